Background: an optimization exercise with open tools, aiming at small area, a short achievable clock period and few clock cycles. Do not read the settings as production practice.
RTL that was checked went through simulation tests only; none was proved equivalent to the original.
Runs are listed by start time; runs that overlapped did not see each other's results, and the first one shown may already differ from the original design.
Some runs may be left out. An edit can pass the tests and still lose a function that they never use.
The RTL of runs 5, 7 to 10, 14, 28 to 30, 32 to 35, 37, 40, 41, 43, 54, 57, 58, 64 and 65 was laid out without a check of its function.
Power figures rest on the tool's default switching activity, not on a simulated workload.

**flow/config.mk**
```make
export PLATFORM = sky130hd
export DESIGN_NAME = cpu
export DESIGN_NICKNAME = cpu
export VERILOG_FILES = /design/flow/design.v
export SDC_FILE = /design/flow/constraint.sdc
export NUM_CORES = 4
export LEC_CHECK = 0
export CAP_MARGIN = 20
export CORE_MARGIN = 2
export CORE_UTILIZATION = 40
export SLEW_MARGIN = 20
```
**flow/constraint.sdc**
```tcl
create_clock -name core_clock -period 5.5 [get_ports {clk}]
set_input_delay 1.1000 -clock core_clock [delete_from_list [all_inputs] [get_ports {clk}]]
set_output_delay 1.1000 -clock core_clock [all_outputs]
set_load 0.01 [all_outputs]
```
**flow/design.v**
```verilog
module FSM_controller(clk, s, reset, opcode, op, w, nsel, control);
    input clk;
    input s, reset;
    input [1:0] op;
    input [2:0] opcode;
    output w;
    reg w;
    output [2:0] nsel;
    reg [2:0] nsel;
    output [10:0] control;
    reg write, loada, loadb, asel, bsel, loads, loadc;
    reg [3:0] vsel;
    reg [8:0] next_state, present_state;
    assign control = {write, loada, loadb, asel, bsel, loads, loadc, vsel};
    always @(posedge clk) begin
        present_state <= reset ? 9'b000_000_001 : next_state;
    end
    always @(*) begin
        {write, loada, loadb, asel, bsel, loads, loadc, vsel} = {11{1'b0}};
        nsel = 3'b000;
        w = 1'b0;
        next_state = 9'b000_000_001;
        case(present_state)
            9'b000_000_001: if(s == 1'b1) begin
                    next_state = 9'b000_000_010;
                    w = 1'b1;
                end else begin
                    next_state = 9'b000_000_001;
                    w = 1'b1;
                end
            9'b000_000_010: if({opcode, op} == 5'b110_10) begin
                    next_state = 9'b000_000_100;
                end else if ({opcode, op} == 5'b110_00 || {opcode, op} == 5'b101_11) begin
                    next_state = 9'b000_010_000;
                end else if ({opcode, op} == 5'b101_00 || {opcode, op} == 5'b101_01 || {opcode, op} == 5'b101_10) begin
                    next_state = 9'b000_001_000;
                end else begin
                    next_state = 9'b000_000_001;
                end
            9'b000_000_100: begin
                    next_state = 9'b000_000_001;
                    nsel = 3'b100;
                    write = 1'b1;
                    vsel = 4'b0100;
                end
            9'b000_001_000: begin
                    next_state = 9'b000_010_000;
                    nsel = 3'b100;
                    loada = 1'b1;
                end
            9'b000_010_000: begin
                    if ({opcode, op} == 5'b110_00 || {opcode, op} == 5'b101_11) begin
                        next_state = 9'b000_100_000;
                    end else begin
                        next_state = 9'b001_000_000;
                    end
                    nsel = 3'b001;
                    loadb = 1'b1;
                end
            9'b001_000_000: begin
                    if ({opcode, op} == 5'b101_01) begin
                        next_state = 9'b100_000_000;
                        loadc= 1'b0;
                    end else begin
                        next_state = 9'b010_000_000;
                        loadc= 1'b1;
                    end
                    asel = 1'b0;
                    bsel = 1'b0;
                end
            9'b000_100_000: begin
                    next_state = 9'b010_000_000;
                    asel = 1'b1;
                    bsel = 1'b0;
                    loadc = 1'b1;
                end
            9'b010_000_000: begin
                    next_state = 9'b000_000_001;
                    nsel = 3'b010;
                    vsel = 4'b0001;
                    write = 1'b1;
                end
            9'b100_000_000: begin
                    next_state = 9'b000_000_001;
                    loads = 1'b1;
                end
        endcase
    end
endmodule
module ALU(Ain, Bin, ALUop, out, Z, N, O);
    input [15:0] Ain, Bin;
    input [1:0] ALUop;
    output [15:0] out;
    reg [15:0] out;
    output Z, N, O;
    reg Z, N, O;
    always @(*) begin
        {Z, N, O} = 3'b000;
        if (ALUop == 2'b00) begin
            out = Ain + Bin;
        end else if (ALUop == 2'b01) begin
            out = Ain - Bin;
            Z = (out == 16'd0) ? 1'b1 : 1'b0;
            N = (out[15] == 1'b1) ? 1'b1 : 1'b0;
            O = (out [15] != out[7]) ? 1'b1 : 1'b0;
        end else if (ALUop == 2'b10) begin
            out = Ain & Bin;
        end else if (ALUop == 2'b11) begin
            out = ~Bin;
        end else begin
            out = {16{1'bx}};
        end
    end
endmodule
module shifter (in, shift, sout);
    input [15:0] in;
    input [1:0] shift;
    output [15:0] sout;
    reg [15:0] sout;
    always @(*) begin
        if (shift == 2'b00) begin
            sout = in;  
        end else if (shift == 2'b01) begin
            sout = {in[14:0], 1'b0};  
        end else if (shift == 2'b10) begin
            sout = {1'b0, in[15:1]};  
        end else if (shift == 2'b11) begin
            sout = {in[15], in[15:1]};  
        end else begin
            sout = {16{1'bx}};
        end
    end
endmodule
module regfile(data_in, writenum, write, readnum, clk, data_out);
    input [15:0] data_in;
    input [2:0] writenum, readnum;
    input write, clk;
    output [15:0] data_out;
    reg [15:0] data_out;
    wire [7:0] onehot_writenum, onehot_readnum, load_enable;
    wire [15:0] R0, R1, R2, R3, R4, R5, R6, R7;
    three_to_eight_decoder top(writenum, onehot_writenum);
    three_to_eight_decoder bot(readnum, onehot_readnum);
    assign load_enable = onehot_writenum & {8{write}};
    vDFFE #(16) R0_out(clk, load_enable[0], data_in, R0);
    vDFFE #(16) R1_out(clk, load_enable[1], data_in, R1);
    vDFFE #(16) R2_out(clk, load_enable[2], data_in, R2);
    vDFFE #(16) R3_out(clk, load_enable[3], data_in, R3);
    vDFFE #(16) R4_out(clk, load_enable[4], data_in, R4);
    vDFFE #(16) R5_out(clk, load_enable[5], data_in, R5);
    vDFFE #(16) R6_out(clk, load_enable[6], data_in, R6);
    vDFFE #(16) R7_out(clk, load_enable[7], data_in, R7);
    always @(*) begin
        if (onehot_readnum[0] == 1'b1) begin
            data_out = R0;
        end else if (onehot_readnum[1] == 1'b1) begin
            data_out = R1;          
        end else if (onehot_readnum[2] == 1'b1) begin
            data_out = R2;
        end else if (onehot_readnum[3] == 1'b1) begin
            data_out = R3;
        end else if (onehot_readnum[4] == 1'b1) begin
            data_out = R4;
        end else if (onehot_readnum[5] == 1'b1) begin
            data_out = R5;
        end else if (onehot_readnum[6] == 1'b1) begin
            data_out = R6;
        end else if (onehot_readnum[7] == 1'b1) begin
            data_out = R7;
        end else begin
            data_out = {16{1'bx}};
        end
    end
endmodule
module three_to_eight_decoder(in, out);
    input [2:0] in;
    output [7:0] out;
    reg [7:0] out;
    always @(*) begin
        if (in == 3'b000) begin
            out = 8'b0000001;
        end else if (in == 3'b001) begin
            out = 8'b00000010;
        end else if (in == 3'b010) begin
            out = 8'b00000100;
        end else if (in == 3'b011) begin
            out = 8'b00001000;
        end else if (in == 3'b100) begin
            out = 8'b00010000;
        end else if (in == 3'b101) begin
            out = 8'b00100000;
        end else if (in == 3'b110) begin
            out = 8'b01000000;
        end else if (in == 3'b111) begin
            out = 8'b10000000;
        end else begin
            out = 8'bxxxxxxxx;
        end
    end
endmodule
module vDFFE(clk, en, in, out);
    parameter n = 1;  
    input clk, en;
    input [n-1:0] in;
    output [n-1:0] out;
    reg [n-1:0] out;
    wire [n-1:0] next_out;
    assign next_out = en ? in: out;
    always @(posedge clk) begin
        out <= next_out;
    end
endmodule
module instruction_decoder(instruction, nsel, opcode, op, ALUop, sximm5, sximm8, shift, readnum, writenum);
    input [15:0] instruction;
    input [2:0] nsel;  
    output [15:0] sximm5, sximm8;
    output [2:0] opcode, readnum, writenum;
    output [1:0] op, ALUop, shift;
    reg[2:0] readnum, writenum;
    wire [2:0] Rn = instruction[10:8];
    wire [2:0] Rd = instruction[7:5];
    wire [2:0] Rm = instruction[2:0];
    assign opcode = instruction[15:13];
    assign op = instruction [12:11];
    assign ALUop = instruction[12:11];
    assign shift = instruction[4:3];
    always @(*) begin
        if (nsel[2] == 1'b1) begin
            readnum = Rn;
            writenum = Rn;
        end else if (nsel[1] == 1'b1) begin
            readnum = Rd;
            writenum = Rd;
        end else if (nsel[0] == 1'b1) begin
            readnum = Rm;
            writenum = Rm;
        end else begin
            readnum = 3'bxxx;
            writenum = 3'bxxx;
        end
    end
    assign sximm5 = instruction[4] ? {{11{1'b1}}, instruction[4:0]} : {{11{1'b0}}, instruction[4:0]};
    assign sximm8 = instruction[7] ? {{8{1'b1}}, instruction[7:0]} : {{8{1'b0}}, instruction[7:0]};
endmodule
module datapath (clk,
                readnum,
                vsel,  
                loada,
                loadb,
                shift,
                asel,
                bsel,
                ALUop,
                loadc,
                loads,
                sximm5,  
                writenum,
                write,  
                datapath_in,
                mdata,  
                PC,  
                status,
                datapath_out);
    input [15:0] datapath_in, sximm5, mdata;  
    input [7:0] PC;  
    input [3:0] vsel;  
    input [2:0] writenum, readnum;
    input [1:0] ALUop, shift;
    input write, clk, loada, loadb, asel, bsel, loads, loadc;
    output [2:0] status;
    output [15:0] datapath_out;
    wire [15:0] data_out, loada_out, loadb_out, sout, Ain, Bin, out;
    reg [15:0] data_in;
    wire zout, nout, oout;
    always @(*) begin
        if (vsel[3] == 1'b1) begin
            data_in = mdata;
        end else if (vsel[2] == 1'b1) begin
            data_in = datapath_in;
        end else if (vsel[1] == 1'b1) begin
            data_in = {8'b0, PC};
        end else if (vsel[0] == 1'b1) begin
            data_in = datapath_out;
        end else begin
            data_in = {16{1'bx}};
        end
    end
    regfile REGFILE(data_in, writenum, write, readnum, clk, data_out);
    vDFFE #(16) load_a(clk, loada, data_out, loada_out);
    vDFFE #(16) load_b(clk, loadb, data_out, loadb_out);
    shifter shift_op(loadb_out, shift, sout);
    assign Ain = asel ? {16{1'b0}} : loada_out;
    assign Bin = bsel ? sximm5 : sout;  
    ALU alu_op(Ain, Bin, ALUop, out, zout, nout, oout);
    vDFFE #(16) vDFFE_c(clk, loadc, out, datapath_out);
    vDFFE #(3) vDFFE_s(clk, loads, {zout, nout, oout}, status);
endmodule
module cpu(clk, reset, s, load, in, out, N, V, Z, w);
    input clk, reset, s, load;
    input [15:0] in;
    output [15:0] out;
    output N, V, Z, w;
    wire [15:0] currentInstruction, sximm5, sximm8;
    wire [10:0] control_signal;
    wire [2:0] nsel, opcode, readnum, writenum;
    wire [1:0] op, ALUop, shift;
    vDFFE #(16) vDFFE_instruction(.clk(clk), .en(load), .in(in), .out(currentInstruction));
    instruction_decoder decoder(.instruction(currentInstruction), .nsel(nsel), .opcode(opcode),
    .op(op), .ALUop(ALUop), .sximm5(sximm5), .sximm8(sximm8), .shift(shift),
    .readnum(readnum), .writenum(writenum));
    FSM_controller controller(.clk(clk), .s(s), .reset(reset), .opcode(opcode), .op(op), .w(w), .nsel(nsel), .control(control_signal));
    datapath DP(.clk(clk), .readnum(readnum), .vsel(control_signal[3:0]), .loada(control_signal[9]),
                .loadb(control_signal[8]), .shift(shift), .asel(control_signal[7]), .bsel(control_signal[6]),
                .ALUop(ALUop), .loadc(control_signal[4]), .loads(control_signal[5]), .sximm5(sximm5), .writenum(writenum),
                .write(control_signal[10]), .datapath_in(sximm8), .mdata({16{1'b0}}),
                .PC({8{1'b0}}), .status({Z, N, V}), .datapath_out(out));
endmodule
```
**flow/run.sh**
```bash
#!/bin/bash
# synth_recipe.tcl (not shown) runs the flow's synth.tcl, then flattens the netlist and writes it again
# the make line also repeats each setting of config.mk as NAME=value (left out here)
make -C /OpenROAD-flow-scripts/flow DESIGN_CONFIG=/design/flow/config.mk WORK_HOME=/design/flow/orfs CLKGATE_MAP_FILE= SYNTH_SCRIPT=/design/flow/synth_recipe.tcl finish
```
==> results of run 1 <==
[Yosys cell counts, types with 4 or more instances]
cell,instances,share of area [%]
and3_1,4,0.25
edfxtp_1,195,58
o21a_1,4,0.30
ha_1,31,3.9
buf_1,8,0.30
mux2_2,20,2.2
a21oi_1,33,1.6
nor2b_1,7,0.43
xnor2_1,23,2.0
and2_1,16,0.99
mux4_2,22,4.9
mux2i_1,21,2.1
dfxtp_1,9,1.8
inv_1,33,1.2
o21bai_1,4,0.30
a21o_1,10,0.75
nor3b_1,4,0.30
clkbuf_1,19,0.71
nor3_1,14,0.70
buf_2,7,0.35
nand2b_1,10,0.62
nand2_1,99,3.7
a41oi_1,16,1.4
o21ai_0,31,1.5
o211ai_1,5,0.37
nor2_1,52,1.9
a211oi_1,5,0.37
[cell usage in the layout (no fill, tap or decap), types with 20 or more instances in the layout]
cell type	n
edfxtp_1	195
nand2_1	99
nor2_1	52
clkdlybuf4s50_1	39
inv_1	33
a21oi_1	33
ha_1	31
o21ai_0	30
xnor2_1	23
clkbuf_16	23
mux4_2	22
mux2_2	20
[tightest hold or removal path, cell delays in order (launching register included)]
cell	delay, ns
dfxtp_1	0.34
nand3_1	0.12
nor3b_1	0.06
[sequential cells by signal (all words and copies together) (netlist names)]
| signal | cells |
|---|---|
| DP.REGFILE.R0_out.out | 16 |
| DP.REGFILE.R1_out.out | 16 |
| DP.REGFILE.R2_out.out | 16 |
| DP.REGFILE.R3_out.out | 16 |
| DP.REGFILE.R4_out.out | 16 |
| DP.REGFILE.R5_out.out | 16 |
| DP.REGFILE.R6_out.out | 16 |
| DP.REGFILE.R7_out.out | 16 |
| DP.load_a.out | 16 |
| DP.load_b.out | 16 |
| DP.vDFFE_c.out | 16 |
| DP.vDFFE_s.out | 3 |
| controller.present_state | 9 |
| vDFFE_instruction.out | 16 |
[cell families after synthesis]
logic type | count (synthesis) | synth area share (%)
simple gates | 235 | 11.5
flops | 204 | 59.9
compound gates | 138 | 9.40
buf+inv | 72 | 2.99
mux | 65 | 9.62
fa+ha+maj | 33 | 4.25
xor+xnor | 26 | 2.26
[stage by stage]
| stage | hold slack, ns | total power [mW] | utilization, % | cells | setup slack, ns |
|---|---|---|---|---|---|
| 2_1_floorplan | 0.507 | 2.00 | - | 773 | 0.981 |
| 3_3_place_gp | 0.560 | 2.10 | 43.7 | 1118 | 1.00 |
| 3_5_place_dp | 0.557 | 2.10 | 43.7 | 1118 | 0.876 |
| 4_1_cts | 0.568 | 3.52 | 46.5 | 1160 | 0.848 |
| 5_1_grt | 0.602 | 3.61 | 46.5 | 1160 | 0.615 |
| 6_report | 0.564 | 3.49 | 46.5 | 1160 | 0.903 |
[layout make-up]
| cell class | count | share of cell area, % |
|---|---|---|
| clock buffers | 28 | 5.12 |
| clock inverters | 14 | 0.873 |
| inverters | 34 | 1.10 |
| multi-input cells | 497 | 33.0 |
| flip-flops and latches | 204 | 52.0 |
| well taps | 330 | 3.56 |
| repair buffers | 53 | 4.38 |
[how the worst max path moves through the flow]
| stage | startpoint | end | depth (start not counted) |
|---|---|---|---|
| 2_1_floorplan | controller.present_state[4] | DP.REGFILE.R6_out.out[0] | 7 |
| 3_5_place_dp | controller.present_state[4] | DP.vDFFE_s.out[2] | 13 |
| 4_1_cts | controller.present_state[4] | DP.vDFFE_s.out[2] | 13 |
| 5_1_grt | controller.present_state[4] | DP.vDFFE_s.out[2] | 15 |
| 3_3_place_gp | controller.present_state[4] | DP.vDFFE_s.out[2] | 13 |
| 6_report | controller.present_state[4] | DP.vDFFE_s.out[2] | 13 |
[metal layers]
layer / GRT usage, % / part of all wire (%) / vias up
met5: 0 / 0 / -
met1: 24.1 / 46 / 3062
met2: 29.1 / 49 / 121
met3: 2.11 / 3.9 / 24
met4: 3.66 / 1.4 / 0
li1: - / - / 2969
[power groups by stage]
stage / logic, mW / registers [mW] / clock network, mW
after detailed placement: 0.343 / 1.75 / 0
after floorplan: 0.260 / 1.74 / 0
after global placement: 0.343 / 1.75 / 0
after global routing: 0.378 / 1.72 / 1.51
after CTS: 0.346 / 1.72 / 1.45
final: 0.345 / 1.72 / 1.42
==> impl_metrics.py, run 1 <==
metrics = {
    "run_status": {
        "outcome": "finished clean",
    },
    "timing": {
        "rsz0062_at_grt": "false",
        "period_share_pct": 83.6,
        "worst_pin_slew_ns": 0.834,
        "setup_tns_ns": 0,
        "fin_skew_ns": 0.0109,
        "clock.fmax_ghz": 0.218,
        "maxSlewViolCount": 0,
        "timing.slew.headroom_pct": 43.2,
        "hold_viol": 0,
        "layout_min_cycle_time_ns": 4.60,
        "setup_viol": 0,
    },
    "hold_path": {
        "holdPathStages": 2,
        "min_from": "controller.present_state[4]",
        "hold_end": "controller.present_state[6]",
        "min_path_type": "flip-flop to flip-flop",
    },
    "setup_path": {
        "crit_chain": "or4_4 -> nor4_1 -> nand2_1 -> and2_1 -> ha_1 -> nor3_2 -> or3_1 -> a311oi_2 -> xnor2_1 -> a2111oi_4 -> o211ai_1 -> or4_1 -> nor4_2",
        "path_class": "flip-flop to flip-flop",
        "cp-start-kind": "flip-flop",
        "r2r_end": "DP.vDFFE_s.out[2]",
        "worstPathArrival_ns": 4.94,
        "required_ns": 5.84,
        "slowest_stage": "or4_4",
        "r2r_slack_ns": 0.90,
        "cp_top_family": "simple AND/OR/NAND/NOR gates",
        "reg2reg_depth": 13,
        "worstSetupEndpointType": "flip-flop",
        "path_max_fanout": 18,
        "cp_num_buf_inv": 0,
        "slowest_delay_ns": 0.58,
        "r2r-start": "controller.present_state[4]",
    },
    "routing": {
        "final_antenna_net_count": 0,
        "via_count": 6176,
        "wl_mm": 22.4,
        "drc": 0,
        "drt_iter0_markers": 442,
        "post_drt_wl_per_cell_um": 19.3,
        "firstDrtPassIters": 5,
        "routed_via_density": 5.32,
    },
    "yosys": {
        "ys_warn_count": 9,
        "synthArstFlopShare_pct": 0,
        "synthCells": 773,
        "synth-edff-count": 195,
        "yosys_most_used_dff": "edfxtp_1",
        "ys_seq_elements": 204,
        "synth.avg_cell_area_um2": 13.0,
        "netlist-cell-type-count": 72,
        "syn-cell-area_um2": 10100,
        "ys_seq_area_share_pct": 59.9,
        "syn_nets": 826,
    },
    "clocking": {
        "clock_latency_ns": 0.51,
        "cts_sinks": 204,
        "htreeDepth": 1,
        "cts_resized": 0,
        "hold_buffers": 0,
        "numCtsBuffers": 23,
        "cts-root-buf": "clkbuf_16",
        "clk_pin_slew_worst_paths_ns": 0.07,
        "cts_setup_buffers": 0,
        "cts_tree": "yes",
        "cts.path.max_buffers": 3,
    },
    "floorplanning": {
        "core_area_um2": 25000,
        "die-area_um2": 26500,
        "placementRows": 58,
        "initial_core_util_pct": 40.3,
        "io_pins": 40,
        "die_x_um": 163,
        "die_h_um": 163,
    },
    "power": {
        "swShare_pct": 23.3,
        "power_density_nw_per_um2": 300,
        "p_comb_share_pct": 9.9,
        "p_int_mw": 2.67,
        "switching_power_mw": 0.813,
        "p_leak_nw": 3.98,
        "seqPwrFrac_pct": 49.4,
        "clkPwrFrac_pct": 40.8,
        "irDropWorstVdd_v": 0.000210,
    },
    "finish": {
        "post-route-cell-area_um2": 11600,
        "antennaDiodeCount": 0,
        "flow.area_growth_from_synthesis_pct": 15.3,
        "seqCellArea_um2": 6040,
        "nFillCells": 2254,
        "final_net_count": 866,
        "drive_gt1_share_pct": 14.2,
        "multiInputGateArea_um2": 3830,
    },
    "place": {
        "io_buffers": 39,
        "gp_congestion": 0.853,
        "placed_area_um2": 10900,
        "hpwl_mm": 16.2,
    },
    "grt": {
        "grt_pass1_vias": 6237,
        "grt_pass1_wl_mm": 35.3,
        "grt_overflow": 0,
        "grt_max_degree": 43,
        "grt.total_usage_pct": 17.2,
        "grt_antenna_before_repair": 0,
    },
    "flow_run": {
        "max_cap_viol_count": 0,
    },
}
Testbench counts, summed over its fixed seeds: cycles 29,179.
==> inputs of run 2 (changes only) <==
==> flow/design.v (replaced) <==
module FSM_controller(clk, reset, s, w, start);
    input clk, reset, s;
    output w, start;
    reg w;
    always @(posedge clk) w <= ~reset;
    assign start = s & ~reset;
endmodule
module ALU(clk, p, g, ci, wc, cmp, sum, out, Z, N, V);
    input clk;
    input [15:0] p, g;
    input ci, wc, cmp;
    output [15:0] sum, out;
    output Z, N, V;
    wire [16:0] g0 = {g, ci};
    wire [16:0] p0 = {p, 1'b0};
    wire [16:0] g1, p1, g2, p2, g3, p3, g4, p4;
    genvar i;
    generate
        for (i = 0; i < 17; i = i + 1) begin : l1
            if (i >= 1) begin : c
                assign g1[i] = g0[i] | (p0[i] & g0[i-1]);
                assign p1[i] = p0[i] & p0[i-1];
            end else begin : n
                assign g1[i] = g0[i];
                assign p1[i] = p0[i];
            end
        end
        for (i = 0; i < 17; i = i + 1) begin : l2
            if (i >= 2) begin : c
                assign g2[i] = g1[i] | (p1[i] & g1[i-2]);
                assign p2[i] = p1[i] & p1[i-2];
            end else begin : n
                assign g2[i] = g1[i];
                assign p2[i] = p1[i];
            end
        end
        for (i = 0; i < 17; i = i + 1) begin : l3
            if (i >= 4) begin : c
                assign g3[i] = g2[i] | (p2[i] & g2[i-4]);
                assign p3[i] = p2[i] & p2[i-4];
            end else begin : n
                assign g3[i] = g2[i];
                assign p3[i] = p2[i];
            end
        end
        for (i = 0; i < 17; i = i + 1) begin : l4
            if (i >= 8) begin : c
                assign g4[i] = g3[i] | (p3[i] & g3[i-8]);
                assign p4[i] = p3[i] & p3[i-8];
            end else begin : n
                assign g4[i] = g3[i];
                assign p4[i] = p3[i];
            end
        end
    endgenerate
    wire [15:0] c = g4[15:0];
    assign sum = p ^ c;
    reg [15:0] creg;
    reg [2:0] freg;
    assign out = wc ? sum : creg;
    assign {Z, N, V} = cmp ? {&p, sum[15], sum[15] ^ sum[7]} : freg;
    always @(posedge clk) begin
        creg <= out;
        freg <= {Z, N, V};
    end
endmodule
module shifter (in, shift, sout);
    input [15:0] in;
    input [1:0] shift;
    output [15:0] sout;
    reg [15:0] sout;
    always @(*) begin
        case (shift)
            2'b00: sout = in;                   
            2'b01: sout = {in[14:0], 1'b0};     
            2'b10: sout = {1'b0, in[15:1]};     
            default: sout = {in[15], in[15:1]};  
        endcase
    end
endmodule
module regfile(clk, we, wa, wd, ra, rb, a, b);
    input clk, we;
    input [2:0] wa, ra, rb;
    input [15:0] wd;
    output [15:0] a, b;
    reg [15:0] r [0:7];
    integer k;
    always @(posedge clk)
        for (k = 0; k < 8; k = k + 1)
            if (we && wa == k) r[k] <= wd;
    wire hit_a = we && (wa == ra);
    wire hit_b = we && (wa == rb);
    assign a = hit_a ? wd : r[ra];
    assign b = hit_b ? wd : r[rb];
endmodule
module instruction_decoder(ins, start, wr, wc, cmp, ci, fn, rd, rn, rm, sh);
    input [15:0] ins;
    input start;
    output wr, wc, cmp, ci;
    output [3:0] fn;
    output [2:0] rd, rn, rm;
    output [1:0] sh;
    wire [2:0] opcode = ins[15:13];
    wire [1:0] op = ins[12:11];
    wire movi = (opcode == 3'b110) && (op == 2'b10);
    wire movr = (opcode == 3'b110) && (op == 2'b00);
    wire alu  = (opcode == 3'b101);
    wire iscmp = alu && (op == 2'b01);
    assign wr  = start & (movi | movr | (alu & ~iscmp));
    assign wc  = start & (movr | (alu & ~iscmp));
    assign cmp = start & iscmp;
    assign ci  = iscmp;
    assign fn[0] = (opcode == 3'b110) && (op == 2'b10);
    assign fn[1] = (opcode != 3'b110) && (op[1] == 1'b0);   
    assign fn[2] = (opcode != 3'b110) && (op == 2'b10);     
    assign fn[3] = (opcode != 3'b110) && (op[0] == 1'b1);   
    assign rn = ins[10:8];
    assign rd = movi ? ins[10:8] : ins[7:5];
    assign rm = ins[2:0];
    assign sh = ins[4:3];
endmodule
module datapath(a, b, imm, fn, p, g);
    input [15:0] a, b;
    input [7:0] imm;
    input [3:0] fn;
    output [15:0] p, g;
    wire [15:0] bx = b ^ {16{fn[3]}};
    wire [15:0] ax = a & {16{fn[1]}};
    wire [15:0] sx = {{8{imm[7]}}, imm};
    assign g = ax & bx;
    assign p = fn[0] ? sx : fn[2] ? (a & b) : (ax ^ bx);
endmodule
module cpu(clk, reset, s, load, in, out, N, V, Z, w);
    input clk, reset, s, load;
    input [15:0] in;
    output [15:0] out;
    output N, V, Z, w;
    reg [15:0] ir;
    always @(posedge clk) if (load) ir <= in;
    wire [15:0] ins = load ? in : ir;
    FSM_controller ctl(.clk(clk), .reset(reset), .s(s), .w(w), .start(start));
    wire start;
    wire wr1, wc1, cmp1, ci1;
    wire [2:0] rd1, rn, rm;
    wire [1:0] sh;
    wire [3:0] fn1;
    instruction_decoder dec(.ins(ins), .start(start), .wr(wr1), .wc(wc1), .cmp(cmp1),
                            .ci(ci1), .fn(fn1), .rd(rd1), .rn(rn), .rm(rm), .sh(sh));
    reg [15:0] p2, g2;
    reg ci2, wr2, wc2, cmp2;
    reg [2:0] rd2;
    wire [15:0] res2;
    wire [15:0] a, braw, b;
    regfile rf(.clk(clk), .we(wr2), .wa(rd2), .wd(res2), .ra(rn), .rb(rm), .a(a), .b(braw));
    shifter shf(.in(braw), .shift(sh), .sout(b));
    wire [15:0] p1, g1;
    datapath dp(.a(a), .b(b), .imm(ins[7:0]), .fn(fn1), .p(p1), .g(g1));
    always @(posedge clk) begin
        p2 <= p1;
        g2 <= g1;
        ci2 <= ci1;
        wr2 <= wr1;
        wc2 <= wc1;
        cmp2 <= cmp1;
        rd2 <= rd1;
    end
    ALU alu(.clk(clk), .p(p2), .g(g2), .ci(ci2), .wc(wc2), .cmp(cmp2),
            .sum(res2), .out(out), .Z(Z), .N(N), .V(V));
endmodule
==> impl_metrics.py, run 2 <==
metrics = {
    "timing": {
        "worst_pin_slew_ns": 0.996,
        "layout_min_cycle_time_ns": 4.69,
        "setup_ws_ns": 0.812,
        "hold_viol": 0,
        "timing.slew.headroom_pct": 33.5,
        "rsz0062_at_grt": "false",
        "setup_viol": 0,
        "period_share_pct": 85.2,
        "setup_tns_ns": 0,
    },
    "finish": {
        "antennaDiodeCount": 0,
        "final_cell_mix": "nand2_1, edfxtp_1, a21oi_1",
        "nFillCells": 2429,
        "regMostFlops": "rf.r",
    },
    "routing": {
        "met3_length_mm": 2.86,
        "firstDrtPassIters": 6,
        "final_antenna_net_count": 0,
        "via_count": 8678,
        "drt_iter0_markers": 1182,
        "dr.max_layer_used": "met4",
        "wl_mm": 32.9,
        "wl_met1_mm": 14.2,
        "routed_via_density": 6.04,
    },
    "place": {
        "hpwl_mm": 23.1,
        "gp_congestion": 0.911,
    },
    "yosys": {
        "synth_top_family_by_area": "compound AO/OA/AOI/OAI gates",
        "synth_mux_area_share_pct": 8.80,
        "synth_area_leader_cell": "edfxtp_1",
        "synth.most_common_cell": "nand2_1",
        "netlist-cell-type-count": 78,
        "synth_top_cell_area_share_pct": 36.4,
        "synth_compound_area_share_pct": 17.0,
        "synth.avg_cell_area_um2": 10.1,
        "ys_seq_elements": 202,
        "yosys.area_share.xor_xnor_pct": 2.57,
        "yosys_most_used_dff": "edfxtp_1",
    },
    "clocking": {
        "hold_buffers": 0,
        "clk_pin_slew_worst_paths_ns": 0.06,
        "cts_resized": 0,
        "clock_latency_ns": 0.52,
        "cts_tree": "yes",
        "cts.path.max_buffers": 3,
        "numCtsBuffers": 22,
        "cts_setup_buffers": 0,
        "htreeDepth": 1,
    },
    "grt": {
        "grt_antenna_before_repair": 0,
        "use_met3_pct": 3.50,
        "grt_max_degree": 48,
        "grt_pass1_vias": 8367,
        "grt_use_met2_pct": 36.9,
        "grt_overflow": 0,
        "grt.total_usage_pct": 23.6,
        "grt_pass1_wl_mm": 50.8,
        "busiest_layer": "met2",
    },
    "floorplanning": {
        "die_h_um": 166,
        "die-area_um2": 27700,
        "placementRows": 59,
        "die_x_um": 166,
        "core_area_um2": 26000,
    },
    "setup_path": {
        "path_class": "flip-flop to output pin",
        "cp_num_buf_inv": 1,
        "path_max_fanout": 7,
        "worstPathArrival_ns": 3.59,
        "slowest_delay_ns": 0.62,
        "worstSetupEndpointType": "output pin",
        "cp_top_family": "compound AO/OA/AOI/OAI gates",
        "slowest_stage": "a2111oi_2",
        "required_ns": 4.40,
    },
    "run_status": {
        "outcome": "finished clean",
    },
    "power": {
        "p_leak_nw": 4.46,
        "irDropWorstVdd_v": 0.000307,
    },
    "flow_run": {
        "max_cap_viol_count": 0,
    },
}
## run 2: cell types whose count changed after synthesis, moves of 16 or more
cell	delta
edfxtp_1	-67
dfxtp_1	+65
nand2_1	+59
a21oi_1	+46
nand3_1	+41
nor2_1	+23
a31oi_1	+18
a41oi_1	-16
## run 2: worst reg2reg max path: stages (launching register included)
cell       delay [ns]
dfxtp_1          0.37
a21oi_1          0.31
a21oi_1          0.26
a2111oi_2        0.62
nor3_1           0.20
nor3_1           0.49
buf_4            0.30
nand2b_1         0.13
nand3b_1         0.13
xnor2_1          0.16
ha_1             0.30
a21oi_1          0.12
o21ai_1          0.09
## run 2: report_power, final
part / internal (mW) / switching (mW) / leakage (nW)
combinational: 0.654 / 1.08 / 2.32
clock: 0.916 / 0.614 / 0.367
sequential: 1.98 / 0.153 / 1.77
total: 3.55 / 1.85 / 4.46
## run 2: final cells by class
type,instances,area [um^2],share of cell area [%]
sequential,202,5330,43.7
clock inverter,4,45.0,0.369
tap,335,419,3.44
clock buffer,36,699,5.74
multi-input combinational,750,4890,40.1
inverter,26,97.6,0.800
timing repair buffer,84,723,5.93
## run 2: worst paths after layout
check                            startpoint          end  slack (ns)  cells after the start
worst max-delay path                  p2[5]      out[14]        0.81                      7
worst min-delay path            alu.creg[8]  alu.creg[8]        0.47                      1
worst max register to register        p2[5]       p2[13]        1.89                     12
worst min register to register  alu.creg[8]  alu.creg[8]        0.47                      1
## run 2: through the flow
step,utilization (%),area (um^2),power [mW],hold WS (ns),std cells
after floorplan,-,10500,3.16,0.439,1043
after global placement,44.1,11500,3.86,0.456,1397
after detailed placement,44.1,11500,3.88,0.460,1397
after CTS,46.9,12200,5.41,0.476,1437
after global routing,46.9,12200,5.66,0.484,1437
final,46.9,12200,5.40,0.469,1437
Testbench counts for the RTL of run 2, summed over its fixed seeds: cycles 6,000.
==> inputs of run 3 (changes only) <==
--- a/flow/config.mk
+++ b/flow/config.mk
@@ -8,4 +8,5 @@
 export CAP_MARGIN = 20
 export CORE_MARGIN = 2
 export CORE_UTILIZATION = 40
+export SETUP_SLACK_MARGIN = 2.5
 export SLEW_MARGIN = 20
==> impl_metrics.py, run 3 <==
metrics = {
    "run_status": {
        "outcome": "finished clean",
    },
    "timing": {
        "setup_ws_ns": 1.64,
        "period_share_pct": 70.1,
        "rsz0062_at_grt": "true",
        "worst_pin_slew_ns": 1.08,
        "hold_viol": 0,
        "timing.slew.headroom_pct": 27.5,
        "setup_viol": 0,
        "setup_tns_ns": 0,
        "fin_skew_ns": 0.0185,
        "finalHoldWorstSlack_ns": 0.468,
    },
    "power": {
        "power_density_nw_per_um2": 418,
        "p_leak_nw": 5.80,
        "seqPwrFrac_pct": 34.0,
        "comb_cell_power_mw": 2.72,
        "power_mw": 6.40,
        "swShare_pct": 35.2,
        "clkPwrFrac_pct": 23.5,
        "sequentialPower_mw": 2.18,
        "irDropWorstVdd_v": 0.000416,
        "power_leader": "combinational cells",
        "p_int_mw": 4.15,
        "switching_power_mw": 2.26,
        "power_clock_mw": 1.51,
    },
    "floorplanning": {
        "placementRows": 59,
        "core_area_um2": 26000,
        "die_x_um": 166,
        "initial_core_util_pct": 40.6,
        "io_pins": 40,
    },
    "clocking": {
        "clk_pin_slew_worst_paths_ns": 0.06,
        "numCtsBuffers": 22,
        "clock_latency_ns": 0.52,
        "cts.path.max_buffers": 3,
        "hold_buffers": 0,
        "htreeDepth": 1,
        "cts-root-buf": "clkbuf_16",
    },
    "yosys": {
        "ys_seq_area_share_pct": 50.5,
        "synth_top_cell_area_share_pct": 36.4,
        "ys_seq_elements": 202,
        "netlist-cell-type-count": 78,
        "ys_warn_count": 6,
        "synthCells": 1043,
        "synthArstFlopShare_pct": 0,
        "yosys_most_used_dff": "edfxtp_1",
        "synth.area.top_cells": "edfxtp_1, dfxtp_1, nand2_1",
        "synth.most_common_cell": "nand2_1",
        "synth_common_cells": "nand2_1, edfxtp_1, a21oi_1, nor2_1, dfxtp_1",
    },
    "place": {
        "dp_worst_setup_slack_ns": 0.858,
        "io_buffers": 39,
        "placed_area_um2": 11500,
        "gp_congestion": 0.895,
    },
    "routing": {
        "drc": 0,
        "wl_mm": 38.5,
        "via_count": 9838,
        "firstDrtPassIters": 7,
    },
    "grt": {
        "grt_pass1_vias": 9197,
        "grt_max_degree": 34,
        "grt_overflow": 0,
        "grt_antenna_before_repair": 1,
        "grt_pass1_wl_mm": 55.3,
        "grt.total_usage_pct": 25.7,
    },
    "finish": {
        "regMostFlops": "rf.r",
        "drive_gt1_share_pct": 40.3,
        "antennaDiodeCount": 0,
        "instances_no_fill": 1607,
        "final_cell_mix": "buf_4, nand2_1, edfxtp_1",
        "fin_util_pct": 58.9,
    },
    "setup_path": {
        "worstSetupEndpointType": "output pin",
        "required_ns": 4.40,
        "cp-start-kind": "flip-flop",
        "path_max_fanout": 4,
    },
}
[run 3: cell counts after synthesis]
Identical to the previous run, type by type.
[run 3: routing by layer]
metal | global-route usage, % | wire, um | vias to the layer above
met5 | 0 | 12 | -
met4 | 7.57 | 1160 | 2
met3 | 5.34 | 3940 | 96
met2 | 40.9 | 17700 | 608
met1 | 35.4 | 15600 | 4823
li1 | - | - | 4309
[run 3: final timing paths]
check	cells after the start	to	slack (ns)
worst min register to register	1	alu.creg[5]	0.47
worst max-delay path	13	V	1.64
worst max register to register	17	p2[12]	2.15
worst min-delay path	1	alu.creg[5]	0.47
[run 3: what timing repair did]
item,CTS,global route
buffers inserted,116,51
setup endpoints to repair,54,50
pin swaps,80,85
resized for setup,310,137
hold endpoints to repair,0,0
cloned,8,2
[run 3: final cells by class]
class	instances	area [um^2]
fill	2071	10700
multi-input combinational	751	6120
sequential	202	5380
timing repair buffer	252	2490
clock buffer	31	628
tap	335	419
inverter	26	160
clock inverter	9	104
timing repair inverter	1	11.3
[run 3: cell families (layout without fill, tap and decap cells)]
| group | after synthesis | after routing | synth area share [%] |
|---|---|---|---|
| compound gates | 269 | 269 | 17.0 |
| xor+xnor | 31 | 31 | 2.57 |
| fa+ha+maj | 16 | 16 | 1.90 |
| buf+inv | 91 | 319 | 3.62 |
| flops | 202 | 202 | 50.5 |
| mux | 74 | 74 | 8.80 |
| simple gates | 360 | 361 | 15.7 |
[run 3: worst max-delay path, stage by stage, from the launching register on]
cell and delay, ns:
dfxtp_4 0.37, ha_4 0.16, o211ai_1 0.22, buf_4 0.17, a21oi_4 0.05, buf_6 0.15, nor3_4 0.18, buf_6 0.13
nor3_4 0.05, nor3_4 0.17, buf_6 0.15, xnor2_2 0.06, mux2_4 0.27, buf_6 0.12
==> inputs of run 4 (changes only) <==
--- a/flow/config.mk
+++ b/flow/config.mk
@@ -8,5 +8,5 @@
 export CAP_MARGIN = 20
 export CORE_MARGIN = 2
 export CORE_UTILIZATION = 40
-export SETUP_SLACK_MARGIN = 2.5
+export SETUP_SLACK_MARGIN = 1.5
 export SLEW_MARGIN = 20
==> impl_metrics.py, run 4 <==
metrics = {
    "clocking": {
        "clock_latency_ns": 0.51,
        "hold_buffers": 0,
        "cts_setup_buffers": 11,
        "htreeDepth": 1,
        "cts.path.max_buffers": 3,
        "cts_resized": 30,
        "cts_tree": "yes",
        "numCtsBuffers": 22,
        "clk_pin_slew_worst_paths_ns": 0.06,
    },
    "yosys": {
        "synth_common_cells": "nand2_1, edfxtp_1, a21oi_1, nor2_1, dfxtp_1",
        "syn_nets": 1079,
        "ys_seq_area_share_pct": 50.5,
        "yosys_most_used_dff": "edfxtp_1",
        "synth_top_cell_area_share_pct": 36.4,
        "synthCells": 1043,
        "netlist-cell-type-count": 78,
        "synth_area_leader_cell": "edfxtp_1",
        "synth.most_common_cell": "nand2_1",
    },
    "power": {
        "p_leak_nw": 4.68,
    },
    "timing": {
        "hold_viol": 0,
        "setup_tns_ns": 0,
        "finalHoldWorstSlack_ns": 0.469,
        "setup_viol": 0,
        "timing.slew.headroom_pct": 30.4,
        "period_share_pct": 72.6,
        "maxSlewViolCount": 0,
        "worst_pin_slew_ns": 1.04,
        "layout_min_cycle_time_ns": 3.99,
    },
    "finish": {
        "final_cell_mix": "nand2_1, edfxtp_1, nor2_1, buf_4, a21oi_1",
        "fin_util_pct": 48.9,
        "antennaDiodeCount": 0,
        "largest_register_ffs": 128,
        "final_common_cell": "nand2_1",
        "drive_gt1_share_pct": 18.6,
        "flow.area_growth_from_synthesis_pct": 20.4,
        "regMostFlops": "rf.r",
    },
    "routing": {
        "dr.max_layer_used": "met4",
        "wl_mm": 33.5,
        "firstDrtPassIters": 5,
        "met3_length_mm": 2.77,
        "drt_iter0_markers": 1256,
        "drc": 0,
    },
    "setup_path": {
        "worstPathArrival_ns": 2.89,
        "critPathLaunch": "p2[0]",
        "cp_num_buf_inv": 2,
        "r2r-start": "p2[0]",
        "crit_chain": "ha_2 -> o211ai_1 -> buf_4 -> a21oi_4 -> o2111ai_1 -> a21oi_2 -> xnor2_2 -> a21oi_1 -> clkdlybuf4s50_1",
        "cp_top_family": "compound AO/OA/AOI/OAI gates",
        "worstSetupEndpointType": "output pin",
        "path_class": "flip-flop to output pin",
        "cp-start-kind": "flip-flop",
        "path_max_fanout": 4,
    },
    "floorplanning": {
        "die_x_um": 166,
        "io_pins": 40,
        "placementRows": 59,
        "core_area_um2": 26000,
        "die-area_um2": 27700,
    },
    "grt": {
        "use_met1_pct": 34.5,
        "grt_pass1_wl_mm": 51.2,
        "use_met3_pct": 3.27,
        "grt_antenna_before_repair": 0,
        "grt_max_degree": 48,
        "grt_overflow": 0,
        "grt.total_usage_pct": 23.7,
        "grt_pass1_vias": 8432,
    },
    "flow_run": {
        "max_cap_viol_count": 0,
    },
    "place": {
        "io_buffers": 39,
        "gp_congestion": 0.911,
    },
    "hold_path": {
        "min_path_type": "flip-flop to flip-flop",
        "min_from": "alu.creg[8]",
    },
    "run_status": {
        "outcome": "finished clean",
    },
}
==> run 4: cell types whose count changed in the layout (fill, tap and decap cells not counted), sizes merged, moves of 2 or more <==
| cell | before | now |
|---|---|---|
| clkbuf | 33 | 36 |
| clkinvlp | 5 | 1 |
| buf | 226 | 78 |
| bufbuf | 3 | 0 |
| clkdlybuf4s50 | 13 | 32 |
| clkdlybuf4s15 | 4 | 2 |
==> run 4: cells by family after synthesis <==
logic type | count (synthesis) | share of synthesized area [%]
adder cells (fa/ha/maj) | 16 | 1.90
XOR/XNOR | 31 | 2.57
AO/OA/AOI/OAI | 269 | 17.0
flip-flops | 202 | 50.5
multiplexers | 74 | 8.80
AND/OR/NAND/NOR | 360 | 15.7
buffers and inverters | 91 | 3.62
==> run 4: metrics by stage <==
step / std cells / total power, mW / setup WS [ns] / instance area, um^2
final: 1469 / 5.64 / 1.51 / 12700
after detailed placement: 1397 / 3.88 / 0.912 / 11500
after global routing: 1469 / 5.90 / 1.38 / 12700
after CTS: 1448 / 5.53 / 1.36 / 12400
after floorplan: 1043 / 3.16 / 1.73 / 10500
after global placement: 1397 / 3.86 / 0.931 / 11500
==> run 4: layout make-up <==
cell class	instances	area, um^2
multi-input combinational	750	5090
tap	335	419
timing repair buffer	116	997
clock buffer	36	699
fill	2406	13300
clock inverter	4	45.0
sequential	202	5330
inverter	26	111
==> run 4: path summary, 6_finish.rpt <==
check,end,slack (ns),depth (start not counted)
worst max-delay path,out[13],1.51,9
worst min-delay path,alu.creg[8],0.47,1
worst max register to register,p2[6],2.17,14
worst min register to register,alu.creg[8],0.47,1
==> run 4: power by group <==
part           switching [mW]  internal [mW]
clock                   0.609          0.916
combinational            1.16          0.799
sequential              0.168           1.98
total                    1.94           3.70
==> inputs of run 5 (changes only) <==
--- a/flow/design.v
+++ b/flow/design.v
@@ -1,9 +1,12 @@
-module FSM_controller(clk, reset, s, w, start);
-    input clk, reset, s;
-    output w, start;
-    reg w;
-    always @(posedge clk) w <= ~reset;
-    assign start = s & ~reset;
+module FSM_controller(clk, reset, s, load, w, rep, start);
+    input clk, reset, s, load;
+    output w, rep, start;
+    reg w, rep;
+    always @(posedge clk) begin
+        w <= ~reset & ~(s & ~load);
+        rep <= ~reset & s & ~load;
+    end
+    assign start = ~reset & ((s & load) | rep);
 endmodule
 module ALU(clk, p, g, ci, wc, cmp, sum, out, Z, N, V);
     input clk;
@@ -57,7 +60,9 @@
     assign sum = p ^ c;
     reg [15:0] creg;
     reg [2:0] freg;
-    assign out = wc ? sum : creg;
+    wire [15:0] o0 = wc ? p : creg;
+    wire [15:0] o1 = wc ? ~p : creg;
+    assign out = (o1 & c) | (o0 & ~c);
     assign {Z, N, V} = cmp ? {&p, sum[15], sum[15] ^ sum[7]} : freg;
     always @(posedge clk) begin
         creg <= out;
@@ -137,8 +142,9 @@
     output N, V, Z, w;
     reg [15:0] ir;
     always @(posedge clk) if (load) ir <= in;
-    wire [15:0] ins = load ? in : ir;
-    FSM_controller ctl(.clk(clk), .reset(reset), .s(s), .w(w), .start(start));
+    wire rep;
+    wire [15:0] ins = rep ? ir : in;
+    FSM_controller ctl(.clk(clk), .reset(reset), .s(s), .load(load), .w(w), .rep(rep), .start(start));
     wire start;
     wire wr1, wc1, cmp1, ci1;
     wire [2:0] rd1, rn, rm;
==> impl_metrics.py, run 5 <==
metrics = {
    "finish": {
        "n_all_buffers": 113,
        "seqCellArea_um2": 5520,
        "top_area_cell_class": "flip-flops and latches",
        "sh_seq_area_pct": 43.4,
        "instances_no_fill": 1389,
        "buffer_area_share_pct": 7.74,
        "final_net_count": 1075,
        "final_common_cell": "edfxtp_1",
        "post-route-cell-area_um2": 12700,
        "multiInputGateArea_um2": 4990,
        "inverters": 12,
        "nFillCells": 2361,
        "regMostFlops": "rf.r",
        "largest_register_ffs": 128,
    },
    "timing": {
        "finalHoldWorstSlack_ns": 0.468,
        "worst_pin_slew_ns": 0.923,
        "clock.fmax_ghz": 0.253,
        "setup_viol": 0,
        "period_share_pct": 71.8,
        "fin_skew_ns": 0.0397,
    },
    "setup_path": {
        "worstPathArrival_ns": 2.85,
        "slowest_delay_ns": 0.40,
        "reg2reg_depth": 17,
        "slowest_stage": "dfxtp_4",
        "r2r_end": "p2[11]",
        "path_class": "flip-flop to output pin",
        "cp_top_family": "buffers and inverters",
        "r2r_slack_ns": 1.84,
        "path_max_fanout": 5,
        "cp_num_buf_inv": 4,
        "cp-start-kind": "flip-flop",
        "required_ns": 4.40,
    },
    "clocking": {
        "cts.path.max_buffers": 3,
        "cts_tree": "yes",
        "cts_sinks": 203,
        "numCtsBuffers": 22,
    },
    "yosys": {
        "syn-cell-area_um2": 10500,
        "synth-edff-count": 144,
        "syn_nets": 991,
        "synth_area_leader_cell": "edfxtp_1",
        "synth_common_cells": "edfxtp_1, nand2_1, nor2_1, a21oi_1, dfxtp_1",
        "synth.avg_cell_area_um2": 11.0,
        "synth.area.top_cells": "edfxtp_1, dfxtp_1, mux4_2",
        "yosys_most_used_dff": "edfxtp_1",
    },
    "floorplanning": {
        "placementRows": 59,
        "nWellTaps": 335,
        "die_x_um": 166,
        "die-area_um2": 27600,
    },
    "grt": {
        "grt_use_met2_pct": 34.2,
        "grt_max_degree": 31,
    },
    "routing": {
        "firstDrtPassIters": 7,
        "final_antenna_net_count": 0,
        "routed_via_density": 6.00,
        "met3_length_mm": 2.93,
        "met2_length_mm": 13.9,
        "wl_mm": 31.4,
        "wl_met1_mm": 13.3,
        "dr.max_layer_used": "met5",
    },
    "power": {
        "power_density_nw_per_um2": 395,
        "power_mw": 5.02,
        "p_int_mw": 3.44,
        "switching_power_mw": 1.58,
        "p_leak_nw": 4.56,
        "seqPwrFrac_pct": 40.6,
    },
    "hold_path": {
        "min_from": "alu.creg[11]",
        "holdPathStages": 1,
    },
    "flow_run": {
        "max_cap_viol_count": 0,
    },
    "place": {
        "hpwl_mm": 21.0,
        "io_buffers": 39,
        "gp_congestion": 0.906,
    },
    "run_status": {
        "outcome": "finished clean",
    },
}
==> run 5: cell count changes after synthesis, moves of 6 or more <==
| cell | previous run | this run |
|---|---|---|
| buf_1 | 8 | 1 |
| edfxtp_1 | 128 | 144 |
| and2_1 | 13 | 5 |
| nor3_1 | 25 | 19 |
| o22ai_1 | 15 | 6 |
| a221oi_1 | 5 | 14 |
| nor2_1 | 75 | 84 |
| inv_1 | 20 | 12 |
| mux4_2 | 7 | 20 |
| dfxtp_1 | 74 | 59 |
| nand2_1 | 158 | 117 |
| nand3_1 | 44 | 30 |
| clkbuf_1 | 34 | 24 |
==> run 5: worst max path at each step <==
| stage | from | to | cells past startpoint |
|---|---|---|---|
| 2_1_floorplan | in[0] | p2[11] | 9 |
| 3_3_place_gp | in[1] | p2[11] | 10 |
| 3_5_place_dp | in[1] | p2[11] | 10 |
| 4_1_cts | ci2 | V | 10 |
| 5_1_grt | in[1] | p2[12] | 12 |
| 6_report | ci2 | out[13] | 11 |
==> run 5: timing repair <==
action | in CTS | in global routing
buffers inserted | 19 | 17
pin swaps | 10 | 12
setup endpoints to repair | 21 | 20
gates cloned | 0 | 2
resized for setup | 34 | 34
==> run 5: power by group through the flow <==
stage / combinational [mW] / clock, mW / sequential, mW
after global placement: 1.24 / 0 / 2.05
after CTS: 1.33 / 1.55 / 2.02
after detailed placement: 1.25 / 0 / 2.05
after floorplan: 0.747 / 0 / 2.01
final: 1.45 / 1.53 / 2.04
after global routing: 1.56 / 1.62 / 2.05
==> run 5: cells by family (layout without fill, tap and decap cells) <==
kind of cell	count (synthesis)	after routing	synth area share, %
AOI/OAI and AO/OA	259	259	16.4
xor gates and xnor gates	34	34	2.83
adders and majority gates	16	16	1.90
muxes	82	83	11.0
and+or+nand+nor	295	295	12.4
buffers and inverters	66	164	3.20
DFF	203	203	52.3
==> inputs of run 6 (changes only) <==
--- a/flow/design.v
+++ b/flow/design.v
@@ -1,12 +1,9 @@
-module FSM_controller(clk, reset, s, load, w, rep, start);
-    input clk, reset, s, load;
-    output w, rep, start;
-    reg w, rep;
-    always @(posedge clk) begin
-        w <= ~reset & ~(s & ~load);
-        rep <= ~reset & s & ~load;
-    end
-    assign start = ~reset & ((s & load) | rep);
+module FSM_controller(clk, reset, s, w, start);
+    input clk, reset, s;
+    output w, start;
+    reg w;
+    always @(posedge clk) w <= ~reset;
+    assign start = s & ~reset;
 endmodule
 module ALU(clk, p, g, ci, wc, cmp, sum, out, Z, N, V);
     input clk;
@@ -60,9 +57,7 @@
     assign sum = p ^ c;
     reg [15:0] creg;
     reg [2:0] freg;
-    wire [15:0] o0 = wc ? p : creg;
-    wire [15:0] o1 = wc ? ~p : creg;
-    assign out = (o1 & c) | (o0 & ~c);
+    assign out = wc ? sum : creg;
     assign {Z, N, V} = cmp ? {&p, sum[15], sum[15] ^ sum[7]} : freg;
     always @(posedge clk) begin
         creg <= out;
@@ -142,9 +137,8 @@
     output N, V, Z, w;
     reg [15:0] ir;
     always @(posedge clk) if (load) ir <= in;
-    wire rep;
-    wire [15:0] ins = rep ? ir : in;
-    FSM_controller ctl(.clk(clk), .reset(reset), .s(s), .load(load), .w(w), .rep(rep), .start(start));
+    wire [15:0] ins = load ? in : ir;
+    FSM_controller ctl(.clk(clk), .reset(reset), .s(s), .w(w), .start(start));
     wire start;
     wire wr1, wc1, cmp1, ci1;
     wire [2:0] rd1, rn, rm;
==> flow/flow/run.sh (new file) <==
#!/bin/bash
# Standard synthesis, then the standard layout with port buffers of a
# stronger cell and sizing not held to each cell's footprint.
set -euo pipefail
bash standard.sh synth > synth.log 2>&1
bash standard.sh MATCH_CELL_FOOTPRINT=0 'BUFFER_PORTS_ARGS=-buffer_cell sky130_fd_sc_hd__buf_4' finish > layout.log 2>&1
==> flow/standard.sh (new file) <==
#!/bin/bash
# synth_recipe.tcl (not shown) runs the flow's synth.tcl, then flattens the netlist and writes it again
# the make line also repeats each setting of config.mk as NAME=value (left out here)
make -C /OpenROAD-flow-scripts/flow DESIGN_CONFIG=/design/flow/config.mk WORK_HOME=/design/flow/orfs CLKGATE_MAP_FILE= SYNTH_SCRIPT=/design/flow/synth_recipe.tcl "${@:-finish}"
removed: flow/run.sh
==> impl_metrics.py, run 6 <==
metrics = {
    "run_status": {
        "outcome": "finished clean",
    },
    "yosys": {
        "synth.avg_cell_area_um2": 10.1,
        "syn_nets": 1079,
        "ys_seq_area_share_pct": 50.5,
        "synthCells": 1043,
        "synth_common_cells": "nand2_1, edfxtp_1, a21oi_1, nor2_1, dfxtp_1",
        "synth-edff-count": 128,
        "synth.most_common_cell": "nand2_1",
        "synth_area_leader_cell": "edfxtp_1",
        "syn-cell-area_um2": 10500,
        "synth.area.top_cells": "edfxtp_1, dfxtp_1, nand2_1",
        "netlist-cell-type-count": 78,
        "ys_warn_count": 6,
        "yosys_most_used_dff": "edfxtp_1",
        "synthArstFlopShare_pct": 0,
        "synth_top_cell_area_share_pct": 36.4,
        "ys_seq_elements": 202,
    },
    "floorplanning": {
        "io_pins": 40,
        "die_h_um": 166,
        "placementRows": 59,
        "initial_core_util_pct": 40.6,
        "core_area_um2": 26000,
        "die_x_um": 166,
        "die-area_um2": 27700,
    },
    "setup_path": {
        "worstPathArrival_ns": 2.85,
        "cp-start-kind": "flip-flop",
        "reg2reg_depth": 11,
        "required_ns": 4.40,
        "r2r_slack_ns": 2.13,
        "path_max_fanout": 10,
        "path_class": "flip-flop to output pin",
        "worstSetupEndpointType": "output pin",
    },
    "timing": {
        "rsz0062_at_grt": "true",
        "setup_viol": 0,
        "timing.slew.headroom_pct": 29.1,
        "fin_skew_ns": 0.0166,
        "clock.fmax_ghz": 0.253,
        "layout_min_cycle_time_ns": 3.95,
        "hold_viol": 0,
        "maxSlewViolCount": 0,
        "worst_pin_slew_ns": 1.06,
        "finalHoldWorstSlack_ns": 0.472,
        "period_share_pct": 71.8,
        "setup_tns_ns": 0,
    },
    "power": {
        "irDropWorstVdd_v": 0.000335,
        "p_leak_nw": 4.57,
        "power_density_nw_per_um2": 457,
    },
    "grt": {
        "grt_pass1_wl_mm": 50.0,
        "grt_pass1_vias": 8317,
        "grt_overflow": 0,
        "grt_antenna_before_repair": 0,
        "grt_max_degree": 41,
        "grt.total_usage_pct": 23.3,
    },
    "place": {
        "hpwl_mm": 22.4,
        "io_buffers": 39,
        "gp_congestion": 0.893,
    },
    "finish": {
        "final_common_cell": "nand2_1",
        "fin_util_pct": 47.6,
        "flow.area_growth_from_synthesis_pct": 17.2,
        "drive_gt1_share_pct": 18.7,
        "largest_register_ffs": 128,
        "regMostFlops": "rf.r",
        "final_net_count": 1122,
        "final_cell_mix": "nand2_1, edfxtp_1, a21oi_1",
    },
    "routing": {
        "drt_iter0_markers": 1033,
        "firstDrtPassIters": 5,
        "final_antenna_net_count": 0,
        "drc": 0,
        "routed_via_density": 6.05,
        "post_drt_wl_per_cell_um": 22.9,
        "via_count": 8717,
        "wl_mm": 33.0,
    },
    "clocking": {
        "cts_tree": "yes",
        "cts.path.max_buffers": 3,
        "htreeDepth": 1,
        "clock_latency_ns": 0.52,
        "cts-root-buf": "clkbuf_16",
        "numCtsBuffers": 24,
        "hold_buffers": 0,
        "clk_pin_slew_worst_paths_ns": 0.06,
        "cts_sinks": 202,
    },
    "flow_run": {
        "max_cap_viol_count": 0,
    },
    "hold_path": {
        "holdPathStages": 1,
        "min_path_type": "flip-flop to flip-flop",
    },
}
## run 6: worst max-delay path, cell delays in order (launching register included)
cell and delay [ns]:
dfxtp_1 0.38, a21oi_2 0.24, o211ai_1 0.12, buf_4 0.18, a2111oi_4 0.49, nor3_2 0.14, nor3_2 0.22, buf_4 0.25
mux2_2 0.19, buf_4 0.12
## run 6: logic make-up after synthesis
group	Yosys count	synth area share, %
simple gates	360	15.7
buf+inv	91	3.62
xor+xnor	31	2.57
fa+ha+maj	16	1.90
mux	74	8.80
flops	202	50.5
compound gates	269	17.0
## run 6: cell type report
class                      count  area [um^2]
timing repair buffer          82          647
clock buffer                  26          629
clock inverter                18          240
tap                          335          419
multi-input combinational    750         5000
sequential                   202         5330
inverter                      26          101
fill                        2427        13600
antenna                        1         2.50
## run 6: metrics by stage
step | cell area (um^2) | setup slack, ns | power [mW] | std cells
after global placement | 11300 | 0.995 | 3.80 | 1385
final | 12400 | 1.55 | 5.65 | 1440
after detailed placement | 11300 | 0.963 | 3.82 | 1385
after CTS | 12200 | 1.50 | 5.60 | 1435
after global routing | 12400 | 1.45 | 5.90 | 1439
after floorplan | 10500 | 1.73 | 3.16 | 1043
## run 6: path summary, 6_finish.rpt
kind                               endpoint   startpoint
worst max register to register       p2[10]        g2[3]
worst min-delay path            alu.creg[8]  alu.creg[8]
worst min register to register  alu.creg[8]  alu.creg[8]
worst max-delay path                out[14]        p2[5]
## run 6: timing repair
action	4_1_cts	5_1_grt
gates resized for setup	8	23
pin swaps	3	6
setup endpoints to repair	10	26
setup buffers	6	3
## run 6: power by group
group	internal, mW	switching (mW)
Sequential	1.98	0.157
Clock	1.10	0.640
Combinational	0.654	1.11
## run 6: routing by layer
metal  GRT usage, %  part of all wire, %
met4           8.62                  3.7
met3           4.39                  8.1
met2           37.3                   45
met5              0                    0
met1           31.7                   43
Testbench counts for the RTL of run 6, summed over its fixed seeds: cycles 6,000.
==> inputs of run 7 (changes only) <==
==> flow/design.v (replaced) <==
module FSM_controller(reset, s, load, rep, w_nx, rep_nx, start);
    input reset, s, load, rep;
    output w_nx, rep_nx, start;
    assign w_nx = ~reset & ~(s & ~load);
    assign rep_nx = ~reset & s & ~load;
    assign start = ~reset & ((s & load) | rep);
endmodule
module ALU(a, b, ci, andop, wc, cmp, creg, freg, res, out, f);
    input [15:0] a, b, creg;
    input ci, andop, wc, cmp;
    input [2:0] freg;
    output [15:0] res, out;
    output [2:0] f;
    wire [15:0] c;
    carries cy(.g(a & b), .t(a | b), .ci(ci), .c(c));
    wire [15:0] x = a ^ b;
    wire [15:0] r0 = andop ? (a & b) : x;
    wire [15:0] r1 = andop ? (a & b) : ~x;
    assign res = (c & r1) | (~c & r0);
    wire [15:0] o0 = wc ? r0 : creg;
    wire [15:0] o1 = wc ? r1 : creg;
    assign out = (c & o1) | (~c & o0);
    wire z = cmp ? &x : freg[2];
    wire n0 = cmp ? x[15] : freg[1];
    wire n1 = cmp ? ~x[15] : freg[1];
    wire v0 = cmp ? (x[15] ^ res[7]) : freg[0];
    wire v1 = cmp ? ~(x[15] ^ res[7]) : freg[0];
    assign f = {z, c[15] ? n1 : n0, c[15] ? v1 : v0};
endmodule
module carries(g, t, ci, c);
    input [15:0] g, t;
    input ci;
    output [15:0] c;
    wire [16:0] g0 = {g, ci};
    wire [16:0] t0 = {t, 1'b0};
    wire [16:0] g1, t1, g2, t2, g3, t3, g4;
    genvar i;
    generate
        for (i = 0; i < 17; i = i + 1) begin : l1
            if (i >= 1) begin : c
                assign g1[i] = g0[i] | (t0[i] & g0[i-1]);
                assign t1[i] = t0[i] & t0[i-1];
            end else begin : n
                assign g1[i] = g0[i];
                assign t1[i] = t0[i];
            end
        end
        for (i = 0; i < 17; i = i + 1) begin : l2
            if (i >= 2) begin : c
                assign g2[i] = g1[i] | (t1[i] & g1[i-2]);
                assign t2[i] = t1[i] & t1[i-2];
            end else begin : n
                assign g2[i] = g1[i];
                assign t2[i] = t1[i];
            end
        end
        for (i = 0; i < 17; i = i + 1) begin : l3
            if (i >= 4) begin : c
                assign g3[i] = g2[i] | (t2[i] & g2[i-4]);
                assign t3[i] = t2[i] & t2[i-4];
            end else begin : n
                assign g3[i] = g2[i];
                assign t3[i] = t2[i];
            end
        end
        for (i = 0; i < 17; i = i + 1) begin : l4
            if (i >= 8) begin : c
                assign g4[i] = g3[i] | (t3[i] & g3[i-8]);
            end else begin : n
                assign g4[i] = g3[i];
            end
        end
    endgenerate
    assign c = g4[15:0];
endmodule
module shifter (in, shift, sout);
    input [15:0] in;
    input [1:0] shift;
    output [15:0] sout;
    reg [15:0] sout;
    always @(*) begin
        case (shift)
            2'b00: sout = in;                   
            2'b01: sout = {in[14:0], 1'b0};     
            2'b10: sout = {1'b0, in[15:1]};     
            default: sout = {in[15], in[15:1]};  
        endcase
    end
endmodule
module regfile(we, wa, wd, r0, r1, r2, r3, r4, r5, r6, r7, n0, n1, n2, n3, n4, n5, n6, n7);
    input we;
    input [2:0] wa;
    input [15:0] wd;
    input [15:0] r0, r1, r2, r3, r4, r5, r6, r7;
    output [15:0] n0, n1, n2, n3, n4, n5, n6, n7;
    assign n0 = (we && wa == 3'd0) ? wd : r0;
    assign n1 = (we && wa == 3'd1) ? wd : r1;
    assign n2 = (we && wa == 3'd2) ? wd : r2;
    assign n3 = (we && wa == 3'd3) ? wd : r3;
    assign n4 = (we && wa == 3'd4) ? wd : r4;
    assign n5 = (we && wa == 3'd5) ? wd : r5;
    assign n6 = (we && wa == 3'd6) ? wd : r6;
    assign n7 = (we && wa == 3'd7) ? wd : r7;
endmodule
module readport(sel, d0, d1, d2, d3, d4, d5, d6, d7, q);
    input [2:0] sel;
    input [15:0] d0, d1, d2, d3, d4, d5, d6, d7;
    output [15:0] q;
    reg [15:0] q;
    always @(*) begin
        case (sel)
            3'd0: q = d0;
            3'd1: q = d1;
            3'd2: q = d2;
            3'd3: q = d3;
            3'd4: q = d4;
            3'd5: q = d5;
            3'd6: q = d6;
            default: q = d7;
        endcase
    end
endmodule
module instruction_decoder(ins, start, wr, wc, cmp, andop, ci, aen, movi, inv, ben, rd, rn, rm, sh);
    input [15:0] ins;
    input start;
    output wr, wc, cmp, andop, ci, aen, movi, inv, ben;
    output [2:0] rd, rn, rm;
    output [1:0] sh;
    wire [2:0] opcode = ins[15:13];
    wire [1:0] op = ins[12:11];
    wire alu  = (opcode == 3'b101);
    wire mov  = (opcode == 3'b110);
    wire movr = mov && (op == 2'b00);
    wire iscmp = alu && (op == 2'b01);
    assign movi = mov && (op == 2'b10);
    assign wr  = start & (movi | movr | (alu & ~iscmp));
    assign wc  = start & (movr | (alu & ~iscmp));
    assign cmp = start & iscmp;
    assign andop = alu && (op == 2'b10);
    assign ci  = iscmp;
    assign aen = alu && (op != 2'b11);    
    assign inv = alu && op[0];            
    assign ben = ~movi;
    assign rn = ins[10:8];
    assign rd = movi ? ins[10:8] : ins[7:5];
    assign rm = ins[2:0];
    assign sh = ins[4:3];
endmodule
module datapath(a, b, imm, aen, movi, inv, ben, a1, b1);
    input [15:0] a, b;
    input [7:0] imm;
    input aen, movi, inv, ben;
    output [15:0] a1, b1;
    assign a1 = movi ? {{8{imm[7]}}, imm} : (a & {16{aen}});
    assign b1 = (b ^ {16{inv}}) & {16{ben}};
endmodule
module cpu(clk, reset, s, load, in, out, N, V, Z, w);
    input clk, reset, s, load;
    input [15:0] in;
    output [15:0] out;
    output N, V, Z, w;
    reg w, rep;
    reg [15:0] ir;
    wire w_nx, rep_nx, start;
    FSM_controller ctl(.reset(reset), .s(s), .load(load), .rep(rep),
                       .w_nx(w_nx), .rep_nx(rep_nx), .start(start));
    always @(posedge clk) begin
        w <= w_nx;
        rep <= rep_nx;
        if (load) ir <= in;
    end
    wire [15:0] ins = rep ? ir : in;
    wire wr1, wc1, cmp1, and1, ci1, aen, movi, inv, ben;
    wire [2:0] rd1, rn, rm;
    wire [1:0] sh;
    instruction_decoder dec(.ins(ins), .start(start), .wr(wr1), .wc(wc1), .cmp(cmp1),
                            .andop(and1), .ci(ci1), .aen(aen), .movi(movi), .inv(inv), .ben(ben),
                            .rd(rd1), .rn(rn), .rm(rm), .sh(sh));
    reg [15:0] r0, r1, r2, r3, r4, r5, r6, r7;
    wire [15:0] n0, n1, n2, n3, n4, n5, n6, n7;
    reg wr2;
    reg [2:0] rd2;
    wire [15:0] res;
    regfile rf(.we(wr2), .wa(rd2), .wd(res),
               .r0(r0), .r1(r1), .r2(r2), .r3(r3), .r4(r4), .r5(r5), .r6(r6), .r7(r7),
               .n0(n0), .n1(n1), .n2(n2), .n3(n3), .n4(n4), .n5(n5), .n6(n6), .n7(n7));
    always @(posedge clk) begin
        r0 <= n0; r1 <= n1; r2 <= n2; r3 <= n3;
        r4 <= n4; r5 <= n5; r6 <= n6; r7 <= n7;
    end
    wire [15:0] a, braw, b;
    readport pa(.sel(rn), .d0(n0), .d1(n1), .d2(n2), .d3(n3), .d4(n4), .d5(n5), .d6(n6), .d7(n7), .q(a));
    readport pb(.sel(rm), .d0(n0), .d1(n1), .d2(n2), .d3(n3), .d4(n4), .d5(n5), .d6(n6), .d7(n7), .q(braw));
    shifter shf(.in(braw), .shift(sh), .sout(b));
    wire [15:0] a1, b1;
    datapath dp(.a(a), .b(b), .imm(ins[7:0]), .aen(aen), .movi(movi), .inv(inv), .ben(ben),
                .a1(a1), .b1(b1));
    reg [15:0] a2, b2, creg;
    reg ci2, wc2, cmp2, and2;
    reg [2:0] freg;
    wire [15:0] out_nx;
    wire [2:0] f_nx;
    always @(posedge clk) begin
        a2 <= a1;
        b2 <= b1;
        ci2 <= ci1;
        wr2 <= wr1;
        wc2 <= wc1;
        cmp2 <= cmp1;
        and2 <= and1;
        rd2 <= rd1;
        creg <= out_nx;
        freg <= f_nx;
    end
    ALU alu(.a(a2), .b(b2), .ci(ci2), .andop(and2), .wc(wc2), .cmp(cmp2), .creg(creg), .freg(freg),
            .res(res), .out(out_nx), .f(f_nx));
    assign out = out_nx;
    assign {Z, N, V} = f_nx;
endmodule
--- a/flow/config.mk
+++ b/flow/config.mk
@@ -10,3 +10,5 @@
 export CORE_UTILIZATION = 40
 export SETUP_SLACK_MARGIN = 1.5
 export SLEW_MARGIN = 20
+export SYNTH_HIERARCHICAL = 0
+export SYNTH_MINIMUM_KEEP_SIZE = 0
==> impl_metrics.py, run 7 <==
metrics = {
    "clocking": {
        "cts-root-buf": "clkbuf_16",
        "cts_tree": "yes",
        "cts.path.max_buffers": 3,
        "cts_sinks": 205,
        "hold_buffers": 0,
        "clk_pin_slew_worst_paths_ns": 0.06,
    },
    "floorplanning": {
        "die-area_um2": 30300,
        "die_x_um": 174,
        "die_h_um": 174,
        "io_pins": 40,
        "initial_core_util_pct": 40.4,
        "placementRows": 62,
    },
    "place": {
        "hpwl_mm": 32.5,
        "placed_area_um2": 12400,
        "io_buffers": 39,
    },
    "setup_path": {
        "worstPathArrival_ns": 2.94,
        "slowest_stage": "a211o_4",
        "cp_num_buf_inv": 2,
        "path_class": "flip-flop to output pin",
        "path_max_fanout": 4,
        "crit_chain": "inv_1 -> ha_2 -> nand2b_4 -> a211o_4 -> o211ai_4 -> a211oi_4 -> o2111a_1 -> nor3_4 -> a21oi_2 -> buf_4",
    },
    "timing": {
        "setup_tns_ns": 0,
        "maxSlewViolCount": 0,
        "layout_min_cycle_time_ns": 4.04,
        "hold_viol": 0,
        "setup_ws_ns": 1.46,
        "timing.slew.headroom_pct": 31.2,
        "setup_viol": 0,
        "fin_skew_ns": 0.0287,
    },
    "routing": {
        "routed_via_density": 6.32,
        "via_count": 11900,
        "drt_iter0_markers": 1660,
        "wl_mm": 45.5,
        "drc": 0,
        "post_drt_wl_per_cell_um": 24.2,
        "firstDrtPassIters": 6,
    },
    "yosys": {
        "synth-edff-count": 16,
        "synthArstFlopShare_pct": 0,
        "ys_seq_area_share_pct": 36.8,
        "synthCells": 1437,
        "synth_common_cells": "dfxtp_1, nor2_1, nand2_1, a21oi_1, o21ai_0",
        "ys_warn_count": 3,
        "yosys_most_used_dff": "dfxtp_1",
        "synth_top_cell_area_share_pct": 32.7,
        "netlist-cell-type-count": 100,
        "synth_area_leader_cell": "dfxtp_1",
        "synth.area.top_cells": "dfxtp_1, nor2_1, a21oi_1",
        "synth.avg_cell_area_um2": 8.05,
    },
    "power": {
        "seqPwrFrac_pct": 39.0,
        "switching_power_mw": 1.57,
        "sequentialPower_mw": 1.85,
        "power_density_nw_per_um2": 345,
        "p_leak_nw": 5.09,
        "power_leader": "registers",
        "power_clock_mw": 1.61,
        "p_int_mw": 3.16,
        "p_comb_share_pct": 27.0,
    },
    "run_status": {
        "outcome": "finished clean",
    },
    "finish": {
        "post-route-cell-area_um2": 13700,
        "final_net_count": 1531,
        "fin_util_pct": 47.9,
        "final_common_cell": "nor2_1",
        "instances_no_fill": 1882,
        "flow.area_growth_from_synthesis_pct": 18.5,
    },
    "grt": {
        "grt.total_usage_pct": 29.2,
        "grt_antenna_before_repair": 1,
        "grt_overflow": 0,
        "grt_max_degree": 34,
        "grt_pass1_wl_mm": 67.6,
    },
    "hold_path": {
        "holdPathStages": 2,
    },
    "flow_run": {
        "max_cap_viol_count": 0,
    },
}
-- run 7: cell types whose count changed after synthesis, sizes merged, moves of 17 or more --
cell / before / now
a211oi: 7 / 29
a21oi: 79 / 122
clkbuf: 35 / 58
dfxtp: 74 / 189
edfxtp: 128 / 16
inv: 24 / 60
nand3: 44 / 25
nor2: 75 / 186
o21ai: 46 / 130
xnor2: 23 / 6
-- run 7: cell type report --
type | count | area (um^2) | share of cell area (%)
diodes | 1 | 2.50 | 0.0182
repair buffers | 113 | 882 | 6.43
flip-flops and latches | 205 | 4280 | 31.2
clock inverters | 9 | 90.1 | 0.657
multi-input cells | 1076 | 7050 | 51.4
well taps | 384 | 480 | 3.50
clock buffers | 34 | 699 | 5.10
inverters | 60 | 230 | 1.68
-- run 7: metal layers --
layer	vias up	part of all wire [%]	global-route usage, %
met5	-	0	0
met4	0	7.3	17.3
met3	181	11	5.75
met2	758	41	43.4
met1	5577	40	39.2
li1	5375	-	-
-- run 7: what timing repair did --
item | in CTS | in global routing
gates resized for setup | 33 | 58
buffers inserted | 13 | 11
pin swaps | 12 | 21
endpoints found under the setup margin | 18 | 13
-- run 7: final timing paths --
| path | from | endpoint | slack, ns |
|---|---|---|---|
| worst max-delay path | a2[0] | out[14] | 1.46 |
| worst min-delay path | freg[1] | freg[1] | 0.47 |
| worst max register to register | rd2[2] | a2[5] | 1.60 |
| worst min register to register | freg[1] | freg[1] | 0.47 |
-- run 7: cell families (layout without fill, tap and decap cells) --
group	count (synthesis)	after routing	share of synthesized area, %
and+or+nand+nor	484	484	19.5
muxes	55	55	4.98
buffers and inverters	156	216	5.69
adders and majority gates	31	31	3.35
AOI/OAI and AO/OA	498	498	29.1
other	0	1	0
DFF	205	205	36.8
xor gates and xnor gates	8	8	0.605
==> inputs of run 8 (changes only) <==
--- a/flow/config.mk
+++ b/flow/config.mk
@@ -10,5 +10,5 @@
 export CORE_UTILIZATION = 40
 export SETUP_SLACK_MARGIN = 1.5
 export SLEW_MARGIN = 20
-export SYNTH_HIERARCHICAL = 0
+export SYNTH_HIERARCHICAL = 1
 export SYNTH_MINIMUM_KEEP_SIZE = 0
==> impl_metrics.py, run 8 <==
metrics = {
    "place": {
        "gp_congestion": 0.834,
        "hpwl_mm": 19.7,
        "io_buffers": 39,
        "dp_worst_setup_slack_ns": 1.14,
    },
    "routing": {
        "firstDrtPassIters": 6,
        "routed_via_density": 5.70,
        "wl_mm": 29.7,
        "drc": 0,
        "drt_iter0_markers": 713,
        "final_antenna_net_count": 0,
        "post_drt_wl_per_cell_um": 21.1,
        "via_count": 8044,
    },
    "floorplanning": {
        "die_x_um": 169,
        "die_h_um": 169,
        "die-area_um2": 28500,
        "core_area_um2": 26800,
        "io_pins": 40,
        "placementRows": 60,
        "initial_core_util_pct": 40.5,
    },
    "setup_path": {
        "path_max_fanout": 4,
        "worstPathArrival_ns": 2.99,
        "required_ns": 4.40,
        "worstSetupEndpointType": "output pin",
        "cp-start-kind": "flip-flop",
        "path_class": "flip-flop to output pin",
    },
    "timing": {
        "fin_skew_ns": 0.0189,
        "worst_pin_slew_ns": 1.15,
        "clock.fmax_ghz": 0.245,
        "period_share_pct": 74.3,
        "hold_viol": 0,
        "maxSlewViolCount": 0,
        "setup_ws_ns": 1.41,
        "setup_viol": 0,
        "timing.slew.headroom_pct": 23.3,
        "layout_min_cycle_time_ns": 4.09,
        "setup_tns_ns": 0,
        "rsz0062_at_grt": "true",
    },
    "finish": {
        "final_common_cell": "dfxtp_1",
        "final_cell_mix": "dfxtp_1, mux2_2, nand2_1",
        "fin_util_pct": 45.7,
        "flow.area_growth_from_synthesis_pct": 12.7,
        "multiInputGateArea_um2": 6050,
        "final_net_count": 1105,
        "antennaDiodeCount": 0,
        "nFillCells": 2497,
        "drive_gt1_share_pct": 32.8,
        "seqCellArea_um2": 4270,
    },
    "power": {
        "clkPwrFrac_pct": 36.1,
        "switching_power_mw": 1.31,
        "power_mw": 4.46,
        "power_clock_mw": 1.61,
        "p_comb_share_pct": 24.3,
        "irDropWorstVdd_v": 0.000217,
        "seqPwrFrac_pct": 39.6,
        "power_density_nw_per_um2": 364,
        "swShare_pct": 29.4,
        "comb_cell_power_mw": 1.08,
        "power_leader": "registers",
        "sequentialPower_mw": 1.76,
        "p_int_mw": 3.15,
        "p_leak_nw": 5.18,
    },
    "grt": {
        "grt_pass1_wl_mm": 45.2,
        "grt_overflow": 0,
        "grt_max_degree": 35,
        "grt_antenna_before_repair": 0,
        "grt.total_usage_pct": 20.4,
        "grt_pass1_vias": 7791,
    },
    "clocking": {
        "cts-root-buf": "clkbuf_16",
        "htreeDepth": 1,
        "clock_latency_ns": 0.52,
        "hold_buffers": 0,
        "cts_tree": "yes",
        "clk_pin_slew_worst_paths_ns": 0.06,
        "cts.path.max_buffers": 3,
        "numCtsBuffers": 23,
        "cts_sinks": 205,
    },
    "yosys": {
        "synth.avg_cell_area_um2": 10.4,
        "ys_warn_count": 9,
        "syn_nets": 1097,
        "synthCells": 1045,
        "syn-cell-area_um2": 10900,
    },
    "hold_path": {
        "min_path_type": "flip-flop to flip-flop",
    },
    "run_status": {
        "outcome": "finished clean",
    },
    "flow_run": {
        "max_cap_viol_count": 0,
    },
}
[run 8: layer usage]
metal	GRT usage (%)	wire, um	part of all wire [%]
met5	0	0	0
met4	9.07	1250	4.2
met3	2.97	1530	5.1
met2	33.0	13600	46
met1	27.3	13400	45
[run 8: timing repair]
item / in CTS / in global routing
pin swaps: 3 / 18
buffers inserted: 3 / 10
resized for setup: 24 / 34
setup endpoints to repair: 17 / 14
[run 8: area by class of cell]
cell class / count / share of cell area, %
Clock inverter: 12 / 1.20
Multi-Input combinational cell: 702 / 49.4
Clock buffer: 30 / 5.24
Tap cell: 341 / 3.48
Timing Repair Buffer: 65 / 4.02
Inverter: 56 / 1.74
Sequential cell: 205 / 34.9
[run 8: path summary, 6_finish.rpt]
path                              start  endpoint  slack (ns)  cells past startpoint
worst max-delay path              b2[3]   out[14]        1.41                     12
worst min register to register  creg[5]   creg[5]        0.47                      1
worst min-delay path            creg[5]   creg[5]        0.47                      1
worst max register to register    b2[3]    b2[15]        1.61                     20
[run 8: per-stage QoR]
stage / hold slack (ns) / cells / instance area (um^2)
after floorplan: 0.450 / 1045 / 10900
after global placement: 0.456 / 1356 / 11100
after detailed placement: 0.463 / 1356 / 11100
after CTS: 0.479 / 1401 / 12000
after global routing: 0.487 / 1411 / 12200
final: 0.475 / 1411 / 12200
[run 8: critical path, stage by stage (launching register included)]
cell and delay (ns):
dfxtp_2 0.32, inv_2 0.06, ha_4 0.14, inv_4 0.04
o21a_1 0.18, o211a_1 0.26, a21oi_4 0.22, a21oi_4 0.10
a221o_1 0.38, xnor2_2 0.22, o21ai_4 0.11, mux2_4 0.30
buf_6 0.13
==> inputs of run 9 (changes only) <==
--- a/flow/design.v
+++ b/flow/design.v
@@ -5,21 +5,21 @@
     assign rep_nx = ~reset & s & ~load;
     assign start = ~reset & ((s & load) | rep);
 endmodule
-module ALU(a, b, ci, andop, wc, cmp, creg, freg, res, out, f);
-    input [15:0] a, b, creg;
-    input ci, andop, wc, cmp;
+module ALU(g, t, ci, gsel, wc, cmp, creg, freg, res, out, f);
+    input [15:0] g, t, creg;
+    input ci, gsel, wc, cmp;
     input [2:0] freg;
     output [15:0] res, out;
     output [2:0] f;
     wire [15:0] c;
-    carries cy(.g(a & b), .t(a | b), .ci(ci), .c(c));
-    wire [15:0] x = a ^ b;
-    wire [15:0] r0 = andop ? (a & b) : x;
-    wire [15:0] r1 = andop ? (a & b) : ~x;
-    assign res = (c & r1) | (~c & r0);
+    carries cy(.g(g), .t(t), .ci(ci), .c(c));
+    wire [15:0] x = t & ~g;
+    wire [15:0] r0 = gsel ? g : x;
+    wire [15:0] r1 = gsel ? g : ~x;
+    csel16 sres(.c(c), .d0(r0), .d1(r1), .y(res));
     wire [15:0] o0 = wc ? r0 : creg;
     wire [15:0] o1 = wc ? r1 : creg;
-    assign out = (c & o1) | (~c & o0);
+    csel16 sout(.c(c), .d0(o0), .d1(o1), .y(out));
     wire z = cmp ? &x : freg[2];
     wire n0 = cmp ? x[15] : freg[1];
     wire n1 = cmp ? ~x[15] : freg[1];
@@ -27,47 +27,62 @@
     wire v1 = cmp ? ~(x[15] ^ res[7]) : freg[0];
     assign f = {z, c[15] ? n1 : n0, c[15] ? v1 : v0};
 endmodule
+module csel16(c, d0, d1, y);
+    input [15:0] c, d0, d1;
+    output [15:0] y;
+    assign y = (c & d1) | (~c & d0);
+endmodule
+module pfx_n(gh, th, gl, tl, ng, nt);
+    input gh, th, gl, tl;
+    output ng, nt;
+    assign ng = ~(gh | (th & gl));
+    assign nt = ~(th & tl);
+endmodule
+module pfx_p(ngh, nth, ngl, ntl, g, t);
+    input ngh, nth, ngl, ntl;
+    output g, t;
+    assign g = ~(ngh & (nth | ngl));
+    assign t = ~(nth | ntl);
+endmodule
 module carries(g, t, ci, c);
     input [15:0] g, t;
     input ci;
     output [15:0] c;
     wire [16:0] g0 = {g, ci};
     wire [16:0] t0 = {t, 1'b0};
-    wire [16:0] g1, t1, g2, t2, g3, t3, g4;
+    wire [16:0] g1, t1, g2, t2, g3, t3, g4, t4;    
     genvar i;
     generate
         for (i = 0; i < 17; i = i + 1) begin : l1
-            if (i >= 1) begin : c
-                assign g1[i] = g0[i] | (t0[i] & g0[i-1]);
-                assign t1[i] = t0[i] & t0[i-1];
-            end else begin : n
-                assign g1[i] = g0[i];
-                assign t1[i] = t0[i];
+            if (i >= 1) begin : nd
+                pfx_n u(.gh(g0[i]), .th(t0[i]), .gl(g0[i-1]), .tl(t0[i-1]), .ng(g1[i]), .nt(t1[i]));
+            end else begin : pass
+                assign g1[i] = ~g0[i];
+                assign t1[i] = ~t0[i];
             end
         end
         for (i = 0; i < 17; i = i + 1) begin : l2
-            if (i >= 2) begin : c
-                assign g2[i] = g1[i] | (t1[i] & g1[i-2]);
-                assign t2[i] = t1[i] & t1[i-2];
-            end else begin : n
-                assign g2[i] = g1[i];
-                assign t2[i] = t1[i];
+            if (i >= 2) begin : nd
+                pfx_p u(.ngh(g1[i]), .nth(t1[i]), .ngl(g1[i-2]), .ntl(t1[i-2]), .g(g2[i]), .t(t2[i]));
+            end else begin : pass
+                assign g2[i] = ~g1[i];
+                assign t2[i] = ~t1[i];
             end
         end
         for (i = 0; i < 17; i = i + 1) begin : l3
-            if (i >= 4) begin : c
-                assign g3[i] = g2[i] | (t2[i] & g2[i-4]);
-                assign t3[i] = t2[i] & t2[i-4];
-            end else begin : n
-                assign g3[i] = g2[i];
-                assign t3[i] = t2[i];
+            if (i >= 4) begin : nd
+                pfx_n u(.gh(g2[i]), .th(t2[i]), .gl(g2[i-4]), .tl(t2[i-4]), .ng(g3[i]), .nt(t3[i]));
+            end else begin : pass
+                assign g3[i] = ~g2[i];
+                assign t3[i] = ~t2[i];
             end
         end
         for (i = 0; i < 17; i = i + 1) begin : l4
-            if (i >= 8) begin : c
-                assign g4[i] = g3[i] | (t3[i] & g3[i-8]);
-            end else begin : n
-                assign g4[i] = g3[i];
+            if (i >= 8) begin : nd
+                pfx_p u(.ngh(g3[i]), .nth(t3[i]), .ngl(g3[i-8]), .ntl(t3[i-8]), .g(g4[i]), .t(t4[i]));
+            end else begin : pass
+                assign g4[i] = ~g3[i];
+                assign t4[i] = ~t3[i];
             end
         end
     endgenerate
@@ -120,10 +135,10 @@
         endcase
     end
 endmodule
-module instruction_decoder(ins, start, wr, wc, cmp, andop, ci, aen, movi, inv, ben, rd, rn, rm, sh);
+module instruction_decoder(ins, start, wr, wc, cmp, gsel, ci, aen, movi, inv, rd, rn, rm, sh);
     input [15:0] ins;
     input start;
-    output wr, wc, cmp, andop, ci, aen, movi, inv, ben;
+    output wr, wc, cmp, gsel, ci, aen, movi, inv;
     output [2:0] rd, rn, rm;
     output [1:0] sh;
     wire [2:0] opcode = ins[15:13];
@@ -136,23 +151,25 @@
     assign wr  = start & (movi | movr | (alu & ~iscmp));
     assign wc  = start & (movr | (alu & ~iscmp));
     assign cmp = start & iscmp;
-    assign andop = alu && (op == 2'b10);
+    assign gsel = movi | (alu && (op == 2'b10));    
     assign ci  = iscmp;
     assign aen = alu && (op != 2'b11);    
     assign inv = alu && op[0];            
-    assign ben = ~movi;
     assign rn = ins[10:8];
     assign rd = movi ? ins[10:8] : ins[7:5];
     assign rm = ins[2:0];
     assign sh = ins[4:3];
 endmodule
-module datapath(a, b, imm, aen, movi, inv, ben, a1, b1);
+module datapath(a, b, imm, aen, movi, inv, g, t);
     input [15:0] a, b;
     input [7:0] imm;
-    input aen, movi, inv, ben;
-    output [15:0] a1, b1;
-    assign a1 = movi ? {{8{imm[7]}}, imm} : (a & {16{aen}});
-    assign b1 = (b ^ {16{inv}}) & {16{ben}};
+    input aen, movi, inv;
+    output [15:0] g, t;
+    wire [15:0] am = a & {16{aen}};
+    wire [15:0] bx = b ^ {16{inv}};
+    wire [15:0] sx = {{8{imm[7]}}, imm} & {16{movi}};
+    assign g = (am & bx) | sx;
+    assign t = (am | bx) & {16{~movi}};
 endmodule
 module cpu(clk, reset, s, load, in, out, N, V, Z, w);
     input clk, reset, s, load;
@@ -170,11 +187,11 @@
         if (load) ir <= in;
     end
     wire [15:0] ins = rep ? ir : in;
-    wire wr1, wc1, cmp1, and1, ci1, aen, movi, inv, ben;
+    wire wr1, wc1, cmp1, gsel1, ci1, aen, movi, inv;
     wire [2:0] rd1, rn, rm;
     wire [1:0] sh;
     instruction_decoder dec(.ins(ins), .start(start), .wr(wr1), .wc(wc1), .cmp(cmp1),
-                            .andop(and1), .ci(ci1), .aen(aen), .movi(movi), .inv(inv), .ben(ben),
+                            .gsel(gsel1), .ci(ci1), .aen(aen), .movi(movi), .inv(inv),
                             .rd(rd1), .rn(rn), .rm(rm), .sh(sh));
     reg [15:0] r0, r1, r2, r3, r4, r5, r6, r7;
     wire [15:0] n0, n1, n2, n3, n4, n5, n6, n7;
@@ -192,27 +209,27 @@
     readport pa(.sel(rn), .d0(n0), .d1(n1), .d2(n2), .d3(n3), .d4(n4), .d5(n5), .d6(n6), .d7(n7), .q(a));
     readport pb(.sel(rm), .d0(n0), .d1(n1), .d2(n2), .d3(n3), .d4(n4), .d5(n5), .d6(n6), .d7(n7), .q(braw));
     shifter shf(.in(braw), .shift(sh), .sout(b));
-    wire [15:0] a1, b1;
-    datapath dp(.a(a), .b(b), .imm(ins[7:0]), .aen(aen), .movi(movi), .inv(inv), .ben(ben),
-                .a1(a1), .b1(b1));
-    reg [15:0] a2, b2, creg;
-    reg ci2, wc2, cmp2, and2;
+    wire [15:0] g1, t1;
+    datapath dp(.a(a), .b(b), .imm(ins[7:0]), .aen(aen), .movi(movi), .inv(inv),
+                .g(g1), .t(t1));
+    reg [15:0] g2, t2, creg;
+    reg ci2, wc2, cmp2, gsel2;
     reg [2:0] freg;
     wire [15:0] out_nx;
     wire [2:0] f_nx;
     always @(posedge clk) begin
-        a2 <= a1;
-        b2 <= b1;
+        g2 <= g1;
+        t2 <= t1;
         ci2 <= ci1;
         wr2 <= wr1;
         wc2 <= wc1;
         cmp2 <= cmp1;
-        and2 <= and1;
+        gsel2 <= gsel1;
         rd2 <= rd1;
         creg <= out_nx;
         freg <= f_nx;
     end
-    ALU alu(.a(a2), .b(b2), .ci(ci2), .andop(and2), .wc(wc2), .cmp(cmp2), .creg(creg), .freg(freg),
+    ALU alu(.g(g2), .t(t2), .ci(ci2), .gsel(gsel2), .wc(wc2), .cmp(cmp2), .creg(creg), .freg(freg),
             .res(res), .out(out_nx), .f(f_nx));
     assign out = out_nx;
     assign {Z, N, V} = f_nx;
==> impl_metrics.py, run 9 <==
metrics = {
    "run_status": {
        "outcome": "finished clean",
    },
    "finish": {
        "final_net_count": 1134,
        "drive_gt1_share_pct": 32.1,
        "final_cell_mix": "dfxtp_1, mux2_2, nand2_1",
        "post-route-cell-area_um2": 12400,
        "flow.area_growth_from_synthesis_pct": 9.22,
        "antennaDiodeCount": 0,
        "final_common_cell": "dfxtp_1",
    },
    "routing": {
        "final_antenna_net_count": 0,
        "firstDrtPassIters": 5,
        "post_drt_wl_per_cell_um": 19.9,
        "routed_via_density": 5.69,
        "drc": 0,
        "via_count": 8582,
        "wl_mm": 30.1,
        "drt_iter0_markers": 688,
    },
    "hold_path": {
        "min_from": "freg[2]",
        "min_path_type": "flip-flop to flip-flop",
    },
    "timing": {
        "rsz0062_at_grt": "false",
        "worst_pin_slew_ns": 1.04,
        "timing.slew.headroom_pct": 30.4,
        "fin_skew_ns": 0.0226,
        "maxSlewViolCount": 0,
        "layout_min_cycle_time_ns": 3.82,
        "period_share_pct": 69.4,
        "finalHoldWorstSlack_ns": 0.445,
        "setup_tns_ns": 0,
        "clock.fmax_ghz": 0.262,
        "setup_viol": 0,
        "hold_viol": 0,
    },
    "setup_path": {
        "crit_path_frequent_cell": "a21oi_2",
        "crit_chain": "a21oi_2 -> o21ai_4 -> a21oi_2 -> inv_1 -> mux2_4 -> xnor3_1 -> o21ai_0 -> buf_4",
        "path_max_fanout": 9,
        "slowest_stage": "mux2_4",
        "path_class": "flip-flop to output pin",
        "worstSetupEndpointType": "output pin",
        "slowest_delay_ns": 0.38,
        "required_ns": 4.40,
        "r2r-start": "rep",
        "cp-start-kind": "flip-flop",
        "critPathLaunch": "t2[0]",
        "worstPathArrival_ns": 2.72,
    },
    "grt": {
        "grt_pass1_vias": 8184,
        "grt_pass1_wl_mm": 47.0,
        "grt_max_degree": 48,
        "grt_overflow": 0,
        "grt.total_usage_pct": 20.4,
        "grt_antenna_before_repair": 0,
    },
    "place": {
        "gp_congestion": 0.864,
        "placed_area_um2": 11600,
        "hpwl_mm": 21.0,
        "io_buffers": 39,
    },
    "clocking": {
        "numCtsBuffers": 25,
        "clk_pin_slew_worst_paths_ns": 0.06,
        "cts.path.max_buffers": 3,
        "cts_tree": "yes",
        "hold_buffers": 0,
        "cts_sinks": 205,
        "clock_latency_ns": 0.53,
        "cts_setup_buffers": 0,
        "htreeDepth": 1,
        "cts-root-buf": "clkbuf_16",
        "cts_resized": 0,
    },
    "power": {
        "p_leak_nw": 4.71,
        "swShare_pct": 29.6,
        "seqPwrFrac_pct": 39.0,
        "p_int_mw": 3.26,
        "p_comb_share_pct": 26.0,
        "switching_power_mw": 1.37,
        "irDropWorstVdd_v": 0.000280,
        "clkPwrFrac_pct": 35.0,
        "power_density_nw_per_um2": 374,
    },
    "floorplanning": {
        "core_area_um2": 27900,
        "placementRows": 61,
        "initial_core_util_pct": 40.7,
        "die_x_um": 172,
        "die-area_um2": 29700,
        "io_pins": 40,
        "die_h_um": 172,
    },
    "yosys": {
        "syn-cell-area_um2": 11300,
        "synthCells": 1128,
        "ys_warn_count": 9,
        "synth.avg_cell_area_um2": 10.0,
        "syn_nets": 1148,
    },
    "flow_run": {
        "max_cap_viol_count": 0,
    },
}
run 9: area by class of cell:
cell class / count / area, um^2
Sequential cell: 205 / 4270
Clock buffer: 37 / 711
Timing Repair Buffer: 48 / 360
Multi-Input combinational cell: 820 / 6430
Clock inverter: 7 / 91.3
Tap cell: 378 / 473
Fill cell: 2674 / 15500
Inverter: 14 / 52.6
run 9: power groups by stage:
stage	clock, mW	combinational, mW	sequential [mW]
final	1.62	1.20	1.81
after global routing	1.72	1.31	1.83
after CTS	1.65	1.20	1.81
after detailed placement	0	1.20	1.84
after global placement	0	1.18	1.83
after floorplan	0	0.892	1.80
run 9: worst max-delay path, delay by kind of cell (launching register included):
family	cells	cell delay (ns)
mux	1	0.38
flops	1	0.36
xor+xnor	1	0.37
compound gates	4	0.81
buf+inv	2	0.27
run 9: path summary, 6_finish.rpt:
path | end | slack [ns] | depth (start not counted)
worst min-delay path | freg[2] | 0.44 | 2
worst max-delay path | V | 1.68 | 8
worst max register to register | g2[4] | 1.95 | 10
worst min register to register | freg[2] | 0.44 | 2
run 9: routing by layer:
| layer | vias to the layer above | GRT usage, % | routed length, um |
|---|---|---|---|
| met1 | 4172 | 28.0 | 13600 |
| li1 | 4078 | - | - |
| met3 | 69 | 1.90 | 1370 |
| met4 | 0 | 9.06 | 1290 |
| met2 | 263 | 32.7 | 13800 |
| met5 | - | 0 | 0 |
run 9: per-stage QoR:
stage	setup slack, ns	total power [mW]	utilization [%]	instances
6_report	1.68	4.63	44.4	1509
5_1_grt	1.51	4.86	44.4	1509
4_1_cts	1.52	4.66	44.4	1509
3_5_place_dp	1.50	3.04	41.5	1465
3_3_place_gp	1.46	3.02	41.5	1465
2_1_floorplan	2.43	2.69	-	1128
==> inputs of run 10 (changes only) <==
--- a/flow/config.mk
+++ b/flow/config.mk
@@ -7,7 +7,9 @@
 export LEC_CHECK = 0
 export CAP_MARGIN = 20
 export CORE_MARGIN = 2
-export CORE_UTILIZATION = 40
+export CORE_UTILIZATION = 60
+export CTS_CLUSTER_DIAMETER = 100
+export CTS_CLUSTER_SIZE = 40
 export SETUP_SLACK_MARGIN = 1.5
 export SLEW_MARGIN = 20
 export SYNTH_HIERARCHICAL = 1
==> impl_metrics.py, run 10 <==
metrics = {
    "finish": {
        "antennaDiodeCount": 0,
        "drive_gt1_share_pct": 31.6,
        "final_common_cell": "dfxtp_1",
        "instances_no_fill": 1340,
        "final_net_count": 1122,
        "final_cell_mix": "dfxtp_1, mux2_2, nand2_1",
        "nFillCells": 1640,
        "flow.area_growth_from_synthesis_pct": 3.85,
    },
    "timing": {
        "period_share_pct": 69.9,
        "worst_pin_slew_ns": 1.08,
        "fin_skew_ns": 0.0403,
        "maxSlewViolCount": 0,
        "setup_ws_ns": 1.65,
        "hold_viol": 0,
        "clock.fmax_ghz": 0.260,
        "rsz0062_at_grt": "false",
        "layout_min_cycle_time_ns": 3.85,
        "setup_viol": 0,
        "timing.slew.headroom_pct": 28.0,
        "setup_tns_ns": 0,
    },
    "grt": {
        "grt_max_degree": 47,
        "grt_overflow": 0,
        "grt_antenna_before_repair": 0,
        "grt.total_usage_pct": 28.3,
        "grt_pass1_wl_mm": 44.6,
        "grt_pass1_vias": 7849,
    },
    "routing": {
        "wl_met1_mm": 13.2,
        "final_antenna_net_count": 0,
        "met3_length_mm": 1.44,
        "firstDrtPassIters": 5,
        "post_drt_wl_per_cell_um": 21.2,
        "routed_via_density": 6.24,
        "via_count": 8360,
        "drt_iter0_markers": 650,
        "drc": 0,
        "met2_length_mm": 13.0,
        "dr.max_layer_used": "met4",
        "wl_mm": 28.4,
    },
    "hold_path": {
        "min_path_type": "flip-flop to flip-flop",
    },
    "yosys": {
        "syn_nets": 1148,
        "synth.avg_cell_area_um2": 10.0,
        "syn-cell-area_um2": 11300,
        "synthCells": 1128,
        "ys_warn_count": 9,
    },
    "power": {
        "power_mw": 3.91,
        "power_leader": "registers",
        "p_leak_nw": 4.50,
        "comb_cell_power_mw": 1.19,
        "swShare_pct": 31.8,
        "p_comb_share_pct": 30.4,
        "power_clock_mw": 0.920,
        "clkPwrFrac_pct": 23.5,
        "switching_power_mw": 1.24,
        "seqPwrFrac_pct": 46.1,
        "p_int_mw": 2.67,
        "power_density_nw_per_um2": 332,
        "sequentialPower_mw": 1.80,
        "irDropWorstVdd_v": 0.000293,
    },
    "run_status": {
        "outcome": "finished clean",
    },
    "clocking": {
        "cts_tree": "yes",
        "cts-root-buf": "clkbuf_16",
        "hold_buffers": 0,
        "cts_setup_buffers": 0,
        "cts.path.max_buffers": 3,
        "htreeDepth": 1,
        "cts_sinks": 205,
        "numCtsBuffers": 11,
        "clk_pin_slew_worst_paths_ns": 0.11,
        "clock_latency_ns": 0.48,
    },
    "setup_path": {
        "r2r_end": "t2[9]",
        "r2r-start": "t2[7]",
        "path_class": "flip-flop to output pin",
        "cp_num_buf_inv": 2,
        "cp_top_family": "compound AO/OA/AOI/OAI gates",
        "critPathLaunch": "t2[1]",
        "cp-endpoint": "V",
        "slowest_delay_ns": 0.46,
        "crit_chain": "nand2_1 -> o21ai_2 -> a21oi_2 -> inv_1 -> mux2_4 -> xnor3_1 -> o21ai_0 -> buf_4",
        "slowest_stage": "dfxtp_1",
        "cp.depth": 8,
        "path_max_fanout": 9,
        "cp-start-kind": "flip-flop",
        "reg2reg_depth": 14,
        "r2r_slack_ns": 2.06,
        "worstSetupEndpointType": "output pin",
        "worstPathArrival_ns": 2.75,
        "required_ns": 4.40,
    },
    "floorplanning": {
        "die-area_um2": 20000,
        "initial_core_util_pct": 60.8,
        "core_area_um2": 18600,
        "placementRows": 50,
        "io_pins": 40,
        "die_x_um": 141,
        "die_h_um": 141,
    },
    "place": {
        "dp_cells": 1321,
        "gp_congestion": 0.937,
        "hpwl_mm": 20.4,
        "io_buffers": 39,
        "dp_worst_setup_slack_ns": 1.78,
    },
    "flow_run": {
        "max_cap_viol_count": 0,
    },
}
-- run 10: per-stage QoR --
| stage | cell area, um^2 | hold WS (ns) | utilization [%] |
|---|---|---|---|
| after floorplan | 11300 | 0.450 | - |
| after CTS | 11700 | 0.458 | 63.0 |
| after global placement | 11400 | 0.432 | 61.1 |
| final | 11800 | 0.458 | 63.1 |
| after global routing | 11800 | 0.491 | 63.1 |
| after detailed placement | 11400 | 0.428 | 61.1 |
-- run 10: timing repair --
action                     in CTS  in global routing
pin swaps                       0                  0
setup endpoints to repair       1                  1
resized for setup               1                  3
-- run 10: worst min-delay path: cells and delay by family, from the launching register on --
family / cells / cell delay [ns]
AND/OR/NAND/NOR: 1 / 0.05
flip-flops: 1 / 0.33
AO/OA/AOI/OAI: 1 / 0.06
-- run 10: worst min path at each step --
stage,start,to,slack [ns],cells after the start
6_report,freg[2],freg[2],0.46,2
5_1_grt,freg[2],freg[2],0.49,2
4_1_cts,freg[2],freg[2],0.46,2
3_5_place_dp,freg[2],freg[2],0.43,2
3_3_place_gp,freg[2],freg[2],0.43,2
2_1_floorplan,r0[6],r0[6],0.45,1
-- run 10: area by class of cell --
| class | instances | area, um^2 | share of cell area (%) |
|---|---|---|---|
| flip-flops and latches | 205 | 4270 | 36.3 |
| multi-input cells | 820 | 6420 | 54.5 |
| inverters | 14 | 52.6 | 0.446 |
| clock inverters | 6 | 73.8 | 0.627 |
| well taps | 234 | 293 | 2.49 |
| clock buffers | 11 | 275 | 2.34 |
| repair buffers | 50 | 387 | 3.28 |
-- run 10: metal layers --
layer  GRT usage, %  vias to the layer above
li1               -                     4034
met1           40.6                     4014
met2           45.8                      266
met3           2.53                       46
met4           7.89                        0
met5              0                        -
==> inputs of run 11 (changes only) <==
--- a/flow/design.v
+++ b/flow/design.v
@@ -23,8 +23,10 @@
     wire z = cmp ? &x : freg[2];
     wire n0 = cmp ? x[15] : freg[1];
     wire n1 = cmp ? ~x[15] : freg[1];
-    wire v0 = cmp ? (x[15] ^ res[7]) : freg[0];
-    wire v1 = cmp ? ~(x[15] ^ res[7]) : freg[0];
+    wire v00 = cmp ? (x[15] ^ x[7]) : freg[0];
+    wire v11 = cmp ? ~(x[15] ^ x[7]) : freg[0];
+    wire v0 = c[7] ? v11 : v00;    
+    wire v1 = c[7] ? v00 : v11;    
     assign f = {z, c[15] ? n1 : n0, c[15] ? v1 : v0};
 endmodule
 module csel16(c, d0, d1, y);
==> flow/config.mk (replaced) <==
export PLATFORM = sky130hd
export DESIGN_NAME = cpu
export DESIGN_NICKNAME = cpu
export VERILOG_FILES = /design/flow/design.v
export SDC_FILE = /design/flow/constraint.sdc
export NUM_CORES = 4
export LEC_CHECK = 0
export CAP_MARGIN = 20
export CORE_MARGIN = 2
export CORE_UTILIZATION = 40
export SETUP_SLACK_MARGIN = 2.5
export SLEW_MARGIN = 20
export SYNTH_HIERARCHICAL = 1
export SYNTH_MINIMUM_KEEP_SIZE = 0
==> impl_metrics.py, run 11 <==
metrics = {
    "run_status": {
        "outcome": "finished clean",
    },
    "clocking": {
        "cts.path.max_buffers": 3,
        "clk_pin_slew_worst_paths_ns": 0.06,
        "cts-root-buf": "clkbuf_16",
        "numCtsBuffers": 24,
        "htreeDepth": 1,
        "cts_tree": "yes",
        "clock_latency_ns": 0.53,
        "cts_sinks": 205,
    },
    "timing": {
        "setup_viol": 0,
        "finalHoldWorstSlack_ns": 0.481,
        "rsz0062_at_grt": "true",
        "period_share_pct": 58.6,
        "fin_skew_ns": 0.0252,
        "maxSlewViolCount": 0,
        "setup_tns_ns": 0,
        "timing.slew.headroom_pct": 38.7,
        "setup_ws_ns": 2.28,
        "hold_viol": 0,
        "layout_min_cycle_time_ns": 3.22,
        "worst_pin_slew_ns": 0.916,
        "clock.fmax_ghz": 0.310,
    },
    "routing": {
        "post_drt_wl_per_cell_um": 21.1,
        "drc": 0,
        "wl_mm": 33.1,
        "routed_via_density": 5.69,
        "via_count": 8920,
        "drt_iter0_markers": 590,
        "final_antenna_net_count": 0,
        "firstDrtPassIters": 5,
    },
    "finish": {
        "antennaDiodeCount": 0,
        "nFillCells": 2535,
        "final_net_count": 1193,
        "final_cell_mix": "dfxtp_1, nand2_1, mux2_2",
        "multiInputGateArea_um2": 7120,
        "seqCellArea_um2": 4360,
        "post-route-cell-area_um2": 13900,
        "instances_no_fill": 1569,
        "final_common_cell": "dfxtp_1",
        "flow.area_growth_from_synthesis_pct": 23.1,
        "drive_gt1_share_pct": 45.8,
    },
    "place": {
        "dp_worst_setup_slack_ns": 1.55,
        "dp_cells": 1463,
        "gp_congestion": 0.860,
        "hpwl_mm": 21.3,
        "placed_area_um2": 11500,
        "io_buffers": 39,
    },
    "setup_path": {
        "required_ns": 4.40,
        "cp_num_buf_inv": 3,
        "r2r_end": "t2[6]",
        "reg2reg_depth": 14,
        "cp_top_family": "compound AO/OA/AOI/OAI gates",
        "slowest_delay_ns": 0.38,
        "path_max_fanout": 5,
        "r2r-start": "t2[1]",
        "worstPathArrival_ns": 2.12,
        "path_class": "flip-flop to output pin",
        "crit_chain": "a21oi_4 -> buf_6 -> o21ai_4 -> a21oi_4 -> o21ai_4 -> buf_4 -> mux2_4 -> buf_6",
        "worstSetupEndpointType": "output pin",
        "cp-start-kind": "flip-flop",
        "slowest_stage": "dfxtp_4",
        "r2r_slack_ns": 2.37,
    },
    "yosys": {
        "syn-cell-area_um2": 11300,
        "ys_warn_count": 9,
        "synth.avg_cell_area_um2": 10.0,
        "synthCells": 1126,
        "syn_nets": 1146,
    },
    "floorplanning": {
        "initial_core_util_pct": 40.5,
        "core_area_um2": 27800,
        "io_pins": 40,
        "die_h_um": 172,
        "die-area_um2": 29500,
        "placementRows": 61,
        "die_x_um": 172,
    },
    "power": {
        "power_density_nw_per_um2": 352,
        "seqPwrFrac_pct": 37.6,
        "p_int_mw": 3.39,
        "clkPwrFrac_pct": 33.7,
        "switching_power_mw": 1.49,
        "swShare_pct": 30.6,
        "p_comb_share_pct": 28.8,
        "p_leak_nw": 5.35,
        "irDropWorstVdd_v": 0.000259,
    },
    "grt": {
        "grt_pass1_vias": 8715,
        "grt_max_degree": 47,
        "grt_antenna_before_repair": 0,
        "grt_overflow": 0,
        "grt_pass1_wl_mm": 49.8,
        "grt.total_usage_pct": 21.8,
    },
    "hold_path": {
        "min_from": "r0[1]",
        "hold_end": "r0[1]",
        "min_path_type": "flip-flop to flip-flop",
        "holdPathStages": 1,
    },
    "flow_run": {
        "max_cap_viol_count": 0,
    },
}
==> run 11: worst max-delay path by stage <==
stage           from       to  slack (ns)  cells after the start
2_1_floorplan  in[1]   t2[10]        2.49                     12
3_3_place_gp   in[0]    t2[1]        1.59                     10
3_5_place_dp   in[0]    t2[1]        1.55                     10
4_1_cts        g2[0]        Z        2.31                      5
5_1_grt        t2[7]  out[12]        2.19                      6
6_report       g2[1]  out[13]        2.28                      8
==> run 11: power groups by stage <==
| stage | Clock (mW) | Combinational (mW) | Sequential (mW) |
|---|---|---|---|
| after floorplan | 0 | 0.893 | 1.80 |
| after global placement | 0 | 1.18 | 1.83 |
| after detailed placement | 0 | 1.20 | 1.83 |
| after CTS | 1.66 | 1.27 | 1.82 |
| after global routing | 1.72 | 1.51 | 1.85 |
| final | 1.64 | 1.41 | 1.83 |
==> run 11: final cells by class <==
type / instances / share of cell area (%)
multi-input combinational: 819 / 51.4
sequential: 205 / 31.4
timing repair buffer: 109 / 7.37
clock buffer: 34 / 5.07
tap: 378 / 3.41
clock inverter: 10 / 0.849
inverter: 13 / 0.424
timing repair inverter: 1 / 0.0542
==> run 11: layer usage <==
metal  part of all wire [%]  global-route usage, %
met1                     44                   28.9
met2                     47                   36.7
met3                    5.4                   2.83
met4                    3.0                   7.31
met5                      0                      0
==> run 11: repair_timing <==
| action | in CTS | in global routing |
|---|---|---|
| setup buffers | 35 | 21 |
| setup endpoints to repair | 51 | 51 |
| hold buffers | 0 | 0 |
| gates cloned | 4 | 2 |
| pin swaps | 38 | 34 |
| gates resized for setup | 118 | 127 |
==> run 11: stage by stage <==
step / utilization, % / power, mW
finish: 49.9 / 4.88
floorplan: - / 2.69
global route: 49.9 / 5.08
CTS: 47.3 / 4.75
detailed placement: 41.6 / 3.03
global placement: 41.6 / 3.01
Testbench counts for the RTL of run 11, summed over its fixed seeds: cycles 6,000.
==> inputs of run 12 (changes only) <==
--- a/flow/config.mk
+++ b/flow/config.mk
@@ -8,7 +8,7 @@
 export CAP_MARGIN = 20
 export CORE_MARGIN = 2
 export CORE_UTILIZATION = 40
-export SETUP_SLACK_MARGIN = 2.5
+export SETUP_SLACK_MARGIN = 2.0
 export SLEW_MARGIN = 20
 export SYNTH_HIERARCHICAL = 1
 export SYNTH_MINIMUM_KEEP_SIZE = 0
==> impl_metrics.py, run 12 <==
metrics = {
    "finish": {
        "buffer_area_share_pct": 3.16,
        "post-route-cell-area_um2": 12500,
        "multiInputGateArea_um2": 6460,
        "nMultiInputCombCells": 819,
        "inverters": 14,
        "final_common_cell": "dfxtp_1",
        "sh_seq_area_pct": 34.2,
        "flow.area_growth_from_synthesis_pct": 11.1,
        "clockNetworkAreaShare_pct": 6.76,
        "seqCellArea_um2": 4280,
        "top_area_cell_class": "multi-input gates",
        "multi_input_area_share_pct": 51.6,
    },
    "clocking": {
        "clk_pin_slew_worst_paths_ns": 0.06,
        "cts_tree": "yes",
        "hold_buffers": 0,
        "cts.path.max_buffers": 3,
        "htreeDepth": 1,
        "clock_latency_ns": 0.54,
        "numCtsBuffers": 24,
        "cts-root-buf": "clkbuf_16",
        "cts_sinks": 205,
    },
    "power": {
        "p_leak_nw": 4.75,
        "seqPwrFrac_pct": 38.5,
        "switching_power_mw": 1.41,
        "clkPwrFrac_pct": 35.8,
        "p_comb_share_pct": 25.8,
        "irDropWorstVdd_v": 0.000287,
    },
    "routing": {
        "drt_iter0_markers": 569,
        "routed_via_density": 5.65,
        "wl_mm": 30.2,
        "via_count": 8534,
        "drc": 0,
        "post_drt_wl_per_cell_um": 20.0,
    },
    "hold_path": {
        "hold_end": "r0[14]",
        "holdPathStages": 1,
        "min_path_type": "flip-flop to flip-flop",
        "min_from": "r0[14]",
    },
    "timing": {
        "hold_viol": 0,
        "fin_skew_ns": 0.0334,
        "setup_tns_ns": 0,
        "worst_pin_slew_ns": 1.00,
        "setup_viol": 0,
        "rsz0062_at_grt": "true",
    },
    "run_status": {
        "outcome": "finished clean",
    },
    "floorplanning": {
        "core_area_um2": 27800,
        "initial_core_util_pct": 40.5,
    },
    "flow_run": {
        "max_cap_viol_count": 0,
    },
    "setup_path": {
        "r2r-start": "t2[1]",
        "r2r_slack_ns": 2.17,
        "slowest_stage": "dfxtp_1",
        "worstPathArrival_ns": 2.34,
        "cp-start-kind": "flip-flop",
        "slowest_delay_ns": 0.39,
        "crit_chain": "a21oi_2 -> o21ai_4 -> a21oi_2 -> inv_1 -> xnor2_2 -> xnor2_1 -> a21oi_1 -> buf_4",
        "reg2reg_depth": 14,
        "crit_path_frequent_cell": "a21oi_2",
        "r2r_end": "t2[7]",
        "worstSetupEndpointType": "output pin",
        "path_max_fanout": 5,
        "cp_top_family": "compound AO/OA/AOI/OAI gates",
    },
    "grt": {
        "grt.total_usage_pct": 20.2,
        "grt_max_degree": 48,
        "grt_antenna_before_repair": 0,
        "grt_overflow": 0,
    },
    "place": {
        "hpwl_mm": 20.8,
        "io_buffers": 39,
        "placed_area_um2": 11500,
        "dp_worst_setup_slack_ns": 1.45,
    },
    "yosys": {
        "ys_warn_count": 9,
        "synth.avg_cell_area_um2": 10.0,
        "syn-cell-area_um2": 11300,
    },
}
## run 12: how the worst max path moves through the flow
stage           from      to  slack [ns]  cells after the start
4_1_cts        g2[1]       V        2.01                      8
3_5_place_dp   in[1]  t2[10]        1.45                     10
2_1_floorplan  in[1]  t2[14]        2.43                     12
3_3_place_gp   in[1]  t2[10]        1.46                     10
5_1_grt        g2[1]       V        1.94                      8
6_report       g2[1]       V        2.06                      8
## run 12: per-layer routing
metal	wire [um]	track usage, %
met2	14000	32.4
met4	1130	8.07
met3	1560	2.25
met5	0	0
met1	13500	27.8
## run 12: repair_timing
action | in CTS | in global routing
endpoints found under the setup margin | 29 | 30
resized for setup | 15 | 18
cloned | 1 | 0
setup buffers | 0 | 3
pin swaps | 2 | 4
endpoints found under the hold margin | 0 | 0
## run 12: worst reg2reg max path, stage by stage (launching register included)
cell,delay (ns)
dfxtp_2,0.42
nand2_1,0.16
o21ai_4,0.25
a21oi_4,0.10
inv_1,0.13
mux2_4,0.37
mux2_4,0.29
nor2b_1,0.14
a211oi_2,0.21
a211oi_1,0.09
o32a_1,0.45
mux2i_1,0.19
o21ai_1,0.10
xnor2_1,0.22
a21oi_1,0.09
## run 12: power by group through the flow
stage,sequential [mW],combinational [mW],clock (mW)
final,1.81,1.21,1.68
after global routing,1.83,1.32,1.77
after global placement,1.83,1.17,0
after detailed placement,1.83,1.19,0
after floorplan,1.80,0.885,0
after CTS,1.81,1.20,1.71
## run 12: stage by stage
step,instances,utilization [%],total power [mW],hold WS (ns)
after floorplan,1126,-,2.68,0.450
after global placement,1463,41.4,3.00,0.458
after detailed placement,1463,41.4,3.02,0.467
after CTS,1508,44.6,4.71,0.479
after global routing,1511,45.0,4.92,0.493
final,1511,45.0,4.70,0.478
==> inputs of run 13 (changes only) <==
--- a/flow/design.v
+++ b/flow/design.v
@@ -25,13 +25,21 @@
     wire n1 = cmp ? ~x[15] : freg[1];
     wire v00 = cmp ? (x[15] ^ x[7]) : freg[0];
     wire v11 = cmp ? ~(x[15] ^ x[7]) : freg[0];
-    wire v0 = c[7] ? v11 : v00;    
-    wire v1 = c[7] ? v00 : v11;    
-    assign f = {z, c[15] ? n1 : n0, c[15] ? v1 : v0};
+    wire v0, v1, n, v;
+    csel1 s0(.c(c[7]), .d0(v00), .d1(v11), .y(v0));    
+    csel1 s1(.c(c[7]), .d0(v11), .d1(v00), .y(v1));    
+    csel1 sn(.c(c[15]), .d0(n0), .d1(n1), .y(n));
+    csel1 sv(.c(c[15]), .d0(v0), .d1(v1), .y(v));
+    assign f = {z, n, v};
 endmodule
 module csel16(c, d0, d1, y);
     input [15:0] c, d0, d1;
     output [15:0] y;
+    assign y = (c & d1) | (~c & d0);
+endmodule
+module csel1(c, d0, d1, y);
+    input c, d0, d1;
+    output y;
     assign y = (c & d1) | (~c & d0);
 endmodule
 module pfx_n(gh, th, gl, tl, ng, nt);
@@ -137,12 +145,11 @@
         endcase
     end
 endmodule
-module instruction_decoder(ins, start, wr, wc, cmp, gsel, ci, aen, movi, inv, rd, rn, rm, sh);
+module instruction_decoder(ins, start, wr, wc, cmp, gsel, ci, aen, movi, inv, rd);
     input [15:0] ins;
     input start;
     output wr, wc, cmp, gsel, ci, aen, movi, inv;
-    output [2:0] rd, rn, rm;
-    output [1:0] sh;
+    output [2:0] rd;
     wire [2:0] opcode = ins[15:13];
     wire [1:0] op = ins[12:11];
     wire alu  = (opcode == 3'b101);
@@ -157,10 +164,14 @@
     assign ci  = iscmp;
     assign aen = alu && (op != 2'b11);    
     assign inv = alu && op[0];            
-    assign rn = ins[10:8];
     assign rd = movi ? ins[10:8] : ins[7:5];
-    assign rm = ins[2:0];
-    assign sh = ins[4:3];
+endmodule
+module insmux(rep, in, ir, q);
+    parameter n = 16;
+    input rep;
+    input [n-1:0] in, ir;
+    output [n-1:0] q;
+    assign q = rep ? ir : in;
 endmodule
 module datapath(a, b, imm, aen, movi, inv, g, t);
     input [15:0] a, b;
@@ -188,13 +199,18 @@
         rep <= rep_nx;
         if (load) ir <= in;
     end
-    wire [15:0] ins = rep ? ir : in;
+    wire [15:0] ins;
+    wire [2:0] rn, rm;
+    wire [1:0] sh;
+    insmux #(16) mi(.rep(rep), .in(in), .ir(ir), .q(ins));
+    insmux #(3) mn(.rep(rep), .in(in[10:8]), .ir(ir[10:8]), .q(rn));
+    insmux #(3) mm(.rep(rep), .in(in[2:0]), .ir(ir[2:0]), .q(rm));
+    insmux #(2) ms(.rep(rep), .in(in[4:3]), .ir(ir[4:3]), .q(sh));
     wire wr1, wc1, cmp1, gsel1, ci1, aen, movi, inv;
-    wire [2:0] rd1, rn, rm;
-    wire [1:0] sh;
+    wire [2:0] rd1;
     instruction_decoder dec(.ins(ins), .start(start), .wr(wr1), .wc(wc1), .cmp(cmp1),
                             .gsel(gsel1), .ci(ci1), .aen(aen), .movi(movi), .inv(inv),
-                            .rd(rd1), .rn(rn), .rm(rm), .sh(sh));
+                            .rd(rd1));
     reg [15:0] r0, r1, r2, r3, r4, r5, r6, r7;
     wire [15:0] n0, n1, n2, n3, n4, n5, n6, n7;
     reg wr2;
==> impl_metrics.py, run 13 <==
metrics = {
    "yosys": {
        "ys_warn_count": 9,
        "syn-cell-area_um2": 11400,
        "syn_nets": 1155,
        "synth.avg_cell_area_um2": 10.1,
        "synthCells": 1135,
    },
    "power": {
        "p_leak_nw": 4.83,
        "power_density_nw_per_um2": 369,
        "power_mw": 4.70,
        "irDropWorstVdd_v": 0.000259,
    },
    "setup_path": {
        "cp_top_family": "multiplexers",
        "cp_num_buf_inv": 1,
        "r2r-start": "rep",
        "cp-start-kind": "flip-flop",
        "crit_chain": "nor2b_1 -> xor2_1 -> mux2_2 -> mux2_4 -> mux2_4 -> buf_4",
        "crit_path_frequent_cell": "mux2_4",
        "worstPathArrival_ns": 2.30,
        "slowest_delay_ns": 0.36,
        "slowest_stage": "dfxtp_1",
        "path_class": "flip-flop to output pin",
        "required_ns": 4.40,
        "critPathLaunch": "t2[15]",
        "worstSetupEndpointType": "output pin",
        "path_max_fanout": 5,
    },
    "clocking": {
        "cts_sinks": 205,
        "htreeDepth": 1,
        "hold_buffers": 0,
        "cts_tree": "yes",
        "clock_latency_ns": 0.51,
        "cts.path.max_buffers": 3,
        "numCtsBuffers": 24,
        "clk_pin_slew_worst_paths_ns": 0.06,
        "cts-root-buf": "clkbuf_16",
    },
    "routing": {
        "routed_via_density": 5.67,
        "drt_iter0_markers": 658,
        "final_antenna_net_count": 0,
        "drc": 0,
        "firstDrtPassIters": 6,
        "wl_mm": 30.5,
        "post_drt_wl_per_cell_um": 20.0,
        "via_count": 8674,
    },
    "hold_path": {
        "min_path_type": "flip-flop to flip-flop",
        "min_from": "freg[2]",
    },
    "finish": {
        "drive_gt1_share_pct": 35.8,
        "final_common_cell": "dfxtp_1",
        "antennaDiodeCount": 0,
        "final_net_count": 1154,
        "nFillCells": 2690,
        "final_cell_mix": "dfxtp_1, mux2_2, nand2_1",
        "flow.area_growth_from_synthesis_pct": 11.4,
    },
    "timing": {
        "finalHoldWorstSlack_ns": 0.463,
        "worst_pin_slew_ns": 1.09,
        "hold_viol": 0,
        "layout_min_cycle_time_ns": 3.40,
        "period_share_pct": 61.9,
        "fin_skew_ns": 0.0133,
        "setup_tns_ns": 0,
        "maxSlewViolCount": 0,
        "rsz0062_at_grt": "true",
        "clock.fmax_ghz": 0.294,
        "setup_viol": 0,
        "timing.slew.headroom_pct": 27.0,
    },
    "floorplanning": {
        "placementRows": 61,
        "die-area_um2": 29900,
        "io_pins": 40,
        "core_area_um2": 27900,
        "die_x_um": 173,
        "die_h_um": 173,
        "initial_core_util_pct": 40.9,
    },
    "place": {
        "hpwl_mm": 21.6,
        "io_buffers": 39,
        "gp_congestion": 0.859,
    },
    "run_status": {
        "outcome": "finished clean",
    },
    "grt": {
        "grt_pass1_wl_mm": 47.6,
        "grt_max_degree": 34,
        "grt.total_usage_pct": 19.8,
        "grt_antenna_before_repair": 0,
        "grt_overflow": 0,
        "grt_pass1_vias": 8444,
    },
    "flow_run": {
        "max_cap_viol_count": 0,
    },
}
[run 13: path summary, 6_finish.rpt]
kind	depth (start not counted)	end	slack [ns]
max	6	V	2.10
min	2	freg[2]	0.46
max reg2reg	9	t2[12]	2.16
min reg2reg	2	freg[2]	0.46
[run 13: final cells by class]
class,instances,area [um^2],area share [%]
repair inverters,1,7.51,0.0590
inverters,14,56.3,0.443
well taps,378,473,3.72
clock buffers,33,686,5.39
repair buffers,56,424,3.33
flip-flops and latches,205,4280,33.7
clock inverters,10,129,1.01
multi-input cells,832,6660,52.4
[run 13: routing by layer]
metal / vias to the layer above / part of all wire [%] / global-route usage (%)
met5: - / 0 / 0
met4: 0 / 2.8 / 6.81
met3: 54 / 5.1 / 2.62
met2: 255 / 45 / 31.9
met1: 4226 / 47 / 27.2
li1: 4139 / - / -
[run 13: what timing repair did]
item,in CTS,in global routing
setup buffers,0,6
cloned,1,0
setup endpoints to repair,43,38
pin swaps,0,6
resized for setup,8,34
[run 13: stage by stage]
step | util (%) | instance area (um^2) | instances | setup slack (ns)
after floorplan | - | 11400 | 1135 | 2.56
after global placement | 41.9 | 11700 | 1479 | 1.61
after detailed placement | 41.9 | 11700 | 1479 | 1.56
after CTS | 44.9 | 12600 | 1523 | 1.95
after global routing | 45.5 | 12700 | 1529 | 1.99
final | 45.5 | 12700 | 1529 | 2.10
[run 13: power by group]
group,internal [mW],switching (mW),leakage [nW]
combinational,0.598,0.648,2.72
sequential,1.71,0.104,1.70
clock,1.01,0.626,0.406
total,3.32,1.38,4.83
[run 13: worst reg2reg max path: stages, from the launching register on]
cell     delay (ns)
dfxtp_1        0.60
mux2_2         0.63
nor2_1         0.82
nand2_1        0.12
a21oi_1        0.19
o22a_1         0.22
mux2i_1        0.09
o21ai_0        0.27
xnor2_1        0.18
a21oi_1        0.09
Testbench counts for the RTL of run 13, summed over its fixed seeds: cycles 6,000.
==> inputs of run 14 (changes only) <==
--- a/flow/design.v
+++ b/flow/design.v
@@ -5,15 +5,15 @@
     assign rep_nx = ~reset & s & ~load;
     assign start = ~reset & ((s & load) | rep);
 endmodule
-module ALU(g, t, ci, gsel, wc, cmp, creg, freg, res, out, f);
-    input [15:0] g, t, creg;
+module ALU(g, p, ci, gsel, wc, cmp, creg, freg, res, out, f);
+    input [15:0] g, p, creg;
     input ci, gsel, wc, cmp;
     input [2:0] freg;
     output [15:0] res, out;
     output [2:0] f;
     wire [15:0] c;
-    carries cy(.g(g), .t(t), .ci(ci), .c(c));
-    wire [15:0] x = t & ~g;
+    carries cy(.g(g), .t(p), .ci(ci), .c(c));
+    wire [15:0] x = p;
     wire [15:0] r0 = gsel ? g : x;
     wire [15:0] r1 = gsel ? g : ~x;
     csel16 sres(.c(c), .d0(r0), .d1(r1), .y(res));
@@ -98,17 +98,17 @@
     endgenerate
     assign c = g4[15:0];
 endmodule
-module shifter (in, shift, sout);
-    input [15:0] in;
+module shifter1(shift, keep, left, right, ar, y);
     input [1:0] shift;
-    output [15:0] sout;
-    reg [15:0] sout;
+    input keep, left, right, ar;
+    output y;
+    reg y;
     always @(*) begin
         case (shift)
-            2'b00: sout = in;                   
-            2'b01: sout = {in[14:0], 1'b0};     
-            2'b10: sout = {1'b0, in[15:1]};     
-            default: sout = {in[15], in[15:1]};  
+            2'b00: y = keep;
+            2'b01: y = left;
+            2'b10: y = right;
+            default: y = ar;
         endcase
     end
 endmodule
@@ -127,11 +127,14 @@
     assign n6 = (we && wa == 3'd6) ? wd : r6;
     assign n7 = (we && wa == 3'd7) ? wd : r7;
 endmodule
-module readport(sel, d0, d1, d2, d3, d4, d5, d6, d7, q);
-    input [2:0] sel;
-    input [15:0] d0, d1, d2, d3, d4, d5, d6, d7;
-    output [15:0] q;
-    reg [15:0] q;
+module readport(rep, in, ir, d0, d1, d2, d3, d4, d5, d6, d7, q);
+    input rep;
+    input [2:0] in, ir;
+    input [3:0] d0, d1, d2, d3, d4, d5, d6, d7;
+    output [3:0] q;
+    reg [3:0] q;
+    wire [2:0] sel;
+    insmux #(3) m(.rep(rep), .in(in), .ir(ir), .q(sel));
     always @(*) begin
         case (sel)
             3'd0: q = d0;
@@ -145,25 +148,23 @@
         endcase
     end
 endmodule
-module instruction_decoder(ins, start, wr, wc, cmp, gsel, ci, aen, movi, inv, rd);
+module instruction_decoder(ins, start, wr, wc, cmp, gsel, ci, rd);
     input [15:0] ins;
     input start;
-    output wr, wc, cmp, gsel, ci, aen, movi, inv;
+    output wr, wc, cmp, gsel, ci;
     output [2:0] rd;
     wire [2:0] opcode = ins[15:13];
     wire [1:0] op = ins[12:11];
     wire alu  = (opcode == 3'b101);
     wire mov  = (opcode == 3'b110);
     wire movr = mov && (op == 2'b00);
+    wire movi = mov && (op == 2'b10);
     wire iscmp = alu && (op == 2'b01);
-    assign movi = mov && (op == 2'b10);
     assign wr  = start & (movi | movr | (alu & ~iscmp));
     assign wc  = start & (movr | (alu & ~iscmp));
     assign cmp = start & iscmp;
-    assign gsel = movi | (alu && (op == 2'b10));    
+    assign gsel = movi | (alu && (op == 2'b10));
     assign ci  = iscmp;
-    assign aen = alu && (op != 2'b11);    
-    assign inv = alu && op[0];            
     assign rd = movi ? ins[10:8] : ins[7:5];
 endmodule
 module insmux(rep, in, ir, q);
@@ -173,16 +174,46 @@
     output [n-1:0] q;
     assign q = rep ? ir : in;
 endmodule
-module datapath(a, b, imm, aen, movi, inv, g, t);
-    input [15:0] a, b;
-    input [7:0] imm;
-    input aen, movi, inv;
-    output [15:0] g, t;
-    wire [15:0] am = a & {16{aen}};
-    wire [15:0] bx = b ^ {16{inv}};
-    wire [15:0] sx = {{8{imm[7]}}, imm} & {16{movi}};
-    assign g = (am & bx) | sx;
-    assign t = (am | bx) & {16{~movi}};
+module datapath(rep, in, ir, a, b, g, p);
+    parameter lo = 0;
+    input rep;
+    input [15:0] in, ir, b;
+    input [7:0] a;
+    output [7:0] g, p;
+    wire [7:0] f;
+    insmux #(8) m(.rep(rep), .in({in[15:11], in[4:3], in[7]}), .ir({ir[15:11], ir[4:3], ir[7]}), .q(f));
+    wire [2:0] opcode = f[7:5];
+    wire [1:0] op = f[4:3];
+    wire [1:0] shift = f[2:1];
+    wire [7:0] imm;
+    generate
+        if (lo == 0) begin : low
+            insmux #(7) mimm(.rep(rep), .in(in[6:0]), .ir(ir[6:0]), .q(imm[6:0]));
+            assign imm[7] = f[0];
+        end else begin : high
+            assign imm = {8{f[0]}};
+        end
+    endgenerate
+    wire alu  = (opcode == 3'b101);
+    wire movi = (opcode == 3'b110) && (op == 2'b10);
+    wire aen = alu && (op != 2'b11);
+    wire inv = alu && op[0];
+    wire [17:0] bb = {b[15], b, 1'b0};    
+    wire [7:0] bs;
+    genvar i;
+    generate
+        for (i = 0; i < 8; i = i + 1) begin : sl
+            if (lo + i == 15) begin : top
+                shifter1 s(.shift(shift), .keep(bb[lo+i+1]), .left(bb[lo+i]), .right(1'b0), .ar(bb[17]), .y(bs[i]));
+            end else begin : mid
+                shifter1 s(.shift(shift), .keep(bb[lo+i+1]), .left(bb[lo+i]), .right(bb[lo+i+2]), .ar(bb[lo+i+2]), .y(bs[i]));
+            end
+        end
+    endgenerate
+    wire [7:0] am = a & {8{aen}};
+    wire [7:0] bx = bs ^ {8{inv}};
+    assign g = (am & bx) | (imm & {8{movi}});
+    assign p = (am ^ bx) & {8{~movi}};
 endmodule
 module cpu(clk, reset, s, load, in, out, N, V, Z, w);
     input clk, reset, s, load;
@@ -200,17 +231,11 @@
         if (load) ir <= in;
     end
     wire [15:0] ins;
-    wire [2:0] rn, rm;
-    wire [1:0] sh;
     insmux #(16) mi(.rep(rep), .in(in), .ir(ir), .q(ins));
-    insmux #(3) mn(.rep(rep), .in(in[10:8]), .ir(ir[10:8]), .q(rn));
-    insmux #(3) mm(.rep(rep), .in(in[2:0]), .ir(ir[2:0]), .q(rm));
-    insmux #(2) ms(.rep(rep), .in(in[4:3]), .ir(ir[4:3]), .q(sh));
-    wire wr1, wc1, cmp1, gsel1, ci1, aen, movi, inv;
+    wire wr1, wc1, cmp1, gsel1, ci1;
     wire [2:0] rd1;
     instruction_decoder dec(.ins(ins), .start(start), .wr(wr1), .wc(wc1), .cmp(cmp1),
-                            .gsel(gsel1), .ci(ci1), .aen(aen), .movi(movi), .inv(inv),
-                            .rd(rd1));
+                            .gsel(gsel1), .ci(ci1), .rd(rd1));
     reg [15:0] r0, r1, r2, r3, r4, r5, r6, r7;
     wire [15:0] n0, n1, n2, n3, n4, n5, n6, n7;
     reg wr2;
@@ -223,21 +248,31 @@
         r0 <= n0; r1 <= n1; r2 <= n2; r3 <= n3;
         r4 <= n4; r5 <= n5; r6 <= n6; r7 <= n7;
     end
-    wire [15:0] a, braw, b;
-    readport pa(.sel(rn), .d0(n0), .d1(n1), .d2(n2), .d3(n3), .d4(n4), .d5(n5), .d6(n6), .d7(n7), .q(a));
-    readport pb(.sel(rm), .d0(n0), .d1(n1), .d2(n2), .d3(n3), .d4(n4), .d5(n5), .d6(n6), .d7(n7), .q(braw));
-    shifter shf(.in(braw), .shift(sh), .sout(b));
-    wire [15:0] g1, t1;
-    datapath dp(.a(a), .b(b), .imm(ins[7:0]), .aen(aen), .movi(movi), .inv(inv),
-                .g(g1), .t(t1));
-    reg [15:0] g2, t2, creg;
+    wire [15:0] a, b;
+    genvar k;
+    generate
+        for (k = 0; k < 4; k = k + 1) begin : rd
+            readport pa(.rep(rep), .in(in[10:8]), .ir(ir[10:8]),
+                        .d0(n0[4*k+3:4*k]), .d1(n1[4*k+3:4*k]), .d2(n2[4*k+3:4*k]), .d3(n3[4*k+3:4*k]),
+                        .d4(n4[4*k+3:4*k]), .d5(n5[4*k+3:4*k]), .d6(n6[4*k+3:4*k]), .d7(n7[4*k+3:4*k]),
+                        .q(a[4*k+3:4*k]));
+            readport pb(.rep(rep), .in(in[2:0]), .ir(ir[2:0]),
+                        .d0(n0[4*k+3:4*k]), .d1(n1[4*k+3:4*k]), .d2(n2[4*k+3:4*k]), .d3(n3[4*k+3:4*k]),
+                        .d4(n4[4*k+3:4*k]), .d5(n5[4*k+3:4*k]), .d6(n6[4*k+3:4*k]), .d7(n7[4*k+3:4*k]),
+                        .q(b[4*k+3:4*k]));
+        end
+    endgenerate
+    wire [15:0] g1, p1;
+    datapath #(0) dlo(.rep(rep), .in(in), .ir(ir), .a(a[7:0]), .b(b), .g(g1[7:0]), .p(p1[7:0]));
+    datapath #(8) dhi(.rep(rep), .in(in), .ir(ir), .a(a[15:8]), .b(b), .g(g1[15:8]), .p(p1[15:8]));
+    reg [15:0] g2, p2, creg;
     reg ci2, wc2, cmp2, gsel2;
     reg [2:0] freg;
     wire [15:0] out_nx;
     wire [2:0] f_nx;
     always @(posedge clk) begin
         g2 <= g1;
-        t2 <= t1;
+        p2 <= p1;
         ci2 <= ci1;
         wr2 <= wr1;
         wc2 <= wc1;
@@ -247,7 +282,7 @@
         creg <= out_nx;
         freg <= f_nx;
     end
-    ALU alu(.g(g2), .t(t2), .ci(ci2), .gsel(gsel2), .wc(wc2), .cmp(cmp2), .creg(creg), .freg(freg),
+    ALU alu(.g(g2), .p(p2), .ci(ci2), .gsel(gsel2), .wc(wc2), .cmp(cmp2), .creg(creg), .freg(freg),
             .res(res), .out(out_nx), .f(f_nx));
     assign out = out_nx;
     assign {Z, N, V} = f_nx;
==> flow/run.sh (new file) <==
#!/bin/bash
# synth_recipe.tcl (not shown) runs the flow's synth.tcl, then flattens the netlist and writes it again
# the make line also repeats each setting of config.mk as NAME=value (left out here)
make -C /OpenROAD-flow-scripts/flow DESIGN_CONFIG=/design/flow/config.mk WORK_HOME=/design/flow/orfs CLKGATE_MAP_FILE= SYNTH_SCRIPT=/design/flow/synth_recipe.tcl finish
removed: flow/flow/run.sh
removed: flow/standard.sh
==> impl_metrics.py, run 14 <==
metrics = {
    "finish": {
        "final_cell_mix": "mux2_2, dfxtp_1, mux2_4",
        "nFillCells": 2772,
        "final_net_count": 1236,
        "flow.area_growth_from_synthesis_pct": 20.5,
        "drive_gt1_share_pct": 48.9,
    },
    "setup_path": {
        "r2r_slack_ns": 1.90,
        "worstSetupEndpointType": "flip-flop",
        "required_ns": 5.90,
        "r2r_end": "p2[9]",
        "crit_chain": "nand2_4 -> nor2_4 -> buf_4 -> a21oi_2 -> o21ai_4 -> mux2_4 -> mux2_4 -> a221oi_4 -> a31oi_1 -> o22a_2 -> mux4_2 -> xnor2_2 -> ha_1 -> a21boi_2",
        "reg2reg_depth": 14,
        "path_max_fanout": 8,
        "cp_num_buf_inv": 1,
        "r2r-start": "p2[4]",
        "slowest_delay_ns": 0.50,
        "cp-start-kind": "flip-flop",
        "worstPathArrival_ns": 3.99,
        "crit_path_frequent_cell": "mux2_4",
        "path_class": "flip-flop to flip-flop",
        "cp_top_family": "multiplexers",
        "slowest_stage": "mux4_2",
    },
    "clocking": {
        "hold_buffers": 0,
        "cts_tree": "yes",
        "numCtsBuffers": 25,
        "cts.path.max_buffers": 3,
        "htreeDepth": 1,
        "cts-root-buf": "clkbuf_16",
        "cts_sinks": 205,
        "clk_pin_slew_worst_paths_ns": 0.06,
        "clock_latency_ns": 0.54,
    },
    "timing": {
        "timing.slew.headroom_pct": 41.5,
        "setup_tns_ns": 0,
        "hold_viol": 0,
        "period_share_pct": 65.4,
        "worst_pin_slew_ns": 0.873,
        "fin_skew_ns": 0.0373,
        "rsz0062_at_grt": "true",
        "maxSlewViolCount": 0,
        "clock.fmax_ghz": 0.278,
        "setup_ws_ns": 1.90,
        "layout_min_cycle_time_ns": 3.60,
        "setup_viol": 0,
    },
    "routing": {
        "routed_via_density": 5.79,
        "via_count": 9361,
        "final_antenna_net_count": 0,
        "firstDrtPassIters": 6,
        "wl_mm": 34.1,
        "post_drt_wl_per_cell_um": 21.1,
        "drt_iter0_markers": 759,
        "drc": 0,
    },
    "place": {
        "gp_congestion": 0.874,
        "dp_worst_setup_slack_ns": 1.19,
        "io_buffers": 39,
        "hpwl_mm": 24.1,
    },
    "hold_path": {
        "min_path_type": "flip-flop to flip-flop",
        "holdPathStages": 1,
        "min_from": "r0[10]",
        "hold_end": "r0[10]",
    },
    "power": {
        "irDropWorstVdd_v": 0.000226,
        "power_density_nw_per_um2": 336,
        "p_leak_nw": 6.04,
    },
    "floorplanning": {
        "core_area_um2": 30700,
        "die-area_um2": 32900,
        "die_h_um": 181,
        "io_pins": 40,
        "die_x_um": 181,
        "placementRows": 64,
        "initial_core_util_pct": 40.9,
    },
    "yosys": {
        "syn-cell-area_um2": 12600,
        "syn_nets": 1177,
        "ys_warn_count": 9,
        "synth.avg_cell_area_um2": 11.0,
        "synthCells": 1141,
    },
    "flow_run": {
        "max_cap_viol_count": 0,
    },
    "run_status": {
        "outcome": "finished clean",
    },
    "grt": {
        "grt_overflow": 0,
        "grt.total_usage_pct": 20.4,
        "grt_pass1_vias": 9129,
        "grt_antenna_before_repair": 2,
        "grt_pass1_wl_mm": 52.9,
        "grt_max_degree": 34,
    },
}
[run 14: repair_timing]
action	CTS	global route
resized for setup	152	69
pin swaps	31	23
cloned	1	0
setup endpoints to repair	51	38
buffers inserted	36	17
[run 14: cell type report]
cell class | count | area [um^2] | area share, %
multi-input cells | 831 | 8400 | 55.4
flip-flops and latches | 205 | 4340 | 28.6
repair buffers | 102 | 918 | 6.06
clock buffers | 33 | 737 | 4.86
well taps | 396 | 495 | 3.27
inverters | 35 | 138 | 0.908
clock inverters | 13 | 124 | 0.818
diodes | 1 | 2.50 | 0.0165
[run 14: stage by stage]
step	std cells	hold slack [ns]	utilization [%]	instance area, um^2	power (mW)
6_report	1616	0.477	49.3	15200	5.09
3_3_place_gp	1515	0.457	42.5	13100	3.22
5_1_grt	1615	0.492	49.3	15100	5.34
2_1_floorplan	1141	0.454	-	12600	2.83
3_5_place_dp	1515	0.465	42.5	13100	3.24
4_1_cts	1598	0.481	47.9	14700	5.06
[run 14: per-layer routing]
layer / global-route usage [%] / up-vias / share of wire (%)
li1: - / 4443 / -
met1: 28.2 / 4600 / 48
met2: 32.6 / 253 / 45
met3: 3.37 / 63 / 4.6
met4: 6.05 / 2 / 2.8
met5: 0 / - / 0.021
[run 14: worst max path at each step]
stage	slack (ns)	depth (start not counted)	endpoint	from
finish	1.90	14	p2[9]	p2[4]
global route	1.80	10	p2[13]	in[1]
CTS	1.93	13	p2[13]	p2[10]
detailed placement	1.19	10	p2[9]	in[1]
global placement	1.20	10	p2[8]	in[1]
floorplan	2.14	13	p2[14]	p2[7]
[run 14: where the power goes]
part	total (mW)	switching, mW	internal (mW)
registers	1.90	0.162	1.74
logic	1.49	0.753	0.733
clock network	1.70	0.662	1.04
==> inputs of run 15 (changes only) <==
==> flow/design.v: back to that of run 13 <==
==> flow/flow/run.sh (new file) <==
#!/bin/bash
# Standard synthesis, then the standard layout with port buffers of a
# stronger cell and sizing not held to each cell's footprint.
set -euo pipefail
bash standard.sh synth > synth.log 2>&1
bash standard.sh MATCH_CELL_FOOTPRINT=0 'BUFFER_PORTS_ARGS=-buffer_cell sky130_fd_sc_hd__buf_4' finish > layout.log 2>&1
==> flow/standard.sh (new file) <==
#!/bin/bash
# synth_recipe.tcl (not shown) runs the flow's synth.tcl, then flattens the netlist and writes it again
# the make line also repeats each setting of config.mk as NAME=value (left out here)
make -C /OpenROAD-flow-scripts/flow DESIGN_CONFIG=/design/flow/config.mk WORK_HOME=/design/flow/orfs CLKGATE_MAP_FILE= SYNTH_SCRIPT=/design/flow/synth_recipe.tcl "${@:-finish}"
--- a/flow/config.mk
+++ b/flow/config.mk
@@ -7,7 +7,8 @@
 export LEC_CHECK = 0
 export CAP_MARGIN = 20
 export CORE_MARGIN = 2
-export CORE_UTILIZATION = 40
+export CORE_UTILIZATION = 75
+export CTS_CLUSTER_SIZE = 30
 export SETUP_SLACK_MARGIN = 2.0
 export SLEW_MARGIN = 20
 export SYNTH_HIERARCHICAL = 1
removed: flow/run.sh
==> impl_metrics.py, run 15 <==
metrics = {
    "run_status": {
        "outcome": "finished clean",
    },
    "yosys": {
        "syn-cell-area_um2": 11400,
        "ys_warn_count": 9,
        "syn_nets": 1155,
        "synth.avg_cell_area_um2": 10.1,
        "synthCells": 1135,
    },
    "finish": {
        "flow.area_growth_from_synthesis_pct": 8.34,
        "instances_no_fill": 1333,
        "multiInputGateArea_um2": 6630,
        "drive_gt1_share_pct": 34.8,
        "antennaDiodeCount": 0,
        "final_common_cell": "dfxtp_1",
        "post-route-cell-area_um2": 12400,
        "final_net_count": 1148,
        "final_cell_mix": "dfxtp_1, mux2_2, nand2_1",
        "nFillCells": 937,
        "seqCellArea_um2": 4280,
        "fin_util_pct": 82.3,
    },
    "setup_path": {
        "r2r_slack_ns": 2.19,
        "cp-start-kind": "flip-flop",
        "worstSetupEndpointType": "output pin",
        "path_class": "flip-flop to output pin",
        "required_ns": 4.40,
        "worstPathArrival_ns": 2.33,
        "path_max_fanout": 5,
    },
    "routing": {
        "via_count": 9067,
        "routed_via_density": 6.80,
        "drc": 0,
        "met3_length_mm": 2.18,
        "wl_met1_mm": 12.4,
        "firstDrtPassIters": 6,
        "final_antenna_net_count": 0,
        "dr.max_layer_used": "met4",
        "drt_iter0_markers": 880,
        "met2_length_mm": 14.1,
        "wl_mm": 30.1,
        "post_drt_wl_per_cell_um": 22.6,
    },
    "place": {
        "dp_cells": 1286,
        "hpwl_mm": 19.9,
        "io_buffers": 39,
        "dp_worst_setup_slack_ns": 1.47,
        "gp_congestion": 0.923,
        "placed_area_um2": 11500,
    },
    "timing": {
        "clock.fmax_ghz": 0.291,
        "setup_viol": 0,
        "maxSlewViolCount": 0,
        "fin_skew_ns": 0.0232,
        "setup_ws_ns": 2.07,
        "worst_pin_slew_ns": 0.986,
        "hold_viol": 0,
        "timing.slew.headroom_pct": 34.2,
        "rsz0062_at_grt": "false",
        "finalHoldWorstSlack_ns": 0.486,
        "setup_tns_ns": 0,
        "layout_min_cycle_time_ns": 3.43,
        "period_share_pct": 62.4,
    },
    "power": {
        "irDropWorstVdd_v": 0.000280,
        "power_density_nw_per_um2": 371,
        "p_leak_nw": 4.79,
        "power_mw": 4.59,
    },
    "floorplanning": {
        "initial_core_util_pct": 76.0,
        "io_pins": 40,
        "placementRows": 45,
        "die_h_um": 127,
        "die_x_um": 127,
        "core_area_um2": 15000,
        "die-area_um2": 16200,
    },
    "grt": {
        "grt_overflow": 0,
        "grt_pass1_vias": 8829,
        "grt_max_degree": 46,
        "grt_antenna_before_repair": 0,
        "grt.total_usage_pct": 36.2,
        "grt_pass1_wl_mm": 46.8,
    },
    "clocking": {
        "clock_latency_ns": 0.53,
        "cts_tree": "yes",
        "clk_pin_slew_worst_paths_ns": 0.06,
        "cts-root-buf": "clkbuf_16",
        "numCtsBuffers": 23,
        "cts.path.max_buffers": 3,
        "htreeDepth": 1,
        "cts_sinks": 205,
    },
    "hold_path": {
        "min_path_type": "flip-flop to flip-flop",
    },
    "flow_run": {
        "max_cap_viol_count": 0,
    },
}
run 15: changes by cell type in the layout (fill, tap and decap cells not counted), sizes merged, moves of 17 or more:
cell,delta
nor3b,-17
o21ai,+29
mux2,-63
nand2,+52
nor2,+39
a31oi,-24
clkdlybuf4s50,-17
a21boi,-17
inv,-23
a21oi,+35
nor2b,-17
run 15: routing by layer:
layer / up-vias / track usage (%)
li1: 4126 / -
met1: 4390 / 47.6
met2: 435 / 59.2
met3: 116 / 4.90
met4: 0 / 17.4
met5: - / 0
run 15: final cells by class:
class / count / share of cell area, %
clock inverter: 13 / 0.819
sequential: 205 / 34.6
tap: 188 / 1.90
clock buffer: 29 / 5.33
timing repair buffer: 51 / 3.23
timing repair inverter: 1 / 0.0607
multi-input combinational: 832 / 53.6
inverter: 14 / 0.455
run 15: worst max-delay path: stages, from the launching register on:
cell and delay, ns:
dfxtp_1 0.34, nor2b_1 0.34, xor2_1 0.15, mux2_2 0.30, mux2_4 0.27, mux2_4 0.26, buf_4 0.14
run 15: path summary, 6_finish.rpt:
| check | from | to | depth (start not counted) |
|---|---|---|---|
| hold / removal | r0[14] | r0[14] | 1 |
| setup reg to reg | rd2[0] | t2[1] | 10 |
| hold reg to reg | r0[14] | r0[14] | 1 |
| setup / recovery | t2[15] | V | 6 |
run 15: timing repair:
action,4_1_cts,5_1_grt
setup endpoints to repair,22,50
pin swaps,0,5
hold buffers,0,0
resized for setup,9,23
cloned,0,1
buffers inserted,0,4
run 15: power by group:
group          switching (mW)  internal (mW)  leakage (nW)  total, mW
registers               0.105           1.71          1.70       1.81
clock network           0.629          0.898         0.377       1.53
logic                   0.648          0.596          2.71       1.24
Testbench counts for the RTL of run 15, summed over its fixed seeds: cycles 6,000.
==> inputs of run 16 (changes only) <==
--- a/flow/config.mk
+++ b/flow/config.mk
@@ -7,8 +7,7 @@
 export LEC_CHECK = 0
 export CAP_MARGIN = 20
 export CORE_MARGIN = 2
-export CORE_UTILIZATION = 75
-export CTS_CLUSTER_SIZE = 30
+export CORE_UTILIZATION = 60
 export SETUP_SLACK_MARGIN = 2.0
 export SLEW_MARGIN = 20
 export SYNTH_HIERARCHICAL = 1
==> impl_metrics.py, run 16 <==
metrics = {
    "grt": {
        "grt_antenna_before_repair": 0,
        "grt_pass1_vias": 8329,
        "grt_overflow": 0,
        "grt_pass1_wl_mm": 46.3,
        "grt_max_degree": 46,
        "grt.total_usage_pct": 29.1,
    },
    "clocking": {
        "cts-root-buf": "clkbuf_16",
        "numCtsBuffers": 24,
        "clock_latency_ns": 0.52,
        "cts_tree": "yes",
        "htreeDepth": 1,
        "cts.path.max_buffers": 3,
        "cts_sinks": 205,
        "clk_pin_slew_worst_paths_ns": 0.06,
    },
    "setup_path": {
        "path_class": "flip-flop to output pin",
        "crit_chain": "a21oi_4 -> o21ai_4 -> a21oi_2 -> inv_2 -> mux2_4 -> mux2_4 -> buf_4",
        "required_ns": 4.40,
        "slowest_stage": "dfxtp_1",
        "cp_num_buf_inv": 2,
        "worstPathArrival_ns": 2.30,
        "slowest_delay_ns": 0.36,
        "path_max_fanout": 4,
        "cp_top_family": "multiplexers",
        "worstSetupEndpointType": "output pin",
        "crit_path_frequent_cell": "mux2_4",
        "cp-start-kind": "flip-flop",
    },
    "routing": {
        "via_count": 8685,
        "met2_length_mm": 13.5,
        "routed_via_density": 6.31,
        "final_antenna_net_count": 0,
        "firstDrtPassIters": 5,
        "post_drt_wl_per_cell_um": 21.5,
        "wl_met1_mm": 13.6,
        "drc": 0,
        "wl_mm": 29.6,
        "met3_length_mm": 1.45,
        "drt_iter0_markers": 666,
        "dr.max_layer_used": "met4",
    },
    "finish": {
        "final_common_cell": "dfxtp_1",
        "instances_no_fill": 1376,
        "drive_gt1_share_pct": 34.9,
        "antennaDiodeCount": 0,
        "seqCellArea_um2": 4270,
        "nFillCells": 1551,
        "flow.area_growth_from_synthesis_pct": 9.16,
        "multiInputGateArea_um2": 6650,
        "final_cell_mix": "dfxtp_1, mux2_2, nand2_1",
        "final_net_count": 1147,
    },
    "timing": {
        "maxSlewViolCount": 0,
        "worst_pin_slew_ns": 1.09,
        "period_share_pct": 61.9,
        "setup_ws_ns": 2.10,
        "fin_skew_ns": 0.00767,
        "finalHoldWorstSlack_ns": 0.463,
        "clock.fmax_ghz": 0.294,
        "setup_viol": 0,
        "timing.slew.headroom_pct": 27.1,
        "setup_tns_ns": 0,
        "rsz0062_at_grt": "true",
        "layout_min_cycle_time_ns": 3.40,
        "hold_viol": 0,
    },
    "hold_path": {
        "min_path_type": "flip-flop to flip-flop",
    },
    "power": {
        "swShare_pct": 29.1,
        "seqPwrFrac_pct": 39.0,
        "power_density_nw_per_um2": 373,
        "p_comb_share_pct": 26.4,
        "p_leak_nw": 4.81,
        "irDropWorstVdd_v": 0.000251,
        "switching_power_mw": 1.35,
        "p_int_mw": 3.30,
        "clkPwrFrac_pct": 34.6,
    },
    "floorplanning": {
        "initial_core_util_pct": 61.0,
        "core_area_um2": 18700,
        "die-area_um2": 20100,
        "placementRows": 50,
        "die_h_um": 142,
        "die_x_um": 142,
        "io_pins": 40,
    },
    "run_status": {
        "outcome": "finished clean",
    },
    "place": {
        "gp_congestion": 0.875,
        "io_buffers": 39,
        "dp_cells": 1332,
        "dp_worst_setup_slack_ns": 1.41,
        "hpwl_mm": 20.5,
    },
    "yosys": {
        "ys_warn_count": 9,
        "syn_nets": 1155,
        "syn-cell-area_um2": 11400,
        "synthCells": 1135,
        "synth.avg_cell_area_um2": 10.1,
    },
    "flow_run": {
        "max_cap_viol_count": 0,
    },
}
## run 16: power by group through the flow
stage | Combinational (mW) | Sequential [mW] | Clock (mW)
finish | 1.22 | 1.81 | 1.61
global route | 1.33 | 1.83 | 1.68
CTS | 1.21 | 1.81 | 1.63
detailed placement | 1.20 | 1.84 | 0
global placement | 1.18 | 1.83 | 0
floorplan | 0.914 | 1.80 | 0
## run 16: final timing paths
path	startpoint	end	slack (ns)	depth (start not counted)
worst max-delay path	t2[0]	V	2.10	7
worst min-delay path	freg[2]	freg[2]	0.46	2
worst max register to register	rep	g2[1]	2.19	7
worst min register to register	freg[2]	freg[2]	0.46	2
## run 16: through the flow
step	cell area, um^2	util, %	total power [mW]
after floorplan	11400	-	2.72
after global placement	11500	61.6	3.02
after detailed placement	11500	61.6	3.04
after CTS	12400	66.1	4.65
after global routing	12500	66.6	4.85
final	12500	66.6	4.65
## run 16: final cells by class
type,instances,share of cell area (%)
repair buffers,49,3.05
repair inverters,1,0.0602
clock buffers,36,6.08
multi-input cells,832,53.3
well taps,234,2.35
inverters,14,0.452
clock inverters,5,0.402
flip-flops and latches,205,34.3
## run 16: tightest hold or removal path: cells and delay by family (launching register included)
family / cells / cell delay (ns)
simple gates: 1 / 0.06
compound gates: 1 / 0.06
flops: 1 / 0.31
## run 16: routing by layer
layer,GRT usage [%],vias to the layer above
met4,11.2,0
met3,3.50,78
met1,40.3,4204
met2,46.8,282
met5,0,-
li1,-,4121
## run 16: what timing repair did
item,CTS,global route
buffers inserted,0,2
gates cloned,0,1
endpoints found under the hold margin,0,0
resized for setup,13,19
setup endpoints to repair,49,42
hold buffers,0,0
==> inputs of run 17 (changes only) <==
--- a/flow/config.mk
+++ b/flow/config.mk
@@ -7,7 +7,8 @@
 export LEC_CHECK = 0
 export CAP_MARGIN = 20
 export CORE_MARGIN = 2
-export CORE_UTILIZATION = 60
+export CORE_UTILIZATION = 40
+export CTS_BUF_LIST = sky130_fd_sc_hd__clkbuf_4
 export SETUP_SLACK_MARGIN = 2.0
 export SLEW_MARGIN = 20
 export SYNTH_HIERARCHICAL = 1
==> impl_metrics.py, run 17 <==
metrics = {
    "grt": {
        "grt_pass1_wl_mm": 48.2,
        "grt_max_degree": 34,
        "busiest_layer": "met2",
        "use_met3_pct": 3.36,
        "grt_pass1_vias": 8808,
        "grt.total_usage_pct": 20.1,
        "grt_antenna_before_repair": 1,
        "grt_overflow": 0,
        "grt_use_met2_pct": 32.1,
        "use_met1_pct": 26.9,
    },
    "floorplanning": {
        "placementRows": 61,
        "die_x_um": 173,
        "die_h_um": 173,
        "core_area_um2": 27900,
        "die-area_um2": 29900,
        "initial_core_util_pct": 40.9,
        "io_pins": 40,
    },
    "place": {
        "hpwl_mm": 21.6,
        "dp_worst_setup_slack_ns": 1.56,
        "io_buffers": 39,
        "dp_cells": 1479,
        "gp_congestion": 0.859,
        "placed_area_um2": 11700,
    },
    "timing": {
        "maxSlewViolCount": 0,
        "setup_viol": 0,
        "rsz0062_at_grt": "true",
        "setup_ws_ns": 2.08,
        "finalHoldWorstSlack_ns": 0.475,
        "setup_tns_ns": 0,
        "timing.slew.headroom_pct": 27.4,
        "hold_viol": 0,
        "worst_pin_slew_ns": 1.09,
        "layout_min_cycle_time_ns": 3.42,
        "period_share_pct": 62.1,
        "clock.fmax_ghz": 0.293,
        "fin_skew_ns": 0.0370,
    },
    "setup_path": {
        "worstSetupEndpointType": "output pin",
        "path_class": "flip-flop to output pin",
        "r2r_end": "t2[12]",
        "r2r-start": "rep",
        "required_ns": 4.40,
        "worstPathArrival_ns": 2.32,
        "r2r_slack_ns": 2.19,
        "path_max_fanout": 6,
        "reg2reg_depth": 9,
        "cp-start-kind": "flip-flop",
    },
    "finish": {
        "drive_gt1_share_pct": 40.6,
        "final_common_cell": "dfxtp_1",
        "final_net_count": 1198,
        "fin_util_pct": 45.9,
        "post-route-cell-area_um2": 12800,
        "instances_no_fill": 1597,
        "flow.area_growth_from_synthesis_pct": 12.4,
        "final_cell_mix": "dfxtp_1, mux2_2, nand2_1",
    },
    "run_status": {
        "outcome": "finished clean",
    },
    "routing": {
        "drc": 0,
        "wl_mm": 31.0,
        "via_count": 8977,
        "final_antenna_net_count": 0,
        "routed_via_density": 5.62,
        "drt_iter0_markers": 687,
        "firstDrtPassIters": 7,
        "post_drt_wl_per_cell_um": 19.4,
    },
    "power": {
        "swShare_pct": 31.6,
        "power_density_nw_per_um2": 344,
        "clkPwrFrac_pct": 30.1,
        "switching_power_mw": 1.39,
        "seqPwrFrac_pct": 41.2,
        "power_mw": 4.42,
        "p_comb_share_pct": 28.7,
        "p_leak_nw": 4.96,
        "p_int_mw": 3.02,
        "irDropWorstVdd_v": 0.000159,
    },
    "clocking": {
        "htreeDepth": 2,
        "cts_tree": "yes",
        "hold_buffers": 0,
        "cts-root-buf": "clkbuf_4",
        "cts_sinks": 205,
        "numCtsBuffers": 56,
        "clk_pin_slew_worst_paths_ns": 0.06,
        "clock_latency_ns": 0.69,
        "cts.path.max_buffers": 3,
    },
    "yosys": {
        "syn-cell-area_um2": 11400,
        "synthCells": 1135,
        "syn_nets": 1155,
        "synth.avg_cell_area_um2": 10.1,
        "ys_warn_count": 9,
    },
    "hold_path": {
        "holdPathStages": 1,
        "hold_end": "r0[6]",
        "min_from": "r0[6]",
        "min_path_type": "flip-flop to flip-flop",
    },
    "flow_run": {
        "max_cap_viol_count": 0,
    },
}
[run 17: changes by cell type in the layout (fill, tap and decap cells not counted), sizes merged]
cell / before / now
bufinv: 1 / 0
clkinv: 4 / 11
diode: 0 / 1
clkbuf: 36 / 85
buf: 49 / 68
inv: 13 / 15
[run 17: layout make-up]
cell class	instances	area (um^2)
Multi-Input combinational cell	832	6770
Antenna cell	1	2.50
Clock buffer	85	638
Inverter	14	58.8
Tap cell	378	473
Timing Repair Buffer	68	534
Sequential cell	205	4310
Timing Repair inverter	1	7.51
Clock inverter	13	50.0
Fill cell	2708	15100
[run 17: per-layer routing]
metal / part of all wire, % / routed length, um
met1: 46 / 14200
met2: 45 / 14000
met3: 5.2 / 1630
met4: 3.7 / 1140
met5: 0 / 0
[run 17: how the worst max path moves through the flow]
stage	startpoint	endpoint
3_3_place_gp	in[1]	t2[12]
3_5_place_dp	in[1]	t2[12]
6_report	t2[4]	V
5_1_grt	t2[4]	V
2_1_floorplan	in[1]	t2[14]
4_1_cts	gsel2	out[15]
[run 17: timing repair]
item,4_1_cts,5_1_grt
resized for setup,36,42
endpoints found under the setup margin,51,44
buffers inserted,8,10
gates cloned,1,0
pin swaps,5,11
[run 17: worst max-delay path: stages, from the launching register on]
cell and delay, ns:
dfxtp_2 0.37, a21oi_4 0.22, o21ai_4 0.10, a21oi_4 0.20
inv_4 0.07, mux2_4 0.30, mux2_4 0.28, buf_6 0.12
[run 17: power by group through the flow]
stage | logic, mW | registers, mW | clock network (mW)
floorplan | 0.914 | 1.80 | 0
global placement | 1.21 | 1.84 | 0
detailed placement | 1.23 | 1.84 | 0
CTS | 1.24 | 1.81 | 1.37
global route | 1.37 | 1.84 | 1.44
finish | 1.27 | 1.82 | 1.33
==> inputs of run 18 (changes only) <==
--- a/flow/config.mk
+++ b/flow/config.mk
@@ -8,7 +8,7 @@
 export CAP_MARGIN = 20
 export CORE_MARGIN = 2
 export CORE_UTILIZATION = 40
-export CTS_BUF_LIST = sky130_fd_sc_hd__clkbuf_4
+export CTS_BUF_LIST = sky130_fd_sc_hd__clkbuf_8
 export SETUP_SLACK_MARGIN = 2.0
 export SLEW_MARGIN = 20
 export SYNTH_HIERARCHICAL = 1
==> impl_metrics.py, run 18 <==
metrics = {
    "run_status": {
        "outcome": "finished clean",
    },
    "timing": {
        "hold_viol": 0,
        "rsz0062_at_grt": "false",
        "fin_skew_ns": 0.0336,
        "period_share_pct": 61.6,
        "clock.fmax_ghz": 0.295,
        "setup_viol": 0,
        "timing.slew.headroom_pct": 27.2,
        "worst_pin_slew_ns": 1.09,
        "setup_ws_ns": 2.11,
        "finalHoldWorstSlack_ns": 0.465,
        "maxSlewViolCount": 0,
        "setup_tns_ns": 0,
        "layout_min_cycle_time_ns": 3.39,
    },
    "power": {
        "p_leak_nw": 4.86,
        "switching_power_mw": 1.39,
        "seqPwrFrac_pct": 40.9,
        "clkPwrFrac_pct": 30.9,
        "power_density_nw_per_um2": 351,
        "irDropWorstVdd_v": 0.000299,
        "p_int_mw": 3.05,
        "p_comb_share_pct": 28.2,
        "swShare_pct": 31.3,
    },
    "finish": {
        "fin_util_pct": 45.4,
        "drive_gt1_share_pct": 36.8,
        "final_cell_mix": "dfxtp_1, mux2_2, nand2_1",
        "antennaDiodeCount": 0,
        "nFillCells": 2720,
        "final_common_cell": "dfxtp_1",
        "flow.area_growth_from_synthesis_pct": 11.0,
        "final_net_count": 1169,
    },
    "hold_path": {
        "min_path_type": "flip-flop to flip-flop",
        "min_from": "freg[2]",
    },
    "floorplanning": {
        "die-area_um2": 29900,
        "placementRows": 61,
        "die_x_um": 173,
        "initial_core_util_pct": 40.9,
        "core_area_um2": 27900,
        "io_pins": 40,
        "die_h_um": 173,
    },
    "setup_path": {
        "required_ns": 4.40,
        "worstPathArrival_ns": 2.29,
        "critPathLaunch": "g2[1]",
        "path_max_fanout": 5,
        "cp-start-kind": "flip-flop",
        "r2r-start": "rd2[0]",
        "path_class": "flip-flop to output pin",
        "worstSetupEndpointType": "output pin",
    },
    "yosys": {
        "synth.avg_cell_area_um2": 10.1,
        "synthCells": 1135,
        "syn-cell-area_um2": 11400,
        "ys_warn_count": 9,
        "syn_nets": 1155,
    },
    "grt": {
        "grt_pass1_vias": 8599,
        "grt_overflow": 0,
        "grt.total_usage_pct": 19.9,
        "grt_max_degree": 34,
        "grt_antenna_before_repair": 0,
        "grt_pass1_wl_mm": 47.8,
    },
    "clocking": {
        "cts_sinks": 205,
        "clock_latency_ns": 0.55,
        "clk_pin_slew_worst_paths_ns": 0.06,
        "numCtsBuffers": 38,
        "cts.path.max_buffers": 3,
        "htreeDepth": 2,
        "cts-root-buf": "clkbuf_8",
        "cts_tree": "yes",
    },
    "routing": {
        "final_antenna_net_count": 0,
        "post_drt_wl_per_cell_um": 19.8,
        "drc": 0,
        "drt_iter0_markers": 600,
        "firstDrtPassIters": 5,
        "wl_mm": 30.8,
        "routed_via_density": 5.64,
        "via_count": 8753,
    },
    "place": {
        "gp_congestion": 0.859,
        "hpwl_mm": 21.6,
        "dp_worst_setup_slack_ns": 1.56,
        "io_buffers": 39,
    },
    "flow_run": {
        "max_cap_viol_count": 0,
    },
}
-- run 18: through the flow --
stage               instances  power (mW)  instance area (um^2)
floorplan                1135        2.72                 11400
global placement         1479        3.04                 11700
detailed placement       1479        3.07                 11700
CTS                      1544        4.46                 12500
global route             1551        4.66                 12700
finish                   1551        4.44                 12700
-- run 18: layout make-up --
class	count	area, um^2	share of cell area [%]
clock buffer	45	619	4.89
clock inverter	19	87.6	0.691
inverter	14	56.3	0.444
multi-input combinational	832	6700	52.8
sequential	205	4290	33.8
tap	378	473	3.73
timing repair buffer	57	444	3.51
timing repair inverter	1	7.51	0.0592
-- run 18: path summary, 6_finish.rpt --
check                  to  slack [ns]  cells past startpoint
hold / removal    freg[2]        0.46                      2
setup reg to reg    g2[0]        2.18                      9
hold reg to reg   freg[2]        0.46                      2
setup / recovery        V        2.11                      7
-- run 18: power by group through the flow --
stage          registers, mW  logic, mW  clock network [mW]
2_1_floorplan           1.80      0.914                   0
3_3_place_gp            1.84       1.21                   0
3_5_place_dp            1.84       1.23                   0
4_1_cts                 1.81       1.23                1.42
5_1_grt                 1.84       1.35                1.48
6_report                1.82       1.25                1.37
-- run 18: worst max-delay path, stage by stage, from the launching register on --
cell and delay (ns):
dfxtp_1 0.36, a21oi_2 0.25, o21ai_4 0.13, a21oi_4 0.20, inv_2 0.11, mux2_4 0.31, mux2_4 0.27, buf_4 0.14
-- run 18: repair_timing --
item,CTS,global route
hold buffers,0,0
cloned,1,0
buffers inserted,0,7
pin swaps,0,7
endpoints found under the hold margin,0,0
setup endpoints to repair,49,41
gates resized for setup,9,42
-- run 18: layer usage --
metal  up-vias  part of all wire (%)  track usage, %  wire, um
li1       4177                     -               -         -
met1      4238                    47            26.8     14400
met2       276                    45            31.8     13900
met3        62                   4.9            3.43      1500
met4         0                   3.1            8.16       959
met5         -                     0               0         0
==> inputs of run 19 (changes only) <==
--- a/flow/config.mk
+++ b/flow/config.mk
@@ -8,7 +8,8 @@
 export CAP_MARGIN = 20
 export CORE_MARGIN = 2
 export CORE_UTILIZATION = 40
-export CTS_BUF_LIST = sky130_fd_sc_hd__clkbuf_8
+export CTS_CLUSTER_DIAMETER = 60
+export CTS_CLUSTER_SIZE = 24
 export SETUP_SLACK_MARGIN = 2.0
 export SLEW_MARGIN = 20
 export SYNTH_HIERARCHICAL = 1
==> impl_metrics.py, run 19 <==
metrics = {
    "clocking": {
        "cts_tree": "yes",
        "htreeDepth": 1,
        "cts_sinks": 205,
        "numCtsBuffers": 23,
        "cts.path.max_buffers": 3,
        "cts-root-buf": "clkbuf_16",
        "clk_pin_slew_worst_paths_ns": 0.06,
        "clock_latency_ns": 0.53,
        "cts_resized": 7,
        "hold_buffers": 0,
        "cts_setup_buffers": 0,
    },
    "finish": {
        "drive_gt1_share_pct": 36.1,
        "nFillCells": 2683,
        "final_common_cell": "dfxtp_1",
        "final_net_count": 1153,
        "final_cell_mix": "dfxtp_1, mux2_2, nand2_1",
        "flow.area_growth_from_synthesis_pct": 11.5,
    },
    "routing": {
        "via_count": 8734,
        "met2_length_mm": 14.0,
        "post_drt_wl_per_cell_um": 20.0,
        "wl_mm": 30.6,
        "dr.max_layer_used": "met4",
        "met3_length_mm": 1.50,
        "wl_met1_mm": 14.2,
        "final_antenna_net_count": 0,
        "routed_via_density": 5.71,
        "drc": 0,
        "drt_iter0_markers": 696,
        "firstDrtPassIters": 5,
    },
    "timing": {
        "layout_min_cycle_time_ns": 3.40,
        "clock.fmax_ghz": 0.294,
        "period_share_pct": 61.7,
        "fin_skew_ns": 0.0256,
        "worst_pin_slew_ns": 1.08,
        "setup_tns_ns": 0,
        "hold_viol": 0,
        "maxSlewViolCount": 0,
        "rsz0062_at_grt": "true",
        "timing.slew.headroom_pct": 27.9,
        "setup_ws_ns": 2.10,
        "setup_viol": 0,
    },
    "hold_path": {
        "min_path_type": "flip-flop to flip-flop",
    },
    "yosys": {
        "syn_nets": 1155,
        "syn-cell-area_um2": 11400,
        "synthCells": 1135,
        "synth.avg_cell_area_um2": 10.1,
        "ys_warn_count": 9,
    },
    "setup_path": {
        "slowest_stage": "dfxtp_1",
        "worstPathArrival_ns": 2.30,
        "path_class": "flip-flop to output pin",
        "path_max_fanout": 5,
        "crit_chain": "nor2b_1 -> xor2_1 -> mux2_2 -> mux2_4 -> mux2_4 -> buf_4",
        "cp-start-kind": "flip-flop",
        "required_ns": 4.40,
        "worstSetupEndpointType": "output pin",
        "crit_path_frequent_cell": "mux2_4",
        "slowest_delay_ns": 0.36,
    },
    "grt": {
        "grt_pass1_vias": 8434,
        "grt_overflow": 0,
        "grt_pass1_wl_mm": 47.4,
        "grt_antenna_before_repair": 0,
        "grt.total_usage_pct": 19.7,
        "busiest_layer": "met2",
        "grt_max_degree": 34,
        "use_met1_pct": 27.1,
        "use_met3_pct": 2.35,
        "grt_use_met2_pct": 32.6,
    },
    "floorplanning": {
        "die_h_um": 173,
        "die-area_um2": 29900,
        "placementRows": 61,
        "initial_core_util_pct": 40.9,
        "io_pins": 40,
        "die_x_um": 173,
        "core_area_um2": 27900,
    },
    "run_status": {
        "outcome": "finished clean",
    },
    "place": {
        "hpwl_mm": 21.6,
        "dp_worst_setup_slack_ns": 1.56,
        "io_buffers": 39,
        "gp_congestion": 0.859,
    },
    "power": {
        "p_leak_nw": 4.83,
        "power_density_nw_per_um2": 365,
        "irDropWorstVdd_v": 0.000264,
    },
    "flow_run": {
        "max_cap_viol_count": 0,
    },
}
==> run 19: final timing paths <==
kind	from	end	slack (ns)	depth (start not counted)
min	freg[2]	freg[2]	0.46	2
max reg2reg	g2[4]	t2[7]	2.20	14
min reg2reg	freg[2]	freg[2]	0.46	2
max	t2[15]	V	2.10	6
==> run 19: area by class of cell <==
cell class | instances | area (um^2) | share of cell area, %
multi-input cells | 832 | 6670 | 52.4
inverters | 14 | 56.3 | 0.442
repair buffers | 56 | 437 | 3.43
well taps | 378 | 473 | 3.71
clock inverters | 17 | 200 | 1.57
clock buffers | 25 | 604 | 4.75
diodes | 1 | 2.50 | 0.0196
flip-flops and latches | 205 | 4280 | 33.6
repair inverters | 1 | 7.51 | 0.0589
==> run 19: stage by stage <==
step / power [mW] / area (um^2) / hold WS, ns / utilization [%] / cells
2_1_floorplan: 2.72 / 11400 / 0.450 / - / 1135
3_3_place_gp: 3.04 / 11700 / 0.435 / 41.9 / 1479
3_5_place_dp: 3.07 / 11700 / 0.439 / 41.9 / 1479
4_1_cts: 4.66 / 12500 / 0.458 / 44.9 / 1522
5_1_grt: 4.86 / 12700 / 0.487 / 45.6 / 1528
6_report: 4.65 / 12700 / 0.465 / 45.6 / 1529
==> run 19: critical path, delay by kind of cell, from the launching register on <==
kind,cells,cell delay (ns)
simple gates,1,0.33
flops,1,0.36
mux,3,0.82
buf+inv,1,0.14
xor+xnor,1,0.13
==> run 19: power by group <==
group / switching, mW / internal [mW] / leakage [nW] / total [mW]
combinational: 0.646 / 0.600 / 2.73 / 1.25
sequential: 0.105 / 1.71 / 1.70 / 1.81
clock: 0.740 / 0.853 / 0.395 / 1.59
total: 1.49 / 3.16 / 4.83 / 4.65
==> inputs of run 20 (changes only) <==
--- a/flow/config.mk
+++ b/flow/config.mk
@@ -8,8 +8,9 @@
 export CAP_MARGIN = 20
 export CORE_MARGIN = 2
 export CORE_UTILIZATION = 40
-export CTS_CLUSTER_DIAMETER = 60
-export CTS_CLUSTER_SIZE = 24
+export CTS_BUF_LIST = sky130_fd_sc_hd__clkbuf_8
+export CTS_CLUSTER_DIAMETER = 50
+export CTS_CLUSTER_SIZE = 16
 export SETUP_SLACK_MARGIN = 2.0
 export SLEW_MARGIN = 20
 export SYNTH_HIERARCHICAL = 1
==> impl_metrics.py, run 20 <==
metrics = {
    "timing": {
        "hold_viol": 0,
        "setup_viol": 0,
        "layout_min_cycle_time_ns": 3.41,
        "fin_skew_ns": 0.0367,
        "rsz0062_at_grt": "true",
        "timing.slew.headroom_pct": 29.2,
        "maxSlewViolCount": 0,
        "clock.fmax_ghz": 0.294,
        "setup_tns_ns": 0,
        "worst_pin_slew_ns": 1.06,
        "period_share_pct": 61.9,
    },
    "finish": {
        "final_common_cell": "dfxtp_1",
        "fin_util_pct": 45.0,
        "drive_gt1_share_pct": 36.7,
        "antennaDiodeCount": 0,
        "final_net_count": 1158,
        "flow.area_growth_from_synthesis_pct": 10.0,
        "final_cell_mix": "dfxtp_1, mux2_2, nand2_1",
    },
    "setup_path": {
        "cp-start-kind": "flip-flop",
        "path_max_fanout": 5,
        "required_ns": 4.40,
        "worstPathArrival_ns": 2.31,
        "path_class": "flip-flop to output pin",
        "slowest_delay_ns": 0.39,
        "slowest_stage": "dfxtp_1",
        "crit_chain": "a21oi_4 -> o21ai_4 -> a21oi_4 -> inv_2 -> mux2_4 -> mux2_4 -> buf_4",
        "reg2reg_depth": 9,
        "worstSetupEndpointType": "output pin",
    },
    "routing": {
        "final_antenna_net_count": 0,
        "routed_via_density": 5.66,
        "wl_mm": 30.6,
        "post_drt_wl_per_cell_um": 19.9,
        "drt_iter0_markers": 691,
        "drc": 0,
        "via_count": 8697,
        "firstDrtPassIters": 7,
    },
    "place": {
        "gp_congestion": 0.859,
        "hpwl_mm": 21.6,
        "io_buffers": 39,
    },
    "power": {
        "p_leak_nw": 4.77,
        "power_density_nw_per_um2": 342,
        "irDropWorstVdd_v": 0.000211,
    },
    "floorplanning": {
        "die_x_um": 173,
        "die-area_um2": 29900,
        "core_area_um2": 27900,
        "io_pins": 40,
        "die_h_um": 173,
        "initial_core_util_pct": 40.9,
        "placementRows": 61,
    },
    "clocking": {
        "cts-root-buf": "clkbuf_8",
        "cts_sinks": 205,
        "clk_pin_slew_worst_paths_ns": 0.08,
        "numCtsBuffers": 26,
        "cts_tree": "yes",
        "cts.path.max_buffers": 3,
        "htreeDepth": 1,
        "clock_latency_ns": 0.58,
        "hold_buffers": 0,
    },
    "grt": {
        "grt.total_usage_pct": 19.6,
        "grt_max_degree": 34,
        "grt_antenna_before_repair": 0,
        "grt_overflow": 0,
        "grt_pass1_wl_mm": 47.3,
        "grt_pass1_vias": 8423,
    },
    "run_status": {
        "outcome": "finished clean",
    },
    "yosys": {
        "synthCells": 1135,
        "synth.avg_cell_area_um2": 10.1,
        "syn-cell-area_um2": 11400,
        "syn_nets": 1155,
        "ys_warn_count": 9,
    },
    "hold_path": {
        "holdPathStages": 2,
        "min_path_type": "flip-flop to flip-flop",
    },
    "flow_run": {
        "max_cap_viol_count": 0,
    },
}
run 20: final cells by class:
type / instances / area [um^2]
clock buffer: 32 / 440
multi-input combinational: 832 / 6680
timing repair buffer: 58 / 467
fill: 2701 / 15400
clock inverter: 16 / 149
sequential: 205 / 4290
tap: 378 / 473
inverter: 14 / 56.3
timing repair inverter: 1 / 7.51
run 20: worst max-delay path: cells and delay by family, from the launching register on:
family	cells	cell delay, ns
buffers and inverters	2	0.25
flip-flops	1	0.39
AO/OA/AOI/OAI	3	0.54
multiplexers	2	0.58
run 20: power by group:
group,internal (mW),switching [mW],total [mW]
registers,1.71,0.104,1.81
clock network,0.602,0.640,1.24
logic,0.602,0.646,1.25
total,2.91,1.39,4.30
run 20: metal layers:
| layer | GRT usage, % | share of wire, % |
|---|---|---|
| met1 | 27.1 | 47 |
| met2 | 31.9 | 45 |
| met3 | 2.55 | 5.3 |
| met4 | 6.14 | 2.5 |
| met5 | 0 | 0 |
run 20: metrics by stage:
stage	instances	worst slack (ns)	power (mW)	area [um^2]	hold WS (ns)
floorplan	1135	2.56	2.72	11400	0.450
global route	1536	1.99	4.51	12600	0.490
CTS	1528	1.88	4.30	12300	0.461
detailed placement	1479	1.56	3.07	11700	0.439
finish	1536	2.09	4.30	12600	0.465
global placement	1479	1.61	3.04	11700	0.435
run 20: worst paths after layout:
kind / end / slack [ns] / start
max: V / 2.09 / g2[1]
min: freg[2] / 0.46 / freg[2]
max reg2reg: g2[0] / 2.17 / rd2[0]
min reg2reg: freg[2] / 0.46 / freg[2]
run 20: what timing repair did:
action | in CTS | in global routing
pin swaps | 0 | 6
endpoints found under the setup margin | 50 | 45
setup buffers | 0 | 8
resized for setup | 8 | 39
cloned | 1 | 0
==> inputs of run 21 (changes only) <==
==> flow/config.mk (replaced) <==
export PLATFORM = sky130hd
export DESIGN_NAME = cpu
export DESIGN_NICKNAME = cpu
export VERILOG_FILES = /design/flow/design.v
export SDC_FILE = /design/flow/constraint.sdc
export NUM_CORES = 4
export LEC_CHECK = 0
export ABC_AREA = 1
export CAP_MARGIN = 20
export CORE_MARGIN = 2
export CORE_UTILIZATION = 40
export SETUP_SLACK_MARGIN = 2.4
export SLEW_MARGIN = 20
export SYNTH_HIERARCHICAL = 1
export SYNTH_MINIMUM_KEEP_SIZE = 0
==> impl_metrics.py, run 21 <==
metrics = {
    "clocking": {
        "cts_sinks": 205,
        "numCtsBuffers": 26,
        "cts-root-buf": "clkbuf_16",
        "clock_latency_ns": 0.54,
        "clk_pin_slew_worst_paths_ns": 0.06,
        "cts_tree": "yes",
        "cts.path.max_buffers": 3,
        "htreeDepth": 1,
    },
    "routing": {
        "drt_iter0_markers": 1108,
        "wl_mm": 41.3,
        "via_count": 13000,
        "post_drt_wl_per_cell_um": 17.0,
        "routed_via_density": 5.35,
        "drc": 0,
        "firstDrtPassIters": 6,
        "final_antenna_net_count": 0,
    },
    "timing": {
        "maxSlewViolCount": 0,
        "finalHoldWorstSlack_ns": 0.461,
        "timing.slew.headroom_pct": 51.2,
        "period_share_pct": 56.7,
        "clock.fmax_ghz": 0.320,
        "worst_pin_slew_ns": 0.730,
        "rsz0062_at_grt": "true",
        "hold_viol": 0,
        "setup_tns_ns": 0,
        "setup_viol": 0,
        "setup_ws_ns": 2.38,
        "layout_min_cycle_time_ns": 3.12,
        "fin_skew_ns": 0.0170,
    },
    "grt": {
        "grt_pass1_wl_mm": 65.3,
        "grt_max_degree": 65,
        "grt_antenna_before_repair": 1,
        "grt.total_usage_pct": 24.5,
        "grt_overflow": 0,
        "grt_pass1_vias": 11800,
    },
    "floorplanning": {
        "initial_core_util_pct": 40.4,
        "io_pins": 40,
        "die-area_um2": 33100,
        "placementRows": 65,
        "core_area_um2": 31400,
        "die_h_um": 182,
        "die_x_um": 182,
    },
    "setup_path": {
        "required_ns": 4.40,
        "path_class": "flip-flop to output pin",
        "crit_chain": "nand2_2 -> nor2_4 -> a21oi_4 -> o21ai_4 -> inv_1 -> nand2_1 -> nand2_2 -> buf_6",
        "cp_num_buf_inv": 2,
        "cp_top_family": "simple AND/OR/NAND/NOR gates",
        "crit_path_frequent_cell": "nand2_2",
        "slowest_delay_ns": 0.42,
        "r2r_end": "t2[15]",
        "worstSetupEndpointType": "output pin",
        "r2r-start": "t2[4]",
        "path_max_fanout": 8,
        "slowest_stage": "dfxtp_2",
        "worstPathArrival_ns": 2.02,
        "r2r_slack_ns": 2.57,
        "cp-start-kind": "flip-flop",
        "reg2reg_depth": 19,
        "cp.depth": 8,
        "critPathLaunch": "t2[4]",
    },
    "yosys": {
        "ys_warn_count": 9,
        "synthCells": 2034,
        "synth.avg_cell_area_um2": 6.24,
        "syn-cell-area_um2": 12700,
        "syn_nets": 2054,
    },
    "place": {
        "placed_area_um2": 12900,
        "dp_worst_setup_slack_ns": 1.77,
        "io_buffers": 39,
        "hpwl_mm": 28.1,
        "dp_cells": 2361,
        "gp_congestion": 0.904,
    },
    "hold_path": {
        "min_path_type": "flip-flop to flip-flop",
        "holdPathStages": 2,
        "min_from": "freg[2]",
        "hold_end": "freg[2]",
    },
    "finish": {
        "drive_gt1_share_pct": 16.3,
        "instances_no_fill": 2424,
        "flow.area_growth_from_synthesis_pct": 11.9,
        "fin_util_pct": 45.2,
        "final_cell_mix": "nand2_1, nand3_1, inv_1",
        "final_common_cell": "nand2_1",
        "final_net_count": 2022,
        "post-route-cell-area_um2": 14200,
    },
    "flow_run": {
        "max_cap_viol_count": 0,
    },
    "power": {
        "p_leak_nw": 6.75,
        "power_density_nw_per_um2": 281,
        "irDropWorstVdd_v": 0.000218,
        "power_mw": 4.00,
    },
    "run_status": {
        "outcome": "finished clean",
    },
}
==> run 21: per-layer routing <==
layer	vias to the layer above	wire length [um]	global-route usage (%)
met5	-	0	0
met4	0	1380	7.39
met3	97	3160	3.81
met2	502	17900	38.4
met1	5933	18800	34.8
li1	6448	-	-
==> run 21: repair_timing <==
| item | CTS | global route |
|---|---|---|
| cloned | 0 | 1 |
| pin swaps | 9 | 9 |
| buffers inserted | 6 | 8 |
| gates resized for setup | 50 | 67 |
| hold buffers | 0 | 0 |
| setup endpoints to repair | 50 | 48 |
==> run 21: worst max path at each step <==
stage               endpoint  slack, ns
floorplan             t2[10]       2.97
global placement      t2[10]       1.82
detailed placement    g2[15]       1.77
CTS                        N       2.40
global route               V       2.30
finish                     V       2.38
==> run 21: worst register-to-register path, stage by stage, from the launching register on <==
cell,delay (ns)
dfxtp_2,0.42
nand2_2,0.15
nor2_4,0.15
a21oi_4,0.11
o21ai_4,0.31
inv_1,0.08
nand2_1,0.07
nand2_2,0.18
nand3_1,0.16
nand2_1,0.11
nand3_1,0.09
nand2_1,0.07
nor2_2,0.22
nand3_1,0.17
nand3_1,0.11
nand3_1,0.13
nand2_1,0.10
nand3_1,0.07
nand2_1,0.06
inv_1,0.04
==> run 21: final cells by class <==
| type | count | area [um^2] |
|---|---|---|
| well taps | 402 | 503 |
| clock inverters | 13 | 98.8 |
| repair inverters | 1 | 5.00 |
| clock buffers | 34 | 742 |
| multi-input cells | 1504 | 7170 |
| inverters | 188 | 734 |
| diodes | 1 | 2.50 |
| repair buffers | 76 | 631 |
| flip-flops and latches | 205 | 4310 |
| fillers | 3279 | 17200 |
==> run 21: power breakdown <==
group	leakage (nW)	switching (mW)	total (mW)	internal (mW)
Clock	0.419	0.684	1.68	0.994
Combinational	4.63	0.458	0.677	0.218
Sequential	1.70	0.0433	1.64	1.60
==> inputs of run 22 (changes only) <==
--- a/flow/config.mk
+++ b/flow/config.mk
@@ -9,7 +9,7 @@
 export CAP_MARGIN = 20
 export CORE_MARGIN = 2
 export CORE_UTILIZATION = 40
-export SETUP_SLACK_MARGIN = 2.4
+export SETUP_SLACK_MARGIN = 2.0
 export SLEW_MARGIN = 20
 export SYNTH_HIERARCHICAL = 1
 export SYNTH_MINIMUM_KEEP_SIZE = 0
==> impl_metrics.py, run 22 <==
metrics = {
    "grt": {
        "use_met1_pct": 34.2,
        "grt_use_met2_pct": 37.5,
        "grt_pass1_vias": 11700,
        "grt_pass1_wl_mm": 64.4,
        "grt_overflow": 0,
        "grt_antenna_before_repair": 1,
        "grt_max_degree": 65,
        "use_met3_pct": 3.89,
        "grt.total_usage_pct": 24.2,
        "busiest_layer": "met2",
    },
    "yosys": {
        "syn-cell-area_um2": 12700,
        "syn_nets": 2054,
        "synthCells": 2034,
        "synth.avg_cell_area_um2": 6.24,
        "ys_warn_count": 9,
    },
    "power": {
        "swShare_pct": 29.5,
        "seqPwrFrac_pct": 41.4,
        "p_comb_share_pct": 16.4,
        "switching_power_mw": 1.17,
        "p_leak_nw": 6.62,
        "clkPwrFrac_pct": 42.2,
        "irDropWorstVdd_v": 0.000217,
        "p_int_mw": 2.80,
        "power_density_nw_per_um2": 289,
    },
    "floorplanning": {
        "placementRows": 65,
        "die_h_um": 182,
        "core_area_um2": 31400,
        "die-area_um2": 33100,
        "initial_core_util_pct": 40.4,
        "die_x_um": 182,
        "io_pins": 40,
    },
    "timing": {
        "rsz0062_at_grt": "true",
        "clock.fmax_ghz": 0.300,
        "timing.slew.headroom_pct": 31.2,
        "hold_viol": 0,
        "setup_tns_ns": 0,
        "setup_viol": 0,
        "period_share_pct": 60.6,
        "maxSlewViolCount": 0,
        "layout_min_cycle_time_ns": 3.33,
        "fin_skew_ns": 0.0160,
        "worst_pin_slew_ns": 1.03,
    },
    "run_status": {
        "outcome": "finished clean",
    },
    "routing": {
        "dr.max_layer_used": "met4",
        "firstDrtPassIters": 6,
        "met3_length_mm": 2.97,
        "wl_met1_mm": 18.6,
        "final_antenna_net_count": 0,
        "wl_mm": 40.2,
        "via_count": 12800,
        "drc": 0,
        "drt_iter0_markers": 1083,
        "met2_length_mm": 17.4,
        "post_drt_wl_per_cell_um": 16.7,
        "routed_via_density": 5.29,
    },
    "setup_path": {
        "path_class": "flip-flop to output pin",
        "slowest_stage": "dfxtp_2",
        "cp-start-kind": "flip-flop",
        "worstPathArrival_ns": 2.23,
        "crit_chain": "a21oi_2 -> o21ai_2 -> a21oi_2 -> inv_1 -> inv_1 -> nand2_1 -> nand2_1 -> nand2_1 -> nand2_1 -> buf_4",
        "crit_path_frequent_cell": "nand2_1",
        "critPathLaunch": "ci2",
        "slowest_delay_ns": 0.37,
        "r2r-start": "rep",
        "cp_num_buf_inv": 3,
        "worstSetupEndpointType": "output pin",
        "path_max_fanout": 8,
        "required_ns": 4.40,
        "cp_top_family": "compound AO/OA/AOI/OAI gates",
    },
    "clocking": {
        "cts.path.max_buffers": 3,
        "clock_latency_ns": 0.54,
        "cts_tree": "yes",
        "cts-root-buf": "clkbuf_16",
        "cts_sinks": 205,
        "clk_pin_slew_worst_paths_ns": 0.06,
        "hold_buffers": 0,
        "numCtsBuffers": 26,
        "cts_setup_buffers": 0,
        "htreeDepth": 1,
        "cts_resized": 2,
    },
    "place": {
        "placed_area_um2": 12900,
        "hpwl_mm": 28.1,
        "io_buffers": 39,
        "gp_congestion": 0.904,
    },
    "hold_path": {
        "min_from": "freg[2]",
        "min_path_type": "flip-flop to flip-flop",
    },
    "finish": {
        "post-route-cell-area_um2": 13800,
        "final_cell_mix": "nand2_1, dfxtp_1, nand3_1",
        "flow.area_growth_from_synthesis_pct": 8.48,
        "final_common_cell": "nand2_1",
        "drive_gt1_share_pct": 12.6,
        "final_net_count": 2010,
    },
    "flow_run": {
        "max_cap_viol_count": 0,
    },
}
-- run 22: cell count changes in the layout (fill, tap and decap cells not counted), moves of 5 or more --
cell     previous run  this run
nand2_1           851       873
dfxtp_1           165       186
nand2_2            47        29
nor2_1            107       125
nor2_2             18         3
dfxtp_2            16         2
dfxtp_4             8         1
a21oi_2            21        27
a21oi_4             6         0
buf_6               6         0
o21ai_2            47        53
o21ai_4             7         1
inv_4               5         0
-- run 22: power groups by stage --
stage          logic, mW  registers, mW  clock network (mW)
2_1_floorplan      0.447           1.66                   0
3_3_place_gp       0.633           1.67                   0
3_5_place_dp       0.644           1.67                   0
4_1_cts            0.645           1.64                1.71
5_1_grt            0.726           1.65                1.77
6_report           0.652           1.64                1.68
-- run 22: cell type report --
class,instances,area (um^2)
Clock buffer,34,742
Timing Repair Buffer,65,488
Antenna cell,1,2.50
Inverter,188,722
Tap cell,402,503
Clock inverter,13,98.8
Sequential cell,205,4270
Fill cell,3340,17600
Multi-Input combinational cell,1504,6930
-- run 22: path summary, 6_finish.rpt --
| kind | endpoint | depth (start not counted) | slack, ns |
|---|---|---|---|
| worst min register to register | freg[2] | 2 | 0.46 |
| worst max-delay path | V | 10 | 2.17 |
| worst max register to register | t2[11] | 14 | 2.28 |
| worst min-delay path | freg[2] | 2 | 0.46 |
-- run 22: metrics by stage --
step / hold WS (ns) / cells / utilization, % / setup WS (ns) / power [mW]
after floorplan: 0.435 / 2034 / - / 2.97 / 2.11
after global placement: 0.443 / 2361 / 41.0 / 1.82 / 2.31
after detailed placement: 0.446 / 2361 / 41.0 / 1.77 / 2.32
after CTS: 0.463 / 2408 / 43.7 / 2.05 / 3.99
after global routing: 0.488 / 2411 / 43.8 / 1.98 / 4.15
final: 0.461 / 2412 / 43.8 / 2.17 / 3.97
==> inputs of run 23 (changes only) <==
==> flow/config.mk (replaced) <==
export PLATFORM = sky130hd
export DESIGN_NAME = cpu
export DESIGN_NICKNAME = cpu
export VERILOG_FILES = /design/flow/design.v
export SDC_FILE = /design/flow/constraint.sdc
export NUM_CORES = 4
export LEC_CHECK = 0
export CAP_MARGIN = 20
export CORE_MARGIN = 2
export CORE_UTILIZATION = 40
export CTS_BUF_LIST = sky130_fd_sc_hd__clkbuf_8
export CTS_CLUSTER_DIAMETER = 50
export CTS_CLUSTER_SIZE = 16
export SETUP_SLACK_MARGIN = 2.2
export SLEW_MARGIN = 20
export SYNTH_HIERARCHICAL = 1
export SYNTH_MINIMUM_KEEP_SIZE = 0
==> impl_metrics.py, run 23 <==
metrics = {
    "grt": {
        "grt_pass1_wl_mm": 47.9,
        "grt.total_usage_pct": 19.9,
        "grt_max_degree": 34,
        "grt_overflow": 0,
        "grt_antenna_before_repair": 0,
        "grt_pass1_vias": 8559,
    },
    "hold_path": {
        "min_path_type": "flip-flop to flip-flop",
    },
    "flow_run": {
        "max_cap_viol_count": 0,
    },
    "finish": {
        "final_common_cell": "dfxtp_1",
        "instances_no_fill": 1553,
        "final_cell_mix": "dfxtp_1, mux2_2, nand2_1",
        "fin_util_pct": 46.7,
        "flow.area_growth_from_synthesis_pct": 14.3,
        "antennaDiodeCount": 0,
        "final_net_count": 1175,
        "drive_gt1_share_pct": 41.6,
    },
    "floorplanning": {
        "initial_core_util_pct": 40.9,
        "die_x_um": 173,
        "die_h_um": 173,
        "die-area_um2": 29900,
        "core_area_um2": 27900,
        "io_pins": 40,
        "placementRows": 61,
    },
    "run_status": {
        "outcome": "finished clean",
    },
    "timing": {
        "fin_skew_ns": 0.0365,
        "setup_viol": 0,
        "worst_pin_slew_ns": 1.06,
        "maxSlewViolCount": 0,
        "timing.slew.headroom_pct": 29.1,
        "rsz0062_at_grt": "true",
        "clock.fmax_ghz": 0.303,
        "period_share_pct": 60.0,
        "setup_ws_ns": 2.20,
        "layout_min_cycle_time_ns": 3.30,
        "hold_viol": 0,
        "setup_tns_ns": 0,
    },
    "yosys": {
        "syn-cell-area_um2": 11400,
        "synth.avg_cell_area_um2": 10.1,
        "synthCells": 1135,
        "ys_warn_count": 9,
        "syn_nets": 1155,
    },
    "routing": {
        "drt_iter0_markers": 719,
        "final_antenna_net_count": 0,
        "post_drt_wl_per_cell_um": 20.1,
        "routed_via_density": 5.73,
        "via_count": 8902,
        "drc": 0,
        "firstDrtPassIters": 5,
        "wl_mm": 31.1,
    },
    "clocking": {
        "numCtsBuffers": 26,
        "cts_tree": "yes",
        "cts.path.max_buffers": 3,
        "htreeDepth": 1,
        "cts-root-buf": "clkbuf_8",
        "clk_pin_slew_worst_paths_ns": 0.07,
        "cts_sinks": 205,
        "clock_latency_ns": 0.58,
        "hold_buffers": 0,
    },
    "setup_path": {
        "worstSetupEndpointType": "output pin",
        "required_ns": 4.40,
        "path_class": "flip-flop to output pin",
        "worstPathArrival_ns": 2.20,
        "path_max_fanout": 6,
        "cp-start-kind": "flip-flop",
    },
    "place": {
        "dp_worst_setup_slack_ns": 1.56,
        "hpwl_mm": 21.6,
        "gp_congestion": 0.859,
        "io_buffers": 39,
        "dp_cells": 1479,
    },
    "power": {
        "irDropWorstVdd_v": 0.000220,
        "power_density_nw_per_um2": 335,
        "p_leak_nw": 4.95,
    },
}
-- run 23: repair_timing --
action | CTS | global route
cloned | 1 | 0
resized for setup | 56 | 82
setup buffers | 12 | 13
pin swaps | 8 | 28
setup endpoints to repair | 51 | 46
-- run 23: worst paths after layout --
check	start	end	slack (ns)	depth (start not counted)
hold reg to reg	freg[2]	freg[2]	0.49	2
hold / removal	freg[2]	freg[2]	0.49	2
setup / recovery	t2[4]	V	2.20	7
setup reg to reg	g2[0]	g2[7]	2.34	14
-- run 23: per-layer routing --
metal	up-vias	part of all wire (%)	track usage, %
met5	-	0	0
li1	4188	-	-
met4	0	2.7	6.39
met1	4366	46	27.5
met3	48	5.5	2.55
met2	300	46	32.3
-- run 23: power breakdown --
| part | internal [mW] | total (mW) | leakage [nW] | switching, mW |
|---|---|---|---|---|
| logic | 0.628 | 1.30 | 2.93 | 0.669 |
| clock network | 0.602 | 1.24 | 0.305 | 0.640 |
| registers | 1.71 | 1.82 | 1.71 | 0.112 |
-- run 23: final cells by class --
class / instances / area [um^2]
clock buffers: 32 / 440
clock inverters: 16 / 149
fillers: 2634 / 14900
inverters: 14 / 62.6
multi-input cells: 832 / 6970
flip-flops and latches: 205 / 4330
well taps: 378 / 473
repair buffers: 75 / 618
repair inverters: 1 / 7.51
-- run 23: worst max-delay path, cell delays in order, from the launching register on --
cell and delay (ns):
dfxtp_4 0.38, a21oi_4 0.21, o21ai_4 0.10, a21oi_4 0.20, inv_4 0.06, mux2_4 0.29
mux2_4 0.28, buf_6 0.12
-- run 23: per-stage QoR --
stage / hold WS (ns) / instance area (um^2) / power (mW)
after floorplan: 0.450 / 11400 / 2.72
after detailed placement: 0.439 / 11700 / 3.07
after global routing: 0.509 / 13000 / 4.57
after global placement: 0.435 / 11700 / 3.04
final: 0.486 / 13000 / 4.36
after CTS: 0.461 / 12600 / 4.33
==> inputs of run 24 (changes only) <==
--- a/flow/config.mk
+++ b/flow/config.mk
@@ -11,7 +11,7 @@
 export CTS_BUF_LIST = sky130_fd_sc_hd__clkbuf_8
 export CTS_CLUSTER_DIAMETER = 50
 export CTS_CLUSTER_SIZE = 16
-export SETUP_SLACK_MARGIN = 2.2
+export SETUP_SLACK_MARGIN = 2.3
 export SLEW_MARGIN = 20
 export SYNTH_HIERARCHICAL = 1
 export SYNTH_MINIMUM_KEEP_SIZE = 0
==> impl_metrics.py, run 24 <==
metrics = {
    "flow_run": {
        "max_cap_viol_count": 0,
    },
    "routing": {
        "post_drt_wl_per_cell_um": 20.1,
        "via_count": 8855,
        "drc": 0,
        "wl_mm": 31.4,
        "final_antenna_net_count": 0,
        "routed_via_density": 5.68,
        "drt_iter0_markers": 741,
        "firstDrtPassIters": 5,
    },
    "yosys": {
        "syn_nets": 1155,
        "synthCells": 1135,
        "syn-cell-area_um2": 11400,
        "synth.avg_cell_area_um2": 10.1,
        "ys_warn_count": 9,
    },
    "clocking": {
        "numCtsBuffers": 26,
        "htreeDepth": 1,
        "cts-root-buf": "clkbuf_8",
        "clk_pin_slew_worst_paths_ns": 0.07,
        "cts.path.max_buffers": 3,
        "clock_latency_ns": 0.58,
        "cts_tree": "yes",
        "hold_buffers": 0,
        "cts_sinks": 205,
    },
    "grt": {
        "grt_antenna_before_repair": 0,
        "grt_max_degree": 34,
        "grt_pass1_vias": 8670,
        "grt.total_usage_pct": 20.1,
        "grt_overflow": 0,
        "grt_pass1_wl_mm": 48.5,
    },
    "finish": {
        "final_common_cell": "dfxtp_1",
        "drive_gt1_share_pct": 43.1,
        "post-route-cell-area_um2": 13200,
        "multiInputGateArea_um2": 7030,
        "instances_no_fill": 1559,
        "nFillCells": 2625,
        "final_net_count": 1181,
        "seqCellArea_um2": 4360,
        "antennaDiodeCount": 0,
        "final_cell_mix": "dfxtp_1, mux2_2, nand2_1",
        "flow.area_growth_from_synthesis_pct": 15.5,
    },
    "floorplanning": {
        "die_x_um": 173,
        "die_h_um": 173,
        "core_area_um2": 27900,
        "io_pins": 40,
        "initial_core_util_pct": 40.9,
        "placementRows": 61,
        "die-area_um2": 29900,
    },
    "setup_path": {
        "slowest_delay_ns": 0.39,
        "slowest_stage": "dfxtp_4",
        "r2r_slack_ns": 2.32,
        "worstPathArrival_ns": 2.18,
        "cp_top_family": "compound AO/OA/AOI/OAI gates",
        "cp_num_buf_inv": 3,
        "cp-start-kind": "flip-flop",
        "required_ns": 4.40,
        "path_class": "flip-flop to output pin",
        "worstSetupEndpointType": "output pin",
        "path_max_fanout": 5,
        "crit_chain": "nand2_2 -> o21ai_4 -> buf_4 -> inv_1 -> o21ai_4 -> mux2_4 -> buf_4",
    },
    "power": {
        "power_mw": 4.39,
        "p_leak_nw": 5.01,
        "irDropWorstVdd_v": 0.000219,
        "power_density_nw_per_um2": 333,
    },
    "place": {
        "hpwl_mm": 21.6,
        "gp_congestion": 0.859,
        "io_buffers": 39,
        "dp_cells": 1479,
        "placed_area_um2": 11700,
    },
    "hold_path": {
        "min_path_type": "flip-flop to flip-flop",
    },
    "timing": {
        "fin_skew_ns": 0.0402,
        "period_share_pct": 59.7,
        "layout_min_cycle_time_ns": 3.28,
        "maxSlewViolCount": 0,
        "hold_viol": 0,
        "clock.fmax_ghz": 0.304,
        "rsz0062_at_grt": "true",
        "timing.slew.headroom_pct": 29.6,
        "finalHoldWorstSlack_ns": 0.489,
        "worst_pin_slew_ns": 1.06,
        "setup_tns_ns": 0,
        "setup_viol": 0,
    },
    "run_status": {
        "outcome": "finished clean",
    },
}
[run 24: layout make-up]
cell class | instances | area share (%)
Timing Repair inverter | 1 | 0.0569
Clock buffer | 32 | 3.34
Clock inverter | 16 | 1.13
Sequential cell | 205 | 33.0
Inverter | 14 | 0.446
Tap cell | 378 | 3.59
Multi-Input combinational cell | 832 | 53.3
Timing Repair Buffer | 81 | 5.12
[run 24: worst paths after layout]
check / to / from / depth (start not counted)
min reg2reg: freg[2] / freg[2] / 2
max: out[11] / t2[1] / 7
max reg2reg: g2[7] / g2[0] / 14
min: freg[2] / freg[2] / 2
[run 24: worst reg2reg max path: stages (launching register included)]
cell,delay (ns)
dfxtp_4,0.37
a21oi_4,0.20
o21ai_4,0.11
a21oi_4,0.24
inv_2,0.06
mux2_4,0.36
mux2_4,0.30
nor2b_4,0.13
a211oi_2,0.17
a211oi_2,0.06
o32a_1,0.46
mux2i_1,0.17
o21ai_1,0.11
xnor2_1,0.22
o21ai_1,0.10
[run 24: where the power goes]
group,leakage (nW),switching (mW),total [mW],internal (mW)
Clock,0.305,0.637,1.24,0.602
Combinational,2.99,0.681,1.32,0.643
Sequential,1.72,0.112,1.83,1.71
[run 24: metal layers]
layer  part of all wire [%]  wire length, um  vias up  global-route usage, %
met4                    2.9              903        0                   6.89
met3                    5.5             1720       50                   2.29
met5                      0                0        -                      0
met2                     46            14300      308                   32.6
li1                       -                -     4199                      -
met1                     46            14400     4298                   27.9
[run 24: through the flow]
step                      utilization (%)  setup slack, ns
final                                47.2             2.22
after global routing                 47.2             2.15
after CTS                            46.2             2.18
after detailed placement             41.9             1.56
after global placement               41.9             1.61
after floorplan                         -             2.56
[run 24: repair_timing]
item / CTS / global route
pin swaps: 21 / 29
cloned: 1 / 0
endpoints found under the setup margin: 51 / 51
gates resized for setup: 106 / 62
buffers inserted: 25 / 6
==> inputs of run 25 (changes only) <==
==> flow/config.mk (replaced) <==
export PLATFORM = sky130hd
export DESIGN_NAME = cpu
export DESIGN_NICKNAME = cpu
export VERILOG_FILES = /design/flow/design.v
export SDC_FILE = /design/flow/constraint.sdc
export NUM_CORES = 4
export LEC_CHECK = 0
export CAP_MARGIN = 20
export CORE_MARGIN = 2
export CORE_UTILIZATION = 40
export CTS_CLUSTER_DIAMETER = 120
export CTS_CLUSTER_SIZE = 25
export SETUP_SLACK_MARGIN = 2.0
export SLEW_MARGIN = 20
export SYNTH_HIERARCHICAL = 1
export SYNTH_MINIMUM_KEEP_SIZE = 0
==> impl_metrics.py, run 25 <==
metrics = {
    "run_status": {
        "outcome": "finished clean",
    },
    "timing": {
        "hold_viol": 0,
        "finalHoldWorstSlack_ns": 0.469,
        "setup_viol": 0,
        "rsz0062_at_grt": "true",
        "worst_pin_slew_ns": 1.07,
        "maxSlewViolCount": 0,
        "fin_skew_ns": 0.0278,
        "setup_tns_ns": 0,
        "period_share_pct": 61.5,
        "timing.slew.headroom_pct": 28.3,
        "clock.fmax_ghz": 0.296,
        "layout_min_cycle_time_ns": 3.38,
    },
    "floorplanning": {
        "core_area_um2": 27900,
        "die-area_um2": 29900,
        "placementRows": 61,
        "initial_core_util_pct": 40.9,
        "die_x_um": 173,
        "die_h_um": 173,
        "io_pins": 40,
    },
    "power": {
        "irDropWorstVdd_v": 0.000251,
        "power_density_nw_per_um2": 327,
        "p_leak_nw": 4.60,
    },
    "routing": {
        "post_drt_wl_per_cell_um": 20.2,
        "final_antenna_net_count": 0,
        "drt_iter0_markers": 708,
        "via_count": 8618,
        "drc": 0,
        "wl_mm": 30.3,
        "firstDrtPassIters": 5,
        "routed_via_density": 5.73,
    },
    "setup_path": {
        "cp-start-kind": "flip-flop",
        "crit_path_frequent_cell": "buf_4",
        "slowest_stage": "dfxtp_4",
        "path_class": "flip-flop to output pin",
        "slowest_delay_ns": 0.52,
        "path_max_fanout": 26,
        "cp_num_buf_inv": 2,
        "cp_top_family": "multiplexers",
        "worstSetupEndpointType": "output pin",
        "cp.depth": 5,
        "required_ns": 4.40,
        "worstPathArrival_ns": 2.28,
        "crit_chain": "buf_4 -> mux2_2 -> o21ba_2 -> mux2_4 -> buf_4",
        "reg2reg_depth": 9,
    },
    "clocking": {
        "cts_sinks": 205,
        "cts.path.max_buffers": 3,
        "cts_setup_buffers": 0,
        "cts-root-buf": "clkbuf_16",
        "numCtsBuffers": 12,
        "cts_tree": "yes",
        "clock_latency_ns": 0.49,
        "clk_pin_slew_worst_paths_ns": 0.09,
        "hold_buffers": 0,
        "htreeDepth": 1,
        "cts_resized": 6,
    },
    "yosys": {
        "syn-cell-area_um2": 11400,
        "synthCells": 1135,
        "ys_warn_count": 9,
        "synth.avg_cell_area_um2": 10.1,
        "syn_nets": 1155,
    },
    "grt": {
        "grt_antenna_before_repair": 0,
        "grt_overflow": 0,
        "grt_max_degree": 34,
        "grt_pass1_vias": 8319,
        "grt_pass1_wl_mm": 47.1,
        "grt.total_usage_pct": 19.6,
    },
    "place": {
        "hpwl_mm": 21.6,
        "io_buffers": 39,
        "gp_congestion": 0.859,
    },
    "finish": {
        "final_cell_mix": "dfxtp_1, mux2_2, nand2_1",
        "flow.area_growth_from_synthesis_pct": 7.50,
        "nFillCells": 2727,
        "seqCellArea_um2": 4290,
        "drive_gt1_share_pct": 34.8,
        "final_net_count": 1143,
        "multiInputGateArea_um2": 6670,
        "antennaDiodeCount": 0,
        "final_common_cell": "dfxtp_1",
    },
    "hold_path": {
        "holdPathStages": 2,
        "min_path_type": "flip-flop to flip-flop",
    },
    "flow_run": {
        "max_cap_viol_count": 0,
    },
}
==> run 25: power by group <==
part / total [mW] / internal [mW] / switching, mW
Clock: 0.962 / 0.441 / 0.521
Sequential: 1.81 / 1.71 / 0.104
Combinational: 1.25 / 0.599 / 0.647
==> run 25: path summary, 6_finish.rpt <==
| path | start | end | slack, ns |
|---|---|---|---|
| setup reg to reg | rep | t2[12] | 2.18 |
| hold reg to reg | freg[2] | freg[2] | 0.47 |
| setup / recovery | gsel2 | out[15] | 2.12 |
| hold / removal | freg[2] | freg[2] | 0.47 |
==> run 25: worst reg2reg max path: cells and delay by family, from the launching register on <==
family	cells	cell delay, ns
AOI/OAI and AO/OA	4	0.76
and+or+nand+nor	2	0.94
DFF	1	0.61
muxes	2	0.71
xor gates and xnor gates	1	0.19
==> run 25: metal layers <==
layer / vias to the layer above / share of wire, % / GRT usage (%)
met5: - / 0 / 0
met4: 0 / 2.5 / 5.90
met3: 42 / 5.0 / 2.42
met2: 260 / 46 / 31.9
met1: 4217 / 47 / 27.2
li1: 4099 / - / -
==> run 25: layout make-up <==
class	instances	share of cell area, %
inverter	14	0.459
timing repair inverter	1	0.0612
sequential	205	34.9
clock inverter	2	0.204
clock buffer	15	2.71
tap	378	3.85
multi-input combinational	832	54.3
timing repair buffer	57	3.49
==> run 25: through the flow <==
step | worst slack (ns) | util [%] | total power [mW] | instances | instance area [um^2]
5_1_grt | 1.99 | 43.9 | 4.22 | 1504 | 12300
4_1_cts | 1.97 | 43.3 | 4.03 | 1497 | 12100
6_report | 2.12 | 43.9 | 4.02 | 1504 | 12300
3_5_place_dp | 1.56 | 41.9 | 3.07 | 1479 | 11700
2_1_floorplan | 2.56 | - | 2.72 | 1135 | 11400
3_3_place_gp | 1.61 | 41.9 | 3.04 | 1479 | 11700
==> inputs of run 26 (changes only) <==
==> flow/design.v: back to that of run 11 <==
==> impl_metrics.py, run 26 <==
metrics = {
    "place": {
        "placed_area_um2": 11500,
        "dp_cells": 1463,
        "dp_worst_setup_slack_ns": 1.45,
        "io_buffers": 39,
        "hpwl_mm": 20.8,
        "gp_congestion": 0.866,
    },
    "clocking": {
        "cts.path.max_buffers": 3,
        "cts-root-buf": "clkbuf_16",
        "hold_buffers": 0,
        "numCtsBuffers": 12,
        "cts_sinks": 205,
        "clk_pin_slew_worst_paths_ns": 0.11,
        "htreeDepth": 1,
        "cts_tree": "yes",
        "clock_latency_ns": 0.49,
    },
    "power": {
        "p_comb_share_pct": 30.4,
        "swShare_pct": 31.8,
        "power_density_nw_per_um2": 331,
        "p_int_mw": 2.71,
        "power_mw": 3.98,
        "irDropWorstVdd_v": 0.000333,
        "clkPwrFrac_pct": 24.2,
        "seqPwrFrac_pct": 45.4,
        "p_leak_nw": 4.51,
        "switching_power_mw": 1.26,
    },
    "timing": {
        "period_share_pct": 62.8,
        "setup_ws_ns": 2.05,
        "clock.fmax_ghz": 0.289,
        "setup_viol": 0,
        "hold_viol": 0,
        "rsz0062_at_grt": "true",
        "finalHoldWorstSlack_ns": 0.485,
        "fin_skew_ns": 0.0431,
        "setup_tns_ns": 0,
        "layout_min_cycle_time_ns": 3.45,
        "timing.slew.headroom_pct": 34.6,
        "worst_pin_slew_ns": 0.977,
        "maxSlewViolCount": 0,
    },
    "finish": {
        "post-route-cell-area_um2": 12000,
        "instances_no_fill": 1481,
        "drive_gt1_share_pct": 32.5,
        "flow.area_growth_from_synthesis_pct": 6.59,
        "fin_util_pct": 43.2,
        "final_common_cell": "dfxtp_1",
        "nFillCells": 2751,
        "antennaDiodeCount": 0,
        "final_cell_mix": "dfxtp_1, mux2_2, nand2_1",
        "final_net_count": 1121,
    },
    "grt": {
        "grt_antenna_before_repair": 0,
        "use_met1_pct": 27.4,
        "grt_max_degree": 48,
        "busiest_layer": "met2",
        "grt_pass1_vias": 7904,
        "grt_use_met2_pct": 32.4,
        "use_met3_pct": 1.96,
        "grt_pass1_wl_mm": 45.7,
        "grt_overflow": 0,
        "grt.total_usage_pct": 19.8,
    },
    "setup_path": {
        "path_class": "flip-flop to output pin",
        "cp_top_family": "simple AND/OR/NAND/NOR gates",
        "slowest_delay_ns": 0.47,
        "required_ns": 4.40,
        "cp_num_buf_inv": 1,
        "crit_path_frequent_cell": "nand2_1",
        "crit_chain": "nand2_1 -> nor2_1 -> nand2_1 -> o21ai_4 -> xor2_2 -> xnor2_1 -> a21oi_1 -> buf_4",
        "worstSetupEndpointType": "output pin",
        "slowest_stage": "dfxtp_1",
        "cp-start-kind": "flip-flop",
        "worstPathArrival_ns": 2.35,
        "path_max_fanout": 5,
    },
    "routing": {
        "dr.max_layer_used": "met4",
        "met2_length_mm": 13.7,
        "firstDrtPassIters": 5,
        "wl_met1_mm": 13.7,
        "met3_length_mm": 1.34,
        "drt_iter0_markers": 554,
        "via_count": 8427,
        "final_antenna_net_count": 0,
        "post_drt_wl_per_cell_um": 20.1,
        "routed_via_density": 5.69,
        "drc": 0,
        "wl_mm": 29.8,
    },
    "floorplanning": {
        "die_x_um": 172,
        "initial_core_util_pct": 40.5,
        "die-area_um2": 29500,
        "io_pins": 40,
        "placementRows": 61,
        "core_area_um2": 27800,
        "die_h_um": 172,
    },
    "run_status": {
        "outcome": "finished clean",
    },
    "hold_path": {
        "min_path_type": "flip-flop to flip-flop",
    },
    "yosys": {
        "syn_nets": 1146,
        "synth.avg_cell_area_um2": 10.0,
        "synthCells": 1126,
        "ys_warn_count": 9,
        "syn-cell-area_um2": 11300,
    },
    "flow_run": {
        "max_cap_viol_count": 0,
    },
}
[run 26: timing repair]
| action | CTS | global route |
|---|---|---|
| resized for setup | 4 | 28 |
| pin swaps | 0 | 3 |
| setup buffers | 0 | 1 |
| endpoints found under the setup margin | 24 | 49 |
| cloned | 0 | 1 |
[run 26: path summary, 6_finish.rpt]
| check | from | to | slack (ns) | cells past startpoint |
|---|---|---|---|---|
| setup / recovery | t2[9] | V | 2.05 | 8 |
| hold / removal | freg[1] | freg[1] | 0.48 | 2 |
| hold reg to reg | freg[1] | freg[1] | 0.48 | 2 |
| setup reg to reg | t2[1] | t2[7] | 2.15 | 14 |
[run 26: area by class of cell]
class / count / area, um^2 / area share [%]
Multi-Input combinational cell: 819 / 6460 / 53.8
Sequential cell: 205 / 4280 / 35.6
Tap cell: 378 / 473 / 3.94
Timing Repair Buffer: 49 / 380 / 3.17
Clock buffer: 15 / 333 / 2.77
Inverter: 13 / 52.6 / 0.438
Clock inverter: 1 / 20.0 / 0.167
Timing Repair inverter: 1 / 7.51 / 0.0625
[run 26: worst reg2reg max path, stage by stage, from the launching register on]
cell	delay (ns)
dfxtp_2	0.43
nand2_1	0.15
o21ai_4	0.27
a21oi_4	0.11
inv_1	0.13
mux2_4	0.37
mux2_4	0.29
nor2b_1	0.14
a211oi_2	0.21
a211oi_1	0.09
o32a_1	0.44
mux2i_1	0.20
o21ai_1	0.10
xnor2_1	0.22
a21oi_1	0.09
[run 26: power by group through the flow]
stage               logic, mW  registers, mW  clock network (mW)
CTS                      1.19           1.80               0.985
global route             1.31           1.83                1.03
floorplan               0.885           1.80                   0
detailed placement       1.19           1.83                   0
finish                   1.21           1.80               0.964
global placement         1.17           1.83                   0
Testbench counts for the RTL of run 26, summed over its fixed seeds: cycles 6,000.
==> inputs of run 27 (changes only) <==
==> flow/design.v: back to that of run 13 <==
--- a/flow/config.mk
+++ b/flow/config.mk
@@ -7,7 +7,7 @@
 export LEC_CHECK = 0
 export CAP_MARGIN = 20
 export CORE_MARGIN = 2
-export CORE_UTILIZATION = 40
+export CORE_UTILIZATION = 55
 export CTS_CLUSTER_DIAMETER = 120
 export CTS_CLUSTER_SIZE = 25
 export SETUP_SLACK_MARGIN = 2.0
==> impl_metrics.py, run 27 <==
metrics = {
    "place": {
        "gp_congestion": 0.864,
        "io_buffers": 39,
        "dp_worst_setup_slack_ns": 1.42,
        "dp_cells": 1368,
        "hpwl_mm": 20.9,
    },
    "routing": {
        "via_count": 8597,
        "drt_iter0_markers": 629,
        "wl_mm": 29.7,
        "final_antenna_net_count": 0,
        "routed_via_density": 6.18,
        "drc": 0,
        "firstDrtPassIters": 5,
        "post_drt_wl_per_cell_um": 21.4,
    },
    "timing": {
        "layout_min_cycle_time_ns": 3.40,
        "setup_ws_ns": 2.10,
        "timing.slew.headroom_pct": 26.2,
        "clock.fmax_ghz": 0.294,
        "period_share_pct": 61.8,
        "rsz0062_at_grt": "true",
        "setup_viol": 0,
        "setup_tns_ns": 0,
        "fin_skew_ns": 0.0294,
        "worst_pin_slew_ns": 1.11,
        "maxSlewViolCount": 0,
        "hold_viol": 0,
    },
    "grt": {
        "grt.total_usage_pct": 27.0,
        "grt_max_degree": 46,
        "grt_overflow": 0,
        "grt_pass1_vias": 8208,
        "grt_pass1_wl_mm": 46.7,
        "grt_antenna_before_repair": 0,
    },
    "yosys": {
        "syn-cell-area_um2": 11400,
        "synth.avg_cell_area_um2": 10.1,
        "synthCells": 1135,
        "syn_nets": 1155,
        "ys_warn_count": 9,
    },
    "setup_path": {
        "cp-start-kind": "flip-flop",
        "path_class": "flip-flop to output pin",
        "path_max_fanout": 4,
        "r2r_slack_ns": 2.18,
        "r2r_end": "t2[6]",
        "worstSetupEndpointType": "output pin",
        "worstPathArrival_ns": 2.30,
        "reg2reg_depth": 14,
        "required_ns": 4.40,
        "critPathLaunch": "t2[0]",
        "cp-endpoint": "V",
        "r2r-start": "t2[0]",
    },
    "hold_path": {
        "holdPathStages": 2,
        "min_from": "freg[2]",
        "min_path_type": "flip-flop to flip-flop",
    },
    "finish": {
        "final_common_cell": "dfxtp_1",
        "nFillCells": 1857,
        "final_cell_mix": "dfxtp_1, mux2_2, nand2_1",
        "flow.area_growth_from_synthesis_pct": 5.82,
        "final_net_count": 1139,
        "drive_gt1_share_pct": 33.9,
        "antennaDiodeCount": 0,
        "instances_no_fill": 1391,
    },
    "power": {
        "power_mw": 3.99,
        "irDropWorstVdd_v": 0.000275,
        "p_leak_nw": 4.61,
        "power_density_nw_per_um2": 330,
    },
    "clocking": {
        "cts_tree": "yes",
        "cts_sinks": 205,
        "clk_pin_slew_worst_paths_ns": 0.10,
        "htreeDepth": 1,
        "numCtsBuffers": 12,
        "cts.path.max_buffers": 3,
        "hold_buffers": 0,
        "cts-root-buf": "clkbuf_16",
        "clock_latency_ns": 0.49,
    },
    "floorplanning": {
        "core_area_um2": 20300,
        "initial_core_util_pct": 56.2,
        "die_h_um": 148,
        "io_pins": 40,
        "die-area_um2": 21900,
        "placementRows": 52,
        "die_x_um": 148,
    },
    "run_status": {
        "outcome": "finished clean",
    },
    "flow_run": {
        "max_cap_viol_count": 0,
    },
}
==> run 27: cell type report <==
cell class | count | area [um^2] | area share, %
Sequential cell | 205 | 4290 | 35.5
Timing Repair Buffer | 54 | 417 | 3.45
Inverter | 14 | 52.6 | 0.435
Clock inverter | 1 | 20.0 | 0.166
Clock buffer | 15 | 333 | 2.75
Multi-Input combinational cell | 832 | 6640 | 54.9
Tap cell | 270 | 338 | 2.80
==> run 27: worst min path at each step <==
stage          slack, ns  endpoint
2_1_floorplan       0.45     r0[6]
3_3_place_gp        0.43   freg[2]
3_5_place_dp        0.45   freg[2]
4_1_cts             0.46   freg[2]
5_1_grt             0.48   freg[2]
6_report            0.46   freg[2]
==> run 27: power by group <==
| group | total (mW) | internal [mW] | leakage [nW] | switching, mW |
|---|---|---|---|---|
| sequential | 1.81 | 1.71 | 1.70 | 0.101 |
| combinational | 1.23 | 0.596 | 2.73 | 0.632 |
| clock | 0.956 | 0.440 | 0.172 | 0.516 |
==> run 27: per-stage QoR <==
step	hold WS [ns]	area (um^2)	util (%)
after floorplan	0.450	11400	-
after global placement	0.433	11600	56.9
after detailed placement	0.445	11600	56.9
after CTS	0.465	12000	58.9
after global routing	0.476	12100	59.5
final	0.461	12100	59.5
==> run 27: critical path, cell delays in order, from the launching register on <==
cell,delay [ns]
dfxtp_1,0.45
a21oi_4,0.11
o21ai_4,0.28
a21oi_4,0.11
inv_2,0.15
mux2_4,0.31
mux2_4,0.27
buf_4,0.14
==> run 27: routing by layer <==
layer  global-route usage [%]  wire, um
met1                     38.4     13600
met2                     42.7     13600
met3                     2.70      1400
met4                     9.95      1100
met5                        0         0
==> run 27: what timing repair did <==
| item | 4_1_cts | 5_1_grt |
|---|---|---|
| setup buffers | 2 | 4 |
| resized for setup | 10 | 24 |
| endpoints found under the setup margin | 43 | 34 |
| pin swaps | 0 | 5 |
Testbench counts for the RTL of run 27, summed over its fixed seeds: cycles 6,000.
==> inputs of run 28 (changes only) <==
--- a/flow/design.v
+++ b/flow/design.v
@@ -5,26 +5,30 @@
     assign rep_nx = ~reset & s & ~load;
     assign start = ~reset & ((s & load) | rep);
 endmodule
-module ALU(g, t, ci, gsel, wc, cmp, creg, freg, res, out, f);
+module ALU(g, t, x15, x7, ci, gsel, wc, cmp, creg, freg, res, out, f);
     input [15:0] g, t, creg;
-    input ci, gsel, wc, cmp;
+    input x15, x7;    
+    input ci, cmp;
+    input [3:0] gsel, wc;    
     input [2:0] freg;
     output [15:0] res, out;
     output [2:0] f;
     wire [15:0] c;
     carries cy(.g(g), .t(t), .ci(ci), .c(c));
     wire [15:0] x = t & ~g;
-    wire [15:0] r0 = gsel ? g : x;
-    wire [15:0] r1 = gsel ? g : ~x;
+    wire [15:0] gs = {{4{gsel[3]}}, {4{gsel[2]}}, {4{gsel[1]}}, {4{gsel[0]}}};
+    wire [15:0] ws = {{4{wc[3]}}, {4{wc[2]}}, {4{wc[1]}}, {4{wc[0]}}};
+    wire [15:0] r0 = (gs & g) | (~gs & x);
+    wire [15:0] r1 = (gs & g) | (~gs & ~x);
     csel16 sres(.c(c), .d0(r0), .d1(r1), .y(res));
-    wire [15:0] o0 = wc ? r0 : creg;
-    wire [15:0] o1 = wc ? r1 : creg;
+    wire [15:0] o0 = (ws & r0) | (~ws & creg);
+    wire [15:0] o1 = (ws & r1) | (~ws & creg);
     csel16 sout(.c(c), .d0(o0), .d1(o1), .y(out));
     wire z = cmp ? &x : freg[2];
-    wire n0 = cmp ? x[15] : freg[1];
-    wire n1 = cmp ? ~x[15] : freg[1];
-    wire v00 = cmp ? (x[15] ^ x[7]) : freg[0];
-    wire v11 = cmp ? ~(x[15] ^ x[7]) : freg[0];
+    wire n0 = cmp ? x15 : freg[1];
+    wire n1 = cmp ? ~x15 : freg[1];
+    wire v00 = cmp ? (x15 ^ x7) : freg[0];
+    wire v11 = cmp ? ~(x15 ^ x7) : freg[0];
     wire v0, v1, n, v;
     csel1 s0(.c(c[7]), .d0(v00), .d1(v11), .y(v0));    
     csel1 s1(.c(c[7]), .d0(v11), .d1(v00), .y(v1));    
@@ -145,10 +149,10 @@
         endcase
     end
 endmodule
-module instruction_decoder(ins, start, wr, wc, cmp, gsel, ci, aen, movi, inv, rd);
+module instruction_decoder(ins, start, wr, cmp, ci, aen, movi, inv, rd);
     input [15:0] ins;
     input start;
-    output wr, wc, cmp, gsel, ci, aen, movi, inv;
+    output wr, cmp, ci, aen, movi, inv;
     output [2:0] rd;
     wire [2:0] opcode = ins[15:13];
     wire [1:0] op = ins[12:11];
@@ -158,9 +162,7 @@
     wire iscmp = alu && (op == 2'b01);
     assign movi = mov && (op == 2'b10);
     assign wr  = start & (movi | movr | (alu & ~iscmp));
-    assign wc  = start & (movr | (alu & ~iscmp));
     assign cmp = start & iscmp;
-    assign gsel = movi | (alu && (op == 2'b10));    
     assign ci  = iscmp;
     assign aen = alu && (op != 2'b11);    
     assign inv = alu && op[0];            
@@ -173,16 +175,33 @@
     output [n-1:0] q;
     assign q = rep ? ir : in;
 endmodule
-module datapath(a, b, imm, aen, movi, inv, g, t);
+module ctl2(opc, start, wc, gsel);
+    input [4:0] opc;    
+    input start;
+    output wc, gsel;
+    wire alu = (opc[4:2] == 3'b101);
+    wire movr = (opc == 5'b110_00);
+    assign wc = start & (movr | (alu & (opc[1:0] != 2'b01)));
+    assign gsel = (opc == 5'b110_10) | (opc == 5'b101_10);
+endmodule
+module datapath(a, b, imm, aen, movi, inv, g, t, x15, x7);
     input [15:0] a, b;
     input [7:0] imm;
     input aen, movi, inv;
     output [15:0] g, t;
+    output x15, x7;    
     wire [15:0] am = a & {16{aen}};
     wire [15:0] bx = b ^ {16{inv}};
     wire [15:0] sx = {{8{imm[7]}}, imm} & {16{movi}};
     assign g = (am & bx) | sx;
     assign t = (am | bx) & {16{~movi}};
+    xbit b15(.a(am[15]), .b(bx[15]), .movi(movi), .x(x15));
+    xbit b7(.a(am[7]), .b(bx[7]), .movi(movi), .x(x7));
+endmodule
+module xbit(a, b, movi, x);
+    input a, b, movi;
+    output x;
+    assign x = (a ^ b) & ~movi;
 endmodule
 module cpu(clk, reset, s, load, in, out, N, V, Z, w);
     input clk, reset, s, load;
@@ -206,11 +225,18 @@
     insmux #(3) mn(.rep(rep), .in(in[10:8]), .ir(ir[10:8]), .q(rn));
     insmux #(3) mm(.rep(rep), .in(in[2:0]), .ir(ir[2:0]), .q(rm));
     insmux #(2) ms(.rep(rep), .in(in[4:3]), .ir(ir[4:3]), .q(sh));
-    wire wr1, wc1, cmp1, gsel1, ci1, aen, movi, inv;
+    wire wr1, cmp1, ci1, aen, movi, inv;
+    wire [3:0] wc1, gsel1;
     wire [2:0] rd1;
-    instruction_decoder dec(.ins(ins), .start(start), .wr(wr1), .wc(wc1), .cmp(cmp1),
-                            .gsel(gsel1), .ci(ci1), .aen(aen), .movi(movi), .inv(inv),
+    instruction_decoder dec(.ins(ins), .start(start), .wr(wr1), .cmp(cmp1),
+                            .ci(ci1), .aen(aen), .movi(movi), .inv(inv),
                             .rd(rd1));
+    genvar k;
+    generate
+        for (k = 0; k < 4; k = k + 1) begin : cs
+            ctl2 c(.opc(ins[15:11]), .start(start), .wc(wc1[k]), .gsel(gsel1[k]));
+        end
+    endgenerate
     reg [15:0] r0, r1, r2, r3, r4, r5, r6, r7;
     wire [15:0] n0, n1, n2, n3, n4, n5, n6, n7;
     reg wr2;
@@ -228,10 +254,12 @@
     readport pb(.sel(rm), .d0(n0), .d1(n1), .d2(n2), .d3(n3), .d4(n4), .d5(n5), .d6(n6), .d7(n7), .q(braw));
     shifter shf(.in(braw), .shift(sh), .sout(b));
     wire [15:0] g1, t1;
+    wire x15_1, x7_1;
     datapath dp(.a(a), .b(b), .imm(ins[7:0]), .aen(aen), .movi(movi), .inv(inv),
-                .g(g1), .t(t1));
+                .g(g1), .t(t1), .x15(x15_1), .x7(x7_1));
     reg [15:0] g2, t2, creg;
-    reg ci2, wc2, cmp2, gsel2;
+    reg ci2, cmp2, x15_2, x7_2;
+    reg [3:0] wc2, gsel2;
     reg [2:0] freg;
     wire [15:0] out_nx;
     wire [2:0] f_nx;
@@ -243,11 +271,13 @@
         wc2 <= wc1;
         cmp2 <= cmp1;
         gsel2 <= gsel1;
+        x15_2 <= x15_1;
+        x7_2 <= x7_1;
         rd2 <= rd1;
         creg <= out_nx;
         freg <= f_nx;
     end
-    ALU alu(.g(g2), .t(t2), .ci(ci2), .gsel(gsel2), .wc(wc2), .cmp(cmp2), .creg(creg), .freg(freg),
+    ALU alu(.g(g2), .t(t2), .x15(x15_2), .x7(x7_2), .ci(ci2), .gsel(gsel2), .wc(wc2), .cmp(cmp2), .creg(creg), .freg(freg),
             .res(res), .out(out_nx), .f(f_nx));
     assign out = out_nx;
     assign {Z, N, V} = f_nx;
--- a/flow/config.mk
+++ b/flow/config.mk
@@ -7,7 +7,7 @@
 export LEC_CHECK = 0
 export CAP_MARGIN = 20
 export CORE_MARGIN = 2
-export CORE_UTILIZATION = 55
+export CORE_UTILIZATION = 40
 export CTS_CLUSTER_DIAMETER = 120
 export CTS_CLUSTER_SIZE = 25
 export SETUP_SLACK_MARGIN = 2.0
==> impl_metrics.py, run 28 <==
metrics = {
    "run_status": {
        "outcome": "finished clean",
    },
    "floorplanning": {
        "initial_core_util_pct": 40.9,
        "die_h_um": 176,
        "die-area_um2": 30900,
        "io_pins": 40,
        "core_area_um2": 28900,
        "die_x_um": 176,
        "placementRows": 62,
    },
    "timing": {
        "setup_ws_ns": 2.10,
        "maxSlewViolCount": 0,
        "period_share_pct": 61.7,
        "rsz0062_at_grt": "true",
        "hold_viol": 0,
        "fin_skew_ns": 0.0210,
        "setup_viol": 0,
        "setup_tns_ns": 0,
        "worst_pin_slew_ns": 0.963,
        "clock.fmax_ghz": 0.295,
        "layout_min_cycle_time_ns": 3.40,
        "timing.slew.headroom_pct": 35.6,
    },
    "place": {
        "dp_worst_setup_slack_ns": 1.44,
        "io_buffers": 39,
        "hpwl_mm": 22.0,
        "gp_congestion": 0.838,
        "dp_cells": 1501,
    },
    "setup_path": {
        "path_max_fanout": 7,
        "r2r_end": "x7_2",
        "reg2reg_depth": 16,
        "r2r-start": "t2[5]",
        "worstSetupEndpointType": "flip-flop",
        "worstPathArrival_ns": 3.77,
        "required_ns": 5.88,
        "cp-start-kind": "flip-flop",
        "r2r_slack_ns": 2.10,
        "path_class": "flip-flop to flip-flop",
    },
    "yosys": {
        "syn-cell-area_um2": 11800,
        "ys_warn_count": 9,
        "synth.avg_cell_area_um2": 10.3,
        "syn_nets": 1169,
        "synthCells": 1149,
    },
    "clocking": {
        "clock_latency_ns": 0.49,
        "numCtsBuffers": 12,
        "cts.path.max_buffers": 3,
        "hold_buffers": 0,
        "cts-root-buf": "clkbuf_16",
        "cts_sinks": 213,
        "clk_pin_slew_worst_paths_ns": 0.11,
        "cts_tree": "yes",
        "htreeDepth": 1,
    },
    "finish": {
        "flow.area_growth_from_synthesis_pct": 8.59,
        "final_common_cell": "dfxtp_1",
        "instances_no_fill": 1535,
        "final_net_count": 1169,
        "final_cell_mix": "dfxtp_1, mux2_2, nand2_1",
        "drive_gt1_share_pct": 36.7,
        "antennaDiodeCount": 0,
    },
    "power": {
        "power_mw": 4.07,
        "power_density_nw_per_um2": 318,
        "irDropWorstVdd_v": 0.000234,
        "p_leak_nw": 4.85,
    },
    "routing": {
        "post_drt_wl_per_cell_um": 20.2,
        "drc": 0,
        "drt_iter0_markers": 694,
        "final_antenna_net_count": 0,
        "routed_via_density": 5.76,
        "firstDrtPassIters": 5,
        "wl_mm": 31.0,
        "via_count": 8835,
    },
    "hold_path": {
        "min_from": "freg[2]",
        "min_path_type": "flip-flop to flip-flop",
        "hold_end": "freg[2]",
        "holdPathStages": 2,
    },
    "flow_run": {
        "max_cap_viol_count": 0,
    },
    "grt": {
        "grt.total_usage_pct": 20.0,
        "grt_pass1_wl_mm": 48.8,
        "grt_overflow": 0,
        "grt_max_degree": 34,
        "grt_antenna_before_repair": 0,
        "grt_pass1_vias": 8559,
    },
}
-- run 28: area by class of cell --
type                       count  area, um^2
timing repair buffer          66         495
tap                          384         480
inverter                      18        67.6
clock inverter                 1        16.3
sequential                   213        4460
clock buffer                  15         333
multi-input combinational    838        6960
fill                        2744       16000
-- run 28: how the worst max path moves through the flow --
stage | to | cells after the start | from | slack [ns]
after global routing | x7_2 | 16 | g2[5] | 1.89
after detailed placement | x15_2 | 12 | in[0] | 1.44
after CTS | x15_2 | 12 | rep | 1.99
after global placement | x15_2 | 12 | in[0] | 1.43
final | x7_2 | 16 | t2[5] | 2.10
after floorplan | x15_2 | 13 | in[1] | 2.36
-- run 28: repair_timing --
item                       in CTS  in global routing
setup buffers                   1                 17
gates resized for setup        14                 48
setup endpoints to repair      32                 36
pin swaps                       1                  9
-- run 28: critical path, cell delays in order, from the launching register on --
cell and delay [ns]:
dfxtp_2 0.38, a21oi_4 0.22, o21ai_4 0.10, a21oi_4 0.18, inv_1 0.11, mux2_4 0.37, mux2_4 0.28, nor2b_1 0.14
a211oi_2 0.22, a211oi_1 0.11, o32a_1 0.43, mux2i_1 0.16, o21ai_1 0.09, xnor2_1 0.22, inv_1 0.08, xnor2_1 0.15
nor2_1 0.05
-- run 28: per-stage QoR --
stage          utilization (%)  area [um^2]  hold slack [ns]
2_1_floorplan                -        11800            0.450
3_3_place_gp              41.9        12100            0.442
3_5_place_dp              41.9        12100            0.447
4_1_cts                   43.4        12500            0.480
5_1_grt                   44.4        12800            0.498
6_report                  44.4        12800            0.471
-- run 28: per-layer routing --
layer	part of all wire, %	track usage (%)
met1	46	27.1
met4	4.0	8.13
met5	0	0
met2	46	32.7
met3	4.1	1.86
-- run 28: power by group --
group          total, mW  switching, mW  internal (mW)
clock network      0.966          0.530          0.436
logic               1.22          0.629          0.586
registers           1.89          0.121           1.77
==> inputs of run 29 (changes only) <==
--- a/flow/design.v
+++ b/flow/design.v
@@ -133,9 +133,9 @@
 endmodule
 module readport(sel, d0, d1, d2, d3, d4, d5, d6, d7, q);
     input [2:0] sel;
-    input [15:0] d0, d1, d2, d3, d4, d5, d6, d7;
-    output [15:0] q;
-    reg [15:0] q;
+    input [7:0] d0, d1, d2, d3, d4, d5, d6, d7;
+    output [7:0] q;
+    reg [7:0] q;
     always @(*) begin
         case (sel)
             3'd0: q = d0;
@@ -219,11 +219,13 @@
         if (load) ir <= in;
     end
     wire [15:0] ins;
-    wire [2:0] rn, rm;
+    wire [2:0] rnl, rnh, rml, rmh;
     wire [1:0] sh;
     insmux #(16) mi(.rep(rep), .in(in), .ir(ir), .q(ins));
-    insmux #(3) mn(.rep(rep), .in(in[10:8]), .ir(ir[10:8]), .q(rn));
-    insmux #(3) mm(.rep(rep), .in(in[2:0]), .ir(ir[2:0]), .q(rm));
+    insmux #(3) mnl(.rep(rep), .in(in[10:8]), .ir(ir[10:8]), .q(rnl));
+    insmux #(3) mnh(.rep(rep), .in(in[10:8]), .ir(ir[10:8]), .q(rnh));
+    insmux #(3) mml(.rep(rep), .in(in[2:0]), .ir(ir[2:0]), .q(rml));
+    insmux #(3) mmh(.rep(rep), .in(in[2:0]), .ir(ir[2:0]), .q(rmh));
     insmux #(2) ms(.rep(rep), .in(in[4:3]), .ir(ir[4:3]), .q(sh));
     wire wr1, cmp1, ci1, aen, movi, inv;
     wire [3:0] wc1, gsel1;
@@ -250,8 +252,14 @@
         r4 <= n4; r5 <= n5; r6 <= n6; r7 <= n7;
     end
     wire [15:0] a, braw, b;
-    readport pa(.sel(rn), .d0(n0), .d1(n1), .d2(n2), .d3(n3), .d4(n4), .d5(n5), .d6(n6), .d7(n7), .q(a));
-    readport pb(.sel(rm), .d0(n0), .d1(n1), .d2(n2), .d3(n3), .d4(n4), .d5(n5), .d6(n6), .d7(n7), .q(braw));
+    readport pal(.sel(rnl), .d0(n0[7:0]), .d1(n1[7:0]), .d2(n2[7:0]), .d3(n3[7:0]),
+                 .d4(n4[7:0]), .d5(n5[7:0]), .d6(n6[7:0]), .d7(n7[7:0]), .q(a[7:0]));
+    readport pah(.sel(rnh), .d0(n0[15:8]), .d1(n1[15:8]), .d2(n2[15:8]), .d3(n3[15:8]),
+                 .d4(n4[15:8]), .d5(n5[15:8]), .d6(n6[15:8]), .d7(n7[15:8]), .q(a[15:8]));
+    readport pbl(.sel(rml), .d0(n0[7:0]), .d1(n1[7:0]), .d2(n2[7:0]), .d3(n3[7:0]),
+                 .d4(n4[7:0]), .d5(n5[7:0]), .d6(n6[7:0]), .d7(n7[7:0]), .q(braw[7:0]));
+    readport pbh(.sel(rmh), .d0(n0[15:8]), .d1(n1[15:8]), .d2(n2[15:8]), .d3(n3[15:8]),
+                 .d4(n4[15:8]), .d5(n5[15:8]), .d6(n6[15:8]), .d7(n7[15:8]), .q(braw[15:8]));
     shifter shf(.in(braw), .shift(sh), .sout(b));
     wire [15:0] g1, t1;
     wire x15_1, x7_1;
==> impl_metrics.py, run 29 <==
metrics = {
    "timing": {
        "worst_pin_slew_ns": 0.730,
        "setup_viol": 0,
        "fin_skew_ns": 0.0210,
        "setup_tns_ns": 0,
        "rsz0062_at_grt": "true",
        "finalHoldWorstSlack_ns": 0.459,
        "maxSlewViolCount": 0,
        "layout_min_cycle_time_ns": 3.36,
        "clock.fmax_ghz": 0.298,
        "timing.slew.headroom_pct": 51.2,
        "hold_viol": 0,
        "period_share_pct": 61.0,
    },
    "grt": {
        "use_met1_pct": 26.2,
        "grt.total_usage_pct": 19.4,
        "grt_antenna_before_repair": 1,
        "grt_pass1_wl_mm": 47.9,
        "busiest_layer": "met2",
        "use_met3_pct": 1.91,
        "grt_max_degree": 33,
        "grt_overflow": 0,
        "grt_pass1_vias": 8589,
        "grt_use_met2_pct": 32.5,
    },
    "finish": {
        "final_cell_mix": "dfxtp_1, mux2_2, nand2_1",
        "final_net_count": 1175,
        "drive_gt1_share_pct": 35.4,
        "post-route-cell-area_um2": 12900,
        "antennaDiodeCount": 0,
        "final_common_cell": "dfxtp_1",
        "fin_util_pct": 43.4,
        "flow.area_growth_from_synthesis_pct": 7.03,
    },
    "clocking": {
        "cts_tree": "yes",
        "numCtsBuffers": 12,
        "clock_latency_ns": 0.49,
        "cts-root-buf": "clkbuf_16",
        "clk_pin_slew_worst_paths_ns": 0.10,
        "cts.path.max_buffers": 3,
        "htreeDepth": 1,
        "hold_buffers": 0,
        "cts_sinks": 213,
    },
    "yosys": {
        "syn_nets": 1184,
        "syn-cell-area_um2": 12000,
        "synthCells": 1164,
        "synth.avg_cell_area_um2": 10.3,
        "ys_warn_count": 9,
    },
    "power": {
        "power_density_nw_per_um2": 321,
        "power_mw": 4.13,
        "p_int_mw": 2.84,
        "irDropWorstVdd_v": 0.000214,
        "seqPwrFrac_pct": 46.0,
        "p_comb_share_pct": 29.5,
        "swShare_pct": 31.1,
        "switching_power_mw": 1.29,
        "p_leak_nw": 4.86,
        "clkPwrFrac_pct": 24.5,
    },
    "floorplanning": {
        "die-area_um2": 31400,
        "core_area_um2": 29600,
        "initial_core_util_pct": 40.5,
        "placementRows": 63,
        "io_pins": 40,
        "die_h_um": 177,
        "die_x_um": 177,
    },
    "place": {
        "gp_congestion": 0.900,
        "io_buffers": 39,
        "hpwl_mm": 22.2,
        "placed_area_um2": 12300,
    },
    "run_status": {
        "outcome": "finished clean",
    },
    "setup_path": {
        "worstSetupEndpointType": "output pin",
        "path_class": "flip-flop to output pin",
        "required_ns": 4.40,
        "slowest_stage": "dfxtp_1",
        "crit_chain": "a21oi_4 -> o21ai_4 -> a21oi_2 -> inv_2 -> mux2_4 -> mux2_4 -> buf_4",
        "path_max_fanout": 6,
        "crit_path_frequent_cell": "mux2_4",
        "cp_num_buf_inv": 2,
        "cp_top_family": "multiplexers",
        "cp-start-kind": "flip-flop",
        "slowest_delay_ns": 0.40,
        "worstPathArrival_ns": 2.26,
    },
    "routing": {
        "drt_iter0_markers": 619,
        "wl_mm": 30.3,
        "via_count": 8893,
        "wl_met1_mm": 14.1,
        "dr.max_layer_used": "met4",
        "met3_length_mm": 1.09,
        "final_antenna_net_count": 0,
        "firstDrtPassIters": 5,
        "drc": 0,
        "met2_length_mm": 14.2,
        "post_drt_wl_per_cell_um": 19.6,
        "routed_via_density": 5.75,
    },
    "hold_path": {
        "min_path_type": "flip-flop to flip-flop",
    },
    "flow_run": {
        "max_cap_viol_count": 0,
    },
}
-- run 29: cell type report --
type | instances | area [um^2]
inverter | 20 | 75.1
clock buffer | 14 | 329
clock inverter | 2 | 38.8
sequential | 213 | 4460
multi-input combinational | 857 | 7070
timing repair buffer | 51 | 395
tap | 390 | 488
fill | 2903 | 16800
-- run 29: final timing paths --
kind / to / startpoint / cells past startpoint / slack [ns]
setup / recovery: V / g2[1] / 7 / 2.14
hold / removal: freg[2] / freg[2] / 2 / 0.46
setup reg to reg: t2[9] / t2[7] / 13 / 2.18
hold reg to reg: freg[2] / freg[2] / 2 / 0.46
-- run 29: what timing repair did --
action / 4_1_cts / 5_1_grt
pin swaps: 1 / 5
setup endpoints to repair: 7 / 32
setup buffers: 3 / 2
resized for setup: 2 / 38
-- run 29: metrics by stage --
stage | cells | worst slack (ns)
after global placement | 1526 | 1.99
after global routing | 1547 | 1.98
after detailed placement | 1526 | 1.93
after CTS | 1545 | 2.02
after floorplan | 1164 | 2.52
final | 1547 | 2.14
-- run 29: worst reg2reg max path, cell delays in order (launching register included) --
cell      delay (ns)
dfxtp_2         0.42
nand2_1         0.13
nor2_1          0.28
nand2_1         0.11
o21ai_2         0.28
mux2_4          0.40
mux2_2          0.32
a221oi_1        0.28
a21oi_1         0.08
o22a_1          0.28
mux2i_1         0.16
o21ai_1         0.09
xnor2_1         0.27
a21oi_1         0.10
-- run 29: power groups by stage --
stage / Combinational (mW) / Clock [mW] / Sequential [mW]
2_1_floorplan: 0.923 / 0 / 1.87
5_1_grt: 1.33 / 1.09 / 1.92
3_5_place_dp: 1.21 / 0 / 1.92
3_3_place_gp: 1.20 / 0 / 1.92
6_report: 1.22 / 1.01 / 1.90
4_1_cts: 1.22 / 1.04 / 1.89
==> inputs of run 30 (changes only) <==
--- a/flow/design.v
+++ b/flow/design.v
@@ -13,6 +13,7 @@
     input [2:0] freg;
     output [15:0] res, out;
     output [2:0] f;
+    localparam [15:0] CINV = 16'b0000_0000_1111_0010;
     wire [15:0] c;
     carries cy(.g(g), .t(t), .ci(ci), .c(c));
     wire [15:0] x = t & ~g;
@@ -20,20 +21,18 @@
     wire [15:0] ws = {{4{wc[3]}}, {4{wc[2]}}, {4{wc[1]}}, {4{wc[0]}}};
     wire [15:0] r0 = (gs & g) | (~gs & x);
     wire [15:0] r1 = (gs & g) | (~gs & ~x);
-    csel16 sres(.c(c), .d0(r0), .d1(r1), .y(res));
+    csel16 sres(.c(c), .d0((r0 & ~CINV) | (r1 & CINV)), .d1((r1 & ~CINV) | (r0 & CINV)), .y(res));
     wire [15:0] o0 = (ws & r0) | (~ws & creg);
     wire [15:0] o1 = (ws & r1) | (~ws & creg);
-    csel16 sout(.c(c), .d0(o0), .d1(o1), .y(out));
+    csel16 sout(.c(c), .d0((o0 & ~CINV) | (o1 & CINV)), .d1((o1 & ~CINV) | (o0 & CINV)), .y(out));
     wire z = cmp ? &x : freg[2];
     wire n0 = cmp ? x15 : freg[1];
     wire n1 = cmp ? ~x15 : freg[1];
     wire v00 = cmp ? (x15 ^ x7) : freg[0];
     wire v11 = cmp ? ~(x15 ^ x7) : freg[0];
-    wire v0, v1, n, v;
-    csel1 s0(.c(c[7]), .d0(v00), .d1(v11), .y(v0));    
-    csel1 s1(.c(c[7]), .d0(v11), .d1(v00), .y(v1));    
+    wire n, v;
     csel1 sn(.c(c[15]), .d0(n0), .d1(n1), .y(n));
-    csel1 sv(.c(c[15]), .d0(v0), .d1(v1), .y(v));
+    csel4 sv(.c1(c[15]), .c0(c[7]), .d00(v11), .d01(v00), .d10(v00), .d11(v11), .y(v));
     assign f = {z, n, v};
 endmodule
 module csel16(c, d0, d1, y);
@@ -45,6 +44,18 @@
     input c, d0, d1;
     output y;
     assign y = (c & d1) | (~c & d0);
+endmodule
+module csel4(c1, c0, d00, d01, d10, d11, y);
+    input c1, c0, d00, d01, d10, d11;
+    output y;
+    reg y;
+    always @(*)
+        case ({c1, c0})
+            2'b00: y = d00;
+            2'b01: y = d01;
+            2'b10: y = d10;
+            default: y = d11;
+        endcase
 endmodule
 module pfx_n(gh, th, gl, tl, ng, nt);
     input gh, th, gl, tl;
@@ -100,7 +111,7 @@
             end
         end
     endgenerate
-    assign c = g4[15:0];
+    assign c = {g4[15:8], g3[7:4], g2[3:2], g1[1], g0[0]};
 endmodule
 module shifter (in, shift, sout);
     input [15:0] in;
@@ -133,9 +144,9 @@
 endmodule
 module readport(sel, d0, d1, d2, d3, d4, d5, d6, d7, q);
     input [2:0] sel;
-    input [7:0] d0, d1, d2, d3, d4, d5, d6, d7;
-    output [7:0] q;
-    reg [7:0] q;
+    input [15:0] d0, d1, d2, d3, d4, d5, d6, d7;
+    output [15:0] q;
+    reg [15:0] q;
     always @(*) begin
         case (sel)
             3'd0: q = d0;
@@ -219,13 +230,11 @@
         if (load) ir <= in;
     end
     wire [15:0] ins;
-    wire [2:0] rnl, rnh, rml, rmh;
+    wire [2:0] rn, rm;
     wire [1:0] sh;
     insmux #(16) mi(.rep(rep), .in(in), .ir(ir), .q(ins));
-    insmux #(3) mnl(.rep(rep), .in(in[10:8]), .ir(ir[10:8]), .q(rnl));
-    insmux #(3) mnh(.rep(rep), .in(in[10:8]), .ir(ir[10:8]), .q(rnh));
-    insmux #(3) mml(.rep(rep), .in(in[2:0]), .ir(ir[2:0]), .q(rml));
-    insmux #(3) mmh(.rep(rep), .in(in[2:0]), .ir(ir[2:0]), .q(rmh));
+    insmux #(3) mn(.rep(rep), .in(in[10:8]), .ir(ir[10:8]), .q(rn));
+    insmux #(3) mm(.rep(rep), .in(in[2:0]), .ir(ir[2:0]), .q(rm));
     insmux #(2) ms(.rep(rep), .in(in[4:3]), .ir(ir[4:3]), .q(sh));
     wire wr1, cmp1, ci1, aen, movi, inv;
     wire [3:0] wc1, gsel1;
@@ -252,14 +261,8 @@
         r4 <= n4; r5 <= n5; r6 <= n6; r7 <= n7;
     end
     wire [15:0] a, braw, b;
-    readport pal(.sel(rnl), .d0(n0[7:0]), .d1(n1[7:0]), .d2(n2[7:0]), .d3(n3[7:0]),
-                 .d4(n4[7:0]), .d5(n5[7:0]), .d6(n6[7:0]), .d7(n7[7:0]), .q(a[7:0]));
-    readport pah(.sel(rnh), .d0(n0[15:8]), .d1(n1[15:8]), .d2(n2[15:8]), .d3(n3[15:8]),
-                 .d4(n4[15:8]), .d5(n5[15:8]), .d6(n6[15:8]), .d7(n7[15:8]), .q(a[15:8]));
-    readport pbl(.sel(rml), .d0(n0[7:0]), .d1(n1[7:0]), .d2(n2[7:0]), .d3(n3[7:0]),
-                 .d4(n4[7:0]), .d5(n5[7:0]), .d6(n6[7:0]), .d7(n7[7:0]), .q(braw[7:0]));
-    readport pbh(.sel(rmh), .d0(n0[15:8]), .d1(n1[15:8]), .d2(n2[15:8]), .d3(n3[15:8]),
-                 .d4(n4[15:8]), .d5(n5[15:8]), .d6(n6[15:8]), .d7(n7[15:8]), .q(braw[15:8]));
+    readport pa(.sel(rn), .d0(n0), .d1(n1), .d2(n2), .d3(n3), .d4(n4), .d5(n5), .d6(n6), .d7(n7), .q(a));
+    readport pb(.sel(rm), .d0(n0), .d1(n1), .d2(n2), .d3(n3), .d4(n4), .d5(n5), .d6(n6), .d7(n7), .q(braw));
     shifter shf(.in(braw), .shift(sh), .sout(b));
     wire [15:0] g1, t1;
     wire x15_1, x7_1;
==> impl_metrics.py, run 30 <==
metrics = {
    "run_status": {
        "outcome": "finished clean",
    },
    "clocking": {
        "clock_latency_ns": 0.49,
        "hold_buffers": 0,
        "cts.path.max_buffers": 3,
        "htreeDepth": 1,
        "cts_sinks": 213,
        "cts_tree": "yes",
        "clk_pin_slew_worst_paths_ns": 0.10,
        "numCtsBuffers": 12,
        "cts-root-buf": "clkbuf_16",
    },
    "setup_path": {
        "required_ns": 4.40,
        "path_max_fanout": 6,
        "r2r-start": "t2[9]",
        "worstSetupEndpointType": "output pin",
        "reg2reg_depth": 16,
        "path_class": "flip-flop to output pin",
        "worstPathArrival_ns": 2.26,
        "cp-start-kind": "flip-flop",
        "r2r_slack_ns": 2.17,
        "r2r_end": "x15_2",
    },
    "floorplanning": {
        "core_area_um2": 28900,
        "die-area_um2": 30900,
        "placementRows": 62,
        "die_h_um": 176,
        "die_x_um": 176,
        "io_pins": 40,
        "initial_core_util_pct": 40.9,
    },
    "routing": {
        "wl_met1_mm": 14.1,
        "post_drt_wl_per_cell_um": 19.9,
        "via_count": 8913,
        "drt_iter0_markers": 575,
        "final_antenna_net_count": 0,
        "drc": 0,
        "met2_length_mm": 14.2,
        "firstDrtPassIters": 5,
        "wl_mm": 30.8,
        "routed_via_density": 5.74,
        "met3_length_mm": 1.51,
        "dr.max_layer_used": "met4",
    },
    "timing": {
        "setup_tns_ns": 0,
        "clock.fmax_ghz": 0.298,
        "setup_viol": 0,
        "setup_ws_ns": 2.14,
        "finalHoldWorstSlack_ns": 0.477,
        "timing.slew.headroom_pct": 35.7,
        "layout_min_cycle_time_ns": 3.36,
        "maxSlewViolCount": 0,
        "worst_pin_slew_ns": 0.960,
        "fin_skew_ns": 0.0249,
        "rsz0062_at_grt": "true",
        "hold_viol": 0,
        "period_share_pct": 61.1,
    },
    "grt": {
        "grt_antenna_before_repair": 0,
        "grt_max_degree": 46,
        "grt.total_usage_pct": 19.9,
        "grt_overflow": 0,
        "grt_pass1_wl_mm": 48.6,
        "grt_pass1_vias": 8674,
    },
    "power": {
        "power_clock_mw": 0.962,
        "irDropWorstVdd_v": 0.000299,
        "power_density_nw_per_um2": 321,
        "p_int_mw": 2.81,
        "power_leader": "registers",
        "clkPwrFrac_pct": 23.4,
        "swShare_pct": 31.5,
        "p_comb_share_pct": 30.4,
        "seqPwrFrac_pct": 46.1,
        "sequentialPower_mw": 1.89,
        "p_leak_nw": 4.86,
        "power_mw": 4.11,
        "switching_power_mw": 1.30,
        "comb_cell_power_mw": 1.25,
    },
    "flow_run": {
        "max_cap_viol_count": 0,
    },
    "hold_path": {
        "min_from": "r0[6]",
        "holdPathStages": 1,
        "hold_end": "r0[6]",
        "min_path_type": "flip-flop to flip-flop",
    },
    "yosys": {
        "ys_warn_count": 10,
        "syn-cell-area_um2": 11800,
        "synth.avg_cell_area_um2": 10.1,
        "syn_nets": 1193,
        "synthCells": 1173,
    },
    "finish": {
        "instances_no_fill": 1553,
        "post-route-cell-area_um2": 12800,
        "final_cell_mix": "dfxtp_1, mux2_2, nand2_1",
        "final_net_count": 1187,
        "flow.area_growth_from_synthesis_pct": 8.40,
        "drive_gt1_share_pct": 33.5,
        "final_common_cell": "dfxtp_1",
        "fin_util_pct": 44.3,
        "antennaDiodeCount": 0,
    },
    "place": {
        "dp_cells": 1524,
        "hpwl_mm": 22.1,
        "gp_congestion": 0.843,
        "io_buffers": 39,
        "placed_area_um2": 12100,
        "dp_worst_setup_slack_ns": 1.38,
    },
}
[run 30: cell types whose count changed in the layout (fill, tap and decap cells not counted), sizes merged, moves of 6 or more]
| cell | before | now |
|---|---|---|
| nand3b | 1 | 7 |
| and4bb | 1 | 7 |
| nor2 | 47 | 78 |
| o21ai | 78 | 84 |
| nand2 | 123 | 135 |
| and2b | 13 | 5 |
| o21ba | 4 | 16 |
| buf | 51 | 61 |
| a31oi | 24 | 0 |
| nor4bb | 11 | 2 |
| mux2 | 230 | 197 |
| a21oi | 87 | 95 |
| a41oi | 0 | 6 |
[run 30: worst max path at each step]
stage                     start  endpoint  slack (ns)  cells past startpoint
after global placement    in[1]     x15_2        1.45                     12
after global routing      t2[9]     x15_2        1.97                     16
after detailed placement  in[1]     x15_2        1.38                     12
after CTS                 t2[2]     x15_2        2.01                     16
final                     g2[1]         V        2.14                      6
after floorplan           in[1]     x15_2        2.36                     13
[run 30: what timing repair did]
item,in CTS,in global routing
setup buffers,0,13
setup endpoints to repair,32,29
pin swaps,1,14
gates resized for setup,20,55
endpoints found under the hold margin,0,0
[run 30: layout make-up]
type	count	area [um^2]
clock inverters	1	16.3
fillers	2813	16100
repair buffers	61	458
clock buffers	15	333
inverters	17	63.8
multi-input cells	862	6970
well taps	384	480
flip-flops and latches	213	4470
[run 30: worst max-delay path: stages (launching register included)]
cell and delay (ns):
dfxtp_2 0.38, a21oi_2 0.25, o21ai_4 0.12, a21oi_4 0.21, buf_4 0.16, mux4_2 0.50, buf_4 0.16
[run 30: metal layers]
layer | global-route usage (%) | vias to the layer above
li1 | - | 4257
met1 | 27.3 | 4311
met2 | 32.8 | 285
met3 | 1.60 | 60
met4 | 7.09 | 0
met5 | 0 | -
==> inputs of run 31 (changes only) <==
==> flow/design.v: back to that of run 13 <==
--- a/flow/config.mk
+++ b/flow/config.mk
@@ -10,7 +10,7 @@
 export CORE_UTILIZATION = 40
 export CTS_CLUSTER_DIAMETER = 120
 export CTS_CLUSTER_SIZE = 25
-export SETUP_SLACK_MARGIN = 2.0
+export SETUP_SLACK_MARGIN = 2.4
 export SLEW_MARGIN = 20
 export SYNTH_HIERARCHICAL = 1
 export SYNTH_MINIMUM_KEEP_SIZE = 0
==> impl_metrics.py, run 31 <==
metrics = {
    "finish": {
        "fin_util_pct": 48.1,
        "antennaDiodeCount": 0,
        "final_cell_mix": "dfxtp_1, mux2_2, nand2_1",
        "drive_gt1_share_pct": 44.0,
        "instances_no_fill": 1556,
        "post-route-cell-area_um2": 13400,
        "final_net_count": 1195,
        "final_common_cell": "dfxtp_1",
        "nFillCells": 2581,
        "flow.area_growth_from_synthesis_pct": 17.8,
    },
    "clocking": {
        "cts-root-buf": "clkbuf_16",
        "clock_latency_ns": 0.49,
        "clk_pin_slew_worst_paths_ns": 0.09,
        "cts.path.max_buffers": 3,
        "numCtsBuffers": 12,
        "cts_tree": "yes",
        "cts_sinks": 205,
        "htreeDepth": 1,
    },
    "power": {
        "power_mw": 4.19,
        "power_density_nw_per_um2": 312,
        "irDropWorstVdd_v": 0.000293,
        "p_leak_nw": 5.15,
    },
    "floorplanning": {
        "core_area_um2": 27900,
        "die_h_um": 173,
        "die-area_um2": 29900,
        "io_pins": 40,
        "initial_core_util_pct": 40.9,
        "die_x_um": 173,
        "placementRows": 61,
    },
    "timing": {
        "fin_skew_ns": 0.0279,
        "rsz0062_at_grt": "true",
        "setup_ws_ns": 2.24,
        "period_share_pct": 59.3,
        "setup_tns_ns": 0,
        "timing.slew.headroom_pct": 26.5,
        "worst_pin_slew_ns": 1.10,
        "setup_viol": 0,
        "maxSlewViolCount": 0,
        "layout_min_cycle_time_ns": 3.26,
        "clock.fmax_ghz": 0.307,
        "hold_viol": 0,
        "finalHoldWorstSlack_ns": 0.488,
    },
    "grt": {
        "grt_pass1_wl_mm": 48.9,
        "grt.total_usage_pct": 20.3,
        "grt_antenna_before_repair": 0,
        "grt_max_degree": 34,
        "grt_overflow": 0,
        "grt_pass1_vias": 8603,
    },
    "routing": {
        "firstDrtPassIters": 5,
        "via_count": 8904,
        "routed_via_density": 5.72,
        "post_drt_wl_per_cell_um": 20.7,
        "drt_iter0_markers": 741,
        "wl_mm": 32.2,
        "drc": 0,
        "final_antenna_net_count": 0,
    },
    "place": {
        "placed_area_um2": 11700,
        "dp_worst_setup_slack_ns": 1.56,
        "io_buffers": 39,
        "dp_cells": 1479,
        "hpwl_mm": 21.6,
        "gp_congestion": 0.859,
    },
    "setup_path": {
        "required_ns": 4.40,
        "slowest_stage": "or4b_4",
        "path_max_fanout": 5,
        "worstPathArrival_ns": 2.16,
        "cp-start-kind": "flip-flop",
        "worstSetupEndpointType": "output pin",
        "crit_chain": "nand2b_1 -> or4b_4 -> o41ai_4 -> buf_4",
        "slowest_delay_ns": 0.54,
        "path_class": "flip-flop to output pin",
    },
    "yosys": {
        "synthCells": 1135,
        "ys_warn_count": 9,
        "syn_nets": 1155,
        "synth.avg_cell_area_um2": 10.1,
        "syn-cell-area_um2": 11400,
    },
    "flow_run": {
        "max_cap_viol_count": 0,
    },
    "hold_path": {
        "min_path_type": "flip-flop to flip-flop",
    },
    "run_status": {
        "outcome": "finished clean",
    },
}
## run 31: worst max-delay path: cells and delay by family (launching register included)
family	cells	cell delay, ns
AND/OR/NAND/NOR	2	0.79
flip-flops	1	0.38
AO/OA/AOI/OAI	1	0.33
buffers and inverters	1	0.18
## run 31: power breakdown
group | switching [mW] | internal [mW] | total, mW
clock | 0.526 | 0.441 | 0.967
combinational | 0.709 | 0.685 | 1.39
sequential | 0.118 | 1.71 | 1.83
## run 31: worst paths after layout
| check | cells after the start | start | to | slack [ns] |
|---|---|---|---|---|
| worst max-delay path | 4 | g2[0] | Z | 2.24 |
| worst min register to register | 1 | r1[4] | r1[4] | 0.49 |
| worst min-delay path | 1 | r1[4] | r1[4] | 0.49 |
| worst max register to register | 14 | g2[4] | g2[7] | 2.38 |
## run 31: timing repair
item                                    in CTS  in global routing
pin swaps                                   37                 49
gates resized for setup                    143                 90
cloned                                       1                  0
endpoints found under the setup margin      51                 51
setup buffers                               34                 25
hold buffers                                 0                  0
## run 31: layer usage
layer | track usage [%] | up-vias | routed length (um)
li1 | - | 4192 | -
met1 | 28.1 | 4378 | 14900
met2 | 33.7 | 284 | 14900
met3 | 2.15 | 50 | 1470
met4 | 5.61 | 0 | 921
met5 | 0 | - | 0
## run 31: layout make-up
class	instances	area, um^2	share of cell area, %
clock buffer	15	333	2.47
tap	378	473	3.52
sequential	205	4360	32.4
clock inverter	2	25.0	0.186
multi-input combinational	832	7250	53.9
timing repair inverter	1	7.51	0.0558
inverter	14	58.8	0.437
timing repair buffer	109	940	6.99
Testbench counts for the RTL of run 31, summed over its fixed seeds: cycles 6,000.
==> inputs of run 32 (changes only) <==
--- a/flow/design.v
+++ b/flow/design.v
@@ -5,17 +5,18 @@
     assign rep_nx = ~reset & s & ~load;
     assign start = ~reset & ((s & load) | rep);
 endmodule
-module ALU(g, t, ci, gsel, wc, cmp, creg, freg, res, out, f);
+module ALU(g, t, ci, wc, cmp, creg, freg, res, out, f);
     input [15:0] g, t, creg;
-    input ci, gsel, wc, cmp;
+    input ci, wc, cmp;
     input [2:0] freg;
     output [15:0] res, out;
     output [2:0] f;
+    localparam [15:0] CINV = 16'b0000_0000_1111_0010;
     wire [15:0] c;
     carries cy(.g(g), .t(t), .ci(ci), .c(c));
     wire [15:0] x = t & ~g;
-    wire [15:0] r0 = gsel ? g : x;
-    wire [15:0] r1 = gsel ? g : ~x;
+    wire [15:0] r0 = x ^ CINV;
+    wire [15:0] r1 = ~x ^ CINV;
     csel16 sres(.c(c), .d0(r0), .d1(r1), .y(res));
     wire [15:0] o0 = wc ? r0 : creg;
     wire [15:0] o1 = wc ? r1 : creg;
@@ -25,11 +26,9 @@
     wire n1 = cmp ? ~x[15] : freg[1];
     wire v00 = cmp ? (x[15] ^ x[7]) : freg[0];
     wire v11 = cmp ? ~(x[15] ^ x[7]) : freg[0];
-    wire v0, v1, n, v;
-    csel1 s0(.c(c[7]), .d0(v00), .d1(v11), .y(v0));    
-    csel1 s1(.c(c[7]), .d0(v11), .d1(v00), .y(v1));    
+    wire n, v;
     csel1 sn(.c(c[15]), .d0(n0), .d1(n1), .y(n));
-    csel1 sv(.c(c[15]), .d0(v0), .d1(v1), .y(v));
+    csel4 sv(.c1(c[15]), .c0(c[7]), .d00(v11), .d01(v00), .d10(v00), .d11(v11), .y(v));
     assign f = {z, n, v};
 endmodule
 module csel16(c, d0, d1, y);
@@ -41,6 +40,18 @@
     input c, d0, d1;
     output y;
     assign y = (c & d1) | (~c & d0);
+endmodule
+module csel4(c1, c0, d00, d01, d10, d11, y);
+    input c1, c0, d00, d01, d10, d11;
+    output y;
+    reg y;
+    always @(*)
+        case ({c1, c0})
+            2'b00: y = d00;
+            2'b01: y = d01;
+            2'b10: y = d10;
+            default: y = d11;
+        endcase
 endmodule
 module pfx_n(gh, th, gl, tl, ng, nt);
     input gh, th, gl, tl;
@@ -48,55 +59,69 @@
     assign ng = ~(gh | (th & gl));
     assign nt = ~(th & tl);
 endmodule
+module pfx_ng(gh, th, gl, ng);
+    input gh, th, gl;
+    output ng;
+    assign ng = ~(gh | (th & gl));
+endmodule
 module pfx_p(ngh, nth, ngl, ntl, g, t);
     input ngh, nth, ngl, ntl;
     output g, t;
     assign g = ~(ngh & (nth | ngl));
     assign t = ~(nth | ntl);
 endmodule
+module pfx_pg(ngh, nth, ngl, g);
+    input ngh, nth, ngl;
+    output g;
+    assign g = ~(ngh & (nth | ngl));
+endmodule
 module carries(g, t, ci, c);
     input [15:0] g, t;
     input ci;
     output [15:0] c;
-    wire [16:0] g0 = {g, ci};
-    wire [16:0] t0 = {t, 1'b0};
-    wire [16:0] g1, t1, g2, t2, g3, t3, g4, t4;    
+    wire [15:0] g0 = {g[14:0], ci};
+    wire [15:0] t0 = {t[14:0], 1'b0};
+    wire [15:0] g1, t1, g2, t2, g3, t3, g4;    
     genvar i;
     generate
-        for (i = 0; i < 17; i = i + 1) begin : l1
-            if (i >= 1) begin : nd
+        for (i = 0; i < 16; i = i + 1) begin : l1
+            if (i >= 2) begin : nd
                 pfx_n u(.gh(g0[i]), .th(t0[i]), .gl(g0[i-1]), .tl(t0[i-1]), .ng(g1[i]), .nt(t1[i]));
+            end else if (i == 1) begin : ng
+                pfx_ng u(.gh(g0[i]), .th(t0[i]), .gl(g0[i-1]), .ng(g1[i]));
+                assign t1[i] = 1'b1;
             end else begin : pass
                 assign g1[i] = ~g0[i];
-                assign t1[i] = ~t0[i];
+                assign t1[i] = 1'b1;
             end
         end
-        for (i = 0; i < 17; i = i + 1) begin : l2
-            if (i >= 2) begin : nd
+        for (i = 0; i < 16; i = i + 1) begin : l2
+            if (i >= 4) begin : nd
                 pfx_p u(.ngh(g1[i]), .nth(t1[i]), .ngl(g1[i-2]), .ntl(t1[i-2]), .g(g2[i]), .t(t2[i]));
+            end else if (i >= 2) begin : ng
+                pfx_pg u(.ngh(g1[i]), .nth(t1[i]), .ngl(g1[i-2]), .g(g2[i]));
+                assign t2[i] = 1'b0;
             end else begin : pass
                 assign g2[i] = ~g1[i];
-                assign t2[i] = ~t1[i];
+                assign t2[i] = 1'b0;
             end
         end
-        for (i = 0; i < 17; i = i + 1) begin : l3
-            if (i >= 4) begin : nd
+        for (i = 0; i < 16; i = i + 1) begin : l3
+            if (i >= 8) begin : nd
                 pfx_n u(.gh(g2[i]), .th(t2[i]), .gl(g2[i-4]), .tl(t2[i-4]), .ng(g3[i]), .nt(t3[i]));
+            end else if (i >= 4) begin : ng
+                pfx_ng u(.gh(g2[i]), .th(t2[i]), .gl(g2[i-4]), .ng(g3[i]));
+                assign t3[i] = 1'b1;
             end else begin : pass
                 assign g3[i] = ~g2[i];
-                assign t3[i] = ~t2[i];
+                assign t3[i] = 1'b1;
             end
         end
-        for (i = 0; i < 17; i = i + 1) begin : l4
-            if (i >= 8) begin : nd
-                pfx_p u(.ngh(g3[i]), .nth(t3[i]), .ngl(g3[i-8]), .ntl(t3[i-8]), .g(g4[i]), .t(t4[i]));
-            end else begin : pass
-                assign g4[i] = ~g3[i];
-                assign t4[i] = ~t3[i];
-            end
+        for (i = 8; i < 16; i = i + 1) begin : l4
+            pfx_pg u(.ngh(g3[i]), .nth(t3[i]), .ngl(g3[i-8]), .g(g4[i]));
         end
     endgenerate
-    assign c = g4[15:0];
+    assign c = {g4[15:8], g3[7:4], g2[3:2], g1[1], g0[0]};
 endmodule
 module shifter (in, shift, sout);
     input [15:0] in;
@@ -145,10 +170,10 @@
         endcase
     end
 endmodule
-module instruction_decoder(ins, start, wr, wc, cmp, gsel, ci, aen, movi, inv, rd);
+module instruction_decoder(ins, start, wr, wc, cmp, ci, arith, andop, movi, inv, rd);
     input [15:0] ins;
     input start;
-    output wr, wc, cmp, gsel, ci, aen, movi, inv;
+    output wr, wc, cmp, ci, arith, andop, movi, inv;
     output [2:0] rd;
     wire [2:0] opcode = ins[15:13];
     wire [1:0] op = ins[12:11];
@@ -160,9 +185,9 @@
     assign wr  = start & (movi | movr | (alu & ~iscmp));
     assign wc  = start & (movr | (alu & ~iscmp));
     assign cmp = start & iscmp;
-    assign gsel = movi | (alu && (op == 2'b10));    
+    assign andop = alu && (op == 2'b10);
     assign ci  = iscmp;
-    assign aen = alu && (op != 2'b11);    
+    assign arith = alu && (op[1] == 1'b0);    
     assign inv = alu && op[0];            
     assign rd = movi ? ins[10:8] : ins[7:5];
 endmodule
@@ -173,16 +198,17 @@
     output [n-1:0] q;
     assign q = rep ? ir : in;
 endmodule
-module datapath(a, b, imm, aen, movi, inv, g, t);
+module datapath(a, b, imm, arith, andop, movi, inv, g, t);
     input [15:0] a, b;
     input [7:0] imm;
-    input aen, movi, inv;
+    input arith, andop, movi, inv;
     output [15:0] g, t;
-    wire [15:0] am = a & {16{aen}};
     wire [15:0] bx = b ^ {16{inv}};
-    wire [15:0] sx = {{8{imm[7]}}, imm} & {16{movi}};
-    assign g = (am & bx) | sx;
-    assign t = (am | bx) & {16{~movi}};
+    wire [15:0] sx = {{8{imm[7]}}, imm};
+    wire [15:0] k1 = (a | {16{~andop}}) & {16{~movi}};
+    wire [15:0] k0 = (a & {16{arith}}) | (sx & {16{movi}});
+    assign g = a & bx & {16{arith}};
+    assign t = (bx & k1) | k0;
 endmodule
 module cpu(clk, reset, s, load, in, out, N, V, Z, w);
     input clk, reset, s, load;
@@ -206,10 +232,10 @@
     insmux #(3) mn(.rep(rep), .in(in[10:8]), .ir(ir[10:8]), .q(rn));
     insmux #(3) mm(.rep(rep), .in(in[2:0]), .ir(ir[2:0]), .q(rm));
     insmux #(2) ms(.rep(rep), .in(in[4:3]), .ir(ir[4:3]), .q(sh));
-    wire wr1, wc1, cmp1, gsel1, ci1, aen, movi, inv;
+    wire wr1, wc1, cmp1, ci1, arith, andop, movi, inv;
     wire [2:0] rd1;
     instruction_decoder dec(.ins(ins), .start(start), .wr(wr1), .wc(wc1), .cmp(cmp1),
-                            .gsel(gsel1), .ci(ci1), .aen(aen), .movi(movi), .inv(inv),
+                            .ci(ci1), .arith(arith), .andop(andop), .movi(movi), .inv(inv),
                             .rd(rd1));
     reg [15:0] r0, r1, r2, r3, r4, r5, r6, r7;
     wire [15:0] n0, n1, n2, n3, n4, n5, n6, n7;
@@ -228,10 +254,10 @@
     readport pb(.sel(rm), .d0(n0), .d1(n1), .d2(n2), .d3(n3), .d4(n4), .d5(n5), .d6(n6), .d7(n7), .q(braw));
     shifter shf(.in(braw), .shift(sh), .sout(b));
     wire [15:0] g1, t1;
-    datapath dp(.a(a), .b(b), .imm(ins[7:0]), .aen(aen), .movi(movi), .inv(inv),
+    datapath dp(.a(a), .b(b), .imm(ins[7:0]), .arith(arith), .andop(andop), .movi(movi), .inv(inv),
                 .g(g1), .t(t1));
     reg [15:0] g2, t2, creg;
-    reg ci2, wc2, cmp2, gsel2;
+    reg ci2, wc2, cmp2;
     reg [2:0] freg;
     wire [15:0] out_nx;
     wire [2:0] f_nx;
@@ -242,12 +268,11 @@
         wr2 <= wr1;
         wc2 <= wc1;
         cmp2 <= cmp1;
-        gsel2 <= gsel1;
         rd2 <= rd1;
         creg <= out_nx;
         freg <= f_nx;
     end
-    ALU alu(.g(g2), .t(t2), .ci(ci2), .gsel(gsel2), .wc(wc2), .cmp(cmp2), .creg(creg), .freg(freg),
+    ALU alu(.g(g2), .t(t2), .ci(ci2), .wc(wc2), .cmp(cmp2), .creg(creg), .freg(freg),
             .res(res), .out(out_nx), .f(f_nx));
     assign out = out_nx;
     assign {Z, N, V} = f_nx;
--- a/flow/config.mk
+++ b/flow/config.mk
@@ -10,7 +10,7 @@
 export CORE_UTILIZATION = 40
 export CTS_CLUSTER_DIAMETER = 120
 export CTS_CLUSTER_SIZE = 25
-export SETUP_SLACK_MARGIN = 2.4
+export SETUP_SLACK_MARGIN = 2.0
 export SLEW_MARGIN = 20
 export SYNTH_HIERARCHICAL = 1
 export SYNTH_MINIMUM_KEEP_SIZE = 0
==> impl_metrics.py, run 32 <==
metrics = {
    "grt": {
        "grt_overflow": 0,
        "grt_max_degree": 49,
        "grt_antenna_before_repair": 0,
    },
    "timing": {
        "setup_tns_ns": 0,
        "finalHoldWorstSlack_ns": 0.465,
        "timing.slew.headroom_pct": 32.2,
        "setup_ws_ns": 2.09,
        "period_share_pct": 61.9,
        "fin_skew_ns": 0.0313,
        "rsz0062_at_grt": "true",
        "worst_pin_slew_ns": 1.02,
        "setup_viol": 0,
        "clock.fmax_ghz": 0.294,
    },
    "place": {
        "io_buffers": 39,
        "gp_congestion": 0.865,
        "placed_area_um2": 11500,
        "dp_cells": 1436,
        "hpwl_mm": 20.9,
    },
    "clocking": {
        "htreeDepth": 1,
        "clk_pin_slew_worst_paths_ns": 0.10,
        "numCtsBuffers": 12,
        "hold_buffers": 0,
        "cts_resized": 20,
        "cts.path.max_buffers": 3,
        "cts-root-buf": "clkbuf_16",
        "clock_latency_ns": 0.48,
    },
    "floorplanning": {
        "die_h_um": 172,
        "core_area_um2": 27800,
        "initial_core_util_pct": 40.6,
        "placementRows": 61,
        "die-area_um2": 29600,
        "io_pins": 40,
    },
    "setup_path": {
        "r2r-start": "g2[0]",
        "slowest_delay_ns": 0.49,
        "path_class": "flip-flop to output pin",
        "critPathLaunch": "t2[7]",
        "reg2reg_depth": 13,
        "r2r_end": "t2[6]",
        "required_ns": 4.40,
        "worstPathArrival_ns": 2.31,
    },
    "finish": {
        "final_common_cell": "dfxtp_1",
        "fin_util_pct": 44.2,
        "antennaDiodeCount": 0,
        "flow.area_growth_from_synthesis_pct": 8.73,
        "final_cell_mix": "dfxtp_1, mux2_2, nand2_1",
        "nFillCells": 2695,
        "drive_gt1_share_pct": 36.7,
        "final_net_count": 1109,
    },
    "power": {
        "swShare_pct": 31.3,
        "power_density_nw_per_um2": 316,
        "clkPwrFrac_pct": 24.7,
        "p_comb_share_pct": 29.1,
        "irDropWorstVdd_v": 0.000239,
        "switching_power_mw": 1.21,
        "p_leak_nw": 4.71,
    },
    "routing": {
        "firstDrtPassIters": 6,
        "drc": 0,
        "final_antenna_net_count": 0,
        "drt_iter0_markers": 595,
        "post_drt_wl_per_cell_um": 20.1,
        "via_count": 8373,
    },
    "hold_path": {
        "min_path_type": "flip-flop to flip-flop",
        "min_from": "freg[2]",
        "hold_end": "freg[2]",
    },
    "yosys": {
        "synth_common_cells": "dfxtp_1, mux2_2, nand2_1, a21oi_1, nor2_1",
        "synthCells": 1099,
        "ys_warn_count": 10,
        "synthArstFlopShare_pct": 0,
        "ys_seq_elements": 204,
        "synth_area_leader_cell": "dfxtp_1",
    },
    "run_status": {
        "outcome": "finished clean",
    },
}
run 32: cells by family after synthesis:
family | Yosys count | synth area share, %
DFF | 204 | 37.6
and+or+nand+nor | 254 | 11.6
buffers and inverters | 112 | 6.32
xor gates and xnor gates | 17 | 1.32
muxes | 238 | 25.5
AOI/OAI and AO/OA | 274 | 17.6
run 32: power by group through the flow:
| stage | clock [mW] | sequential, mW | combinational, mW |
|---|---|---|---|
| 6_report | 0.957 | 1.79 | 1.13 |
| 5_1_grt | 1.03 | 1.82 | 1.23 |
| 4_1_cts | 0.983 | 1.79 | 1.11 |
| 3_5_place_dp | 0 | 1.82 | 1.10 |
| 3_3_place_gp | 0 | 1.81 | 1.08 |
| 2_1_floorplan | 0 | 1.79 | 0.822 |
run 32: per-layer routing:
layer / track usage (%) / routed length, um
met2: 33.2 / 14000
met4: 7.16 / 1050
met1: 26.9 / 13200
met3: 1.76 / 1220
met5: 0 / 0
run 32: layout make-up:
class | count | area [um^2] | area share (%)
well taps | 378 | 473 | 3.85
inverters | 26 | 97.6 | 0.795
clock buffers | 15 | 333 | 2.71
multi-input cells | 783 | 6590 | 53.7
repair buffers | 62 | 490 | 4.00
flip-flops and latches | 204 | 4260 | 34.7
clock inverters | 1 | 30.0 | 0.245
run 32: worst max-delay path by stage:
stage	end	slack, ns	cells after the start
detailed placement	t2[6]	1.24	11
global route	t2[15]	1.96	14
finish	V	2.09	5
CTS	t2[13]	2.00	13
floorplan	t2[0]	2.44	9
global placement	t2[6]	1.31	11
run 32: worst max-delay path, delay by kind of cell, from the launching register on:
family                    cells  cell delay [ns]
and+or+nand+nor               1             0.35
xor gates and xnor gates      1             0.14
buffers and inverters         1             0.16
muxes                         2             0.77
DFF                           1             0.41
==> inputs of run 33 (changes only) <==
--- a/flow/design.v
+++ b/flow/design.v
@@ -7,7 +7,8 @@
 endmodule
 module ALU(g, t, ci, wc, cmp, creg, freg, res, out, f);
     input [15:0] g, t, creg;
-    input ci, wc, cmp;
+    input ci, cmp;
+    input [3:0] wc;    
     input [2:0] freg;
     output [15:0] res, out;
     output [2:0] f;
@@ -18,8 +19,9 @@
     wire [15:0] r0 = x ^ CINV;
     wire [15:0] r1 = ~x ^ CINV;
     csel16 sres(.c(c), .d0(r0), .d1(r1), .y(res));
-    wire [15:0] o0 = wc ? r0 : creg;
-    wire [15:0] o1 = wc ? r1 : creg;
+    wire [15:0] ws = {{4{wc[3]}}, {4{wc[2]}}, {4{wc[1]}}, {4{wc[0]}}};
+    wire [15:0] o0 = (ws & r0) | (~ws & creg);
+    wire [15:0] o1 = (ws & r1) | (~ws & creg);
     csel16 sout(.c(c), .d0(o0), .d1(o1), .y(out));
     wire z = cmp ? &x : freg[2];
     wire n0 = cmp ? x[15] : freg[1];
@@ -170,10 +172,10 @@
         endcase
     end
 endmodule
-module instruction_decoder(ins, start, wr, wc, cmp, ci, arith, andop, movi, inv, rd);
+module instruction_decoder(ins, start, wr, cmp, ci, arith, andop, movi, inv, rd);
     input [15:0] ins;
     input start;
-    output wr, wc, cmp, ci, arith, andop, movi, inv;
+    output wr, cmp, ci, arith, andop, movi, inv;
     output [2:0] rd;
     wire [2:0] opcode = ins[15:13];
     wire [1:0] op = ins[12:11];
@@ -183,7 +185,6 @@
     wire iscmp = alu && (op == 2'b01);
     assign movi = mov && (op == 2'b10);
     assign wr  = start & (movi | movr | (alu & ~iscmp));
-    assign wc  = start & (movr | (alu & ~iscmp));
     assign cmp = start & iscmp;
     assign andop = alu && (op == 2'b10);
     assign ci  = iscmp;
@@ -197,6 +198,14 @@
     input [n-1:0] in, ir;
     output [n-1:0] q;
     assign q = rep ? ir : in;
+endmodule
+module ctlwc(opc, start, wc);
+    input [4:0] opc;    
+    input start;
+    output wc;
+    wire alu = (opc[4:2] == 3'b101);
+    wire movr = (opc == 5'b110_00);
+    assign wc = start & (movr | (alu & (opc[1:0] != 2'b01)));
 endmodule
 module datapath(a, b, imm, arith, andop, movi, inv, g, t);
     input [15:0] a, b;
@@ -232,11 +241,18 @@
     insmux #(3) mn(.rep(rep), .in(in[10:8]), .ir(ir[10:8]), .q(rn));
     insmux #(3) mm(.rep(rep), .in(in[2:0]), .ir(ir[2:0]), .q(rm));
     insmux #(2) ms(.rep(rep), .in(in[4:3]), .ir(ir[4:3]), .q(sh));
-    wire wr1, wc1, cmp1, ci1, arith, andop, movi, inv;
+    wire wr1, cmp1, ci1, arith, andop, movi, inv;
+    wire [3:0] wc1;
     wire [2:0] rd1;
-    instruction_decoder dec(.ins(ins), .start(start), .wr(wr1), .wc(wc1), .cmp(cmp1),
+    instruction_decoder dec(.ins(ins), .start(start), .wr(wr1), .cmp(cmp1),
                             .ci(ci1), .arith(arith), .andop(andop), .movi(movi), .inv(inv),
                             .rd(rd1));
+    genvar k;
+    generate
+        for (k = 0; k < 4; k = k + 1) begin : cs
+            ctlwc c(.opc(ins[15:11]), .start(start), .wc(wc1[k]));
+        end
+    endgenerate
     reg [15:0] r0, r1, r2, r3, r4, r5, r6, r7;
     wire [15:0] n0, n1, n2, n3, n4, n5, n6, n7;
     reg wr2;
@@ -257,7 +273,8 @@
     datapath dp(.a(a), .b(b), .imm(ins[7:0]), .arith(arith), .andop(andop), .movi(movi), .inv(inv),
                 .g(g1), .t(t1));
     reg [15:0] g2, t2, creg;
-    reg ci2, wc2, cmp2;
+    reg ci2, cmp2;
+    reg [3:0] wc2;    
     reg [2:0] freg;
     wire [15:0] out_nx;
     wire [2:0] f_nx;
==> impl_metrics.py, run 33 <==
metrics = {
    "run_status": {
        "outcome": "finished clean",
    },
    "timing": {
        "layout_min_cycle_time_ns": 3.41,
        "rsz0062_at_grt": "true",
        "worst_pin_slew_ns": 0.982,
        "setup_tns_ns": 0,
        "finalHoldWorstSlack_ns": 0.466,
        "clock.fmax_ghz": 0.293,
        "fin_skew_ns": 0.0215,
        "maxSlewViolCount": 0,
    },
    "setup_path": {
        "worstSetupEndpointType": "flip-flop",
        "r2r_slack_ns": 2.12,
        "reg2reg_depth": 7,
        "critPathLaunch": "in[9]",
        "r2r-start": "rep",
        "path_max_fanout": 45,
        "required_ns": 5.87,
        "worstPathArrival_ns": 3.78,
    },
    "yosys": {
        "synth.most_common_cell": "dfxtp_1",
        "synth_common_cells": "dfxtp_1, mux2_2, nand2_1, a21oi_1, nor2_1",
        "yosys_most_used_dff": "dfxtp_1",
        "netlist-cell-type-count": 63,
        "syn-cell-area_um2": 11500,
        "ys_seq_elements": 207,
        "synthCells": 1113,
        "synth.area.top_cells": "dfxtp_1, mux2_2, mux2_4",
        "ys_seq_area_share_pct": 37.4,
    },
    "clocking": {
        "cts_resized": 16,
        "clock_latency_ns": 0.48,
        "clk_pin_slew_worst_paths_ns": 0.10,
        "htreeDepth": 1,
        "cts.path.max_buffers": 3,
        "cts_setup_buffers": 1,
        "numCtsBuffers": 12,
        "cts-root-buf": "clkbuf_16",
        "hold_buffers": 0,
    },
    "floorplanning": {
        "die_x_um": 174,
        "initial_core_util_pct": 40.4,
        "io_pins": 40,
        "die-area_um2": 30100,
        "core_area_um2": 28500,
    },
    "grt": {
        "use_met3_pct": 2.43,
        "grt_antenna_before_repair": 0,
        "grt_overflow": 0,
        "grt_pass1_vias": 8224,
        "grt_pass1_wl_mm": 47.8,
        "grt_max_degree": 46,
        "busiest_layer": "met2",
    },
    "routing": {
        "firstDrtPassIters": 5,
        "drt_iter0_markers": 714,
        "dr.max_layer_used": "met4",
        "post_drt_wl_per_cell_um": 20.5,
        "final_antenna_net_count": 0,
        "drc": 0,
        "met2_length_mm": 14.5,
        "wl_met1_mm": 13.9,
    },
    "power": {
        "power_density_nw_per_um2": 312,
        "p_leak_nw": 4.80,
        "irDropWorstVdd_v": 0.000235,
    },
    "place": {
        "dp_cells": 1460,
        "hpwl_mm": 21.3,
        "dp_worst_setup_slack_ns": 1.45,
        "placed_area_um2": 11800,
        "gp_congestion": 0.863,
    },
    "finish": {
        "post-route-cell-area_um2": 12500,
        "drive_gt1_share_pct": 37.5,
        "final_common_cell": "dfxtp_1",
        "instances_no_fill": 1493,
        "nFillCells": 2720,
    },
    "flow_run": {
        "max_cap_viol_count": 0,
    },
    "hold_path": {
        "hold_end": "freg[2]",
        "holdPathStages": 2,
    },
}
run 33: cell count changes after synthesis, moves of 2 or more:
cell / previous run / this run
o2111a_1: 0 / 4
dfxtp_1: 188 / 191
nor3b_1: 0 / 4
nand2b_1: 3 / 7
buf_4: 17 / 15
and4bb_1: 3 / 0
inv_1: 26 / 24
nor2_1: 62 / 60
nor4bb_1: 2 / 6
run 33: Yosys stat by module (local to each module, per instance), a selection:
module | area, um^2 | times used | flops+latches | cells
ALU | 719 | 1 | 0 | 107
carries | 75.1 | 1 | 0 | 12
csel1 | 15.0 | 1 | 0 | 1
ctlwc | 32.5 | 4 | 0 | 4
datapath | 591 | 1 | 0 | 95
instruction_decoder | 161 | 1 | 0 | 17
pfx_pg | 5.00 | 10 | 0 | 1
readport | 1030 | 2 | 0 | 154
regfile | 1710 | 1 | 0 | 151
run 33: cell families (layout without fill, tap and decap cells):
logic type / Yosys count / in the layout / share of synthesized area [%]
and+or+nand+nor: 265 / 265 / 12.4
DFF: 207 / 207 / 37.4
buffers and inverters: 109 / 105 / 6.12
muxes: 238 / 238 / 25.1
AOI/OAI and AO/OA: 277 / 277 / 17.6
xor gates and xnor gates: 17 / 17 / 1.30
run 33: worst max-delay path, cell delays in order:
cell,delay [ns]
buf_4,0.12
mux2_2,0.60
and2_1,0.38
nand2_1,0.63
nor2_1,0.09
a41oi_1,0.46
nor2b_1,0.09
o311ai_0,0.29
run 33: power breakdown:
part	internal, mW	switching, mW	total [mW]
Clock	0.439	0.524	0.963
Combinational	0.533	0.598	1.13
Sequential	1.71	0.104	1.82
run 33: layout make-up:
class / count / area share, %
Multi-Input combinational cell: 797 / 54.1
Sequential cell: 207 / 34.5
Timing Repair Buffer: 64 / 4.03
Tap cell: 384 / 3.83
Clock buffer: 15 / 2.65
Inverter: 24 / 0.718
Clock inverter: 2 / 0.199
==> inputs of run 34 (changes only) <==
==> flow/design.v: back to that of run 32 <==
--- a/flow/config.mk
+++ b/flow/config.mk
@@ -14,3 +14,4 @@
 export SLEW_MARGIN = 20
 export SYNTH_HIERARCHICAL = 1
 export SYNTH_MINIMUM_KEEP_SIZE = 0
+export TNS_END_PERCENT = 5
==> impl_metrics.py, run 34 <==
metrics = {
    "power": {
        "clkPwrFrac_pct": 24.7,
        "p_leak_nw": 4.70,
        "power_density_nw_per_um2": 316,
        "power_clock_mw": 0.957,
        "p_int_mw": 2.66,
        "irDropWorstVdd_v": 0.000238,
        "comb_cell_power_mw": 1.13,
        "power_mw": 3.88,
        "swShare_pct": 31.3,
    },
    "place": {
        "dp_cells": 1436,
    },
    "yosys": {
        "yosys_most_used_dff": "dfxtp_1",
        "synth.most_common_cell": "dfxtp_1",
        "synth_common_cells": "dfxtp_1, mux2_2, nand2_1, a21oi_1, nor2_1",
        "ys_seq_elements": 204,
        "ys_warn_count": 10,
        "synth_area_leader_cell": "dfxtp_1",
        "netlist-cell-type-count": 58,
        "ys_seq_area_share_pct": 37.6,
        "syn-cell-area_um2": 11300,
        "syn_nets": 1119,
        "synthCells": 1099,
        "synth_top_cell_area_share_pct": 33.3,
        "synth-edff-count": 16,
        "synth.area.top_cells": "dfxtp_1, mux2_2, mux2_4",
    },
    "clocking": {
        "htreeDepth": 1,
        "cts_tree": "yes",
        "cts_setup_buffers": 4,
        "cts-root-buf": "clkbuf_16",
        "clock_latency_ns": 0.48,
        "clk_pin_slew_worst_paths_ns": 0.10,
        "cts_resized": 18,
    },
    "finish": {
        "drive_gt1_share_pct": 36.5,
        "final_cell_mix": "dfxtp_1, mux2_2, nand2_1",
        "nFillCells": 2700,
        "instances_no_fill": 1469,
        "final_net_count": 1109,
        "fin_util_pct": 44.1,
    },
    "timing": {
        "clock.fmax_ghz": 0.293,
        "setup_tns_ns": 0,
        "rsz0062_at_grt": "true",
        "hold_viol": 0,
        "fin_skew_ns": 0.0335,
        "timing.slew.headroom_pct": 31.6,
        "setup_viol": 0,
        "maxSlewViolCount": 0,
    },
    "hold_path": {
        "min_from": "freg[2]",
    },
    "routing": {
        "drt_iter0_markers": 517,
        "firstDrtPassIters": 5,
        "routed_via_density": 5.68,
        "final_antenna_net_count": 0,
    },
    "setup_path": {
        "crit_chain": "nor2b_2 -> xnor2_1 -> mux2_2 -> mux4_2 -> buf_4",
        "slowest_stage": "mux4_2",
        "cp-start-kind": "flip-flop",
        "reg2reg_depth": 13,
        "cp.depth": 5,
        "required_ns": 4.40,
        "r2r_slack_ns": 2.13,
        "path_class": "flip-flop to output pin",
        "cp_top_family": "multiplexers",
        "slowest_delay_ns": 0.49,
        "path_max_fanout": 6,
        "worstPathArrival_ns": 2.31,
    },
    "grt": {
        "grt_antenna_before_repair": 0,
        "grt_overflow": 0,
        "grt_pass1_wl_mm": 45.7,
    },
    "flow_run": {
        "max_cap_viol_count": 0,
    },
    "floorplanning": {
        "die_h_um": 172,
        "core_area_um2": 27800,
        "die-area_um2": 29600,
        "initial_core_util_pct": 40.6,
    },
    "run_status": {
        "outcome": "finished clean",
    },
}
-- run 34: changes by cell type after synthesis, moves of 2 or more --
cell	before	now
nor3b_1	4	0
o2111a_1	4	0
nor4bb_1	6	2
and4bb_1	0	3
nand2b_1	7	3
dfxtp_1	191	188
inv_1	24	26
buf_4	15	17
nor2_1	60	62
-- run 34: final cells by class --
cell class / count / area [um^2] / area share [%]
repair buffers: 62 / 490 / 4.00
clock buffers: 15 / 333 / 2.72
flip-flops and latches: 204 / 4260 / 34.7
inverters: 26 / 97.6 / 0.797
well taps: 378 / 473 / 3.86
multi-input cells: 783 / 6570 / 53.6
clock inverters: 1 / 30.0 / 0.245
-- run 34: cell families (layout without fill, tap and decap cells) --
family | after synthesis | in the layout | synth area share [%]
muxes | 238 | 238 | 25.5
and+or+nand+nor | 254 | 254 | 11.6
buffers and inverters | 112 | 104 | 6.32
DFF | 204 | 204 | 37.6
AOI/OAI and AO/OA | 274 | 274 | 17.6
xor gates and xnor gates | 17 | 17 | 1.32
-- run 34: worst max path at each step --
stage	from	endpoint	slack, ns
floorplan	in[0]	t2[0]	2.44
global placement	in[1]	t2[6]	1.31
detailed placement	in[1]	t2[6]	1.24
CTS	t2[1]	t2[10]	1.97
global route	t2[5]	t2[15]	1.97
finish	t2[7]	V	2.09
-- run 34: through the flow --
step                      area, um^2  setup slack [ns]  hold WS [ns]
after floorplan                11300              2.44         0.450
after global placement         11500              1.31         0.435
after detailed placement       11500              1.24         0.435
after CTS                      12000              1.97         0.468
after global routing           12300              1.97         0.499
final                          12300              2.09         0.466
-- run 34: routing by layer --
metal	vias up	part of all wire, %	global-route usage (%)	wire length (um)
li1	3982	-	-	-
met1	4071	45	26.9	13200
met2	247	47	33.2	14000
met3	47	4.3	1.76	1280
met4	0	3.5	7.16	1040
met5	-	0	0	0
==> inputs of run 35 (changes only) <==
--- a/flow/config.mk
+++ b/flow/config.mk
@@ -7,7 +7,7 @@
 export LEC_CHECK = 0
 export CAP_MARGIN = 20
 export CORE_MARGIN = 2
-export CORE_UTILIZATION = 40
+export CORE_UTILIZATION = 55
 export CTS_CLUSTER_DIAMETER = 120
 export CTS_CLUSTER_SIZE = 25
 export SETUP_SLACK_MARGIN = 2.0
==> impl_metrics.py, run 35 <==
metrics = {
    "run_status": {
        "outcome": "finished clean",
    },
    "finish": {
        "final_cell_mix": "dfxtp_1, mux2_2, nand2_1",
        "multi_input_area_share_pct": 54.6,
        "sh_seq_area_pct": 35.3,
        "buffer_area_share_pct": 3.52,
        "nMultiInputCombCells": 783,
        "n_all_buffers": 55,
        "nFlopsAndLatches": 204,
        "top_area_cell_class": "multi-input gates",
        "antennaDiodeCount": 1,
    },
    "yosys": {
        "synth.avg_cell_area_um2": 10.3,
        "synth_top_cell_area_share_pct": 33.3,
        "syn-cell-area_um2": 11300,
        "synth_common_cells": "dfxtp_1, mux2_2, nand2_1, a21oi_1, nor2_1",
        "synth.most_common_cell": "dfxtp_1",
        "synth-edff-count": 16,
        "synthArstFlopShare_pct": 0,
        "syn_nets": 1119,
        "synthCells": 1099,
        "yosys_most_used_dff": "dfxtp_1",
        "ys_seq_elements": 204,
    },
    "place": {
        "dp_worst_setup_slack_ns": 1.36,
        "gp_congestion": 0.884,
    },
    "power": {
        "power_density_nw_per_um2": 318,
        "p_leak_nw": 4.66,
    },
    "setup_path": {
        "cp_num_buf_inv": 0,
        "r2r_slack_ns": 2.08,
        "critPathLaunch": "g2[0]",
        "cp_top_family": "compound AO/OA/AOI/OAI gates",
        "crit_chain": "a21oi_4 -> o21ai_4 -> a21oi_4 -> mux2_4 -> mux2_4 -> nor2b_1 -> a211oi_1 -> a211oi_1 -> o32a_1 -> mux2i_1 -> o21ai_1 -> xnor2_1 -> o311ai_1",
        "path_max_fanout": 8,
        "r2r-start": "g2[0]",
        "worstSetupEndpointType": "flip-flop",
        "reg2reg_depth": 13,
        "worstPathArrival_ns": 3.79,
        "slowest_stage": "o32a_1",
        "required_ns": 5.87,
        "cp-endpoint": "t2[6]",
    },
    "timing": {
        "clock.fmax_ghz": 0.292,
        "timing.slew.headroom_pct": 32.1,
        "setup_ws_ns": 2.08,
        "fin_skew_ns": 0.0245,
        "worst_pin_slew_ns": 1.02,
        "setup_viol": 0,
        "rsz0062_at_grt": "true",
        "maxSlewViolCount": 0,
    },
    "routing": {
        "wl_mm": 29.1,
        "final_antenna_net_count": 0,
        "drc": 0,
        "drt_iter0_markers": 577,
        "firstDrtPassIters": 6,
    },
    "clocking": {
        "cts_resized": 16,
        "clock_latency_ns": 0.48,
        "numCtsBuffers": 12,
        "clk_pin_slew_worst_paths_ns": 0.10,
        "cts_setup_buffers": 6,
        "hold_buffers": 0,
    },
    "floorplanning": {
        "initial_core_util_pct": 56.0,
        "die_x_um": 147,
        "nWellTaps": 270,
        "io_pins": 40,
        "die_h_um": 147,
        "die-area_um2": 21700,
        "core_area_um2": 20200,
    },
    "grt": {
        "grt_max_degree": 49,
        "grt_pass1_vias": 7856,
        "grt_overflow": 0,
        "grt_pass1_wl_mm": 45.1,
        "grt.total_usage_pct": 26.5,
    },
    "hold_path": {
        "min_path_type": "flip-flop to flip-flop",
    },
    "flow_run": {
        "max_cap_viol_count": 0,
    },
}
## run 35: cell counts after synthesis
No cell type changed its count.
## run 35: power by group
group / internal [mW] / switching (mW)
Clock: 0.441 / 0.510
Sequential: 1.70 / 0.0998
Combinational: 0.521 / 0.578
## run 35: Yosys stat by module (local to each module, per instance), a selection
module,flops+latches,times used,cell area [um^2],cells
ALU,0,1,703,108
FSM_controller,0,1,33.8,5
carries,0,1,75.1,12
cpu,204,1,4240,204
csel4,0,1,22.5,1
datapath,0,1,591,95
instruction_decoder,0,1,160,21
pfx_n,0,22,12.5,2
pfx_ng,0,5,8.76,1
pfx_p,0,12,12.5,2
readport,0,2,1030,154
regfile,0,1,1710,151
shifter,0,1,340,52
## run 35: per-stage QoR
step	hold WS (ns)	area [um^2]	util, %	power, mW	std cells
floorplan	0.450	11300	-	2.61	1099
global placement	0.435	11400	56.4	2.88	1327
detailed placement	0.427	11400	56.4	2.90	1327
CTS	0.458	11900	58.8	3.86	1349
global route	0.506	12100	59.9	4.04	1354
finish	0.458	12100	59.9	3.85	1355
## run 35: how the worst min path moves through the flow
stage,start,to,slack (ns)
floorplan,r0[6],r0[6],0.45
global placement,freg[2],freg[2],0.43
detailed placement,freg[2],freg[2],0.43
CTS,freg[2],freg[2],0.46
global route,r6[8],r6[8],0.51
finish,freg[2],freg[2],0.46
## run 35: kinds of logic (layout without fill, tap and decap cells)
logic type      Yosys count  after routing  synth area share, %
mux                     238            238                 25.5
xor+xnor                 17             17                 1.32
other cells               0              1                    0
simple gates            254            254                 11.6
buf+inv                 112             97                 6.32
compound gates          274            274                 17.6
flops                   204            204                 37.6
## run 35: per-layer routing
metal,GRT usage [%],up-vias,wire length [um]
li1,-,3960,-
met1,37.7,3986,13300
met2,42.2,233,13400
met3,3.60,52,1510
met4,7.69,2,812
met5,0,-,12
==> inputs of run 36 (changes only) <==
--- a/flow/design.v
+++ b/flow/design.v
@@ -156,19 +156,21 @@
     input [2:0] sel;
     input [15:0] d0, d1, d2, d3, d4, d5, d6, d7;
     output [15:0] q;
-    reg [15:0] q;
-    always @(*) begin
-        case (sel)
-            3'd0: q = d0;
-            3'd1: q = d1;
-            3'd2: q = d2;
-            3'd3: q = d3;
-            3'd4: q = d4;
-            3'd5: q = d5;
-            3'd6: q = d6;
-            default: q = d7;
-        endcase
-    end
+    wire [7:0] oh;
+    dec3to8 dec(.sel(sel), .oh(oh));
+    ohmux om(.oh(oh), .d0(d0), .d1(d1), .d2(d2), .d3(d3), .d4(d4), .d5(d5), .d6(d6), .d7(d7), .q(q));
+endmodule
+module dec3to8(sel, oh);
+    input [2:0] sel;
+    output [7:0] oh;
+    assign oh = 8'b1 << sel;
+endmodule
+module ohmux(oh, d0, d1, d2, d3, d4, d5, d6, d7, q);
+    input [7:0] oh;
+    input [15:0] d0, d1, d2, d3, d4, d5, d6, d7;
+    output [15:0] q;
+    assign q = ({16{oh[0]}} & d0) | ({16{oh[1]}} & d1) | ({16{oh[2]}} & d2) | ({16{oh[3]}} & d3) |
+               ({16{oh[4]}} & d4) | ({16{oh[5]}} & d5) | ({16{oh[6]}} & d6) | ({16{oh[7]}} & d7);
 endmodule
 module instruction_decoder(ins, start, wr, wc, cmp, ci, arith, andop, movi, inv, rd);
     input [15:0] ins;
--- a/flow/config.mk
+++ b/flow/config.mk
@@ -7,11 +7,10 @@
 export LEC_CHECK = 0
 export CAP_MARGIN = 20
 export CORE_MARGIN = 2
-export CORE_UTILIZATION = 55
+export CORE_UTILIZATION = 40
 export CTS_CLUSTER_DIAMETER = 120
 export CTS_CLUSTER_SIZE = 25
 export SETUP_SLACK_MARGIN = 2.0
 export SLEW_MARGIN = 20
 export SYNTH_HIERARCHICAL = 1
 export SYNTH_MINIMUM_KEEP_SIZE = 0
-export TNS_END_PERCENT = 5
==> impl_metrics.py, run 36 <==
metrics = {
    "run_status": {
        "outcome": "finished clean",
    },
    "routing": {
        "routed_via_density": 5.78,
        "firstDrtPassIters": 5,
        "drc": 0,
        "post_drt_wl_per_cell_um": 20.8,
        "wl_mm": 27.7,
        "drt_iter0_markers": 512,
    },
    "place": {
        "dp_cells": 1312,
        "placed_area_um2": 11100,
        "gp_congestion": 0.872,
        "dp_worst_setup_slack_ns": 1.90,
        "hpwl_mm": 18.9,
    },
    "setup_path": {
        "required_ns": 4.40,
        "cp-start-kind": "flip-flop",
        "r2r_slack_ns": 2.21,
        "r2r-start": "t2[8]",
        "path_max_fanout": 5,
        "path_class": "flip-flop to output pin",
        "worstSetupEndpointType": "output pin",
        "reg2reg_depth": 12,
    },
    "yosys": {
        "ys_seq_area_share_pct": 38.9,
        "synth_common_cells": "dfxtp_1, mux2_2, a22oi_1, nand2_1, mux2_4",
        "yosys_most_used_dff": "dfxtp_1",
        "synth.most_common_cell": "dfxtp_1",
        "synth_area_leader_cell": "dfxtp_1",
        "synth-edff-count": 16,
        "ys_seq_elements": 204,
        "syn-cell-area_um2": 10900,
        "synthArstFlopShare_pct": 0,
        "synth.avg_cell_area_um2": 10.9,
    },
    "timing": {
        "fin_skew_ns": 0.0292,
        "worst_pin_slew_ns": 1.00,
        "rsz0062_at_grt": "true",
        "period_share_pct": 60.6,
        "setup_tns_ns": 0,
        "finalHoldWorstSlack_ns": 0.457,
    },
    "grt": {
        "grt_overflow": 0,
        "grt.total_usage_pct": 19.2,
        "grt_antenna_before_repair": 0,
        "grt_pass1_vias": 7576,
    },
    "power": {
        "seqPwrFrac_pct": 54.5,
        "sequentialPower_mw": 1.60,
        "swShare_pct": 26.0,
        "p_leak_nw": 4.33,
        "switching_power_mw": 0.760,
        "irDropWorstVdd_v": 0.000182,
        "p_comb_share_pct": 12.9,
        "comb_cell_power_mw": 0.378,
    },
    "finish": {
        "nFillCells": 2597,
        "final_common_cell": "dfxtp_1",
        "final_net_count": 1005,
        "post-route-cell-area_um2": 11600,
        "seqCellArea_um2": 4250,
        "antennaDiodeCount": 0,
        "final_cell_mix": "dfxtp_1, mux2_2, a22oi_1",
    },
    "clocking": {
        "cts_setup_buffers": 0,
        "numCtsBuffers": 12,
        "clock_latency_ns": 0.48,
        "htreeDepth": 1,
        "cts_sinks": 204,
        "cts.path.max_buffers": 3,
        "clk_pin_slew_worst_paths_ns": 0.10,
        "cts-root-buf": "clkbuf_16",
        "hold_buffers": 0,
    },
    "floorplanning": {
        "core_area_um2": 26900,
        "die_x_um": 169,
        "die_h_um": 169,
        "initial_core_util_pct": 40.6,
    },
    "hold_path": {
        "min_from": "freg[2]",
        "min_path_type": "flip-flop to flip-flop",
    },
    "flow_run": {
        "max_cap_viol_count": 0,
    },
}
[run 36: worst max-delay path by stage]
stage | start | to | slack, ns | depth (start not counted)
after floorplan | in[0] | t2[15] | 2.60 | 10
after global placement | ci2 | t2[14] | 1.93 | 12
after detailed placement | ci2 | t2[15] | 1.90 | 12
after CTS | t2[7] | V | 1.90 | 5
after global routing | t2[5] | t2[9] | 2.00 | 12
final | t2[0] | V | 2.17 | 5
[run 36: modules after synthesis (local to each module, per instance), a selection]
module,flops+latches,cells inside,cell area [um^2],times used
dec3to8,0,8,65.1,2
csel4,0,1,22.5,1
regfile,0,151,1710,1
pfx_ng,0,1,8.76,5
pfx_n,0,2,12.5,22
FSM_controller,0,5,33.8,1
shifter,0,52,340,1
datapath,0,95,591,1
csel1,0,1,15.0,1
[run 36: cells by family (layout without fill, tap and decap cells)]
| family | count (synthesis) | count (layout) | share of synthesized area, % |
|---|---|---|---|
| mux | 222 | 222 | 24.7 |
| compound gates | 232 | 232 | 16.0 |
| simple gates | 220 | 220 | 11.4 |
| flops | 204 | 204 | 38.9 |
| buf+inv | 104 | 92 | 7.63 |
| xor+xnor | 17 | 17 | 1.36 |
[run 36: worst max-delay path: stages, from the launching register on]
cell	delay (ns)
dfxtp_1	0.36
a21oi_4	0.28
o21ai_4	0.13
a21oi_4	0.25
mux4_2	0.58
buf_4	0.17
[run 36: final cells by class]
type,instances,area share (%)
Multi-Input combinational cell,691,52.3
Sequential cell,204,36.7
Tap cell,341,3.69
Timing Repair Buffer,52,3.38
Clock buffer,15,2.88
Inverter,24,0.779
Clock inverter,1,0.260
[run 36: metal layers]
metal  share of wire, %  vias up  GRT usage [%]
met5                  0        -              0
met1                 45     3752           25.2
li1                   -     3656              -
met2                 46      202           31.6
met4                4.1        0           7.47
met3                4.8       63           3.40
Testbench counts for the RTL of run 36, summed over its fixed seeds: cycles 6,000.
==> inputs of run 37 (changes only) <==
--- a/flow/design.v
+++ b/flow/design.v
@@ -127,15 +127,18 @@
     input [15:0] in;
     input [1:0] shift;
     output [15:0] sout;
-    reg [15:0] sout;
-    always @(*) begin
-        case (shift)
-            2'b00: sout = in;                   
-            2'b01: sout = {in[14:0], 1'b0};     
-            2'b10: sout = {1'b0, in[15:1]};     
-            default: sout = {in[15], in[15:1]};  
-        endcase
-    end
+    wire [3:0] oh;    
+    assign oh = {shift == 2'b11, shift[1], shift == 2'b01, shift == 2'b00};
+    shmux m(.oh(oh), .in(in), .sout(sout));
+endmodule
+module shmux(oh, in, sout);
+    input [3:0] oh;
+    input [15:0] in;
+    output [15:0] sout;
+    wire [16:0] up = {1'b0, in};           
+    wire [15:0] dn = {in[14:0], 1'b0};     
+    assign sout = ({16{oh[0]}} & in) | ({16{oh[1]}} & dn) | ({16{oh[2]}} & up[16:1]) |
+                  ({oh[3] & in[15], 15'b0});
 endmodule
 module regfile(we, wa, wd, r0, r1, r2, r3, r4, r5, r6, r7, n0, n1, n2, n3, n4, n5, n6, n7);
     input we;
==> impl_metrics.py, run 37 <==
metrics = {
    "run_status": {
        "outcome": "finished clean",
    },
    "setup_path": {
        "cp_top_family": "multiplexers",
        "path_max_fanout": 6,
        "required_ns": 4.40,
        "slowest_delay_ns": 0.49,
        "worstSetupEndpointType": "output pin",
        "worstPathArrival_ns": 2.31,
        "crit_chain": "nor2b_2 -> xnor2_1 -> mux2_2 -> mux4_2 -> buf_4",
        "cp.depth": 5,
        "path_class": "flip-flop to output pin",
    },
    "yosys": {
        "synth.avg_cell_area_um2": 11.0,
        "syn-cell-area_um2": 10800,
        "ys_seq_area_share_pct": 39.1,
        "synth_compound_area_share_pct": 16.8,
        "synth.area.top_cells": "dfxtp_1, mux2_2, a22oi_1",
        "netlist-cell-type-count": 50,
        "synthArstFlopShare_pct": 0,
        "synth.most_common_cell": "dfxtp_1",
        "ys_warn_count": 8,
        "synth_common_cells": "dfxtp_1, mux2_2, a22oi_1, mux2_4, nor2_1",
        "ys_seq_elements": 204,
        "synth_mux_area_share_pct": 23.5,
        "synth_top_cell_area_share_pct": 34.7,
        "syn_nets": 1005,
        "synthCells": 985,
        "synth-edff-count": 16,
    },
    "timing": {
        "setup_tns_ns": 0,
        "setup_viol": 0,
        "rsz0062_at_grt": "true",
        "clock.fmax_ghz": 0.293,
        "worst_pin_slew_ns": 1.06,
        "period_share_pct": 62.0,
        "setup_ws_ns": 2.09,
        "hold_viol": 0,
        "fin_skew_ns": 0.0369,
    },
    "clocking": {
        "clock_latency_ns": 0.49,
        "clk_pin_slew_worst_paths_ns": 0.10,
        "hold_buffers": 0,
        "cts_sinks": 204,
        "cts_tree": "yes",
        "cts-root-buf": "clkbuf_16",
        "htreeDepth": 1,
    },
    "place": {
        "hpwl_mm": 19.3,
        "placed_area_um2": 11000,
        "gp_congestion": 0.854,
    },
    "power": {
        "p_leak_nw": 4.44,
        "power_density_nw_per_um2": 253,
        "power_mw": 2.94,
    },
    "grt": {
        "grt_max_degree": 49,
        "grt_pass1_wl_mm": 43.6,
        "grt_overflow": 0,
        "grt.total_usage_pct": 19.8,
        "grt_pass1_vias": 7511,
    },
    "finish": {
        "nFillCells": 2501,
        "post-route-cell-area_um2": 11600,
        "final_net_count": 1001,
        "fin_util_pct": 43.4,
        "final_common_cell": "dfxtp_1",
        "drive_gt1_share_pct": 40.3,
        "antennaDiodeCount": 0,
        "flow.area_growth_from_synthesis_pct": 7.29,
    },
    "routing": {
        "drt_iter0_markers": 839,
        "via_count": 7801,
        "firstDrtPassIters": 6,
        "drc": 0,
    },
    "floorplanning": {
        "die_x_um": 169,
        "die-area_um2": 28400,
        "initial_core_util_pct": 40.5,
        "placementRows": 60,
    },
    "hold_path": {
        "holdPathStages": 2,
    },
    "flow_run": {
        "max_cap_viol_count": 0,
    },
}
## run 37: worst min-delay path, cell delays in order, from the launching register on
cell	delay [ns]
dfxtp_1	0.32
nand2_1	0.05
o41ai_2	0.06
## run 37: cell families (layout without fill, tap and decap cells)
| kind of cell | after synthesis | after routing |
|---|---|---|
| compound gates | 232 | 232 |
| xor+xnor | 17 | 17 |
| buf+inv | 116 | 114 |
| flops | 204 | 204 |
| mux | 207 | 207 |
| simple gates | 209 | 209 |
## run 37: path summary, 6_finish.rpt
check | to | startpoint | slack (ns)
setup / recovery | V | t2[7] | 2.09
hold reg to reg | freg[2] | freg[2] | 0.46
hold / removal | freg[2] | freg[2] | 0.46
setup reg to reg | t2[11] | g2[0] | 2.15
## run 37: per-stage QoR
step,hold slack [ns],cells
after floorplan,0.456,985
after global placement,0.439,1301
after detailed placement,0.445,1301
after CTS,0.471,1319
after global routing,0.500,1324
final,0.458,1324
## run 37: final cells by class
type / instances / area share, %
timing repair buffer: 60 / 3.87
sequential: 204 / 36.6
inverter: 38 / 1.23
multi-input combinational: 665 / 51.5
clock inverter: 1 / 0.258
tap: 341 / 3.67
clock buffer: 15 / 2.86
## run 37: metal layers
metal	up-vias	GRT usage [%]	wire, um
li1	3651	-	-
met1	3834	27.1	12700
met2	271	33.0	13500
met3	45	2.48	1720
met4	0	5.66	668
met5	-	0	0
## run 37: what timing repair did
item,4_1_cts,5_1_grt
endpoints found under the hold margin,0,0
buffers inserted,2,5
resized for setup,13,36
gates cloned,0,0
endpoints found under the setup margin,21,29
pin swaps,1,15
## run 37: report_power, final
part / internal, mW / switching [mW]
sequential: 1.56 / 0.0383
combinational: 0.165 / 0.214
clock: 0.441 / 0.521
total: 2.16 / 0.773
==> inputs of run 38 (changes only) <==
--- a/flow/design.v
+++ b/flow/design.v
@@ -127,18 +127,15 @@
     input [15:0] in;
     input [1:0] shift;
     output [15:0] sout;
-    wire [3:0] oh;    
-    assign oh = {shift == 2'b11, shift[1], shift == 2'b01, shift == 2'b00};
-    shmux m(.oh(oh), .in(in), .sout(sout));
-endmodule
-module shmux(oh, in, sout);
-    input [3:0] oh;
-    input [15:0] in;
-    output [15:0] sout;
-    wire [16:0] up = {1'b0, in};           
-    wire [15:0] dn = {in[14:0], 1'b0};     
-    assign sout = ({16{oh[0]}} & in) | ({16{oh[1]}} & dn) | ({16{oh[2]}} & up[16:1]) |
-                  ({oh[3] & in[15], 15'b0});
+    reg [15:0] sout;
+    always @(*) begin
+        case (shift)
+            2'b00: sout = in;                   
+            2'b01: sout = {in[14:0], 1'b0};     
+            2'b10: sout = {1'b0, in[15:1]};     
+            default: sout = {in[15], in[15:1]};  
+        endcase
+    end
 endmodule
 module regfile(we, wa, wd, r0, r1, r2, r3, r4, r5, r6, r7, n0, n1, n2, n3, n4, n5, n6, n7);
     input we;
--- a/flow/config.mk
+++ b/flow/config.mk
@@ -10,7 +10,7 @@
 export CORE_UTILIZATION = 40
 export CTS_CLUSTER_DIAMETER = 120
 export CTS_CLUSTER_SIZE = 25
-export SETUP_SLACK_MARGIN = 2.0
+export SETUP_SLACK_MARGIN = 2.4
 export SLEW_MARGIN = 20
 export SYNTH_HIERARCHICAL = 1
 export SYNTH_MINIMUM_KEEP_SIZE = 0
==> impl_metrics.py, run 38 <==
metrics = {
    "run_status": {
        "outcome": "finished clean",
    },
    "timing": {
        "setup_tns_ns": 0,
        "period_share_pct": 58.4,
        "setup_ws_ns": 2.29,
        "finalHoldWorstSlack_ns": 0.461,
        "rsz0062_at_grt": "true",
        "timing.slew.headroom_pct": 34.0,
        "clock.fmax_ghz": 0.312,
        "hold_viol": 0,
    },
    "finish": {
        "antennaDiodeCount": 0,
        "fin_util_pct": 45.6,
        "drive_gt1_share_pct": 45.6,
        "post-route-cell-area_um2": 12300,
        "flow.area_growth_from_synthesis_pct": 12.3,
        "final_net_count": 1032,
    },
    "setup_path": {
        "r2r_end": "t2[14]",
        "worstPathArrival_ns": 2.11,
        "slowest_delay_ns": 0.38,
        "slowest_stage": "dfxtp_4",
        "critPathLaunch": "t2[0]",
        "cp-start-kind": "flip-flop",
        "crit_chain": "a21oi_4 -> o21ai_4 -> a21oi_4 -> buf_6 -> o21ai_4 -> mux4_2 -> buf_6",
        "r2r-start": "t2[0]",
        "path_max_fanout": 5,
        "worstSetupEndpointType": "output pin",
        "required_ns": 4.40,
    },
    "yosys": {
        "ys_warn_count": 9,
        "synth.most_common_cell": "dfxtp_1",
        "synth-edff-count": 16,
        "syn_nets": 1019,
        "synth_common_cells": "dfxtp_1, mux2_2, a22oi_1, nand2_1, mux2_4",
        "yosys_most_used_dff": "dfxtp_1",
        "syn-cell-area_um2": 10900,
        "synth_top_cell_area_share_pct": 34.5,
        "synth_area_leader_cell": "dfxtp_1",
        "ys_seq_elements": 204,
    },
    "floorplanning": {
        "die_x_um": 169,
        "die_h_um": 169,
        "initial_core_util_pct": 40.6,
        "core_area_um2": 26900,
        "die-area_um2": 28600,
        "placementRows": 60,
    },
    "routing": {
        "via_count": 7825,
        "dr.max_layer_used": "met4",
        "routed_via_density": 5.77,
        "drt_iter0_markers": 432,
        "met2_length_mm": 13.3,
        "wl_mm": 28.4,
        "firstDrtPassIters": 5,
    },
    "grt": {
        "grt_antenna_before_repair": 0,
        "grt_overflow": 0,
        "grt.total_usage_pct": 19.4,
        "grt_max_degree": 49,
        "grt_pass1_wl_mm": 43.2,
    },
    "place": {
        "dp_worst_setup_slack_ns": 1.90,
        "io_buffers": 39,
        "gp_congestion": 0.872,
        "placed_area_um2": 11100,
    },
    "clocking": {
        "cts.path.max_buffers": 3,
        "clock_latency_ns": 0.48,
        "hold_buffers": 0,
        "cts_tree": "yes",
        "htreeDepth": 1,
        "cts_setup_buffers": 8,
    },
    "flow_run": {
        "max_cap_viol_count": 0,
    },
    "power": {
        "clkPwrFrac_pct": 32.4,
        "power_mw": 2.95,
        "seqPwrFrac_pct": 54.2,
        "switching_power_mw": 0.776,
    },
    "hold_path": {
        "hold_end": "freg[2]",
        "min_path_type": "flip-flop to flip-flop",
    },
}
run 38: cell types whose count changed in the layout (fill, tap and decap cells not counted), moves of 9 or more:
cell      change
a222oi_1     -14
a22oi_1      -12
a22oi_2      +12
buf_6        +13
dfxtp_1      -16
dfxtp_4      +16
inv_1        -16
mux2i_1      +15
o21ai_1       +9
run 38: how the worst max path moves through the flow:
stage	end	slack [ns]	cells past startpoint
global placement	t2[14]	1.93	12
global route	t2[14]	2.21	14
finish	V	2.29	7
CTS	V	2.20	5
floorplan	t2[15]	2.60	10
detailed placement	t2[15]	1.90	12
run 38: power groups by stage:
stage                     Clock (mW)  Combinational (mW)  Sequential [mW]
after global placement             0               0.369             1.62
final                          0.955               0.397             1.60
after detailed placement           0               0.373             1.63
after global routing            1.03               0.426             1.61
after floorplan                    0               0.297             1.61
after CTS                      0.977               0.380             1.60
run 38: critical path: cells and delay by family, from the launching register on:
family	cells	cell delay (ns)
AOI/OAI and AO/OA	4	0.59
DFF	1	0.38
muxes	1	0.38
buffers and inverters	2	0.28
run 38: area by class of cell:
cell class              count  area [um^2]
inverters                  24         93.8
multi-input cells         691         6410
repair buffers             79          649
fillers                  2503        14600
clock inverters             1         30.0
clock buffers              15          333
well taps                 341          427
flip-flops and latches    204         4320
run 38: logic make-up (layout without fill, tap and decap cells):
logic type / Yosys count / count (layout) / share of synthesized area [%]
simple gates: 220 / 220 / 11.4
mux: 222 / 222 / 24.7
buf+inv: 104 / 119 / 7.63
compound gates: 232 / 232 / 16.0
flops: 204 / 204 / 38.9
xor+xnor: 17 / 17 / 1.36
run 38: routing by layer:
layer,global-route usage [%],vias to the layer above
met2,31.9,204
met3,3.10,67
met1,25.5,3838
met4,7.62,0
met5,0,-
li1,-,3716
Testbench counts for the RTL of run 38, summed over its fixed seeds: cycles 6,000.
==> inputs of run 39 (changes only) <==
--- a/flow/config.mk
+++ b/flow/config.mk
@@ -10,7 +10,7 @@
 export CORE_UTILIZATION = 40
 export CTS_CLUSTER_DIAMETER = 120
 export CTS_CLUSTER_SIZE = 25
-export SETUP_SLACK_MARGIN = 2.4
+export SETUP_SLACK_MARGIN = 2.2
 export SLEW_MARGIN = 20
 export SYNTH_HIERARCHICAL = 1
 export SYNTH_MINIMUM_KEEP_SIZE = 0
==> impl_metrics.py, run 39 <==
metrics = {
    "yosys": {
        "ys_seq_area_share_pct": 38.9,
        "synth.area.top_cells": "dfxtp_1, mux2_2, a22oi_1",
        "netlist-cell-type-count": 50,
        "synth_top_cell_area_share_pct": 34.5,
        "ys_seq_elements": 204,
        "synth.most_common_cell": "dfxtp_1",
        "syn_nets": 1019,
        "synth_common_cells": "dfxtp_1, mux2_2, a22oi_1, nand2_1, mux2_4",
        "synth.avg_cell_area_um2": 10.9,
        "synthArstFlopShare_pct": 0,
    },
    "floorplanning": {
        "placementRows": 60,
        "io_pins": 40,
        "die-area_um2": 28600,
        "die_x_um": 169,
        "core_area_um2": 26900,
        "initial_core_util_pct": 40.6,
    },
    "grt": {
        "grt.total_usage_pct": 19.2,
        "use_met3_pct": 3.10,
        "grt_overflow": 0,
        "grt_max_degree": 49,
        "grt_use_met2_pct": 31.5,
        "grt_pass1_vias": 7557,
        "grt_antenna_before_repair": 0,
    },
    "routing": {
        "via_count": 7759,
        "met3_length_mm": 1.35,
        "drc": 0,
        "post_drt_wl_per_cell_um": 20.8,
        "met2_length_mm": 13.0,
        "final_antenna_net_count": 0,
        "wl_mm": 27.9,
    },
    "place": {
        "hpwl_mm": 18.9,
        "dp_cells": 1312,
        "placed_area_um2": 11100,
        "dp_worst_setup_slack_ns": 1.90,
        "io_buffers": 39,
    },
    "timing": {
        "maxSlewViolCount": 0,
        "rsz0062_at_grt": "true",
        "setup_viol": 0,
        "layout_min_cycle_time_ns": 3.27,
        "timing.slew.headroom_pct": 34.9,
        "clock.fmax_ghz": 0.306,
        "setup_tns_ns": 0,
        "finalHoldWorstSlack_ns": 0.457,
        "worst_pin_slew_ns": 0.977,
        "hold_viol": 0,
        "period_share_pct": 59.5,
    },
    "power": {
        "power_mw": 2.93,
    },
    "setup_path": {
        "crit_chain": "a21oi_4 -> o21ai_4 -> a21oi_4 -> mux4_2 -> buf_4",
        "crit_path_frequent_cell": "a21oi_4",
        "cp_top_family": "compound AO/OA/AOI/OAI gates",
        "worstSetupEndpointType": "output pin",
        "slowest_stage": "mux4_2",
        "r2r_end": "t2[9]",
        "path_max_fanout": 5,
        "required_ns": 4.40,
    },
    "finish": {
        "drive_gt1_share_pct": 41.3,
        "flow.area_growth_from_synthesis_pct": 8.23,
        "final_net_count": 1018,
        "final_common_cell": "dfxtp_1",
    },
    "run_status": {
        "outcome": "finished clean",
    },
    "clocking": {
        "cts_tree": "yes",
        "cts-root-buf": "clkbuf_16",
        "hold_buffers": 0,
        "numCtsBuffers": 12,
        "clk_pin_slew_worst_paths_ns": 0.10,
        "clock_latency_ns": 0.48,
    },
    "hold_path": {
        "holdPathStages": 2,
        "min_path_type": "flip-flop to flip-flop",
        "hold_end": "freg[2]",
        "min_from": "freg[2]",
    },
    "flow_run": {
        "max_cap_viol_count": 0,
    },
}
## run 39: cell counts after synthesis
Identical to the previous run, type by type.
## run 39: logic make-up after synthesis
family | after synthesis | synth area share (%)
xor+xnor | 17 | 1.36
buf+inv | 104 | 7.63
compound gates | 232 | 16.0
mux | 222 | 24.7
simple gates | 220 | 11.4
flops | 204 | 38.9
## run 39: repair_timing
action / 4_1_cts / 5_1_grt
buffers inserted: 0 / 13
pin swaps: 0 / 18
gates resized for setup: 24 / 50
endpoints found under the setup margin: 31 / 28
## run 39: Yosys stat by module, one instance, submodules excluded, a selection
module / times used / cell area [um^2] / flops+latches
pfx_ng: 5 / 8.76 / 0
csel16: 2 / 240 / 0
pfx_n: 22 / 12.5 / 0
regfile: 1 / 1710 / 0
instruction_decoder: 1 / 160 / 0
ALU: 1 / 703 / 0
ohmux: 2 / 779 / 0
dec3to8: 2 / 65.1 / 0
csel1: 1 / 15.0 / 0
carries: 1 / 75.1 / 0
shifter: 1 / 340 / 0
csel4: 1 / 22.5 / 0
pfx_p: 12 / 12.5 / 0
## run 39: layout make-up
type                            count  area [um^2]
Fill cell                        2566        15100
Clock inverter                      1         30.0
Timing Repair Buffer               65          492
Clock buffer                       15          333
Sequential cell                   204         4270
Multi-Input combinational cell    691         6180
Inverter                           24         90.1
Tap cell                          341          427
## run 39: worst max-delay path by stage
stage | to | startpoint | depth (start not counted)
after detailed placement | t2[15] | ci2 | 12
after floorplan | t2[15] | in[0] | 10
after global placement | t2[14] | ci2 | 12
final | V | ci2 | 5
after CTS | V | t2[0] | 5
after global routing | t2[9] | t2[3] | 12
## run 39: report_power, final
group	switching, mW	leakage [nW]	total (mW)	internal (mW)
Clock	0.510	0.174	0.950	0.441
Combinational	0.213	2.56	0.383	0.170
Sequential	0.0389	1.68	1.60	1.56
==> inputs of run 40 (changes only) <==
--- a/flow/design.v
+++ b/flow/design.v
@@ -156,9 +156,13 @@
     input [2:0] sel;
     input [15:0] d0, d1, d2, d3, d4, d5, d6, d7;
     output [15:0] q;
-    wire [7:0] oh;
-    dec3to8 dec(.sel(sel), .oh(oh));
-    ohmux om(.oh(oh), .d0(d0), .d1(d1), .d2(d2), .d3(d3), .d4(d4), .d5(d5), .d6(d6), .d7(d7), .q(q));
+    wire [7:0] ohl, ohh;
+    dec3to8 decl(.sel(sel), .oh(ohl));
+    dec3to8 dech(.sel(sel), .oh(ohh));
+    ohmux oml(.oh(ohl), .d0(d0[7:0]), .d1(d1[7:0]), .d2(d2[7:0]), .d3(d3[7:0]),
+              .d4(d4[7:0]), .d5(d5[7:0]), .d6(d6[7:0]), .d7(d7[7:0]), .q(q[7:0]));
+    ohmux omh(.oh(ohh), .d0(d0[15:8]), .d1(d1[15:8]), .d2(d2[15:8]), .d3(d3[15:8]),
+              .d4(d4[15:8]), .d5(d5[15:8]), .d6(d6[15:8]), .d7(d7[15:8]), .q(q[15:8]));
 endmodule
 module dec3to8(sel, oh);
     input [2:0] sel;
@@ -167,10 +171,10 @@
 endmodule
 module ohmux(oh, d0, d1, d2, d3, d4, d5, d6, d7, q);
     input [7:0] oh;
-    input [15:0] d0, d1, d2, d3, d4, d5, d6, d7;
-    output [15:0] q;
-    assign q = ({16{oh[0]}} & d0) | ({16{oh[1]}} & d1) | ({16{oh[2]}} & d2) | ({16{oh[3]}} & d3) |
-               ({16{oh[4]}} & d4) | ({16{oh[5]}} & d5) | ({16{oh[6]}} & d6) | ({16{oh[7]}} & d7);
+    input [7:0] d0, d1, d2, d3, d4, d5, d6, d7;
+    output [7:0] q;
+    assign q = ({8{oh[0]}} & d0) | ({8{oh[1]}} & d1) | ({8{oh[2]}} & d2) | ({8{oh[3]}} & d3) |
+               ({8{oh[4]}} & d4) | ({8{oh[5]}} & d5) | ({8{oh[6]}} & d6) | ({8{oh[7]}} & d7);
 endmodule
 module instruction_decoder(ins, start, wr, wc, cmp, ci, arith, andop, movi, inv, rd);
     input [15:0] ins;
--- a/flow/config.mk
+++ b/flow/config.mk
@@ -10,7 +10,7 @@
 export CORE_UTILIZATION = 40
 export CTS_CLUSTER_DIAMETER = 120
 export CTS_CLUSTER_SIZE = 25
-export SETUP_SLACK_MARGIN = 2.2
+export SETUP_SLACK_MARGIN = 2.0
 export SLEW_MARGIN = 20
 export SYNTH_HIERARCHICAL = 1
 export SYNTH_MINIMUM_KEEP_SIZE = 0
==> impl_metrics.py, run 40 <==
metrics = {
    "place": {
        "dp_worst_setup_slack_ns": 1.76,
        "gp_congestion": 0.887,
        "placed_area_um2": 11200,
        "io_buffers": 39,
        "dp_cells": 1330,
        "hpwl_mm": 21.0,
    },
    "yosys": {
        "synthArstFlopShare_pct": 0,
        "synth.area.top_cells": "dfxtp_1, mux2_2, a22oi_1",
        "ys_warn_count": 9,
        "synth.avg_cell_area_um2": 10.8,
        "synth_common_cells": "dfxtp_1, mux2_2, a22oi_1, nand2_1, mux2_4",
        "ys_seq_area_share_pct": 38.5,
        "yosys_most_used_dff": "dfxtp_1",
        "synth_top_cell_area_share_pct": 34.2,
        "synth.most_common_cell": "dfxtp_1",
        "synthCells": 1015,
        "ys_seq_elements": 204,
        "synth_area_leader_cell": "dfxtp_1",
        "syn-cell-area_um2": 11000,
        "synth-edff-count": 16,
        "netlist-cell-type-count": 50,
        "syn_nets": 1035,
    },
    "power": {
        "p_comb_share_pct": 13.3,
        "power_clock_mw": 0.967,
        "p_int_mw": 2.17,
        "power_density_nw_per_um2": 252,
        "p_leak_nw": 4.40,
        "comb_cell_power_mw": 0.395,
        "seqPwrFrac_pct": 54.0,
        "clkPwrFrac_pct": 32.7,
        "switching_power_mw": 0.784,
        "power_mw": 2.96,
        "power_leader": "registers",
        "swShare_pct": 26.5,
        "sequentialPower_mw": 1.60,
        "irDropWorstVdd_v": 0.000148,
    },
    "floorplanning": {
        "die_h_um": 170,
        "placementRows": 60,
        "initial_core_util_pct": 40.7,
        "core_area_um2": 27000,
        "die-area_um2": 28900,
        "io_pins": 40,
        "die_x_um": 170,
    },
    "timing": {
        "fin_skew_ns": 0.0256,
        "worst_pin_slew_ns": 0.983,
        "setup_ws_ns": 2.07,
        "layout_min_cycle_time_ns": 3.43,
        "period_share_pct": 62.4,
        "setup_viol": 0,
        "finalHoldWorstSlack_ns": 0.473,
        "timing.slew.headroom_pct": 34.5,
        "setup_tns_ns": 0,
        "maxSlewViolCount": 0,
        "clock.fmax_ghz": 0.292,
        "hold_viol": 0,
        "rsz0062_at_grt": "true",
    },
    "setup_path": {
        "worstSetupEndpointType": "output pin",
        "worstPathArrival_ns": 2.33,
        "cp-start-kind": "flip-flop",
        "path_max_fanout": 6,
        "required_ns": 4.40,
        "path_class": "flip-flop to output pin",
    },
    "clocking": {
        "cts_sinks": 204,
        "hold_buffers": 0,
        "numCtsBuffers": 12,
        "cts-root-buf": "clkbuf_16",
        "clock_latency_ns": 0.48,
        "htreeDepth": 1,
        "cts.path.max_buffers": 3,
        "clk_pin_slew_worst_paths_ns": 0.11,
        "cts_setup_buffers": 0,
        "cts_tree": "yes",
    },
    "finish": {
        "fin_util_pct": 43.4,
        "final_common_cell": "dfxtp_1",
        "post-route-cell-area_um2": 11700,
        "final_net_count": 1023,
        "final_cell_mix": "dfxtp_1, mux2_2, a22oi_1",
        "flow.area_growth_from_synthesis_pct": 6.48,
        "drive_gt1_share_pct": 38.1,
        "antennaDiodeCount": 0,
        "instances_no_fill": 1347,
    },
    "run_status": {
        "outcome": "finished clean",
    },
    "routing": {
        "final_antenna_net_count": 0,
        "drc": 0,
        "via_count": 7918,
        "post_drt_wl_per_cell_um": 21.7,
        "wl_mm": 29.2,
        "firstDrtPassIters": 5,
        "drt_iter0_markers": 781,
        "routed_via_density": 5.88,
    },
    "grt": {
        "grt_max_degree": 49,
        "grt_pass1_wl_mm": 44.9,
        "grt.total_usage_pct": 20.0,
        "grt_antenna_before_repair": 0,
        "grt_pass1_vias": 7602,
        "grt_overflow": 0,
    },
    "hold_path": {
        "min_path_type": "flip-flop to flip-flop",
    },
    "flow_run": {
        "max_cap_viol_count": 0,
    },
}
[run 40: cell count changes in the layout (fill, tap and decap cells not counted), sizes merged]
cell,before,now
buf,65,54
and3b,6,12
clkbuf,15,16
nor3b,7,13
nor3,3,5
and3,4,6
[run 40: per-layer routing]
| layer | wire [um] | vias to the layer above | track usage (%) |
|---|---|---|---|
| met1 | 13600 | 3873 | 27.9 |
| met4 | 842 | 0 | 5.20 |
| met2 | 13300 | 258 | 32.2 |
| met3 | 1510 | 61 | 3.37 |
| met5 | 0 | - | 0 |
| li1 | - | 3726 | - |
[run 40: final cells by class]
class | instances | area (um^2)
Multi-Input combinational cell | 707 | 6190
Sequential cell | 204 | 4250
Clock buffer | 16 | 337
Timing Repair Buffer | 54 | 405
Clock inverter | 1 | 30.0
Tap cell | 341 | 427
Inverter | 24 | 90.1
Fill cell | 2532 | 15300
[run 40: final timing paths]
path           start      end  slack, ns  depth (start not counted)
max            t2[7]        V       2.07                          5
min          freg[2]  freg[2]       0.47                          2
max reg2reg    t2[1]   t2[10]       2.17                         12
min reg2reg  freg[2]  freg[2]       0.47                          2
[run 40: cell families (layout without fill, tap and decap cells)]
group / count (synthesis) / count (layout) / share of synthesized area, %
AO/OA/AOI/OAI: 232 / 232 / 16.1
XOR/XNOR: 17 / 17 / 1.35
buffers and inverters: 104 / 95 / 6.91
flip-flops: 204 / 204 / 38.5
multiplexers: 222 / 222 / 24.5
AND/OR/NAND/NOR: 236 / 236 / 12.5
[run 40: worst max-delay path: stages (launching register included)]
cell	delay, ns
dfxtp_1	0.40
nor2b_2	0.35
xnor2_1	0.15
mux2_2	0.29
mux4_2	0.49
buf_4	0.16
[run 40: timing repair]
item / CTS / global route
setup endpoints to repair: 13 / 23
pin swaps: 0 / 1
resized for setup: 6 / 19
==> inputs of run 41 (changes only) <==
--- a/flow/design.v
+++ b/flow/design.v
@@ -123,20 +123,6 @@
     endgenerate
     assign c = {g4[15:8], g3[7:4], g2[3:2], g1[1], g0[0]};
 endmodule
-module shifter (in, shift, sout);
-    input [15:0] in;
-    input [1:0] shift;
-    output [15:0] sout;
-    reg [15:0] sout;
-    always @(*) begin
-        case (shift)
-            2'b00: sout = in;                   
-            2'b01: sout = {in[14:0], 1'b0};     
-            2'b10: sout = {1'b0, in[15:1]};     
-            default: sout = {in[15], in[15:1]};  
-        endcase
-    end
-endmodule
 module regfile(we, wa, wd, r0, r1, r2, r3, r4, r5, r6, r7, n0, n1, n2, n3, n4, n5, n6, n7);
     input we;
     input [2:0] wa;
@@ -156,13 +142,9 @@
     input [2:0] sel;
     input [15:0] d0, d1, d2, d3, d4, d5, d6, d7;
     output [15:0] q;
-    wire [7:0] ohl, ohh;
-    dec3to8 decl(.sel(sel), .oh(ohl));
-    dec3to8 dech(.sel(sel), .oh(ohh));
-    ohmux oml(.oh(ohl), .d0(d0[7:0]), .d1(d1[7:0]), .d2(d2[7:0]), .d3(d3[7:0]),
-              .d4(d4[7:0]), .d5(d5[7:0]), .d6(d6[7:0]), .d7(d7[7:0]), .q(q[7:0]));
-    ohmux omh(.oh(ohh), .d0(d0[15:8]), .d1(d1[15:8]), .d2(d2[15:8]), .d3(d3[15:8]),
-              .d4(d4[15:8]), .d5(d5[15:8]), .d6(d6[15:8]), .d7(d7[15:8]), .q(q[15:8]));
+    wire [7:0] oh;
+    dec3to8 dec(.sel(sel), .oh(oh));
+    ohmux om(.oh(oh), .d0(d0), .d1(d1), .d2(d2), .d3(d3), .d4(d4), .d5(d5), .d6(d6), .d7(d7), .q(q));
 endmodule
 module dec3to8(sel, oh);
     input [2:0] sel;
@@ -171,10 +153,10 @@
 endmodule
 module ohmux(oh, d0, d1, d2, d3, d4, d5, d6, d7, q);
     input [7:0] oh;
-    input [7:0] d0, d1, d2, d3, d4, d5, d6, d7;
-    output [7:0] q;
-    assign q = ({8{oh[0]}} & d0) | ({8{oh[1]}} & d1) | ({8{oh[2]}} & d2) | ({8{oh[3]}} & d3) |
-               ({8{oh[4]}} & d4) | ({8{oh[5]}} & d5) | ({8{oh[6]}} & d6) | ({8{oh[7]}} & d7);
+    input [15:0] d0, d1, d2, d3, d4, d5, d6, d7;
+    output [15:0] q;
+    assign q = ({16{oh[0]}} & d0) | ({16{oh[1]}} & d1) | ({16{oh[2]}} & d2) | ({16{oh[3]}} & d3) |
+               ({16{oh[4]}} & d4) | ({16{oh[5]}} & d5) | ({16{oh[6]}} & d6) | ({16{oh[7]}} & d7);
 endmodule
 module instruction_decoder(ins, start, wr, wc, cmp, ci, arith, andop, movi, inv, rd);
     input [15:0] ins;
@@ -204,12 +186,21 @@
     output [n-1:0] q;
     assign q = rep ? ir : in;
 endmodule
-module datapath(a, b, imm, arith, andop, movi, inv, g, t);
+module datapath(a, b, sh, imm, arith, andop, movi, inv, g, t);
     input [15:0] a, b;
     input [7:0] imm;
+    input [1:0] sh;
     input arith, andop, movi, inv;
     output [15:0] g, t;
-    wire [15:0] bx = b ^ {16{inv}};
+    reg [15:0] bs;    
+    always @(*)
+        case (sh)
+            2'b00: bs = b;                   
+            2'b01: bs = {b[14:0], 1'b0};     
+            2'b10: bs = {1'b0, b[15:1]};     
+            default: bs = {b[15], b[15:1]};  
+        endcase
+    wire [15:0] bx = bs ^ {16{inv}};
     wire [15:0] sx = {{8{imm[7]}}, imm};
     wire [15:0] k1 = (a | {16{~andop}}) & {16{~movi}};
     wire [15:0] k0 = (a & {16{arith}}) | (sx & {16{movi}});
@@ -255,12 +246,11 @@
         r0 <= n0; r1 <= n1; r2 <= n2; r3 <= n3;
         r4 <= n4; r5 <= n5; r6 <= n6; r7 <= n7;
     end
-    wire [15:0] a, braw, b;
+    wire [15:0] a, braw;
     readport pa(.sel(rn), .d0(n0), .d1(n1), .d2(n2), .d3(n3), .d4(n4), .d5(n5), .d6(n6), .d7(n7), .q(a));
     readport pb(.sel(rm), .d0(n0), .d1(n1), .d2(n2), .d3(n3), .d4(n4), .d5(n5), .d6(n6), .d7(n7), .q(braw));
-    shifter shf(.in(braw), .shift(sh), .sout(b));
     wire [15:0] g1, t1;
-    datapath dp(.a(a), .b(b), .imm(ins[7:0]), .arith(arith), .andop(andop), .movi(movi), .inv(inv),
+    datapath dp(.a(a), .b(braw), .sh(sh), .imm(ins[7:0]), .arith(arith), .andop(andop), .movi(movi), .inv(inv),
                 .g(g1), .t(t1));
     reg [15:0] g2, t2, creg;
     reg ci2, wc2, cmp2;
==> impl_metrics.py, run 41 <==
metrics = {
    "run_status": {
        "outcome": "finished clean",
    },
    "timing": {
        "clock.fmax_ghz": 0.295,
        "layout_min_cycle_time_ns": 3.39,
        "period_share_pct": 61.7,
        "maxSlewViolCount": 0,
        "fin_skew_ns": 0.0315,
        "hold_viol": 0,
        "timing.slew.headroom_pct": 26.4,
        "setup_ws_ns": 2.11,
        "setup_tns_ns": 0,
    },
    "power": {
        "switching_power_mw": 0.780,
        "power_density_nw_per_um2": 252,
        "p_leak_nw": 4.56,
        "irDropWorstVdd_v": 0.000248,
        "power_clock_mw": 0.968,
        "p_int_mw": 2.17,
        "sequentialPower_mw": 1.60,
        "seqPwrFrac_pct": 54.2,
        "p_comb_share_pct": 13.0,
        "clkPwrFrac_pct": 32.9,
        "power_leader": "registers",
    },
    "setup_path": {
        "worstSetupEndpointType": "output pin",
        "required_ns": 4.40,
        "worstPathArrival_ns": 2.29,
        "cp_top_family": "compound AO/OA/AOI/OAI gates",
        "cp-start-kind": "flip-flop",
        "crit_chain": "a21oi_4 -> o21ai_4 -> a21oi_4 -> mux4_2 -> buf_4",
        "path_class": "flip-flop to output pin",
        "crit_path_frequent_cell": "a21oi_4",
    },
    "clocking": {
        "cts_tree": "yes",
        "cts-root-buf": "clkbuf_16",
        "cts.path.max_buffers": 3,
        "htreeDepth": 1,
        "clk_pin_slew_worst_paths_ns": 0.10,
        "clock_latency_ns": 0.49,
        "cts_sinks": 204,
    },
    "finish": {
        "drive_gt1_share_pct": 38.2,
        "antennaDiodeCount": 0,
        "final_net_count": 1017,
        "instances_no_fill": 1341,
        "final_cell_mix": "dfxtp_1, mux2_2, a22oi_1",
    },
    "yosys": {
        "netlist-cell-type-count": 51,
        "synthArstFlopShare_pct": 0,
        "synth-edff-count": 16,
        "yosys_most_used_dff": "dfxtp_1",
        "synth.most_common_cell": "dfxtp_1",
        "synth.area.top_cells": "dfxtp_1, mux2_2, a22oi_1",
        "syn_nets": 1022,
        "synth_common_cells": "dfxtp_1, mux2_2, a22oi_1, mux2_4, nand2_1",
        "synth_area_leader_cell": "dfxtp_1",
    },
    "floorplanning": {
        "core_area_um2": 27000,
        "initial_core_util_pct": 40.7,
    },
    "grt": {
        "grt_pass1_vias": 7478,
        "grt_antenna_before_repair": 0,
        "grt_pass1_wl_mm": 43.3,
        "grt_overflow": 0,
        "grt_max_degree": 49,
        "grt.total_usage_pct": 19.4,
    },
    "place": {
        "dp_cells": 1314,
        "io_buffers": 39,
        "dp_worst_setup_slack_ns": 1.76,
        "gp_congestion": 0.830,
    },
    "routing": {
        "wl_mm": 28.5,
        "firstDrtPassIters": 7,
        "drt_iter0_markers": 633,
        "post_drt_wl_per_cell_um": 21.3,
        "final_antenna_net_count": 0,
        "via_count": 7846,
        "routed_via_density": 5.85,
    },
    "hold_path": {
        "min_path_type": "flip-flop to flip-flop",
    },
    "flow_run": {
        "max_cap_viol_count": 0,
    },
}
[run 41: cell types whose count changed after synthesis, moves of 8 or more]
cell      delta
xor2_1      +13
buf_6        +9
a221o_1     +15
nand2_1     -23
nor2b_1     -15
nor2_1      -15
and3_1       +8
and2_1      +15
xnor2_1     -12
a21oi_1     +16
o311ai_1     -9
inv_1       +15
buf_2       -10
[run 41: metal layers]
| layer | GRT usage (%) | share of wire, % |
|---|---|---|
| met1 | 27.3 | 48 |
| met2 | 31.1 | 45 |
| met3 | 2.80 | 4.7 |
| met4 | 5.35 | 2.6 |
| met5 | 0 | 0 |
[run 41: cell type report]
class	count	area (um^2)
fillers	2577	15200
multi-input cells	677	6050
flip-flops and latches	204	4250
repair buffers	63	473
well taps	341	427
clock buffers	15	333
inverters	39	146
clock inverters	2	25.0
[run 41: logic make-up after synthesis]
kind of cell	synth area share [%]
AO/OA/AOI/OAI	16.8
flip-flops	38.7
buffers and inverters	7.97
XOR/XNOR	1.44
multiplexers	24.5
AND/OR/NAND/NOR	10.6
[run 41: timing repair]
action,in CTS,in global routing
setup buffers,3,7
hold buffers,0,0
setup endpoints to repair,17,32
cloned,0,0
pin swaps,2,2
resized for setup,3,22
[run 41: worst paths after layout]
check           from  slack (ns)      end  cells after the start
max            t2[0]        2.11        V                      5
min          freg[2]        0.47  freg[2]                      2
max reg2reg    t2[8]        2.17   t2[10]                     12
min reg2reg  freg[2]        0.47  freg[2]                      2
[run 41: per-stage QoR]
stage / utilization, % / instance area, um^2
floorplan: - / 11000
CTS: 42.8 / 11500
global route: 43.4 / 11700
detailed placement: 41.3 / 11100
global placement: 41.3 / 11100
finish: 43.4 / 11700
[run 41: tightest hold or removal path, stage by stage, from the launching register on]
cell     delay [ns]
dfxtp_1        0.32
nand2_1        0.06
o41ai_2        0.06
==> inputs of run 42 (changes only) <==
--- a/flow/design.v
+++ b/flow/design.v
@@ -123,6 +123,20 @@
     endgenerate
     assign c = {g4[15:8], g3[7:4], g2[3:2], g1[1], g0[0]};
 endmodule
+module shifter (in, shift, sout);
+    input [15:0] in;
+    input [1:0] shift;
+    output [15:0] sout;
+    reg [15:0] sout;
+    always @(*) begin
+        case (shift)
+            2'b00: sout = in;                   
+            2'b01: sout = {in[14:0], 1'b0};     
+            2'b10: sout = {1'b0, in[15:1]};     
+            default: sout = {in[15], in[15:1]};  
+        endcase
+    end
+endmodule
 module regfile(we, wa, wd, r0, r1, r2, r3, r4, r5, r6, r7, n0, n1, n2, n3, n4, n5, n6, n7);
     input we;
     input [2:0] wa;
@@ -186,21 +200,12 @@
     output [n-1:0] q;
     assign q = rep ? ir : in;
 endmodule
-module datapath(a, b, sh, imm, arith, andop, movi, inv, g, t);
+module datapath(a, b, imm, arith, andop, movi, inv, g, t);
     input [15:0] a, b;
     input [7:0] imm;
-    input [1:0] sh;
     input arith, andop, movi, inv;
     output [15:0] g, t;
-    reg [15:0] bs;    
-    always @(*)
-        case (sh)
-            2'b00: bs = b;                   
-            2'b01: bs = {b[14:0], 1'b0};     
-            2'b10: bs = {1'b0, b[15:1]};     
-            default: bs = {b[15], b[15:1]};  
-        endcase
-    wire [15:0] bx = bs ^ {16{inv}};
+    wire [15:0] bx = b ^ {16{inv}};
     wire [15:0] sx = {{8{imm[7]}}, imm};
     wire [15:0] k1 = (a | {16{~andop}}) & {16{~movi}};
     wire [15:0] k0 = (a & {16{arith}}) | (sx & {16{movi}});
@@ -246,11 +251,12 @@
         r0 <= n0; r1 <= n1; r2 <= n2; r3 <= n3;
         r4 <= n4; r5 <= n5; r6 <= n6; r7 <= n7;
     end
-    wire [15:0] a, braw;
+    wire [15:0] a, braw, b;
     readport pa(.sel(rn), .d0(n0), .d1(n1), .d2(n2), .d3(n3), .d4(n4), .d5(n5), .d6(n6), .d7(n7), .q(a));
     readport pb(.sel(rm), .d0(n0), .d1(n1), .d2(n2), .d3(n3), .d4(n4), .d5(n5), .d6(n6), .d7(n7), .q(braw));
+    shifter shf(.in(braw), .shift(sh), .sout(b));
     wire [15:0] g1, t1;
-    datapath dp(.a(a), .b(braw), .sh(sh), .imm(ins[7:0]), .arith(arith), .andop(andop), .movi(movi), .inv(inv),
+    datapath dp(.a(a), .b(b), .imm(ins[7:0]), .arith(arith), .andop(andop), .movi(movi), .inv(inv),
                 .g(g1), .t(t1));
     reg [15:0] g2, t2, creg;
     reg ci2, wc2, cmp2;
==> flow/flow/run.sh (replaced) <==
#!/bin/bash
# Standard synthesis, then the standard layout with port buffers of a
# stronger cell and sizing not held to each cell's footprint.
set -euo pipefail
bash standard.sh synth > synth.log 2>&1
bash standard.sh MATCH_CELL_FOOTPRINT=0 'BUFFER_PORTS_ARGS=-buffer_cell sky130_fd_sc_hd__buf_2' finish > layout.log 2>&1
==> impl_metrics.py, run 42 <==
metrics = {
    "floorplanning": {
        "die_x_um": 169,
        "io_pins": 40,
        "initial_core_util_pct": 40.6,
        "die-area_um2": 28600,
        "core_area_um2": 26900,
        "die_h_um": 169,
        "placementRows": 60,
    },
    "timing": {
        "fin_skew_ns": 0.0286,
        "timing.slew.headroom_pct": 34.4,
        "finalHoldWorstSlack_ns": 0.473,
        "layout_min_cycle_time_ns": 3.38,
        "setup_tns_ns": 0,
        "period_share_pct": 61.5,
        "hold_viol": 0,
        "worst_pin_slew_ns": 0.983,
        "rsz0062_at_grt": "true",
        "setup_viol": 0,
        "setup_ws_ns": 2.12,
        "clock.fmax_ghz": 0.295,
        "maxSlewViolCount": 0,
    },
    "power": {
        "power_density_nw_per_um2": 255,
        "power_mw": 2.92,
        "irDropWorstVdd_v": 0.000211,
        "p_leak_nw": 4.32,
    },
    "setup_path": {
        "worstPathArrival_ns": 2.28,
        "path_max_fanout": 5,
        "cp.depth": 6,
        "cp-start-kind": "flip-flop",
        "slowest_delay_ns": 0.42,
        "reg2reg_depth": 8,
        "required_ns": 4.40,
        "cp_num_buf_inv": 1,
        "cp_top_family": "compound AO/OA/AOI/OAI gates",
        "worstSetupEndpointType": "output pin",
        "crit_chain": "nand2_1 -> nor2_1 -> a21oi_2 -> o21ai_1 -> mux2_4 -> buf_2",
        "slowest_stage": "dfxtp_1",
        "path_class": "flip-flop to output pin",
    },
    "routing": {
        "final_antenna_net_count": 0,
        "drc": 0,
        "firstDrtPassIters": 7,
        "via_count": 7724,
        "wl_mm": 27.8,
        "post_drt_wl_per_cell_um": 20.9,
        "routed_via_density": 5.81,
        "drt_iter0_markers": 499,
    },
    "place": {
        "hpwl_mm": 18.8,
        "gp_congestion": 0.846,
        "dp_cells": 1313,
        "dp_worst_setup_slack_ns": 1.88,
        "io_buffers": 39,
        "placed_area_um2": 11000,
    },
    "yosys": {
        "ys_seq_elements": 204,
        "netlist-cell-type-count": 50,
        "ys_seq_area_share_pct": 38.9,
        "synth.most_common_cell": "dfxtp_1",
        "synthCells": 999,
        "syn_nets": 1019,
        "synth_area_leader_cell": "dfxtp_1",
        "ys_warn_count": 9,
        "yosys_most_used_dff": "dfxtp_1",
        "synth.avg_cell_area_um2": 10.9,
        "syn-cell-area_um2": 10900,
        "synth_top_cell_area_share_pct": 34.5,
        "synthArstFlopShare_pct": 0,
        "synth.area.top_cells": "dfxtp_1, mux2_2, a22oi_1",
        "synth-edff-count": 16,
        "synth_common_cells": "dfxtp_1, mux2_2, a22oi_1, nand2_1, mux2_4",
    },
    "flow_run": {
        "max_cap_viol_count": 0,
    },
    "finish": {
        "final_net_count": 1006,
        "final_cell_mix": "dfxtp_1, mux2_2, a22oi_1",
        "flow.area_growth_from_synthesis_pct": 4.88,
        "final_common_cell": "dfxtp_1",
        "post-route-cell-area_um2": 11500,
        "instances_no_fill": 1329,
        "fin_util_pct": 42.6,
        "drive_gt1_share_pct": 37.2,
        "antennaDiodeCount": 0,
    },
    "clocking": {
        "cts.path.max_buffers": 3,
        "numCtsBuffers": 12,
        "cts_sinks": 204,
        "cts-root-buf": "clkbuf_16",
        "clock_latency_ns": 0.48,
        "cts_tree": "yes",
        "clk_pin_slew_worst_paths_ns": 0.10,
        "htreeDepth": 1,
    },
    "hold_path": {
        "min_path_type": "flip-flop to flip-flop",
        "holdPathStages": 2,
    },
    "grt": {
        "grt_pass1_vias": 7425,
        "grt_max_degree": 49,
        "grt_overflow": 0,
        "grt_antenna_before_repair": 0,
        "grt.total_usage_pct": 19.1,
        "grt_pass1_wl_mm": 42.6,
    },
    "run_status": {
        "outcome": "finished clean",
    },
}
[run 42: cell types whose count changed in the layout (fill, tap and decap cells not counted), sizes merged, moves of 10 or more]
cell	before	now
nand2	40	63
a21oi	64	47
inv	40	24
o311ai	0	16
a221o	15	0
and2	15	0
nor2	37	52
nor2b	15	30
xor2	13	0
xnor2	5	17
buf	63	53
[run 42: cells by family after synthesis]
family / synth area share, %
buffers and inverters: 7.63
XOR/XNOR: 1.36
AO/OA/AOI/OAI: 16.0
flip-flops: 38.9
multiplexers: 24.7
AND/OR/NAND/NOR: 11.4
[run 42: what timing repair did]
| item | 4_1_cts | 5_1_grt |
|---|---|---|
| resized for setup | 3 | 18 |
| hold buffers | 0 | 0 |
| endpoints found under the hold margin | 0 | 0 |
| setup buffers | 0 | 0 |
| endpoints found under the setup margin | 11 | 26 |
[run 42: power by group]
| group | internal [mW] | switching [mW] |
|---|---|---|
| Sequential | 1.56 | 0.0371 |
| Combinational | 0.155 | 0.212 |
| Clock | 0.441 | 0.516 |
[run 42: cell type report]
| type | instances | area (um^2) |
|---|---|---|
| Inverter | 24 | 90.1 |
| Tap cell | 341 | 427 |
| Sequential cell | 204 | 4250 |
| Multi-Input combinational cell | 691 | 6030 |
| Clock buffer | 15 | 333 |
| Timing Repair Buffer | 53 | 300 |
| Clock inverter | 1 | 30.0 |
| Fill cell | 2630 | 15400 |
[run 42: final timing paths]
path	slack [ns]	end	startpoint
setup / recovery	2.12	out[12]	t2[2]
hold / removal	0.47	freg[2]	freg[2]
setup reg to reg	2.20	t2[3]	rd2[0]
hold reg to reg	0.47	freg[2]	freg[2]
[run 42: routing by layer]
layer  wire length (um)  vias to the layer above  global-route usage [%]
met3               1420                       43                    2.89
met5                  0                        -                       0
met4                876                        0                    6.65
li1                   -                     3657                       -
met1              12400                     3818                    25.4
met2              13000                      206                    31.6
Testbench counts for the RTL of run 42, summed over its fixed seeds: cycles 6,000.
==> inputs of run 43 (changes only) <==
--- a/flow/design.v
+++ b/flow/design.v
@@ -137,40 +137,45 @@
         endcase
     end
 endmodule
-module regfile(we, wa, wd, r0, r1, r2, r3, r4, r5, r6, r7, n0, n1, n2, n3, n4, n5, n6, n7);
+module regfile(we, wa, wk);
     input we;
     input [2:0] wa;
-    input [15:0] wd;
-    input [15:0] r0, r1, r2, r3, r4, r5, r6, r7;
-    output [15:0] n0, n1, n2, n3, n4, n5, n6, n7;
-    assign n0 = (we && wa == 3'd0) ? wd : r0;
-    assign n1 = (we && wa == 3'd1) ? wd : r1;
-    assign n2 = (we && wa == 3'd2) ? wd : r2;
-    assign n3 = (we && wa == 3'd3) ? wd : r3;
-    assign n4 = (we && wa == 3'd4) ? wd : r4;
-    assign n5 = (we && wa == 3'd5) ? wd : r5;
-    assign n6 = (we && wa == 3'd6) ? wd : r6;
-    assign n7 = (we && wa == 3'd7) ? wd : r7;
-endmodule
-module readport(sel, d0, d1, d2, d3, d4, d5, d6, d7, q);
-    input [2:0] sel;
-    input [15:0] d0, d1, d2, d3, d4, d5, d6, d7;
+    output [7:0] wk;
+    assign wk = {8{we}} & (8'b1 << wa);
+endmodule
+module readport(sel, we, wr, wa, wd, d0, d1, d2, d3, d4, d5, d6, d7, q);
+    input [2:0] sel, wa;
+    input [7:0] we;
+    input wr;
+    input [15:0] wd, d0, d1, d2, d3, d4, d5, d6, d7;
     output [15:0] q;
     wire [7:0] oh;
-    dec3to8 dec(.sel(sel), .oh(oh));
-    ohmux om(.oh(oh), .d0(d0), .d1(d1), .d2(d2), .d3(d3), .d4(d4), .d5(d5), .d6(d6), .d7(d7), .q(q));
-endmodule
-module dec3to8(sel, oh);
+    wire hit;
+    rdec dec(.sel(sel), .we(we), .oh(oh));
+    hitcmp hc(.sel(sel), .wr(wr), .wa(wa), .hit(hit));
+    ohmux om(.oh(oh), .hit(hit), .wd(wd), .d0(d0), .d1(d1), .d2(d2), .d3(d3), .d4(d4), .d5(d5),
+             .d6(d6), .d7(d7), .q(q));
+endmodule
+module rdec(sel, we, oh);
     input [2:0] sel;
+    input [7:0] we;
     output [7:0] oh;
-    assign oh = 8'b1 << sel;
-endmodule
-module ohmux(oh, d0, d1, d2, d3, d4, d5, d6, d7, q);
+    assign oh = (8'b1 << sel) & ~we;
+endmodule
+module hitcmp(sel, wr, wa, hit);
+    input [2:0] sel, wa;
+    input wr;
+    output hit;
+    assign hit = wr & (sel == wa);
+endmodule
+module ohmux(oh, hit, wd, d0, d1, d2, d3, d4, d5, d6, d7, q);
     input [7:0] oh;
-    input [15:0] d0, d1, d2, d3, d4, d5, d6, d7;
+    input hit;
+    input [15:0] wd, d0, d1, d2, d3, d4, d5, d6, d7;
     output [15:0] q;
     assign q = ({16{oh[0]}} & d0) | ({16{oh[1]}} & d1) | ({16{oh[2]}} & d2) | ({16{oh[3]}} & d3) |
-               ({16{oh[4]}} & d4) | ({16{oh[5]}} & d5) | ({16{oh[6]}} & d6) | ({16{oh[7]}} & d7);
+               ({16{oh[4]}} & d4) | ({16{oh[5]}} & d5) | ({16{oh[6]}} & d6) | ({16{oh[7]}} & d7) |
+               ({16{hit}} & wd);
 endmodule
 module instruction_decoder(ins, start, wr, wc, cmp, ci, arith, andop, movi, inv, rd);
     input [15:0] ins;
@@ -240,20 +245,26 @@
                             .ci(ci1), .arith(arith), .andop(andop), .movi(movi), .inv(inv),
                             .rd(rd1));
     reg [15:0] r0, r1, r2, r3, r4, r5, r6, r7;
-    wire [15:0] n0, n1, n2, n3, n4, n5, n6, n7;
     reg wr2;
     reg [2:0] rd2;
     wire [15:0] res;
-    regfile rf(.we(wr2), .wa(rd2), .wd(res),
-               .r0(r0), .r1(r1), .r2(r2), .r3(r3), .r4(r4), .r5(r5), .r6(r6), .r7(r7),
-               .n0(n0), .n1(n1), .n2(n2), .n3(n3), .n4(n4), .n5(n5), .n6(n6), .n7(n7));
+    wire [7:0] we;
+    regfile rf(.we(wr2), .wa(rd2), .wk(we));
     always @(posedge clk) begin
-        r0 <= n0; r1 <= n1; r2 <= n2; r3 <= n3;
-        r4 <= n4; r5 <= n5; r6 <= n6; r7 <= n7;
+        if (we[0]) r0 <= res;
+        if (we[1]) r1 <= res;
+        if (we[2]) r2 <= res;
+        if (we[3]) r3 <= res;
+        if (we[4]) r4 <= res;
+        if (we[5]) r5 <= res;
+        if (we[6]) r6 <= res;
+        if (we[7]) r7 <= res;
     end
     wire [15:0] a, braw, b;
-    readport pa(.sel(rn), .d0(n0), .d1(n1), .d2(n2), .d3(n3), .d4(n4), .d5(n5), .d6(n6), .d7(n7), .q(a));
-    readport pb(.sel(rm), .d0(n0), .d1(n1), .d2(n2), .d3(n3), .d4(n4), .d5(n5), .d6(n6), .d7(n7), .q(braw));
+    readport pa(.sel(rn), .we(we), .wr(wr2), .wa(rd2), .wd(res), .d0(r0), .d1(r1), .d2(r2), .d3(r3),
+                .d4(r4), .d5(r5), .d6(r6), .d7(r7), .q(a));
+    readport pb(.sel(rm), .we(we), .wr(wr2), .wa(rd2), .wd(res), .d0(r0), .d1(r1), .d2(r2), .d3(r3),
+                .d4(r4), .d5(r5), .d6(r6), .d7(r7), .q(braw));
     shifter shf(.in(braw), .shift(sh), .sout(b));
     wire [15:0] g1, t1;
     datapath dp(.a(a), .b(b), .imm(ins[7:0]), .arith(arith), .andop(andop), .movi(movi), .inv(inv),
==> flow/flow/run.sh (replaced) <==
#!/bin/bash
# Standard synthesis, then the standard layout with port buffers of a
# stronger cell and sizing not held to each cell's footprint.
set -euo pipefail
bash standard.sh synth > synth.log 2>&1
bash standard.sh MATCH_CELL_FOOTPRINT=0 'BUFFER_PORTS_ARGS=-buffer_cell sky130_fd_sc_hd__buf_4' finish > layout.log 2>&1
==> impl_metrics.py, run 43 <==
metrics = {
    "yosys": {
        "ys_warn_count": 9,
        "netlist-cell-type-count": 54,
        "synthCells": 858,
        "synth_area_leader_cell": "edfxtp_1",
        "synthArstFlopShare_pct": 0,
        "synth.avg_cell_area_um2": 12.5,
        "syn_nets": 878,
        "ys_seq_elements": 204,
        "synth.area.top_cells": "edfxtp_1, dfxtp_1, mux2_4",
        "synth.most_common_cell": "edfxtp_1",
        "ys_seq_area_share_pct": 51.5,
    },
    "grt": {
        "grt_overflow": 0,
        "busiest_layer": "met2",
        "use_met1_pct": 26.6,
        "grt_pass1_vias": 7259,
        "grt_use_met2_pct": 34.2,
        "use_met3_pct": 2.61,
        "grt_max_degree": 49,
    },
    "timing": {
        "setup_ws_ns": 2.09,
        "timing.slew.headroom_pct": 22.1,
        "maxSlewViolCount": 0,
        "setup_viol": 0,
        "clock.fmax_ghz": 0.294,
        "finalHoldWorstSlack_ns": 0.464,
        "hold_viol": 0,
        "layout_min_cycle_time_ns": 3.41,
        "rsz0062_at_grt": "true",
    },
    "routing": {
        "met3_length_mm": 1.82,
        "final_antenna_net_count": 0,
        "wl_met1_mm": 12.1,
        "met2_length_mm": 13.4,
        "drc": 0,
        "wl_mm": 27.8,
        "post_drt_wl_per_cell_um": 23.0,
        "firstDrtPassIters": 8,
        "dr.max_layer_used": "met4",
    },
    "floorplanning": {
        "core_area_um2": 26200,
        "die-area_um2": 28200,
        "io_pins": 40,
        "initial_core_util_pct": 41.0,
        "die_h_um": 168,
        "placementRows": 59,
        "die_x_um": 168,
    },
    "hold_path": {
        "holdPathStages": 2,
        "min_path_type": "flip-flop to flip-flop",
    },
    "setup_path": {
        "r2r_slack_ns": 2.27,
        "path_class": "flip-flop to output pin",
        "required_ns": 4.40,
        "reg2reg_depth": 8,
        "path_max_fanout": 5,
        "cp-start-kind": "flip-flop",
    },
    "finish": {
        "fin_util_pct": 44.4,
        "antennaDiodeCount": 0,
        "final_net_count": 890,
        "post-route-cell-area_um2": 11600,
        "seqCellArea_um2": 5530,
        "nFillCells": 2390,
    },
    "power": {
        "p_int_mw": 2.72,
        "irDropWorstVdd_v": 0.000150,
        "seqPwrFrac_pct": 49.4,
        "p_leak_nw": 4.01,
    },
    "flow_run": {
        "max_cap_viol_count": 0,
    },
    "clocking": {
        "cts-root-buf": "clkbuf_16",
        "cts_sinks": 204,
        "clk_pin_slew_worst_paths_ns": 0.11,
        "cts_tree": "yes",
        "cts.path.max_buffers": 3,
    },
    "place": {
        "io_buffers": 39,
        "gp_congestion": 0.840,
        "dp_cells": 1187,
    },
    "run_status": {
        "outcome": "finished clean",
    },
}
==> run 43: per-module statistics from Yosys (local to each module, per instance), excerpt <==
module	times used	flops+latches	cells inside
cpu	1	204	204
csel1	1	0	1
csel16	2	0	16
csel4	1	0	1
hitcmp	2	0	4
pfx_ng	5	0	1
pfx_pg	10	0	1
rdec	2	0	8
==> run 43: path summary, 6_finish.rpt <==
kind,startpoint,end
setup / recovery,t2[5],out[9]
hold / removal,freg[2],freg[2]
setup reg to reg,rd2[2],t2[7]
hold reg to reg,freg[2],freg[2]
==> run 43: layout make-up <==
| type | instances | share of cell area (%) |
|---|---|---|
| clock buffers | 19 | 2.99 |
| flip-flops and latches | 204 | 47.5 |
| repair buffers | 57 | 3.71 |
| multi-input cells | 571 | 41.2 |
| clock inverters | 1 | 0.258 |
| inverters | 24 | 0.774 |
| well taps | 335 | 3.60 |
==> run 43: power by group through the flow <==
stage	logic [mW]	clock network [mW]	registers, mW
2_1_floorplan	0.702	0	1.91
3_3_place_gp	0.948	0	1.93
3_5_place_dp	0.969	0	1.93
4_1_cts	0.976	0.989	1.90
5_1_grt	1.08	1.04	1.91
6_report	0.979	0.966	1.90
==> run 43: repair_timing <==
action,4_1_cts,5_1_grt
pin swaps,0,3
setup endpoints to repair,17,20
gates cloned,0,0
resized for setup,13,12
hold buffers,0,0
setup buffers,0,4
==> run 43: critical path, stage by stage (launching register included) <==
cell and delay (ns):
dfxtp_1 0.44, nand2_1 0.14, nor2_1 0.24, nand2_1 0.09, o21ai_1 0.43, mux2_4 0.35, buf_4 0.14
==> run 43: cells by family after synthesis <==
kind of cell / Yosys count / synth area share, %
flip-flops: 204 / 51.5
multiplexers: 94 / 11.4
AND/OR/NAND/NOR: 222 / 11.5
XOR/XNOR: 23 / 1.88
AO/OA/AOI/OAI: 232 / 18.7
buffers and inverters: 83 / 5.02
==> inputs of run 44 (changes only) <==
==> flow/design.v: back to that of run 36 <==
--- a/flow/config.mk
+++ b/flow/config.mk
@@ -10,6 +10,7 @@
 export CORE_UTILIZATION = 40
 export CTS_CLUSTER_DIAMETER = 120
 export CTS_CLUSTER_SIZE = 25
+export PLACE_DENSITY = 0.75
 export SETUP_SLACK_MARGIN = 2.0
 export SLEW_MARGIN = 20
 export SYNTH_HIERARCHICAL = 1
==> impl_metrics.py, run 44 <==
metrics = {
    "hold_path": {
        "holdPathStages": 2,
        "min_path_type": "flip-flop to flip-flop",
    },
    "timing": {
        "fin_skew_ns": 0.0283,
        "clock.fmax_ghz": 0.295,
        "maxSlewViolCount": 0,
        "setup_viol": 0,
        "finalHoldWorstSlack_ns": 0.455,
        "period_share_pct": 61.6,
    },
    "grt": {
        "grt_max_degree": 49,
        "busiest_layer": "met2",
        "grt_use_met2_pct": 29.7,
        "grt.total_usage_pct": 18.6,
        "grt_antenna_before_repair": 0,
        "grt_overflow": 0,
        "use_met1_pct": 25.3,
    },
    "clocking": {
        "htreeDepth": 1,
        "cts_sinks": 204,
        "cts_tree": "yes",
        "cts_setup_buffers": 0,
        "clk_pin_slew_worst_paths_ns": 0.10,
        "hold_buffers": 0,
        "cts.path.max_buffers": 3,
        "clock_latency_ns": 0.48,
        "numCtsBuffers": 12,
        "cts-root-buf": "clkbuf_16",
    },
    "setup_path": {
        "cp_num_buf_inv": 1,
        "cp_top_family": "multiplexers",
        "slowest_stage": "mux4_2",
        "worstPathArrival_ns": 2.29,
        "cp-start-kind": "flip-flop",
        "required_ns": 4.40,
        "cp.depth": 5,
        "crit_chain": "nor2b_2 -> xnor2_1 -> mux2_2 -> mux4_2 -> buf_4",
        "path_class": "flip-flop to output pin",
        "reg2reg_depth": 12,
        "path_max_fanout": 6,
    },
    "yosys": {
        "yosys_most_used_dff": "dfxtp_1",
        "synth_area_leader_cell": "dfxtp_1",
        "synth_mux_area_share_pct": 24.7,
        "synth.area.top_cells": "dfxtp_1, mux2_2, a22oi_1",
        "synthCells": 999,
        "ys_warn_count": 9,
        "netlist-cell-type-count": 50,
        "syn-cell-area_um2": 10900,
        "synth.most_common_cell": "dfxtp_1",
        "synth-edff-count": 16,
        "syn_nets": 1019,
        "synth_top_family_by_area": "multiplexers",
        "ys_seq_area_share_pct": 38.9,
    },
    "place": {
        "hpwl_mm": 18.3,
        "gp_congestion": 0.882,
        "dp_cells": 1312,
    },
    "floorplanning": {
        "die_x_um": 169,
        "initial_core_util_pct": 40.6,
        "die-area_um2": 28600,
        "die_h_um": 169,
        "io_pins": 40,
    },
    "finish": {
        "final_cell_mix": "dfxtp_1, mux2_2, a22oi_1",
        "final_net_count": 1006,
        "instances_no_fill": 1329,
        "fin_util_pct": 43.0,
        "final_common_cell": "dfxtp_1",
    },
    "routing": {
        "final_antenna_net_count": 0,
        "routed_via_density": 5.98,
        "dr.max_layer_used": "met4",
        "wl_mm": 27.1,
        "via_count": 7950,
        "drt_iter0_markers": 739,
        "post_drt_wl_per_cell_um": 20.4,
    },
    "run_status": {
        "outcome": "finished clean",
    },
    "power": {
        "power_density_nw_per_um2": 253,
    },
}
[run 44: cell types whose count changed after synthesis, moves of 10 or more]
cell,change
dfxtp_1,+128
edfxtp_1,-128
mux2_2,+118
a22oi_1,+90
a222oi_1,-32
nand3_1,-32
nand4_1,+32
buf_6,+27
a22o_1,-20
a221oi_2,-18
a221oi_1,-14
a22o_2,-12
mux2_4,+10
[run 44: final timing paths]
check                              from       to  slack, ns
worst max-delay path              t2[7]        V       2.11
worst min-delay path            freg[2]  freg[2]       0.46
worst max register to register    t2[6]    t2[9]       2.17
worst min register to register  freg[2]  freg[2]       0.46
[run 44: through the flow]
stage | total power [mW] | area, um^2 | worst slack (ns)
4_1_cts | 2.93 | 11400 | 1.90
3_5_place_dp | 2.00 | 11100 | 1.80
3_3_place_gp | 1.98 | 11100 | 1.91
6_report | 2.92 | 11500 | 2.11
2_1_floorplan | 1.91 | 10900 | 2.60
5_1_grt | 3.03 | 11500 | 2.00
[run 44: cell type report]
type,count,area [um^2]
Tap cell,341,427
Sequential cell,204,4250
Multi-Input combinational cell,691,6020
Fill cell,2534,15300
Clock inverter,1,30.0
Clock buffer,15,333
Inverter,24,90.1
Timing Repair Buffer,53,398
[run 44: report_power, final]
| part | switching (mW) | total (mW) | internal, mW |
|---|---|---|---|
| sequential | 0.0391 | 1.60 | 1.56 |
| clock | 0.508 | 0.949 | 0.441 |
| combinational | 0.211 | 0.377 | 0.166 |
| total | 0.758 | 2.92 | 2.16 |
[run 44: worst reg2reg max path, stage by stage (launching register included)]
cell      delay, ns
dfxtp_1        0.43
nand2_1        0.16
nor2_1         0.23
nand2_1        0.08
o21ai_1        0.38
mux2_4         0.40
mux2_2         0.31
a22oi_1        0.22
nand4_1        0.24
mux2i_1        0.23
o21ai_1        0.09
xnor2_1        0.16
o311ai_1       0.31
Testbench counts for the RTL of run 44, summed over its fixed seeds: cycles 6,000.
==> inputs of run 45 (changes only) <==
--- a/flow/config.mk
+++ b/flow/config.mk
@@ -10,7 +10,7 @@
 export CORE_UTILIZATION = 40
 export CTS_CLUSTER_DIAMETER = 120
 export CTS_CLUSTER_SIZE = 25
-export PLACE_DENSITY = 0.75
+export PLACE_DENSITY = 0.9
 export SETUP_SLACK_MARGIN = 2.0
 export SLEW_MARGIN = 20
 export SYNTH_HIERARCHICAL = 1
==> impl_metrics.py, run 45 <==
metrics = {
    "run_status": {
        "outcome": "finished clean",
    },
    "timing": {
        "fin_skew_ns": 0.0333,
        "worst_pin_slew_ns": 1.01,
        "period_share_pct": 61.6,
        "maxSlewViolCount": 0,
        "setup_ws_ns": 2.11,
        "layout_min_cycle_time_ns": 3.39,
        "timing.slew.headroom_pct": 32.6,
    },
    "power": {
        "seqPwrFrac_pct": 54.6,
        "p_comb_share_pct": 13.2,
        "irDropWorstVdd_v": 0.000333,
        "p_int_mw": 2.17,
        "switching_power_mw": 0.763,
        "power_mw": 2.93,
    },
    "setup_path": {
        "worstPathArrival_ns": 2.29,
        "r2r_end": "t2[10]",
        "path_max_fanout": 5,
        "worstSetupEndpointType": "output pin",
        "slowest_stage": "mux4_2",
        "r2r-start": "t2[3]",
        "required_ns": 4.40,
        "path_class": "flip-flop to output pin",
        "crit_path_frequent_cell": "a21oi_4",
        "r2r_slack_ns": 2.11,
        "cp-start-kind": "flip-flop",
        "slowest_delay_ns": 0.55,
    },
    "place": {
        "gp_congestion": 0.907,
        "dp_cells": 1311,
        "io_buffers": 39,
        "dp_worst_setup_slack_ns": 1.66,
        "hpwl_mm": 18.9,
    },
    "floorplanning": {
        "die_x_um": 169,
        "initial_core_util_pct": 40.6,
        "io_pins": 40,
        "placementRows": 60,
        "die_h_um": 169,
        "core_area_um2": 26900,
    },
    "yosys": {
        "synthAdderAreaFrac_pct": 0,
        "synth.most_common_cell": "dfxtp_1",
        "synth_top_family_by_area": "multiplexers",
        "synth_compound_area_share_pct": 16.0,
        "synth_common_cells": "dfxtp_1, mux2_2, a22oi_1, nand2_1, mux2_4",
        "synth.area.top_cells": "dfxtp_1, mux2_2, a22oi_1",
        "synth-edff-count": 16,
        "ys_seq_elements": 204,
        "ys_seq_area_share_pct": 38.9,
        "synth.avg_cell_area_um2": 10.9,
        "syn-cell-area_um2": 10900,
        "netlist-cell-type-count": 50,
        "synth_area_leader_cell": "dfxtp_1",
    },
    "routing": {
        "wl_mm": 27.8,
        "routed_via_density": 6.13,
        "drc": 0,
        "post_drt_wl_per_cell_um": 20.9,
        "drt_iter0_markers": 787,
        "via_count": 8150,
    },
    "clocking": {
        "cts_tree": "yes",
        "htreeDepth": 1,
        "numCtsBuffers": 12,
        "hold_buffers": 0,
        "cts-root-buf": "clkbuf_16",
    },
    "grt": {
        "grt.total_usage_pct": 18.7,
        "grt_pass1_wl_mm": 43.1,
        "grt_pass1_vias": 8170,
    },
    "finish": {
        "final_cell_mix": "dfxtp_1, mux2_2, a22oi_1",
        "drive_gt1_share_pct": 37.2,
        "antennaDiodeCount": 0,
        "instances_no_fill": 1329,
        "final_common_cell": "dfxtp_1",
    },
    "hold_path": {
        "holdPathStages": 2,
        "min_path_type": "flip-flop to flip-flop",
    },
}
==> run 45: worst max-delay path: cells and delay by family, from the launching register on <==
family,cells,cell delay (ns)
buffers and inverters,1,0.16
multiplexers,1,0.55
AO/OA/AOI/OAI,3,0.73
flip-flops,1,0.37
==> run 45: per-layer routing <==
layer	vias up	part of all wire [%]	global-route usage, %	wire [um]
li1	3654	-	-	-
met1	3963	40	23.6	11200
met2	435	47	31.8	13200
met3	98	7.8	2.61	2170
met4	0	4.7	8.21	1300
met5	-	0	0	0
==> run 45: area by class of cell <==
| type | count | area (um^2) |
|---|---|---|
| fillers | 2376 | 15300 |
| inverters | 24 | 90.1 |
| clock inverters | 1 | 30.0 |
| multi-input cells | 691 | 6040 |
| clock buffers | 15 | 333 |
| repair buffers | 53 | 423 |
| well taps | 341 | 427 |
| flip-flops and latches | 204 | 4250 |
==> run 45: stage by stage <==
stage               cell area, um^2  utilization [%]  hold WS (ns)
global placement              11100             41.2         0.436
floorplan                     10900                -         0.456
CTS                           11500             42.7         0.476
detailed placement            11100             41.2         0.457
global route                  11600             43.1         0.498
finish                        11600             43.1         0.480
==> run 45: timing repair <==
action                                  4_1_cts  5_1_grt
pin swaps                                     0        2
endpoints found under the setup margin       13       18
resized for setup                             8       13
buffers inserted                              0        2
==> run 45: how the worst max path moves through the flow <==
| stage | from | cells past startpoint | to |
|---|---|---|---|
| 3_5_place_dp | ci2 | 12 | t2[15] |
| 2_1_floorplan | in[0] | 10 | t2[15] |
| 5_1_grt | t2[0] | 12 | t2[15] |
| 4_1_cts | ci2 | 5 | V |
| 6_report | t2[0] | 5 | V |
| 3_3_place_gp | in[0] | 9 | t2[1] |
==> run 45: logic make-up (layout without fill, tap and decap cells) <==
kind of cell    after synthesis  count (layout)
compound gates              232             232
buf+inv                     104              93
mux                         222             222
xor+xnor                     17              17
simple gates                220             220
flops                       204             204
==> inputs of run 46 (changes only) <==
--- a/flow/config.mk
+++ b/flow/config.mk
@@ -7,10 +7,9 @@
 export LEC_CHECK = 0
 export CAP_MARGIN = 20
 export CORE_MARGIN = 2
-export CORE_UTILIZATION = 40
+export CORE_UTILIZATION = 41
 export CTS_CLUSTER_DIAMETER = 120
 export CTS_CLUSTER_SIZE = 25
-export PLACE_DENSITY = 0.9
 export SETUP_SLACK_MARGIN = 2.0
 export SLEW_MARGIN = 20
 export SYNTH_HIERARCHICAL = 1
==> impl_metrics.py, run 46 <==
metrics = {
    "yosys": {
        "ys_warn_count": 9,
        "yosys_most_used_dff": "dfxtp_1",
        "synth_area_leader_cell": "dfxtp_1",
        "synth.avg_cell_area_um2": 10.9,
        "synth_top_cell_area_share_pct": 34.5,
        "synth.area.top_cells": "dfxtp_1, mux2_2, a22oi_1",
        "ys_seq_area_share_pct": 38.9,
        "synthCells": 999,
        "netlist-cell-type-count": 50,
        "synth-edff-count": 16,
    },
    "timing": {
        "setup_ws_ns": 2.15,
        "setup_tns_ns": 0,
        "hold_viol": 0,
        "finalHoldWorstSlack_ns": 0.458,
        "maxSlewViolCount": 0,
        "fin_skew_ns": 0.0270,
        "layout_min_cycle_time_ns": 3.35,
        "worst_pin_slew_ns": 0.994,
        "setup_viol": 0,
    },
    "hold_path": {
        "min_path_type": "flip-flop to flip-flop",
        "holdPathStages": 2,
        "hold_end": "freg[2]",
        "min_from": "freg[2]",
    },
    "power": {
        "power_clock_mw": 0.935,
        "power_mw": 2.91,
        "clkPwrFrac_pct": 32.1,
        "p_leak_nw": 4.35,
        "p_comb_share_pct": 13.0,
        "swShare_pct": 26.4,
        "power_leader": "registers",
        "seqPwrFrac_pct": 54.9,
        "power_density_nw_per_um2": 252,
    },
    "finish": {
        "final_net_count": 1008,
        "nFillCells": 2535,
        "fin_util_pct": 44.3,
        "post-route-cell-area_um2": 11600,
    },
    "routing": {
        "firstDrtPassIters": 7,
        "dr.max_layer_used": "met4",
        "wl_met1_mm": 12.5,
        "routed_via_density": 5.83,
        "wl_mm": 27.7,
        "post_drt_wl_per_cell_um": 20.9,
        "via_count": 7726,
        "final_antenna_net_count": 0,
    },
    "run_status": {
        "outcome": "finished clean",
    },
    "place": {
        "placed_area_um2": 11100,
        "dp_cells": 1309,
        "io_buffers": 39,
        "gp_congestion": 0.840,
    },
    "setup_path": {
        "slowest_delay_ns": 0.43,
        "worstSetupEndpointType": "output pin",
        "worstPathArrival_ns": 2.25,
        "cp-start-kind": "flip-flop",
        "path_max_fanout": 5,
        "cp_top_family": "flip-flops",
        "r2r-start": "rd2[2]",
        "path_class": "flip-flop to output pin",
        "r2r_slack_ns": 2.20,
    },
    "clocking": {
        "cts_tree": "yes",
        "clk_pin_slew_worst_paths_ns": 0.10,
        "cts_sinks": 204,
        "cts.path.max_buffers": 3,
        "htreeDepth": 1,
    },
    "floorplanning": {
        "die_x_um": 167,
        "core_area_um2": 26100,
        "die_h_um": 167,
    },
    "grt": {
        "grt_pass1_vias": 7648,
        "grt_overflow": 0,
        "grt_max_degree": 49,
        "grt_pass1_wl_mm": 43.0,
        "grt.total_usage_pct": 19.4,
    },
}
-- run 46: kinds of logic (layout without fill, tap and decap cells) --
kind of cell,Yosys count,count (layout),synth area share (%)
XOR/XNOR,17,17,1.36
buffers and inverters,104,95,7.63
AO/OA/AOI/OAI,232,232,16.0
AND/OR/NAND/NOR,220,220,11.4
flip-flops,204,204,38.9
multiplexers,222,222,24.7
-- run 46: worst max path at each step --
stage,start,to,slack [ns],cells after the start
2_1_floorplan,in[0],t2[15],2.60,10
3_3_place_gp,ci2,t2[15],1.90,12
3_5_place_dp,ci2,t2[15],1.82,12
4_1_cts,ci2,V,1.99,6
5_1_grt,rd2[2],t2[2],2.00,9
6_report,t2[4],V,2.15,6
-- run 46: worst reg2reg max path, stage by stage, from the launching register on --
cell      delay [ns]
dfxtp_1         0.69
nor4bb_4        0.37
buf_4           0.35
mux2_2          0.41
a22oi_1         0.19
nand4_1         0.26
nand2_1         0.15
o21ai_0         0.11
xnor2_1         0.17
o311ai_0        0.46
-- run 46: metal layers --
metal	vias up	track usage, %
met5	-	0
met4	0	5.97
met3	37	2.32
met2	208	33.2
met1	3826	25.7
li1	3655	-
-- run 46: layout make-up --
| type | count | area (um^2) | share of cell area, % |
|---|---|---|---|
| clock inverter | 2 | 46.3 | 0.400 |
| inverter | 24 | 90.1 | 0.779 |
| tap | 335 | 419 | 3.62 |
| sequential | 204 | 4250 | 36.7 |
| clock buffer | 14 | 308 | 2.66 |
| timing repair buffer | 55 | 413 | 3.57 |
| multi-input combinational | 691 | 6050 | 52.3 |
-- run 46: repair_timing --
action / 4_1_cts / 5_1_grt
resized for setup: 7 / 18
pin swaps: 0 / 0
hold buffers: 0 / 0
endpoints found under the setup margin: 11 / 26
==> inputs of run 47 (changes only) <==
--- a/flow/config.mk
+++ b/flow/config.mk
@@ -7,7 +7,7 @@
 export LEC_CHECK = 0
 export CAP_MARGIN = 20
 export CORE_MARGIN = 2
-export CORE_UTILIZATION = 41
+export CORE_UTILIZATION = 45
 export CTS_CLUSTER_DIAMETER = 120
 export CTS_CLUSTER_SIZE = 25
 export SETUP_SLACK_MARGIN = 2.0
==> impl_metrics.py, run 47 <==
metrics = {
    "timing": {
        "setup_tns_ns": 0,
        "worst_pin_slew_ns": 0.980,
        "rsz0062_at_grt": "true",
        "setup_viol": 0,
        "clock.fmax_ghz": 0.296,
    },
    "routing": {
        "met2_length_mm": 12.9,
        "drc": 0,
        "wl_met1_mm": 12.6,
        "final_antenna_net_count": 0,
        "via_count": 7676,
        "routed_via_density": 5.83,
        "post_drt_wl_per_cell_um": 21.1,
        "wl_mm": 27.8,
    },
    "setup_path": {
        "worstPathArrival_ns": 2.28,
        "slowest_stage": "mux4_2",
        "reg2reg_depth": 12,
        "cp-endpoint": "V",
        "slowest_delay_ns": 0.48,
        "r2r_slack_ns": 2.21,
        "r2r-start": "t2[0]",
        "path_max_fanout": 6,
        "cp_top_family": "multiplexers",
        "critPathLaunch": "t2[7]",
        "r2r_end": "t2[14]",
    },
    "clocking": {
        "clk_pin_slew_worst_paths_ns": 0.10,
        "cts_sinks": 204,
        "cts_tree": "yes",
        "cts.path.max_buffers": 3,
        "hold_buffers": 0,
        "htreeDepth": 1,
        "cts-root-buf": "clkbuf_16",
    },
    "yosys": {
        "ys_warn_count": 9,
        "synth-edff-count": 16,
        "ys_seq_area_share_pct": 38.9,
        "synth.area.top_cells": "dfxtp_1, mux2_2, a22oi_1",
        "synthCells": 999,
        "yosys.area_share.xor_xnor_pct": 1.36,
        "synthArstFlopShare_pct": 0,
        "synth_mux_area_share_pct": 24.7,
        "synth_common_cells": "dfxtp_1, mux2_2, a22oi_1, nand2_1, mux2_4",
        "synth_area_leader_cell": "dfxtp_1",
        "synth_compound_area_share_pct": 16.0,
        "yosys.area_share.simple_pct": 11.4,
        "netlist-cell-type-count": 50,
        "synthAdderAreaFrac_pct": 0,
        "syn_nets": 1019,
        "ys_seq_elements": 204,
    },
    "grt": {
        "grt_max_degree": 49,
        "busiest_layer": "met2",
        "use_met1_pct": 29.5,
        "grt_pass1_wl_mm": 43.4,
        "grt_use_met2_pct": 35.6,
        "grt.total_usage_pct": 21.6,
        "use_met3_pct": 3.14,
    },
    "floorplanning": {
        "core_area_um2": 24100,
        "initial_core_util_pct": 45.3,
        "die_h_um": 160,
        "die-area_um2": 25500,
    },
    "finish": {
        "final_cell_mix": "dfxtp_1, mux2_2, a22oi_1",
        "flow.area_growth_from_synthesis_pct": 5.81,
        "fin_util_pct": 47.9,
        "antennaDiodeCount": 0,
    },
    "place": {
        "placed_area_um2": 11100,
        "io_buffers": 39,
        "gp_congestion": 0.843,
    },
    "hold_path": {
        "holdPathStages": 2,
        "min_path_type": "flip-flop to flip-flop",
    },
    "power": {
        "p_leak_nw": 4.35,
        "seqPwrFrac_pct": 54.3,
        "switching_power_mw": 0.771,
    },
    "run_status": {
        "outcome": "finished clean",
    },
}
## run 47: layout make-up
cell class	count	area, um^2
clock buffer	15	333
fill	2310	12500
timing repair buffer	57	428
tap	324	405
inverter	24	90.1
sequential	204	4250
multi-input combinational	691	6030
clock inverter	2	25.0
## run 47: power groups by stage
| stage | sequential (mW) | clock, mW | combinational, mW |
|---|---|---|---|
| after floorplan | 1.61 | 0 | 0.297 |
| after global placement | 1.62 | 0 | 0.368 |
| after detailed placement | 1.63 | 0 | 0.372 |
| after CTS | 1.59 | 0.994 | 0.374 |
| after global routing | 1.60 | 1.04 | 0.408 |
| final | 1.59 | 0.965 | 0.378 |
## run 47: per-module statistics from Yosys, one instance, submodules excluded, excerpt
module | times used | cell area, um^2 | flip-flops and latches | cells
pfx_n | 22 | 12.5 | 0 | 2
carries | 1 | 75.1 | 0 | 12
cpu | 1 | 4240 | 204 | 204
pfx_p | 12 | 12.5 | 0 | 2
csel4 | 1 | 22.5 | 0 | 1
csel16 | 2 | 240 | 0 | 16
ohmux | 2 | 779 | 0 | 96
csel1 | 1 | 15.0 | 0 | 1
ALU | 1 | 703 | 0 | 108
instruction_decoder | 1 | 160 | 0 | 21
regfile | 1 | 1710 | 0 | 151
pfx_pg | 10 | 5.00 | 0 | 1
shifter | 1 | 340 | 0 | 52
datapath | 1 | 591 | 0 | 95
## run 47: timing repair
action | 4_1_cts | 5_1_grt
gates resized for setup | 8 | 15
endpoints found under the setup margin | 13 | 23
setup buffers | 2 | 1
pin swaps | 1 | 2
## run 47: metrics by stage
stage                     worst slack (ns)  total power [mW]  instances
after floorplan                       2.60              1.91        999
after global placement                1.86              1.99       1297
after detailed placement              1.76              2.00       1297
after CTS                             2.01              2.96       1316
after global routing                  1.96              3.05       1317
final                                 2.12              2.94       1317
==> inputs of run 48 (changes only) <==
==> flow/flow/run.sh (replaced) <==
#!/bin/bash
# Standard synthesis, then the standard layout with port buffers of a
# stronger cell and sizing not held to each cell's footprint.
set -euo pipefail
bash standard.sh synth > synth.log 2>&1
bash standard.sh MATCH_CELL_FOOTPRINT=0 RECOVER_POWER=100 'BUFFER_PORTS_ARGS=-buffer_cell sky130_fd_sc_hd__buf_4' finish > layout.log 2>&1
--- a/flow/config.mk
+++ b/flow/config.mk
@@ -7,7 +7,7 @@
 export LEC_CHECK = 0
 export CAP_MARGIN = 20
 export CORE_MARGIN = 2
-export CORE_UTILIZATION = 45
+export CORE_UTILIZATION = 40
 export CTS_CLUSTER_DIAMETER = 120
 export CTS_CLUSTER_SIZE = 25
 export SETUP_SLACK_MARGIN = 2.0
==> impl_metrics.py, run 48 <==
metrics = {
    "run_status": {
        "outcome": "failed layout checks",
        "checkFailReasons": "max-capacitance violations, max-slew violations",
    },
    "timing": {
        "worst_pin_slew_ns": 1.99,
        "period_share_pct": 76.2,
        "hold_viol": 0,
        "layout_min_cycle_time_ns": 4.19,
        "maxSlewViolCount": 49,
        "rsz0062_at_grt": "true",
        "finalHoldWorstSlack_ns": 0.468,
        "clock.fmax_ghz": 0.239,
        "fin_skew_ns": 0.0274,
    },
    "yosys": {
        "synth.avg_cell_area_um2": 10.9,
        "ys_seq_area_share_pct": 38.9,
        "synth.area.top_cells": "dfxtp_1, mux2_2, a22oi_1",
        "ys_warn_count": 9,
        "yosys_most_used_dff": "dfxtp_1",
        "synthArstFlopShare_pct": 0,
        "synth-edff-count": 16,
        "synthCells": 999,
        "netlist-cell-type-count": 50,
        "synth_top_cell_area_share_pct": 34.5,
    },
    "setup_path": {
        "path_class": "flip-flop to output pin",
        "r2r_end": "t2[11]",
        "worstPathArrival_ns": 3.09,
        "cp-start-kind": "flip-flop",
        "slowest_delay_ns": 1.41,
        "required_ns": 4.40,
        "crit_path_frequent_cell": "clkbuf_1",
        "crit_chain": "clkbuf_1 -> mux2_2 -> mux2_4 -> clkbuf_1",
        "critPathLaunch": "wc2",
        "cp_num_buf_inv": 2,
        "worstSetupEndpointType": "output pin",
        "cp-endpoint": "out[8]",
        "path_max_fanout": 48,
    },
    "clocking": {
        "htreeDepth": 1,
        "cts.path.max_buffers": 3,
        "cts-root-buf": "clkbuf_16",
        "cts_tree": "yes",
        "numCtsBuffers": 12,
        "clk_pin_slew_worst_paths_ns": 0.10,
        "cts_setup_buffers": 0,
    },
    "grt": {
        "grt.total_usage_pct": 19.2,
        "grt_pass1_vias": 7576,
        "grt_pass1_wl_mm": 42.8,
        "grt_antenna_before_repair": 0,
    },
    "floorplanning": {
        "die_h_um": 169,
        "core_area_um2": 26900,
        "io_pins": 40,
    },
    "flow_run": {
        "max_cap_viol_count": 3,
    },
    "place": {
        "dp_cells": 1312,
        "gp_congestion": 0.872,
        "dp_worst_setup_slack_ns": 1.90,
        "io_buffers": 39,
    },
    "routing": {
        "final_antenna_net_count": 0,
        "via_count": 7705,
        "wl_mm": 27.5,
        "post_drt_wl_per_cell_um": 20.7,
        "drc": 0,
        "routed_via_density": 5.80,
    },
    "finish": {
        "nFillCells": 2673,
        "antennaDiodeCount": 0,
        "drive_gt1_share_pct": 20.9,
        "flow.area_growth_from_synthesis_pct": 2.44,
        "fin_util_pct": 41.6,
        "seqCellArea_um2": 4250,
        "multiInputGateArea_um2": 5800,
    },
    "power": {
        "irDropWorstVdd_v": 0.000180,
        "power_mw": 2.89,
        "power_density_nw_per_um2": 258,
    },
    "hold_path": {
        "hold_end": "freg[2]",
        "min_path_type": "flip-flop to flip-flop",
    },
}
-- run 48: metal layers --
metal / wire length (um) / GRT usage (%) / share of wire [%] / up-vias
met2: 12700 / 31.6 / 46 / 218
li1: - / - / - / 3670
met1: 12300 / 25.2 / 45 / 3749
met4: 1220 / 7.47 / 4.4 / 0
met3: 1360 / 3.40 / 4.9 / 68
met5: 0 / 0 / 0 / -
-- run 48: modules after synthesis (local to each module, per instance), a selection --
| module | times used | area, um^2 |
|---|---|---|
| pfx_n | 22 | 12.5 |
| instruction_decoder | 1 | 160 |
| dec3to8 | 2 | 65.1 |
| cpu | 1 | 4240 |
| csel16 | 2 | 240 |
| csel4 | 1 | 22.5 |
| regfile | 1 | 1710 |
| ohmux | 2 | 779 |
| carries | 1 | 75.1 |
| shifter | 1 | 340 |
| csel1 | 1 | 15.0 |
| FSM_controller | 1 | 33.8 |
| pfx_ng | 5 | 8.76 |
-- run 48: worst register-to-register path, delay by kind of cell (launching register included) --
kind | cells | cell delay (ns)
AOI/OAI and AO/OA | 3 | 0.70
xor gates and xnor gates | 1 | 0.18
DFF | 1 | 0.56
muxes | 2 | 1.04
and+or+nand+nor | 2 | 1.44
-- run 48: area by class of cell --
class	count	share of cell area (%)
Inverter	24	0.805
Timing Repair Buffer	52	2.38
Sequential cell	204	37.9
Multi-Input combinational cell	691	51.8
Clock inverter	1	0.268
Tap cell	341	3.81
Clock buffer	15	2.97
-- run 48: power breakdown --
group / internal, mW / switching (mW)
sequential: 1.56 / 0.0325
combinational: 0.139 / 0.208
clock: 0.441 / 0.509
-- run 48: kinds of logic (layout without fill, tap and decap cells) --
logic type,count (synthesis),in the layout,share of synthesized area [%]
buffers and inverters,104,92,7.63
AOI/OAI and AO/OA,232,232,16.0
DFF,204,204,38.9
muxes,222,222,24.7
and+or+nand+nor,220,220,11.4
xor gates and xnor gates,17,17,1.36
==> inputs of run 49 (changes only) <==
==> flow/flow/run.sh (replaced) <==
#!/bin/bash
# Standard synthesis, then the standard layout with port buffers of a
# stronger cell and sizing not held to each cell's footprint.
set -euo pipefail
bash standard.sh synth > synth.log 2>&1
bash standard.sh MATCH_CELL_FOOTPRINT=0 RECOVER_POWER=50 'BUFFER_PORTS_ARGS=-buffer_cell sky130_fd_sc_hd__buf_4' finish > layout.log 2>&1
==> impl_metrics.py, run 49 <==
metrics = {
    "finish": {
        "final_net_count": 1005,
        "post-route-cell-area_um2": 11300,
        "drive_gt1_share_pct": 29.8,
        "fin_util_pct": 42.2,
        "final_common_cell": "dfxtp_1",
        "flow.area_growth_from_synthesis_pct": 3.85,
        "final_cell_mix": "dfxtp_1, a22oi_1, mux2_2",
        "instances_no_fill": 1328,
        "antennaDiodeCount": 0,
    },
    "yosys": {
        "ys_seq_area_share_pct": 38.9,
        "netlist-cell-type-count": 50,
        "ys_seq_elements": 204,
        "synthArstFlopShare_pct": 0,
        "synthCells": 999,
        "syn-cell-area_um2": 10900,
        "synth.avg_cell_area_um2": 10.9,
        "synth_top_cell_area_share_pct": 34.5,
        "ys_warn_count": 9,
        "synth.area.top_cells": "dfxtp_1, mux2_2, a22oi_1",
        "synth_area_leader_cell": "dfxtp_1",
        "synth_common_cells": "dfxtp_1, mux2_2, a22oi_1, nand2_1, mux2_4",
        "synth.most_common_cell": "dfxtp_1",
        "synth-edff-count": 16,
        "yosys_most_used_dff": "dfxtp_1",
        "syn_nets": 1019,
    },
    "floorplanning": {
        "io_pins": 40,
        "die_h_um": 169,
        "placementRows": 60,
        "die_x_um": 169,
        "core_area_um2": 26900,
        "die-area_um2": 28600,
        "initial_core_util_pct": 40.6,
    },
    "routing": {
        "met3_length_mm": 1.36,
        "drt_iter0_markers": 450,
        "routed_via_density": 5.77,
        "dr.max_layer_used": "met4",
        "final_antenna_net_count": 0,
        "met2_length_mm": 12.8,
        "wl_met1_mm": 12.4,
        "post_drt_wl_per_cell_um": 20.8,
        "wl_mm": 27.6,
        "firstDrtPassIters": 5,
        "via_count": 7665,
        "drc": 0,
    },
    "setup_path": {
        "path_class": "flip-flop to output pin",
        "worstSetupEndpointType": "output pin",
        "required_ns": 4.40,
        "worstPathArrival_ns": 3.12,
        "r2r_slack_ns": 1.54,
        "cp-start-kind": "flip-flop",
        "path_max_fanout": 48,
    },
    "clocking": {
        "cts_tree": "yes",
        "numCtsBuffers": 12,
        "cts.path.max_buffers": 3,
        "clk_pin_slew_worst_paths_ns": 0.10,
        "cts_resized": 5,
        "hold_buffers": 0,
        "cts_sinks": 204,
        "cts_setup_buffers": 0,
        "clock_latency_ns": 0.48,
        "htreeDepth": 1,
        "cts-root-buf": "clkbuf_16",
    },
    "timing": {
        "setup_tns_ns": 0,
        "layout_min_cycle_time_ns": 4.22,
        "setup_viol": 0,
        "period_share_pct": 76.6,
        "fin_skew_ns": 0.0287,
        "clock.fmax_ghz": 0.237,
        "hold_viol": 0,
        "setup_ws_ns": 1.28,
        "worst_pin_slew_ns": 2.01,
        "timing.slew.headroom_pct": -33.8,
        "finalHoldWorstSlack_ns": 0.470,
        "maxSlewViolCount": 49,
        "rsz0062_at_grt": "true",
    },
    "grt": {
        "grt_pass1_vias": 7576,
        "use_met1_pct": 25.2,
        "grt_antenna_before_repair": 0,
        "grt_max_degree": 49,
        "grt_use_met2_pct": 31.6,
        "grt.total_usage_pct": 19.2,
        "grt_pass1_wl_mm": 42.8,
        "busiest_layer": "met2",
        "grt_overflow": 0,
        "use_met3_pct": 3.40,
    },
    "power": {
        "irDropWorstVdd_v": 0.000179,
        "p_leak_nw": 4.24,
        "power_density_nw_per_um2": 256,
        "power_mw": 2.91,
    },
    "place": {
        "io_buffers": 39,
        "placed_area_um2": 11100,
        "hpwl_mm": 18.9,
        "dp_cells": 1312,
        "gp_congestion": 0.872,
        "dp_worst_setup_slack_ns": 1.90,
    },
    "hold_path": {
        "min_path_type": "flip-flop to flip-flop",
    },
    "flow_run": {
        "max_cap_viol_count": 3,
    },
    "run_status": {
        "checkFailReasons": "max-capacitance violations, max-slew violations",
        "outcome": "failed layout checks",
    },
}
## run 49: Yosys stat by module, one instance, submodules excluded, excerpt
module / cell area [um^2] / times used / cells inside
ALU: 703 / 1 / 108
FSM_controller: 33.8 / 1 / 5
cpu: 4240 / 1 / 204
csel1: 15.0 / 1 / 1
csel16: 240 / 2 / 16
datapath: 591 / 1 / 95
dec3to8: 65.1 / 2 / 8
instruction_decoder: 160 / 1 / 21
ohmux: 779 / 2 / 96
pfx_ng: 8.76 / 5 / 1
pfx_p: 12.5 / 12 / 2
pfx_pg: 5.00 / 10 / 1
regfile: 1710 / 1 / 151
shifter: 340 / 1 / 52
## run 49: final timing paths
kind,startpoint,endpoint,cells after the start
setup reg to reg,rd2[1],t2[4],8
setup / recovery,wc2,out[13],4
hold / removal,freg[2],freg[2],2
hold reg to reg,freg[2],freg[2],2
## run 49: final cells by class
type	instances	area [um^2]
fill	2637	15500
multi-input combinational	691	5880
sequential	204	4250
tap	341	427
timing repair buffer	52	338
clock buffer	15	333
inverter	24	90.1
clock inverter	1	30.0
## run 49: power by group
group          internal (mW)  switching, mW  leakage (nW)  total, mW
logic                  0.158          0.210          2.38      0.368
clock network          0.441          0.508         0.174      0.949
registers               1.56         0.0326          1.68       1.59
total                   2.16          0.751          4.24       2.91
## run 49: critical path, cell delays in order, from the launching register on
cell	delay, ns
dfxtp_1	0.32
clkbuf_1	1.42
mux2_2	0.45
mux2_4	0.28
buf_4	0.15
## run 49: logic make-up (layout without fill, tap and decap cells)
kind of cell | count (synthesis) | count (layout) | synth area share (%)
flops | 204 | 204 | 38.9
xor+xnor | 17 | 17 | 1.36
simple gates | 220 | 220 | 11.4
buf+inv | 104 | 92 | 7.63
mux | 222 | 222 | 24.7
compound gates | 232 | 232 | 16.0
==> inputs of run 50 (changes only) <==
==> flow/flow/run.sh (replaced) <==
#!/bin/bash
# Standard synthesis; every combinational cell set to its family's smallest
# size (flow/downsize.tcl); then the standard layout with port buffers of a
# stronger cell and sizing not held to each cell's footprint, whose timing
# repair sizes up what the timing needs.
set -euo pipefail
bash standard.sh synth > synth.log 2>&1
openroad -no_init -exit flow/downsize.tcl > downsize.log 2>&1
touch orfs/results/sky130hd/cpu/base/1_synth.sdc
bash standard.sh MATCH_CELL_FOOTPRINT=0 'BUFFER_PORTS_ARGS=-buffer_cell sky130_fd_sc_hd__buf_4' finish > layout.log 2>&1
==> flow/flow/downsize.tcl (new file) <==
# Sets every combinational cell of the synthesized netlist to the smallest
# cell of its family (same function and pins); flip-flops and clock cells
# are left as they are. The layout's timing repair then sizes up what the
# timing needs.
set odb orfs/results/sky130hd/cpu/base/1_synth.odb
read_db $odb
set db [ord::get_db]
set block [ord::get_db_block]
set n 0
set saved 0
foreach inst [$block getInsts] {
  set m [$inst getMaster]
  set name [$m getName]
  if {![regexp {^(sky130_fd_sc_hd__[a-z0-9]+)_([0-9]+)$} $name -> fam sz]} { continue }
  if {[regexp {__(df|dl|sdf|edf|clk|probe|lpflow|conb|tap|fill|decap)} $fam]} { continue }
  set best $m
  set ba [expr {[$m getWidth] * [$m getHeight]}]
  foreach s {0 1 2 3 4 6 8 12 16} {
    set c [$db findMaster ${fam}_$s]
    if {$c eq "NULL" || $c eq ""} { continue }
    set a [expr {[$c getWidth] * [$c getHeight]}]
    if {$a < $ba} { set best $c; set ba $a }
  }
  if {$best ne $m} {
    set saved [expr {$saved + [$m getWidth] * [$m getHeight] - $ba}]
    $inst swapMaster $best
    incr n
  }
}
puts "downsized $n cells, [expr {$saved / 1e6}] um2"
write_db $odb
==> impl_metrics.py, run 50 <==
metrics = {
    "setup_path": {
        "cp_top_family": "multiplexers",
        "slowest_stage": "mux4_2",
        "crit_chain": "nor2b_2 -> xnor2_1 -> mux2_2 -> mux4_2 -> buf_4",
        "slowest_delay_ns": 0.49,
        "cp-start-kind": "flip-flop",
        "cp_num_buf_inv": 1,
        "cp.depth": 5,
        "required_ns": 4.40,
        "path_class": "flip-flop to output pin",
        "reg2reg_depth": 12,
        "worstPathArrival_ns": 2.29,
        "worstSetupEndpointType": "output pin",
        "path_max_fanout": 6,
    },
    "finish": {
        "final_common_cell": "dfxtp_1",
        "fin_util_pct": 45.3,
        "post-route-cell-area_um2": 11100,
        "antennaDiodeCount": 0,
        "drive_gt1_share_pct": 26.5,
        "nFillCells": 2319,
        "instances_no_fill": 1316,
        "final_net_count": 1009,
        "final_cell_mix": "dfxtp_1, mux2_2, a22oi_1",
        "flow.area_growth_from_synthesis_pct": 10.6,
    },
    "timing": {
        "fin_skew_ns": 0.0237,
        "rsz0062_at_grt": "true",
        "maxSlewViolCount": 0,
        "setup_viol": 0,
        "period_share_pct": 61.6,
        "timing.slew.headroom_pct": 34.0,
        "setup_ws_ns": 2.11,
        "layout_min_cycle_time_ns": 3.39,
        "clock.fmax_ghz": 0.295,
        "finalHoldWorstSlack_ns": 0.480,
        "setup_tns_ns": 0,
        "worst_pin_slew_ns": 0.991,
        "hold_viol": 0,
    },
    "floorplanning": {
        "io_pins": 40,
        "die_h_um": 162,
        "die-area_um2": 26300,
        "placementRows": 57,
        "initial_core_util_pct": 41.0,
        "core_area_um2": 24400,
        "die_x_um": 162,
    },
    "yosys": {
        "ys_warn_count": 9,
        "syn-cell-area_um2": 9990,
        "syn_nets": 1019,
        "synthCells": 999,
        "synth.avg_cell_area_um2": 10.0,
    },
    "routing": {
        "wl_met1_mm": 12.9,
        "drc": 0,
        "wl_mm": 27.2,
        "via_count": 7739,
        "dr.max_layer_used": "met4",
        "post_drt_wl_per_cell_um": 20.7,
        "met2_length_mm": 12.2,
        "routed_via_density": 5.88,
        "firstDrtPassIters": 7,
        "final_antenna_net_count": 0,
        "met3_length_mm": 1.41,
        "drt_iter0_markers": 632,
    },
    "grt": {
        "grt_max_degree": 49,
        "grt_pass1_wl_mm": 42.6,
        "grt_pass1_vias": 7417,
        "grt_antenna_before_repair": 0,
        "grt_overflow": 0,
        "grt.total_usage_pct": 20.6,
    },
    "clocking": {
        "cts_sinks": 204,
        "hold_buffers": 0,
        "clock_latency_ns": 0.49,
        "cts.path.max_buffers": 3,
        "clk_pin_slew_worst_paths_ns": 0.10,
        "htreeDepth": 1,
        "cts-root-buf": "clkbuf_16",
        "numCtsBuffers": 12,
        "cts_tree": "yes",
    },
    "place": {
        "placed_area_um2": 10600,
        "dp_cells": 1299,
        "gp_congestion": 0.874,
        "dp_worst_setup_slack_ns": 1.63,
        "hpwl_mm": 18.4,
        "io_buffers": 39,
    },
    "power": {
        "p_int_mw": 2.14,
        "clkPwrFrac_pct": 33.2,
        "p_comb_share_pct": 11.9,
        "seqPwrFrac_pct": 54.9,
        "irDropWorstVdd_v": 0.000162,
        "p_leak_nw": 4.15,
        "power_mw": 2.89,
        "power_density_nw_per_um2": 262,
        "swShare_pct": 26.1,
        "switching_power_mw": 0.756,
    },
    "hold_path": {
        "min_path_type": "flip-flop to flip-flop",
        "holdPathStages": 2,
    },
    "run_status": {
        "outcome": "finished clean",
    },
    "flow_run": {
        "max_cap_viol_count": 0,
    },
}
## run 50: worst reg2reg max path: stages, from the launching register on
cell	delay, ns
dfxtp_1	0.42
nand2_1	0.14
o21ai_4	0.23
a21oi_4	0.12
o21ai_2	0.27
mux2_2	0.46
mux2_2	0.32
a22oi_1	0.22
nand4_1	0.23
mux2i_1	0.19
o21ai_0	0.11
xnor2_1	0.17
o311ai_0	0.32
## run 50: cell type report
type	instances	area (um^2)	area share, %
Tap cell	324	405	3.67
Clock inverter	2	25.0	0.226
Multi-Input combinational cell	691	5530	50.0
Clock buffer	15	333	3.01
Inverter	24	90.1	0.815
Timing Repair Buffer	56	420	3.80
Sequential cell	204	4250	38.4
## run 50: worst paths after layout
| check | startpoint | end | slack [ns] |
|---|---|---|---|
| worst min-delay path | freg[2] | freg[2] | 0.48 |
| worst min register to register | freg[2] | freg[2] | 0.48 |
| worst max register to register | t2[1] | t2[15] | 2.21 |
| worst max-delay path | t2[7] | V | 2.11 |
## run 50: repair_timing
| action | in CTS | in global routing |
|---|---|---|
| buffers inserted | 0 | 0 |
| resized for setup | 7 | 28 |
| endpoints found under the setup margin | 17 | 22 |
| hold endpoints to repair | 0 | 0 |
## run 50: layer usage
layer  GRT usage [%]  up-vias
met2            32.8      241
met3            2.43       62
met4            7.44        0
met5               0        -
li1                -     3668
met1            28.9     3768
## run 50: power by group through the flow
stage	Sequential (mW)	Combinational (mW)	Clock [mW]
after floorplan	1.61	0.226	0
after CTS	1.59	0.338	0.988
final	1.59	0.344	0.960
after detailed placement	1.62	0.336	0
after global routing	1.60	0.371	1.04
after global placement	1.62	0.330	0
==> inputs of run 51 (changes only) <==
--- a/flow/config.mk
+++ b/flow/config.mk
@@ -10,7 +10,7 @@
 export CORE_UTILIZATION = 40
 export CTS_CLUSTER_DIAMETER = 120
 export CTS_CLUSTER_SIZE = 25
-export SETUP_SLACK_MARGIN = 2.0
+export SETUP_SLACK_MARGIN = 2.6
 export SLEW_MARGIN = 20
 export SYNTH_HIERARCHICAL = 1
 export SYNTH_MINIMUM_KEEP_SIZE = 0
==> impl_metrics.py, run 51 <==
metrics = {
    "power": {
        "switching_power_mw": 0.791,
        "clkPwrFrac_pct": 32.2,
        "swShare_pct": 26.6,
        "p_comb_share_pct": 14.1,
        "power_density_nw_per_um2": 232,
        "irDropWorstVdd_v": 0.000166,
        "power_mw": 2.97,
        "p_int_mw": 2.18,
        "p_leak_nw": 4.80,
        "seqPwrFrac_pct": 53.7,
    },
    "clocking": {
        "cts_sinks": 204,
        "cts-root-buf": "clkbuf_16",
        "htreeDepth": 1,
        "numCtsBuffers": 12,
        "cts_tree": "yes",
        "clock_latency_ns": 0.48,
        "cts.path.max_buffers": 3,
        "clk_pin_slew_worst_paths_ns": 0.10,
        "hold_buffers": 0,
    },
    "setup_path": {
        "critPathLaunch": "t2[14]",
        "worstPathArrival_ns": 2.15,
        "r2r_end": "t2[9]",
        "slowest_stage": "dfxtp_1",
        "crit_chain": "nand2_1 -> nor2_1 -> nand2_1 -> o21ai_4 -> buf_6 -> mux2_4 -> buf_6",
        "cp-start-kind": "flip-flop",
        "worstSetupEndpointType": "output pin",
        "cp-endpoint": "N",
        "cp_top_family": "simple AND/OR/NAND/NOR gates",
        "path_class": "flip-flop to output pin",
        "cp.depth": 7,
        "cp_num_buf_inv": 2,
        "required_ns": 4.40,
        "r2r-start": "t2[9]",
        "slowest_delay_ns": 0.43,
        "reg2reg_depth": 14,
        "path_max_fanout": 4,
        "r2r_slack_ns": 2.26,
    },
    "grt": {
        "grt_pass1_vias": 8054,
        "grt_overflow": 0,
        "grt.total_usage_pct": 22.0,
        "grt_max_degree": 33,
        "grt_pass1_wl_mm": 45.3,
        "grt_antenna_before_repair": 0,
    },
    "finish": {
        "final_common_cell": "dfxtp_1",
        "instances_no_fill": 1383,
        "final_cell_mix": "dfxtp_1, mux2_2, a22oi_1",
        "post-route-cell-area_um2": 12800,
        "drive_gt1_share_pct": 47.4,
        "flow.area_growth_from_synthesis_pct": 28.2,
        "fin_util_pct": 52.5,
        "final_net_count": 1077,
        "antennaDiodeCount": 0,
    },
    "yosys": {
        "syn_nets": 1019,
        "synth.avg_cell_area_um2": 10.0,
        "syn-cell-area_um2": 9990,
        "ys_warn_count": 9,
        "synthCells": 999,
    },
    "routing": {
        "drc": 0,
        "drt_iter0_markers": 666,
        "final_antenna_net_count": 0,
        "via_count": 8162,
        "routed_via_density": 5.90,
        "post_drt_wl_per_cell_um": 22.0,
        "wl_mm": 30.4,
        "firstDrtPassIters": 5,
    },
    "timing": {
        "period_share_pct": 59.2,
        "layout_min_cycle_time_ns": 3.25,
        "worst_pin_slew_ns": 0.974,
        "timing.slew.headroom_pct": 35.1,
        "finalHoldWorstSlack_ns": 0.456,
        "fin_skew_ns": 0.0237,
        "maxSlewViolCount": 0,
        "hold_viol": 0,
        "setup_viol": 0,
        "clock.fmax_ghz": 0.307,
        "rsz0062_at_grt": "true",
        "setup_tns_ns": 0,
        "setup_ws_ns": 2.25,
    },
    "place": {
        "io_buffers": 39,
        "dp_worst_setup_slack_ns": 1.77,
        "placed_area_um2": 10600,
        "gp_congestion": 0.891,
        "dp_cells": 1299,
        "hpwl_mm": 18.3,
    },
    "floorplanning": {
        "die_h_um": 162,
        "io_pins": 40,
        "initial_core_util_pct": 41.0,
        "die_x_um": 162,
        "die-area_um2": 26300,
        "placementRows": 57,
        "core_area_um2": 24400,
    },
    "run_status": {
        "outcome": "finished clean",
    },
    "flow_run": {
        "max_cap_viol_count": 0,
    },
    "hold_path": {
        "min_path_type": "flip-flop to flip-flop",
    },
}
## run 51: cell types whose count changed in the layout (fill, tap and decap cells not counted), sizes merged
| cell | change |
|---|---|
| clkinv | +1 |
| buf | +65 |
| inv | -3 |
| clkbuf | +3 |
| clkinvlp | +1 |
## run 51: cell type report
cell class | instances | area, um^2
multi-input cells | 691 | 6470
inverters | 24 | 96.3
well taps | 324 | 405
flip-flops and latches | 204 | 4310
fillers | 2196 | 11600
repair buffers | 124 | 1160
clock inverters | 1 | 30.0
clock buffers | 15 | 333
## run 51: repair_timing
action | in CTS | in global routing
cloned | 3 | 1
hold endpoints to repair | 0 | 0
gates resized for setup | 251 | 130
setup endpoints to repair | 51 | 49
setup buffers | 38 | 26
pin swaps | 60 | 44
## run 51: power groups by stage
stage               Sequential, mW  Clock, mW  Combinational (mW)
detailed placement            1.62          0               0.337
floorplan                     1.61          0               0.229
global route                  1.61       1.04               0.443
finish                        1.60      0.958               0.419
global placement              1.62          0               0.332
CTS                           1.59      0.979               0.383
## run 51: layer usage
metal,vias up,track usage (%),part of all wire (%)
li1,3793,-,-
met1,4053,29.4,46
met2,240,36.2,46
met3,76,3.80,5.2
met4,0,7.24,3.1
met5,-,0,0
## run 51: worst min-delay path by stage
stage / from / to / slack [ns] / depth (start not counted)
after CTS: freg[2] / freg[2] / 0.46 / 2
after global routing: freg[2] / freg[2] / 0.50 / 2
after floorplan: r0[14] / r0[14] / 0.45 / 1
after detailed placement: freg[2] / freg[2] / 0.45 / 2
final: freg[2] / freg[2] / 0.46 / 2
after global placement: freg[2] / freg[2] / 0.45 / 2
==> inputs of run 52 (changes only) <==
--- a/flow/config.mk
+++ b/flow/config.mk
@@ -10,7 +10,7 @@
 export CORE_UTILIZATION = 40
 export CTS_CLUSTER_DIAMETER = 120
 export CTS_CLUSTER_SIZE = 25
-export SETUP_SLACK_MARGIN = 2.6
+export SETUP_SLACK_MARGIN = 2.4
 export SLEW_MARGIN = 20
 export SYNTH_HIERARCHICAL = 1
 export SYNTH_MINIMUM_KEEP_SIZE = 0
==> impl_metrics.py, run 52 <==
metrics = {
    "run_status": {
        "outcome": "finished clean",
    },
    "grt": {
        "grt_overflow": 0,
        "grt_antenna_before_repair": 0,
        "grt_use_met2_pct": 35.2,
        "use_met1_pct": 28.0,
        "grt_pass1_vias": 7593,
        "grt.total_usage_pct": 20.9,
        "use_met3_pct": 3.47,
        "busiest_layer": "met2",
        "grt_max_degree": 49,
        "grt_pass1_wl_mm": 43.0,
    },
    "hold_path": {
        "hold_end": "freg[2]",
        "holdPathStages": 2,
        "min_from": "freg[2]",
        "min_path_type": "flip-flop to flip-flop",
    },
    "setup_path": {
        "worstSetupEndpointType": "output pin",
        "cp_top_family": "multiplexers",
        "reg2reg_depth": 13,
        "path_class": "flip-flop to output pin",
        "required_ns": 4.40,
        "slowest_delay_ns": 0.57,
        "r2r_end": "t2[5]",
        "cp.depth": 5,
        "crit_chain": "a21oi_2 -> o21ai_2 -> a21oi_4 -> mux4_2 -> buf_6",
        "path_max_fanout": 4,
        "cp-start-kind": "flip-flop",
        "r2r_slack_ns": 2.37,
        "worstPathArrival_ns": 2.14,
        "slowest_stage": "mux4_2",
        "cp_num_buf_inv": 1,
        "r2r-start": "t2[0]",
    },
    "timing": {
        "worst_pin_slew_ns": 1.01,
        "maxSlewViolCount": 0,
        "hold_viol": 0,
        "period_share_pct": 58.9,
        "timing.slew.headroom_pct": 32.6,
        "finalHoldWorstSlack_ns": 0.476,
        "setup_ws_ns": 2.26,
        "setup_viol": 0,
        "rsz0062_at_grt": "true",
        "clock.fmax_ghz": 0.309,
        "fin_skew_ns": 0.0244,
        "layout_min_cycle_time_ns": 3.24,
        "setup_tns_ns": 0,
    },
    "power": {
        "power_mw": 2.94,
        "irDropWorstVdd_v": 0.000146,
        "swShare_pct": 26.5,
        "clkPwrFrac_pct": 32.8,
        "p_comb_share_pct": 13.0,
        "power_density_nw_per_um2": 246,
        "p_int_mw": 2.16,
        "seqPwrFrac_pct": 54.2,
        "p_leak_nw": 4.46,
        "switching_power_mw": 0.779,
    },
    "finish": {
        "post-route-cell-area_um2": 11900,
        "final_cell_mix": "dfxtp_1, mux2_2, a22oi_1",
        "antennaDiodeCount": 0,
        "flow.area_growth_from_synthesis_pct": 19.5,
        "instances_no_fill": 1345,
        "final_net_count": 1038,
        "final_common_cell": "dfxtp_1",
        "fin_util_pct": 48.9,
        "drive_gt1_share_pct": 39.1,
    },
    "clocking": {
        "clock_latency_ns": 0.50,
        "clk_pin_slew_worst_paths_ns": 0.09,
        "cts-root-buf": "clkbuf_16",
        "cts_tree": "yes",
        "numCtsBuffers": 12,
        "hold_buffers": 0,
        "cts_sinks": 204,
        "cts.path.max_buffers": 3,
        "htreeDepth": 1,
    },
    "yosys": {
        "syn_nets": 1019,
        "synth.avg_cell_area_um2": 10.0,
        "synthCells": 999,
        "ys_warn_count": 9,
        "syn-cell-area_um2": 9990,
    },
    "floorplanning": {
        "placementRows": 57,
        "initial_core_util_pct": 41.0,
        "die_h_um": 162,
        "core_area_um2": 24400,
        "die-area_um2": 26300,
        "io_pins": 40,
        "die_x_um": 162,
    },
    "routing": {
        "wl_mm": 29.1,
        "post_drt_wl_per_cell_um": 21.6,
        "firstDrtPassIters": 5,
        "final_antenna_net_count": 0,
        "drt_iter0_markers": 602,
        "routed_via_density": 5.91,
        "via_count": 7945,
        "drc": 0,
    },
    "place": {
        "dp_worst_setup_slack_ns": 1.68,
        "io_buffers": 39,
        "placed_area_um2": 10600,
        "hpwl_mm": 18.5,
        "gp_congestion": 0.902,
        "dp_cells": 1300,
    },
    "flow_run": {
        "max_cap_viol_count": 0,
    },
}
-- run 52: what timing repair did --
item	in CTS	in global routing
gates resized for setup	101	140
hold endpoints to repair	0	0
buffers inserted	12	15
pin swaps	12	43
gates cloned	0	1
endpoints found under the setup margin	46	42
-- run 52: power by group through the flow --
stage / combinational, mW / clock (mW) / sequential [mW]
after floorplan: 0.226 / 0 / 1.61
after global placement: 0.331 / 0 / 1.62
after detailed placement: 0.338 / 0 / 1.62
after CTS: 0.349 / 0.989 / 1.59
after global routing: 0.408 / 1.04 / 1.60
final: 0.382 / 0.965 / 1.59
-- run 52: final cells by class --
type                       count  area, um^2
inverter                      24        96.3
fill                        2245       12500
timing repair buffer          85         737
sequential                   204        4300
multi-input combinational    691        6040
clock buffer                  15         333
clock inverter                 2        27.5
tap                          324         405
-- run 52: how the worst max path moves through the flow --
stage          start     end  slack (ns)
2_1_floorplan  in[1]  t2[15]        2.43
5_1_grt        t2[7]       V        2.22
3_3_place_gp     ci2  t2[15]        1.73
4_1_cts          ci2       V        2.27
6_report       t2[6]       V        2.26
3_5_place_dp     ci2  t2[15]        1.68
-- run 52: metal layers --
metal | vias up | part of all wire, % | routed length, um
met5 | - | 0 | 0
met4 | 0 | 2.4 | 711
met3 | 53 | 6.3 | 1820
met2 | 245 | 46 | 13500
met1 | 3922 | 45 | 13100
li1 | 3725 | - | -
-- run 52: worst reg2reg max path, cell delays in order, from the launching register on --
cell and delay [ns]:
dfxtp_4 0.38, a21oi_4 0.21, buf_6 0.14, inv_4 0.04
a21oi_4 0.21, buf_4 0.15, mux2_4 0.35, mux2_1 0.35
a22oi_1 0.19, nand4_1 0.24, mux2i_1 0.21, o21ai_1 0.09
xnor2_1 0.16, o311ai_1 0.30
==> inputs of run 53 (changes only) <==
--- a/flow/config.mk
+++ b/flow/config.mk
@@ -10,7 +10,7 @@
 export CORE_UTILIZATION = 40
 export CTS_CLUSTER_DIAMETER = 120
 export CTS_CLUSTER_SIZE = 25
-export SETUP_SLACK_MARGIN = 2.4
+export SETUP_SLACK_MARGIN = 2.2
 export SLEW_MARGIN = 20
 export SYNTH_HIERARCHICAL = 1
 export SYNTH_MINIMUM_KEEP_SIZE = 0
==> impl_metrics.py, run 53 <==
metrics = {
    "routing": {
        "drc": 0,
        "routed_via_density": 5.90,
        "final_antenna_net_count": 0,
        "post_drt_wl_per_cell_um": 20.8,
        "firstDrtPassIters": 5,
        "via_count": 7820,
        "wl_mm": 27.5,
        "drt_iter0_markers": 696,
    },
    "finish": {
        "final_cell_mix": "dfxtp_1, mux2_2, a22oi_1",
        "multiInputGateArea_um2": 5650,
        "drive_gt1_share_pct": 30.7,
        "final_net_count": 1018,
        "nFillCells": 2307,
        "instances_no_fill": 1325,
        "post-route-cell-area_um2": 11300,
        "final_common_cell": "dfxtp_1",
        "antennaDiodeCount": 0,
        "fin_util_pct": 46.1,
        "seqCellArea_um2": 4260,
        "flow.area_growth_from_synthesis_pct": 12.7,
    },
    "setup_path": {
        "path_max_fanout": 8,
        "worstPathArrival_ns": 2.13,
        "path_class": "flip-flop to output pin",
        "cp_num_buf_inv": 1,
        "cp-start-kind": "flip-flop",
        "slowest_delay_ns": 0.49,
        "required_ns": 4.40,
        "worstSetupEndpointType": "output pin",
        "crit_chain": "nor2b_4 -> xnor2_1 -> mux2_2 -> mux4_2 -> buf_4",
        "cp_top_family": "multiplexers",
        "slowest_stage": "mux4_2",
    },
    "floorplanning": {
        "core_area_um2": 24400,
        "die_x_um": 162,
        "initial_core_util_pct": 41.0,
        "placementRows": 57,
        "die-area_um2": 26300,
        "die_h_um": 162,
        "io_pins": 40,
    },
    "yosys": {
        "ys_warn_count": 9,
        "synth.avg_cell_area_um2": 10.0,
        "syn-cell-area_um2": 9990,
        "synthCells": 999,
        "syn_nets": 1019,
    },
    "clocking": {
        "cts_tree": "yes",
        "hold_buffers": 0,
        "cts-root-buf": "clkbuf_16",
        "clk_pin_slew_worst_paths_ns": 0.10,
        "clock_latency_ns": 0.48,
        "cts_sinks": 204,
        "cts.path.max_buffers": 3,
        "htreeDepth": 1,
        "numCtsBuffers": 12,
    },
    "place": {
        "hpwl_mm": 18.4,
        "dp_worst_setup_slack_ns": 1.63,
        "placed_area_um2": 10600,
        "dp_cells": 1299,
        "gp_congestion": 0.874,
        "io_buffers": 39,
    },
    "timing": {
        "worst_pin_slew_ns": 0.993,
        "setup_ws_ns": 2.27,
        "fin_skew_ns": 0.0209,
        "setup_viol": 0,
        "clock.fmax_ghz": 0.310,
        "maxSlewViolCount": 0,
        "period_share_pct": 58.7,
        "timing.slew.headroom_pct": 33.8,
        "setup_tns_ns": 0,
        "layout_min_cycle_time_ns": 3.23,
        "hold_viol": 0,
        "finalHoldWorstSlack_ns": 0.480,
        "rsz0062_at_grt": "true",
    },
    "grt": {
        "grt_antenna_before_repair": 0,
        "grt.total_usage_pct": 20.8,
        "grt_max_degree": 49,
        "grt_pass1_vias": 7495,
        "grt_overflow": 0,
        "grt_pass1_wl_mm": 42.9,
    },
    "hold_path": {
        "min_path_type": "flip-flop to flip-flop",
    },
    "run_status": {
        "outcome": "finished clean",
    },
    "power": {
        "p_leak_nw": 4.22,
        "irDropWorstVdd_v": 0.000160,
        "power_mw": 2.90,
        "power_density_nw_per_um2": 258,
    },
    "flow_run": {
        "max_cap_viol_count": 0,
    },
}
## run 53: layout make-up
type                            count  share of cell area [%]
Multi-Input combinational cell    691                    50.2
Sequential cell                   204                    37.9
Timing Repair Buffer               65                    4.37
Tap cell                          324                    3.60
Clock buffer                       15                    2.96
Inverter                           24                   0.800
Clock inverter                      2                   0.222
## run 53: where the power goes
group	leakage [nW]	internal, mW	switching [mW]
Clock	0.174	0.442	0.517
Sequential	1.68	1.56	0.0327
Combinational	2.37	0.144	0.209
Total	4.22	2.14	0.758
## run 53: what timing repair did
item / 4_1_cts / 5_1_grt
setup buffers: 2 / 7
pin swaps: 3 / 15
gates resized for setup: 30 / 58
setup endpoints to repair: 29 / 38
## run 53: worst min-delay path: stages (launching register included)
cell and delay [ns]:
dfxtp_1 0.32, nand2_1 0.05, o41ai_1 0.07
## run 53: path summary, 6_finish.rpt
kind / from / endpoint / slack (ns) / cells past startpoint
max: t2[15] / V / 2.27 / 5
min: freg[2] / freg[2] / 0.48 / 2
max reg2reg: t2[4] / t2[10] / 2.32 / 12
min reg2reg: freg[2] / freg[2] / 0.48 / 2
## run 53: routing by layer
layer  routed length [um]  global-route usage (%)  up-vias
li1                     -                       -     3678
met3                 1540                    2.45       65
met5                    0                       0        -
met2                12400                    33.2      254
met4                  787                    7.44        0
met1                12800                    29.0     3823
==> inputs of run 54 (changes only) <==
==> flow/design.v: back to that of run 43 <==
==> impl_metrics.py, run 54 <==
metrics = {
    "floorplanning": {
        "placementRows": 57,
        "die-area_um2": 26300,
        "core_area_um2": 24400,
        "io_pins": 40,
        "die_x_um": 162,
        "initial_core_util_pct": 41.0,
        "die_h_um": 162,
    },
    "run_status": {
        "outcome": "finished clean",
    },
    "timing": {
        "layout_min_cycle_time_ns": 3.26,
        "finalHoldWorstSlack_ns": 0.464,
        "fin_skew_ns": 0.0271,
        "setup_viol": 0,
        "setup_ws_ns": 2.24,
        "clock.fmax_ghz": 0.307,
        "timing.slew.headroom_pct": 36.2,
        "worst_pin_slew_ns": 0.957,
        "maxSlewViolCount": 0,
        "setup_tns_ns": 0,
        "period_share_pct": 59.3,
        "rsz0062_at_grt": "true",
        "hold_viol": 0,
    },
    "power": {
        "irDropWorstVdd_v": 0.000153,
        "power_density_nw_per_um2": 330,
        "power_mw": 3.73,
        "p_leak_nw": 3.85,
    },
    "grt": {
        "grt_max_degree": 49,
        "grt_pass1_vias": 6944,
        "grt_overflow": 0,
        "grt.total_usage_pct": 20.3,
        "grt_antenna_before_repair": 0,
        "grt_pass1_wl_mm": 40.9,
    },
    "clocking": {
        "clock_latency_ns": 0.48,
        "cts.path.max_buffers": 3,
        "cts_tree": "yes",
        "cts-root-buf": "clkbuf_16",
        "clk_pin_slew_worst_paths_ns": 0.10,
        "numCtsBuffers": 12,
        "hold_buffers": 0,
        "htreeDepth": 1,
        "cts_sinks": 204,
    },
    "finish": {
        "antennaDiodeCount": 0,
        "flow.area_growth_from_synthesis_pct": 13.1,
        "fin_util_pct": 46.3,
        "final_net_count": 898,
        "instances_no_fill": 1208,
        "nFillCells": 2276,
        "seqCellArea_um2": 5540,
        "final_common_cell": "edfxtp_1",
        "multiInputGateArea_um2": 4400,
        "post-route-cell-area_um2": 11300,
        "drive_gt1_share_pct": 19.5,
        "final_cell_mix": "edfxtp_1, buf_4, nand2_1",
    },
    "yosys": {
        "syn-cell-area_um2": 9990,
        "syn_nets": 878,
        "synthCells": 858,
        "synth.avg_cell_area_um2": 11.6,
        "ys_warn_count": 9,
    },
    "place": {
        "hpwl_mm": 17.9,
        "placed_area_um2": 10700,
        "dp_cells": 1179,
        "gp_congestion": 0.908,
        "io_buffers": 39,
        "dp_worst_setup_slack_ns": 1.63,
    },
    "hold_path": {
        "min_path_type": "flip-flop to flip-flop",
        "min_from": "freg[2]",
    },
    "setup_path": {
        "worstSetupEndpointType": "output pin",
        "cp-start-kind": "flip-flop",
        "r2r-start": "rd2[0]",
        "required_ns": 4.40,
        "critPathLaunch": "ci2",
        "worstPathArrival_ns": 2.16,
        "path_class": "flip-flop to output pin",
        "path_max_fanout": 5,
    },
    "flow_run": {
        "max_cap_viol_count": 0,
    },
    "routing": {
        "routed_via_density": 5.98,
        "post_drt_wl_per_cell_um": 22.4,
        "firstDrtPassIters": 8,
        "final_antenna_net_count": 0,
        "drt_iter0_markers": 737,
        "via_count": 7224,
        "drc": 0,
        "wl_mm": 27.0,
    },
}
[run 54: cell types whose count changed in the layout (fill, tap and decap cells not counted), sizes merged, moves of 8 or more]
cell and change:
a22o +32, a222oi +32, nand3 +32, mux2 -128
edfxtp +128, a22oi -96, nand4 -33, and4bb +8
a221oi +32, dfxtp -128
[run 54: critical path, cell delays in order (launching register included)]
cell and delay (ns):
dfxtp_2 0.37, a21oi_4 0.26, o21ai_4 0.13, a21oi_4 0.22
mux4_2 0.54, buf_4 0.16
[run 54: final cells by class]
cell class / instances / area share [%]
multi-input cells: 571 / 38.9
well taps: 324 / 3.59
repair buffers: 65 / 4.35
flip-flops and latches: 204 / 49.0
clock inverters: 1 / 0.266
clock buffers: 19 / 3.08
inverters: 24 / 0.797
[run 54: routing by layer]
metal | part of all wire, % | vias to the layer above | track usage (%)
met5 | 0 | - | 0
met3 | 8.5 | 42 | 3.88
met4 | 2.2 | 0 | 6.03
li1 | - | 3400 | -
met1 | 42 | 3469 | 27.3
met2 | 47 | 313 | 33.6
[run 54: where the power goes]
| group | switching (mW) | internal (mW) | total, mW |
|---|---|---|---|
| Sequential | 0.0724 | 1.82 | 1.89 |
| Combinational | 0.506 | 0.378 | 0.884 |
| Clock | 0.504 | 0.451 | 0.956 |
[run 54: final timing paths]
kind | to | slack (ns) | depth (start not counted)
worst min register to register | freg[2] | 0.46 | 2
worst max register to register | t2[2] | 2.40 | 8
worst min-delay path | freg[2] | 0.46 | 2
worst max-delay path | V | 2.24 | 5
[run 54: timing repair]
item                                    4_1_cts  5_1_grt
endpoints found under the setup margin       24       32
pin swaps                                     2        4
gates cloned                                  0        0
resized for setup                            27       39
setup buffers                                 2        7
==> inputs of run 55 (changes only) <==
==> flow/design.v: back to that of run 36 <==
--- a/flow/config.mk
+++ b/flow/config.mk
@@ -10,7 +10,7 @@
 export CORE_UTILIZATION = 40
 export CTS_CLUSTER_DIAMETER = 120
 export CTS_CLUSTER_SIZE = 25
-export SETUP_SLACK_MARGIN = 2.2
+export SETUP_SLACK_MARGIN = 2.3
 export SLEW_MARGIN = 20
 export SYNTH_HIERARCHICAL = 1
 export SYNTH_MINIMUM_KEEP_SIZE = 0
==> impl_metrics.py, run 55 <==
metrics = {
    "run_status": {
        "outcome": "finished clean",
    },
    "power": {
        "power_density_nw_per_um2": 255,
        "power_mw": 2.91,
        "p_leak_nw": 4.26,
        "irDropWorstVdd_v": 0.000162,
    },
    "setup_path": {
        "required_ns": 4.40,
        "slowest_stage": "dfxtp_1",
        "worstPathArrival_ns": 2.12,
        "crit_chain": "nand2_1 -> nor2_1 -> nand2_1 -> o21ai_4 -> mux2_1 -> buf_4",
        "cp-start-kind": "flip-flop",
        "path_class": "flip-flop to output pin",
        "slowest_delay_ns": 0.40,
        "path_max_fanout": 4,
        "crit_path_frequent_cell": "nand2_1",
        "worstSetupEndpointType": "output pin",
    },
    "timing": {
        "period_share_pct": 58.5,
        "fin_skew_ns": 0.0256,
        "worst_pin_slew_ns": 0.993,
        "setup_ws_ns": 2.28,
        "rsz0062_at_grt": "true",
        "clock.fmax_ghz": 0.311,
        "finalHoldWorstSlack_ns": 0.464,
        "setup_tns_ns": 0,
        "timing.slew.headroom_pct": 33.8,
        "hold_viol": 0,
        "layout_min_cycle_time_ns": 3.22,
        "setup_viol": 0,
        "maxSlewViolCount": 0,
    },
    "floorplanning": {
        "core_area_um2": 24400,
        "die-area_um2": 26300,
        "initial_core_util_pct": 41.0,
        "die_x_um": 162,
        "placementRows": 57,
        "die_h_um": 162,
        "io_pins": 40,
    },
    "clocking": {
        "cts_sinks": 204,
        "clock_latency_ns": 0.49,
        "hold_buffers": 0,
        "numCtsBuffers": 12,
        "clk_pin_slew_worst_paths_ns": 0.09,
        "htreeDepth": 1,
        "cts-root-buf": "clkbuf_16",
        "cts_tree": "yes",
        "cts.path.max_buffers": 3,
    },
    "routing": {
        "routed_via_density": 5.90,
        "final_antenna_net_count": 0,
        "wl_mm": 27.7,
        "drt_iter0_markers": 682,
        "post_drt_wl_per_cell_um": 20.9,
        "firstDrtPassIters": 5,
        "via_count": 7847,
        "drc": 0,
    },
    "finish": {
        "seqCellArea_um2": 4270,
        "final_cell_mix": "dfxtp_1, mux2_2, a22oi_1",
        "post-route-cell-area_um2": 11400,
        "flow.area_growth_from_synthesis_pct": 13.9,
        "nFillCells": 2288,
        "final_common_cell": "dfxtp_1",
        "fin_util_pct": 46.7,
        "instances_no_fill": 1329,
        "antennaDiodeCount": 0,
        "drive_gt1_share_pct": 32.9,
        "final_net_count": 1022,
        "multiInputGateArea_um2": 5730,
    },
    "grt": {
        "grt_pass1_vias": 7533,
        "grt_overflow": 0,
        "grt_pass1_wl_mm": 43.2,
        "grt_antenna_before_repair": 0,
        "grt.total_usage_pct": 20.9,
        "grt_max_degree": 49,
    },
    "place": {
        "gp_congestion": 0.874,
        "hpwl_mm": 18.4,
        "dp_cells": 1299,
        "dp_worst_setup_slack_ns": 1.63,
        "io_buffers": 39,
        "placed_area_um2": 10600,
    },
    "yosys": {
        "synthCells": 999,
        "synth.avg_cell_area_um2": 10.0,
        "syn-cell-area_um2": 9990,
        "ys_warn_count": 9,
        "syn_nets": 1019,
    },
    "flow_run": {
        "max_cap_viol_count": 0,
    },
    "hold_path": {
        "min_path_type": "flip-flop to flip-flop",
    },
}
[run 55: changes by cell type in the layout (fill, tap and decap cells not counted), moves of 11 or more]
cell and delta:
mux2_2 +116, edfxtp_1 -128, nand4_1 +33, mux2_4 +11, nand3_1 -31, dfxtp_1 +121
a222oi_1 -32, a22oi_1 +96, a22o_1 -32, a221oi_1 -31
[run 55: report_power, final]
part / switching [mW] / internal (mW) / total, mW
Combinational: 0.209 / 0.147 / 0.356
Clock: 0.517 / 0.442 / 0.959
Sequential: 0.0332 / 1.56 / 1.59
Total: 0.760 / 2.15 / 2.91
[run 55: path summary, 6_finish.rpt]
| check | startpoint | to | slack (ns) | cells past startpoint |
|---|---|---|---|---|
| min | freg[2] | freg[2] | 0.46 | 2 |
| max reg2reg | t2[4] | t2[8] | 2.39 | 13 |
| min reg2reg | freg[2] | freg[2] | 0.46 | 2 |
| max | t2[11] | out[12] | 2.28 | 6 |
[run 55: metal layers]
layer,track usage (%),wire length [um]
met2,33.4,12400
met1,29.3,13000
met5,0,0
met4,7.48,802
met3,2.20,1490
[run 55: layout make-up]
| type | count | share of cell area [%] |
|---|---|---|
| Clock buffer | 15 | 2.92 |
| Clock inverter | 2 | 0.220 |
| Inverter | 24 | 0.792 |
| Multi-Input combinational cell | 691 | 50.3 |
| Sequential cell | 204 | 37.5 |
| Tap cell | 324 | 3.56 |
| Timing Repair Buffer | 69 | 4.62 |
[run 55: timing repair]
action / 4_1_cts / 5_1_grt
setup endpoints to repair: 38 / 34
setup buffers: 7 / 6
resized for setup: 51 / 70
pin swaps: 5 / 17
[run 55: critical path: cells and delay by family (launching register included)]
family	cells	cell delay, ns
flip-flops	1	0.40
AND/OR/NAND/NOR	3	0.48
AO/OA/AOI/OAI	1	0.24
buffers and inverters	1	0.15
multiplexers	1	0.36
Testbench counts for the RTL of run 55, summed over its fixed seeds: cycles 6,000.
==> inputs of run 56 (changes only) <==
--- a/flow/config.mk
+++ b/flow/config.mk
@@ -10,7 +10,7 @@
 export CORE_UTILIZATION = 40
 export CTS_CLUSTER_DIAMETER = 120
 export CTS_CLUSTER_SIZE = 25
-export SETUP_SLACK_MARGIN = 2.3
+export SETUP_SLACK_MARGIN = 2.1
 export SLEW_MARGIN = 20
 export SYNTH_HIERARCHICAL = 1
 export SYNTH_MINIMUM_KEEP_SIZE = 0
==> impl_metrics.py, run 56 <==
metrics = {
    "floorplanning": {
        "io_pins": 40,
        "initial_core_util_pct": 41.0,
        "die-area_um2": 26300,
        "die_x_um": 162,
        "core_area_um2": 24400,
        "die_h_um": 162,
        "placementRows": 57,
    },
    "setup_path": {
        "cp-start-kind": "flip-flop",
        "path_max_fanout": 5,
        "required_ns": 4.40,
        "slowest_stage": "dfxtp_1",
        "worstPathArrival_ns": 2.20,
        "slowest_delay_ns": 0.41,
        "crit_chain": "nand2_1 -> nor2_1 -> a21oi_4 -> o21ai_2 -> mux2_1 -> buf_4",
        "worstSetupEndpointType": "output pin",
        "path_class": "flip-flop to output pin",
    },
    "grt": {
        "grt_pass1_wl_mm": 42.7,
        "grt_pass1_vias": 7431,
        "grt.total_usage_pct": 20.7,
        "grt_max_degree": 49,
        "grt_overflow": 0,
        "grt_antenna_before_repair": 0,
    },
    "place": {
        "io_buffers": 39,
        "placed_area_um2": 10600,
        "hpwl_mm": 18.4,
        "dp_worst_setup_slack_ns": 1.63,
        "dp_cells": 1299,
        "gp_congestion": 0.874,
    },
    "timing": {
        "layout_min_cycle_time_ns": 3.30,
        "setup_ws_ns": 2.20,
        "hold_viol": 0,
        "period_share_pct": 60.0,
        "maxSlewViolCount": 0,
        "rsz0062_at_grt": "true",
        "timing.slew.headroom_pct": 33.5,
        "setup_tns_ns": 0,
        "worst_pin_slew_ns": 0.997,
        "setup_viol": 0,
        "clock.fmax_ghz": 0.303,
        "finalHoldWorstSlack_ns": 0.480,
        "fin_skew_ns": 0.0227,
    },
    "finish": {
        "instances_no_fill": 1316,
        "flow.area_growth_from_synthesis_pct": 10.8,
        "final_common_cell": "dfxtp_1",
        "final_cell_mix": "dfxtp_1, mux2_2, a22oi_1",
        "post-route-cell-area_um2": 11100,
        "drive_gt1_share_pct": 27.2,
        "final_net_count": 1009,
        "antennaDiodeCount": 0,
    },
    "yosys": {
        "synth.avg_cell_area_um2": 10.0,
        "syn-cell-area_um2": 9990,
        "syn_nets": 1019,
        "synthCells": 999,
        "ys_warn_count": 9,
    },
    "clocking": {
        "numCtsBuffers": 12,
        "clock_latency_ns": 0.49,
        "clk_pin_slew_worst_paths_ns": 0.10,
        "cts_tree": "yes",
        "cts_sinks": 204,
        "cts-root-buf": "clkbuf_16",
        "hold_buffers": 0,
        "cts.path.max_buffers": 3,
        "htreeDepth": 1,
        "cts_setup_buffers": 0,
    },
    "routing": {
        "wl_mm": 27.2,
        "drt_iter0_markers": 642,
        "drc": 0,
        "via_count": 7702,
        "firstDrtPassIters": 5,
        "routed_via_density": 5.85,
        "post_drt_wl_per_cell_um": 20.6,
        "final_antenna_net_count": 0,
    },
    "power": {
        "irDropWorstVdd_v": 0.000162,
        "p_leak_nw": 4.15,
        "power_density_nw_per_um2": 261,
    },
    "flow_run": {
        "max_cap_viol_count": 0,
    },
    "run_status": {
        "outcome": "finished clean",
    },
    "hold_path": {
        "min_path_type": "flip-flop to flip-flop",
    },
}
-- run 56: routing by layer --
metal,GRT usage [%],vias to the layer above,part of all wire (%)
met3,2.43,59,5.1
met1,29.0,3760,47
met2,33.0,220,45
met5,0,-,0
met4,7.24,0,2.8
li1,-,3663,-
-- run 56: power by group --
group | internal [mW] | switching, mW | leakage [nW] | total (mW)
clock | 0.442 | 0.518 | 0.174 | 0.960
combinational | 0.139 | 0.206 | 2.30 | 0.345
sequential | 1.56 | 0.0316 | 1.68 | 1.59
total | 2.14 | 0.756 | 4.15 | 2.89
-- run 56: cell type report --
class	instances	area, um^2
Clock buffer	15	333
Clock inverter	2	25.0
Fill cell	2318	13300
Inverter	24	90.1
Multi-Input combinational cell	691	5550
Sequential cell	204	4250
Tap cell	324	405
Timing Repair Buffer	56	420
-- run 56: path summary, 6_finish.rpt --
check | startpoint | to | depth (start not counted) | slack, ns
worst min-delay path | freg[2] | freg[2] | 2 | 0.48
worst max register to register | rep | t2[1] | 9 | 2.25
worst min register to register | freg[2] | freg[2] | 2 | 0.48
worst max-delay path | t2[5] | out[15] | 6 | 2.20
-- run 56: through the flow --
| stage | utilization, % | power (mW) |
|---|---|---|
| final | 45.4 | 2.89 |
| after global routing | 45.4 | 3.01 |
| after CTS | 45.1 | 2.91 |
| after detailed placement | 43.4 | 1.96 |
| after global placement | 43.4 | 1.95 |
| after floorplan | - | 1.84 |
-- run 56: worst max-delay path: cells and delay by family, from the launching register on --
family | cells | cell delay, ns
flops | 1 | 0.41
compound gates | 2 | 0.40
simple gates | 2 | 0.38
mux | 1 | 0.38
buf+inv | 1 | 0.15
-- run 56: repair_timing --
item                       in CTS  in global routing
pin swaps                       0                  1
setup endpoints to repair      22                 31
resized for setup              12                 33
==> inputs of run 57 (changes only) <==
--- a/flow/design.v
+++ b/flow/design.v
@@ -127,15 +127,18 @@
     input [15:0] in;
     input [1:0] shift;
     output [15:0] sout;
-    reg [15:0] sout;
-    always @(*) begin
-        case (shift)
-            2'b00: sout = in;                   
-            2'b01: sout = {in[14:0], 1'b0};     
-            2'b10: sout = {1'b0, in[15:1]};     
-            default: sout = {in[15], in[15:1]};  
-        endcase
-    end
+    wire [3:0] oh;    
+    assign oh = {shift == 2'b11, shift[1], shift == 2'b01, shift == 2'b00};
+    shmux m(.oh(oh), .in(in), .sout(sout));
+endmodule
+module shmux(oh, in, sout);
+    input [3:0] oh;
+    input [15:0] in;
+    output [15:0] sout;
+    wire [16:0] up = {1'b0, in};           
+    wire [15:0] dn = {in[14:0], 1'b0};     
+    assign sout = ({16{oh[0]}} & in) | ({16{oh[1]}} & dn) | ({16{oh[2]}} & up[16:1]) |
+                  ({oh[3] & in[15], 15'b0});
 endmodule
 module regfile(we, wa, wd, r0, r1, r2, r3, r4, r5, r6, r7, n0, n1, n2, n3, n4, n5, n6, n7);
     input we;
--- a/flow/config.mk
+++ b/flow/config.mk
@@ -10,7 +10,7 @@
 export CORE_UTILIZATION = 40
 export CTS_CLUSTER_DIAMETER = 120
 export CTS_CLUSTER_SIZE = 25
-export SETUP_SLACK_MARGIN = 2.1
+export SETUP_SLACK_MARGIN = 2.2
 export SLEW_MARGIN = 20
 export SYNTH_HIERARCHICAL = 1
 export SYNTH_MINIMUM_KEEP_SIZE = 0
==> impl_metrics.py, run 57 <==
metrics = {
    "setup_path": {
        "cp-start-kind": "flip-flop",
        "critPathLaunch": "t2[2]",
        "crit_path_frequent_cell": "a21oi_4",
        "reg2reg_depth": 12,
        "r2r_end": "t2[7]",
        "slowest_delay_ns": 0.57,
        "cp.depth": 5,
        "r2r_slack_ns": 2.28,
        "r2r-start": "t2[1]",
        "cp_top_family": "compound AO/OA/AOI/OAI gates",
        "worstSetupEndpointType": "output pin",
        "worstPathArrival_ns": 2.15,
        "required_ns": 4.40,
        "crit_chain": "a21oi_4 -> o21ai_4 -> a21oi_4 -> mux4_2 -> buf_6",
        "path_max_fanout": 5,
        "slowest_stage": "mux4_2",
        "path_class": "flip-flop to output pin",
        "cp-endpoint": "V",
        "cp_num_buf_inv": 1,
    },
    "timing": {
        "setup_viol": 0,
        "hold_viol": 0,
        "layout_min_cycle_time_ns": 3.25,
        "setup_tns_ns": 0,
        "fin_skew_ns": 0.0315,
        "worst_pin_slew_ns": 1.08,
        "rsz0062_at_grt": "true",
        "clock.fmax_ghz": 0.308,
        "maxSlewViolCount": 0,
        "period_share_pct": 59.1,
        "timing.slew.headroom_pct": 27.7,
    },
    "floorplanning": {
        "die-area_um2": 26100,
        "io_pins": 40,
        "placementRows": 57,
        "die_x_um": 161,
        "core_area_um2": 24300,
        "initial_core_util_pct": 40.8,
        "die_h_um": 161,
    },
    "finish": {
        "flow.area_growth_from_synthesis_pct": 17.2,
        "antennaDiodeCount": 0,
        "fin_util_pct": 47.8,
        "drive_gt1_share_pct": 37.0,
        "nFillCells": 2251,
        "seqCellArea_um2": 4290,
        "final_net_count": 1014,
        "final_cell_mix": "dfxtp_1, mux2_2, a22oi_1",
        "final_common_cell": "dfxtp_1",
        "multiInputGateArea_um2": 5860,
    },
    "clocking": {
        "cts_setup_buffers": 4,
        "numCtsBuffers": 12,
        "clock_latency_ns": 0.49,
        "cts_sinks": 204,
        "cts_tree": "yes",
        "cts.path.max_buffers": 3,
        "cts_resized": 56,
        "htreeDepth": 1,
        "clk_pin_slew_worst_paths_ns": 0.10,
        "cts-root-buf": "clkbuf_16",
        "hold_buffers": 0,
    },
    "grt": {
        "grt.total_usage_pct": 21.4,
        "grt_antenna_before_repair": 0,
        "grt_pass1_vias": 7589,
        "grt_pass1_wl_mm": 43.7,
        "grt_overflow": 0,
        "grt_max_degree": 49,
    },
    "run_status": {
        "outcome": "finished clean",
    },
    "routing": {
        "via_count": 7945,
        "drc": 0,
        "drt_iter0_markers": 923,
        "wl_mm": 29.1,
        "final_antenna_net_count": 0,
        "routed_via_density": 6.01,
        "post_drt_wl_per_cell_um": 22.0,
        "firstDrtPassIters": 6,
    },
    "power": {
        "power_density_nw_per_um2": 253,
        "irDropWorstVdd_v": 0.000152,
        "p_leak_nw": 4.44,
    },
    "yosys": {
        "synthCells": 985,
        "syn_nets": 1005,
        "ys_warn_count": 8,
        "synth.avg_cell_area_um2": 10.1,
        "syn-cell-area_um2": 9920,
    },
    "place": {
        "io_buffers": 39,
        "gp_congestion": 0.938,
        "hpwl_mm": 18.7,
    },
    "hold_path": {
        "min_path_type": "flip-flop to flip-flop",
    },
    "flow_run": {
        "max_cap_viol_count": 0,
    },
}
[run 57: report_power, final]
part	switching [mW]	internal (mW)	total, mW
combinational	0.217	0.147	0.365
sequential	0.0355	1.56	1.59
clock	0.526	0.455	0.981
total	0.779	2.16	2.94
[run 57: final cells by class]
class | instances | area share [%]
clock buffers | 16 | 2.98
clock inverters | 1 | 0.172
inverters | 38 | 1.23
multi-input cells | 665 | 50.4
flip-flops and latches | 204 | 36.9
well taps | 324 | 3.49
repair buffers | 73 | 4.78
[run 57: worst min-delay path by stage]
| stage | start | endpoint | cells after the start |
|---|---|---|---|
| after floorplan | r0[14] | r0[14] | 1 |
| after global placement | freg[2] | freg[2] | 2 |
| after detailed placement | freg[2] | freg[2] | 2 |
| after CTS | freg[2] | freg[2] | 2 |
| after global routing | r2[2] | r2[2] | 1 |
| final | freg[2] | freg[2] | 2 |
[run 57: metal layers]
| metal | global-route usage, % | vias up | wire length (um) |
|---|---|---|---|
| met5 | 0 | - | 0 |
| met3 | 3.16 | 73 | 1950 |
| met4 | 7.55 | 0 | 812 |
| met1 | 29.1 | 3864 | 13200 |
| met2 | 34.7 | 337 | 13200 |
| li1 | - | 3671 | - |
[run 57: worst min-delay path, delay by kind of cell, from the launching register on]
family,cells,cell delay [ns]
AOI/OAI and AO/OA,1,0.07
DFF,1,0.32
and+or+nand+nor,1,0.05
[run 57: metrics by stage]
stage / power [mW] / hold WS, ns / instances / setup slack (ns) / instance area, um^2
after floorplan: 1.83 / 0.454 / 985 / 2.32 / 9920
after global placement: 1.95 / 0.447 / 1283 / 1.53 / 10500
after detailed placement: 1.96 / 0.446 / 1283 / 1.56 / 10500
after CTS: 2.93 / 0.476 / 1304 / 2.17 / 11100
after global routing: 3.05 / 0.512 / 1321 / 2.12 / 11600
final: 2.94 / 0.475 / 1321 / 2.25 / 11600
==> inputs of run 58 (changes only) <==
==> flow/design.v: back to that of run 40 <==
==> impl_metrics.py, run 58 <==
metrics = {
    "clocking": {
        "htreeDepth": 1,
        "numCtsBuffers": 12,
        "clk_pin_slew_worst_paths_ns": 0.10,
        "cts-root-buf": "clkbuf_16",
        "hold_buffers": 0,
        "cts_sinks": 204,
        "cts.path.max_buffers": 3,
        "cts_tree": "yes",
        "clock_latency_ns": 0.48,
    },
    "grt": {
        "grt_max_degree": 49,
        "grt_antenna_before_repair": 0,
        "grt_pass1_wl_mm": 42.5,
        "grt_pass1_vias": 7341,
        "grt.total_usage_pct": 20.4,
        "grt_overflow": 0,
    },
    "finish": {
        "post-route-cell-area_um2": 11400,
        "seqCellArea_um2": 4260,
        "multiInputGateArea_um2": 5840,
        "final_cell_mix": "dfxtp_1, mux2_2, a22oi_1",
        "fin_util_pct": 45.8,
        "final_net_count": 1031,
        "antennaDiodeCount": 0,
        "drive_gt1_share_pct": 30.4,
        "final_common_cell": "dfxtp_1",
        "flow.area_growth_from_synthesis_pct": 13.2,
        "nFillCells": 2375,
        "instances_no_fill": 1344,
    },
    "timing": {
        "clock.fmax_ghz": 0.306,
        "maxSlewViolCount": 0,
        "timing.slew.headroom_pct": 49.6,
        "setup_ws_ns": 2.23,
        "layout_min_cycle_time_ns": 3.27,
        "setup_tns_ns": 0,
        "hold_viol": 0,
        "finalHoldWorstSlack_ns": 0.481,
        "worst_pin_slew_ns": 0.753,
        "fin_skew_ns": 0.0196,
        "setup_viol": 0,
        "rsz0062_at_grt": "true",
        "period_share_pct": 59.4,
    },
    "place": {
        "gp_congestion": 0.863,
        "hpwl_mm": 18.9,
        "io_buffers": 39,
        "placed_area_um2": 10700,
        "dp_cells": 1319,
        "dp_worst_setup_slack_ns": 1.58,
    },
    "yosys": {
        "syn_nets": 1035,
        "synth.avg_cell_area_um2": 9.96,
        "syn-cell-area_um2": 10100,
        "synthCells": 1015,
        "ys_warn_count": 9,
    },
    "floorplanning": {
        "die_x_um": 163,
        "die_h_um": 163,
        "core_area_um2": 25000,
        "initial_core_util_pct": 40.5,
        "die-area_um2": 26600,
        "io_pins": 40,
        "placementRows": 58,
    },
    "setup_path": {
        "path_class": "flip-flop to output pin",
        "worstPathArrival_ns": 2.17,
        "worstSetupEndpointType": "output pin",
        "required_ns": 4.40,
        "cp-start-kind": "flip-flop",
        "path_max_fanout": 4,
    },
    "routing": {
        "via_count": 7791,
        "wl_mm": 27.3,
        "firstDrtPassIters": 7,
        "routed_via_density": 5.80,
        "drc": 0,
        "final_antenna_net_count": 0,
        "post_drt_wl_per_cell_um": 20.3,
        "drt_iter0_markers": 470,
    },
    "hold_path": {
        "min_path_type": "flip-flop to flip-flop",
    },
    "run_status": {
        "outcome": "finished clean",
    },
    "power": {
        "irDropWorstVdd_v": 0.000164,
        "power_density_nw_per_um2": 254,
        "p_leak_nw": 4.28,
        "power_mw": 2.91,
    },
    "flow_run": {
        "max_cap_viol_count": 0,
    },
}
run 58: cell count changes in the layout (fill, tap and decap cells not counted), moves of 12 or more:
cell / before / now
mux2i_1: 0 / 15
mux2_4: 20 / 8
a22oi_1: 116 / 128
nand2_1: 41 / 62
inv_1: 36 / 23
a222oi_1: 14 / 0
a22oi_2: 13 / 1
run 58: cell type report:
class / count / share of cell area, %
Clock buffer: 16 / 2.94
Clock inverter: 1 / 0.262
Inverter: 24 / 0.820
Multi-Input combinational cell: 707 / 51.0
Sequential cell: 204 / 37.3
Tap cell: 330 / 3.61
Timing Repair Buffer: 62 / 4.10
run 58: metal layers:
metal  GRT usage (%)  vias to the layer above  routed length (um)  share of wire, %
li1                -                     3748                   -                 -
met1            29.4                     3768               13000                48
met2            31.9                      229               12000                44
met3            2.11                       46                1490               5.4
met4            6.76                        0                 819               3.0
met5               0                        -                   0                 0
run 58: critical path: stages (launching register included):
cell	delay, ns
dfxtp_1	0.37
a21oi_2	0.25
o21ai_4	0.13
a21oi_4	0.26
mux4_2	0.55
buf_6	0.14
run 58: what timing repair did:
item,4_1_cts,5_1_grt
gates resized for setup,30,76
setup endpoints to repair,33,37
buffers inserted,1,7
pin swaps,1,11
run 58: where the power goes:
group / leakage, nW / internal (mW) / total, mW / switching [mW]
sequential: 1.68 / 1.56 / 1.59 / 0.0329
combinational: 2.42 / 0.150 / 0.364 / 0.214
clock: 0.175 / 0.443 / 0.951 / 0.507
run 58: worst paths after layout:
kind / start / end / slack [ns] / depth (start not counted)
max: g2[1] / V / 2.23 / 5
min: freg[2] / freg[2] / 0.48 / 2
max reg2reg: ci2 / t2[9] / 2.37 / 13
min reg2reg: freg[2] / freg[2] / 0.48 / 2
==> inputs of run 59 (changes only) <==
--- a/flow/design.v
+++ b/flow/design.v
@@ -156,13 +156,9 @@
     input [2:0] sel;
     input [15:0] d0, d1, d2, d3, d4, d5, d6, d7;
     output [15:0] q;
-    wire [7:0] ohl, ohh;
-    dec3to8 decl(.sel(sel), .oh(ohl));
-    dec3to8 dech(.sel(sel), .oh(ohh));
-    ohmux oml(.oh(ohl), .d0(d0[7:0]), .d1(d1[7:0]), .d2(d2[7:0]), .d3(d3[7:0]),
-              .d4(d4[7:0]), .d5(d5[7:0]), .d6(d6[7:0]), .d7(d7[7:0]), .q(q[7:0]));
-    ohmux omh(.oh(ohh), .d0(d0[15:8]), .d1(d1[15:8]), .d2(d2[15:8]), .d3(d3[15:8]),
-              .d4(d4[15:8]), .d5(d5[15:8]), .d6(d6[15:8]), .d7(d7[15:8]), .q(q[15:8]));
+    wire [7:0] oh;
+    dec3to8 dec(.sel(sel), .oh(oh));
+    ohmux om(.oh(oh), .d0(d0), .d1(d1), .d2(d2), .d3(d3), .d4(d4), .d5(d5), .d6(d6), .d7(d7), .q(q));
 endmodule
 module dec3to8(sel, oh);
     input [2:0] sel;
@@ -171,10 +167,10 @@
 endmodule
 module ohmux(oh, d0, d1, d2, d3, d4, d5, d6, d7, q);
     input [7:0] oh;
-    input [7:0] d0, d1, d2, d3, d4, d5, d6, d7;
-    output [7:0] q;
-    assign q = ({8{oh[0]}} & d0) | ({8{oh[1]}} & d1) | ({8{oh[2]}} & d2) | ({8{oh[3]}} & d3) |
-               ({8{oh[4]}} & d4) | ({8{oh[5]}} & d5) | ({8{oh[6]}} & d6) | ({8{oh[7]}} & d7);
+    input [15:0] d0, d1, d2, d3, d4, d5, d6, d7;
+    output [15:0] q;
+    assign q = ({16{oh[0]}} & d0) | ({16{oh[1]}} & d1) | ({16{oh[2]}} & d2) | ({16{oh[3]}} & d3) |
+               ({16{oh[4]}} & d4) | ({16{oh[5]}} & d5) | ({16{oh[6]}} & d6) | ({16{oh[7]}} & d7);
 endmodule
 module instruction_decoder(ins, start, wr, wc, cmp, ci, arith, andop, movi, inv, rd);
     input [15:0] ins;
--- a/flow/config.mk
+++ b/flow/config.mk
@@ -14,3 +14,4 @@
 export SLEW_MARGIN = 20
 export SYNTH_HIERARCHICAL = 1
 export SYNTH_MINIMUM_KEEP_SIZE = 0
+export TNS_END_PERCENT = 5
==> impl_metrics.py, run 59 <==
metrics = {
    "grt": {
        "grt_overflow": 0,
        "grt_max_degree": 49,
        "grt_pass1_wl_mm": 42.8,
        "grt_antenna_before_repair": 0,
        "grt.total_usage_pct": 20.7,
        "grt_pass1_vias": 7476,
    },
    "clocking": {
        "hold_buffers": 0,
        "cts_sinks": 204,
        "cts-root-buf": "clkbuf_16",
        "numCtsBuffers": 12,
        "htreeDepth": 1,
        "cts_tree": "yes",
        "cts.path.max_buffers": 3,
        "clock_latency_ns": 0.49,
        "clk_pin_slew_worst_paths_ns": 0.10,
    },
    "routing": {
        "routed_via_density": 5.91,
        "final_antenna_net_count": 0,
        "post_drt_wl_per_cell_um": 20.8,
        "wl_mm": 27.4,
        "firstDrtPassIters": 5,
        "drt_iter0_markers": 601,
        "drc": 0,
        "via_count": 7792,
    },
    "timing": {
        "setup_viol": 0,
        "period_share_pct": 59.7,
        "hold_viol": 0,
        "rsz0062_at_grt": "true",
        "timing.slew.headroom_pct": 33.6,
        "fin_skew_ns": 0.0250,
        "maxSlewViolCount": 0,
        "layout_min_cycle_time_ns": 3.28,
        "setup_ws_ns": 2.22,
        "setup_tns_ns": 0,
        "worst_pin_slew_ns": 0.996,
        "clock.fmax_ghz": 0.305,
    },
    "yosys": {
        "synth.avg_cell_area_um2": 10.0,
        "synthCells": 999,
        "ys_warn_count": 9,
        "syn_nets": 1019,
        "syn-cell-area_um2": 9990,
    },
    "finish": {
        "final_common_cell": "dfxtp_1",
        "nFillCells": 2310,
        "flow.area_growth_from_synthesis_pct": 11.7,
        "instances_no_fill": 1319,
        "post-route-cell-area_um2": 11200,
        "drive_gt1_share_pct": 28.9,
        "final_net_count": 1012,
        "final_cell_mix": "dfxtp_1, mux2_2, a22oi_1",
        "antennaDiodeCount": 0,
    },
    "setup_path": {
        "crit_chain": "a21oi_4 -> o21ai_4 -> a21oi_4 -> mux4_2 -> buf_4",
        "path_max_fanout": 5,
        "slowest_delay_ns": 0.56,
        "crit_path_frequent_cell": "a21oi_4",
        "worstSetupEndpointType": "output pin",
        "worstPathArrival_ns": 2.18,
        "cp_top_family": "compound AO/OA/AOI/OAI gates",
        "slowest_stage": "mux4_2",
        "path_class": "flip-flop to output pin",
        "cp_num_buf_inv": 1,
        "required_ns": 4.40,
        "cp-start-kind": "flip-flop",
    },
    "floorplanning": {
        "io_pins": 40,
        "die_h_um": 162,
        "core_area_um2": 24400,
        "die_x_um": 162,
        "placementRows": 57,
        "die-area_um2": 26300,
        "initial_core_util_pct": 41.0,
    },
    "place": {
        "hpwl_mm": 18.4,
        "dp_worst_setup_slack_ns": 1.63,
        "dp_cells": 1299,
        "gp_congestion": 0.874,
        "placed_area_um2": 10600,
        "io_buffers": 39,
    },
    "hold_path": {
        "min_path_type": "flip-flop to flip-flop",
    },
    "power": {
        "p_leak_nw": 4.18,
        "irDropWorstVdd_v": 0.000162,
        "power_density_nw_per_um2": 260,
        "power_mw": 2.90,
    },
    "run_status": {
        "outcome": "finished clean",
    },
    "flow_run": {
        "max_cap_viol_count": 0,
    },
}
==> run 59: power by group <==
| part | total, mW | internal [mW] | switching, mW |
|---|---|---|---|
| clock | 0.963 | 0.442 | 0.521 |
| sequential | 1.59 | 1.56 | 0.0322 |
| combinational | 0.349 | 0.142 | 0.207 |
| total | 2.90 | 2.14 | 0.760 |
==> run 59: per-layer routing <==
| layer | wire length [um] | GRT usage (%) | vias up |
|---|---|---|---|
| li1 | - | - | 3678 |
| met1 | 12600 | 29.0 | 3779 |
| met2 | 12400 | 33.2 | 278 |
| met3 | 1740 | 2.45 | 57 |
| met4 | 748 | 7.44 | 0 |
| met5 | 0 | 0 | - |
==> run 59: repair_timing <==
item,in CTS,in global routing
setup endpoints to repair,29,37
pin swaps,0,8
setup buffers,0,3
resized for setup,27,42
==> run 59: area by class of cell <==
| type | count | area, um^2 | share of cell area, % |
|---|---|---|---|
| Clock buffer | 15 | 333 | 2.98 |
| Clock inverter | 2 | 25.0 | 0.224 |
| Inverter | 24 | 90.1 | 0.807 |
| Multi-Input combinational cell | 691 | 5610 | 50.3 |
| Sequential cell | 204 | 4250 | 38.1 |
| Tap cell | 324 | 405 | 3.63 |
| Timing Repair Buffer | 59 | 443 | 3.97 |
==> run 59: final timing paths <==
path                               from      end  slack [ns]  depth (start not counted)
worst max-delay path                ci2        V        2.22                          5
worst min-delay path            freg[2]  freg[2]        0.48                          2
worst max register to register      ci2    t2[7]        2.34                         11
worst min register to register  freg[2]  freg[2]        0.48                          2
==> run 59: per-stage QoR <==
step	hold slack, ns	util (%)
finish	0.480	45.8
detailed placement	0.453	43.4
floorplan	0.454	-
global route	0.513	45.8
global placement	0.458	43.4
CTS	0.482	45.3
Testbench counts for the RTL of run 59, summed over its fixed seeds: cycles 6,000.
==> inputs of run 60 (changes only) <==
--- a/flow/config.mk
+++ b/flow/config.mk
@@ -7,11 +7,10 @@
 export LEC_CHECK = 0
 export CAP_MARGIN = 20
 export CORE_MARGIN = 2
-export CORE_UTILIZATION = 40
+export CORE_UTILIZATION = 50
 export CTS_CLUSTER_DIAMETER = 120
 export CTS_CLUSTER_SIZE = 25
 export SETUP_SLACK_MARGIN = 2.2
 export SLEW_MARGIN = 20
 export SYNTH_HIERARCHICAL = 1
 export SYNTH_MINIMUM_KEEP_SIZE = 0
-export TNS_END_PERCENT = 5
==> impl_metrics.py, run 60 <==
metrics = {
    "run_status": {
        "outcome": "finished clean",
    },
    "floorplanning": {
        "io_pins": 40,
        "die-area_um2": 21100,
        "die_h_um": 145,
        "placementRows": 51,
        "initial_core_util_pct": 51.2,
        "die_x_um": 145,
        "core_area_um2": 19500,
    },
    "routing": {
        "via_count": 7876,
        "wl_mm": 28.2,
        "final_antenna_net_count": 0,
        "drt_iter0_markers": 687,
        "routed_via_density": 6.23,
        "firstDrtPassIters": 5,
        "drc": 0,
        "post_drt_wl_per_cell_um": 22.3,
    },
    "timing": {
        "fin_skew_ns": 0.0292,
        "setup_viol": 0,
        "rsz0062_at_grt": "true",
        "worst_pin_slew_ns": 1.12,
        "maxSlewViolCount": 0,
        "setup_ws_ns": 2.24,
        "hold_viol": 0,
        "period_share_pct": 59.3,
        "clock.fmax_ghz": 0.306,
        "setup_tns_ns": 0,
        "timing.slew.headroom_pct": 25.6,
        "layout_min_cycle_time_ns": 3.26,
    },
    "finish": {
        "drive_gt1_share_pct": 29.9,
        "final_common_cell": "dfxtp_1",
        "post-route-cell-area_um2": 11200,
        "final_net_count": 1018,
        "final_cell_mix": "dfxtp_1, mux2_2, a22oi_1",
        "flow.area_growth_from_synthesis_pct": 12.4,
        "antennaDiodeCount": 0,
    },
    "hold_path": {
        "min_path_type": "flip-flop to flip-flop",
        "holdPathStages": 2,
    },
    "place": {
        "io_buffers": 39,
        "placed_area_um2": 10500,
        "gp_congestion": 0.910,
        "dp_worst_setup_slack_ns": 1.71,
        "hpwl_mm": 18.4,
    },
    "setup_path": {
        "worstPathArrival_ns": 2.16,
        "r2r-start": "t2[6]",
        "r2r_slack_ns": 2.29,
        "reg2reg_depth": 12,
        "required_ns": 4.40,
        "path_class": "flip-flop to output pin",
        "critPathLaunch": "t2[2]",
        "path_max_fanout": 5,
        "worstSetupEndpointType": "output pin",
        "cp-start-kind": "flip-flop",
        "r2r_end": "t2[10]",
        "cp-endpoint": "out[12]",
    },
    "power": {
        "power_mw": 2.90,
        "irDropWorstVdd_v": 0.000229,
        "power_density_nw_per_um2": 258,
        "p_leak_nw": 4.24,
    },
    "grt": {
        "grt_pass1_wl_mm": 43.1,
        "grt_pass1_vias": 7515,
        "grt_max_degree": 49,
        "grt.total_usage_pct": 25.9,
        "grt_antenna_before_repair": 0,
        "grt_overflow": 0,
    },
    "yosys": {
        "synth.avg_cell_area_um2": 10.0,
        "synthCells": 999,
        "syn-cell-area_um2": 9990,
        "syn_nets": 1019,
        "ys_warn_count": 9,
    },
    "clocking": {
        "htreeDepth": 1,
        "cts.path.max_buffers": 3,
        "cts_sinks": 204,
        "numCtsBuffers": 12,
        "cts_tree": "yes",
        "clock_latency_ns": 0.48,
        "clk_pin_slew_worst_paths_ns": 0.11,
        "hold_buffers": 0,
        "cts-root-buf": "clkbuf_16",
    },
    "flow_run": {
        "max_cap_viol_count": 0,
    },
}
-- run 60: worst min-delay path by stage --
stage                     startpoint      end
after floorplan               r0[14]   r0[14]
after global placement       freg[2]  freg[2]
after detailed placement     freg[2]  freg[2]
after CTS                    freg[2]  freg[2]
after global routing           r5[3]    r5[3]
final                        freg[2]  freg[2]
-- run 60: area by class of cell --
cell class	instances	area (um^2)
timing repair buffer	65	492
tap	265	332
multi-input combinational	691	5690
clock inverter	1	30.0
fill	1744	8300
sequential	204	4260
clock buffer	15	333
inverter	24	90.1
-- run 60: metal layers --
| metal | global-route usage, % | up-vias | share of wire (%) |
|---|---|---|---|
| met5 | 0 | - | 0 |
| met4 | 8.73 | 0 | 3.1 |
| met3 | 3.35 | 69 | 7.4 |
| met2 | 40.6 | 295 | 44 |
| met1 | 37.0 | 3829 | 46 |
| li1 | - | 3683 | - |
-- run 60: critical path, stage by stage (launching register included) --
cell     delay [ns]
dfxtp_4        0.40
nand2_1        0.14
nor2_2         0.24
a21oi_4        0.12
o21ai_2        0.25
mux2_1         0.38
buf_4          0.15
-- run 60: stage by stage --
step	instances	utilization, %	hold WS, ns
after CTS	1256	56.4	0.484
final	1265	57.5	0.485
after floorplan	999	-	0.454
after global routing	1265	57.5	0.509
after detailed placement	1239	53.9	0.448
after global placement	1239	53.9	0.456
-- run 60: power breakdown --
part / switching [mW] / leakage [nW] / total, mW / internal [mW]
Combinational: 0.212 / 2.38 / 0.356 / 0.144
Sequential: 0.0320 / 1.68 / 1.59 / 1.56
Clock: 0.515 / 0.174 / 0.956 / 0.441
Total: 0.759 / 4.24 / 2.90 / 2.14
-- run 60: what timing repair did --
action	4_1_cts	5_1_grt
cloned	0	0
buffers inserted	1	9
setup endpoints to repair	32	36
pin swaps	2	13
resized for setup	37	54
==> inputs of run 61 (changes only) <==
--- a/flow/config.mk
+++ b/flow/config.mk
@@ -7,9 +7,9 @@
 export LEC_CHECK = 0
 export CAP_MARGIN = 20
 export CORE_MARGIN = 2
-export CORE_UTILIZATION = 50
+export CORE_UTILIZATION = 40
 export CTS_CLUSTER_DIAMETER = 120
-export CTS_CLUSTER_SIZE = 25
+export CTS_CLUSTER_SIZE = 30
 export SETUP_SLACK_MARGIN = 2.2
 export SLEW_MARGIN = 20
 export SYNTH_HIERARCHICAL = 1
==> impl_metrics.py, run 61 <==
metrics = {
    "power": {
        "p_comb_share_pct": 12.6,
        "p_leak_nw": 4.21,
        "swShare_pct": 25.8,
        "switching_power_mw": 0.719,
        "seqPwrFrac_pct": 57.0,
        "irDropWorstVdd_v": 0.000150,
        "power_density_nw_per_um2": 249,
        "p_int_mw": 2.07,
        "clkPwrFrac_pct": 30.3,
    },
    "timing": {
        "clock.fmax_ghz": 0.309,
        "setup_ws_ns": 2.26,
        "rsz0062_at_grt": "true",
        "layout_min_cycle_time_ns": 3.24,
        "setup_viol": 0,
        "worst_pin_slew_ns": 0.990,
        "setup_tns_ns": 0,
        "hold_viol": 0,
        "fin_skew_ns": 0.0104,
        "maxSlewViolCount": 0,
        "period_share_pct": 58.9,
        "timing.slew.headroom_pct": 34.0,
    },
    "hold_path": {
        "min_path_type": "flip-flop to flip-flop",
    },
    "clocking": {
        "cts-root-buf": "clkbuf_16",
        "numCtsBuffers": 10,
        "hold_buffers": 0,
        "clock_latency_ns": 0.47,
        "cts_sinks": 204,
        "htreeDepth": 1,
        "cts.path.max_buffers": 3,
        "cts_tree": "yes",
        "clk_pin_slew_worst_paths_ns": 0.12,
    },
    "setup_path": {
        "worstSetupEndpointType": "output pin",
        "critPathLaunch": "t2[1]",
        "crit_chain": "nand2_1 -> o21ai_4 -> a21oi_2 -> o21ai_2 -> mux2_2 -> buf_4",
        "cp_num_buf_inv": 1,
        "cp.depth": 6,
        "r2r_end": "t2[8]",
        "required_ns": 4.40,
        "r2r-start": "t2[4]",
        "worstPathArrival_ns": 2.14,
        "path_max_fanout": 5,
        "cp_top_family": "compound AO/OA/AOI/OAI gates",
        "slowest_delay_ns": 0.39,
        "slowest_stage": "dfxtp_2",
        "path_class": "flip-flop to output pin",
        "reg2reg_depth": 13,
        "cp-start-kind": "flip-flop",
        "r2r_slack_ns": 2.34,
        "cp-endpoint": "out[14]",
    },
    "finish": {
        "multiInputGateArea_um2": 5640,
        "seqCellArea_um2": 4260,
        "antennaDiodeCount": 0,
        "final_cell_mix": "dfxtp_1, mux2_2, a22oi_1",
        "drive_gt1_share_pct": 30.2,
        "nFillCells": 2311,
        "final_common_cell": "dfxtp_1",
        "final_net_count": 1018,
        "flow.area_growth_from_synthesis_pct": 12.1,
        "instances_no_fill": 1323,
    },
    "floorplanning": {
        "io_pins": 40,
        "die_x_um": 162,
        "initial_core_util_pct": 41.0,
        "placementRows": 57,
        "core_area_um2": 24400,
        "die-area_um2": 26300,
        "die_h_um": 162,
    },
    "run_status": {
        "outcome": "finished clean",
    },
    "grt": {
        "grt_pass1_wl_mm": 42.8,
        "grt_pass1_vias": 7515,
        "grt_overflow": 0,
        "grt_antenna_before_repair": 0,
        "grt.total_usage_pct": 20.6,
        "grt_max_degree": 49,
    },
    "routing": {
        "wl_mm": 27.4,
        "routed_via_density": 5.93,
        "drc": 0,
        "via_count": 7852,
        "firstDrtPassIters": 5,
        "post_drt_wl_per_cell_um": 20.7,
        "final_antenna_net_count": 0,
        "drt_iter0_markers": 681,
    },
    "flow_run": {
        "max_cap_viol_count": 0,
    },
    "place": {
        "dp_worst_setup_slack_ns": 1.63,
        "io_buffers": 39,
        "gp_congestion": 0.874,
        "hpwl_mm": 18.4,
        "dp_cells": 1299,
    },
    "yosys": {
        "syn_nets": 1019,
        "synth.avg_cell_area_um2": 10.0,
        "ys_warn_count": 9,
        "syn-cell-area_um2": 9990,
        "synthCells": 999,
    },
}
[run 61: worst min-delay path by stage]
stage,from,endpoint,depth (start not counted)
finish,freg[2],freg[2],2
global route,r2[3],r2[3],1
CTS,freg[2],freg[2],2
detailed placement,freg[2],freg[2],2
global placement,freg[2],freg[2],2
floorplan,r0[14],r0[14],1
[run 61: power groups by stage]
stage	logic [mW]	registers, mW	clock network, mW
4_1_cts	0.339	1.59	0.870
5_1_grt	0.380	1.60	0.918
2_1_floorplan	0.226	1.61	0
6_report	0.352	1.59	0.846
3_3_place_gp	0.330	1.62	0
3_5_place_dp	0.336	1.62	0
[run 61: through the flow]
step	total power [mW]	util, %	hold WS [ns]	area [um^2]
floorplan	1.84	-	0.454	9990
global route	2.90	45.9	0.516	11200
CTS	2.80	45.1	0.487	11000
detailed placement	1.96	43.4	0.453	10600
global placement	1.95	43.4	0.458	10600
finish	2.79	45.9	0.484	11200
[run 61: worst min-delay path, delay by kind of cell (launching register included)]
family	cells	cell delay [ns]
and+or+nand+nor	1	0.05
AOI/OAI and AO/OA	1	0.07
DFF	1	0.33
[run 61: routing by layer]
layer	track usage (%)	up-vias	wire length [um]
met4	6.72	0	887
met5	0	-	0
met2	33.0	285	12200
met1	28.9	3818	12600
met3	2.58	73	1740
li1	-	3676	-
[run 61: final cells by class]
type,count,share of cell area [%]
multi-input cells,691,50.4
clock inverters,1,0.0782
well taps,324,3.62
inverters,24,0.804
flip-flops and latches,204,38.1
clock buffers,12,2.49
repair buffers,67,4.53
[run 61: what timing repair did]
item / in CTS / in global routing
buffers inserted: 2 / 9
resized for setup: 31 / 57
endpoints found under the setup margin: 30 / 38
hold endpoints to repair: 0 / 0
pin swaps: 2 / 13
==> inputs of run 62 (changes only) <==
--- a/flow/flow/run.sh
+++ b/flow/flow/run.sh
@@ -7,4 +7,4 @@
 bash standard.sh synth > synth.log 2>&1
 openroad -no_init -exit flow/downsize.tcl > downsize.log 2>&1
 touch orfs/results/sky130hd/cpu/base/1_synth.sdc
-bash standard.sh MATCH_CELL_FOOTPRINT=0 'BUFFER_PORTS_ARGS=-buffer_cell sky130_fd_sc_hd__buf_4' finish > layout.log 2>&1
+bash standard.sh MATCH_CELL_FOOTPRINT=0 SKIP_LAST_GASP=1 'BUFFER_PORTS_ARGS=-buffer_cell sky130_fd_sc_hd__buf_4' finish > layout.log 2>&1
--- a/flow/config.mk
+++ b/flow/config.mk
@@ -9,7 +9,7 @@
 export CORE_MARGIN = 2
 export CORE_UTILIZATION = 40
 export CTS_CLUSTER_DIAMETER = 120
-export CTS_CLUSTER_SIZE = 30
+export CTS_CLUSTER_SIZE = 25
 export SETUP_SLACK_MARGIN = 2.2
 export SLEW_MARGIN = 20
 export SYNTH_HIERARCHICAL = 1
==> impl_metrics.py, run 62 <==
metrics = {
    "routing": {
        "drt_iter0_markers": 696,
        "drc": 0,
        "final_antenna_net_count": 0,
        "firstDrtPassIters": 5,
        "via_count": 7820,
        "wl_mm": 27.5,
        "routed_via_density": 5.90,
        "post_drt_wl_per_cell_um": 20.8,
    },
    "setup_path": {
        "required_ns": 4.40,
        "r2r-start": "t2[4]",
        "path_class": "flip-flop to output pin",
        "path_max_fanout": 8,
        "critPathLaunch": "t2[15]",
        "r2r_end": "t2[10]",
        "cp-start-kind": "flip-flop",
        "cp-endpoint": "V",
        "worstSetupEndpointType": "output pin",
        "reg2reg_depth": 12,
        "worstPathArrival_ns": 2.13,
        "r2r_slack_ns": 2.32,
    },
    "power": {
        "power_density_nw_per_um2": 258,
        "power_mw": 2.90,
        "swShare_pct": 26.1,
        "p_int_mw": 2.14,
        "seqPwrFrac_pct": 54.8,
        "irDropWorstVdd_v": 0.000160,
        "clkPwrFrac_pct": 33.0,
        "p_comb_share_pct": 12.1,
        "switching_power_mw": 0.758,
        "p_leak_nw": 4.22,
    },
    "clocking": {
        "cts_sinks": 204,
        "clock_latency_ns": 0.48,
        "cts-root-buf": "clkbuf_16",
        "cts.path.max_buffers": 3,
        "clk_pin_slew_worst_paths_ns": 0.10,
        "numCtsBuffers": 12,
        "cts_tree": "yes",
        "htreeDepth": 1,
    },
    "place": {
        "placed_area_um2": 10600,
        "dp_cells": 1299,
        "io_buffers": 39,
        "dp_worst_setup_slack_ns": 1.63,
        "gp_congestion": 0.874,
        "hpwl_mm": 18.4,
    },
    "timing": {
        "setup_viol": 0,
        "fin_skew_ns": 0.0209,
        "rsz0062_at_grt": "true",
        "layout_min_cycle_time_ns": 3.23,
        "clock.fmax_ghz": 0.310,
        "maxSlewViolCount": 0,
        "hold_viol": 0,
        "period_share_pct": 58.7,
        "finalHoldWorstSlack_ns": 0.480,
        "setup_ws_ns": 2.27,
        "setup_tns_ns": 0,
        "worst_pin_slew_ns": 0.993,
        "timing.slew.headroom_pct": 33.8,
    },
    "grt": {
        "grt.total_usage_pct": 20.8,
        "grt_overflow": 0,
        "grt_pass1_wl_mm": 42.9,
        "grt_antenna_before_repair": 0,
        "grt_max_degree": 49,
        "grt_pass1_vias": 7495,
    },
    "flow_run": {
        "max_cap_viol_count": 0,
    },
    "floorplanning": {
        "core_area_um2": 24400,
        "io_pins": 40,
        "die-area_um2": 26300,
        "die_x_um": 162,
        "placementRows": 57,
        "initial_core_util_pct": 41.0,
        "die_h_um": 162,
    },
    "finish": {
        "instances_no_fill": 1325,
        "drive_gt1_share_pct": 30.7,
        "final_common_cell": "dfxtp_1",
        "final_net_count": 1018,
        "final_cell_mix": "dfxtp_1, mux2_2, a22oi_1",
        "fin_util_pct": 46.1,
        "antennaDiodeCount": 0,
        "flow.area_growth_from_synthesis_pct": 12.7,
        "post-route-cell-area_um2": 11300,
    },
    "yosys": {
        "synthCells": 999,
        "synth.avg_cell_area_um2": 10.0,
        "syn_nets": 1019,
        "syn-cell-area_um2": 9990,
        "ys_warn_count": 9,
    },
    "hold_path": {
        "min_path_type": "flip-flop to flip-flop",
    },
    "run_status": {
        "outcome": "finished clean",
    },
}
-- run 62: cell types whose count changed in the layout (fill, tap and decap cells not counted), sizes merged --
cell / previous run / this run
buf: 67 / 65
clkbuf: 12 / 15
inv: 24 / 26
clkinv: 1 / 0
-- run 62: layer usage --
metal | up-vias | wire (um) | track usage, %
li1 | 3678 | - | -
met5 | - | 0 | 0
met1 | 3823 | 12800 | 29.0
met4 | 0 | 787 | 7.44
met3 | 65 | 1540 | 2.45
met2 | 254 | 12400 | 33.2
-- run 62: critical path: stages (launching register included) --
cell     delay (ns)
dfxtp_1        0.33
nor2b_4        0.27
xnor2_1        0.11
mux2_2         0.28
mux4_2         0.49
buf_4          0.16
-- run 62: final cells by class --
cell class | instances | area (um^2)
fillers | 2307 | 13100
multi-input cells | 691 | 5650
flip-flops and latches | 204 | 4260
repair buffers | 65 | 492
well taps | 324 | 405
clock buffers | 15 | 333
inverters | 24 | 90.1
clock inverters | 2 | 25.0
-- run 62: how the worst min path moves through the flow --
stage               slack, ns      end  cells after the start     from
CTS                      0.48  freg[2]                      2  freg[2]
global route             0.51   r2[15]                      1   r2[15]
global placement         0.46  freg[2]                      2  freg[2]
floorplan                0.45   r0[14]                      1   r0[14]
finish                   0.48  freg[2]                      2  freg[2]
detailed placement       0.45  freg[2]                      2  freg[2]
-- run 62: what timing repair did --
item                                    CTS  global route
endpoints found under the setup margin   29            38
pin swaps                                 3            15
setup buffers                             2             7
gates resized for setup                  30            58
hold buffers                              0             0
-- run 62: power by group through the flow --
stage / logic [mW] / registers, mW / clock network, mW
floorplan: 0.226 / 1.61 / 0
global placement: 0.330 / 1.62 / 0
detailed placement: 0.336 / 1.62 / 0
CTS: 0.339 / 1.59 / 0.988
global route: 0.379 / 1.60 / 1.04
finish: 0.352 / 1.59 / 0.959
==> inputs of run 63 (changes only) <==
--- a/flow/flow/run.sh
+++ b/flow/flow/run.sh
@@ -7,4 +7,4 @@
 bash standard.sh synth > synth.log 2>&1
 openroad -no_init -exit flow/downsize.tcl > downsize.log 2>&1
 touch orfs/results/sky130hd/cpu/base/1_synth.sdc
-bash standard.sh MATCH_CELL_FOOTPRINT=0 SKIP_LAST_GASP=1 'BUFFER_PORTS_ARGS=-buffer_cell sky130_fd_sc_hd__buf_4' finish > layout.log 2>&1
+bash standard.sh MATCH_CELL_FOOTPRINT=0 SKIP_GATE_CLONING=1 'BUFFER_PORTS_ARGS=-buffer_cell sky130_fd_sc_hd__buf_4' finish > layout.log 2>&1
==> impl_metrics.py, run 63 <==
metrics = {
    "setup_path": {
        "required_ns": 4.40,
        "r2r-start": "t2[4]",
        "path_class": "flip-flop to output pin",
        "r2r_slack_ns": 2.32,
        "worstPathArrival_ns": 2.13,
        "cp-start-kind": "flip-flop",
        "worstSetupEndpointType": "output pin",
        "reg2reg_depth": 12,
        "r2r_end": "t2[10]",
        "path_max_fanout": 8,
    },
    "floorplanning": {
        "core_area_um2": 24400,
        "initial_core_util_pct": 41.0,
        "die_x_um": 162,
        "die-area_um2": 26300,
        "io_pins": 40,
        "die_h_um": 162,
        "placementRows": 57,
    },
    "clocking": {
        "cts_sinks": 204,
        "clock_latency_ns": 0.48,
        "numCtsBuffers": 12,
        "hold_buffers": 0,
        "htreeDepth": 1,
        "cts_tree": "yes",
        "cts-root-buf": "clkbuf_16",
        "cts.path.max_buffers": 3,
        "clk_pin_slew_worst_paths_ns": 0.10,
    },
    "timing": {
        "layout_min_cycle_time_ns": 3.23,
        "clock.fmax_ghz": 0.310,
        "hold_viol": 0,
        "maxSlewViolCount": 0,
        "worst_pin_slew_ns": 0.993,
        "rsz0062_at_grt": "true",
        "period_share_pct": 58.7,
        "fin_skew_ns": 0.0209,
        "setup_viol": 0,
        "setup_tns_ns": 0,
        "timing.slew.headroom_pct": 33.8,
    },
    "power": {
        "seqPwrFrac_pct": 54.8,
        "power_density_nw_per_um2": 258,
        "p_leak_nw": 4.22,
        "p_comb_share_pct": 12.1,
        "irDropWorstVdd_v": 0.000160,
        "p_int_mw": 2.14,
        "switching_power_mw": 0.758,
        "clkPwrFrac_pct": 33.0,
        "swShare_pct": 26.1,
    },
    "flow_run": {
        "max_cap_viol_count": 0,
    },
    "grt": {
        "grt_use_met2_pct": 33.2,
        "grt_pass1_wl_mm": 42.9,
        "use_met1_pct": 29.0,
        "busiest_layer": "met2",
        "use_met3_pct": 2.45,
        "grt_antenna_before_repair": 0,
        "grt_overflow": 0,
        "grt.total_usage_pct": 20.8,
        "grt_max_degree": 49,
        "grt_pass1_vias": 7495,
    },
    "routing": {
        "routed_via_density": 5.90,
        "via_count": 7820,
        "dr.max_layer_used": "met4",
        "wl_mm": 27.5,
        "drt_iter0_markers": 696,
        "wl_met1_mm": 12.8,
        "met2_length_mm": 12.4,
        "post_drt_wl_per_cell_um": 20.8,
        "final_antenna_net_count": 0,
        "drc": 0,
        "firstDrtPassIters": 5,
        "met3_length_mm": 1.54,
    },
    "hold_path": {
        "holdPathStages": 2,
        "hold_end": "freg[2]",
        "min_from": "freg[2]",
        "min_path_type": "flip-flop to flip-flop",
    },
    "finish": {
        "final_common_cell": "dfxtp_1",
        "final_cell_mix": "dfxtp_1, mux2_2, a22oi_1",
        "fin_util_pct": 46.1,
        "drive_gt1_share_pct": 30.7,
        "post-route-cell-area_um2": 11300,
        "final_net_count": 1018,
        "antennaDiodeCount": 0,
        "flow.area_growth_from_synthesis_pct": 12.7,
    },
    "yosys": {
        "syn-cell-area_um2": 9990,
        "synth.avg_cell_area_um2": 10.0,
        "syn_nets": 1019,
        "synthCells": 999,
        "ys_warn_count": 9,
    },
    "run_status": {
        "outcome": "finished clean",
    },
    "place": {
        "hpwl_mm": 18.4,
        "gp_congestion": 0.874,
        "io_buffers": 39,
        "placed_area_um2": 10600,
    },
}
run 63: what timing repair did:
action / in CTS / in global routing
resized for setup: 30 / 58
buffers inserted: 2 / 7
endpoints found under the setup margin: 29 / 38
cloned: 0 / 0
pin swaps: 3 / 15
run 63: worst max path at each step:
stage	start	endpoint	slack, ns	cells after the start
floorplan	rep	t2[7]	2.32	9
global placement	ci2	t2[15]	1.64	12
detailed placement	ci2	t2[15]	1.63	12
CTS	g2[0]	t2[12]	2.20	12
global route	t2[4]	t2[10]	2.13	12
finish	t2[15]	V	2.27	5
run 63: power groups by stage:
stage / Combinational, mW / Sequential, mW / Clock, mW
floorplan: 0.226 / 1.61 / 0
global placement: 0.330 / 1.62 / 0
detailed placement: 0.336 / 1.62 / 0
CTS: 0.339 / 1.59 / 0.988
global route: 0.379 / 1.60 / 1.04
finish: 0.352 / 1.59 / 0.959
run 63: per-stage QoR:
| stage | setup WS (ns) | total power, mW | hold slack (ns) | cells |
|---|---|---|---|---|
| final | 2.27 | 2.90 | 0.480 | 1325 |
| after global routing | 2.13 | 3.01 | 0.513 | 1325 |
| after CTS | 2.20 | 2.92 | 0.482 | 1318 |
| after detailed placement | 1.63 | 1.96 | 0.453 | 1299 |
| after global placement | 1.64 | 1.95 | 0.458 | 1299 |
| after floorplan | 2.32 | 1.84 | 0.454 | 999 |
run 63: final cells by class:
type | count | area [um^2]
Timing Repair Buffer | 65 | 492
Inverter | 24 | 90.1
Clock buffer | 15 | 333
Fill cell | 2307 | 13100
Multi-Input combinational cell | 691 | 5650
Clock inverter | 2 | 25.0
Sequential cell | 204 | 4260
Tap cell | 324 | 405
run 63: critical path, stage by stage (launching register included):
cell and delay [ns]:
dfxtp_1 0.33, nor2b_4 0.27, xnor2_1 0.11, mux2_2 0.28, mux4_2 0.49, buf_4 0.16
==> inputs of run 64 (changes only) <==
--- a/flow/design.v
+++ b/flow/design.v
@@ -228,12 +228,10 @@
         if (load) ir <= in;
     end
     wire [15:0] ins;
-    wire [2:0] rn, rm;
-    wire [1:0] sh;
     insmux #(16) mi(.rep(rep), .in(in), .ir(ir), .q(ins));
-    insmux #(3) mn(.rep(rep), .in(in[10:8]), .ir(ir[10:8]), .q(rn));
-    insmux #(3) mm(.rep(rep), .in(in[2:0]), .ir(ir[2:0]), .q(rm));
-    insmux #(2) ms(.rep(rep), .in(in[4:3]), .ir(ir[4:3]), .q(sh));
+    wire [2:0] rn = ins[10:8];
+    wire [2:0] rm = ins[2:0];
+    wire [1:0] sh = ins[4:3];
     wire wr1, wc1, cmp1, ci1, arith, andop, movi, inv;
     wire [2:0] rd1;
     instruction_decoder dec(.ins(ins), .start(start), .wr(wr1), .wc(wc1), .cmp(cmp1),
--- a/flow/flow/run.sh
+++ b/flow/flow/run.sh
@@ -7,4 +7,4 @@
 bash standard.sh synth > synth.log 2>&1
 openroad -no_init -exit flow/downsize.tcl > downsize.log 2>&1
 touch orfs/results/sky130hd/cpu/base/1_synth.sdc
-bash standard.sh MATCH_CELL_FOOTPRINT=0 SKIP_GATE_CLONING=1 'BUFFER_PORTS_ARGS=-buffer_cell sky130_fd_sc_hd__buf_4' finish > layout.log 2>&1
+bash standard.sh MATCH_CELL_FOOTPRINT=0 'BUFFER_PORTS_ARGS=-buffer_cell sky130_fd_sc_hd__buf_4' finish > layout.log 2>&1
==> impl_metrics.py, run 64 <==
metrics = {
    "run_status": {
        "outcome": "finished clean",
    },
    "setup_path": {
        "path_class": "flip-flop to output pin",
        "reg2reg_depth": 11,
        "worstSetupEndpointType": "output pin",
        "path_max_fanout": 5,
        "required_ns": 4.40,
        "r2r_end": "t2[2]",
        "worstPathArrival_ns": 2.16,
        "critPathLaunch": "t2[2]",
        "r2r_slack_ns": 2.29,
        "r2r-start": "t2[0]",
        "cp-start-kind": "flip-flop",
    },
    "yosys": {
        "synth.avg_cell_area_um2": 9.99,
        "ys_warn_count": 9,
        "synthCells": 991,
        "syn-cell-area_um2": 9900,
        "syn_nets": 1011,
    },
    "grt": {
        "grt_pass1_vias": 7489,
        "use_met3_pct": 3.67,
        "grt_pass1_wl_mm": 43.7,
        "grt_use_met2_pct": 35.0,
        "grt_antenna_before_repair": 0,
        "busiest_layer": "met2",
        "grt_overflow": 0,
        "grt_max_degree": 49,
        "grt.total_usage_pct": 21.6,
        "use_met1_pct": 29.1,
    },
    "timing": {
        "fin_skew_ns": 0.0179,
        "setup_tns_ns": 0,
        "hold_viol": 0,
        "worst_pin_slew_ns": 1.12,
        "setup_ws_ns": 2.24,
        "rsz0062_at_grt": "true",
        "timing.slew.headroom_pct": 25.0,
        "layout_min_cycle_time_ns": 3.26,
        "maxSlewViolCount": 0,
        "setup_viol": 0,
        "finalHoldWorstSlack_ns": 0.476,
        "clock.fmax_ghz": 0.307,
        "period_share_pct": 59.2,
    },
    "power": {
        "swShare_pct": 26.1,
        "irDropWorstVdd_v": 0.000171,
        "switching_power_mw": 0.758,
        "seqPwrFrac_pct": 54.9,
        "p_comb_share_pct": 12.1,
        "p_int_mw": 2.14,
        "power_density_nw_per_um2": 259,
        "p_leak_nw": 4.18,
        "clkPwrFrac_pct": 33.0,
    },
    "finish": {
        "fin_util_pct": 46.0,
        "final_net_count": 1006,
        "antennaDiodeCount": 0,
        "final_cell_mix": "dfxtp_1, mux2_2, a22oi_1",
        "drive_gt1_share_pct": 29.8,
        "flow.area_growth_from_synthesis_pct": 12.9,
        "final_common_cell": "dfxtp_1",
    },
    "routing": {
        "drc": 0,
        "drt_iter0_markers": 725,
        "final_antenna_net_count": 0,
        "dr.max_layer_used": "met4",
        "met2_length_mm": 12.9,
        "wl_mm": 28.9,
        "post_drt_wl_per_cell_um": 22.0,
        "via_count": 7835,
        "routed_via_density": 5.97,
        "firstDrtPassIters": 7,
        "met3_length_mm": 1.75,
        "wl_met1_mm": 13.2,
    },
    "clocking": {
        "cts.path.max_buffers": 3,
        "numCtsBuffers": 12,
        "clk_pin_slew_worst_paths_ns": 0.10,
        "clock_latency_ns": 0.48,
        "hold_buffers": 0,
        "cts_tree": "yes",
        "cts-root-buf": "clkbuf_16",
        "htreeDepth": 1,
        "cts_sinks": 204,
    },
    "place": {
        "dp_worst_setup_slack_ns": 1.58,
        "io_buffers": 39,
        "gp_congestion": 0.905,
        "hpwl_mm": 18.4,
    },
    "floorplanning": {
        "die_x_um": 161,
        "die-area_um2": 26000,
        "die_h_um": 161,
        "initial_core_util_pct": 40.7,
        "placementRows": 57,
        "io_pins": 40,
        "core_area_um2": 24300,
    },
    "flow_run": {
        "max_cap_viol_count": 0,
    },
    "hold_path": {
        "min_from": "freg[2]",
        "hold_end": "freg[2]",
        "holdPathStages": 2,
        "min_path_type": "flip-flop to flip-flop",
    },
}
run 64: how the worst max path moves through the flow:
stage / slack (ns) / cells after the start / endpoint
final: 2.24 / 5 / V
after global routing: 2.14 / 11 / t2[6]
after CTS: 2.19 / 6 / N
after detailed placement: 1.58 / 9 / t2[1]
after global placement: 1.70 / 9 / t2[4]
after floorplan: 2.33 / 10 / t2[7]
run 64: area by class of cell:
class | instances | area (um^2)
Fill cell | 2289 | 13100
Multi-Input combinational cell | 683 | 5600
Sequential cell | 204 | 4260
Timing Repair Buffer | 61 | 458
Tap cell | 324 | 405
Clock buffer | 16 | 337
Inverter | 24 | 90.1
Clock inverter | 1 | 30.0
run 64: power by group through the flow:
stage | Combinational [mW] | Sequential (mW) | Clock, mW
2_1_floorplan | 0.222 | 1.61 | 0
3_3_place_gp | 0.329 | 1.62 | 0
3_5_place_dp | 0.335 | 1.62 | 0
4_1_cts | 0.341 | 1.59 | 0.980
5_1_grt | 0.373 | 1.60 | 1.04
6_report | 0.350 | 1.59 | 0.956
run 64: repair_timing:
| action | CTS | global route |
|---|---|---|
| setup endpoints to repair | 34 | 31 |
| pin swaps | 3 | 7 |
| cloned | 0 | 0 |
| buffers inserted | 4 | 2 |
| resized for setup | 40 | 52 |
run 64: stage by stage:
| step | area (um^2) | power, mW | cells |
|---|---|---|---|
| floorplan | 9900 | 1.83 | 991 |
| global placement | 10500 | 1.95 | 1290 |
| detailed placement | 10500 | 1.96 | 1290 |
| CTS | 11000 | 2.91 | 1311 |
| global route | 11200 | 3.01 | 1313 |
| finish | 11200 | 2.90 | 1313 |
run 64: critical path, cell delays in order, from the launching register on:
cell and delay [ns]:
dfxtp_2 0.36, a21oi_2 0.24, o21ai_4 0.12, a21oi_4 0.25, mux4_2 0.55, buf_4 0.16
==> inputs of run 65 (changes only) <==
==> flow/design.v: back to that of run 43 <==
--- a/flow/config.mk
+++ b/flow/config.mk
@@ -10,7 +10,7 @@
 export CORE_UTILIZATION = 40
 export CTS_CLUSTER_DIAMETER = 120
 export CTS_CLUSTER_SIZE = 25
-export SETUP_SLACK_MARGIN = 2.2
+export SETUP_SLACK_MARGIN = 2.4
 export SLEW_MARGIN = 20
 export SYNTH_HIERARCHICAL = 1
 export SYNTH_MINIMUM_KEEP_SIZE = 0
==> impl_metrics.py, run 65 <==
metrics = {
    "floorplanning": {
        "die-area_um2": 26300,
        "die_h_um": 162,
        "initial_core_util_pct": 41.0,
        "die_x_um": 162,
        "core_area_um2": 24400,
        "placementRows": 57,
        "io_pins": 40,
    },
    "timing": {
        "setup_viol": 0,
        "period_share_pct": 57.9,
        "setup_tns_ns": 0,
        "clock.fmax_ghz": 0.314,
        "layout_min_cycle_time_ns": 3.19,
        "rsz0062_at_grt": "true",
        "maxSlewViolCount": 0,
        "fin_skew_ns": 0.0285,
        "hold_viol": 0,
        "timing.slew.headroom_pct": 35.9,
        "worst_pin_slew_ns": 0.962,
    },
    "setup_path": {
        "reg2reg_depth": 12,
        "worstSetupEndpointType": "output pin",
        "cp-start-kind": "flip-flop",
        "worstPathArrival_ns": 2.09,
        "path_max_fanout": 4,
        "r2r_end": "t2[10]",
        "r2r-start": "t2[1]",
        "required_ns": 4.40,
        "path_class": "flip-flop to output pin",
        "r2r_slack_ns": 2.48,
        "critPathLaunch": "ci2",
    },
    "routing": {
        "post_drt_wl_per_cell_um": 23.4,
        "via_count": 7460,
        "routed_via_density": 6.06,
        "final_antenna_net_count": 0,
        "firstDrtPassIters": 5,
        "wl_mm": 28.8,
        "drt_iter0_markers": 727,
        "drc": 0,
    },
    "yosys": {
        "synthCells": 858,
        "syn-cell-area_um2": 9990,
        "ys_warn_count": 9,
        "syn_nets": 878,
        "synth.avg_cell_area_um2": 11.6,
    },
    "hold_path": {
        "min_from": "freg[2]",
        "min_path_type": "flip-flop to flip-flop",
        "holdPathStages": 2,
        "hold_end": "freg[2]",
    },
    "power": {
        "comb_cell_power_mw": 0.959,
        "power_leader": "registers",
        "seqPwrFrac_pct": 49.8,
        "p_leak_nw": 4.13,
        "p_int_mw": 2.69,
        "swShare_pct": 29.8,
        "irDropWorstVdd_v": 0.000163,
        "power_density_nw_per_um2": 320,
        "p_comb_share_pct": 25.0,
        "sequentialPower_mw": 1.91,
        "switching_power_mw": 1.15,
        "power_clock_mw": 0.970,
        "clkPwrFrac_pct": 25.3,
    },
    "clocking": {
        "cts_tree": "yes",
        "htreeDepth": 1,
        "numCtsBuffers": 12,
        "clk_pin_slew_worst_paths_ns": 0.10,
        "cts_sinks": 204,
        "cts-root-buf": "clkbuf_16",
        "clock_latency_ns": 0.48,
        "cts.path.max_buffers": 3,
        "hold_buffers": 0,
    },
    "grt": {
        "grt_pass1_wl_mm": 42.1,
        "grt_max_degree": 49,
        "grt_antenna_before_repair": 0,
        "grt_pass1_vias": 7181,
        "grt.total_usage_pct": 20.8,
        "grt_overflow": 0,
    },
    "place": {
        "hpwl_mm": 17.8,
        "dp_cells": 1177,
        "io_buffers": 39,
        "gp_congestion": 0.901,
    },
    "finish": {
        "instances_no_fill": 1231,
        "flow.area_growth_from_synthesis_pct": 20.0,
        "drive_gt1_share_pct": 28.9,
        "antennaDiodeCount": 0,
        "final_common_cell": "edfxtp_1",
        "multiInputGateArea_um2": 4810,
        "final_net_count": 921,
        "nFillCells": 2167,
        "seqCellArea_um2": 5570,
        "final_cell_mix": "edfxtp_1, buf_4, nand2_1",
    },
    "flow_run": {
        "max_cap_viol_count": 0,
    },
    "run_status": {
        "outcome": "finished clean",
    },
}
==> run 65: repair_timing <==
item	4_1_cts	5_1_grt
gates resized for setup	92	83
endpoints found under the setup margin	51	43
pin swaps	11	23
buffers inserted	17	14
hold endpoints to repair	0	0
gates cloned	0	3
==> run 65: routing by layer <==
metal / share of wire (%) / up-vias / GRT usage [%] / wire length (um)
met5: 0 / - / 0 / 0
met4: 2.4 / 0 / 5.51 / 688
met3: 7.1 / 41 / 3.19 / 2060
met2: 48 / 279 / 35.0 / 13700
met1: 43 / 3683 / 28.0 / 12300
li1: - / 3457 / - / -
==> run 65: worst max path at each step <==
stage          cells past startpoint      to  slack, ns
2_1_floorplan                     11  t2[13]       2.37
3_3_place_gp                       9  t2[12]       1.56
3_5_place_dp                       9   t2[2]       1.55
4_1_cts                            5       V       2.31
5_1_grt                            6       N       2.22
6_report                           5       V       2.31
==> run 65: cell type report <==
cell class	count	share of cell area, %
clock buffer	19	2.90
multi-input combinational	573	40.1
timing repair buffer	86	6.07
clock inverter	1	0.250
inverter	24	0.751
sequential	204	46.5
tap	324	3.38
==> run 65: metrics by stage <==
step / power (mW) / setup slack (ns) / utilization [%] / instance area (um^2) / hold slack [ns]
2_1_floorplan: 2.47 / 2.37 / - / 10100 / 0.554
3_3_place_gp: 2.75 / 1.56 / 43.8 / 10700 / 0.455
3_5_place_dp: 2.77 / 1.55 / 43.8 / 10700 / 0.458
4_1_cts: 3.78 / 2.31 / 47.2 / 11500 / 0.466
5_1_grt: 4.03 / 2.22 / 49.2 / 12000 / 0.510
6_report: 3.84 / 2.31 / 49.2 / 12000 / 0.482
==> run 65: worst max-delay path, stage by stage, from the launching register on <==
cell and delay, ns:
dfxtp_4 0.38, a21oi_4 0.20, o21ai_4 0.11, a21oi_4 0.23, mux4_2 0.55, buf_6 0.14

## afterwards: timing with drivers on the ports
In the flow no input, the clock included, has a driving cell. The finished layouts below were timed again as built, in two steps.
Step 1, drivers: a clkbuf_16 drives clk and a buf_2 each remaining input, both assumed.
Step 2, shift: input delay + t, output delay - t, t = (earliest + latest rising clock arrival at the registers) / 2. This alone moves slack from input paths to output paths.
a / b / c = ideal ports / drivers / drivers and shift; a / b = the first two.
run | shift t [ns] | slack for setup (ns) | worst hold slack (ns) | worst register clock-pin slew, ns | cell pins on the clock port's net
run 1 | 0.550 | 0.903 / 0.903 / 0.903 | 0.564 / 0.564 / 0.564 | 0.07 / 0.07 | 1
run 2 | 0.561 | 0.812 / 0.764 / 0.825 | 0.469 / 0.469 / 0.469 | 0.07 / 0.07 | 1
run 3 | 0.560 | 1.643 / 1.596 / 1.305 | 0.468 / 0.468 / 0.468 | 0.07 / 0.07 | 1
run 4 | 0.558 | 1.506 / 1.458 / 1.078 | 0.469 / 0.469 / 0.469 | 0.07 / 0.07 | 1
run 5 | 0.572 | 1.550 / 1.500 / 1.041 | 0.468 / 0.468 / 0.468 | 0.07 / 0.07 | 1
run 6 | 0.562 | 1.552 / 1.502 / 1.088 | 0.472 / 0.472 / 0.472 | 0.06 / 0.06 | 1
run 7 | 0.583 | 1.461 / 1.408 / 1.261 | 0.465 / 0.465 / 0.465 | 0.06 / 0.06 | 1
run 8 | 0.565 | 1.413 / 1.362 / 1.503 | 0.475 / 0.475 / 0.475 | 0.07 / 0.07 | 1
run 9 | 0.567 | 1.684 / 1.636 / 1.394 | 0.445 / 0.445 / 0.445 | 0.06 / 0.06 | 1
run 10 | 0.510 | 1.655 / 1.608 / 1.694 | 0.458 / 0.458 / 0.458 | 0.12 / 0.12 | 1
run 11 | 0.569 | 2.279 / 2.227 / 1.967 | 0.481 / 0.481 / 0.481 | 0.06 / 0.06 | 1
run 12 | 0.575 | 2.057 / 2.010 / 1.730 | 0.478 / 0.478 / 0.478 | 0.06 / 0.06 | 1
run 13 | 0.557 | 2.096 / 2.047 / 1.655 | 0.463 / 0.463 / 0.463 | 0.06 / 0.06 | 1
run 14 | 0.575 | 1.904 / 1.904 / 1.422 | 0.477 / 0.477 / 0.477 | 0.07 / 0.07 | 1
run 15 | 0.565 | 2.067 / 2.025 / 1.644 | 0.486 / 0.486 / 0.486 | 0.06 / 0.06 | 1
run 16 | 0.556 | 2.096 / 2.051 / 1.585 | 0.463 / 0.463 / 0.463 | 0.06 / 0.06 | 1
run 17 | 0.709 | 2.082 / 2.042 / 1.684 | 0.475 / 0.475 / 0.475 | 0.07 / 0.07 | 1
run 18 | 0.576 | 2.110 / 2.067 / 1.687 | 0.465 / 0.465 / 0.465 | 0.06 / 0.06 | 1
run 19 | 0.566 | 2.104 / 2.057 / 1.722 | 0.465 / 0.465 / 0.465 | 0.09 / 0.09 | 1
run 20 | 0.603 | 2.093 / 2.049 / 1.663 | 0.465 / 0.465 / 0.465 | 0.09 / 0.09 | 1
run 21 | 0.581 | 2.379 / 2.326 / 2.135 | 0.461 / 0.461 / 0.461 | 0.06 / 0.06 | 1
run 22 | 0.581 | 2.169 / 2.118 / 1.734 | 0.461 / 0.461 / 0.461 | 0.06 / 0.06 | 1
run 23 | 0.603 | 2.201 / 2.156 / 1.817 | 0.486 / 0.486 / 0.486 | 0.10 / 0.10 | 1
run 24 | 0.599 | 2.215 / 2.174 / 1.820 | 0.489 / 0.489 / 0.489 | 0.09 / 0.09 | 1
run 25 | 0.521 | 2.118 / 2.069 / 1.677 | 0.469 / 0.469 / 0.469 | 0.11 / 0.11 | 1
run 26 | 0.512 | 2.045 / 2.001 / 1.786 | 0.485 / 0.485 / 0.485 | 0.11 / 0.11 | 1
run 27 | 0.524 | 2.103 / 2.055 / 1.701 | 0.461 / 0.461 / 0.461 | 0.11 / 0.11 | 1
run 28 | 0.526 | 2.105 / 2.059 / 1.740 | 0.471 / 0.471 / 0.471 | 0.11 / 0.11 | 1
run 29 | 0.530 | 2.142 / 2.090 / 1.950 | 0.459 / 0.459 / 0.459 | 0.11 / 0.11 | 1
run 30 | 0.520 | 2.142 / 2.094 / 1.658 | 0.477 / 0.477 / 0.477 | 0.11 / 0.11 | 1
run 31 | 0.520 | 2.241 / 2.194 / 1.961 | 0.488 / 0.488 / 0.488 | 0.11 / 0.11 | 1
run 32 | 0.507 | 2.093 / 2.051 / 1.684 | 0.465 / 0.465 / 0.465 | 0.11 / 0.11 | 1
run 33 | 0.520 | 2.090 / 2.069 / 1.598 | 0.466 / 0.466 / 0.466 | 0.11 / 0.11 | 1
run 34 | 0.508 | 2.091 / 2.048 / 1.628 | 0.466 / 0.466 / 0.466 | 0.11 / 0.11 | 1
run 35 | 0.511 | 2.079 / 2.060 / 1.591 | 0.458 / 0.458 / 0.458 | 0.10 / 0.10 | 1
run 36 | 0.518 | 2.169 / 2.121 / 1.941 | 0.457 / 0.457 / 0.457 | 0.11 / 0.11 | 1
run 37 | 0.516 | 2.087 / 2.039 / 1.868 | 0.458 / 0.458 / 0.458 | 0.11 / 0.11 | 1
run 38 | 0.516 | 2.290 / 2.243 / 1.998 | 0.461 / 0.461 / 0.461 | 0.11 / 0.11 | 1
run 39 | 0.517 | 2.228 / 2.180 / 1.966 | 0.457 / 0.457 / 0.457 | 0.11 / 0.11 | 1
run 40 | 0.516 | 2.070 / 2.024 / 1.950 | 0.473 / 0.473 / 0.473 | 0.11 / 0.11 | 1
run 41 | 0.522 | 2.105 / 2.058 / 1.688 | 0.465 / 0.465 / 0.465 | 0.11 / 0.11 | 1
run 42 | 0.512 | 2.116 / 2.069 / 1.996 | 0.473 / 0.473 / 0.473 | 0.11 / 0.11 | 1
run 43 | 0.512 | 2.094 / 2.051 / 1.779 | 0.464 / 0.464 / 0.464 | 0.11 / 0.11 | 1
run 44 | 0.514 | 2.112 / 2.067 / 1.961 | 0.455 / 0.455 / 0.455 | 0.10 / 0.10 | 1
run 45 | 0.506 | 2.110 / 2.070 / 1.943 | 0.480 / 0.480 / 0.480 | 0.10 / 0.10 | 1
run 46 | 0.526 | 2.152 / 2.107 / 1.888 | 0.458 / 0.458 / 0.458 | 0.11 / 0.11 | 1
run 47 | 0.528 | 2.123 / 2.076 / 1.996 | 0.450 / 0.450 / 0.450 | 0.11 / 0.11 | 1
run 48 | 0.516 | 1.308 / 1.261 / 1.456 | 0.468 / 0.468 / 0.468 | 0.11 / 0.11 | 1
run 49 | 0.516 | 1.285 / 1.237 / 1.538 | 0.470 / 0.470 / 0.470 | 0.11 / 0.11 | 1
run 50 | 0.523 | 2.115 / 2.067 / 1.773 | 0.480 / 0.480 / 0.480 | 0.11 / 0.11 | 1
run 51 | 0.511 | 2.246 / 2.202 / 2.053 | 0.456 / 0.456 / 0.456 | 0.11 / 0.11 | 1
run 52 | 0.530 | 2.259 / 2.213 / 2.086 | 0.476 / 0.476 / 0.476 | 0.11 / 0.11 | 1
run 53 | 0.524 | 2.271 / 2.223 / 2.069 | 0.480 / 0.480 / 0.480 | 0.11 / 0.11 | 1
run 54 | 0.512 | 2.239 / 2.195 / 1.907 | 0.464 / 0.464 / 0.464 | 0.10 / 0.10 | 1
run 55 | 0.522 | 2.283 / 2.237 / 2.084 | 0.464 / 0.464 / 0.464 | 0.11 / 0.11 | 1
run 56 | 0.524 | 2.202 / 2.155 / 1.769 | 0.480 / 0.480 / 0.480 | 0.11 / 0.11 | 1
run 57 | 0.516 | 2.250 / 2.207 / 1.923 | 0.475 / 0.475 / 0.475 | 0.11 / 0.11 | 1
run 58 | 0.514 | 2.235 / 2.189 / 1.907 | 0.481 / 0.481 / 0.481 | 0.10 / 0.10 | 1
run 59 | 0.524 | 2.219 / 2.172 / 1.867 | 0.480 / 0.480 / 0.480 | 0.11 / 0.11 | 1
run 60 | 0.516 | 2.237 / 2.192 / 1.906 | 0.485 / 0.485 / 0.485 | 0.11 / 0.11 | 1
run 61 | 0.516 | 2.260 / 2.214 / 2.070 | 0.484 / 0.484 / 0.484 | 0.12 / 0.12 | 1
run 62 | 0.524 | 2.271 / 2.223 / 2.069 | 0.480 / 0.480 / 0.480 | 0.11 / 0.11 | 1
run 63 | 0.524 | 2.271 / 2.223 / 2.069 | 0.480 / 0.480 / 0.480 | 0.11 / 0.11 | 1
run 64 | 0.512 | 2.243 / 2.201 / 1.871 | 0.476 / 0.476 / 0.476 | 0.11 / 0.11 | 1
run 65 | 0.511 | 2.315 / 2.270 / 1.906 | 0.482 / 0.482 / 0.482 | 0.11 / 0.11 | 1
For run 16, which loses most, drivers alone change the setup slack by -0.045 ns; drivers and shift together by -0.511 ns.
